This design comes from an exercise in tuning for small area and a short achievable clock period on the open sky130 flow, not from production work. RTL that was checked went through simulation tests only; none was proved equivalent to the original. Runs are listed by start time; runs that overlapped did not see each other's results, and the first one shown may already differ from the original design. Not every run is shown, and edits may drop behaviour that the tests do not exercise. The RTL of runs 10, 26 and 31 was laid out without a check of its function.

==> design/flow/design.v <==
module invert (input wire i, output wire o);
   assign o = !i;
endmodule
module and2 (input wire i0, i1, output wire o);
  assign o = i0 & i1;
endmodule
module or2 (input wire i0, i1, output wire o);
  assign o = i0 | i1;
endmodule
module xor2 (input wire i0, i1, output wire o);
  assign o = i0 ^ i1;
endmodule
module nand2 (input wire i0, i1, output wire o);
   wire t;
   and2 and2_0 (i0, i1, t);
   invert invert_0 (t, o);
endmodule
module nor2 (input wire i0, i1, output wire o);
   wire t;
   or2 or2_0 (i0, i1, t);
   invert invert_0 (t, o);
endmodule
module xnor2 (input wire i0, i1, output wire o);
   wire t;
   xor2 xor2_0 (i0, i1, t);
   invert invert_0 (t, o);
endmodule
module and3 (input wire i0, i1, i2, output wire o);
   wire t;
   and2 and2_0 (i0, i1, t);
   and2 and2_1 (i2, t, o);
endmodule
module or3 (input wire i0, i1, i2, output wire o);
   wire t;
   or2 or2_0 (i0, i1, t);
   or2 or2_1 (i2, t, o);
endmodule
module nor3 (input wire i0, i1, i2, output wire o);
   wire t;
   or2 or2_0 (i0, i1, t);
   nor2 nor2_0 (i2, t, o);
endmodule
module nand3 (input wire i0, i1, i2, output wire o);
   wire t;
   and2 and2_0 (i0, i1, t);
   nand2 nand2_1 (i2, t, o);
endmodule
module xor3 (input wire i0, i1, i2, output wire o);
   wire t;
   xor2 xor2_0 (i0, i1, t);
   xor2 xor2_1 (i2, t, o);
endmodule
module xnor3 (input wire i0, i1, i2, output wire o);
   wire t;
   xor2 xor2_0 (i0, i1, t);
   xnor2 xnor2_0 (i2, t, o);
endmodule
module mux2 (input wire i0, i1, j, output wire o);
  assign o = (j==0)?i0:i1;
endmodule
module mux3 (input wire [0:2] i, input wire j1, j0, output wire o);
  wire  t;
  mux2 mux2_0 (i[0], i[1], j0, t);
  mux2 mux2_1 (t, i[2], j1, o);
endmodule
module mux4 (input wire [0:3] i, input wire j1, j0, output wire o);
  wire  t0, t1;
  mux2 mux2_0 (i[0], i[1], j1, t0);
  mux2 mux2_1 (i[2], i[3], j1, t1);
  mux2 mux2_2 (t0, t1, j0, o);
endmodule
module mux8 (input wire [0:7] i, input wire j2, j1, j0, output wire o);
  wire  t0, t1;
  mux4 mux4_0 (i[0:3], j2, j1, t0);
  mux4 mux4_1 (i[4:7], j2, j1, t1);
  mux2 mux2_0 (t0, t1, j0, o);
endmodule
module demux2 (input wire i, j, output wire o0, o1);
  assign o0 = (j==0)?i:1'b0;
  assign o1 = (j==1)?i:1'b0;
endmodule
module demux4 (input wire i, j1, j0, output wire [0:3] o);
  wire  t0, t1;
  demux2 demux2_0 (i, j1, t0, t1);
  demux2 demux2_1 (t0, j0, o[0], o[1]);
  demux2 demux2_2 (t1, j0, o[2], o[3]);
endmodule
module demux8 (input wire i, j2, j1, j0, output wire [0:7] o);
  wire  t0, t1;
  demux2 demux2_0 (i, j2, t0, t1);
  demux4 demux4_0 (t0, j1, j0, o[0:3]);
  demux4 demux4_1 (t1, j1, j0, o[4:7]);
endmodule
module df (input wire clk, in, output wire out);
  reg df_out;
  always@(posedge clk) df_out <= in;
  assign out = df_out;
endmodule
module dfr (input wire clk, reset, in, output wire out);
  wire reset_, df_in;
  invert invert_0 (reset, reset_);
  and2 and2_0 (in, reset_, df_in);
  df df_0 (clk, df_in, out);
endmodule
module dfrl (input wire clk, reset, load, in, output wire out);
  wire _in;
  mux2 mux2_0(out, in, load, _in);
  dfr dfr_1(clk, reset, _in, out);
endmodule
module dfs (input wire clk, set, in, output wire out);
  wire dfr_in,dfr_out;
  invert invert_0(in, dfr_in);
  invert invert_1(dfr_out, out);
  dfr dfr_2(clk, set, dfr_in, dfr_out);
endmodule
module dfsl (input wire clk, set, load, in, output wire out);
  wire _in;
  mux2 mux2_0(out, in, load, _in);
  dfs dfs_1(clk, set, _in, out);
endmodule
module fa (input wire i0, i1, cin, output wire sum, cout);
   wire t0, t1, t2;
   xor3 _i0 (i0, i1, cin, sum);
   and2 _i1 (i0, i1, t0);
   and2 _i2 (i1, cin, t1);
   and2 _i3 (cin, i0, t2);
   or3 _i4 (t0, t1, t2, cout);
endmodule
module addsub (input wire addsub, i0, i1, cin, output wire sumdiff, cout);
  wire t;
  fa _i0 (i0, t, cin, sumdiff, cout);
  xor2 _i1 (i1, addsub, t);
endmodule
module alu_slice (input wire [1:0] op, input wire i0, i1, cin, output wire o, cout);
   wire t_sumdiff, t_and, t_or, t_andor;
   addsub _i0 (op[0], i0, i1, cin, t_sumdiff, cout);
   and2 _i1 (i0, i1, t_and);
   or2 _i2 (i0, i1, t_or);
   mux2 _i3 (t_and, t_or, op[0], t_andor);
   mux2 _i4 (t_sumdiff, t_andor, op[1], o);
endmodule
module alu (input wire [1:0] op, input wire [15:0] i0, i1,
    output wire [15:0] o, output wire cout);
   wire	[14:0] c;
   alu_slice _i0 (op, i0[0], i1[0], op[0] , o[0], c[0]);
   alu_slice _i1 (op, i0[1], i1[1], c[0], o[1], c[1]);
   alu_slice _i2 (op, i0[2], i1[2], c[1], o[2], c[2]);
   alu_slice _i3 (op, i0[3], i1[3], c[2], o[3], c[3]);
   alu_slice _i4 (op, i0[4], i1[4], c[3], o[4], c[4]);
   alu_slice _i5 (op, i0[5], i1[5], c[4], o[5], c[5]);
   alu_slice _i6 (op, i0[6], i1[6], c[5], o[6], c[6]);
   alu_slice _i7 (op, i0[7], i1[7], c[6], o[7], c[7]);
   alu_slice _i8 (op, i0[8], i1[8], c[7], o[8], c[8]);
   alu_slice _i9 (op, i0[9], i1[9], c[8], o[9], c[9]);
   alu_slice _i10 (op, i0[10], i1[10], c[9] , o[10], c[10]);
   alu_slice _i11 (op, i0[11], i1[11], c[10], o[11], c[11]);
   alu_slice _i12 (op, i0[12], i1[12], c[11], o[12], c[12]);
   alu_slice _i13 (op, i0[13], i1[13], c[12], o[13], c[13]);
   alu_slice _i14 (op, i0[14], i1[14], c[13], o[14], c[14]);
   alu_slice _i15 (op, i0[15], i1[15], c[14], o[15], cout);
endmodule
module pc_slice (input wire clk, reset, cin, load, inc, sub, offset,
  output wire cout, pc);
  wire in, inc_;
  invert invert_0 (inc, inc_);
  and2 and2_0 (offset, inc_, t);
  addsub addsub_0 (sub, pc, t, cin, in, cout);
  dfrl dfrl_0 (clk, reset, load, in, pc);
endmodule
module pc_slice0 (input wire clk, reset, cin, load, inc, sub, offset,
  output wire cout, pc);
  wire in;
  or2 or2_0 (offset, inc, t);
  addsub addsub_0 (sub, pc, t, cin, in, cout);
  dfrl dfrl_0 (clk, reset, load, in, pc);
endmodule
module pc (input wire clk, reset, inc, add, sub, input wire [15:0] offset,
  output wire [15:0] pc);
  wire load; wire [15:0] c;
  or3 or3_0 (inc, add, sub, load);
  pc_slice0 pc_slice_0 (clk, reset, sub, load, inc, sub, offset[0], c[0], pc[0]);
  pc_slice pc_slice_1 (clk, reset, c[0], load, inc, sub, offset[1], c[1], pc[1]);
  pc_slice pc_slice_2 (clk, reset, c[1], load, inc, sub, offset[2], c[2], pc[2]);
  pc_slice pc_slice_3 (clk, reset, c[2], load, inc, sub, offset[3], c[3], pc[3]);
  pc_slice pc_slice_4 (clk, reset, c[3], load, inc, sub, offset[4], c[4], pc[4]);
  pc_slice pc_slice_5 (clk, reset, c[4], load, inc, sub, offset[5], c[5], pc[5]);
  pc_slice pc_slice_6 (clk, reset, c[5], load, inc, sub, offset[6], c[6], pc[6]);
  pc_slice pc_slice_7 (clk, reset, c[6], load, inc, sub, offset[7], c[7], pc[7]);
  pc_slice pc_slice_8 (clk, reset, c[7], load, inc, sub, offset[8], c[8], pc[8]);
  pc_slice pc_slice_9 (clk, reset, c[8], load, inc, sub, offset[9], c[9], pc[9]);
  pc_slice pc_slice_10 (clk, reset, c[9], load, inc, sub, offset[10], c[10], pc[10]);
  pc_slice pc_slice_11 (clk, reset, c[10], load, inc, sub, offset[11], c[11], pc[11]);
  pc_slice pc_slice_12 (clk, reset, c[11], load, inc, sub, offset[12], c[12], pc[12]);
  pc_slice pc_slice_13 (clk, reset, c[12], load, inc, sub, offset[13], c[13], pc[13]);
  pc_slice pc_slice_14 (clk, reset, c[13], load, inc, sub, offset[14], c[14], pc[14]);
  pc_slice pc_slice_15 (clk, reset, c[14], load, inc, sub, offset[15], c[15], pc[15]);
endmodule
module dfrl_16 (input wire  clk, reset, load, input wire [0:15] in, output wire [0:15] out);
  dfrl dfrl_0(clk, reset, load, in[0], out[0]);
  dfrl dfrl_1(clk, reset, load, in[1], out[1]);
  dfrl dfrl_2(clk, reset, load, in[2], out[2]);
  dfrl dfrl_3(clk, reset, load, in[3], out[3]);
  dfrl dfrl_4(clk, reset, load, in[4], out[4]);
  dfrl dfrl_5(clk, reset, load, in[5], out[5]);
  dfrl dfrl_6(clk, reset, load, in[6], out[6]);
  dfrl dfrl_7(clk, reset, load, in[7], out[7]);
  dfrl dfrl_8(clk, reset, load, in[8], out[8]);
  dfrl dfrl_9(clk, reset, load, in[9], out[9]);
  dfrl dfrl_10(clk, reset, load, in[10], out[10]);
  dfrl dfrl_11(clk, reset, load, in[11], out[11]);
  dfrl dfrl_12(clk, reset, load, in[12], out[12]);
  dfrl dfrl_13(clk, reset, load, in[13], out[13]);
  dfrl dfrl_14(clk, reset, load, in[14], out[14]);
  dfrl dfrl_15(clk, reset, load, in[15], out[15]);
endmodule
module mux2_16 (input wire [15:0] i0, i1, input wire j, output wire [15:0] o);
  mux2 mux2_0 (i0[0], i1[0], j, o[0]);
  mux2 mux2_1 (i0[1], i1[1], j, o[1]);
  mux2 mux2_2 (i0[2], i1[2], j, o[2]);
  mux2 mux2_3 (i0[3], i1[3], j, o[3]);
  mux2 mux2_4 (i0[4], i1[4], j, o[4]);
  mux2 mux2_5 (i0[5], i1[5], j, o[5]);
  mux2 mux2_6 (i0[6], i1[6], j, o[6]);
  mux2 mux2_7 (i0[7], i1[7], j, o[7]);
  mux2 mux2_8 (i0[8], i1[8], j, o[8]);
  mux2 mux2_9 (i0[9], i1[9], j, o[9]);
  mux2 mux2_10 (i0[10], i1[10], j, o[10]);
  mux2 mux2_11 (i0[11], i1[11], j, o[11]);
  mux2 mux2_12 (i0[12], i1[12], j, o[12]);
  mux2 mux2_13 (i0[13], i1[13], j, o[13]);
  mux2 mux2_14 (i0[14], i1[14], j, o[14]);
  mux2 mux2_15 (i0[15], i1[15], j, o[15]);
endmodule
module mux8_16 (input wire [0:15] i0, i1, i2, i3, i4, i5, i6, i7, input wire [0:2] j, output wire [0:15] o);
  mux8 mux8_0({i0[0], i1[0], i2[0], i3[0], i4[0], i5[0], i6[0], i7[0]}, j[0], j[1], j[2], o[0]);
  mux8 mux8_1({i0[1], i1[1], i2[1], i3[1], i4[1], i5[1], i6[1], i7[1]}, j[0], j[1], j[2], o[1]);
  mux8 mux8_2({i0[2], i1[2], i2[2], i3[2], i4[2], i5[2], i6[2], i7[2]}, j[0], j[1], j[2], o[2]);
  mux8 mux8_3({i0[3], i1[3], i2[3], i3[3], i4[3], i5[3], i6[3], i7[3]}, j[0], j[1], j[2], o[3]);
  mux8 mux8_4({i0[4], i1[4], i2[4], i3[4], i4[4], i5[4], i6[4], i7[4]}, j[0], j[1], j[2], o[4]);
  mux8 mux8_5({i0[5], i1[5], i2[5], i3[5], i4[5], i5[5], i6[5], i7[5]}, j[0], j[1], j[2], o[5]);
  mux8 mux8_6({i0[6], i1[6], i2[6], i3[6], i4[6], i5[6], i6[6], i7[6]}, j[0], j[1], j[2], o[6]);
  mux8 mux8_7({i0[7], i1[7], i2[7], i3[7], i4[7], i5[7], i6[7], i7[7]}, j[0], j[1], j[2], o[7]);
  mux8 mux8_8({i0[8], i1[8], i2[8], i3[8], i4[8], i5[8], i6[8], i7[8]}, j[0], j[1], j[2], o[8]);
  mux8 mux8_9({i0[9], i1[9], i2[9], i3[9], i4[9], i5[9], i6[9], i7[9]}, j[0], j[1], j[2], o[9]);
  mux8 mux8_10({i0[10], i1[10], i2[10], i3[10], i4[10], i5[10], i6[10], i7[10]}, j[0], j[1], j[2], o[10]);
  mux8 mux8_11({i0[11], i1[11], i2[11], i3[11], i4[11], i5[11], i6[11], i7[11]}, j[0], j[1], j[2], o[11]);
  mux8 mux8_12({i0[12], i1[12], i2[12], i3[12], i4[12], i5[12], i6[12], i7[12]}, j[0], j[1], j[2], o[12]);
  mux8 mux8_13({i0[13], i1[13], i2[13], i3[13], i4[13], i5[13], i6[13], i7[13]}, j[0], j[1], j[2], o[13]);
  mux8 mux8_14({i0[14], i1[14], i2[14], i3[14], i4[14], i5[14], i6[14], i7[14]}, j[0], j[1], j[2], o[14]);
  mux8 mux8_15({i0[15], i1[15], i2[15], i3[15], i4[15], i5[15], i6[15], i7[15]}, j[0], j[1], j[2], o[15]);
endmodule
module reg_file (input wire  clk, reset, wr, input wire [0:2] rd_addr_a, rd_addr_b, wr_addr, input wire [0:15] d_in, output wire [0:15] d_out_a, d_out_b);
  wire [0:7] load;
  wire [0:15] dout_0, dout_1, dout_2, dout_3, dout_4, dout_5, dout_6, dout_7;
  dfrl_16 dfrl_16_0(clk, reset, load[0], d_in, dout_0);
  dfrl_16 dfrl_16_1(clk, reset, load[1], d_in, dout_1);
  dfrl_16 dfrl_16_2(clk, reset, load[2], d_in, dout_2);
  dfrl_16 dfrl_16_3(clk, reset, load[3], d_in, dout_3);
  dfrl_16 dfrl_16_4(clk, reset, load[4], d_in, dout_4);
  dfrl_16 dfrl_16_5(clk, reset, load[5], d_in, dout_5);
  dfrl_16 dfrl_16_6(clk, reset, load[6], d_in, dout_6);
  dfrl_16 dfrl_16_7(clk, reset, load[7], d_in, dout_7);
  demux8 demux8_0(wr, wr_addr[2], wr_addr[1], wr_addr[0], load);
  mux8_16 mux8_16_9(dout_0, dout_1, dout_2, dout_3, dout_4, dout_5, dout_6, dout_7, rd_addr_a, d_out_a);
  mux8_16 mux8_16_10(dout_0, dout_1, dout_2, dout_3, dout_4, dout_5, dout_6, dout_7, rd_addr_b, d_out_b);
endmodule
module reg_alu (input wire clk, reset, sel, wr,   input wire [1:0] op, input wire [2:0] rd_addr_a,
  rd_addr_b, wr_addr, input wire [15:0] d_in, output wire [15:0] d_out_a, d_out_b, output wire cout);
  wire [15:0] d_in_alu, d_in_reg, pc_in, pc_out, alu_in_a, alu_in_b;
  wire cout_0;
  reg_file reg_file_0 (clk, reset, wr, rd_addr_a, rd_addr_b, wr_addr, d_in_reg,  alu_in_a, alu_in_b);
  mux2_16 mux2_16_0 (d_in, d_in_alu, sel, d_in_reg);
  alu alu_0 (op, alu_in_a, alu_in_b, d_in_alu, cout_0);
  dfrl dfrl_0 (clk, reset,  1'b1, cout_0, cout);
  assign d_out_a = alu_in_a;
  assign d_out_b = alu_in_b;
endmodule
module nor5 (input wire [0:4] i, output wire o);
  wire t;
  or3 or3_0 (i[0], i[1], i[2], t);
  nor3 nor3_0 (t, i[3], i[4], o);
endmodule
module ir (input wire clk, reset, load, input wire [15:0] din, output wire [15:0] dout);
  dfrl dfrl_0 (clk, reset, load, din['h0], dout['h0]);
  dfrl dfrl_1 (clk, reset, load, din['h1], dout['h1]);
  dfrl dfrl_2 (clk, reset, load, din['h2], dout['h2]);
  dfrl dfrl_3 (clk, reset, load, din['h3], dout['h3]);
  dfrl dfrl_4 (clk, reset, load, din['h4], dout['h4]);
  dfrl dfrl_5 (clk, reset, load, din['h5], dout['h5]);
  dfrl dfrl_6 (clk, reset, load, din['h6], dout['h6]);
  dfrl dfrl_7 (clk, reset, load, din['h7], dout['h7]);
  dfrl dfrl_8 (clk, reset, load, din['h8], dout['h8]);
  dfrl dfrl_9 (clk, reset, load, din['h9], dout['h9]);
  dfrl dfrl_a (clk, reset, load, din['ha], dout['ha]);
  dfrl dfrl_b (clk, reset, load, din['hb], dout['hb]);
  dfrl dfrl_c (clk, reset, load, din['hc], dout['hc]);
  dfrl dfrl_d (clk, reset, load, din['hd], dout['hd]);
  dfrl dfrl_e (clk, reset, load, din['he], dout['he]);
  dfrl dfrl_f (clk, reset, load, din['hf], dout['hf]);
endmodule
module control_logic (input wire clk, reset, input wire [15:0] cur_ins, output wire [2:0] rd_addr_a, rd_addr_b, wr_addr,
  output wire [1:0] op, output wire sel, jump, pc_inc, load_ir, wr_reg);
  wire ld_ins_, alu_ins, s, ld_ins, w, u, el, ef, eo, fi, fo,lo, wr_reg1, wr_reg2;
  invert invert_0(ld_ins,ld_ins_);
  nor5 nor5_11({cur_ins[11],cur_ins[12],cur_ins[13],cur_ins[14],cur_ins[15]}, alu_ins);
  invert invert_1(cur_ins[14],s);
  and2 and2_0(cur_ins[15], s, ld_ins);
  invert invert_2(cur_ins[10],w);
  invert invert_3(cur_ins[15],u);
  and3 and3_0(cur_ins[14], u, ef, jump);
  dfrl dfrl_0(clk, reset, 1'b1, fo, eo);
  or2 or2_0(el, fo, pc_inc);
  assign load_ir = fo;
  dfsl dfsl_0(clk, reset, 1'b1, fi, fo);
  and2 and2_1(eo, ld_ins_, ef);
  and2 and2_2(eo, ld_ins, el);
  and2 and2_3(ef, alu_ins, wr_reg1);
  and2 and2_4(el, ld_ins, wr_reg2);
  or2 or2_1(wr_reg1, wr_reg2, wr_reg);
  nand2 nand2_0(el, ld_ins, sel);
  dfrl dfrl_1(clk, reset, 1'b1, el, lo);
  or2 or2_3(lo, ef, fi);
  assign rd_addr_a = cur_ins[2:0];
  assign rd_addr_b = cur_ins[5:3];
  assign wr_addr = cur_ins[8:6];
  assign op = cur_ins[10:9];
endmodule
module mproc (input wire clk, reset, input wire [15:0] d_in, output wire [6:0] addr, output wire [15:0] d_out);
  wire pc_inc, cout, cout_, sub, sel, sel_addr; wire [2:0] rd_addr_a, rd_addr_b, wr_addr; wire [1:0] op; wire [8:0] _addr;
  wire [15:0] cur_ins, d_out_a, d_out_b;
  and2 and2_0 (jump, cout, sub);
  pc pc_0 (clk, reset, pc_inc, 1'b0, sub, {8'b0, cur_ins[7:0]}, {_addr, addr});
  ir ir_0 (clk, reset, load_ir, d_in, cur_ins);
  control_logic control_logic_0 (clk, reset, cur_ins, rd_addr_a, rd_addr_b, wr_addr, op, sel, jump, pc_inc, load_ir, wr_reg);
  reg_alu reg_alu_0 (clk, reset, sel, wr_reg, op, rd_addr_a, rd_addr_b, wr_addr, d_in, d_out_a, d_out_b, cout);
  assign d_out = d_out_a;
endmodule
==> design/flow/run.sh <==
#!/bin/bash
# synth_recipe.tcl (not shown) runs the flow's synth.tcl, then flattens the netlist and writes it again
# the make line also repeats each setting of config.mk as NAME=value (left out here)
make -C /OpenROAD-flow-scripts/flow DESIGN_CONFIG=/design/flow/config.mk WORK_HOME=/design/flow/orfs CLKGATE_MAP_FILE= SYNTH_SCRIPT=/design/flow/synth_recipe.tcl finish
==> design/flow/config.mk <==
export PLATFORM = sky130hd
export DESIGN_NAME = mproc
export DESIGN_NICKNAME = mproc
export VERILOG_FILES = /design/flow/design.v
export SDC_FILE = /design/flow/constraint.sdc
export NUM_CORES = 4
export LEC_CHECK = 0
export CAP_MARGIN = 20
export CORE_MARGIN = 2
export CORE_UTILIZATION = 40
export SLEW_MARGIN = 20
==> design/flow/constraint.sdc <==
create_clock -name core_clock -period 8.5 [get_ports {clk}]
set_input_delay 1.7000 -clock core_clock [delete_from_list [all_inputs] [get_ports {clk}]]
set_output_delay 1.7000 -clock core_clock [all_outputs]
set_load 0.01 [all_outputs]
==> results of run 1 <==
==> final cells by class <==
type	instances	area share
Timing Repair Buffer	69	0.0633
Clock buffer	21	0.0481
Sequential cell	155	0.318
Inverter	20	0.00768
Tap cell	275	0.0352
Clock inverter	11	0.0194
Multi-Input combinational cell	533	0.508
==> logic make-up after synthesis <==
family	synth area share
buf+inv	0.0686
simple gates	0.0967
fa+ha+maj	0.0659
compound gates	0.151
xor+xnor	0.0234
flops	0.360
mux	0.234
==> critical path: stages (launching register included) <==
cell                       delay [ns]
sky130_fd_sc_hd__dfxtp_2         0.38
sky130_fd_sc_hd__mux4_1          0.55
sky130_fd_sc_hd__mux2_2          0.31
sky130_fd_sc_hd__xnor2_2         0.16
sky130_fd_sc_hd__fa_2            0.24
sky130_fd_sc_hd__fa_1            0.17
sky130_fd_sc_hd__inv_1           0.06
sky130_fd_sc_hd__fa_1            0.42
sky130_fd_sc_hd__fa_2            0.39
sky130_fd_sc_hd__fa_2            0.41
sky130_fd_sc_hd__fa_2            0.39
sky130_fd_sc_hd__fa_1            0.43
sky130_fd_sc_hd__fa_1            0.43
sky130_fd_sc_hd__fa_1            0.43
sky130_fd_sc_hd__fa_1            0.43
sky130_fd_sc_hd__fa_1            0.43
sky130_fd_sc_hd__fa_2            0.39
sky130_fd_sc_hd__fa_1            0.42
sky130_fd_sc_hd__fa_1            0.39
sky130_fd_sc_hd__inv_1           0.08
sky130_fd_sc_hd__fa_1            0.40
sky130_fd_sc_hd__nor3b_1         0.15
sky130_fd_sc_hd__a221oi_2        0.21
sky130_fd_sc_hd__buf_4           0.20
sky130_fd_sc_hd__a211oi_1        0.08
==> per-stage QoR <==
step / cell area, um2 / hold slack [ns]
floorplan: 8620 / 0.370
CTS: 9750 / 0.394
global route: 9780 / 0.414
finish: 9780 / 0.391
global placement: 9090 / 0.382
detailed placement: 9090 / 0.386
==> metal layers <==
metal / wire, um / track usage
met5: 0 / 0
met4: 211 / 0.0463
met3: 687 / 0.0316
met2: 10200 / 0.315
met1: 10400 / 0.282
==> layout by cell type (no fill, tap or decap), types with 5 or more instances in the layout <==
cell type	instances
sky130_fd_sc_hd__dfxtp_1	151
sky130_fd_sc_hd__nor2_1	149
sky130_fd_sc_hd__a211oi_1	130
sky130_fd_sc_hd__mux4_2	48
sky130_fd_sc_hd__clkdlybuf4s50_1	39
sky130_fd_sc_hd__mux2_2	30
sky130_fd_sc_hd__buf_4	29
sky130_fd_sc_hd__xnor2_1	21
sky130_fd_sc_hd__inv_1	19
sky130_fd_sc_hd__mux2i_1	18
sky130_fd_sc_hd__clkbuf_16	17
sky130_fd_sc_hd__mux4_1	16
sky130_fd_sc_hd__fa_1	15
sky130_fd_sc_hd__maj3_2	14
sky130_fd_sc_hd__a221oi_2	14
sky130_fd_sc_hd__nor3_1	13
sky130_fd_sc_hd__nand2_1	13
sky130_fd_sc_hd__nor2_2	6
sky130_fd_sc_hd__a21oi_1	6
sky130_fd_sc_hd__fa_2	5
sky130_fd_sc_hd__bufinv_16	5
==> worst paths after layout <==
check	slack, ns	end	from	depth (start not counted)
worst min-delay path	0.39	control_logic_0.dfsl_0.dfs_1.dfr_2.df_0.df_out	control_logic_0.dfrl_1.dfr_1.df_0.df_out	1
worst min register to register	0.39	control_logic_0.dfsl_0.dfs_1.dfr_2.df_0.df_out	control_logic_0.dfrl_1.dfr_1.df_0.df_out	1
worst max-delay path	0.39	register	ir_0.dfrl_3.dfr_1.df_0.df_out	24
worst max register to register	0.39	register	ir_0.dfrl_3.dfr_1.df_0.df_out	24
==> run notes, run 1 <==
Status
The flow ran to the end and the layout has no timing, DRC or antenna violations.

Clock network
The number of hold buffers added after CTS was 0. The TritonCTS clock tree is yes. The maximum count of clock buffers along a single path is 2. Once the clock tree was built, the setup fixing pass inserted 0 buffers. The number of clock buffers added by TritonCTS is 17. Post-CTS repair changed the size of 0 cells. For the worst-skew pair, the clock arrives at the later sink with an insertion delay of between 0.4 and 0.5 ns. Clock-pin slew was measured on the worst setup and hold paths at around 0.06 ns. Clock tree synthesis found a total of between 150 and 200 sinks.

The tree is rooted in a sky130_fd_sc_hd__clkbuf_16. The CTS H-tree depth is 4.

Worst setup path
The startpoint kind of the worst setup timing path is a register. Data on the critical path is required at its endpoint by around 8.8 ns. The maximum fanout along the worst path is 8.

The endpoint type of the worst setup path is a register. The data arrival at the endpoint of the critical path is 8.38 ns. The startpoint-to-endpoint class of the critical path is reg -> reg.

Floorplanning
The placement row count is 53. The core region area is between 0.02 and 0.025 mm2. The die outline area is ~0.023 mm2. The number of I/O pins is between 40 and 50. For this configuration, the core starts out at a cell density of 0.409. From left edge to right edge, the die measures 151 um. The die height is between 150 and 200 um.

STA
The final worst clock skew is approximately 0.0086 ns. The final clock period utilization by the worst path is 0.954. Setup repair after global routing left no endpoint under its margin. For the finished layout, the period the worst path requires is 8.11 ns.

The hold violation total from the final report is 0. At the pin with the least slew margin, the transition time is approximately 1.1 ns. The worst path meets setup with approximately 0.39 ns of slack. The final sum of negative setup slack is 0 ns. Based on the critical path, the design can be clocked at up to around 120 MHz. The headroom to the max-slew limit is 0.245. The final-report max-slew violation count is 0. The setup violation total in the final timing report is 0.

Layout
After the last flow step, the layout net total stands at ~830. The total inserted antenna cells is 0. Summing all flip-flop and latch instances after layout gives a little over 0.003 mm2. Summing all multi-input logic gate instances after layout gives between 0.004 and 0.005 mm2. After the flow finishes, the layout carries non-filler instances totaling ~1,100. In the final layout, the share of cells above drive strength 1 is 0.230. The number of fill cells in the layout is 1,935.

The post-layout utilization of the core is 0.464. The area growth from synthesis to layout is 13.4%.

Yosys
Synthesis produced ~810 cells. The flop and latch count out of synthesis is 155. By area the synthesized netlist is led by sky130_fd_sc_hd__dfxtp_1, sky130_fd_sc_hd__mux4_2, sky130_fd_sc_hd__a211oi_1. The number of flops mapped to enable cells by yosys is 0. In the synthesized netlist the dominant register cell turns out to be sky130_fd_sc_hd__dfxtp_1. In the synthesized netlist, the cells that appear most often are sky130_fd_sc_hd__dfxtp_1, sky130_fd_sc_hd__nor2_1, sky130_fd_sc_hd__a211oi_1. The share of the Yosys chip area taken by registers is 0.360. The number of warnings issued by yosys is 6.

The async set-or-reset flop fraction in the synthesized netlist is 0. The cell taking the most area after synthesis is sky130_fd_sc_hd__dfxtp_1. When the netlist entered floorplanning its net count stood at approximately 840. The synthesized netlist contains 39 unique library cells. The mean cell area of the mapped netlist is between 10 and 15 um2. The synthesized cell area is 0.00862 mm2. Of the post-synthesis cell area, the dominant cell type holds 0.360.

Detailed routing
Across all layers, the routed design uses 6,072 vias. The detailed-router iteration count before antenna repair is 4. In the final routed layout, each cell accounts on average for slightly below 20 um.

The number of DRC violations after detailed-routing iteration 0 is just over 400. The post-detailed-routing wire length is roughly 21,000 um. After detailed routing, the number of vias per cell comes to 5.60. After detailed routing, the number of remaining DRC violations is 0.

In this run the remaining antenna-violating nets after routing total 0.

Global route
The number of global-route vias before repair was around 5,900. Entering global routing, the biggest net connects 86 pins. The number of antenna violations at the first check in global routing is 0.

The first global-routing pass estimated 34,100 um of wire. For this run, the total global-route usage over all layers was measured as 0.197. The residual overflow from global routing is 0.

Placed design
Routability-driven placement finished with a final weighted congestion of just over 0.8. The count of buffers inserted at the top-level ports is 40. The placed cell count is 1,052. Detailed placement ended at an HPWL of about 14,000 um. The setup slack at placement is around 0.05 ns.

Flow run
Across the run, the number of max-cap violations was 0.

Min path
The worst hold path belongs to the class reg -> reg.
Power of run 1 is not shown: the default activity estimate is doubtful for this run.
==> inputs of run 2 (changes only) <==
==> design/flow/design.v (replaced) <==
module mproc (input wire clk, reset, input wire [15:0] d_in, output wire [6:0] addr, output wire [15:0] d_out);
  reg  [6:0]   pc;
  reg  [10:0]  ir;       
  reg  [1:0]   cls;      
  reg  [127:0] rf;       
  reg          f, l, c;  
  wire e   = ~f & ~l;
  wire ld  = cls == 2'b10;
  wire ef  = e & ~ld;
  wire el  = e & ld;
  wire jmp = (cls == 2'b01) & ef;
  wire wr  = el | (ef & (cls == 2'b00));
  wire [15:0] a = rf[16*ir[2:0] +: 16];
  wire [15:0] b = rf[16*ir[5:3] +: 16];
  wire [1:0]  op = ir[10:9];
  wire [16:0] s  = {1'b0, a} + {1'b0, b ^ {16{op[0]}}} + {16'b0, op[0]};
  wire [15:0] res = op[1] ? (op[0] ? (a | b) : (a & b)) : s[15:0];
  wire nz = |d_in[13:11];
  wire [1:0] cls_in = {d_in[15] | (~d_in[14] & nz), d_in[14] | (~d_in[15] & nz)};
  wire [15:0] wd = reset ? 16'd0 : (el ? d_in : res);
  wire [2:0]  wa = ir[8:6];
  integer i;
  always @(posedge clk) begin
    c <= s[16];
    for (i = 0; i < 8; i = i + 1)
      if (reset | (wr & (wa == i))) rf[16*i +: 16] <= wd;
    if (reset) begin
      pc <= 7'd0; ir <= 11'd0; cls <= 2'b00; f <= 1'b1; l <= 1'b0; c <= 1'b0;
    end else begin
      if (el | f) pc <= pc + 7'd1;
      else if (jmp & c) pc <= pc - ir[6:0];
      if (f) begin ir <= d_in[10:0]; cls <= cls_in; end
      f <= l | ef;
      l <= el;
    end
  end
  assign addr  = pc;
  assign d_out = a;
endmodule
==> run 2 against run 1 <==
  * Still clean
  * Final area up 3.0%
  * Maximum frequency up 63%
  * Area after synthesis up 2.7%
  * Utilization down 0.055 points
  * Largest cell class is now sequential cells
==> run notes, run 2 <==
Yosys
The share of synthesized area in the top cell type comes to 0.434. The mean cell area of the mapped netlist is 13.3 um2. The fraction of the yosys area taken by sequential cells is 0.486. After technology mapping, the gate count stands at 664. The synthesized cell area is just under 0.009 mm2.

The synthesized netlist contains 67 unique library cells. For this run, the number of Yosys warnings is 1. Counting every net in the synthesized netlist gives 707. The flop and latch count out of synthesis is around 150. The number of flops mapped to enable cells by yosys is 128. sky130_fd_sc_hd__edfxtp_1 is the most common cell in the netlist.

Among all flip-flop cells after synthesis, the most frequent one is sky130_fd_sc_hd__edfxtp_1. Counting flops with an async set or reset pin after synthesis yields a share of 0. The largest total area in the synthesized netlist belongs to sky130_fd_sc_hd__edfxtp_1. In the synthesized netlist, the cells that appear most often are sky130_fd_sc_hd__edfxtp_1, sky130_fd_sc_hd__mux4_2, sky130_fd_sc_hd__nor2_1. Sorting the synthesized cells by area gives the leading types as sky130_fd_sc_hd__edfxtp_1, sky130_fd_sc_hd__mux4_2, sky130_fd_sc_hd__dfxtp_1.

STA
The time the final worst path needs with I/O delays and setup is roughly 5.0 ns. For the pin with the worst max-slew slack, the measured transition is 1.12 ns. For this run, the top clock speed supported by timing is between 200 and 250 MHz. Setup repair after global routing left no endpoint under its margin. The final-report max-slew violation count came to 0. The final worst clock skew is roughly 0.012 ns. The headroom to the max-slew limit is 0.254. After routing, the total negative slack on setup checks comes to 0 ns. Setup violations remaining at the end of the flow were counted as 0. The final clock period utilization by the worst path is 0.587. The hold violation total from the final report came to 0.

Floorplanning
The initial cell density of the core is 0.407. The die outline area is 0.0233 mm2. In this run the vertical extent of the chip is 153 um. The core region area is approximately 0.022 mm2. During I/O placement, the number of pins put on the boundary was 41. From left edge to right edge, the die measures roughly 150 um. The placement row count is between 50 and 60.

Clock network
The clock reaches the later pin of the worst-skew pair after between 0.4 and 0.5 ns. CTS saw ~150 sinks. The post-cts resize count is 0. The TritonCTS clock tree is yes. The maximum count of clock buffers along a single path is 2. After clock tree synthesis, the clock-pin slew on the worst setup and hold paths is approximately 0.060 ns. The number of setup buffers added after CTS is 0.

The clock root buffer is sky130_fd_sc_hd__clkbuf_16. Buffers inserted during clock tree synthesis total 17. For this design, the CTS-stage hold fixing added 0 buffers. The H-tree was split into 4 levels.

Worst setup path
For the worst setup path, the data arrival time is 5.10 ns. The worst setup path is captured at a register. The setup path with the least slack is of type reg -> reg. The startpoint kind of the worst setup timing path is a register. STA puts the critical path data required time at 8.62 ns. The maximum fanout along the worst path is 34.

Placed design
The detailed-placement wirelength estimate is 15,000 um. The congestion estimate from routability-driven global placement came to between 0.9 and 1. The count of buffers inserted at the top-level ports is 40.

Global route
The pin count of the biggest net entering global routing is 42. The number of global-route vias before repair is between 6,000 and 7,000. The number of antenna violations at the first check in global routing was 0. The first global-routing pass estimated about 35,000 um of wire. The residual overflow from global routing is 0.

For this run, the total global-route usage over all layers was measured as 0.200.

Layout
The library cells used most frequently in the layout, excluding fill and tap cells, are sky130_fd_sc_hd__edfxtp_1, sky130_fd_sc_hd__nor2_1, sky130_fd_sc_hd__mux4_2, sky130_fd_sc_hd__clkdlybuf4s50_1, sky130_fd_sc_hd__mux2i_1. The register with the most flip-flops in the layout has about 130 of them. The number of nets at the end of the flow is approximately 740. Of the cells placed in the final design, the portion with a size suffix greater than 1 is 0.202. The register with the most flip-flops is rf.

The area growth from synthesis to layout is 13.9%. The leading cell type in the layout, fill and taps excluded is sky130_fd_sc_hd__edfxtp_1. In the final layout, the registers with the most flip-flops are rf (128), ir (11), pc (7). The total inserted antenna cells is 0.

Status
The flow ran to the end and the layout has no timing, DRC or antenna violations.

Detailed routing
The number of nets still failing antenna checks after routing is 0. In the routed design, unresolved DRC markers number 0. Using the TritonRoute via totals, the vias-per-cell ratio works out to about 6.

The detailed-router iteration count before antenna repair is 5. The final layout contains routed wiring with a total length of between 20,000 and 25,000 um. The number of DRC violations after detailed-routing iteration 0 is 341.

The overall via count from detail_route is between 5,000 and 6,000. The routed wire length per instance is approximately 23 um.

Min path
The worst hold-check path type is reg -> reg.

Flow run
The number of max-cap violations is 0.
## run 2: changes by cell type in the layout (fill, tap and decap cells not counted), sizes merged, moves of 21 or more
| cell | previous run | this run |
|---|---|---|
| edfxtp | 0 | 128 |
| a211oi | 130 | 9 |
| dfxtp | 155 | 23 |
| nor2 | 155 | 63 |
| ha | 0 | 23 |
| a21oi | 6 | 27 |
## run 2: worst max-delay path, stage by stage (launching register included)
cell and delay, ns:
sky130_fd_sc_hd__dfxtp_2 1.03, sky130_fd_sc_hd__mux4_2 0.61, sky130_fd_sc_hd__mux2_2 0.35, sky130_fd_sc_hd__xnor2_1 0.16, sky130_fd_sc_hd__ha_1 0.32, sky130_fd_sc_hd__nand2_1 0.08, sky130_fd_sc_hd__or4b_2 0.68, sky130_fd_sc_hd__a21oi_1 0.20
sky130_fd_sc_hd__nand2b_1 0.27, sky130_fd_sc_hd__mux2i_1 0.26, sky130_fd_sc_hd__nor4_1 0.08, sky130_fd_sc_hd__a211oi_1 0.63
## run 2: final timing paths
path                             start     end  slack [ns]  depth (start not counted)
worst min register to register  cls[1]  cls[1]        0.51                          2
worst max register to register   ir[4]   rf[7]        3.51                         11
worst max-delay path             ir[4]   rf[7]        3.51                         11
worst min-delay path            cls[1]  cls[1]        0.51                          2
## run 2: layer usage
metal,GRT usage,wire length (um),part of all wire
met4,0.0573,387,0.017
met1,0.271,10200,0.44
met5,0,0,0
met3,0.0401,1290,0.056
met2,0.330,11100,0.48
## run 2: stage by stage
step / instances / util / area (um2) / hold slack [ns] / setup slack (ns)
5_1_grt: 988 / 0.463 / 10100 / 0.551 / 3.26
4_1_cts: 988 / 0.463 / 10100 / 0.514 / 3.52
3_3_place_gp: 956 / 0.436 / 9490 / 0.492 / 3.79
6_report: 988 / 0.463 / 10100 / 0.509 / 3.51
3_5_place_dp: 956 / 0.436 / 9490 / 0.504 / 3.54
2_1_floorplan: 664 / - / 8850 / 0.471 / 3.93
## run 2: layout make-up
| cell class | count | area [um2] |
|---|---|---|
| well taps | 280 | 350 |
| clock inverters | 13 | 149 |
| repair buffers | 50 | 475 |
| flip-flops and latches | 151 | 4310 |
| clock buffers | 19 | 433 |
| multi-input cells | 458 | 4300 |
| inverters | 17 | 63.8 |
| fillers | 1906 | 11700 |
## run 2: kinds of logic after synthesis
kind of cell | after synthesis | synth area share
fa+ha+maj | 31 | 0.0438
buf+inv | 55 | 0.0287
mux | 122 | 0.231
compound gates | 115 | 0.0886
flops | 151 | 0.486
xor+xnor | 32 | 0.0372
simple gates | 158 | 0.0847
Power of run 2 is not shown: the default activity estimate is doubtful for this run.
==> inputs of run 3 (changes only) <==
--- a/design/flow/design.v
+++ b/design/flow/design.v
@@ -10,10 +10,20 @@
   wire el  = e & ld;
   wire jmp = (cls == 2'b01) & ef;
   wire wr  = el | (ef & (cls == 2'b00));
-  wire [15:0] a = rf[16*ir[2:0] +: 16];
-  wire [15:0] b = rf[16*ir[5:3] +: 16];
+  wire [7:0] sa = 8'd1 << ir[2:0];
+  wire [7:0] sb = 8'd1 << ir[5:3];
+  reg [15:0] a, b;
+  integer k;
+  always @* begin
+    a = 16'd0; b = 16'd0;
+    for (k = 0; k < 8; k = k + 1) begin
+      a = a | (rf[16*k +: 16] & {16{sa[k]}});
+      b = b | (rf[16*k +: 16] & {16{sb[k]}});
+    end
+  end
   wire [1:0]  op = ir[10:9];
-  wire [16:0] s  = {1'b0, a} + {1'b0, b ^ {16{op[0]}}} + {16'b0, op[0]};
+  wire [17:0] s2 = {1'b0, a, 1'b1} + {1'b0, b ^ {16{op[0]}}, op[0]};
+  wire [16:0] s  = s2[17:1];
   wire [15:0] res = op[1] ? (op[0] ? (a | b) : (a & b)) : s[15:0];
   wire nz = |d_in[13:11];
   wire [1:0] cls_in = {d_in[15] | (~d_in[14] & nz), d_in[14] | (~d_in[15] & nz)};
--- a/design/flow/config.mk
+++ b/design/flow/config.mk
@@ -8,4 +8,5 @@
 export CAP_MARGIN = 20
 export CORE_MARGIN = 2
 export CORE_UTILIZATION = 40
+export SETUP_SLACK_MARGIN = 5.0
 export SLEW_MARGIN = 20
==> run 3 against run 2 <==
  * Via count is 14% higher
  * Routed wire length is 21% higher
  * Final area is 7.9% higher
  * Area after synthesis is 5.8% lower
  * Final cell count is 7.4% higher
  * Register-to-register slack better by 1.2 ns
  * Utilization is 7.1 points higher
  * Sequential share of layout area is 3.0 points lower
  * Worst hold slack better by 0.035 ns
==> run notes, run 3 <==
Yosys
The count of mapped cells out of synthesis is just under 700. The synthesized cell area is about 0.0083 mm2. The post-synthesis share of cell area spent on and, or, nand and nor gates is 0.0849.

The dominant combinational cell family by area after synthesis is compound AO/OA/AOI/OAI gates. The dominant synthesized flop cell is sky130_fd_sc_hd__edfxtp_1. The average instance in the mapped netlist occupies 12.2 um2. The flop and latch count out of synthesis is 151. The fraction of the mapped netlist area in adder cells is 0.0588.

The commonest cells after synthesis are sky130_fd_sc_hd__edfxtp_1, sky130_fd_sc_hd__nor2_1, sky130_fd_sc_hd__nand2_1. After synthesis, the share of flip-flops with an asynchronous set or reset is 0. The compound-gate portion of the synthesized area is 0.163. By area the synthesized netlist is led by sky130_fd_sc_hd__edfxtp_1, sky130_fd_sc_hd__dfxtp_1, sky130_fd_sc_hd__mux4_2. The area share of the largest cell type after synthesis is 0.461. When the netlist entered floorplanning its net count stood at 731.

sky130_fd_sc_hd__edfxtp_1 takes more of the synthesized area than any other cell. After synthesis, the share of cell area in mux cells is 0.111. The most numerous cell in the Yosys netlist is sky130_fd_sc_hd__edfxtp_1. The number of distinct standard cells referenced by the synthesized netlist is 62. The number of warnings issued by yosys is 1. The number of flops mapped to enable cells by yosys is around 130.

The share of the Yosys chip area taken by registers is 0.516. Of the total synthesized cell area, the portion taken by XOR and XNOR cells is 0.0357.

Worst setup path
The worst-case reg-to-reg path depth is 18. The library cell contributing the largest single delay on the critical path is sky130_fd_sc_hd__a222oi_1. In this run the worst path has a maximum fanout of 8. The combined buffer and inverter count along the critical path is 4. The startpoint kind of the worst setup timing path is a register. The startpoint of the worst-slack reg-to-reg timing path is ir[1]. Walking the worst path, the cells encountered are inv_4 > ha_4 > buf_12 > a222oi_1 > nand2_1 > nand2_2 > and2_4 > inv_4 > buf_6. The data arrival at the endpoint of the critical path is ~2.3 ns. Grouping stages by cell kind, the critical path spends the most delay in compound AO/OA/AOI/OAI gates.

The number of cells on the critical path is 9. In this run the worst setup path begins at ir[1]. The biggest cell delay along the critical path is 0.46 ns.

The endpoint type of the worst setup path is an output port. The cell type with the highest occurrence count on the critical path is sky130_fd_sc_hd__inv_4. Data on the critical path is required at its endpoint by 6.80 ns. The critical path in this run is classified as reg -> out.

Clock network
The number of buffers created by CTS is 17. The CTS H-tree depth is 4. The clock net in this run drives a total of approximately 150 sinks. TritonCTS built the clock tree. The clock passes through at most 2 buffers. Buffers inserted to repair hold after CTS numbered 0.

The clock insertion delay at the later pin of the skew report is around 0.43 ns. Clock-pin slew was measured on the worst setup and hold paths at around 0.060 ns. The root buffer cell chosen for the clock tree is sky130_fd_sc_hd__clkbuf_16.

Floorplanning
Pin placement for this block handled around 40 I/O pins. The placement row count is 52. The die is ~150 um wide.

The initial utilization of the core area, before any placement, comes to 0.409. The die height is 148 um. After floorplanning, the core was sized to cover 0.0204 mm2. The die outline area is around 0.022 mm2.

Global route
The number of antenna violations at the first check in global routing is 0. For this run the aggregate overflow at the end of global routing stands at 0. The number of global-route vias before repair is 6,643. Across every metal layer, demand over resource in global routing totals 0.250. The pin count of the biggest net entering global routing is 35. The global-route wire length before repair is ~40,000 um.

STA
The final-report max-slew violation count came to 0. The fmax is 250 MHz. The setup violation total in the final timing report is 0.

For the pin with the worst max-slew slack, the measured transition is ~1.1 ns. The final clock period utilization by the worst path is 0.471. The headroom to the max-slew limit is 0.242. Between clock sinks in the finished design, the worst skew comes to 0.00975 ns. The final sum of negative setup slack is 0 ns. Setup repair after global routing could not meet its margin everywhere. The routed design could run at a clock period as short as 4.00 ns.

The hold violation total from the final report came to 0.

Placed design
The final weighted congestion in routability-driven placement is ~0.88. The count of buffers inserted at the top-level ports is 40. The detailed-placement wirelength estimate is between 15,000 and 20,000 um.

Layout
Summing all multi-input logic gate instances after layout gives 0.00427 mm2. Counting flops per register, the top entry is rf. In the layout the commonest cells are sky130_fd_sc_hd__edfxtp_1, sky130_fd_sc_hd__nor2_1, sky130_fd_sc_hd__buf_4, sky130_fd_sc_hd__nand2_1, sky130_fd_sc_hd__mux2i_1.

The largest registers in the layout are rf (128), ir (11), pc (7). Relative to the synthesized area, the layout overhead comes to 30.4%. The flip-flop count of the largest register, all copies and words added is around 130. The leading cell type in the layout, fill and taps excluded is sky130_fd_sc_hd__edfxtp_1. The number of nets at the end of the flow is about 820.

In the final layout, the share of cells above drive strength 1 is 0.303. The sequential cell area is 0.00432 mm2. The number of fill cells in the layout is about 1,700.

Detailed routing
The post-detailed-routing wire length is between 20,000 and 30,000 um. The number of DRC violations after detailed-routing iteration 0 is 944. The per-cell via count in the routed design is roughly 6.4.

The routed layout has slightly below 7,000 vias. For this run, the detailed router's first-pass iteration total came to 9. The routed wire length per instance is 26.3 um. In the routed design, unresolved DRC markers number 0. The number of nets still failing antenna checks after routing is 0.

Min path
The tightest min-delay check is of the reg -> reg type. The worst hold path depth is 2. The beginning of the worst hold path is pc[3].

Status
The run finished with no timing, DRC or antenna violations.

Flow run
The number of max-cap violations is 0.
-- run 3: changes by cell type in the layout (fill, tap and decap cells not counted), sizes merged, moves of 14 or more --
cell	previous run	this run
nand2	30	47
mux2	25	11
buf	10	89
a222oi	0	32
clkdlybuf4s50	40	24
mux4	62	19
-- run 3: timing repair --
| action | 4_1_cts | 5_1_grt |
|---|---|---|
| pin swaps | 53 | 52 |
| gates resized for setup | 151 | 45 |
| endpoints found under the setup margin | 137 | 129 |
| cloned | 8 | 0 |
| buffers inserted | 38 | 22 |
-- run 3: tightest hold or removal path, stage by stage, from the launching register on --
cell and delay (ns):
sky130_fd_sc_hd__dfxtp_1 0.33, sky130_fd_sc_hd__a21oi_1 0.12, sky130_fd_sc_hd__nor2_1 0.05
-- run 3: area by class of cell --
| class | instances | share of cell area |
|---|---|---|
| Inverter | 20 | 0.00852 |
| Antenna cell | 1 | 0.000230 |
| Multi-Input combinational cell | 469 | 0.393 |
| Clock buffer | 19 | 0.0398 |
| Tap cell | 270 | 0.0311 |
| Sequential cell | 151 | 0.397 |
| Timing Repair Buffer | 118 | 0.114 |
| Clock inverter | 13 | 0.0165 |
-- run 3: final timing paths --
check | endpoint | slack, ns
setup / recovery | d_out[5] | 4.50
hold / removal | pc[3] | 0.54
setup reg to reg | rf[8] | 4.69
hold reg to reg | pc[3] | 0.54
-- run 3: kinds of logic after synthesis --
| family | count (synthesis) |
|---|---|
| AOI/OAI and AO/OA | 173 |
| xor gates and xnor gates | 34 |
| adders and majority gates | 41 |
| buffers and inverters | 64 |
| DFF | 151 |
| muxes | 67 |
| and+or+nand+nor | 154 |
-- run 3: per-layer routing --
layer	track usage	wire length [um]	up-vias
met2	0.384	12500	439
met1	0.337	11100	3342
li1	-	-	2882
met4	0.110	1250	0
met3	0.0623	3100	87
met5	0	0	-
-- run 3: metrics by stage --
stage	setup WS, ns	hold WS (ns)	instance area (um2)	instances	utilization
2_1_floorplan	5.01	0.486	8420	684	-
3_3_place_gp	4.13	0.499	9040	960	0.444
3_5_place_dp	4.07	0.524	9040	960	0.444
4_1_cts	4.54	0.532	10500	1038	0.514
5_1_grt	4.48	0.588	10900	1060	0.534
6_report	4.50	0.544	10900	1061	0.534
Power of run 3 is not shown: the default activity estimate is doubtful for this run.
==> inputs of run 4 (changes only) <==
--- a/design/flow/config.mk
+++ b/design/flow/config.mk
@@ -5,6 +5,7 @@
 export SDC_FILE = /design/flow/constraint.sdc
 export NUM_CORES = 4
 export LEC_CHECK = 0
+export ABC_AREA = 1
 export CAP_MARGIN = 20
 export CORE_MARGIN = 2
 export CORE_UTILIZATION = 40
==> run 4 against run 3 <==
  * Count of clock-buffer cells in the layout is 2 lower
  * Critical endpoint is now d_out[3]
  * Still clean
  * Utilization rose by 1.4 points
  * First-iteration DRC count is 2.2% higher
  * Global-route usage rose by 3.3 points
  * Via count increased by 19%
  * Synthesized cell count rose by 39%
==> run notes, run 4 <==
Status
The flow ran to the end and the layout has no timing, DRC or antenna violations.

Placed design
The placed instances occupy a cell area of a little over 0.009 mm2. The HPWL after detailed placement is 19,400 um. The congestion estimate from routability-driven global placement came to slightly below 1. Port buffering added 40 buffers.

The placed cell count is around 1,300.

STA
Setup repair after global routing could not meet its margin everywhere. The final-report max-slew violation count is 0. Setup violations remaining at the end of the flow were counted as 0.

The clock arrives with 0.0108 ns of skew. The fmax is between 200 and 300 MHz. The hold violation total from the final report is 0. Headroom to the max-slew limit came out at 0.370. The final clock period utilization by the worst path is 0.452.

The final sum of negative setup slack is 0 ns. The time the final worst path needs with I/O delays and setup is about 3.8 ns. For the pin with the worst max-slew slack, the measured transition is 0.944 ns.

Yosys
By area, the combinational part of the netlist is dominated by simple AND/OR/NAND/NOR gates. The compound-gate portion of the synthesized area is 0.160. The fraction of the yosys area taken by sequential cells is 0.507. The flop and latch count out of synthesis is approximately 150. The count of mapped cells out of synthesis is ~950. After synthesis, the cell types taking the most area are sky130_fd_sc_hd__edfxtp_1, sky130_fd_sc_hd__nand2_1, sky130_fd_sc_hd__dfxtp_1. Of the total synthesized cell area, the portion taken by full adders, half adders and majority gates is 0.0436. The number of nets handed over by synthesis was 995. The parity-gate share of the synthesized area counting xor and xnor cells is 0.00825. After synthesis, the mean cell area works out to between 8 and 9 um2. Ranked by instance count, the synthesized netlist is headed by sky130_fd_sc_hd__nand2_1, sky130_fd_sc_hd__edfxtp_1, sky130_fd_sc_hd__inv_1. The number of warnings issued by yosys is 1.

The number of distinct standard cells referenced by the synthesized netlist is 53. The biggest area contributor in the post-synthesis netlist is sky130_fd_sc_hd__edfxtp_1. The multiplexer fraction of the synthesized cell area is 0. The post-synthesis share of cell area spent on and, or, nand and nor gates is 0.204. By instance count, the leading cell after synthesis is sky130_fd_sc_hd__nand2_1.

The async set-or-reset flop fraction in the synthesized netlist is 0. The synthesized cell area is around 0.0085 mm2. In the synthesized netlist the dominant register cell turns out to be sky130_fd_sc_hd__edfxtp_1.

The share of synthesized area in the top cell type comes to 0.453. Counting flops with a built-in enable in the synthesized netlist gives ~130.

Clock network
Buffers inserted to repair hold after CTS numbered 0. The TritonCTS clock tree is yes. The maximum count of clock buffers along a single path is 2. The number of buffers created by CTS is 17. The CTS H-tree depth is 4. Clock-pin slew was measured on the worst setup and hold paths at 0.07 ns. The clock net sink count is 151. The clock root buffer is sky130_fd_sc_hd__clkbuf_16.

The clock insertion delay at the later pin of the skew report is roughly 0.45 ns.

Floorplanning
For this configuration, the core starts out at a cell density of 0.405. roughly 40 I/O pins were placed. The total area inside the core boundary comes to 0.0210 mm2. The floorplan step defined a die boundary enclosing 0.0224 mm2. The overall die width is 150 um. In this run the vertical extent of the chip is 150 um. Row generation in the floorplan step produced 53 rows.

Layout
In the final layout, the share of cells above drive strength 1 is 0.314. The top cell types in the final layout, fill and taps aside, are sky130_fd_sc_hd__nand2_1, sky130_fd_sc_hd__edfxtp_1, sky130_fd_sc_hd__inv_1, sky130_fd_sc_hd__buf_4, sky130_fd_sc_hd__a21oi_1. The register with the most flip-flops in the layout has approximately 130 of them. The register with the most flip-flops is rf. The final standard cell count with taps included and fillers excluded is roughly 1,400. The number of fill cells in the layout is 1,873. Relative to the synthesized area, the layout overhead comes to 35.3%. The post-route cell area is between 0.01 and 0.015 mm2. In the final design database the tool counted ~1,100 nets. In the final layout, the registers with the most flip-flops are rf (128), ir (11), pc (7). Leaving out fill and tap cells, the most frequent cell in the layout is sky130_fd_sc_hd__nand2_1.

The total inserted antenna cells is 0.

Detailed routing
The post-detailed-routing wire length is roughly 32,000 um. The detailed router finished its first iteration with between 900 and 1,000 violations. For this block, the via count after detailed routing is about 8,000. The first TritonRoute pass finished after 6 iterations.

Dividing the detail-routed wire length by the instance count gives ~23 um. The number of nets still failing antenna checks after routing is 0. Dividing the detail-routed via count by the number of cells gives approximately 5.9. In the routed design, unresolved DRC markers number 0.

Global route
The total global routing track utilization is 0.283. The global-route wire length before repair is ~46,000 um. The number of global-route vias before repair is ~7,600.

The pin count of the biggest net entering global routing is 29. The residual overflow from global routing is 0. The number of antenna violations at the first check in global routing is 0.

Worst setup path
The endpoint type of the worst setup path is an output port. The critical path starts at ir[1]. In this run the worst path has a maximum fanout of 5. The data arrival at the endpoint of the critical path is 2.14 ns. The cell type with the highest occurrence count on the critical path is sky130_fd_sc_hd__ha_4. Traced cell by cell, the critical path runs through inv_4 > ha_4 > ha_4 > buf_12 > buf_4 > a221oi_2 > o2111ai_2 > buf_2. The startpoint kind of the worst setup timing path is a register.

The combined buffer and inverter count along the critical path is 4. The startpoint-to-endpoint class of the critical path is reg -> out. The required time of the critical path is 6.80 ns. Among cell families on the critical path, the largest total delay comes from buffers and inverters. The startpoint of the worst-slack reg-to-reg timing path is ir[1]. The slowest stage of the critical path belongs to the cell sky130_fd_sc_hd__dfxtp_4.

The biggest cell delay along the critical path is just under 0.4 ns.

Flow run
The tool flagged a number of max-cap violations equal to 0.

Min path
The worst hold path begins at pc[6]. The worst hold-check path type is reg -> reg.
[run 4: kinds of logic (layout without fill, tap and decap cells)]
logic type      count (synthesis)  in the layout
compound gates                215            215
xor+xnor                        8              8
fa+ha+maj                      29             29
buf+inv                       161            299
flops                         151            151
simple gates                  384            384
[run 4: per-stage QoR]
step | hold slack [ns] | setup WS, ns | util
CTS | 0.451 | 4.67 | 0.520
detailed placement | 0.439 | 3.83 | 0.442
global route | 0.471 | 4.59 | 0.548
global placement | 0.437 | 3.89 | 0.442
finish | 0.456 | 4.66 | 0.548
floorplan | 0.416 | 5.02 | -
[run 4: cell type report]
type / instances / area (um2) / area share
tap: 275 / 344 / 0.0300
multi-input combinational: 636 / 4460 / 0.388
timing repair buffer: 131 / 1150 / 0.100
inverter: 136 / 599 / 0.0522
sequential: 151 / 4330 / 0.377
clock buffer: 17 / 425 / 0.0370
clock inverter: 15 / 176 / 0.0154
[run 4: layer usage]
metal	global-route usage	routed length, um	vias up
met5	0	0	-
met4	0.153	1430	0
met3	0.0713	3610	105
met1	0.372	12500	3836
li1	-	-	3592
met2	0.430	14100	505
[run 4: final timing paths]
kind	to	slack [ns]	cells past startpoint
worst max register to register	rf[14]	4.73	23
worst min-delay path	pc[6]	0.46	1
worst min register to register	pc[6]	0.46	1
worst max-delay path	d_out[3]	4.66	8
[run 4: timing repair]
action	in CTS	in global routing
gates cloned	0	1
pin swaps	43	48
setup buffers	56	22
gates resized for setup	225	102
setup endpoints to repair	185	136
hold endpoints to repair	0	0
Power of run 4 is not shown: the default activity estimate is doubtful for this run.
==> inputs of run 5 (changes only) <==
--- a/design/flow/design.v
+++ b/design/flow/design.v
@@ -3,6 +3,7 @@
   reg  [10:0]  ir;       
   reg  [1:0]   cls;      
   reg  [127:0] rf;       
+  reg  [15:0]  opa, opb; 
   reg          f, l, c;  
   wire e   = ~f & ~l;
   wire ld  = cls == 2'b10;
@@ -10,17 +11,18 @@
   wire el  = e & ld;
   wire jmp = (cls == 2'b01) & ef;
   wire wr  = el | (ef & (cls == 2'b00));
-  wire [7:0] sa = 8'd1 << ir[2:0];
-  wire [7:0] sb = 8'd1 << ir[5:3];
-  reg [15:0] a, b;
+  wire [7:0] sa = 8'd1 << d_in[2:0];
+  wire [7:0] sb = 8'd1 << d_in[5:3];
+  reg [15:0] ra, rb;
   integer k;
   always @* begin
-    a = 16'd0; b = 16'd0;
+    ra = 16'd0; rb = 16'd0;
     for (k = 0; k < 8; k = k + 1) begin
-      a = a | (rf[16*k +: 16] & {16{sa[k]}});
-      b = b | (rf[16*k +: 16] & {16{sb[k]}});
+      ra = ra | (rf[16*k +: 16] & {16{sa[k]}});
+      rb = rb | (rf[16*k +: 16] & {16{sb[k]}});
     end
   end
+  wire [15:0] a = opa, b = opb;
   wire [1:0]  op = ir[10:9];
   wire [17:0] s2 = {1'b0, a, 1'b1} + {1'b0, b ^ {16{op[0]}}, op[0]};
   wire [16:0] s  = s2[17:1];
@@ -29,11 +31,16 @@
   wire [1:0] cls_in = {d_in[15] | (~d_in[14] & nz), d_in[14] | (~d_in[15] & nz)};
   wire [15:0] wd = reset ? 16'd0 : (el ? d_in : res);
   wire [2:0]  wa = ir[8:6];
+  wire        fs = f & ~reset;
+  wire        ua = reset | f | (wr & (wa == ir[2:0]));
+  wire        ub = reset | f | (wr & (wa == ir[5:3]));
   integer i;
   always @(posedge clk) begin
     c <= s[16];
     for (i = 0; i < 8; i = i + 1)
       if (reset | (wr & (wa == i))) rf[16*i +: 16] <= wd;
+    if (ua) opa <= fs ? ra : wd;
+    if (ub) opb <= fs ? rb : wd;
     if (reset) begin
       pc <= 7'd0; ir <= 11'd0; cls <= 2'b00; f <= 1'b1; l <= 1'b0; c <= 1'b0;
     end else begin
@@ -45,5 +52,5 @@
     end
   end
   assign addr  = pc;
-  assign d_out = a;
+  assign d_out = opa;
 endmodule
==> run 5 against run 4 <==
  * Largest cell class is now sequential cells
  * First-iteration DRC count grew 11%
  * Flip-flop and latch count is 32 higher
  * Non-clock buffer count down 65
  * Utilization is 7.6 points lower
  * Worst hold slack gained 0.054 ns
  * Routed wire length decreased by 4.1%
  * Critical path type is now in -> reg
  * Maximum frequency is 11% higher
  * Critical path depth is the same
  * Final area is essentially flat
  * Sequential share of layout area rose by 8.2 points
  * Worst setup slack better by 0.39 ns
==> run notes, run 5 <==
Status
The run finished with no timing, DRC or antenna violations.

STA
Setup violations remaining at the end of the flow were counted as 0. The final-report max-slew violation count was 0. The worst path in the final design needs a cycle of between 3 and 4 ns, including I/O delays and setup.

Headroom to the max-slew limit came out at 0.446. The final sum of negative setup slack is 0 ns. Of the available clock period, the critical path in the final layout requires 0.406.

For the pin with the worst max-slew slack, the measured transition is ~0.82 ns. The hold violation total from the final report was 0. Setup repair after global routing could not meet its margin everywhere. For this run, the top clock speed supported by timing is a little under 300 MHz. The final worst clock skew is between 0.01 and 0.015 ns.

Yosys
Ranked by total cell area, the synthesized netlist is headed by sky130_fd_sc_hd__edfxtp_1, sky130_fd_sc_hd__nand2_1, sky130_fd_sc_hd__inv_1. The synthesized design contains approximately 180 register bits. The net count after synthesis is between 1,000 and 1,500.

The most numerous cell in the Yosys netlist is sky130_fd_sc_hd__nand2_1. The number of flops mapped to enable cells by yosys is 160. The area share of the largest cell type after synthesis is 0.485. Among all flip-flop cells after synthesis, the most frequent one is sky130_fd_sc_hd__edfxtp_1. The synthesized cell area is between 0.009 and 0.01 mm2. The number of distinct standard cells referenced by the synthesized netlist is 45. The synthesized design spends more area on one cell type than any other, namely sky130_fd_sc_hd__edfxtp_1. The fraction of the yosys area taken by sequential cells is 0.531. The count of mapped cells out of synthesis is ~1,100. The mean cell area of the mapped netlist is about 9.2 um2. For this run, the number of Yosys warnings is 1. Of all flip-flops after synthesis, the portion carrying an async set or reset was 0. The commonest cells after synthesis are sky130_fd_sc_hd__nand2_1, sky130_fd_sc_hd__inv_1, sky130_fd_sc_hd__edfxtp_1.

Detailed routing
The routed design has about 30,000 um of wire. The overall via count from detail_route is roughly 8,200. In the routed design, unresolved DRC markers number 0. The per-cell via count in the routed design is 5.60.

The first detailed-routing pass ran for 7 iterations. The number of nets still failing antenna checks after routing is 0. The number of DRC violations after detailed-routing iteration 0 is about 1,100. The routed wire length per instance is around 21 um.

Layout
In the final layout, the registers with the most flip-flops are rf (128), opa (16), opb (16). Ranked by flip-flop count, first place goes to rf. The top cell types in the final layout, fill and taps aside, are sky130_fd_sc_hd__nand2_1, sky130_fd_sc_hd__inv_1, sky130_fd_sc_hd__edfxtp_1, sky130_fd_sc_hd__nor2_1, sky130_fd_sc_hd__o22ai_1.

The fraction of final layout cells sized beyond drive strength 1 is 0.0862. The library cell used most frequently in the layout, excluding fill and tap cells, is sky130_fd_sc_hd__nand2_1. The number of antenna diodes in the final layout is 0. The post-layout utilization of the core is 0.472.

The flip-flop count of the largest register, all copies and words added is about 130. The number of nets at the end of the flow is 1,169. The area growth from synthesis to layout is 15.8%. The filler cells instantiated in the layout total ~2,300.

Worst setup path
Along the worst path, the maximum fanout reaches 16. Traced cell by cell, the critical path runs through clkdlybuf4s50_1 > inv_2 > nand3_4 > o22ai_1 > nor2_1 > o2111ai_1 > o21ai_0 > nand2_1. STA classifies the critical path startpoint as an input pin. The data arrival at the endpoint of the critical path is ~3.6 ns. The required time of the critical path is 8.67 ns. The biggest cell delay along the critical path is roughly 0.66 ns. The critical path in this run is classified as in -> reg. The library cell contributing the largest single delay on the critical path is sky130_fd_sc_hd__clkdlybuf4s50_1.

The endpoint type of the worst setup path is a register. The worst register-to-register path has a setup slack of approximately 5.3 ns.

Global route
The total global routing track utilization is 0.234. The first global-routing pass estimated around 46,000 um of wire. The number of global-route vias before repair is between 7,000 and 8,000.

The number of antenna violations at the first check in global routing is 0. Entering global routing, the biggest net connects 35 pins. The residual overflow from global routing is 0.

Clock network
CTS saw between 150 and 200 sinks. The number of buffers created by CTS is 17. The maximum count of clock buffers along a single path is 2.

The clock insertion delay at the later pin of the skew report is ~0.43 ns. The CTS H-tree depth is 4. The tree is rooted in a sky130_fd_sc_hd__clkbuf_16. The TritonCTS clock tree is yes.

The clock transition time at the flip-flop clock pins of the worst setup and hold paths is approximately 0.070 ns. The count of hold-fix buffers inserted at cts is 0.

Floorplanning
just over 40 I/O pins were placed. The die covers approximately 0.026 mm2. For this configuration, the core starts out at a cell density of 0.408. In this run the vertical extent of the chip is between 150 and 200 um. The placement row count is between 50 and 60. The core region area is 0.0243 mm2. The overall die width is 161 um.

Placed design
The detailed-placement wirelength estimate is slightly below 20,000 um. The congestion estimate from routability-driven global placement came to 0.917. Port buffering added 40 buffers.

Min path
In this run the worst hold path is classified as reg -> reg.

Flow run
The tool flagged a number of max-cap violations equal to 0.
[run 5: per-stage QoR]
stage / instances / area [um2] / setup WS [ns] / hold WS [ns]
2_1_floorplan: 1079 / 9910 / 5.44 / 0.432
3_3_place_gp: 1417 / 10700 / 4.20 / 0.498
4_1_cts: 1457 / 11400 / 4.99 / 0.507
5_1_grt: 1461 / 11500 / 4.94 / 0.531
6_report: 1461 / 11500 / 5.04 / 0.510
3_5_place_dp: 1417 / 10700 / 4.36 / 0.498
[run 5: layout make-up]
cell class / instances / area [um2] / share of cell area
sequential: 183 / 5270 / 0.459
timing repair buffer: 66 / 633 / 0.0552
clock inverter: 14 / 124 / 0.0108
multi-input combinational: 669 / 3900 / 0.340
tap: 324 / 405 / 0.0353
clock buffer: 18 / 429 / 0.0374
inverter: 187 / 723 / 0.0630
[run 5: cells by family after synthesis]
kind of cell,synth area share
fa+ha+maj,0.0500
xor+xnor,0.0256
compound gates,0.159
flops,0.531
buf+inv,0.0904
simple gates,0.143
[run 5: worst paths after layout]
kind         cells after the start    start     end
max reg2reg                     16        f   pc[6]
min reg2reg                      2   cls[0]  cls[0]
max                              8  d_in[5]  opb[5]
min                              2   cls[0]  cls[0]
[run 5: critical path: cells and delay by family]
kind / cells / cell delay [ns]
AOI/OAI and AO/OA: 3 / 0.56
and+or+nand+nor: 3 / 0.51
buffers and inverters: 2 / 0.85
[run 5: per-layer routing]
metal / global-route usage / wire length, um / vias up / part of all wire
li1: - / - / 3837 / -
met5: 0 / 0 / - / 0
met2: 0.376 / 13700 / 460 / 0.45
met3: 0.0511 / 2920 / 67 / 0.096
met1: 0.315 / 12800 / 3819 / 0.42
met4: 0.0816 / 923 / 0 / 0.030
[run 5: repair_timing]
item	CTS	global route
buffers inserted	8	4
resized for setup	16	10
endpoints found under the setup margin	22	35
Power of run 5 is not shown: the default activity estimate is doubtful for this run.
==> inputs of run 6 (changes only) <==
--- a/design/flow/config.mk
+++ b/design/flow/config.mk
@@ -5,7 +5,6 @@
 export SDC_FILE = /design/flow/constraint.sdc
 export NUM_CORES = 4
 export LEC_CHECK = 0
-export ABC_AREA = 1
 export CAP_MARGIN = 20
 export CORE_MARGIN = 2
 export CORE_UTILIZATION = 40
==> run 6 against run 5 <==
  * Die area increased by 3.9%
  * Critical path depth decreased by 2
  * Synthesized cell count decreased by 18%
  * Sequential share of layout area decreased by 0.69 points
  * Count of clock-buffer cells in the layout decreased by 1
  * Routed wire length decreased by 5.6%
  * Clock skew increased by 0.0011 ns
  * First-iteration DRC count decreased by 23%
  * Utilization decreased by 1.1 points
  * Global-route usage decreased by 1.7 points
  * Highest routed layer unchanged
  * Maximum frequency increased by 0.27%
  * Final cell count decreased by 15%
==> run notes, run 6 <==
STA
Setup violations remaining at the end of the flow were counted as 0. The final sum of negative setup slack is 0 ns. On the final layout, the worst clock skew is 0.0138 ns. The headroom to the max-slew limit is 0.289. The slew at the pin with the worst max-slew slack is about 1.1 ns. The final-report max-slew violation count is 0. The fmax is 290 MHz.

Subtracting the final worst setup slack from the clock period gives approximately 3.4 ns. Setup slack closes at 5.05 ns. The hold violation total from the final report is 0. Setup repair after global routing could not meet its margin everywhere.

Dividing the final minimum period by the clock period gives 0.405.

Min path
The worst hold-check path type is reg -> reg. The worst hold path begins at pc[2].

Yosys
The most numerous cell in the Yosys netlist is sky130_fd_sc_hd__edfxtp_1. Synthesis produced between 800 and 900 cells. In this run, distinct cell masters in the synthesized netlist total 72. The number of warnings issued by yosys is 1. In the synthesized netlist the dominant register cell turns out to be sky130_fd_sc_hd__edfxtp_1.

The number of nets handed over by synthesis was slightly above 900. The synthesized cell area is 0.0103 mm2. The fraction of the yosys area taken by sequential cells is 0.511. The async set-or-reset flop fraction in the synthesized netlist is 0. Sorting the synthesized cells by area gives the leading types as sky130_fd_sc_hd__edfxtp_1, sky130_fd_sc_hd__mux4_2, sky130_fd_sc_hd__dfxtp_1.

The cell taking the most area after synthesis is sky130_fd_sc_hd__edfxtp_1. By count the netlist is led by sky130_fd_sc_hd__edfxtp_1, sky130_fd_sc_hd__nor2_1, sky130_fd_sc_hd__a21oi_1. After synthesis the netlist holds a flip-flop and latch count of 183. The share of synthesized area in the top cell type comes to 0.466. The number of flops mapped to enable cells by yosys is between 150 and 200. The mean cell area of the mapped netlist is between 10 and 15 um2.

Clock network
In this run, post-CTS hold repair placed 0 buffers. In this run, post-CTS repair resized a total of 10 instances. In this run the number of H-tree levels came out at 4. TritonCTS created 17 clock buffers.

Post-CTS timing repair inserted 0 buffers for setup. Counting along the longest clock path gives a buffer depth of 2. Clock tree synthesis found a total of 183 sinks. The TritonCTS clock tree is yes.

The tree is rooted in a sky130_fd_sc_hd__clkbuf_16. After clock tree synthesis, the clock-pin slew on the worst setup and hold paths is 0.08 ns. The clock insertion delay at the later pin of the skew report is between 0.4 and 0.5 ns.

Detailed routing
The post-detailed-routing wire length is roughly 29,000 um. Using the TritonRoute via totals, the vias-per-cell ratio works out to roughly 6. Before antenna repair, the detailed router went through 7 iterations. After detailed routing, the number of remaining DRC violations is 0. The detailed router finished its first iteration with 820 violations. After detailed routing, the average wire length per cell comes to roughly 23 um. In this run the remaining antenna-violating nets after routing total 0. Detailed routing inserted a total of between 7,000 and 8,000 vias.

Placed design
The detailed-placement wirelength estimate is 19,000 um. The congestion estimate from routability-driven global placement came to roughly 0.89. Timing analysis after detailed placement gives a worst setup slack of ~4.3 ns. Buffers placed on the I/O ports in this run total 40. The placed cell count is 1,207.

Layout
The fraction of final layout cells sized beyond drive strength 1 is 0.135. Counting the fill cells in the layout gives ~2,300. The library cell used most frequently in the layout, excluding fill and tap cells, is sky130_fd_sc_hd__edfxtp_1. In the final layout, the registers with the most flip-flops are rf (128), opa (16), opb (16).

The register with the most flip-flops is rf. The total inserted antenna cells is 0. The area growth from synthesis to layout is 13.1%.

Registers take around 0.0053 mm2. The flip-flop count of the largest register, all copies and words added is 128. The number of nets at the end of the flow is around 940. In the final layout, the multi-input gates occupy 0.00481 mm2. Leaving out filler cells and counting taps, the final layout contains ~1,200. The top cell types in the final layout, fill and taps aside, are sky130_fd_sc_hd__edfxtp_1, sky130_fd_sc_hd__nor2_1, sky130_fd_sc_hd__a21oi_1, sky130_fd_sc_hd__mux2i_1, sky130_fd_sc_hd__nand2_1.

Floorplanning
For this design the top-level I/O count stands at slightly above 40. The core region is ~0.025 mm2. For this configuration, the core starts out at a cell density of 0.408. The die height is roughly 160 um.

After floorplanning, the core was divided into a little under 60 placement rows. The die outline area is between 0.02 and 0.03 mm2. The overall die width is 164 um.

Flow run
The number of max-cap violations is 0.

Worst setup path
The maximum fanout along the worst path is 39. The required time of the critical path is about 8.7 ns. The endpoint type of the worst setup path is a register. The register-to-register setup slack is 5.18 ns.

The startpoint identified for the worst register-to-register timing path is f. Tracing the worst setup path back leads to its startpoint at d_in[3]. STA classifies the critical path startpoint as an input pin. The critical path in this run is classified as in -> reg. The data arrival at the endpoint of the critical path is between 3 and 4 ns.

Global route
The total global routing track utilization is 0.217. The number of global-route vias before repair is a little over 7,000. Entering global routing, the biggest net connects 64 pins.

The global-route wire length before repair is approximately 44,000 um. Global routing finished with a remaining overflow of 0. The number of antenna violations at the first check in global routing is 0.

Status
The flow ran to the end and the layout has no timing, DRC or antenna violations.
run 6: kinds of logic after synthesis:
group / Yosys count / synth area share
muxes: 84 / 0.118
AOI/OAI and AO/OA: 254 / 0.168
xor gates and xnor gates: 35 / 0.0298
adders and majority gates: 36 / 0.0423
and+or+nand+nor: 216 / 0.101
buffers and inverters: 77 / 0.0304
DFF: 183 / 0.511
run 6: layer usage:
layer,global-route usage,part of all wire,wire length (um),up-vias
met1,0.315,0.46,13200,3750
met4,0.0553,0.017,473,0
met5,0,0,0,-
met3,0.0329,0.073,2100,38
li1,-,-,-,3467
met2,0.343,0.45,12900,311
run 6: worst max-delay path, cell delays in order:
cell	delay [ns]
sky130_fd_sc_hd__clkdlybuf4s50_1	0.49
sky130_fd_sc_hd__buf_8	0.29
sky130_fd_sc_hd__mux4_2	0.54
sky130_fd_sc_hd__mux2_2	0.28
sky130_fd_sc_hd__a21oi_1	0.18
sky130_fd_sc_hd__o41ai_1	0.09
run 6: stage by stage:
stage / area (um2) / utilization / hold slack, ns
6_report: 11700 / 0.461 / 0.543
2_1_floorplan: 10300 / - / 0.502
4_1_cts: 11600 / 0.459 / 0.544
5_1_grt: 11700 / 0.461 / 0.573
3_5_place_dp: 11000 / 0.434 / 0.527
3_3_place_gp: 11000 / 0.434 / 0.524
run 6: final cells by class:
cell class | instances | share of cell area
multi-input combinational | 625 | 0.413
timing repair buffer | 54 | 0.0445
clock buffer | 17 | 0.0365
sequential | 183 | 0.452
tap | 330 | 0.0354
inverter | 15 | 0.00483
clock inverter | 15 | 0.0136
run 6: final timing paths:
check	cells past startpoint	end
min reg2reg	2	pc[2]
max reg2reg	12	pc[6]
min	2	pc[2]
max	6	opb[9]
Power of run 6 is not shown: the default activity estimate is doubtful for this run.
==> inputs of run 7 (changes only) <==
--- a/design/flow/config.mk
+++ b/design/flow/config.mk
@@ -5,8 +5,10 @@
 export SDC_FILE = /design/flow/constraint.sdc
 export NUM_CORES = 4
 export LEC_CHECK = 0
+export ABC_AREA = 1
 export CAP_MARGIN = 20
 export CORE_MARGIN = 2
-export CORE_UTILIZATION = 40
+export CORE_UTILIZATION = 70
+export CTS_BUF_LIST = sky130_fd_sc_hd__clkbuf_8
 export SETUP_SLACK_MARGIN = 5.0
 export SLEW_MARGIN = 20
==> run 7 against run 6 <==
  * Utilization increased by 34 points
  * Routed wire length decreased by 0.71%
  * Non-clock buffer count increased by 12
  * Via count increased by 13%
  * Final area decreased by 4.5%
  * Worst setup slack got worse by 0.12 ns
  * Global-route usage increased by 16 points
  * Critical path type unchanged
  * Largest cell class unchanged
==> run notes, run 7 <==
Status
The run finished with no timing, DRC or antenna violations.

Layout
The largest registers in the layout are rf (128), opa (16), opb (16). The register with the most flip-flops in the layout has between 100 and 150 of them. Of the cells placed in the final design, the portion with a size suffix greater than 1 is 0.0854. The library cell used most frequently in the layout, excluding fill and tap cells, is sky130_fd_sc_hd__nand2_1. At the end of the flow, the number of nets in the layout was approximately 1,200.

Relative to the synthesized area, the layout overhead comes to 12.3%. The register with the most flip-flops is rf. The number of antenna diodes in the final layout is 0. Leaving out fill and tap cells, the most frequent cells in the layout are sky130_fd_sc_hd__nand2_1, sky130_fd_sc_hd__inv_1, sky130_fd_sc_hd__edfxtp_1, sky130_fd_sc_hd__nor2_1, sky130_fd_sc_hd__o22ai_1. The post-route cell area is 0.0111 mm2.

Yosys
The post-synthesis share of cell area spent on and, or, nand and nor gates is 0.143. For this run, the number of Yosys warnings is 1. Of the total synthesized cell area, the portion taken by XOR and XNOR cells is 0.0256.

After synthesis, the share of flip-flops with an asynchronous set or reset is 0. Sorting the synthesized cells by area gives the leading types as sky130_fd_sc_hd__edfxtp_1, sky130_fd_sc_hd__nand2_1, sky130_fd_sc_hd__inv_1. Counting flops and latches in the post-synthesis netlist gives around 180.

The most numerous cell in the Yosys netlist is sky130_fd_sc_hd__nand2_1. The compound-gate portion of the synthesized area came to 0.159. The dominant synthesized flop cell is sky130_fd_sc_hd__edfxtp_1. The net count after synthesis is about 1,100.

Of the post-synthesis cell area, the dominant cell type holds 0.485. Measured against the total synthesized area, the mux share comes to 0. The fraction of the yosys area taken by sequential cells is 0.531.

The mapped netlist covers between 0.009 and 0.01 mm2. The netlist uses 45 different library cells. The mean cell area of the mapped netlist is a little over 9 um2. By count the netlist is led by sky130_fd_sc_hd__nand2_1, sky130_fd_sc_hd__inv_1, sky130_fd_sc_hd__edfxtp_1. The dominant combinational cell family by area after synthesis is compound AO/OA/AOI/OAI gates. The cell taking the most area after synthesis is sky130_fd_sc_hd__edfxtp_1. Counting flops with a built-in enable in the synthesized netlist gives 160. In the synthesized netlist, the number of instances is 1,079. Of the total synthesized cell area, the portion taken by full adders, half adders and majority gates is 0.0500.

Floorplanning
In this run the count of I/O pins placed on the die edge is slightly above 40. The die height is ~120 um. The initial cell density of the core is 0.714. The die covers around 0.015 mm2. In this run the core area contains 43 standard-cell rows. The overall die width is 123 um. In this run the standard cell core region covers between 0.01 and 0.015 mm2.

Clock network
The clock root buffer is sky130_fd_sc_hd__clkbuf_8. The TritonCTS clock tree is yes. The clock insertion delay at the later pin of the skew report is 0.47 ns.

The clock transition time at the flip-flop clock pins of the worst setup and hold paths is between 0.1 and 0.15 ns. The CTS H-tree depth is 4. The count of hold-fix buffers inserted at cts is 0. The clock net sink count is roughly 180.

Clock tree synthesis inserted a total of 17 buffers. The clock passes through at most 2 buffers.

STA
The final worst clock skew is roughly 0.016 ns. Setup repair after global routing could not meet its margin everywhere. Measured against its own limit, the worst slew margin works out to 0.475. The worst path in the final design needs a cycle of roughly 3.6 ns, including I/O delays and setup. Setup violations remaining at the end of the flow were counted as 0. The final-report max-slew violation count is 0. At the pin with the least slew margin, the transition time is 0.788 ns.

In the post-route analysis, the smallest setup slack over all paths is just under 5 ns. Across all hold checks on the routed design, the worst slack comes to between 0.5 and 0.6 ns. The fmax is around 280 MHz. The final sum of negative setup slack is 0 ns.

The hold violation total from the final report is 0. Of the available clock period, the critical path in the final layout requires 0.419.

Detailed routing
The detailed-router iteration count before antenna repair is 6. The routed layout has between 8,000 and 9,000 vias. In the routed design, unresolved DRC markers number 0. Dividing the detail-routed wire length by the instance count gives between 20 and 25 um.

Dividing the detail-routed via count by the number of cells gives 6.47. After detailed routing, the met3 layer carries 3890 um of wire. The post-detailed-routing wire length is ~28,000 um. The highest metal layer carrying signal wires in the routed design is met4. Detailed routing placed a total of roughly 13,000 um of wire on met2. The number of nets still failing antenna checks after routing is 0. The first routing iteration left between 1,000 and 1,500 violations. For this block, wires on met1 add up to between 10,000 and 15,000 um.

Worst setup path
The cell type with the highest occurrence count on the critical path is sky130_fd_sc_hd__nand2_1. The critical path crosses 9 cells after its start point. Walking the worst path, the cells encountered are clkdlybuf4s50_1 > nor2_1 > nand2_1 > clkinvlp_4 > buf_12 > nand2_1 > o2111ai_1 > o31ai_1 > nand2_1. The capturing element of the worst setup path is opa[15]. The biggest cell delay along the critical path is between 0.7 and 0.8 ns. The combined buffer and inverter count along the critical path is 3. The endpoint type of the worst setup path is a register. The critical path starts at d_in[1]. Counting cells, the worst reg-to-reg path comes to 14.

The register-to-register setup slack is ~5.3 ns. STA classifies the critical path startpoint as an input pin. The gate family responsible for the most delay along the worst path is buffers and inverters.

The library cell contributing the largest single delay on the critical path is sky130_fd_sc_hd__clkdlybuf4s50_1. Data on the critical path is required at its endpoint by 8.73 ns. The critical path in this run is classified as in -> reg. Of all nets on the critical path, the largest fanout is 13. The reg-to-reg endpoint is rf[111]. The startpoint of the worst-slack reg-to-reg timing path is ir[9].

Data arrives at the worst endpoint at about 3.8 ns.

Global route
Across every metal layer, demand over resource in global routing totals 0.381. The pin count of the biggest net entering global routing is 35. The first global-routing pass estimated approximately 42,000 um of wire. The number of antenna violations at the first check in global routing came to 0. The number of global-route vias before repair came to just under 8,000. After global routing the overflow that remains totals 0.

Flow run
Across the run, the number of max-cap violations was 0.

Placed design
Buffers placed on the I/O ports in this run total 40. In this run the cell area measured after placement is 0.0105 mm2. The wire-length estimate of the detail-placed layout is 18,300 um. The final weighted congestion in routability-driven placement is 0.908. At the placement stage, the worst setup path has a slack of between 4 and 5 ns.

Min path
The worst hold-check path type is reg -> reg.
## run 7: cell count changes after synthesis, moves of 22 or more
cell,previous run,this run
sky130_fd_sc_hd__mux2i_1,39,0
sky130_fd_sc_hd__clkbuf_1,35,13
sky130_fd_sc_hd__nand2_1,37,202
sky130_fd_sc_hd__o21ai_0,32,62
sky130_fd_sc_hd__mux4_2,28,0
sky130_fd_sc_hd__o22ai_1,7,64
sky130_fd_sc_hd__nand3_1,11,41
sky130_fd_sc_hd__inv_1,15,181
## run 7: area by class of cell
class | count | area (um2)
clock buffers | 17 | 234
flip-flops and latches | 183 | 5270
multi-input cells | 669 | 3890
inverters | 187 | 724
clock inverters | 14 | 144
well taps | 180 | 225
fillers | 902 | 2750
repair buffers | 66 | 647
## run 7: repair_timing
item	4_1_cts	5_1_grt
endpoints found under the setup margin	24	20
pin swaps	0	1
buffers inserted	0	11
resized for setup	5	18
endpoints found under the hold margin	0	0
## run 7: how the worst min path moves through the flow
stage	endpoint	cells after the start	slack, ns	start
3_3_place_gp	f	2	0.47	l
3_5_place_dp	f	2	0.46	l
6_report	pc[6]	2	0.51	pc[6]
2_1_floorplan	f	2	0.43	l
4_1_cts	f	2	0.51	l
5_1_grt	pc[6]	2	0.52	pc[6]
## run 7: metrics by stage
| step | instances | utilization |
|---|---|---|
| 2_1_floorplan | 1079 | - |
| 3_3_place_gp | 1274 | 0.759 |
| 3_5_place_dp | 1274 | 0.759 |
| 4_1_cts | 1305 | 0.787 |
| 5_1_grt | 1316 | 0.802 |
| 6_report | 1316 | 0.802 |
## run 7: per-layer routing
layer | vias up | track usage
met2 | 705 | 0.599
met1 | 3865 | 0.515
met3 | 130 | 0.0830
li1 | 3813 | -
met4 | 0 | 0.164
met5 | - | 0
## run 7: cells by family after synthesis
family,Yosys count
DFF,183
adders and majority gates,42
and+or+nand+nor,340
AOI/OAI and AO/OA,258
xor gates and xnor gates,29
buffers and inverters,227
## run 7: tightest hold or removal path, cell delays in order, from the launching register on
cell                      delay, ns
sky130_fd_sc_hd__dfxtp_1       0.34
sky130_fd_sc_hd__nor2_1        0.10
sky130_fd_sc_hd__nor2_1        0.05
Power of run 7 is not shown: the default activity estimate is doubtful for this run.
==> inputs of run 8 (changes only) <==
--- a/design/flow/config.mk
+++ b/design/flow/config.mk
@@ -9,6 +9,5 @@
 export CAP_MARGIN = 20
 export CORE_MARGIN = 2
 export CORE_UTILIZATION = 70
-export CTS_BUF_LIST = sky130_fd_sc_hd__clkbuf_8
 export SETUP_SLACK_MARGIN = 5.0
 export SLEW_MARGIN = 20
==> run 8 against run 7 <==
  * Critical path depth fell by 1
  * Register-to-register slack barely moved
  * First-iteration DRC count rose by 26%
  * Non-clock buffer count fell by 4
  * Final cell count fell by 0.30%
  * Utilization rose by 0.95 points
  * Routed wire length rose by 1.1%
  * Worst hold slack got worse by 0.0092 ns
  * Final area rose by 1.2%
==> run notes, run 8 <==
Yosys
Counting flops with an async set or reset pin after synthesis yields a share of 0. Synthesis instantiated 45 different standard cells from the library. Sorting the synthesized cells by how often they occur yields sky130_fd_sc_hd__nand2_1, sky130_fd_sc_hd__inv_1, sky130_fd_sc_hd__edfxtp_1.

sky130_fd_sc_hd__edfxtp_1 takes more of the synthesized area than any other cell. The mean cell area of the mapped netlist is 9.19 um2. The fraction of the yosys area taken by sequential cells is 0.531.

The number of flops mapped to enable cells by yosys is 160. The area share of the largest cell type after synthesis is 0.485. The dominant synthesized flop cell is sky130_fd_sc_hd__edfxtp_1.

Counting flops and latches in the post-synthesis netlist gives 183. The net count after synthesis is approximately 1,100. The most numerous cell in the Yosys netlist is sky130_fd_sc_hd__nand2_1.

For this run, the number of Yosys warnings is 1. By area the synthesized netlist is led by sky130_fd_sc_hd__edfxtp_1, sky130_fd_sc_hd__nand2_1, sky130_fd_sc_hd__inv_1. The count of mapped cells out of synthesis is about 1,100. In this run the cell area of the synthesized design comes to 0.00991 mm2.

STA
The final worst clock skew is about 0.012 ns. The hold violation total from the final report is 0. Setup repair after global routing left no endpoint under its margin. The time the final worst path needs with I/O delays and setup is ~3.4 ns. Headroom to the max-slew limit came out at 0.455. In the finished design, the share of the clock period the worst path needs comes to 0.404. The final-report max-slew violation count came to 0. For the final routed database, the setup TNS stands at 0 ns. The setup violation total in the final timing report is 0.

The fmax is 291 MHz. The slew at the pin with the worst max-slew slack is a little over 0.8 ns.

Layout
In the final layout, the registers with the most flip-flops are rf (128), opa (16), opb (16). The top cell types in the final layout, fill and taps aside, are sky130_fd_sc_hd__nand2_1, sky130_fd_sc_hd__inv_1, sky130_fd_sc_hd__edfxtp_1, sky130_fd_sc_hd__nor2_1, sky130_fd_sc_hd__o22ai_1. The area growth from synthesis to layout is 13.6%.

The number of antenna diodes in the final layout is 0. The register with the most flip-flops is rf. The number of nets at the end of the flow is 1,165.

The flip-flop count of the largest register, all copies and words added is roughly 130. The leading cell type in the layout, fill and taps excluded is sky130_fd_sc_hd__nand2_1. The fraction of final layout cells sized beyond drive strength 1 is 0.0795.

Flow run
Across the run, the number of max-cap violations was 0.

Worst setup path
The reg-to-reg endpoint is rf[127]. The worst setup path is of the in -> reg kind. The startpoint kind of the worst setup timing path is an input pin.

STA classifies the critical path endpoint as a register. For flop-to-flop paths, the worst setup slack is between 5 and 6 ns. The required time of the critical path is just under 9 ns. In this run the worst path has a maximum fanout of 16. The data arrival at the endpoint of the critical path is 3.59 ns. In this run the critical register-to-register path is launched from ir[9].

The number of cells on the worst reg-to-reg path is 14.

Floorplanning
The initial cell density of the core is 0.714. The floorplan step defined a die boundary enclosing 0.0151 mm2. Measured along the y axis, the die boundary spans 123 um.

The total area inside the core boundary comes to roughly 0.014 mm2. The placement row count is 43. From left edge to right edge, the die measures 123 um.

The number of I/O pins is a little over 40.

Detailed routing
The number of DRC violations after detailed-routing iteration 0 is approximately 1,500. The detailed route wirelength on metal2 is between 10,000 and 15,000 um. The routed wire length per instance is between 20 and 25 um.

Before antenna repair, the detailed router went through 6 iterations. The number of remaining DRC errors is 0. The detailed router placed about 8,600 vias in this run. The per-cell via count in the routed design is ~6.6. The count of nets left with antenna violations once routing finished came out at 0. The met3 wire length is ~4000 um. In this run the top signal layer used is met4. After detailed routing, the wire length on met1 is between 10,000 and 15,000 um.

After detailed routing, the total wire length is 28,800 um.

Global route
Entering global routing, the biggest net connects 35 pins. The number of global-route vias before repair is 7,977. The number of antenna violations at the first check in global routing is 0. After global routing the overflow that remains totals 0. The total global routing track utilization is 0.391. The first global-routing pass estimated between 40,000 and 50,000 um of wire.

Clock network
The clock transition time at the flip-flop clock pins of the worst setup and hold paths is roughly 0.070 ns. The clock root buffer is sky130_fd_sc_hd__clkbuf_16. The CTS H-tree depth is 4. The number of buffers created by CTS is 17.

The clock insertion delay at the later pin of the skew report is around 0.44 ns. TritonCTS built the clock tree. The number of hold buffers added after CTS was 0.

Counting every sink on the clock net gives 183. The maximum count of clock buffers along a single path is 2.

Placed design
The detailed-placement wirelength estimate is about 18,000 um. At the end of routability-driven placement, the weighted congestion stood at between 0.9 and 1. Input and output buffers added on the ports amount to 40.

Min path
The startpoint identified for the worst hold timing path is l. The worst hold path belongs to the class reg -> reg. Along the worst hold path, the cell count comes to 2. The worst hold path terminates at f.

Status
The run finished with no timing, DRC or antenna violations.
## run 8: final cells by class
| class | count | area, um2 |
|---|---|---|
| tap | 180 | 225 |
| multi-input combinational | 669 | 3890 |
| inverter | 187 | 717 |
| fill | 882 | 2620 |
| clock inverter | 13 | 140 |
| timing repair buffer | 62 | 594 |
| sequential | 183 | 5270 |
| clock buffer | 18 | 429 |
## run 8: critical path, stage by stage
cell and delay (ns):
sky130_fd_sc_hd__clkdlybuf4s15_1 0.46, sky130_fd_sc_hd__inv_1 0.19, sky130_fd_sc_hd__nand3_1 0.11, sky130_fd_sc_hd__inv_1 0.31
sky130_fd_sc_hd__nand2_1 0.15, sky130_fd_sc_hd__o21ai_0 0.09, sky130_fd_sc_hd__nor4_1 0.41, sky130_fd_sc_hd__o21ai_0 0.16
## run 8: timing repair
action                     in CTS  in global routing
gates cloned                    0                  0
resized for setup              14                 10
buffers inserted                6                  1
pin swaps                       0                  0
setup endpoints to repair      32                 17
## run 8: worst max path at each step
stage	startpoint	to	slack (ns)	depth (start not counted)
floorplan	reset	rf[112]	5.44	4
global placement	reset	opa[3]	4.44	7
detailed placement	reset	opa[3]	4.32	7
CTS	d_in[2]	opa[13]	4.97	9
global route	d_in[4]	opb[6]	5.00	8
finish	d_in[4]	opb[6]	5.07	8
## run 8: cell families after synthesis
group,after synthesis,synth area share
and+or+nand+nor,340,0.143
AOI/OAI and AO/OA,258,0.159
buffers and inverters,227,0.0904
DFF,183,0.531
adders and majority gates,42,0.0500
xor gates and xnor gates,29,0.0256
## run 8: metrics by stage
| step | setup slack [ns] | hold WS [ns] | utilization | area [um2] | instances |
|---|---|---|---|---|---|
| finish | 5.07 | 0.502 | 0.811 | 11300 | 1312 |
| global route | 5.00 | 0.519 | 0.811 | 11300 | 1312 |
| CTS | 4.97 | 0.498 | 0.809 | 11200 | 1311 |
| detailed placement | 4.32 | 0.463 | 0.759 | 10500 | 1274 |
| global placement | 4.44 | 0.466 | 0.759 | 10500 | 1274 |
| floorplan | 5.44 | 0.432 | - | 9910 | 1079 |
## run 8: per-layer routing
layer	global-route usage	vias to the layer above
li1	-	3811
met4	0.186	0
met2	0.615	698
met5	0	-
met1	0.520	3942
met3	0.0863	148
Power of run 8 is not shown: the default activity estimate is doubtful for this run.
==> inputs of run 9 (changes only) <==
--- a/design/flow/design.v
+++ b/design/flow/design.v
@@ -11,17 +11,25 @@
   wire el  = e & ld;
   wire jmp = (cls == 2'b01) & ef;
   wire wr  = el | (ef & (cls == 2'b00));
-  wire [7:0] sa = 8'd1 << d_in[2:0];
-  wire [7:0] sb = 8'd1 << d_in[5:3];
-  reg [15:0] ra, rb;
-  integer k;
-  always @* begin
-    ra = 16'd0; rb = 16'd0;
-    for (k = 0; k < 8; k = k + 1) begin
-      ra = ra | (rf[16*k +: 16] & {16{sa[k]}});
-      rb = rb | (rf[16*k +: 16] & {16{sb[k]}});
-    end
-  end
+  wire       fs = f & ~reset;
+  wire [7:0] sa = (8'd1 << d_in[2:0]) & {8{fs}};
+  wire [7:0] sb = (8'd1 << d_in[5:3]) & {8{fs}};
+  wire [15:0] ra = (rf[15:0] & {16{sa[0]}}) |
+                     (rf[31:16] & {16{sa[1]}}) |
+                     (rf[47:32] & {16{sa[2]}}) |
+                     (rf[63:48] & {16{sa[3]}}) |
+                     (rf[79:64] & {16{sa[4]}}) |
+                     (rf[95:80] & {16{sa[5]}}) |
+                     (rf[111:96] & {16{sa[6]}}) |
+                     (rf[127:112] & {16{sa[7]}});
+  wire [15:0] rb = (rf[15:0] & {16{sb[0]}}) |
+                     (rf[31:16] & {16{sb[1]}}) |
+                     (rf[47:32] & {16{sb[2]}}) |
+                     (rf[63:48] & {16{sb[3]}}) |
+                     (rf[79:64] & {16{sb[4]}}) |
+                     (rf[95:80] & {16{sb[5]}}) |
+                     (rf[111:96] & {16{sb[6]}}) |
+                     (rf[127:112] & {16{sb[7]}});
   wire [15:0] a = opa, b = opb;
   wire [1:0]  op = ir[10:9];
   wire [17:0] s2 = {1'b0, a, 1'b1} + {1'b0, b ^ {16{op[0]}}, op[0]};
@@ -31,7 +39,6 @@
   wire [1:0] cls_in = {d_in[15] | (~d_in[14] & nz), d_in[14] | (~d_in[15] & nz)};
   wire [15:0] wd = reset ? 16'd0 : (el ? d_in : res);
   wire [2:0]  wa = ir[8:6];
-  wire        fs = f & ~reset;
   wire        ua = reset | f | (wr & (wa == ir[2:0]));
   wire        ub = reset | f | (wr & (wa == ir[5:3]));
   integer i;
@@ -39,8 +46,8 @@
     c <= s[16];
     for (i = 0; i < 8; i = i + 1)
       if (reset | (wr & (wa == i))) rf[16*i +: 16] <= wd;
-    if (ua) opa <= fs ? ra : wd;
-    if (ub) opb <= fs ? rb : wd;
+    if (ua) opa <= ra | (wd & {16{~fs}});
+    if (ub) opb <= rb | (wd & {16{~fs}});
     if (reset) begin
       pc <= 7'd0; ir <= 11'd0; cls <= 2'b00; f <= 1'b1; l <= 1'b0; c <= 1'b0;
     end else begin
--- a/design/flow/config.mk
+++ b/design/flow/config.mk
@@ -8,6 +8,6 @@
 export ABC_AREA = 1
 export CAP_MARGIN = 20
 export CORE_MARGIN = 2
-export CORE_UTILIZATION = 70
+export CORE_UTILIZATION = 50
 export SETUP_SLACK_MARGIN = 5.0
 export SLEW_MARGIN = 20
==> run 9 against run 8 <==
  * Critical path type unchanged
  * Highest routed layer unchanged
  * Via count shrank 6.6%
  * Synthesized cell count fell by 1.1%
  * Critical endpoint is now opa[10]
  * Worst setup slack got worse by 0.034 ns
  * Count of clock-buffer cells in the layout down 1
==> run notes, run 9 <==
Detailed routing
For this block, the via count after detailed routing is approximately 8,000. Wires add up to 30,100 um. The first routing iteration left around 1,000 violations. The number of remaining DRC errors is 0. After detailed routing, the met2 layer carries about 13,000 um of wire. The per-cell via count in the routed design is around 5.8. The top layer used by detailed routing is met4. The number of nets still failing antenna checks after routing is 0. In the detailed route, the total length drawn on met3 is 2980 um. The detailed-router iteration count before antenna repair is 5. The detailed router put a total of approximately 13,000 um of wire on met1.

The routed wire length per instance is ~22 um.

Layout
In the final layout, the registers with the most flip-flops are rf (128), opa (16), opb (16). The final standard cell count with taps included and fillers excluded is about 1,400. The post-layout utilization of the core is 0.580. After the last flow step, the layout net total stands at around 1,200.

Of the cells placed in the final design, the portion with a size suffix greater than 1 is 0.0858. From synthesis to final layout, the design area changed by 14.3%. The register with the most flip-flops is rf.

In the layout the commonest cells are sky130_fd_sc_hd__nand2_1, sky130_fd_sc_hd__edfxtp_1, sky130_fd_sc_hd__inv_1, sky130_fd_sc_hd__nor2_1. The register with the most flip-flops in the layout has 128 of them. 0 antenna diodes ended up in the layout. Leaving out fill and tap cells, the most frequent cell in the layout is sky130_fd_sc_hd__nand2_1. The multi-input combinational cells in the finished layout cover a total of around 0.004 mm2.

The number of fill cells in the layout is roughly 1,700. The sequential cell area is roughly 0.0053 mm2.

STA
The fmax is about 290 MHz. The hold violation total from the final report was 0. Setup repair after global routing could not meet its margin everywhere. The final worst clock skew is ~0.014 ns. The slew at the pin with the worst max-slew slack is approximately 0.9 ns. The final sum of negative setup slack is 0 ns. Setup violations remaining at the end of the flow were counted as 0.

The final-report max-slew violation count came to 0. The time the final worst path needs with I/O delays and setup is 3.47 ns. Of the available clock period, the critical path in the final layout requires 0.408. The headroom to the max-slew limit is 0.409.

Yosys
The fraction of the mapped netlist area in adder cells is 0.0495. The net count after synthesis is around 1,100. The mean cell area of the mapped netlist is just over 9 um2. The dominant combinational cell family by area after synthesis is simple AND/OR/NAND/NOR gates. The parity-gate share of the synthesized area counting xor and xnor cells is 0.0250. The most numerous cell in the Yosys netlist is sky130_fd_sc_hd__nand2_1. By count the netlist is led by sky130_fd_sc_hd__nand2_1, sky130_fd_sc_hd__edfxtp_1, sky130_fd_sc_hd__inv_1. The portion of synthesized area spent on multiplexers is 0. The synthesized design contains approximately 180 register bits. The compound-gate portion of the synthesized area was 0.124. The synthesized cell area is 0.00981 mm2. The post-synthesis share of cell area spent on and, or, nand and nor gates is 0.195. The cell taking the most area after synthesis is sky130_fd_sc_hd__edfxtp_1. In this run, distinct cell masters in the synthesized netlist total 44. The number of warnings issued by yosys is 1. Ranked by total cell area, the synthesized netlist is headed by sky130_fd_sc_hd__edfxtp_1, sky130_fd_sc_hd__nand2_1, sky130_fd_sc_hd__inv_1. The number of flops mapped to enable cells by yosys is 160. The async set-or-reset flop fraction in the synthesized netlist is 0. Synthesis handed over a netlist of 1,067 instances. The area share of the largest cell type after synthesis is 0.490.

The share of the Yosys chip area taken by registers is 0.537. The dominant synthesized flop cell is sky130_fd_sc_hd__edfxtp_1.

Flow run
The number of max-cap violations is 0.

Worst setup path
Data on the critical path arrives at its endpoint at between 3 and 4 ns. The required time of the critical path is between 8 and 9 ns. STA classifies the critical path startpoint as an input pin. The endpoint type of the worst setup path is a register. By startpoint and endpoint, the worst setup path is classified as in -> reg. The maximum fanout along the worst path is 10.

Floorplanning
The die outline area is slightly above 0.02 mm2. In this run the horizontal extent of the chip is 144 um. After floorplanning, the core was divided into between 50 and 60 placement rows. The number of I/O pins is 41. In this run the vertical extent of the chip is ~140 um. The initial cell density of the core is 0.507. The core region is ~0.019 mm2.

Global route
The pin count of the biggest net entering global routing is 37. The first global-routing pass estimated around 45,000 um of wire. The number of global-route vias before repair came to 7,321.

The residual overflow from global routing is 0. Across every metal layer, demand over resource in global routing totals 0.299. The number of antenna violations at the first check in global routing is 0.

Placed design
The placed cell count is 1,357. The detailed-placement wirelength estimate is 20,900 um. The count of buffers added on input and output ports is 40. The final weighted congestion in routability-driven placement is slightly above 0.9.

Clock network
The tree is rooted in a sky130_fd_sc_hd__clkbuf_16. The CTS H-tree depth is 4. The maximum count of clock buffers along a single path is 2. For the worst-skew pair, the clock arrives at the later sink with an insertion delay of roughly 0.43 ns.

The number of buffers created by CTS is 17. The clock net sink count is around 180. The TritonCTS clock tree is yes. The clock transition time at the flip-flop clock pins of the worst setup and hold paths is around 0.070 ns.

Status
The run finished with no timing, DRC or antenna violations.

Min path
The worst hold-check path type is reg -> reg.
==> run 9: cell count changes in the layout (fill, tap and decap cells not counted), sizes merged, moves of 8 or more <==
cell | previous run | this run
a21oi | 63 | 54
a22o | 0 | 10
inv | 189 | 147
nand2 | 203 | 277
nand3 | 46 | 38
nand4 | 4 | 19
nor3 | 5 | 26
o21ai | 68 | 60
o221ai | 8 | 0
o22ai | 64 | 25
o31ai | 14 | 0
==> run 9: stage by stage <==
stage / cell area [um2] / hold slack (ns) / worst slack, ns
detailed placement: 10600 / 0.433 / 3.80
finish: 11200 / 0.445 / 5.03
CTS: 11200 / 0.445 / 5.02
floorplan: 9810 / 0.414 / 5.30
global route: 11200 / 0.488 / 4.97
global placement: 10600 / 0.440 / 3.88
==> run 9: final cells by class <==
| class | instances | area share |
|---|---|---|
| tap | 265 | 0.0296 |
| multi-input combinational | 709 | 0.354 |
| timing repair buffer | 63 | 0.0509 |
| clock buffer | 17 | 0.0379 |
| clock inverter | 14 | 0.00904 |
| inverter | 144 | 0.0493 |
| sequential | 183 | 0.470 |
==> run 9: cells by family (layout without fill, tap and decap cells) <==
group / Yosys count / after routing
AOI/OAI and AO/OA: 195 / 195
xor gates and xnor gates: 28 / 28
adders and majority gates: 41 / 41
buffers and inverters: 175 / 238
DFF: 183 / 183
and+or+nand+nor: 445 / 445
==> run 9: timing repair <==
item / 4_1_cts / 5_1_grt
gates resized for setup: 11 / 8
hold buffers: 0 / 0
buffers inserted: 3 / 4
endpoints found under the setup margin: 80 / 14
pin swaps: 0 / 0
==> run 9: critical path, stage by stage <==
cell	delay, ns
sky130_fd_sc_hd__clkdlybuf4s50_1	0.65
sky130_fd_sc_hd__nor2_1	0.11
sky130_fd_sc_hd__nand2_2	0.27
sky130_fd_sc_hd__inv_2	0.22
sky130_fd_sc_hd__a32o_1	0.25
sky130_fd_sc_hd__nor3_1	0.31
sky130_fd_sc_hd__nand2_1	0.11
==> run 9: path summary, 6_finish.rpt <==
path	from	end	slack [ns]	depth (start not counted)
hold / removal	l	f	0.44	2
hold reg to reg	l	f	0.44	2
setup reg to reg	ir[9]	rf[20]	5.20	11
setup / recovery	d_in[2]	opa[10]	5.03	7
==> run 9: metal layers <==
metal / global-route usage / up-vias
met5: 0 / -
met4: 0.0996 / 0
met3: 0.0467 / 77
met2: 0.467 / 461
met1: 0.430 / 3705
li1: - / 3789
Power of run 9 is not shown: the default activity estimate is doubtful for this run.
==> inputs of run 10 (changes only) <==
==> design/flow/design.v (replaced) <==
module mproc (input wire clk, reset, input wire [15:0] d_in, output wire [6:0] addr, output wire [15:0] d_out);
  reg  [6:0]   pc;
  reg  [10:0]  ir;       
  reg  [1:0]   cls;      
  reg  [127:0] rf;       
  reg  [15:0]  opa, opb; 
  reg          f, l, c;  
  wire e   = ~f & ~l;
  wire ld  = cls == 2'b10;
  wire ef  = e & ~ld;
  wire el  = e & ld;
  wire jmp = (cls == 2'b01) & ef;
  wire wr  = el | (ef & (cls == 2'b00));
  wire       fs = f & ~reset;
  wire [7:0] sa = (8'd1 << d_in[2:0]) & {8{fs}};
  wire [7:0] sb = (8'd1 << d_in[5:3]) & {8{fs}};
  wire [15:0] ra, rb;
  rdmux rdmux_a (.rf(rf), .sel(sa), .wd(wd), .wen(~fs), .o(ra));
  rdmux rdmux_b (.rf(rf), .sel(sb), .wd(wd), .wen(~fs), .o(rb));
  wire [15:0] a = opa, b = opb;
  wire [1:0]  op = ir[10:9];
  wire [15:0] res;
  wire        co;
  alu alu_0 (.a(a), .b(b), .op(op), .res(res), .co(co));
  wire nz = |d_in[13:11];
  wire [1:0] cls_in = {d_in[15] | (~d_in[14] & nz), d_in[14] | (~d_in[15] & nz)};
  wire [15:0] wd = reset ? 16'd0 : (el ? d_in : res);
  wire [2:0]  wa = ir[8:6];
  wire        ua = reset | f | (wr & (wa == ir[2:0]));
  wire        ub = reset | f | (wr & (wa == ir[5:3]));
  integer i;
  always @(posedge clk) begin
    c <= co;
    for (i = 0; i < 8; i = i + 1)
      if (reset | (wr & (wa == i))) rf[16*i +: 16] <= wd;
    if (ua) opa <= ra;
    if (ub) opb <= rb;
    if (reset) begin
      pc <= 7'd0; ir <= 11'd0; cls <= 2'b00; f <= 1'b1; l <= 1'b0; c <= 1'b0;
    end else begin
      if (el | f) pc <= pc + 7'd1;
      else if (jmp & c) pc <= pc - ir[6:0];
      if (f) begin ir <= d_in[10:0]; cls <= cls_in; end
      f <= l | ef;
      l <= el;
    end
  end
  assign addr  = pc;
  assign d_out = opa;
endmodule
module rdmux (input wire [127:0] rf, input wire [7:0] sel, input wire [15:0] wd, input wire wen,
  output wire [15:0] o);
  assign o = (rf[15:0] & {16{sel[0]}}) | (rf[31:16] & {16{sel[1]}}) |
             (rf[47:32] & {16{sel[2]}}) | (rf[63:48] & {16{sel[3]}}) |
             (rf[79:64] & {16{sel[4]}}) | (rf[95:80] & {16{sel[5]}}) |
             (rf[111:96] & {16{sel[6]}}) | (rf[127:112] & {16{sel[7]}}) |
             (wd & {16{wen}});
endmodule
module alu (input wire [15:0] a, b, input wire [1:0] op, output wire [15:0] res, output wire co);
  wire [17:0] s2 = {1'b0, a, 1'b1} + {1'b0, b ^ {16{op[0]}}, op[0]};
  assign co  = s2[17];
  assign res = op[1] ? (op[0] ? (a | b) : (a & b)) : s2[16:1];
endmodule
==> design/flow/flow/run.sh (new file) <==
#!/bin/bash
# The standard layout, with repair_timing aiming for a larger setup margin and
# plain buffers on the ports.
set -euo pipefail
bash standard.sh SETUP_SLACK_MARGIN=5.8 "BUFFER_PORTS_ARGS=-buffer_cell sky130_fd_sc_hd__buf_2" finish > run_standard.log 2>&1
==> design/flow/standard.sh (new file) <==
#!/bin/bash
# synth_recipe.tcl (not shown) runs the flow's synth.tcl, then flattens the netlist and writes it again
# the make line also repeats each setting of config.mk as NAME=value (left out here)
make -C /OpenROAD-flow-scripts/flow DESIGN_CONFIG=/design/flow/config.mk WORK_HOME=/design/flow/orfs CLKGATE_MAP_FILE= SYNTH_SCRIPT=/design/flow/synth_recipe.tcl "${@:-finish}"
--- a/design/flow/config.mk
+++ b/design/flow/config.mk
@@ -5,9 +5,10 @@
 export SDC_FILE = /design/flow/constraint.sdc
 export NUM_CORES = 4
 export LEC_CHECK = 0
-export ABC_AREA = 1
 export CAP_MARGIN = 20
 export CORE_MARGIN = 2
 export CORE_UTILIZATION = 50
 export SETUP_SLACK_MARGIN = 5.0
 export SLEW_MARGIN = 20
+export SYNTH_HIERARCHICAL = 1
+export SYNTH_MINIMUM_KEEP_SIZE = 0
removed: design/flow/run.sh
==> run 10 against run 9 <==
  * Still clean on timing, DRC and antenna
  * Final area up 14%
  * Worst setup slack better by 0.33 ns
  * Flip-flop and latch count unchanged
  * First-iteration DRC count down 9.6%
  * Synthesized cell count is 26% lower
  * Critical path type is now reg -> reg
  * Largest cell class unchanged
==> run notes, run 10 <==
Clock network
The clock net sink count is 183. Hold repair after CTS inserted 0 buffers. The number of buffers created by CTS is 17. CTS placed an instance of sky130_fd_sc_hd__clkbuf_16 at the clock tree root. Counting along the longest clock path gives a buffer depth of 2. After clock tree synthesis, the clock-pin slew on the worst setup and hold paths is about 0.08 ns.

TritonCTS built the clock tree. The clock insertion delay at the later pin of the skew report is around 0.44 ns. The H-tree was split into 4 levels.

Yosys
The fraction of the yosys area taken by sequential cells is 0.544. The portion of synthesized area spent on multiplexers is 0.0202. For this run, asynchronously set or reset flops after synthesis account for 0. The area share of the largest cell type after synthesis is 0.496.

The dominant synthesized flop cell is sky130_fd_sc_hd__edfxtp_1. During synthesis, Yosys emitted a total of 7 warnings. The synthesized netlist contains 72 unique library cells. After synthesis, the largest family of logic cells by area is compound AO/OA/AOI/OAI gates.

The most numerous cell in the Yosys netlist is sky130_fd_sc_hd__edfxtp_1. Summed over all instances, the cell type with the most area after synthesis is sky130_fd_sc_hd__edfxtp_1. The compound-gate portion of the synthesized area is 0.210.

The synthesized cell area is 0.00968 mm2. The commonest cells after synthesis are sky130_fd_sc_hd__edfxtp_1, sky130_fd_sc_hd__nand2_1, sky130_fd_sc_hd__nor2_1. The fraction of the mapped netlist area in adder cells is 0.0522. The parity-gate share of the synthesized area counting xor and xnor cells is 0.0353. The synthesized design contains 183 register bits. Counting flops with a built-in enable in the synthesized netlist gives between 150 and 200. By area the synthesized netlist is led by sky130_fd_sc_hd__edfxtp_1, sky130_fd_sc_hd__dfxtp_1, sky130_fd_sc_hd__ha_1. The mean cell area of the mapped netlist is roughly 12 um2. The count of mapped cells out of synthesis is between 700 and 800. The post-synthesis share of cell area spent on and, or, nand and nor gates is 0.101. The net count after synthesis is approximately 840.

Global route
Global routing finished with a remaining overflow of 0. The first global-routing pass estimated 44,300 um of wire. The total global routing track utilization is 0.294.

The number of antenna violations at the first check in global routing is 0. The number of global-route vias before repair is 7,483. Entering global routing, the biggest net connects 33 pins.

Floorplanning
The initialized floorplan defines 50 standard-cell rows. For this configuration, the core starts out at a cell density of 0.514. The total area inside the core boundary comes to 0.0188 mm2.

Measured along the x axis, the die boundary spans between 100 and 150 um. The floorplan step set the die height to 143 um. The die outline area is 0.0205 mm2. In this run the count of I/O pins placed on the die edge is a little over 40.

Placed design
The count of buffers inserted at the top-level ports is 40. At the end of routability-driven placement, the weighted congestion stood at around 0.86. The placed cell count is around 1,100. After legalization and detailed placement, the total HPWL measured 17,900 um.

Layout
More flip-flops sit in one register than any other, and that register is rf. Fill cells in the final layout number around 1,300. The largest registers in the layout are rf (128), opa (16), opb (16). The flip-flop count of the largest register, all copies and words added is between 100 and 150. Excluding fillers, the count of instances in the completed layout stands at roughly 1,200.

In the final layout, the share of cells above drive strength 1 is 0.389. The total inserted antenna cells is 0. The area growth from synthesis to layout is 32.4%. After the last flow step, the layout net total stands at around 1,000.

Leaving out fill and tap cells, the most frequent cells in the layout are sky130_fd_sc_hd__edfxtp_1, sky130_fd_sc_hd__buf_4, sky130_fd_sc_hd__nand2_1, sky130_fd_sc_hd__nor2_1, sky130_fd_sc_hd__buf_6. The leading cell type in the layout, fill and taps excluded is sky130_fd_sc_hd__edfxtp_1.

Detailed routing
The overall via count from detail_route is 7,753. In the final routed layout, each cell accounts on average for around 25 um. The per-cell via count in the routed design is approximately 6.5. The detailed-router iteration count before antenna repair is 8.

In this run, the number of DRC markers left after iteration 0 of detailed routing was between 900 and 1,000. The post-detailed-routing wire length is roughly 30,000 um. For this run, design rule violations remaining after detail routing come to 0. The count of nets left with antenna violations once routing finished came out at 0.

Flow run
The number of max-cap violations is 0.

STA
The slew at the pin with the worst max-slew slack is approximately 0.84 ns. The setup violation total in the final timing report is 0. Setup repair after global routing could not meet its margin everywhere.

Derived from the worst setup path, the maximum achievable clock frequency is roughly 320 MHz. Counting I/O delays and the setup requirement, the final critical path takes between 3 and 4 ns. The hold violation total from the final report came to 0. The final-report max-slew violation count is 0.

Setup total negative slack on the finished layout was measured at 0 ns. Headroom to the max-slew limit came out at 0.436. Of the available clock period, the critical path in the final layout requires 0.368. The final worst clock skew is about 0.015 ns.

Worst setup path
Setup slack on the worst reg-to-reg path comes out at about 5.4 ns. Following the worst setup path forward leads to its endpoint at opb[4]. STA classifies the critical path startpoint as a register. The data arrival at the endpoint of the critical path is ~3.3 ns. The startpoint of the worst-slack reg-to-reg timing path is ir[9]. The worst setup path is captured at a register. By startpoint and endpoint, the worst setup path is classified as reg -> reg. Along the worst path, the maximum fanout reaches 6. The critical path launch point is ir[9]. The reg-to-reg endpoint is opb[4]. For the worst flop-to-flop path, the logic depth is 15. Data on the critical path is required at its endpoint by around 8.7 ns.

Min path
The worst hold-check path type is reg -> reg.

Status
The run finished with no timing, DRC or antenna violations.
==> run 10: layer usage <==
| layer | up-vias | track usage | wire, um |
|---|---|---|---|
| li1 | 3426 | - | - |
| met1 | 3853 | 0.399 | 12700 |
| met2 | 401 | 0.480 | 14300 |
| met3 | 73 | 0.0466 | 2140 |
| met4 | 0 | 0.105 | 884 |
| met5 | - | 0 | 0 |
==> run 10: timing repair <==
item,4_1_cts,5_1_grt
pin swaps,67,71
endpoints found under the setup margin,340,186
gates cloned,5,1
resized for setup,98,76
setup buffers,70,41
==> run 10: how the worst min path moves through the flow <==
stage / from / endpoint / slack (ns) / depth (start not counted)
after floorplan: ir[10] / ir[10] / 0.46 / 2
after global placement: pc[6] / pc[6] / 0.50 / 2
after detailed placement: pc[6] / pc[6] / 0.51 / 2
after CTS: pc[6] / pc[6] / 0.52 / 2
after global routing: pc[1] / pc[1] / 0.55 / 2
final: pc[1] / pc[1] / 0.52 / 2
==> run 10: per-stage QoR <==
| step | hold WS (ns) | worst slack (ns) | cell area, um2 | utilization |
|---|---|---|---|---|
| floorplan | 0.458 | 5.33 | 10100 | - |
| global placement | 0.495 | 4.68 | 10400 | 0.550 |
| detailed placement | 0.508 | 4.62 | 10400 | 0.550 |
| CTS | 0.519 | 5.39 | 12200 | 0.648 |
| global route | 0.552 | 5.25 | 12800 | 0.681 |
| finish | 0.518 | 5.37 | 12800 | 0.681 |
==> run 10: area by class of cell <==
type                       count  area, um2  area share
sequential                   183       5280       0.412
timing repair buffer         171       1640       0.128
clock inverter                15        191      0.0149
clock buffer                  17        425      0.0332
tap                          260        325      0.0254
inverter                       9       38.8     0.00303
multi-input combinational    546       4920       0.384
==> run 10: kinds of logic (layout without fill, tap and decap cells) <==
| group | count (synthesis) | in the layout |
|---|---|---|
| AO/OA/AOI/OAI | 242 | 242 |
| AND/OR/NAND/NOR | 203 | 203 |
| flip-flops | 183 | 183 |
| buffers and inverters | 61 | 212 |
| adder cells (fa/ha/maj) | 43 | 43 |
| XOR/XNOR | 39 | 39 |
| multiplexers | 19 | 19 |
==> run 10: worst max-delay path, cell delays in order (launching register included) <==
cell and delay [ns]:
sky130_fd_sc_hd__dfxtp_4 0.38, sky130_fd_sc_hd__buf_12 0.13, sky130_fd_sc_hd__buf_6 0.11, sky130_fd_sc_hd__xor2_1 0.15, sky130_fd_sc_hd__ha_1 0.31, sky130_fd_sc_hd__a21o_1 0.23
sky130_fd_sc_hd__a221oi_4 0.32, sky130_fd_sc_hd__buf_4 0.17, sky130_fd_sc_hd__buf_6 0.11, sky130_fd_sc_hd__buf_4 0.10, sky130_fd_sc_hd__xor2_1 0.13, sky130_fd_sc_hd__o21ai_1 0.09
sky130_fd_sc_hd__nand2_1 0.14, sky130_fd_sc_hd__a21oi_4 0.12, sky130_fd_sc_hd__a221oi_2 0.23, sky130_fd_sc_hd__nand3_1 0.12
==> run 10: per-module statistics from Yosys, one instance, submodules excluded <==
module / copies in the design / flops+latches / cells
alu: 1 / 0 / 199
rdmux: 2 / 0 / 93
mproc: 1 / 183 / 405
Power of run 10 is not shown: the default activity estimate is doubtful for this run.
==> inputs of run 11 (changes only) <==
==> design/flow/design.v (replaced) <==
module mproc (input wire clk, reset, input wire [15:0] d_in, output wire [6:0] addr, output wire [15:0] d_out);
  reg  [6:0]   pc;
  reg  [10:0]  ir;       
  reg  [1:0]   cls;      
  reg  [127:0] rf;       
  reg  [15:0]  opa, opb; 
  reg          f, l, c;  
  wire e   = ~f & ~l;
  wire ld  = cls == 2'b10;
  wire ef  = e & ~ld;
  wire el  = e & ld;
  wire jmp = (cls == 2'b01) & ef;
  wire wr  = el | (ef & (cls == 2'b00));
  wire       fs = f & ~reset;
  wire [7:0] sa = (8'd1 << d_in[2:0]) & {8{fs}};
  wire [7:0] sb = (8'd1 << d_in[5:3]) & {8{fs}};
  wire [15:0] ra = (rf[15:0] & {16{sa[0]}}) |
                     (rf[31:16] & {16{sa[1]}}) |
                     (rf[47:32] & {16{sa[2]}}) |
                     (rf[63:48] & {16{sa[3]}}) |
                     (rf[79:64] & {16{sa[4]}}) |
                     (rf[95:80] & {16{sa[5]}}) |
                     (rf[111:96] & {16{sa[6]}}) |
                     (rf[127:112] & {16{sa[7]}});
  wire [15:0] rb = (rf[15:0] & {16{sb[0]}}) |
                     (rf[31:16] & {16{sb[1]}}) |
                     (rf[47:32] & {16{sb[2]}}) |
                     (rf[63:48] & {16{sb[3]}}) |
                     (rf[79:64] & {16{sb[4]}}) |
                     (rf[95:80] & {16{sb[5]}}) |
                     (rf[111:96] & {16{sb[6]}}) |
                     (rf[127:112] & {16{sb[7]}});
  wire [15:0] a = opa, b = opb;
  wire [1:0]  op = ir[10:9];
  wire [17:0] s2 = {1'b0, a, 1'b1} + {1'b0, b ^ {16{op[0]}}, op[0]};
  wire [16:0] s  = s2[17:1];
  wire [15:0] res = op[1] ? (op[0] ? (a | b) : (a & b)) : s[15:0];
  wire nz = |d_in[13:11];
  wire [1:0] cls_in = {d_in[15] | (~d_in[14] & nz), d_in[14] | (~d_in[15] & nz)};
  wire [15:0] wd = reset ? 16'd0 : (el ? d_in : res);
  wire [2:0]  wa = ir[8:6];
  wire        ua = reset | f | (wr & (wa == ir[2:0]));
  wire        ub = reset | f | (wr & (wa == ir[5:3]));
  integer i;
  always @(posedge clk) begin
    c <= s[16];
    for (i = 0; i < 8; i = i + 1)
      if (reset | (wr & (wa == i))) rf[16*i +: 16] <= wd;
    if (ua) opa <= ra | (wd & {16{~fs}});
    if (ub) opb <= rb | (wd & {16{~fs}});
    if (reset) begin
      pc <= 7'd0; ir <= 11'd0; cls <= 2'b00; f <= 1'b1; l <= 1'b0; c <= 1'b0;
    end else begin
      if (el | f) pc <= pc + 7'd1;
      else if (jmp & c) pc <= pc - ir[6:0];
      if (f) begin ir <= d_in[10:0]; cls <= cls_in; end
      f <= l | ef;
      l <= el;
    end
  end
  assign addr  = pc;
  assign d_out = opa;
endmodule
==> design/flow/config.mk (replaced) <==
export PLATFORM = sky130hd
export DESIGN_NAME = mproc
export DESIGN_NICKNAME = mproc
export VERILOG_FILES = /design/flow/design.v
export SDC_FILE = /design/flow/constraint.sdc
export NUM_CORES = 4
export LEC_CHECK = 0
export ABC_AREA = 1
export CAP_MARGIN = 20
export CORE_MARGIN = 2
export CORE_UTILIZATION = 50
export SETUP_SLACK_MARGIN = 5.0
export SLEW_MARGIN = 20
==> run 11 against run 10 <==
  * Count of clock-buffer cells in the layout is the same
  * Flip-flop and latch count unchanged
  * Utilization down 2.2 points
  * Final area down 0.71%
  * Synthesized cell count increased by 35%
  * Largest cell class unchanged
  * Maximum frequency grew 11%
  * Non-clock buffer count fell by 31
  * Worst setup slack improved by 0.31 ns
  * First-iteration DRC count grew 2.1%
==> run notes, run 11 <==
Clock network
The TritonCTS clock tree is yes. The later pin in the worst-skew pair is clocked with a latency of 0.44 ns. The H-tree generated during clock tree synthesis spans 4 levels. For this design, the sink count on the clock tree is around 180.

The clock transition time at the flip-flop clock pins of the worst setup and hold paths is approximately 0.070 ns. The maximum count of clock buffers along a single path is 2. The number of clock buffers added by TritonCTS is 17. The clock root buffer is sky130_fd_sc_hd__clkbuf_16.

Floorplanning
The floorplan step defined a core boundary enclosing between 0.015 and 0.02 mm2. For this configuration, the core starts out at a cell density of 0.507. The overall die width is ~140 um. The die covers slightly above 0.02 mm2. In this run the vertical extent of the chip is between 100 and 150 um. about 40 I/O pins were placed.

After floorplanning, the core was divided into 51 placement rows.

Global route
The number of global-route vias before repair is between 8,000 and 9,000. The total global routing track utilization is 0.320. The pin count of the biggest net entering global routing is 35. The global-route wire length before repair is 48,200 um. The residual overflow from global routing is 0.

The number of antenna violations at the first check in global routing is 0.

Yosys
Of the total synthesized cell area, the portion taken by AND, OR, NAND and NOR gates is 0.195. Synthesis produced a netlist with a net count of 1,112. Yosys mapped a number of flops with a built-in enable equal to between 150 and 200.

Of the total synthesized cell area, the portion taken by XOR and XNOR cells is 0.0250. After synthesis, the largest family of logic cells by area is simple AND/OR/NAND/NOR gates. For this run, the number of Yosys warnings is 1. The fraction of the mapped netlist area in adder cells is 0.0495. By area the synthesized netlist is led by sky130_fd_sc_hd__edfxtp_1, sky130_fd_sc_hd__nand2_1, sky130_fd_sc_hd__inv_1.

The async set-or-reset flop fraction in the synthesized netlist is 0. The compound-gate portion of the synthesized area was 0.124. The number of different library cells used by synthesis comes to 44. The multiplexer fraction of the synthesized cell area is 0. The mean cell area of the mapped netlist is about 9 um2. Synthesis inferred 183 register bits. Of the post-synthesis cell area, the dominant cell type holds 0.490. The dominant synthesized flop cell is sky130_fd_sc_hd__edfxtp_1. The synthesized cell area is approximately 0.01 mm2.

Among all cell types in the netlist, the one instantiated most often is sky130_fd_sc_hd__nand2_1. After technology mapping, the gate count stands at approximately 1,100. The cell taking the most area after synthesis is sky130_fd_sc_hd__edfxtp_1.

Sorting the synthesized cells by how often they occur yields sky130_fd_sc_hd__nand2_1, sky130_fd_sc_hd__edfxtp_1, sky130_fd_sc_hd__inv_1. For this run, the register share of the synthesized area comes to 0.537.

STA
The final sum of negative setup slack is 0 ns. Setup repair after global routing could not meet its margin everywhere. The final-report max-slew violation count is 0. The setup violation total in the final timing report is 0.

On the final layout, the worst clock skew is between 0.01 and 0.015 ns. The hold violation total from the final report is 0. In the finished design, the share of the clock period the worst path needs comes to 0.332. In this run the tightest slew margin relative to its limit is 0.620. For the pin with the worst max-slew slack, the measured transition is between 0.5 and 0.6 ns. The time the final worst path needs with I/O delays and setup is around 2.8 ns. The fmax is roughly 350 MHz.

Detailed routing
The number of DRC violations after detailed-routing iteration 0 is between 900 and 1,000. The post-detailed-routing wire length is about 34,000 um. The detailed-router iteration count before antenna repair is 5. The number of remaining DRC errors is 0. The per-cell via count in the routed design is ~5.9. The overall via count from detail_route is roughly 8,700. The number of nets still failing antenna checks after routing is 0. The routed wire length per instance is approximately 23 um.

Worst setup path
The required time of the critical path is between 6 and 7 ns. For the worst setup path, the data arrival time is approximately 1.1 ns. The setup path with the least slack is of type reg -> out. The biggest cell delay along the critical path is ~0.50 ns.

The endpoint type of the worst setup path is an output port. The gate family responsible for the most delay along the worst path is flip-flops. The reg-to-reg endpoint is opb[14]. Of all nets on the critical path, the largest fanout is 4.

The startpoint kind of the worst setup timing path is a register. Counting both buffers and inverters, the worst setup path holds a total of 1. In this run the register-to-register setup slack is between 5 and 6 ns.

The library cell contributing the largest single delay on the critical path is sky130_fd_sc_hd__edfxtp_1. The signal on the critical path passes through buf_2. Measured in cells, the most critical reg-to-reg path has a length of 14. The startpoint of the worst-slack reg-to-reg timing path is opa[5].

Min path
Counting instances, the worst hold path has a depth of 2. The beginning of the worst hold path is l. The endpoint of the worst hold path is f.

The min-delay analysis places its worst path in the category reg -> reg.

Layout
The library cell used most frequently in the layout, excluding fill and tap cells, is sky130_fd_sc_hd__nand2_1. In the final layout, the registers with the most flip-flops are rf (128), opa (16), opb (16). The flip-flop count of the largest register, all copies and words added is around 130. The final layout contains between 1,000 and 1,500 nets. After filler insertion, the fill cell instance count of the layout stands at around 1,500. In the final layout, the share of cells above drive strength 1 is 0.275. The total inserted antenna cells is 0. The top cell types in the final layout, fill and taps aside, are sky130_fd_sc_hd__nand2_1, sky130_fd_sc_hd__edfxtp_1, sky130_fd_sc_hd__inv_1, sky130_fd_sc_hd__buf_4, sky130_fd_sc_hd__nor2_1.

The register with the most flip-flops in the final layout is rf. From synthesis to final layout, the design area changed by 29.7%.

Placed design
Detailed placement finished with a half-perimeter wire length of 21,100 um. The count of buffers added on input and output ports is 40. At the end of routability-driven placement, the weighted congestion stood at between 0.9 and 1.

Flow run
The tool flagged a number of max-cap violations equal to 0.

Status
The run finished with no timing, DRC or antenna violations.
==> run 11: tightest hold or removal path, stage by stage, from the launching register on <==
cell and delay, ns:
sky130_fd_sc_hd__dfxtp_1 0.33, sky130_fd_sc_hd__nor2_1 0.04, sky130_fd_sc_hd__nand2_1 0.05
==> run 11: logic make-up after synthesis <==
logic type      count (synthesis)
compound gates                195
fa+ha+maj                      41
buf+inv                       175
flops                         183
simple gates                  445
xor+xnor                       28
==> run 11: area by class of cell <==
class	count	area, um2	area share
clock buffer	17	425	0.0334
sequential	183	5270	0.414
timing repair buffer	140	1230	0.0964
multi-input combinational	709	4720	0.371
tap	265	332	0.0261
timing repair inverter	1	8.76	0.000688
clock inverter	15	160	0.0126
inverter	144	583	0.0458
==> run 11: repair_timing <==
| item | CTS | global route |
|---|---|---|
| setup endpoints to repair | 311 | 146 |
| setup buffers | 61 | 22 |
| pin swaps | 19 | 57 |
| gates cloned | 1 | 3 |
| hold buffers | 0 | 0 |
| resized for setup | 70 | 142 |
==> run 11: stage by stage <==
stage | hold slack (ns) | setup slack [ns] | area, um2 | cells | utilization
floorplan | 0.414 | 5.35 | 10000 | 1067 | -
global placement | 0.424 | 4.07 | 10600 | 1355 | 0.546
detailed placement | 0.433 | 3.96 | 10600 | 1355 | 0.546
CTS | 0.450 | 5.69 | 11900 | 1449 | 0.618
global route | 0.487 | 5.65 | 12700 | 1474 | 0.658
finish | 0.454 | 5.68 | 12700 | 1474 | 0.658
==> run 11: routing by layer <==
metal | vias to the layer above | track usage | part of all wire
li1 | 3948 | - | -
met1 | 4088 | 0.433 | 0.39
met2 | 557 | 0.509 | 0.46
met3 | 97 | 0.0649 | 0.11
met4 | 0 | 0.124 | 0.037
met5 | - | 0 | 0
==> run 11: worst max-delay path by stage <==
| stage | endpoint | depth (start not counted) | from | slack [ns] |
|---|---|---|---|---|
| after floorplan | opa[0] | 4 | f | 5.35 |
| after global placement | opa[0] | 10 | reset | 4.07 |
| after detailed placement | opa[0] | 10 | reset | 3.96 |
| after CTS | d_out[1] | 1 | opa[1] | 5.69 |
| after global routing | d_out[1] | 1 | opa[1] | 5.65 |
| final | d_out[1] | 1 | opa[1] | 5.68 |
Power of run 11 is not shown: the default activity estimate is doubtful for this run.
==> inputs of run 12 (changes only) <==
==> design/flow/flow/run.sh (replaced) <==
#!/bin/bash
# The standard layout, with repair_timing aiming for a larger setup margin.
set -euo pipefail
bash standard.sh SETUP_SLACK_MARGIN=5.6 finish > run_standard.log 2>&1
==> run 12 against run 11 <==
  * Count of clock-buffer cells in the layout unchanged
  * Sequential share of layout area increased by 3.1 points
  * Critical path depth did not move
  * Maximum frequency is 1.9% lower
  * Worst hold slack improved by 0.021 ns
  * Critical endpoint is now d_out[3]
==> run notes, run 12 <==
Status
The run finished with no timing, DRC or antenna violations.

Yosys
Synthesis produced a netlist with a net count of 1,112. Averaged over all synthesized cells, the footprint is 9.19 um2. The synthesized netlist occupies a cell area of roughly 0.01 mm2. The cell taking the most area after synthesis is sky130_fd_sc_hd__edfxtp_1. For this run, the register share of the synthesized area comes to 0.537. The share of synthesized area in the top cell type comes to 0.490. The number of warnings issued by yosys is 1.

The number of distinct standard cells referenced by the synthesized netlist is 44. The async set-or-reset flop fraction in the synthesized netlist is 0. The dominant synthesized flop cell is sky130_fd_sc_hd__edfxtp_1. The number of flops mapped to enable cells by yosys is 160. The count of mapped cells out of synthesis is about 1,100. After synthesis, the most frequently instantiated cells are sky130_fd_sc_hd__nand2_1, sky130_fd_sc_hd__edfxtp_1, sky130_fd_sc_hd__inv_1. By area the synthesized netlist is led by sky130_fd_sc_hd__edfxtp_1, sky130_fd_sc_hd__nand2_1, sky130_fd_sc_hd__inv_1. The flop and latch count out of synthesis is roughly 180. The most numerous cell in the Yosys netlist is sky130_fd_sc_hd__nand2_1.

Worst setup path
The maximum fanout along the worst path is 2. The biggest cell delay along the critical path is roughly 0.43 ns. The setup check on the worst reg-to-reg path leaves a slack of roughly 5.7 ns. The startpoint identified for the worst register-to-register timing path is ir[9]. The startpoint-to-endpoint class of the critical path is reg -> out. The gate family responsible for the most delay along the worst path is flip-flops. The worst setup path is captured at an output port.

The startpoint kind of the worst setup timing path is a register. The library cell contributing the largest single delay on the critical path is sky130_fd_sc_hd__edfxtp_1. Data on the critical path is required at its endpoint by between 6 and 7 ns. Walking the worst path, the cells encountered are dlygate4sd2_1. The data arrival at the endpoint of the critical path is 1.18 ns. The number of buffers and inverters on the critical path is 1. The worst register-to-register path ends at opb[7].

The worst register-to-register path has a depth of 13. The critical path launch point is opa[3].

Placed design
The detailed-placement wirelength estimate is 21,100 um. In this run the tool buffered the top-level ports with 40 buffer cells. The final weighted congestion in routability-driven placement is 0.913. Prior to clock tree synthesis, the placed netlist has a worst setup slack of between 3 and 4 ns.

Layout
The fraction of final layout cells sized beyond drive strength 1 is 0.161. For this run, the post-layout net count is about 1,200. Relative to the synthesized area, the layout overhead comes to 20.6%. The largest registers in the layout are rf (128), opa (16), opb (16). The number of fill cells in the layout is roughly 1,600.

The register with the most flip-flops is rf. The total inserted antenna cells is 0. Summing all flip-flop and latch instances after layout gives roughly 0.0053 mm2. The flip-flop count of the largest register, all copies and words added is 128. In the layout the commonest cells are sky130_fd_sc_hd__nand2_1, sky130_fd_sc_hd__edfxtp_1, sky130_fd_sc_hd__inv_1, sky130_fd_sc_hd__nor2_1, sky130_fd_sc_hd__buf_4.

The leading cell type in the layout, fill and taps excluded is sky130_fd_sc_hd__nand2_1. Summing all multi-input logic gate instances after layout gives between 0.004 and 0.005 mm2.

Global route
The number of global-route vias before repair is approximately 7,700. Entering global routing, the biggest net connects 37 pins. The total global routing track utilization is 0.309.

The number of antenna violations at the first check in global routing came to 0. The residual overflow from global routing is 0. The global-route wire length before repair is approximately 46,000 um.

STA
The final clock period utilization by the worst path is 0.338. The time the final worst path needs with I/O delays and setup is between 2 and 3 ns. The slew at the pin with the worst max-slew slack is roughly 0.86 ns. Measured against its own limit, the worst slew margin works out to 0.422. The smallest setup slack after layout is roughly 5.6 ns. Setup total negative slack on the finished layout was measured at 0 ns.

Setup violations remaining at the end of the flow were counted as 0. The final worst clock skew is between 0.01 and 0.015 ns. Setup repair after global routing could not meet its margin everywhere. The fmax is around 350 MHz. The final-report max-slew violation count is 0. The hold violation total from the final report was 0.

Min path
The path with the worst hold slack has its endpoint at f. The beginning of the worst hold path is l. The worst hold path was traced through 2 stages. The worst hold-check path type is reg -> reg.

Detailed routing
The routed layout has between 8,000 and 9,000 vias. The post-detailed-routing wire length is about 31,000 um. The first detailed-routing pass took 6 iterations. The number of remaining DRC errors is 0.

The number of nets still failing antenna checks after routing is 0. The number of DRC violations after detailed-routing iteration 0 is 748. The per-cell via count in the routed design is 5.72.

The routed wire length per instance is 21.8 um.

Clock network
The CTS H-tree depth is 4. The clock transition time at the flip-flop clock pins of the worst setup and hold paths is around 0.070 ns. CTS saw between 150 and 200 sinks. For the worst-skew pair, the clock arrives at the later sink with an insertion delay of 0.44 ns.

The clock passes through at most 2 buffers. In this run the clock root is driven by a sky130_fd_sc_hd__clkbuf_16. TritonCTS built the clock tree. The number of buffers created by CTS is 17.

Floorplanning
The region available for standard cell placement spans about 0.019 mm2. The floorplan has between 50 and 60 rows. The floorplan step set the die width to 144 um. For this configuration, the core starts out at a cell density of 0.507. Pin placement for this block handled ~40 I/O pins. The die outline area is 0.0208 mm2.

The die height is 144 um.

Flow run
The number of max-cap violations is 0.
-- run 12: cell counts after synthesis --
No cell type changed its count.
-- run 12: kinds of logic after synthesis --
family          Yosys count  synth area share
flops                   183             0.537
xor+xnor                 28            0.0250
fa+ha+maj                41            0.0495
buf+inv                 175            0.0705
simple gates            445             0.195
compound gates          195             0.124
-- run 12: what timing repair did --
item / CTS / global route
setup buffers: 39 / 10
pin swaps: 14 / 7
hold buffers: 0 / 0
setup endpoints to repair: 340 / 128
gates resized for setup: 101 / 38
-- run 12: worst max-delay path by stage --
stage                     cells past startpoint        to  slack, ns
after global routing                         13   opb[10]       5.49
after global placement                       10    opa[0]       3.55
after CTS                                     1  d_out[4]       5.60
final                                         1  d_out[3]       5.62
after detailed placement                     10    opa[7]       3.43
after floorplan                               4    opa[0]       5.35
-- run 12: cell type report --
| cell class | count | share of cell area |
|---|---|---|
| repair buffers | 104 | 0.0733 |
| inverters | 144 | 0.0481 |
| well taps | 265 | 0.0280 |
| multi-input cells | 709 | 0.358 |
| clock inverters | 15 | 0.0118 |
| flip-flops and latches | 183 | 0.445 |
| clock buffers | 17 | 0.0360 |
-- run 12: per-stage QoR --
| step | std cells | instance area [um2] | util | hold slack (ns) |
|---|---|---|---|---|
| 3_3_place_gp | 1356 | 10700 | 0.552 | 0.435 |
| 5_1_grt | 1437 | 11800 | 0.612 | 0.488 |
| 4_1_cts | 1427 | 11700 | 0.605 | 0.457 |
| 3_5_place_dp | 1356 | 10700 | 0.552 | 0.445 |
| 6_report | 1437 | 11800 | 0.612 | 0.475 |
| 2_1_floorplan | 1067 | 9890 | - | 0.414 |
-- run 12: per-layer routing --
layer	track usage	vias up	share of wire
met5	0	-	0
met3	0.0599	65	0.095
li1	-	3871	-
met1	0.426	3865	0.42
met4	0.101	0	0.027
met2	0.493	417	0.46
Power of run 12 is not shown: the default activity estimate is doubtful for this run.
==> inputs of run 13 (changes only) <==
==> design/flow/flow/run.sh (replaced) <==
#!/bin/bash
# The standard layout, with repair_timing aiming for a larger setup margin and
# plain buffers on the ports.
set -euo pipefail
bash standard.sh SETUP_SLACK_MARGIN=5.6 "BUFFER_PORTS_ARGS=-buffer_cell sky130_fd_sc_hd__buf_2" finish > run_standard.log 2>&1
--- a/design/flow/config.mk
+++ b/design/flow/config.mk
@@ -9,5 +9,6 @@
 export CAP_MARGIN = 20
 export CORE_MARGIN = 2
 export CORE_UTILIZATION = 50
+export CTS_CLUSTER_SIZE = 30
 export SETUP_SLACK_MARGIN = 5.0
 export SLEW_MARGIN = 20
==> run 13 against run 12 <==
  * Non-clock buffer count down 15
  * First-iteration DRC count increased by 35%
  * Synthesized cell count stayed put
  * Utilization decreased by 0.80 points
  * Critical endpoint is now opb[2]
  * Global-route usage shrank 0.33 points
  * Flip-flop and latch count unchanged
  * Final area fell by 1.3%
  * Final cell count fell by 0.97%
  * Largest cell class unchanged
  * Count of clock-buffer cells in the layout up 1
  * Routed wire length down 0.89%
==> run notes, run 13 <==
Detailed routing
The final layout contains routed wiring with a total length of slightly above 30,000 um. The number of DRC violations after detailed-routing iteration 0 is between 1,000 and 1,500. The first detailed-routing pass ran for 6 iterations. For this run, design rule violations remaining after detail routing come to 0. Detailed routing inserted a total of just over 8,000 vias. The per-cell via count in the routed design is around 5.8. Once detail routing completed, the nets flagged for antenna violations numbered 0. In the final routed layout, each cell accounts on average for around 22 um.

Worst setup path
The critical path contains buffers and inverters numbering 4 combined. The endpoint type of the worst setup path is a register. The cell family contributing the most delay on the critical path is simple AND/OR/NAND/NOR gates. The library cell contributing the largest single delay on the critical path is sky130_fd_sc_hd__nor3_1.

The required time of the critical path is 8.66 ns. Walking the worst path, the cells encountered are buf_8 > clkinv_16 > nand2_4 > nor2_1 > nand2_2 > clkinvlp_4 > buf_4 > a22o_1 > nor3_1 > nand2_1. The largest single stage delay on the critical path is roughly 0.2 ns. The number of cells on the critical path is 10. For the worst setup path, the data arrival time is 3.07 ns.

The worst-case reg-to-reg path depth is 16. The maximum fanout along the worst path is 16. The critical path is of the in -> reg type. The worst setup path is launched from an input pin.

Floorplanning
After floorplanning, the core was sized to cover about 0.019 mm2. The number of I/O pins is 41. The initial utilization of the core area, before any placement, comes to 0.507.

The floorplan step set the die height to around 140 um. The floorplan has 51 rows. The overall die width is 144 um.

The die covers 0.0208 mm2.

Status
The run finished with no timing, DRC or antenna violations.

STA
The worst path needs a little under 3 ns of the cycle, external delays included. The worst pin sits at a relative slew slack of 0.455. The hold violation total from the final report is 0. Adding up every negative setup slack in the final design gives 0 ns. The slew at the pin with the worst max-slew slack is 0.815 ns. The clock arrives with about 0.015 ns of skew.

The final-report max-slew violation count was 0. Setup repair after global routing could not meet its margin everywhere. The setup violation total in the final timing report is 0.

Hold is met by around 0.43 ns. The final clock period utilization by the worst path is 0.342. Timing would allow up to approximately 340 MHz.

Yosys
The dominant synthesized flop cell is sky130_fd_sc_hd__edfxtp_1. The largest total area in the synthesized netlist belongs to sky130_fd_sc_hd__edfxtp_1. The net count after synthesis is about 1,100. Of the post-synthesis cell area, the dominant cell type holds 0.490.

The commonest cells after synthesis are sky130_fd_sc_hd__nand2_1, sky130_fd_sc_hd__edfxtp_1, sky130_fd_sc_hd__inv_1. The number of flops mapped to enable cells by yosys is between 150 and 200. The synthesized netlist occupies a cell area of 0.00981 mm2. The share of the Yosys chip area taken by registers is 0.537. The most numerous cell in the Yosys netlist is sky130_fd_sc_hd__nand2_1.

The async set-or-reset flop fraction in the synthesized netlist is 0. The flop and latch count out of synthesis is about 180. By area the synthesized netlist is led by sky130_fd_sc_hd__edfxtp_1, sky130_fd_sc_hd__nand2_1, sky130_fd_sc_hd__inv_1. Counting every instance in the synthesized netlist gives around 1,100.

In this run the mean area of a mapped cell was a little over 9 um2. The synthesized netlist contains 44 unique library cells. The number of warnings issued by yosys is 1.

Layout
Once layout is complete, the utilization of the core stands at 0.604. The post-route cell area is 0.0117 mm2. The leading cell type in the layout, fill and taps excluded is sky130_fd_sc_hd__nand2_1.

The register with the most flip-flops in the layout has 128 of them. Ranked by flip-flop count, first place goes to rf. For this run, the post-layout net count is roughly 1,200. In the layout the commonest cells are sky130_fd_sc_hd__nand2_1, sky130_fd_sc_hd__edfxtp_1, sky130_fd_sc_hd__inv_1, sky130_fd_sc_hd__nor2_1, sky130_fd_sc_hd__o21ai_0. The repair_antennas step left the layout with diodes totalling 0. The area growth from synthesis to layout is 19.0%. The largest registers in the layout are rf (128), opa (16), opb (16). In the final layout, the share of cells above drive strength 1 is 0.169.

Clock network
For this design, the sink count on the clock tree is roughly 180. TritonCTS created 17 clock buffers. Clock latency on the worst-skew pair, taken at its later pin, is 0.44 ns.

The root buffer cell chosen for the clock tree is sky130_fd_sc_hd__clkbuf_16. The CTS H-tree depth is 4. TritonCTS built the clock tree.

Hold repair after CTS inserted 0 buffers. The maximum count of clock buffers along a single path is 2. The clock transition time at the flip-flop clock pins of the worst setup and hold paths is 0.08 ns.

Placed design
The cell area reported after detailed placement is 0.0105 mm2. The count of buffers inserted at the top-level ports is 40. Routability-driven placement finished with a final weighted congestion of 0.940. Detailed placement finished with a half-perimeter wire length of around 21,000 um.

Global route
The pin count of the biggest net entering global routing is 37. The number of antenna violations at the first check in global routing was 0. The number of global-route vias before repair came to 7,659. Across every metal layer, demand over resource in global routing totals 0.305. The first global-routing pass estimated 46,000 um of wire. The residual overflow from global routing is 0.

Flow run
The number of max-cap violations is 0.

Min path
The tightest min-delay check is of the reg -> reg type. The worst hold path depth is 2.
run 13: cell counts after synthesis:
Identical to the previous run, type by type.
run 13: cell type report:
cell class                 instances  area, um2
inverter                         144        581
tap                              265        332
timing repair inverter             1       11.3
fill                            1693       7660
clock buffer                      18        429
timing repair buffer              89        644
clock inverter                    14        179
multi-input combinational        709       4240
sequential                       183       5270
run 13: routing by layer:
layer	vias to the layer above	track usage	routed length [um]
li1	3828	-	-
met1	3869	0.422	12800
met2	491	0.483	14100
met3	89	0.0530	2980
met4	0	0.119	1170
met5	-	0	0
run 13: through the flow:
stage / setup WS [ns] / instances
2_1_floorplan: 5.35 / 1067
3_5_place_dp: 3.99 / 1355
3_3_place_gp: 4.07 / 1355
4_1_cts: 5.50 / 1416
6_report: 5.59 / 1423
5_1_grt: 5.51 / 1423
run 13: kinds of logic (layout without fill, tap and decap cells):
logic type,Yosys count,in the layout,share of synthesized area
adders and majority gates,41,41,0.0495
DFF,183,183,0.537
xor gates and xnor gates,28,28,0.0250
and+or+nand+nor,445,445,0.195
AOI/OAI and AO/OA,195,195,0.124
buffers and inverters,175,266,0.0705
run 13: what timing repair did:
action | CTS | global route
endpoints found under the setup margin | 149 | 111
gates resized for setup | 40 | 26
buffers inserted | 29 | 6
pin swaps | 11 | 6
cloned | 0 | 1
run 13: tightest hold or removal path, delay by kind of cell, from the launching register on:
family / cells / cell delay [ns]
flops: 1 / 0.33
simple gates: 2 / 0.09
run 13: path summary, 6_finish.rpt:
path,startpoint,end,slack [ns]
worst max-delay path,reset,opb[2],5.59
worst min-delay path,l,f,0.43
worst max register to register,ir[9],opb[5],5.77
worst min register to register,l,f,0.43
Power of run 13 is not shown: the default activity estimate is doubtful for this run.
==> inputs of run 14 (changes only) <==
==> design/flow/config.mk (replaced) <==
export PLATFORM = sky130hd
export DESIGN_NAME = mproc
export DESIGN_NICKNAME = mproc
export VERILOG_FILES = /design/flow/design.v
export SDC_FILE = /design/flow/constraint.sdc
export NUM_CORES = 4
export LEC_CHECK = 0
export CAP_MARGIN = 20
export CORE_MARGIN = 2
export CORE_UTILIZATION = 50
export SETUP_SLACK_MARGIN = 5.0
export SLEW_MARGIN = 20
==> run 14 against run 13 <==
  * Still clean on timing, DRC and antenna
  * Flip-flop and latch count unchanged
  * Worst hold slack better by 0.084 ns
  * Synthesized cell count down 20%
  * Register-to-register slack worse by 0.16 ns
  * Worst setup slack worse by 0.10 ns
  * Clock skew up 0.0032 ns
  * Non-clock buffer count up 33
  * Utilization up 4.1 points
  * Die area up 0.47%
  * Count of clock-buffer cells in the layout down 1
  * Largest cell class unchanged
  * Highest routed layer unchanged
==> run notes, run 14 <==
Layout
Leaving out fill and tap cells, the most frequent cells in the layout are sky130_fd_sc_hd__edfxtp_1, sky130_fd_sc_hd__a22oi_1, sky130_fd_sc_hd__buf_4, sky130_fd_sc_hd__nor2_1, sky130_fd_sc_hd__nand2_1. Leaving out fill and tap cells, the most frequent cell in the layout is sky130_fd_sc_hd__edfxtp_1. In the final layout, the registers with the most flip-flops are rf (128), opa (16), opb (16). In the final layout, the share of cells above drive strength 1 is 0.300. Relative to the synthesized area, the layout overhead comes to 26.8%. Ranked by flip-flop count, first place goes to rf. Across the whole layout, storage elements account for 0.00527 mm2.

0 antenna diodes ended up in the layout. Counting the fill cells in the layout gives ~1,500. The total area of multi-input combinational cells is approximately 0.005 mm2. After the last flow step, the layout net total stands at around 990. The register with the most flip-flops in the layout has between 100 and 150 of them.

Detailed routing
The number of nets still failing antenna checks after routing is 0. In the routed layout, each cell is associated on average with a via count of between 6 and 7. Before antenna repair, the detailed router went through 6 iterations.

The overall via count from detail_route is 8,477. The routed wire length per instance is 28.2 um. In this run, the number of DRC markers left after iteration 0 of detailed routing was 999. The routed design has roughly 35,000 um of wire. The number of remaining DRC errors is 0.

Yosys
The count of mapped cells out of synthesis is 857. Averaged over all synthesized cells, the footprint is 11.5 um2. Counting distinct cell types in the post-synthesis netlist gives 80. The synthesized design spends more area on one cell type than any other, namely sky130_fd_sc_hd__edfxtp_1. For this run, asynchronously set or reset flops after synthesis account for 0.

Summing every instance area after synthesis gives slightly below 0.01 mm2. By instance count, the leading cell after synthesis is sky130_fd_sc_hd__edfxtp_1. By count the netlist is led by sky130_fd_sc_hd__edfxtp_1, sky130_fd_sc_hd__a22oi_1, sky130_fd_sc_hd__nor2_1. For this run, the number of Yosys warnings is 1. In this run, synthesis produced a sequential element count of 183. Of the post-synthesis cell area, the dominant cell type holds 0.487. Ranked by total cell area, the synthesized netlist is headed by sky130_fd_sc_hd__edfxtp_1, sky130_fd_sc_hd__a22oi_1, sky130_fd_sc_hd__dfxtp_1. The number of flops mapped to enable cells by yosys is 160. The fraction of the yosys area taken by sequential cells is 0.534. The most used flip-flop cell after synthesis is sky130_fd_sc_hd__edfxtp_1.

The net count after synthesis is roughly 900.

Floorplanning
From bottom edge to top edge, the die measures ~140 um. The floorplan has just over 50 rows. The die outline area is between 0.02 and 0.025 mm2. After floorplanning, the core was sized to cover 0.0194 mm2. 41 I/O pins were placed. For this configuration, the core starts out at a cell density of 0.508. The floorplan step set the die width to about 140 um.

Worst setup path
STA classifies the critical path endpoint as a register. Along the worst path, the maximum fanout reaches 16. The startpoint-to-endpoint class of the critical path is in -> reg.

The worst setup path is launched from an input pin. STA puts the critical path data arrival time at around 3.2 ns. The required time of the critical path is approximately 8.7 ns.

Clock network
The TritonCTS clock tree is yes. The count of hold-fix buffers inserted at cts is 0. The clock transition time at the flip-flop clock pins of the worst setup and hold paths is roughly 0.08 ns. The clock root buffer is sky130_fd_sc_hd__clkbuf_16. At the later pin of the worst-skew pair, clock insertion delay measures 0.44 ns. The tree built by TritonCTS fans out to between 150 and 200 sinks. The CTS H-tree depth is 4.

The longest clock path from root to sink contains 2 buffers. The number of buffers created by CTS is 17.

STA
The hold violation total from the final report was 0. Setup repair after global routing could not meet its margin everywhere. The slew at the pin with the worst max-slew slack is roughly 0.77 ns.

The worst pin sits at a relative slew slack of 0.486. Timing would allow up to 332 MHz. The setup violation total in the final timing report is 0. The final worst clock skew is roughly 0.018 ns.

The final sum of negative setup slack is 0 ns. Dividing the final minimum period by the clock period gives 0.354. The final-report max-slew violation count came to 0. The time the final worst path needs with I/O delays and setup is between 3 and 4 ns.

Global route
The number of global-route vias before repair is between 8,000 and 9,000. The pin count of the biggest net entering global routing is 39. For this run, the total global-route usage over all layers was measured as 0.335. The total overflow left after global routing is 0. The number of antenna violations at the first check in global routing is 1.

The first global-routing pass estimated about 51,000 um of wire.

Status
The run finished with no timing, DRC or antenna violations.

Placed design
The final weighted congestion in routability-driven placement is between 0.9 and 1. The detailed-placement wirelength estimate is 21,600 um. The count of buffers inserted at the top-level ports is 40.

Min path
The worst hold-check path type is reg -> reg.

Flow run
Max-cap violations in this run came to 0.
## run 14: worst paths after layout
check	cells past startpoint	from	slack (ns)	end
setup / recovery	8	d_in[3]	5.49	opb[12]
hold / removal	2	pc[6]	0.52	pc[6]
setup reg to reg	9	ir[9]	5.61	rf[127]
hold reg to reg	2	pc[6]	0.52	pc[6]
## run 14: metrics by stage
| step | setup WS, ns | instance area (um2) | hold slack (ns) | utilization | cells |
|---|---|---|---|---|---|
| floorplan | 5.35 | 10200 | 0.478 | - | 857 |
| global placement | 4.43 | 10500 | 0.465 | 0.543 | 1125 |
| detailed placement | 4.35 | 10500 | 0.498 | 0.543 | 1125 |
| CTS | 5.51 | 12000 | 0.510 | 0.619 | 1211 |
| global route | 5.49 | 12500 | 0.530 | 0.644 | 1224 |
| finish | 5.49 | 12500 | 0.519 | 0.644 | 1224 |
## run 14: cell families after synthesis
| group | count (synthesis) | synth area share |
|---|---|---|
| AOI/OAI and AO/OA | 287 | 0.211 |
| xor gates and xnor gates | 41 | 0.0364 |
| and+or+nand+nor | 231 | 0.126 |
| buffers and inverters | 59 | 0.0270 |
| adders and majority gates | 38 | 0.0462 |
| muxes | 18 | 0.0192 |
| DFF | 183 | 0.534 |
## run 14: worst max-delay path, stage by stage
cell and delay (ns):
sky130_fd_sc_hd__buf_4 0.14, sky130_fd_sc_hd__nand2b_4 0.16, sky130_fd_sc_hd__buf_4 0.12, sky130_fd_sc_hd__nor3_2 0.03
sky130_fd_sc_hd__buf_4 0.23, sky130_fd_sc_hd__a221oi_4 0.27, sky130_fd_sc_hd__nand3_2 0.14, sky130_fd_sc_hd__or3b_1 0.37
## run 14: area by class of cell
| class | instances | area share |
|---|---|---|
| clock buffers | 17 | 0.0340 |
| flip-flops and latches | 183 | 0.421 |
| repair buffers | 122 | 0.0921 |
| well taps | 265 | 0.0265 |
| clock inverters | 15 | 0.0157 |
| inverters | 6 | 0.00210 |
| multi-input cells | 616 | 0.408 |
## run 14: layer usage
layer / up-vias / GRT usage / routed length [um]
li1: 3604 / - / -
met1: 4160 / 0.438 / 13400
met2: 567 / 0.531 / 16000
met3: 146 / 0.0768 / 3510
met4: 0 / 0.160 / 1720
met5: - / 0 / 0
## run 14: what timing repair did
item	in CTS	in global routing
gates resized for setup	72	72
pin swaps	25	28
hold endpoints to repair	0	0
setup endpoints to repair	313	156
buffers inserted	49	12
cloned	5	1
Power of run 14 is not shown: the default activity estimate is doubtful for this run.
==> inputs of run 15 (changes only) <==
--- a/design/flow/config.mk
+++ b/design/flow/config.mk
@@ -5,8 +5,10 @@
 export SDC_FILE = /design/flow/constraint.sdc
 export NUM_CORES = 4
 export LEC_CHECK = 0
+export ABC_AREA = 1
 export CAP_MARGIN = 20
 export CORE_MARGIN = 2
 export CORE_UTILIZATION = 50
+export CTS_BUF_LIST = sky130_fd_sc_hd__clkbuf_8
 export SETUP_SLACK_MARGIN = 5.0
 export SLEW_MARGIN = 20
==> run 15 against run 14 <==
  * Maximum frequency rose by 2.5%
  * Synthesized cell count rose by 25%
  * Worst hold slack got worse by 0.076 ns
  * Worst setup slack better by 0.072 ns
  * Area after synthesis decreased by 0.48%
  * Die area is 0.47% lower
  * Final area decreased by 8.2%
  * Sequential share of layout area increased by 3.7 points
  * Via count down 3.0%
  * Critical path depth rose by 5
  * First-iteration DRC count shrank 16%
  * Non-clock buffer count down 25
==> run notes, run 15 <==
Detailed routing
The number of DRC violations after detailed-routing iteration 0 is ~840. For this block, the routed nets add up to just over 30,000 um of wire. In this run the remaining antenna-violating nets after routing total 0. Summing over every cut layer, the via total after detailed routing is 8,226. The number of remaining DRC errors is 0.

Dividing the detail-routed wire length by the instance count gives around 22 um. After detailed routing, the number of vias per cell comes to between 5 and 6. The detailed-router iteration count before antenna repair is 5.

Layout
The post-layout utilization of the core is 0.594. The number of fill cells in the layout is ~1,700. The largest registers in the layout are rf (128), opa (16), opb (16). For this run, the post-layout net count is about 1,200. 0 antenna diodes ended up in the layout. The fraction of final layout cells sized beyond drive strength 1 is 0.170. The register with the most flip-flops in the layout has roughly 130 of them. The total area of multi-input combinational cells is 0.00420 mm2.

The library cells used most frequently in the layout, excluding fill and tap cells, are sky130_fd_sc_hd__nand2_1, sky130_fd_sc_hd__edfxtp_1, sky130_fd_sc_hd__inv_1, sky130_fd_sc_hd__nor2_1, sky130_fd_sc_hd__o21ai_0. The leading cell type in the layout, fill and taps excluded is sky130_fd_sc_hd__nand2_1. rf holds more flip-flops than any other register. The sequential cell area is around 0.0053 mm2. From synthesis to final layout, the design area changed by 17.0%. The count of cells in the finished layout, fillers not included, comes to approximately 1,400.

Worst setup path
At the worst endpoint, the arrival time is around 3.2 ns. The startpoint-to-endpoint class of the critical path is in -> reg. The startpoint kind of the worst setup timing path is an input pin. STA puts the critical path data required time at 8.73 ns. For the worst flop-to-flop path, the logic depth is 16. The worst setup path is captured at a register. Along the worst path, the maximum fanout reaches 31.

Yosys
Of all flip-flops after synthesis, the portion carrying an async set or reset was 0. The count of mapped cells out of synthesis is about 1,100. By area the synthesized netlist is led by sky130_fd_sc_hd__edfxtp_1, sky130_fd_sc_hd__nand2_1, sky130_fd_sc_hd__inv_1. The most numerous cell in the Yosys netlist is sky130_fd_sc_hd__nand2_1. The synthesized cell area is ~0.0098 mm2. Yosys mapped the design onto 44 distinct sky130hd cell types. The number of warnings issued by yosys is 1. The most used flip-flop cell after synthesis is sky130_fd_sc_hd__edfxtp_1.

The number of nets handed over by synthesis was around 1,100. For this run, the register share of the synthesized area comes to 0.537. The commonest cells after synthesis are sky130_fd_sc_hd__nand2_1, sky130_fd_sc_hd__edfxtp_1, sky130_fd_sc_hd__inv_1. The flop and latch count out of synthesis is between 150 and 200. The share of synthesized area in the top cell type comes to 0.490.

The number of flops mapped to enable cells by yosys is 160. The mean cell area of the mapped netlist is just over 9 um2. The synthesized design spends more area on one cell type than any other, namely sky130_fd_sc_hd__edfxtp_1.

STA
The final-report max-slew violation count is 0. Setup violations remaining at the end of the flow were counted as 0. The time the final worst path needs with I/O delays and setup is 2.94 ns. In the final timing run, aggregate negative setup slack is 0 ns. The hold violation total from the final report was 0. For the pin with the worst max-slew slack, the measured transition is around 0.84 ns. Timing would allow up to ~340 MHz.

The final clock period utilization by the worst path is 0.345. Setup repair after global routing could not meet its margin everywhere. The final worst clock skew is about 0.019 ns. Headroom to the max-slew limit came out at 0.440.

Floorplanning
The die is ~140 um wide. The initial cell density of the core is 0.507. The die outline area is 0.0208 mm2. The number of I/O pins is just over 40. The placement row count is 51. Measured along the y axis, the die boundary spans between 100 and 150 um. The core region area is between 0.015 and 0.02 mm2.

Global route
The pin count of the biggest net entering global routing is 37. The number of antenna violations at the first check in global routing is 0. Across every metal layer, demand over resource in global routing totals 0.306. The first global-routing pass estimated 46,000 um of wire. Global routing finished with a remaining overflow of 0. The number of global-route vias before repair is 7,637.

Clock network
The clock root buffer is sky130_fd_sc_hd__clkbuf_8. The clock insertion delay at the later pin of the skew report is roughly 0.48 ns. CTS saw 183 sinks. The CTS H-tree depth is 4. The maximum count of clock buffers along a single path is 2. The TritonCTS clock tree is yes.

The number of clock buffers added by TritonCTS is 17. The count of hold-fix buffers inserted at cts is 0. The clock transition time at the flip-flop clock pins of the worst setup and hold paths is roughly 0.11 ns.

Min path
In this run the worst hold path is classified as reg -> reg. The worst hold path was traced through 2 stages.

Placed design
The congestion estimate from routability-driven global placement came to approximately 0.94. In this run, placement finished with an instance count of ~1,400. In this run the tool buffered the top-level ports with 40 buffer cells. Once detailed placement completed, the half-perimeter wirelength came to between 20,000 and 25,000 um.

Status
The flow ran to the end and the layout has no timing, DRC or antenna violations.

Flow run
The tool flagged a number of max-cap violations equal to 0.
## run 15: cell type report
cell class                 instances  area share
clock buffer                      17      0.0204
clock inverter                    15      0.0159
inverter                         144      0.0487
multi-input combinational        709       0.366
sequential                       183       0.459
tap                              265      0.0289
timing repair buffer              97      0.0618
## run 15: worst paths after layout
kind,start,end,slack [ns]
setup / recovery,reset,opb[10],5.56
hold / removal,l,f,0.44
setup reg to reg,ir[9],opb[5],5.78
hold reg to reg,l,f,0.44
## run 15: critical path, cell delays in order
cell	delay, ns
sky130_fd_sc_hd__buf_4	0.17
sky130_fd_sc_hd__inv_8	0.11
sky130_fd_sc_hd__nand2_4	0.13
sky130_fd_sc_hd__nor2_1	0.06
sky130_fd_sc_hd__nand2_2	0.11
sky130_fd_sc_hd__clkinvlp_4	0.10
sky130_fd_sc_hd__buf_4	0.16
sky130_fd_sc_hd__nand2_1	0.07
sky130_fd_sc_hd__nand3_1	0.06
sky130_fd_sc_hd__a21oi_1	0.13
sky130_fd_sc_hd__nand4_1	0.09
sky130_fd_sc_hd__a21oi_1	0.17
sky130_fd_sc_hd__nand2_1	0.07
## run 15: cells by family after synthesis
kind of cell    share of synthesized area
flops                               0.537
compound gates                      0.124
buf+inv                            0.0705
xor+xnor                           0.0250
simple gates                        0.195
fa+ha+maj                          0.0495
## run 15: what timing repair did
action / 4_1_cts / 5_1_grt
resized for setup: 38 / 16
endpoints found under the setup margin: 151 / 128
pin swaps: 10 / 6
setup buffers: 28 / 15
hold endpoints to repair: 0 / 0
## run 15: through the flow
step	area (um2)	setup WS, ns	hold WS (ns)
final	11500	5.56	0.443
after global routing	11500	5.55	0.465
after CTS	11300	5.50	0.438
after detailed placement	10500	3.99	0.425
after global placement	10500	4.07	0.429
after floorplan	9890	5.35	0.414
## run 15: layer usage
| layer | GRT usage | routed length, um | share of wire |
|---|---|---|---|
| met5 | 0 | 0 | 0 |
| met4 | 0.114 | 961 | 0.031 |
| met3 | 0.0533 | 2900 | 0.094 |
| met2 | 0.485 | 14100 | 0.46 |
| met1 | 0.423 | 12900 | 0.42 |
Power of run 15 is not shown: the default activity estimate is doubtful for this run.
==> inputs of run 16 (changes only) <==
==> design/flow/flow/run.sh (replaced) <==
#!/bin/bash
# The standard layout, with repair_timing aiming for a larger setup margin and
# plain buffers on the ports.
set -euo pipefail
bash standard.sh SETUP_SLACK_MARGIN=5.45 "BUFFER_PORTS_ARGS=-buffer_cell sky130_fd_sc_hd__buf_2" finish > run_standard.log 2>&1
==> run 16 against run 15 <==
  * Largest cell class unchanged
  * Critical endpoint is now opa[11]
  * Die area unchanged
  * Worst setup slack got worse by 0.092 ns
  * Area after synthesis unchanged
==> run notes, run 16 <==
Worst setup path
The data arrival at the endpoint of the critical path is around 3.3 ns. The worst setup path is of the in -> reg kind. Along the worst path, the maximum fanout reaches 10. At the worst endpoint, the required time is 8.73 ns. The startpoint kind of the worst setup timing path is an input pin.

The endpoint type of the worst setup path is a register.

Detailed routing
The post-detailed-routing wire length is between 30,000 and 40,000 um. The number of remaining DRC errors is 0. The number of DRC violations after detailed-routing iteration 0 is roughly 830. The overall via count from detail_route is 8,071. In the final routed layout, each cell accounts on average for roughly 22 um. In this run the remaining antenna-violating nets after routing total 0. The detailed-router iteration count before antenna repair is 6. The per-cell via count in the routed design is 5.73.

Layout
The library cell used most frequently in the layout, excluding fill and tap cells, is sky130_fd_sc_hd__nand2_1. The library cells used most frequently in the layout, excluding fill and tap cells, are sky130_fd_sc_hd__nand2_1, sky130_fd_sc_hd__edfxtp_1, sky130_fd_sc_hd__inv_1, sky130_fd_sc_hd__nor2_1, sky130_fd_sc_hd__o21ai_0. The sequential cell area is between 0.005 and 0.006 mm2.

Counting the fill cells in the layout gives 1,750. The total inserted antenna cells is 0. The multi-input combinational cells in the finished layout cover a total of 0.00416 mm2. The register with the most flip-flops in the final layout is rf. In the final layout, the share of cells above drive strength 1 is 0.147. The number of nets at the end of the flow is 1,178. The largest registers in the layout are rf (128), opa (16), opb (16). The register with the most flip-flops in the layout has between 100 and 150 of them. The area growth from synthesis to layout is 14.6%.

Yosys
Of the synthesized area, sequential elements account for 0.537. The count of mapped cells out of synthesis is between 1,000 and 1,500. The area share of the largest cell type after synthesis is 0.490.

The number of warnings issued by yosys is 1. The dominant synthesized flop cell is sky130_fd_sc_hd__edfxtp_1. Counting flops and latches in the post-synthesis netlist gives between 150 and 200. A synthesized cell averages 9.19 um2.

Yosys attributes the largest share of cell area to sky130_fd_sc_hd__edfxtp_1, sky130_fd_sc_hd__nand2_1, sky130_fd_sc_hd__inv_1. In the synthesized netlist the async set-or-reset flop fraction comes to 0. sky130_fd_sc_hd__nand2_1 is the most common cell in the netlist. The number of different library cells used by synthesis comes to 44. The biggest area contributor in the post-synthesis netlist is sky130_fd_sc_hd__edfxtp_1. The synthesized design contains 160 enable-type register cells. The commonest cells after synthesis are sky130_fd_sc_hd__nand2_1, sky130_fd_sc_hd__edfxtp_1, sky130_fd_sc_hd__inv_1. The synthesized netlist occupies a cell area of slightly below 0.01 mm2. The net count after synthesis is about 1,100.

Clock network
The clock insertion delay at the later pin of the skew report is around 0.48 ns. TritonCTS built the clock tree. The clock transition time at the flip-flop clock pins of the worst setup and hold paths is 0.10 ns.

The clock net sink count is 183. CTS built an H-tree with a depth of 4. CTS placed an instance of sky130_fd_sc_hd__clkbuf_8 at the clock tree root. The maximum count of clock buffers along a single path is 2. TritonCTS created 17 clock buffers.

STA
The setup violation total in the final timing report is 0. The final-report max-slew violation count is 0. The final clock period utilization by the worst path is 0.356. Counting I/O delays and the setup requirement, the final critical path takes between 3 and 4 ns.

Setup repair after global routing could not meet its margin everywhere. The smallest setup slack after layout is 5.47 ns. The clock arrives with between 0.015 and 0.02 ns of skew.

The headroom to the max-slew limit is 0.448. The fmax is ~330 MHz. Adding up every negative setup slack in the final design gives 0 ns. The hold violation total from the final report is 0. At the pin with the least slew margin, the transition time is between 0.8 and 0.9 ns.

Global route
The number of global-route vias before repair came to 7,618. The first global-routing pass estimated 44,800 um of wire. Summed over all layers, the global routing overflow is 0. The pin count of the biggest net entering global routing is 37. For this run, the total global-route usage over all layers was measured as 0.300. The number of antenna violations at the first check in global routing is 0.

Placed design
The detailed-placement wirelength estimate is roughly 21,000 um. At the end of routability-driven placement, the weighted congestion stood at 0.932. The count of buffers added on input and output ports is 40. The setup slack at placement is 3.85 ns.

Floorplanning
The die is 144 um wide. The core region area is about 0.019 mm2. Pin placement for this block handled ~40 I/O pins. For this configuration, the core starts out at a cell density of 0.507.

The die covers between 0.02 and 0.025 mm2. The placement row count is 51. The die height is 144 um.

Min path
In this run the worst hold path is classified as reg -> reg.

Flow run
The tool flagged a number of max-cap violations equal to 0.

Status
The flow ran to the end and the layout has no timing, DRC or antenna violations.
## run 16: cell types whose count changed in the layout (fill, tap and decap cells not counted), sizes merged
cell / change
bufinv: +3
buf: -19
inv: -2
clkinv: -4
clkinvlp: +1
## run 16: repair_timing
item | CTS | global route
cloned | 0 | 0
setup buffers | 20 | 2
hold buffers | 0 | 0
pin swaps | 7 | 1
resized for setup | 23 | 19
endpoints found under the setup margin | 106 | 104
## run 16: worst max-delay path, stage by stage
cell                        delay, ns
sky130_fd_sc_hd__buf_4           0.17
sky130_fd_sc_hd__nor2_4          0.09
sky130_fd_sc_hd__nand2_1         0.42
sky130_fd_sc_hd__inv_2           0.28
sky130_fd_sc_hd__nand2_1         0.12
sky130_fd_sc_hd__o2111ai_1       0.11
sky130_fd_sc_hd__nor3_1          0.27
sky130_fd_sc_hd__nand2_1         0.09
## run 16: routing by layer
layer  share of wire  track usage  routed length [um]
met5               0            0                   0
met3           0.098       0.0593                2990
met2            0.45        0.482               13800
met4           0.036        0.125                1110
met1            0.41        0.399               12600
## run 16: metrics by stage
stage | cell area [um2] | util | hold slack, ns | std cells
3_3_place_gp | 10500 | 0.542 | 0.433 | 1357
6_report | 11200 | 0.581 | 0.456 | 1409
2_1_floorplan | 9870 | - | 0.414 | 1067
5_1_grt | 11200 | 0.581 | 0.477 | 1409
3_5_place_dp | 10500 | 0.542 | 0.435 | 1357
4_1_cts | 11100 | 0.577 | 0.461 | 1407
## run 16: kinds of logic after synthesis
logic type,after synthesis,synth area share
AOI/OAI and AO/OA,195,0.124
adders and majority gates,41,0.0495
buffers and inverters,175,0.0705
and+or+nand+nor,445,0.195
DFF,183,0.537
xor gates and xnor gates,28,0.0250
## run 16: path summary, 6_finish.rpt
kind / from / endpoint / slack, ns / cells past startpoint
min reg2reg: l / f / 0.46 / 2
min: l / f / 0.46 / 2
max: reset / opa[11] / 5.47 / 8
max reg2reg: ir[9] / rf[4] / 5.66 / 11
## run 16: final cells by class
class                   count  area share
multi-input cells         709       0.370
well taps                 265      0.0295
clock inverters            13      0.0170
inverters                 144      0.0497
clock buffers              17      0.0208
flip-flops and latches    183       0.468
repair buffers             78      0.0449
Power of run 16 is not shown: the default activity estimate is doubtful for this run.
==> inputs of run 17 (changes only) <==
--- a/design/flow/design.v
+++ b/design/flow/design.v
@@ -11,6 +11,11 @@
   wire el  = e & ld;
   wire jmp = (cls == 2'b01) & ef;
   wire wr  = el | (ef & (cls == 2'b00));
+  wire [2:0]  wa = ir[8:6];
+  wire [15:0] res;
+  wire [15:0] wd = reset ? 16'd0 : (el ? d_in : res);
+  wire        ua = reset | f | (wr & (wa == ir[2:0]));
+  wire        ub = reset | f | (wr & (wa == ir[5:3]));
   wire       fs = f & ~reset;
   wire [7:0] sa = (8'd1 << d_in[2:0]) & {8{fs}};
   wire [7:0] sb = (8'd1 << d_in[5:3]) & {8{fs}};
@@ -21,7 +26,8 @@
                      (rf[79:64] & {16{sa[4]}}) |
                      (rf[95:80] & {16{sa[5]}}) |
                      (rf[111:96] & {16{sa[6]}}) |
-                     (rf[127:112] & {16{sa[7]}});
+                     (rf[127:112] & {16{sa[7]}}) |
+                     (wd & {16{ua & ~fs}}) | (opa & {16{~ua}});
   wire [15:0] rb = (rf[15:0] & {16{sb[0]}}) |
                      (rf[31:16] & {16{sb[1]}}) |
                      (rf[47:32] & {16{sb[2]}}) |
@@ -29,25 +35,22 @@
                      (rf[79:64] & {16{sb[4]}}) |
                      (rf[95:80] & {16{sb[5]}}) |
                      (rf[111:96] & {16{sb[6]}}) |
-                     (rf[127:112] & {16{sb[7]}});
+                     (rf[127:112] & {16{sb[7]}}) |
+                     (wd & {16{ub & ~fs}}) | (opb & {16{~ub}});
   wire [15:0] a = opa, b = opb;
   wire [1:0]  op = ir[10:9];
   wire [17:0] s2 = {1'b0, a, 1'b1} + {1'b0, b ^ {16{op[0]}}, op[0]};
   wire [16:0] s  = s2[17:1];
-  wire [15:0] res = op[1] ? (op[0] ? (a | b) : (a & b)) : s[15:0];
+  assign res = op[1] ? (op[0] ? (a | b) : (a & b)) : s[15:0];
   wire nz = |d_in[13:11];
   wire [1:0] cls_in = {d_in[15] | (~d_in[14] & nz), d_in[14] | (~d_in[15] & nz)};
-  wire [15:0] wd = reset ? 16'd0 : (el ? d_in : res);
-  wire [2:0]  wa = ir[8:6];
-  wire        ua = reset | f | (wr & (wa == ir[2:0]));
-  wire        ub = reset | f | (wr & (wa == ir[5:3]));
   integer i;
   always @(posedge clk) begin
     c <= s[16];
     for (i = 0; i < 8; i = i + 1)
       if (reset | (wr & (wa == i))) rf[16*i +: 16] <= wd;
-    if (ua) opa <= ra | (wd & {16{~fs}});
-    if (ub) opb <= rb | (wd & {16{~fs}});
+    opa <= ra;
+    opb <= rb;
     if (reset) begin
       pc <= 7'd0; ir <= 11'd0; cls <= 2'b00; f <= 1'b1; l <= 1'b0; c <= 1'b0;
     end else begin
==> design/flow/flow/run.sh (replaced) <==
#!/bin/bash
# The standard layout, with repair_timing aiming for a larger setup margin and
# plain buffers on the ports.
set -euo pipefail
bash standard.sh SETUP_SLACK_MARGIN=5.9 "BUFFER_PORTS_ARGS=-buffer_cell sky130_fd_sc_hd__buf_2" finish > run_standard.log 2>&1
--- a/design/flow/config.mk
+++ b/design/flow/config.mk
@@ -9,6 +9,5 @@
 export CAP_MARGIN = 20
 export CORE_MARGIN = 2
 export CORE_UTILIZATION = 50
-export CTS_BUF_LIST = sky130_fd_sc_hd__clkbuf_8
 export SETUP_SLACK_MARGIN = 5.0
 export SLEW_MARGIN = 20
==> run 17 against run 16 <==
  * Area after synthesis grew 1.3%
  * Sequential share of layout area shrank 8.6 points
  * Synthesized cell count grew 15%
  * Final area rose by 17%
  * Utilization increased by 9.2 points
  * Flip-flop and latch count is the same
  * First-iteration DRC count grew 39%
  * Critical path type unchanged
  * Largest cell class is now multi-input combinational cells
==> run notes, run 17 <==
Yosys
The net count after synthesis is 1,267. The area share of the largest cell type after synthesis is 0.387. After synthesis, the share of flip-flops with an asynchronous set or reset is 0.

Counting flops and latches in the post-synthesis netlist gives 183. After synthesis, the largest family of logic cells by area is simple AND/OR/NAND/NOR gates. The fraction of the mapped netlist area in adder cells is 0.0348. Counting instances in the post-synthesis netlist gives the leading cell types as sky130_fd_sc_hd__nand2_1, sky130_fd_sc_hd__inv_1, sky130_fd_sc_hd__nor2_1. The largest total area in the synthesized netlist belongs to sky130_fd_sc_hd__edfxtp_1. The number of warnings issued by yosys is 1. For this run, the register share of the synthesized area comes to 0.498. Of the total synthesized cell area, the portion taken by AND, OR, NAND and NOR gates is 0.202. By instance count, the leading cell after synthesis is sky130_fd_sc_hd__nand2_1. Measured against the total synthesized area, the mux share comes to 0. The compound-gate portion of the synthesized area was 0.152. For this run, the leading register cell type out of synthesis is sky130_fd_sc_hd__edfxtp_1. The number of distinct standard cells referenced by the synthesized netlist is 46. Ranked by total cell area, the synthesized netlist is headed by sky130_fd_sc_hd__edfxtp_1, sky130_fd_sc_hd__dfxtp_1, sky130_fd_sc_hd__nand2_1.

The synthesized cell area is 0.00994 mm2. Of the total synthesized cell area, the portion taken by XOR and XNOR cells is 0.0123. Synthesis produced a netlist whose cell count is between 1,000 and 1,500. Counting flops with a built-in enable in the synthesized netlist gives ~130. Each instance of the synthesized netlist takes up on average just over 8 um2.

Worst setup path
The required time of the critical path is around 8.8 ns. The worst setup path is of the in -> reg kind. The gate family responsible for the most delay along the worst path is simple AND/OR/NAND/NOR gates. Of all nets on the critical path, the largest fanout is 5. Data arrives at the worst endpoint at roughly 3.1 ns. The startpoint kind of the worst setup timing path is an input pin. The library cell contributing the largest single delay on the critical path is sky130_fd_sc_hd__nor4_4. The combined buffer and inverter count along the critical path is 4. In this run the critical register-to-register path is launched from ir[9]. The worst-case reg-to-reg path depth is 13. In this design, the stage delay of the slowest critical-path cell is 0.37 ns.

The register-to-register setup slack is just under 6 ns. The cell type with the highest occurrence count on the critical path is sky130_fd_sc_hd__nand2_4. The signal on the critical path passes through buf_2 > inv_2 > nor2_4 > nand2_4 > clkinvlp_4 > buf_6 > nand2_4 > o21ai_4 > nor4_4 > nand3_1.

The worst setup path is captured at a register. The endpoint identified for the worst register-to-register timing path is rf[105].

Global route
The number of antenna violations at the first check in global routing was 0. The first global-routing pass estimated a little over 50,000 um of wire. In the global route stage, overall resource usage came out at 0.318. Global routing finished with a remaining overflow of 0. Entering global routing, the biggest net connects 38 pins. The number of global-route vias before repair is roughly 8,600.

Layout
The largest registers in the layout are rf (128), opa (16), opb (16). Leaving out fill and tap cells, the most frequent cell in the layout is sky130_fd_sc_hd__nand2_1. The final standard cell count with taps included and fillers excluded is around 1,600.

The number of fill cells in the layout is approximately 1,500. The fraction of final layout cells sized beyond drive strength 1 is 0.257. The register with the most flip-flops in the layout has ~130 of them. In the layout the commonest cells are sky130_fd_sc_hd__nand2_1, sky130_fd_sc_hd__inv_1, sky130_fd_sc_hd__edfxtp_1, sky130_fd_sc_hd__nor2_1, sky130_fd_sc_hd__buf_4.

The register with the most flip-flops is rf. The area growth from synthesis to layout is 31.9%. The final layout contains 1,388 nets. 0 antenna diodes ended up in the layout.

STA
The hold violation total from the final report was 0. The final clock period utilization by the worst path is 0.327. Static timing analysis puts the maximum clock frequency at between 300 and 400 MHz. The setup violation total in the final timing report is 0.

The final-report max-slew violation count is 0. The time the final worst path needs with I/O delays and setup is 2.78 ns. Clock skew on the completed layout was measured at 0.0126 ns.

Setup repair after global routing could not meet its margin everywhere. The final sum of negative setup slack is 0 ns. At the pin with the least slew margin, the transition time is 0.678 ns. The headroom to the max-slew limit is 0.543.

Placed design
The placed cell count is ~1,500. The final weighted congestion in routability-driven placement is ~0.92. The detailed-placement wirelength estimate is roughly 22,000 um.

The count of buffers inserted at the top-level ports is 40.

Floorplanning
The die is between 100 and 150 um tall. The placement row count is between 50 and 60. The total area inside the core boundary comes to between 0.015 and 0.02 mm2.

The initial utilization of the core area, before any placement, comes to 0.511. The floorplan step defined a die boundary enclosing ~0.021 mm2. During I/O placement, the number of pins put on the boundary was 41.

The overall die width is approximately 140 um.

Min path
The worst hold-check path type is reg -> reg. The endpoint of the worst hold path is f. The beginning of the worst hold path is l. The worst hold path depth is 2.

Detailed routing
The number of DRC violations after detailed-routing iteration 0 is around 1,200. After detailed routing, the total wire length is between 30,000 and 40,000 um. The per-cell via count in the routed design is around 6. After detailed routing, the number of remaining DRC violations is 0. The number of nets still failing antenna checks after routing is 0. Summing over every cut layer, the via total after detailed routing is roughly 9,700. The detailed-router iteration count before antenna repair is 6.

The routed wire length per instance is 22.4 um.

Clock network
The clock tree synthesis step divided the H-tree into 4 levels. TritonCTS built the clock tree. The maximum count of clock buffers along a single path is 2.

The clock insertion delay at the later pin of the skew report is 0.44 ns. The number of buffers created by CTS is 17. The count of hold-fix buffers inserted at cts is 0. The clock transition time at the flip-flop clock pins of the worst setup and hold paths is roughly 0.080 ns. Clock tree synthesis selected as its root buffer the cell sky130_fd_sc_hd__clkbuf_16. For this design, the sink count on the clock tree is ~180.

Status
The flow ran to the end and the layout has no timing, DRC or antenna violations.

Flow run
Across the run, the number of max-cap violations was 0.
[run 17: cell count changes after synthesis, sizes merged, moves of 17 or more]
cell | previous run | this run
o22ai | 25 | 70
a21oi | 54 | 76
inv | 144 | 215
nor3 | 26 | 9
nand2 | 277 | 241
nand3 | 38 | 63
nor2 | 76 | 148
dfxtp | 23 | 55
edfxtp | 160 | 128
[run 17: cell type report]
class / instances / area, um2 / area share
inverter: 217 / 896 / 0.0684
sequential: 183 / 5010 / 0.382
tap: 265 / 332 / 0.0253
multi-input combinational: 789 / 5020 / 0.383
clock inverter: 15 / 180 / 0.0137
timing repair buffer: 133 / 1220 / 0.0931
clock buffer: 17 / 425 / 0.0325
timing repair inverter: 2 / 16.3 / 0.00124
[run 17: how the worst max path moves through the flow]
stage	from	endpoint	slack [ns]	cells past startpoint
CTS	opa[6]	d_out[6]	5.86	1
finish	d_in[4]	opb[2]	5.72	10
floorplan	reset	opb[3]	5.65	11
global placement	reset	opa[7]	4.57	8
global route	reset	opb[0]	5.73	12
detailed placement	reset	opa[4]	4.55	8
[run 17: worst reg2reg max path: cells and delay by family, from the launching register on]
family | cells | cell delay (ns)
adders and majority gates | 1 | 0.37
xor gates and xnor gates | 1 | 0.17
DFF | 1 | 0.38
buffers and inverters | 2 | 0.20
AOI/OAI and AO/OA | 1 | 0.36
and+or+nand+nor | 8 | 0.85
[run 17: metal layers]
metal  share of wire  vias up  global-route usage  wire length, um
met3            0.12      133              0.0789             4330
met2            0.44      692               0.492            16000
met1            0.40     4493               0.434            14300
met4           0.043        0               0.116             1560
li1                -     4370                   -                -
met5               0        -                   0                0
[run 17: what timing repair did]
item,4_1_cts,5_1_grt
setup endpoints to repair,190,210
pin swaps,18,40
hold endpoints to repair,0,0
cloned,1,7
buffers inserted,42,40
resized for setup,151,114
[run 17: kinds of logic after synthesis]
| group | after synthesis |
|---|---|
| AOI/OAI and AO/OA | 257 |
| xor gates and xnor gates | 14 |
| buffers and inverters | 254 |
| and+or+nand+nor | 487 |
| adders and majority gates | 27 |
| DFF | 183 |
[run 17: through the flow]
step	utilization	cell area [um2]	setup WS [ns]	hold WS [ns]
3_5_place_dp	0.547	10600	4.55	0.476
2_1_floorplan	-	10300	5.65	0.441
5_1_grt	0.673	13100	5.73	0.535
3_3_place_gp	0.547	10600	4.57	0.456
6_report	0.673	13100	5.72	0.497
4_1_cts	0.626	12200	5.86	0.481
Power of run 17 is not shown: the default activity estimate is doubtful for this run.
==> inputs of run 18 (changes only) <==
--- a/design/flow/config.mk
+++ b/design/flow/config.mk
@@ -9,5 +9,6 @@
 export CAP_MARGIN = 20
 export CORE_MARGIN = 2
 export CORE_UTILIZATION = 50
+export CTS_BUF_LIST = sky130_fd_sc_hd__clkbuf_8 sky130_fd_sc_hd__clkbuf_16
 export SETUP_SLACK_MARGIN = 5.0
 export SLEW_MARGIN = 20
==> run 18 against run 17 <==
  * Sequential share of layout area unchanged
  * Area after synthesis unchanged
  * Global-route usage is the same
  * Count of clock-buffer cells in the layout stayed put
  * Final cell count did not move
  * Synthesized cell count did not move
  * Critical path type unchanged
  * Critical endpoint unchanged
  * Highest routed layer unchanged
==> run notes, run 18 <==
Clock network
The clock drives 183 sinks. In this run the clock root is driven by a sky130_fd_sc_hd__clkbuf_16. In this run the deepest clock path goes through 2 buffers. The number of buffers created by CTS is 17.

The clock reaches the later pin of the worst-skew pair after approximately 0.44 ns. The clock transition time at the flip-flop clock pins of the worst setup and hold paths is roughly 0.080 ns. The H-tree was split into 4 levels.

The TritonCTS clock tree is yes.

Worst setup path
The critical path goes through buf_2 > inv_2 > nor2_4 > nand2_4 > clkinvlp_4 > buf_6 > nand2_4 > o21ai_4 > nor4_4 > nand3_1. STA classifies the critical path startpoint as an input pin. Grouping stages by cell kind, the critical path spends the most delay in simple AND/OR/NAND/NOR gates. The slowest stage of the critical path belongs to the cell sky130_fd_sc_hd__nor4_4. Of all nets on the critical path, the largest fanout is 5.

The startpoint-to-endpoint class of the critical path is in -> reg. The combined buffer and inverter count along the critical path is 4. For this run, the slowest stage of the critical path takes about 0.37 ns.

The data arrival at the endpoint of the critical path is 3.07 ns. The endpoint type of the worst setup path is a register. The most numerous cell type found on the critical path is sky130_fd_sc_hd__nand2_4. Data on the critical path is required at its endpoint by 8.79 ns.

Detailed routing
The number of nets still failing antenna checks after routing is 0. The routed wire length per instance is 22.4 um. Summed over all layers, the routed wires come to 36,300 um.

The first detailed-routing pass took 6 iterations. After detailed routing, the number of vias per cell comes to around 6. For this block, the initial DRC count from the detailed router was 1,154. The top layer used by detailed routing is met4. The routed design uses between 4000 and 5000 um of met3 wire. The overall via count from detail_route is between 9,000 and 10,000.

In the final routing, the length of wire on met1 measures roughly 14,000 um. After detailed routing, the number of remaining DRC violations is 0. The routed design uses about 16,000 um of met2 wire.

Yosys
The number of distinct standard cells referenced by the synthesized netlist is 46. Counting flops with an async set or reset pin after synthesis yields a share of 0. For this run, the number of Yosys warnings is 1. The mean cell area of the mapped netlist is slightly above 8 um2. The cell taking the most area after synthesis is sky130_fd_sc_hd__edfxtp_1. The synthesized cell area is 0.00994 mm2. The number of nets in the synthesized netlist is 1,267.

The most numerous cell in the Yosys netlist is sky130_fd_sc_hd__nand2_1. The share of the Yosys chip area taken by registers is 0.498. Counting flops with a built-in enable in the synthesized netlist gives approximately 130. The count of mapped cells out of synthesis is about 1,200.

In this run, synthesis produced a sequential element count of 183. Counting instances in the post-synthesis netlist gives the leading cell types as sky130_fd_sc_hd__nand2_1, sky130_fd_sc_hd__inv_1, sky130_fd_sc_hd__nor2_1. Of the post-synthesis cell area, the dominant cell type holds 0.387. By area the synthesized netlist is led by sky130_fd_sc_hd__edfxtp_1, sky130_fd_sc_hd__dfxtp_1, sky130_fd_sc_hd__nand2_1.

The dominant synthesized flop cell is sky130_fd_sc_hd__edfxtp_1.

STA
Setup violations remaining at the end of the flow were counted as 0. The final worst clock skew is roughly 0.013 ns. The final-report max-slew violation count is 0.

At the pin with the least slew margin, the transition time is ~0.68 ns. The hold violation total from the final report is 0. For the finished layout, the period the worst path requires is 2.78 ns. Setup repair after global routing could not meet its margin everywhere. The final sum of negative setup slack is 0 ns. Of the available clock period, the critical path in the final layout requires 0.327. The fmax is approximately 360 MHz. Measured against its own limit, the worst slew margin works out to 0.543.

Global route
The number of global-route vias before repair is 8,559. Entering global routing, the biggest net connects 38 pins. The first global-routing pass estimated 50,300 um of wire. The residual overflow from global routing is 0. The number of antenna violations at the first check in global routing is 0.

The total global routing track utilization is 0.318.

Placed design
The count of buffers inserted at the top-level ports is 40. Routability-driven placement finished with a final weighted congestion of 0.922. The cell area reported after detailed placement is 0.0106 mm2. Detailed placement finished with a half-perimeter wire length of between 20,000 and 25,000 um.

Layout
The fraction of final layout cells sized beyond drive strength 1 is 0.257. The area growth from synthesis to layout is 31.9%. The flip-flop count of the largest register, all copies and words added is between 100 and 150. The repair_antennas step left the layout with diodes totalling 0.

The number of fill cells in the layout is approximately 1,500. Once layout is done, the placed cells without fillers occupy 0.0131 mm2. The library cells used most frequently in the layout, excluding fill and tap cells, are sky130_fd_sc_hd__nand2_1, sky130_fd_sc_hd__inv_1, sky130_fd_sc_hd__edfxtp_1, sky130_fd_sc_hd__nor2_1, sky130_fd_sc_hd__buf_4. In the final layout, the registers with the most flip-flops are rf (128), opa (16), opb (16). Once layout is complete, the utilization of the core stands at 0.673. The leading cell type in the layout, fill and taps excluded is sky130_fd_sc_hd__nand2_1. The number of nets at the end of the flow is around 1,400. Ranked by flip-flop count, first place goes to rf.

Floorplanning
The floorplan step defined a die boundary enclosing between 0.02 and 0.025 mm2. between 40 and 50 I/O pins were placed. The initial utilization of the core area, before any placement, comes to 0.511. The floorplan step set the die width to roughly 140 um.

The floorplan step set the die height to approximately 140 um. The placement row count is 51. The core region area is between 0.015 and 0.02 mm2.

Status
The run finished with no timing, DRC or antenna violations.

Min path
In this run the worst hold path is classified as reg -> reg.

Flow run
The number of max-cap violations is 0.
==> run 18: stage by stage <==
step	instances	hold WS (ns)	setup WS, ns
final	1621	0.497	5.72
after global routing	1621	0.535	5.73
after CTS	1574	0.481	5.86
after detailed placement	1499	0.476	4.55
after global placement	1499	0.456	4.57
after floorplan	1222	0.441	5.65
==> run 18: logic make-up after synthesis <==
kind of cell	after synthesis	synth area share
AOI/OAI and AO/OA	257	0.153
xor gates and xnor gates	14	0.0123
adders and majority gates	27	0.0348
buffers and inverters	254	0.100
DFF	183	0.498
and+or+nand+nor	487	0.202
==> run 18: repair_timing <==
item	4_1_cts	5_1_grt
cloned	1	7
buffers inserted	42	40
hold buffers	0	0
endpoints found under the setup margin	190	210
resized for setup	151	114
pin swaps	18	40
==> run 18: worst paths after layout <==
check / slack [ns] / depth (start not counted) / endpoint / startpoint
worst max-delay path: 5.72 / 10 / opb[2] / d_in[4]
worst min-delay path: 0.50 / 2 / f / l
worst max register to register: 5.94 / 13 / rf[105] / ir[9]
worst min register to register: 0.50 / 2 / f / l
==> run 18: per-layer routing <==
metal  vias to the layer above  GRT usage
met4                         0      0.116
met3                       133     0.0789
met1                      4493      0.434
li1                       4370          -
met2                       692      0.492
met5                         -          0
==> run 18: cell type report <==
type / count / area [um2] / share of cell area
inverter: 217 / 896 / 0.0684
sequential: 183 / 5010 / 0.382
clock inverter: 15 / 180 / 0.0137
clock buffer: 17 / 425 / 0.0325
tap: 265 / 332 / 0.0253
timing repair buffer: 133 / 1220 / 0.0931
multi-input combinational: 789 / 5020 / 0.383
timing repair inverter: 2 / 16.3 / 0.00124
==> run 18: worst register-to-register path, delay by kind of cell, from the launching register on <==
kind,cells,cell delay (ns)
AOI/OAI and AO/OA,1,0.36
xor gates and xnor gates,1,0.17
and+or+nand+nor,8,0.85
DFF,1,0.38
buffers and inverters,2,0.20
adders and majority gates,1,0.37
Power of run 18 is not shown: the default activity estimate is doubtful for this run.
==> inputs of run 19 (changes only) <==
==> design/flow/flow/run.sh (replaced) <==
#!/bin/bash
# The standard layout, with: abc mapping by flow/map.abc in synthesis,
# repair_timing aiming for a larger setup margin, plain buffers on the ports.
set -euo pipefail
W=$(pwd)
export FLOW_SYNTH_TCL=$W/synth_recipe.tcl
export ABC_SCRIPT_OVERRIDE=$W/flow/map.abc
bash standard.sh SYNTH_SCRIPT=$W/flow/synth_abc.tcl SETUP_SLACK_MARGIN=5.7 "BUFFER_PORTS_ARGS=-buffer_cell sky130_fd_sc_hd__buf_2" finish > run_standard.log 2>&1
==> design/flow/flow/map.abc (new file) <==
strash
&get -n
&dch
&nf -R 1000
&put
topo
stime -c
==> design/flow/flow/synth_abc.tcl (new file) <==
# The standard flow's synthesis (synth_recipe.tcl), with abc mapping the combinational
# logic by the script in ABC_SCRIPT_OVERRIDE instead of ORFS's abc script.
proc abc {args} {
  set i [lsearch -exact $args -script]
  if {$i >= 0} { lset args [expr {$i + 1}] $::env(ABC_SCRIPT_OVERRIDE) }
  yosys abc {*}$args
}
source $::env(FLOW_SYNTH_TCL)
--- a/design/flow/config.mk
+++ b/design/flow/config.mk
@@ -9,6 +9,6 @@
 export CAP_MARGIN = 20
 export CORE_MARGIN = 2
 export CORE_UTILIZATION = 50
-export CTS_BUF_LIST = sky130_fd_sc_hd__clkbuf_8 sky130_fd_sc_hd__clkbuf_16
+export CTS_BUF_LIST = sky130_fd_sc_hd__clkbuf_8
 export SETUP_SLACK_MARGIN = 5.0
 export SLEW_MARGIN = 20
==> run 19 against run 18 <==
  * Utilization barely moved
  * Routed wire length fell by 9.9%
  * Sequential share of layout area rose by 5.0 points
  * Count of clock-buffer cells in the layout rose by 1
  * Clock skew rose by 0.0048 ns
  * Final area fell by 12%
  * Worst setup slack got worse by 0.25 ns
  * Area after synthesis fell by 13%
  * Maximum frequency fell by 8.1%
  * First-iteration DRC count rose by 29%
  * Via count fell by 17%
  * Flip-flop and latch count did not move
==> run notes, run 19 <==
STA
Headroom to the max-slew limit came out at 0.497. For the final database, setup skew stands at roughly 0.017 ns. Of the available clock period, the critical path in the final layout requires 0.355. The setup violation total in the final timing report is 0. The slew at the pin with the worst max-slew slack is about 0.75 ns.

After routing, the total negative slack on setup checks comes to 0 ns. Setup repair after global routing could not meet its margin everywhere. Derived from the worst setup path, the maximum achievable clock frequency is approximately 330 MHz. The hold violation total from the final report is 0. The smallest setup slack after layout is approximately 5.5 ns.

The final-report max-slew violation count is 0. The worst path in the final design needs a cycle of approximately 3.0 ns, including I/O delays and setup.

Yosys
Counting flops with an async set or reset pin after synthesis yields a share of 0. The count of mapped cells out of synthesis is ~760. The synthesized cell area is around 0.0086 mm2. The mean cell area of the mapped netlist is between 10 and 15 um2. In this run, synthesis produced a sequential element count of between 150 and 200. In the synthesized netlist the dominant register cell turns out to be sky130_fd_sc_hd__edfxtp_1. The area share of the largest cell type after synthesis is 0.445. The share of the Yosys chip area taken by registers is 0.573. For this run, the number of Yosys warnings is 1. The net count after synthesis is 800. Sorting the synthesized cells by area gives the leading types as sky130_fd_sc_hd__edfxtp_1, sky130_fd_sc_hd__dfxtp_1, sky130_fd_sc_hd__a222oi_1. Yosys mapped a number of flops with a built-in enable equal to between 100 and 150. The number of distinct standard cells referenced by the synthesized netlist is 38. Of all cell types, the one taking the most synthesized area is sky130_fd_sc_hd__edfxtp_1. Sorting the synthesized cells by how often they occur yields sky130_fd_sc_hd__edfxtp_1, sky130_fd_sc_hd__nand2_1, sky130_fd_sc_hd__a21oi_1, sky130_fd_sc_hd__a222oi_1, sky130_fd_sc_hd__dfxtp_1. In the post-synthesis netlist, the cell with the most instances is sky130_fd_sc_hd__edfxtp_1.

Floorplanning
For this design the top-level I/O count stands at 41. The placement row count is 48. After floorplanning, the core was sized to cover 0.0171 mm2.

For this configuration, the core starts out at a cell density of 0.506. The die outline area is approximately 0.018 mm2. The die height is 135 um.

The overall die width is between 100 and 150 um.

Global route
For met3 alone, demand over resource in global routing was 0.111. The residual overflow from global routing is 0. The number of antenna violations at the first check in global routing is 0. The met2 routing resource usage after global routing is 0.536. The first global-routing pass estimated between 40,000 and 50,000 um of wire.

The most used routing layer in global routing is met2. Entering global routing, the biggest net connects 34 pins. For this run, the total global-route usage over all layers was measured as 0.355. The number of global-route vias before repair is between 7,000 and 8,000. The met1 usage is 0.454.

Worst setup path
The worst setup path is of the in -> reg kind. The reg-to-reg endpoint is opb[12]. The register-to-register setup slack is about 5.5 ns. The critical path starts at reset. STA classifies the critical path startpoint as an input pin.

Data on the critical path is required at its endpoint by between 8 and 9 ns. The maximum fanout along the worst path is 6. The startpoint of the worst-slack reg-to-reg timing path is ir[9]. The endpoint type of the worst setup path is a register. The worst register-to-register path has a depth of 17.

The data arrival at the endpoint of the critical path is approximately 3.4 ns. The capturing element of the worst setup path is opa[4].

Layout
Of the cells placed in the final design, the portion with a size suffix greater than 1 is 0.328. rf holds more flip-flops than any other register. The library cell used most frequently in the layout, excluding fill and tap cells, is sky130_fd_sc_hd__edfxtp_1. In the final layout, the registers with the most flip-flops are rf (128), opa (16), opb (16).

0 antenna diodes ended up in the layout. The flip-flop count of the largest register, all copies and words added is 128. For this run, the post-layout net count is approximately 980. The area growth from synthesis to layout is 33.1%. The top cell types in the final layout, fill and taps aside, are sky130_fd_sc_hd__edfxtp_1, sky130_fd_sc_hd__nand2_1, sky130_fd_sc_hd__buf_4, sky130_fd_sc_hd__a222oi_1, sky130_fd_sc_hd__a21oi_1.

Detailed routing
The number of DRC violations after detailed-routing iteration 0 is between 1,000 and 1,500. The detail route stage leaves a number of antenna-violating nets equal to 0. The per-cell via count in the routed design is 6.89. In the routed design, unresolved DRC markers number 0.

The routed wire length per instance is 28.0 um. The first detailed-routing pass took 9 iterations. The post-detailed-routing wire length is around 33,000 um. Summing over every cut layer, the via total after detailed routing is 8,056.

Placed design
The count of buffers inserted at the top-level ports is 40. The setup slack at placement is approximately 4.3 ns. Summed over all nets, the half-perimeter wirelength after detailed placement is around 17,000 um.

The final weighted congestion in routability-driven placement is roughly 0.88.

Clock network
The clock transition time at the flip-flop clock pins of the worst setup and hold paths is about 0.09 ns. TritonCTS built the clock tree. Buffers inserted during clock tree synthesis total 17.

The tree built by TritonCTS fans out to 183 sinks. In this run the deepest clock path goes through 2 buffers. The clock root buffer is sky130_fd_sc_hd__clkbuf_8. The CTS H-tree depth is 4. The later pin in the worst-skew pair is clocked with a latency of a little under 0.5 ns. Hold repair after CTS inserted 0 buffers.

Min path
The worst hold-check path type is reg -> reg.

Flow run
The number of max-cap violations is 0.

Status
The flow ran to the end and the layout has no timing, DRC or antenna violations.
==> run 19: cell count changes in the layout (fill, tap and decap cells not counted), sizes merged, moves of 20 or more <==
cell    before  now
nor2       148   49
a222oi       0   56
a21oi       76   56
a221o        0   21
xor2         8   36
o22ai       70    2
o21ai       73   49
buf        130  155
inv        217    9
nand2      245  119
nand3       63   20
==> run 19: timing repair <==
action | 4_1_cts | 5_1_grt
gates cloned | 1 | 1
buffers inserted | 85 | 24
endpoints found under the hold margin | 0 | 0
pin swaps | 59 | 61
endpoints found under the setup margin | 278 | 135
resized for setup | 95 | 74
==> run 19: metal layers <==
layer	wire length [um]	share of wire
met5	0	0
met4	1920	0.059
met3	4390	0.13
met2	14400	0.44
met1	11900	0.37
==> run 19: kinds of logic (layout without fill, tap and decap cells) <==
family | count (synthesis) | in the layout | share of synthesized area
AOI/OAI and AO/OA | 238 | 238 | 0.202
DFF | 183 | 183 | 0.573
buffers and inverters | 10 | 198 | 0.00435
muxes | 2 | 2 | 0.00232
xor gates and xnor gates | 41 | 41 | 0.0416
and+or+nand+nor | 241 | 242 | 0.121
adders and majority gates | 40 | 40 | 0.0551
==> run 19: cell type report <==
cell class                 count  area [um2]
fill                        1276        5570
sequential                   183        4970
multi-input combinational    563        4270
timing repair buffer         156        1560
tap                          225         282
clock buffer                  18         248
clock inverter                14         121
inverter                      10        38.8
==> run 19: worst min path at each step <==
| stage | from | endpoint | slack [ns] | cells after the start |
|---|---|---|---|---|
| final | rf[87] | opa[7] | 0.49 | 2 |
| after global routing | rf[66] | opb[2] | 0.51 | 2 |
| after CTS | rf[86] | opa[6] | 0.49 | 2 |
| after detailed placement | rf[86] | opa[6] | 0.47 | 2 |
| after global placement | rf[66] | opb[2] | 0.45 | 2 |
| after floorplan | rf[66] | opb[2] | 0.44 | 2 |
==> run 19: worst max-delay path, stage by stage <==
cell and delay [ns]:
sky130_fd_sc_hd__buf_16 0.08, sky130_fd_sc_hd__nand2b_4 0.16, sky130_fd_sc_hd__buf_12 0.11, sky130_fd_sc_hd__nor3_4 0.04
sky130_fd_sc_hd__buf_12 0.16, sky130_fd_sc_hd__buf_12 0.15, sky130_fd_sc_hd__a222oi_1 0.33, sky130_fd_sc_hd__nand4_1 0.14
sky130_fd_sc_hd__a221o_1 0.27, sky130_fd_sc_hd__a221o_1 0.25
==> run 19: per-stage QoR <==
step | cells | hold WS (ns) | cell area, um2 | util
floorplan | 755 | 0.443 | 8850 | -
global placement | 1025 | 0.454 | 9400 | 0.551
detailed placement | 1026 | 0.469 | 9420 | 0.552
CTS | 1144 | 0.489 | 11000 | 0.645
global route | 1169 | 0.510 | 11500 | 0.674
finish | 1169 | 0.492 | 11500 | 0.674
Power of run 19 is not shown: the default activity estimate is doubtful for this run.
==> inputs of run 20 (changes only) <==
==> design/flow/flow/map.abc (replaced) <==
strash
dch
map -a
topo
stime -c
==> run 20 against run 19 <==
  * Utilization is 0.80 points higher
  * Worst hold slack worse by 0.033 ns
  * Register-to-register slack worse by 0.23 ns
  * Critical path type is now reg -> reg
  * Non-clock buffer count is 11 higher
  * Highest routed layer unchanged
  * Area after synthesis is 4.9% higher
  * Clock skew is 0.0042 ns lower
  * Flip-flop and latch count stayed put
  * Critical path depth is 12 higher
==> run notes, run 20 <==
STA
The final-report max-slew violation count was 0. Once routing completed, OpenROAD measured the worst setup slack at between 5 and 6 ns. The headroom to the max-slew limit is 0.496.

Summed over all failing endpoints, the final setup total negative slack is 0 ns. At the pin with the least slew margin, the transition time is roughly 0.76 ns. The setup violation total in the final timing report is 0. The hold violation total from the final report was 0.

Counting I/O delays and the setup requirement, the final critical path takes between 3 and 4 ns. Of the available clock period, the critical path in the final layout requires 0.377. For this run, the top clock speed supported by timing is 312 MHz.

Setup repair after global routing could not meet its margin everywhere. For the final database, setup skew stands at between 0.01 and 0.015 ns.

Global route
Entering global routing, the biggest net connects 23 pins. The number of antenna violations at the first check in global routing was 0. The total overflow left after global routing is 0. The total global routing track utilization is 0.347.

The number of global-route vias before repair is ~8,100. The first global-routing pass estimated ~50,000 um of wire.

Floorplanning
The floorplan step defined a core boundary enclosing approximately 0.018 mm2. The die is between 100 and 150 um tall. During I/O placement, the number of pins put on the boundary was just over 40. For this configuration, the core starts out at a cell density of 0.508. The placement row count is 49. The overall die width is ~140 um.

The die covers 0.0192 mm2.

Layout
The largest registers in the layout are rf (128), opa (16), opb (16). At the end of the flow the core is filled with cells to 0.682. 0 antenna diodes ended up in the layout. From synthesis to final layout, the design area changed by 34.3%. The register with the most flip-flops in the layout has ~130 of them. Counting the fill cells in the layout gives ~1,400. Summing all multi-input logic gate instances after layout gives ~0.0044 mm2. The register with the most flip-flops is rf.

The number of nets at the end of the flow is ~1,200. In the layout the commonest cells are sky130_fd_sc_hd__edfxtp_1, sky130_fd_sc_hd__nand2_1, sky130_fd_sc_hd__clkinv_1, sky130_fd_sc_hd__buf_4, sky130_fd_sc_hd__nor2_1. The fraction of final layout cells sized beyond drive strength 1 is 0.328. The leading cell type in the layout, fill and taps excluded is sky130_fd_sc_hd__edfxtp_1. The sequential cell area is 0.00498 mm2.

Yosys
The async set-or-reset flop fraction in the synthesized netlist is 0. The most numerous cell in the Yosys netlist is sky130_fd_sc_hd__clkinv_1. The synthesized cell area is about 0.009 mm2. The net count after synthesis is 991. Sorting the synthesized cells by how often they occur yields sky130_fd_sc_hd__clkinv_1, sky130_fd_sc_hd__nand2_1, sky130_fd_sc_hd__edfxtp_1. The mean cell area of the mapped netlist is between 9 and 10 um2. The synthesized design spends more area on one cell type than any other, namely sky130_fd_sc_hd__edfxtp_1. Synthesis produced a netlist whose cell count is 946. After synthesis the netlist holds a flip-flop and latch count of 183. The area share of the largest cell type after synthesis is 0.424. The number of distinct standard cells referenced by the synthesized netlist is 34. For this run, the register share of the synthesized area comes to 0.546. For this run, the number of Yosys warnings is 1. The dominant synthesized flop cell is sky130_fd_sc_hd__edfxtp_1.

Yosys mapped a number of flops with a built-in enable equal to approximately 130. By area the synthesized netlist is led by sky130_fd_sc_hd__edfxtp_1, sky130_fd_sc_hd__dfxtp_1, sky130_fd_sc_hd__clkinv_1.

Worst setup path
The largest single stage delay on the critical path is approximately 0.46 ns. The most numerous cell type found on the critical path is sky130_fd_sc_hd__nor2_4. Walking the worst path, the cells encountered are clkinv_8 > nor2_4 > nor2_2 > ha_1 > nand2_1 > clkinv_2 > a221o_2 > nand2_4 > nand2_4 > a21oi_4 > clkinv_2 > a21oi_4 > inv_4 > buf_4 > buf_6 > buf_6 > nor2_4 > o221ai_2 > o21ai_4 > nor2_4 > nand2_1 > nand4_1.

STA classifies the critical path startpoint as a register. The startpoint-to-endpoint class of the critical path is reg -> reg. The required time of the critical path is approximately 9 ns. The critical path contains buffers and inverters numbering 7 combined.

The library cell contributing the largest single delay on the critical path is sky130_fd_sc_hd__dfxtp_4. The maximum fanout along the worst path is 6. The endpoint type of the worst setup path is a register. The gate family responsible for the most delay along the worst path is compound AO/OA/AOI/OAI gates. The data arrival at the endpoint of the critical path is 3.56 ns.

Clock network
The count of hold-fix buffers inserted at cts is 0. CTS saw ~180 sinks. The cell sitting at the root of the clock tree is a sky130_fd_sc_hd__clkbuf_8.

After clock tree synthesis, the clock-pin slew on the worst setup and hold paths is around 0.10 ns. The number of buffers created by CTS is 17. The clock passes through at most 2 buffers.

TritonCTS built the clock tree. CTS built an H-tree with a depth of 4. The clock reaches the later pin of the worst-skew pair after approximately 0.47 ns.

Placed design
During placement, the flow inserted port buffers numbering 40. At the end of routability-driven placement, the weighted congestion stood at between 0.9 and 1. Once detailed placement completed, the half-perimeter wirelength came to approximately 21,000 um. The setup slack at placement is between 4 and 5 ns.

Detailed routing
The number of remaining DRC errors is 0. The routed wire length per instance is ~25 um. The first detailed-routing pass took 7 iterations. The first routing iteration left ~1,200 violations. The overall via count from detail_route is 8,805. For this block, the routed nets add up to ~34,000 um of wire. In the routed layout, each cell is associated on average with a via count of around 6.4. In this run the remaining antenna-violating nets after routing total 0.

Flow run
The number of max-cap violations is 0.

Status
The run finished with no timing, DRC or antenna violations.

Min path
The worst hold-check path type is reg -> reg.
[run 20: changes by cell type in the layout (fill, tap and decap cells not counted), moves of 25 or more]
cell                       delta
sky130_fd_sc_hd__clkinv_1    +95
sky130_fd_sc_hd__o22ai_1     +25
sky130_fd_sc_hd__buf_4       +32
sky130_fd_sc_hd__a222oi_1    -56
sky130_fd_sc_hd__nor2_1      +51
sky130_fd_sc_hd__a221oi_1    +31
[run 20: final timing paths]
check / start / end / slack, ns / cells after the start
max: ir[9] / opb[12] / 5.29 / 22
min reg2reg: pc[6] / pc[6] / 0.46 / 2
min: pc[6] / pc[6] / 0.46 / 2
max reg2reg: ir[9] / opb[12] / 5.29 / 22
[run 20: metrics by stage]
step	hold WS [ns]	cells	cell area [um2]
floorplan	0.455	946	9360
detailed placement	0.446	1227	10000
global route	0.495	1375	12200
CTS	0.461	1350	11700
finish	0.458	1375	12200
global placement	0.438	1227	10000
[run 20: final cells by class]
| class | instances | share of cell area |
|---|---|---|
| clock inverter | 15 | 0.0117 |
| tap | 229 | 0.0236 |
| clock buffer | 17 | 0.0192 |
| timing repair buffer | 167 | 0.121 |
| sequential | 183 | 0.409 |
| multi-input combinational | 623 | 0.364 |
| inverter | 141 | 0.0511 |
[run 20: what timing repair did]
action / CTS / global route
setup buffers: 88 / 23
gates cloned: 3 / 2
endpoints found under the hold margin: 0 / 0
resized for setup: 111 / 76
setup endpoints to repair: 307 / 133
pin swaps: 43 / 30
[run 20: tightest hold or removal path: cells and delay by family, from the launching register on]
kind	cells	cell delay (ns)
AO/OA/AOI/OAI	1	0.05
flip-flops	1	0.32
buffers and inverters	1	0.05
[run 20: cells by family (layout without fill, tap and decap cells)]
family / Yosys count / after routing / share of synthesized area
simple gates: 300 / 301 / 0.135
compound gates: 277 / 277 / 0.205
flops: 183 / 183 / 0.546
buf+inv: 141 / 340 / 0.0584
fa+ha+maj: 27 / 27 / 0.0381
xor+xnor: 18 / 18 / 0.0174
[run 20: metal layers]
layer	part of all wire	global-route usage	vias up	routed length, um
met5	0	0	-	0
met4	0.054	0.158	0	1860
met3	0.11	0.0673	129	3720
met2	0.45	0.536	614	15200
met1	0.39	0.480	4195	13300
li1	-	-	3867	-
Power of run 20 is not shown: the default activity estimate is doubtful for this run.
==> inputs of run 21 (changes only) <==
==> design/flow/flow/run.sh (replaced) <==
#!/bin/bash
# The standard layout, with repair_timing aiming for a larger setup margin and
# plain buffers on the ports.
set -euo pipefail
bash standard.sh SETUP_SLACK_MARGIN=5.7 "BUFFER_PORTS_ARGS=-buffer_cell sky130_fd_sc_hd__buf_2" finish > run_standard.log 2>&1
removed: design/flow/flow/map.abc
removed: design/flow/flow/synth_abc.tcl
==> run 21 against run 20 <==
  * Still clean on timing, DRC and antenna
  * Final cell count increased by 13%
  * Die area rose by 9.4%
  * Worst hold slack improved by 0.028 ns
  * Synthesized cell count up 29%
  * Area after synthesis increased by 9.7%
  * Utilization fell by 8.2 points
  * Sequential share of layout area up 1.6 points
  * Critical endpoint is now opa[4]
  * Largest cell class unchanged
==> run notes, run 21 <==
Status
The flow ran to the end and the layout has no timing, DRC or antenna violations.

Clock network
For the worst-skew pair, the clock arrives at the later sink with an insertion delay of approximately 0.47 ns. The maximum count of clock buffers along a single path is 2. The clock root buffer is sky130_fd_sc_hd__clkbuf_8. The number of buffers created by CTS is 17.

The clock net sink count is ~180. The H-tree was split into 4 levels. After clock tree synthesis, the clock-pin slew on the worst setup and hold paths is roughly 0.10 ns. The TritonCTS clock tree is yes. For this design, the CTS-stage hold fixing added 0 buffers.

STA
The headroom to the max-slew limit is 0.385. The final worst clock skew is approximately 0.024 ns. The time the final worst path needs with I/O delays and setup is between 2 and 3 ns. Setup violations remaining at the end of the flow were counted as 0. The slew at the pin with the worst max-slew slack is about 0.9 ns. The fmax is 356 MHz. The hold violation total from the final report came to 0. The final clock period utilization by the worst path is 0.330. Setup repair after global routing could not meet its margin everywhere. Across all hold checks on the routed design, the worst slack comes to slightly below 0.5 ns.

The final-report max-slew violation count is 0. The final sum of negative setup slack is 0 ns.

Min path
The worst hold-check path type is reg -> reg. The worst hold path begins at l.

Placed design
The congestion estimate from routability-driven global placement came to between 0.9 and 1. In this run, placement finished with an instance count of roughly 1,500. The count of buffers inserted at the top-level ports is 40. The detailed-placement wirelength estimate is 22,100 um.

Floorplanning
The region available for standard cell placement spans 0.0195 mm2. The die outline area is 0.0210 mm2. The number of I/O pins is just over 40. Measured along the x axis, the die boundary spans ~140 um.

The initial cell density of the core is 0.511. The floorplan has 51 rows. The die height is between 100 and 150 um.

Detailed routing
In this run the remaining antenna-violating nets after routing total 0. In the final routed layout, each cell accounts on average for around 21 um. The detailed-router iteration count before antenna repair is 8.

The number of remaining DRC errors is 0. The overall via count from detail_route is 8,961. For this block, the routed nets add up to 32,600 um of wire. The number of DRC violations after detailed-routing iteration 0 is between 1,000 and 1,500. The per-cell via count in the routed design is between 5 and 6.

Worst setup path
The endpoint type of the worst setup path is a register. For flop-to-flop paths, the worst setup slack is 5.78 ns. The data arrival at the endpoint of the critical path is 3.21 ns. STA classifies the critical path startpoint as an input pin. The maximum fanout along the worst path is 9.

In this run the worst setup path begins at d_in[0]. At the worst endpoint, the required time is 8.91 ns. The startpoint of the worst-slack reg-to-reg timing path is ir[9]. The setup path with the least slack is of type in -> reg.

Layout
At the end of the flow, the number of nets in the layout was about 1,300. Relative to the synthesized area, the layout overhead comes to 17.4%. The leading cell type in the layout, fill and taps excluded is sky130_fd_sc_hd__nand2_1. The library cells used most frequently in the layout, excluding fill and tap cells, are sky130_fd_sc_hd__nand2_1, sky130_fd_sc_hd__inv_1, sky130_fd_sc_hd__nor2_1, sky130_fd_sc_hd__edfxtp_1, sky130_fd_sc_hd__o22ai_1. The final standard cell count with taps included and fillers excluded is between 1,500 and 2,000. The register with the most flip-flops is rf. Summing all multi-input logic gate instances after layout gives 0.00456 mm2. The fraction of final layout cells sized beyond drive strength 1 is 0.156. The largest registers in the layout are rf (128), opa (16), opb (16). The sequential cell area is between 0.004 and 0.005 mm2.

The number of fill cells in the layout is 1,756. The flip-flop count of the largest register, all copies and words added is between 100 and 150. The repair_antennas step left the layout with diodes totalling 0.

Yosys
The async set-or-reset flop fraction in the synthesized netlist is 0. Synthesis produced a netlist with a net count of approximately 1,300. The area share of the largest cell type after synthesis is 0.387.

The count of mapped cells out of synthesis is 1,222. In the post-synthesis netlist, the biggest area contributors are sky130_fd_sc_hd__edfxtp_1, sky130_fd_sc_hd__dfxtp_1, sky130_fd_sc_hd__nand2_1. The cell taking the most area after synthesis is sky130_fd_sc_hd__edfxtp_1.

Synthesis inferred 183 register bits. Among all flip-flop cells after synthesis, the most frequent one is sky130_fd_sc_hd__edfxtp_1. The mean cell area of the mapped netlist is about 8.1 um2.

The synthesized netlist contains 46 unique library cells. For this run, the number of Yosys warnings is 1. The share of the Yosys chip area taken by registers is 0.498.

Ranked by instance count, the synthesized netlist is headed by sky130_fd_sc_hd__nand2_1, sky130_fd_sc_hd__inv_1, sky130_fd_sc_hd__nor2_1. The most numerous cell in the Yosys netlist is sky130_fd_sc_hd__nand2_1. The mapped netlist covers approximately 0.01 mm2. In this run, synthesis inferred between 100 and 150 flip-flops with an integrated enable.

Global route
In the global route stage, overall resource usage came out at 0.307. The residual overflow from global routing is 0. The first global-routing pass estimated 48,900 um of wire. Entering global routing, the biggest net connects 33 pins. The number of antenna violations at the first check in global routing is 0. The number of global-route vias before repair is 8,292.

Flow run
The number of max-cap violations is 0.
[run 21: cell types whose count changed in the layout (fill, tap and decap cells not counted), moves of 21 or more]
cell                       before  now
sky130_fd_sc_hd__nand3_1       15   63
sky130_fd_sc_hd__a221oi_1      33    0
sky130_fd_sc_hd__clkinv_1     104    0
sky130_fd_sc_hd__clkinv_2      23    1
sky130_fd_sc_hd__a21oi_1       43   64
sky130_fd_sc_hd__buf_4         99   33
sky130_fd_sc_hd__inv_1          1  204
sky130_fd_sc_hd__nor2_1        77  135
sky130_fd_sc_hd__o22ai_1       27   68
sky130_fd_sc_hd__nand2_1      120  221
[run 21: worst paths after layout]
path,end,cells past startpoint
max reg2reg,rf[18],9
max,opa[4],9
min reg2reg,f,2
min,f,2
[run 21: worst max-delay path: stages]
cell and delay (ns):
sky130_fd_sc_hd__buf_2 0.16, sky130_fd_sc_hd__inv_1 0.07, sky130_fd_sc_hd__nor2_1 0.45, sky130_fd_sc_hd__nand2_4 0.23, sky130_fd_sc_hd__clkinv_4 0.16, sky130_fd_sc_hd__a21oi_1 0.09, sky130_fd_sc_hd__o2111ai_1 0.20, sky130_fd_sc_hd__nor2_1 0.07
sky130_fd_sc_hd__nand2_1 0.07
[run 21: area by class of cell]
cell class | instances | share of cell area
Sequential cell | 183 | 0.425
Timing Repair inverter | 1 | 0.000965
Multi-Input combinational cell | 785 | 0.390
Timing Repair Buffer | 76 | 0.0429
Tap cell | 265 | 0.0284
Clock inverter | 15 | 0.0175
Clock buffer | 17 | 0.0201
Inverter | 217 | 0.0748
[run 21: what timing repair did]
action / in CTS / in global routing
buffers inserted: 14 / 13
endpoints found under the setup margin: 173 / 149
pin swaps: 5 / 10
gates resized for setup: 72 / 30
cloned: 0 / 1
[run 21: layer usage]
layer	up-vias	GRT usage	share of wire
li1	4220	-	-
met1	4163	0.441	0.44
met5	-	0	0
met3	63	0.0399	0.086
met2	515	0.484	0.45
met4	0	0.0970	0.023
[run 21: stage by stage]
step,cell area [um2],worst slack [ns],utilization
after global placement,10600,4.51,0.544
after floorplan,10200,5.65,-
after detailed placement,10600,4.40,0.544
final,11700,5.69,0.600
after global routing,11700,5.65,0.600
after CTS,11400,5.66,0.587
[run 21: cell families (layout without fill, tap and decap cells)]
group,count (synthesis),after routing,synth area share
buffers and inverters,254,326,0.100
AO/OA/AOI/OAI,257,257,0.153
adder cells (fa/ha/maj),27,27,0.0348
flip-flops,183,183,0.498
AND/OR/NAND/NOR,487,487,0.202
XOR/XNOR,14,14,0.0123
Power of run 21 is not shown: the default activity estimate is doubtful for this run.
==> inputs of run 22 (changes only) <==
--- a/design/flow/config.mk
+++ b/design/flow/config.mk
@@ -8,7 +8,7 @@
 export ABC_AREA = 1
 export CAP_MARGIN = 20
 export CORE_MARGIN = 2
-export CORE_UTILIZATION = 50
+export CORE_UTILIZATION = 60
 export CTS_BUF_LIST = sky130_fd_sc_hd__clkbuf_8
 export SETUP_SLACK_MARGIN = 5.0
 export SLEW_MARGIN = 20
==> run 22 against run 21 <==
  * Critical path depth decreased by 2
  * Global-route usage increased by 5.3 points
  * Flip-flop and latch count unchanged
  * Area after synthesis unchanged
  * Die area decreased by 16%
  * Critical path type unchanged
  * Largest cell class unchanged
==> run notes, run 22 <==
Min path
The path class of the tightest hold or removal check is reg -> reg. The worst hold path depth is 2. The beginning of the worst hold path is l. The worst hold path terminates at f.

Floorplanning
For this design the top-level I/O count stands at 41. The die outline area is 0.0176 mm2. The placement row count is 47. For this configuration, the core starts out at a cell density of 0.606. The die height is between 100 and 150 um. The overall die width is roughly 130 um. The core region area is around 0.016 mm2.

Detailed routing
The overall via count from detail_route is 9,207. The number of DRC violations after detailed-routing iteration 0 is about 1,300. In the routed layout, each cell is associated on average with a via count of 6.06. The number of nets still failing antenna checks after routing is 0.

After detailed routing, the number of remaining DRC violations is 0. The first detailed-routing pass took 6 iterations. The routed wire length per instance is between 20 and 25 um. In the detailed route, the total length drawn on met3 is 3700 um. Signal routing reaches up to met4. Summed over all layers, the routed wires come to approximately 32,000 um. The detailed route wirelength on metal2 is approximately 14,000 um. In the final routing, the length of wire on met1 measures around 13,000 um.

Yosys
The fraction of the yosys area taken by sequential cells is 0.498. Synthesis produced a netlist whose cell count is ~1,200. The most numerous cell in the Yosys netlist is sky130_fd_sc_hd__nand2_1.

The async set-or-reset flop fraction in the synthesized netlist is 0. The number of distinct standard cells referenced by the synthesized netlist is 46. The flop and latch count out of synthesis is approximately 180. The net count after synthesis is between 1,000 and 1,500. The area share of the largest cell type after synthesis is 0.387.

The synthesized design contains ~130 enable-type register cells. The synthesized cell area is about 0.01 mm2. By area the synthesized netlist is led by sky130_fd_sc_hd__edfxtp_1, sky130_fd_sc_hd__dfxtp_1, sky130_fd_sc_hd__nand2_1.

For this run, the number of Yosys warnings is 1. The mean cell area of the mapped netlist is approximately 8.1 um2. The cell taking the most area after synthesis is sky130_fd_sc_hd__edfxtp_1. By count the netlist is led by sky130_fd_sc_hd__nand2_1, sky130_fd_sc_hd__inv_1, sky130_fd_sc_hd__nor2_1. The dominant synthesized flop cell is sky130_fd_sc_hd__edfxtp_1.

STA
For this run, the top clock speed supported by timing is between 300 and 400 MHz. The final-report max-slew violation count is 0. For the final database, setup skew stands at around 0.023 ns.

The slew at the pin with the worst max-slew slack is between 1 and 1.5 ns. Setup violations remaining at the end of the flow were counted as 0. The headroom to the max-slew limit is 0.325.

The hold violation total from the final report is 0. The final-layout worst hold slack is roughly 0.5 ns. The final clock period utilization by the worst path is 0.330. Setup repair after global routing could not meet its margin everywhere. The time the final worst path needs with I/O delays and setup is roughly 2.8 ns. The final sum of negative setup slack is 0 ns.

Worst setup path
The startpoint of the worst-slack reg-to-reg timing path is ir[7]. At the worst endpoint, the required time is 8.93 ns. The worst-case reg-to-reg path depth is 7.

The data arrival at the endpoint of the critical path is 3.23 ns. The endpoint type of the worst setup path is a register. The maximum fanout along the worst path is 12. By startpoint and endpoint, the worst setup path is classified as in -> reg. The startpoint kind of the worst setup timing path is an input pin. The reg-to-reg endpoint is opb[10]. Across all register-to-register paths, the minimum setup slack is between 5 and 6 ns.

Layout
Leaving out fill and tap cells, the most frequent cell in the layout is sky130_fd_sc_hd__nand2_1. The largest registers in the layout are rf (128), opa (16), opb (16). 0 antenna diodes ended up in the layout. Counting flops per register, the top entry is rf. The number of fill cells in the layout is around 1,300. In the layout the commonest cells are sky130_fd_sc_hd__nand2_1, sky130_fd_sc_hd__inv_1, sky130_fd_sc_hd__nor2_1, sky130_fd_sc_hd__edfxtp_1, sky130_fd_sc_hd__o22ai_1. Relative to the synthesized area, the layout overhead comes to 17.1%.

The finished layout holds ~1,500 standard cells, fillers aside. In the final layout, the share of cells above drive strength 1 is 0.157. The register with the most flip-flops in the layout has between 100 and 150 of them. The number of nets at the end of the flow is about 1,300. After routing the design area is 0.0116 mm2.

Clock network
The CTS H-tree depth is 4. The clock root buffer is sky130_fd_sc_hd__clkbuf_8. The longest clock path from root to sink contains 2 buffers. The number of clock buffers added by TritonCTS is 17. For this design, the CTS-stage hold fixing added 0 buffers. Clock latency on the worst-skew pair, taken at its later pin, is 0.50 ns. The clock net sink count is roughly 180.

The clock transition time at the flip-flop clock pins of the worst setup and hold paths is between 0.1 and 0.15 ns. TritonCTS built the clock tree.

Global route
The global-route wire length before repair is ~48,000 um. Across every metal layer, demand over resource in global routing totals 0.360. Summed over all layers, the global routing overflow is 0. The number of global-route vias before repair is slightly above 8,000. The pin count of the biggest net entering global routing is 33. The number of antenna violations at the first check in global routing is 0.

Placed design
The placed cell count is 1,454. Once detailed placement completed, the half-perimeter wirelength came to ~21,000 um. Once placement finished, the instance area stood at 0.0105 mm2. During placement, the flow inserted port buffers numbering 40. The final weighted congestion in routability-driven placement is 0.973.

Flow run
Max-cap violations in this run came to 0.

Status
The flow ran to the end and the layout has no timing, DRC or antenna violations.
run 22: cell counts after synthesis:
No cell type changed its count.
run 22: cell families (layout without fill, tap and decap cells):
| family | after synthesis | count (layout) | share of synthesized area |
|---|---|---|---|
| compound gates | 257 | 257 | 0.153 |
| fa+ha+maj | 27 | 27 | 0.0348 |
| buf+inv | 254 | 331 | 0.100 |
| xor+xnor | 14 | 14 | 0.0123 |
| flops | 183 | 183 | 0.498 |
| simple gates | 487 | 487 | 0.202 |
run 22: final cells by class:
cell class                 count  area [um2]  area share
multi-input combinational    785        4520       0.388
timing repair buffer          81         573      0.0492
sequential                   183        4960       0.426
timing repair inverter         1        11.3    0.000968
tap                          220         275      0.0237
clock buffer                  17         234      0.0201
inverter                     217         873      0.0751
clock inverter                15         190      0.0163
run 22: metal layers:
metal  vias up  GRT usage
met4         0      0.152
met3       120     0.0739
met2       627      0.543
li1       4248          -
met5         -          0
met1      4212      0.508
run 22: timing repair:
item                       in CTS  in global routing
gates cloned                    0                  1
setup endpoints to repair     173                149
resized for setup              66                 33
setup buffers                   8                 24
pin swaps                       3                 15
run 22: worst max-delay path by stage:
stage | depth (start not counted) | endpoint | startpoint
floorplan | 11 | opb[5] | reset
CTS | 10 | opa[9] | reset
finish | 7 | opb[1] | reset
detailed placement | 8 | opa[12] | reset
global placement | 8 | opa[12] | reset
global route | 16 | pc[5] | f
run 22: stage by stage:
stage	setup WS (ns)	util
after floorplan	5.65	-
after global placement	4.46	0.642
after detailed placement	4.45	0.642
after CTS	5.69	0.687
after global routing	5.67	0.709
final	5.70	0.709
run 22: worst max-delay path: stages:
cell and delay [ns]:
sky130_fd_sc_hd__buf_16 0.13, sky130_fd_sc_hd__buf_4 0.18, sky130_fd_sc_hd__nor2_2 0.35, sky130_fd_sc_hd__nand2_1 0.31, sky130_fd_sc_hd__clkinvlp_4 0.34, sky130_fd_sc_hd__nand2_1 0.11, sky130_fd_sc_hd__nand3_1 0.10
Power of run 22 is not shown: the default activity estimate is doubtful for this run.
==> inputs of run 23 (changes only) <==
--- a/design/flow/design.v
+++ b/design/flow/design.v
@@ -2,7 +2,8 @@
   reg  [6:0]   pc;
   reg  [10:0]  ir;       
   reg  [1:0]   cls;      
-  reg  [127:0] rf;       
+  reg  [127:0] rfn;      
+  wire [127:0] rf = ~rfn;
   reg  [15:0]  opa, opb; 
   reg          f, l, c;  
   wire e   = ~f & ~l;
@@ -48,7 +49,7 @@
   always @(posedge clk) begin
     c <= s[16];
     for (i = 0; i < 8; i = i + 1)
-      if (reset | (wr & (wa == i))) rf[16*i +: 16] <= wd;
+      if (reset | (wr & (wa == i))) rfn[16*i +: 16] <= ~wd;
     opa <= ra;
     opb <= rb;
     if (reset) begin
--- a/design/flow/config.mk
+++ b/design/flow/config.mk
@@ -8,7 +8,7 @@
 export ABC_AREA = 1
 export CAP_MARGIN = 20
 export CORE_MARGIN = 2
-export CORE_UTILIZATION = 60
+export CORE_UTILIZATION = 50
 export CTS_BUF_LIST = sky130_fd_sc_hd__clkbuf_8
 export SETUP_SLACK_MARGIN = 5.0
 export SLEW_MARGIN = 20
==> run 23 against run 22 <==
  * Synthesized cell count down 10%
  * Still clean on timing, DRC and antenna
  * Global-route usage decreased by 5.8 points
  * Die area up 16%
  * Routed wire length decreased by 5.1%
  * Via count shrank 8.4%
==> run notes, run 23 <==
STA
At the pin with the least slew margin, the transition time is 0.767 ns. The fmax is 355 MHz. The hold violation total from the final report is 0. Of the available clock period, the critical path in the final layout requires 0.331. Setup repair after global routing could not meet its margin everywhere. Headroom to the max-slew limit came out at 0.488. For the finished layout, the period the worst path requires is approximately 2.8 ns.

The final-report max-slew violation count is 0. The clock arrives with approximately 0.023 ns of skew. The final-layout worst hold slack is about 0.5 ns. Setup violations remaining at the end of the flow were counted as 0. For the final routed database, the setup TNS stands at 0 ns.

Worst setup path
The startpoint-to-endpoint class of the critical path is in -> reg. The data arrival at the endpoint of the critical path is 3.22 ns. For the worst setup path, the data required time is 8.90 ns. The worst setup path is captured at a register. The startpoint kind of the worst setup timing path is an input pin. In this run the worst path has a maximum fanout of 16.

Floorplanning
Measured along the y axis, the die boundary spans 143 um. The core region area is 0.0188 mm2. For this configuration, the core starts out at a cell density of 0.512. The die outline area is 0.0204 mm2. After floorplanning, the core was divided into 50 placement rows. The overall die width is 143 um. 41 I/O pins were placed.

Layout
In the layout the commonest cells are sky130_fd_sc_hd__nand2_1, sky130_fd_sc_hd__nor2_1, sky130_fd_sc_hd__edfxtp_1, sky130_fd_sc_hd__o22ai_1, sky130_fd_sc_hd__inv_1. The final standard cell count with taps included and fillers excluded is about 1,400. The register with the most flip-flops in the layout has about 130 of them. The register with the most flip-flops is rfn. In the final layout, the share of cells above drive strength 1 is 0.152. 0 antenna diodes ended up in the layout. The largest registers in the layout are rfn (128), opa (16), opb (16). The leading cell type in the layout, fill and taps excluded is sky130_fd_sc_hd__nand2_1. The number of nets at the end of the flow is ~1,200.

The area growth from synthesis to layout is 14.1%. Measured on the finished design, the core utilization comes to 0.585.

Placed design
The final weighted congestion in routability-driven placement is 0.873. Once detailed placement completed, the half-perimeter wirelength came to just under 20,000 um. The count of buffers inserted at the top-level ports is 40. The placed cell count is between 1,000 and 1,500.

Clock network
For the worst-skew pair, the clock arrives at the later sink with an insertion delay of just under 0.5 ns. TritonCTS built the clock tree. The number of buffers created by CTS is 17. Clock-pin slew was measured on the worst setup and hold paths at ~0.12 ns.

For this design, the CTS-stage hold fixing added 0 buffers. The clock net sink count is around 180. The CTS H-tree depth is 4.

The clock root buffer is sky130_fd_sc_hd__clkbuf_8. Counting along the longest clock path gives a buffer depth of 2.

Detailed routing
The number of remaining DRC errors is 0. Once detail routing completed, the nets flagged for antenna violations numbered 0. After detailed routing, the number of vias per cell comes to 5.99.

After detailed routing, the average wire length per cell comes to ~21 um. Across all layers, the routed design uses between 8,000 and 9,000 vias. Before antenna repair, the detailed router went through 6 iterations. The number of DRC violations after detailed-routing iteration 0 is roughly 830. After detailed routing, the total wire length is roughly 30,000 um.

Global route
The number of global-route vias before repair is ~7,700. Entering global routing, the biggest net connects 36 pins. Summed over all layers, the global routing overflow is 0. In the global route stage, overall resource usage came out at 0.301.

The global-route wire length before repair is 45,300 um. The number of antenna violations at the first check in global routing is 0.

Yosys
For this run, the number of Yosys warnings is 1. The most numerous cell in the Yosys netlist is sky130_fd_sc_hd__nand2_1. Of all cell types, the one taking the most synthesized area is sky130_fd_sc_hd__edfxtp_1.

The area share of the largest cell type after synthesis is 0.398. Counting flops with a built-in enable in the synthesized netlist gives approximately 130. After synthesis the cells add up to just under 0.01 mm2. Ranked by instance count, the synthesized netlist is headed by sky130_fd_sc_hd__nand2_1, sky130_fd_sc_hd__nor2_1, sky130_fd_sc_hd__edfxtp_1.

Among all flip-flop cells after synthesis, the most frequent one is sky130_fd_sc_hd__edfxtp_1. After synthesis the netlist holds a flip-flop and latch count of roughly 180. By area the synthesized netlist is led by sky130_fd_sc_hd__edfxtp_1, sky130_fd_sc_hd__dfxtp_1, sky130_fd_sc_hd__nand2_1. The count of mapped cells out of synthesis is 1,096. Synthesis produced a netlist with a net count of between 1,000 and 1,500.

Dividing the synthesized area by the synthesized cell count gives about 8.8 um2. Counting distinct cell types in the post-synthesis netlist gives 48. The fraction of the yosys area taken by sequential cells is 0.512. The async set-or-reset flop fraction in the synthesized netlist is 0.

Status
The run finished with no timing, DRC or antenna violations.

Min path
In this run the worst hold path is classified as reg -> reg.

Flow run
The number of max-cap violations is 0.
[run 23: cell type report]
class	count	area, um2
inverter	115	452
timing repair buffer	61	405
fill	1641	7820
clock buffer	17	234
clock inverter	15	203
sequential	183	4970
multi-input combinational	757	4410
tap	260	325
timing repair inverter	1	8.76
[run 23: kinds of logic after synthesis]
logic type                 synth area share
adders and majority gates            0.0358
AOI/OAI and AO/OA                     0.162
and+or+nand+nor                       0.202
buffers and inverters                0.0707
DFF                                   0.512
xor gates and xnor gates             0.0163
[run 23: routing by layer]
layer	share of wire	vias to the layer above	global-route usage
li1	-	3939	-
met1	0.44	3975	0.433
met2	0.44	458	0.460
met3	0.088	61	0.0500
met4	0.028	0	0.113
met5	0	-	0
[run 23: path summary, 6_finish.rpt]
path	from	slack, ns	endpoint	cells after the start
setup / recovery	d_in[5]	5.68	opb[1]	8
hold / removal	pc[6]	0.51	pc[6]	2
setup reg to reg	ir[6]	5.83	opa[2]	6
hold reg to reg	pc[6]	0.51	pc[6]	2
[run 23: worst max-delay path: stages]
cell and delay [ns]:
sky130_fd_sc_hd__buf_2 0.19, sky130_fd_sc_hd__clkinvlp_4 0.24, sky130_fd_sc_hd__nor2_8 0.22, sky130_fd_sc_hd__nand2_4 0.19, sky130_fd_sc_hd__or2_2 0.34, sky130_fd_sc_hd__o2111ai_1 0.15, sky130_fd_sc_hd__nor3_1 0.09, sky130_fd_sc_hd__o21ai_1 0.09
[run 23: what timing repair did]
item	in CTS	in global routing
gates resized for setup	43	33
pin swaps	3	3
setup buffers	3	9
cloned	2	0
setup endpoints to repair	173	128
[run 23: metrics by stage]
| stage | worst slack [ns] | cell area [um2] |
|---|---|---|
| final | 5.68 | 11000 |
| after floorplan | 5.71 | 9810 |
| after CTS | 5.70 | 10800 |
| after global routing | 5.66 | 11000 |
| after global placement | 4.14 | 10100 |
| after detailed placement | 4.10 | 10100 |
Power of run 23 is not shown: the default activity estimate is doubtful for this run.
==> inputs of run 24 (changes only) <==
==> design/flow/flow/run.sh (replaced) <==
#!/bin/bash
# The standard layout, with repair_timing aiming for a larger setup margin and
# plain buffers on the ports.
set -euo pipefail
bash standard.sh SETUP_SLACK_MARGIN=5.8 "BUFFER_PORTS_ARGS=-buffer_cell sky130_fd_sc_hd__buf_2" finish > run_standard.log 2>&1
--- a/design/flow/config.mk
+++ b/design/flow/config.mk
@@ -8,7 +8,7 @@
 export ABC_AREA = 1
 export CAP_MARGIN = 20
 export CORE_MARGIN = 2
-export CORE_UTILIZATION = 50
+export CORE_UTILIZATION = 65
 export CTS_BUF_LIST = sky130_fd_sc_hd__clkbuf_8
 export SETUP_SLACK_MARGIN = 5.0
 export SLEW_MARGIN = 20
==> run 24 against run 23 <==
  * Still clean
  * Final cell count down 4.0%
  * Critical path type unchanged
  * Flip-flop and latch count did not move
  * Clock skew decreased by 0.0096 ns
==> run notes, run 24 <==
Layout
In the final layout, the registers with the most flip-flops are rfn (128), opa (16), opb (16). Summing all flip-flop and latch instances after layout gives between 0.005 and 0.006 mm2. Leaving out fill and tap cells, the most frequent cell in the layout is sky130_fd_sc_hd__nand2_1. The number of fill cells in the layout is 1,001. The total inserted antenna cells is 0. Compared with the post-synthesis result, the final layout area differs by 16.3%. The fraction of final layout cells sized beyond drive strength 1 is 0.180.

In the layout the commonest cells are sky130_fd_sc_hd__nand2_1, sky130_fd_sc_hd__edfxtp_1, sky130_fd_sc_hd__nor2_1, sky130_fd_sc_hd__o22ai_1, sky130_fd_sc_hd__inv_1. In the final layout, the multi-input gates occupy about 0.0045 mm2. The flip-flop count of the largest register, all copies and words added is around 130.

The net count of the finished layout is roughly 1,200. Ranked by flip-flop count, first place goes to rfn.

Worst setup path
The critical path launch point is d_in[0]. The endpoint type of the worst setup path is a register. Along the worst path, the maximum fanout reaches 16. The startpoint kind of the worst setup timing path is an input pin. At the worst endpoint, the arrival time is between 3 and 4 ns. The startpoint of the worst-slack reg-to-reg timing path is ir[6].

The startpoint-to-endpoint class of the critical path is in -> reg. The required time of the critical path is approximately 8.9 ns.

STA
The fmax is 364 MHz. The final-report max-slew violation count was 0. Setup repair after global routing could not meet its margin everywhere. The clock arrives with 0.0131 ns of skew.

Setup violations remaining at the end of the flow were counted as 0. The time the final worst path needs with I/O delays and setup is roughly 2.7 ns. In the finished design, the share of the clock period the worst path needs comes to 0.323. Measured against its own limit, the worst slew margin works out to 0.466. The slew at the pin with the worst max-slew slack is about 0.8 ns. The hold violation total from the final report came to 0. The final sum of negative setup slack is 0 ns.

Yosys
Sorting the synthesized cells by area gives the leading types as sky130_fd_sc_hd__edfxtp_1, sky130_fd_sc_hd__dfxtp_1, sky130_fd_sc_hd__nand2_1. The most numerous cell in the Yosys netlist is sky130_fd_sc_hd__nand2_1. The number of nets handed over by synthesis was around 1,100. The number of flops mapped to enable cells by yosys is 128.

The number of distinct standard cells referenced by the synthesized netlist is 48. After synthesis the netlist holds a flip-flop and latch count of about 180. For this run, the number of Yosys warnings is 1.

By count the netlist is led by sky130_fd_sc_hd__nand2_1, sky130_fd_sc_hd__nor2_1, sky130_fd_sc_hd__edfxtp_1. The mean cell area of the mapped netlist is ~8.8 um2. The share of synthesized area in the top cell type comes to 0.398. The fraction of the yosys area taken by sequential cells is 0.512. Of all cell types, the one taking the most synthesized area is sky130_fd_sc_hd__edfxtp_1. The synthesized netlist occupies a cell area of slightly below 0.01 mm2. The dominant synthesized flop cell is sky130_fd_sc_hd__edfxtp_1. After technology mapping, the gate count stands at 1,096. Counting flops with an async set or reset pin after synthesis yields a share of 0.

Detailed routing
The detail route stage leaves a number of antenna-violating nets equal to 0. After the first detailed-routing iteration, the DRC count stood at ~1,400. For this block, the via count after detailed routing is 8,839. The post-detailed-routing wire length is 30,400 um.

For this run, the detailed router's first-pass iteration total came to 7. The per-cell via count in the routed design is around 6.5. After detailed routing, the number of remaining DRC violations is 0.

The routed wire length per instance is about 22 um.

Clock network
Clock latency on the worst-skew pair, taken at its later pin, is around 0.48 ns. After clock tree synthesis, the clock-pin slew on the worst setup and hold paths is ~0.10 ns. The CTS H-tree depth is 4.

Clock tree synthesis inserted a total of 17 buffers. The clock root buffer is sky130_fd_sc_hd__clkbuf_8. TritonCTS built the clock tree. The count of hold-fix buffers inserted at cts is 0. The clock net sink count is ~180.

The clock passes through at most 2 buffers.

Global route
For this run the aggregate overflow at the end of global routing stands at 0. The global-route wire length before repair is about 45,000 um. The total global routing track utilization is 0.379.

Entering global routing, the biggest net connects 36 pins. The number of antenna violations at the first check in global routing was 0. The number of global-route vias before repair is a little over 8,000.

Floorplanning
The initial cell density of the core is 0.664. The floorplan step set the die height to roughly 130 um. The core region area is around 0.015 mm2.

The floorplan has 44 rows. The die outline area is 0.0158 mm2. The overall die width is about 130 um. During I/O placement, the number of pins put on the boundary was just over 40.

Placed design
The count of buffers inserted at the top-level ports is 40. Routability-driven placement finished with a final weighted congestion of around 0.91. The detailed-placement wirelength estimate is between 15,000 and 20,000 um.

Min path
The beginning of the worst hold path is l. The tightest min-delay check is of the reg -> reg type.

Status
The flow ran to the end and the layout has no timing, DRC or antenna violations.

Flow run
The number of max-cap violations is 0.
[run 24: metrics by stage]
step	area (um2)	instances	hold WS, ns	utilization	setup WS (ns)
2_1_floorplan	9850	1096	0.459	-	5.79
3_3_place_gp	10100	1288	0.475	0.694	4.73
3_5_place_dp	10100	1288	0.481	0.694	4.71
4_1_cts	10900	1340	0.503	0.751	5.80
5_1_grt	11200	1353	0.524	0.772	5.71
6_report	11200	1353	0.498	0.772	5.75
[run 24: routing by layer]
layer,vias up,routed length [um],track usage
li1,3994,-,-
met1,4067,11900,0.532
met2,639,13300,0.563
met3,139,3880,0.0913
met4,0,1340,0.178
met5,-,0,0
[run 24: logic make-up (layout without fill, tap and decap cells)]
group / Yosys count / after routing / share of synthesized area
buffers and inverters: 157 / 229 / 0.0707
flip-flops: 183 / 183 / 0.512
AO/OA/AOI/OAI: 266 / 266 / 0.162
adder cells (fa/ha/maj): 27 / 27 / 0.0358
XOR/XNOR: 18 / 18 / 0.0163
AND/OR/NAND/NOR: 445 / 446 / 0.202
[run 24: worst paths after layout]
path,endpoint,slack (ns),cells after the start
worst min-delay path,f,0.50,2
worst max-delay path,opa[5],5.75,9
worst min register to register,f,0.50,2
worst max register to register,opa[5],5.77,6
[run 24: cell type report]
| cell class | instances | share of cell area |
|---|---|---|
| Sequential cell | 183 | 0.447 |
| Multi-Input combinational cell | 757 | 0.398 |
| Timing Repair Buffer | 82 | 0.0564 |
| Inverter | 115 | 0.0403 |
| Clock buffer | 17 | 0.0209 |
| Tap cell | 184 | 0.0205 |
| Clock inverter | 14 | 0.0155 |
| Timing Repair inverter | 1 | 0.000781 |
[run 24: what timing repair did]
item,4_1_cts,5_1_grt
setup buffers,19,13
gates resized for setup,69,51
pin swaps,3,3
endpoints found under the setup margin,185,157
gates cloned,2,0
[run 24: critical path, stage by stage]
cell                      delay [ns]
sky130_fd_sc_hd__buf_2          0.19
sky130_fd_sc_hd__inv_1          0.17
sky130_fd_sc_hd__nor2_4         0.25
sky130_fd_sc_hd__nand2_4        0.23
sky130_fd_sc_hd__o22ai_1        0.25
sky130_fd_sc_hd__nor2_1         0.06
sky130_fd_sc_hd__nand2_1        0.09
sky130_fd_sc_hd__a31oi_1        0.04
sky130_fd_sc_hd__o21ai_0        0.12
Power of run 24 is not shown: the default activity estimate is doubtful for this run.
==> inputs of run 25 (changes only) <==
==> design/flow/flow/run.sh (replaced) <==
#!/bin/bash
# The standard layout, with repair_timing aiming for a larger setup margin and
# plain buffers on the ports.
set -euo pipefail
bash standard.sh SETUP_SLACK_MARGIN=5.8 "BUFFER_PORTS_ARGS=-buffer_cell sky130_fd_sc_hd__buf_1" finish > run_standard.log 2>&1
--- a/design/flow/config.mk
+++ b/design/flow/config.mk
@@ -8,7 +8,7 @@
 export ABC_AREA = 1
 export CAP_MARGIN = 20
 export CORE_MARGIN = 2
-export CORE_UTILIZATION = 65
+export CORE_UTILIZATION = 50
 export CTS_BUF_LIST = sky130_fd_sc_hd__clkbuf_8
 export SETUP_SLACK_MARGIN = 5.0
 export SLEW_MARGIN = 20
==> run 25 against run 24 <==
  * Largest cell class unchanged
  * Synthesized cell count did not move
  * Critical path type unchanged
  * First-iteration DRC count shrank 22%
  * Critical endpoint is now opb[14]
  * Area after synthesis unchanged
  * Count of clock-buffer cells in the layout unchanged
  * Worst hold slack improved by 0.0035 ns
  * Via count decreased by 2.2%
  * Non-clock buffer count is 17 higher
  * Worst setup slack improved by 0.017 ns
==> run notes, run 25 <==
Status
The run finished with no timing, DRC or antenna violations.

Yosys
The cell taking the most area after synthesis is sky130_fd_sc_hd__edfxtp_1. The count of mapped cells out of synthesis is 1,096. By count the netlist is led by sky130_fd_sc_hd__nand2_1, sky130_fd_sc_hd__nor2_1, sky130_fd_sc_hd__edfxtp_1. After synthesis, the cell types taking the most area are sky130_fd_sc_hd__edfxtp_1, sky130_fd_sc_hd__dfxtp_1, sky130_fd_sc_hd__nand2_1. Counting every net in the synthesized netlist gives around 1,100.

The share of the Yosys chip area taken by registers is 0.512. The number of distinct standard cells referenced by the synthesized netlist is 48. The mean cell area of the mapped netlist is around 8.8 um2. Synthesis inferred between 150 and 200 register bits. In the synthesized netlist the dominant register cell turns out to be sky130_fd_sc_hd__edfxtp_1. sky130_fd_sc_hd__nand2_1 is the most common cell in the netlist. The synthesized cell area is 0.00965 mm2. In the synthesized netlist the async set-or-reset flop fraction comes to 0. Counting flops with a built-in enable in the synthesized netlist gives between 100 and 150.

Of the post-synthesis cell area, the dominant cell type holds 0.398. For this run, the number of Yosys warnings is 1.

STA
The clock arrives with about 0.020 ns of skew. The headroom to the max-slew limit is 0.413. The slew at the pin with the worst max-slew slack is just under 0.9 ns.

Once routing completed, OpenROAD measured the worst setup slack at roughly 5.8 ns. Derived from the worst setup path, the maximum achievable clock frequency is approximately 370 MHz. Setup violations remaining at the end of the flow were counted as 0. Of the available clock period, the critical path in the final layout requires 0.321.

The final-report max-slew violation count is 0. Subtracting the final worst setup slack from the clock period gives ~2.7 ns. The hold violation total from the final report is 0. In the final timing run, aggregate negative setup slack is 0 ns.

Setup repair after global routing could not meet its margin everywhere.

Global route
The number of global-route vias before repair is roughly 7,700. The number of antenna violations at the first check in global routing is 0. The met2 routing resource usage after global routing is 0.457. In the global route stage, met1 resource usage came out at 0.428. The total global routing track utilization is 0.303. The pin count of the biggest net entering global routing is 36. The global-route wire length before repair is around 45,000 um. The residual overflow from global routing is 0. The most used routing layer in global routing is met2. The met3 layer usage reported by global route is 0.0677.

Clock network
The TritonCTS clock tree is yes. The clock net sink count is roughly 180. The clock root buffer is sky130_fd_sc_hd__clkbuf_8. After clock tree synthesis, the flow added hold-fix buffers numbering 0. The number of buffers created by CTS is 17.

The H-tree was split into 4 levels. The clock insertion delay at the later pin of the skew report is 0.47 ns. The maximum count of clock buffers along a single path is 2.

Clock-pin slew was measured on the worst setup and hold paths at roughly 0.09 ns.

Layout
The register with the most flip-flops in the layout has 128 of them. The final standard cell count with taps included and fillers excluded is around 1,400. Relative to the synthesized area, the layout overhead comes to 20.3%. The largest registers in the layout are rfn (128), opa (16), opb (16).

rfn holds more flip-flops than any other register. The fraction of final layout cells sized beyond drive strength 1 is 0.194. In the layout the commonest cells are sky130_fd_sc_hd__nand2_1, sky130_fd_sc_hd__edfxtp_1, sky130_fd_sc_hd__nor2_1, sky130_fd_sc_hd__o22ai_1, sky130_fd_sc_hd__inv_1. The total inserted antenna cells is 0. After the last flow step, the layout net total stands at ~1,200. The leading cell type in the layout, fill and taps excluded is sky130_fd_sc_hd__nand2_1.

Detailed routing
In the routed layout, each cell is associated on average with a via count of 5.97. The overall via count from detail_route is approximately 8,600. In this run the remaining antenna-violating nets after routing total 0.

The detailed router finished its first iteration with ~1,100 violations. The routed wire length per instance is 21.6 um. In the routed design, unresolved DRC markers number 0. The post-detailed-routing wire length is 31,300 um. The first detailed-routing pass took 5 iterations.

Worst setup path
The data arrival at the endpoint of the critical path is roughly 3.1 ns. Of all nets on the critical path, the largest fanout is 7. The startpoint of the worst-slack reg-to-reg timing path is ir[9]. The required time of the critical path is roughly 9 ns.

The critical path is of the in -> reg type. The critical path launch point is d_in[5]. STA classifies the critical path endpoint as a register. The startpoint kind of the worst setup timing path is an input pin.

Placed design
OpenSTA, run right after detailed placement, puts the worst setup slack at 4.38 ns. Once placement completed, the tool counted placed cells totaling ~1,400. The detailed-placement wirelength estimate is 19,500 um. The congestion estimate from routability-driven global placement came to about 0.87. The count of buffers inserted at the top-level ports is 40.

Floorplanning
Measured along the y axis, the die boundary spans roughly 140 um. 41 I/O pins were placed. The overall die width is roughly 140 um. The die covers a little over 0.02 mm2.

The placement row count is 50. The core region area is 0.0188 mm2. For this configuration, the core starts out at a cell density of 0.512.

Min path
The beginning of the worst hold path is l. The worst hold-check path type is reg -> reg.

Flow run
The number of max-cap violations is 0.
## run 25: cell count changes in the layout (fill, tap and decap cells not counted), sizes merged, moves of 2 or more
cell,delta
buf,+15
inv,+3
clkbuf,+2
clkinvlp,-2
## run 25: area by class of cell
cell class | instances | area (um2)
multi-input combinational | 759 | 4520
clock inverter | 15 | 178
clock buffer | 17 | 234
inverter | 115 | 452
fill | 1572 | 7220
timing repair buffer | 99 | 875
sequential | 183 | 5010
tap | 260 | 325
timing repair inverter | 1 | 8.76
## run 25: stage by stage
step	instance area, um2	utilization	hold WS, ns
after floorplan	9850	-	0.459
after global placement	10100	0.539	0.476
after detailed placement	10100	0.539	0.480
after CTS	11100	0.587	0.501
after global routing	11600	0.616	0.526
final	11600	0.616	0.502
## run 25: logic make-up (layout without fill, tap and decap cells)
kind of cell | after synthesis | in the layout | share of synthesized area
simple gates | 445 | 448 | 0.202
compound gates | 266 | 266 | 0.162
flops | 183 | 183 | 0.512
buf+inv | 157 | 247 | 0.0707
fa+ha+maj | 27 | 27 | 0.0358
xor+xnor | 18 | 18 | 0.0163
## run 25: timing repair
action | in CTS | in global routing
setup endpoints to repair | 313 | 165
pin swaps | 5 | 10
gates resized for setup | 105 | 64
cloned | 3 | 2
setup buffers | 21 | 26
## run 25: routing by layer
metal,up-vias,share of wire
li1,4034,-
met4,0,0.033
met2,509,0.44
met5,-,0
met3,89,0.11
met1,4015,0.42
## run 25: critical path, cell delays in order
cell and delay, ns:
sky130_fd_sc_hd__buf_2 0.19, sky130_fd_sc_hd__clkinvlp_4 0.13, sky130_fd_sc_hd__nor2_1 0.27, sky130_fd_sc_hd__nand2_4 0.17, sky130_fd_sc_hd__buf_12 0.18, sky130_fd_sc_hd__o22ai_1 0.16, sky130_fd_sc_hd__nor2_1 0.07, sky130_fd_sc_hd__nand2_1 0.13
sky130_fd_sc_hd__a31oi_1 0.06, sky130_fd_sc_hd__nand2_1 0.08
## run 25: worst paths after layout
| check | to | slack [ns] | cells after the start |
|---|---|---|---|
| setup / recovery | opb[14] | 5.77 | 10 |
| hold / removal | f | 0.50 | 2 |
| setup reg to reg | opb[0] | 5.96 | 13 |
| hold reg to reg | f | 0.50 | 2 |
Power of run 25 is not shown: the default activity estimate is doubtful for this run.
==> inputs of run 26 (changes only) <==
--- a/design/flow/design.v
+++ b/design/flow/design.v
@@ -40,14 +40,32 @@
                      (wd & {16{ub & ~fs}}) | (opb & {16{~ub}});
   wire [15:0] a = opa, b = opb;
   wire [1:0]  op = ir[10:9];
-  wire [17:0] s2 = {1'b0, a, 1'b1} + {1'b0, b ^ {16{op[0]}}, op[0]};
-  wire [16:0] s  = s2[17:1];
-  assign res = op[1] ? (op[0] ? (a | b) : (a & b)) : s[15:0];
+  wire [15:0] bx = b ^ {16{op[0]}};
+  wire [15:0] g0 = a & bx, p0 = a ^ bx;
+  wire [15:0] g1, p1, g2, p2, g3, p3, g4, p4;
+  wire [15:0] gi = {g0[15:1], g0[0] | (p0[0] & op[0])};
+  genvar gi_;
+  generate
+    for (gi_ = 0; gi_ < 16; gi_ = gi_ + 1) begin : pfx
+      if ((gi_ % 2) >= 1) begin assign g1[gi_] = gi[gi_] | (p0[gi_] & gi[gi_ - 1 - (gi_ % 1)]); assign p1[gi_] = p0[gi_] & p0[gi_-1]; end
+      else begin assign g1[gi_] = gi[gi_]; assign p1[gi_] = p0[gi_]; end
+      if ((gi_ % 4) >= 2) begin assign g2[gi_] = g1[gi_] | (p1[gi_] & g1[gi_ - (gi_ % 2) - 1]); assign p2[gi_] = p1[gi_] & p1[gi_ - (gi_ % 2) - 1]; end
+      else begin assign g2[gi_] = g1[gi_]; assign p2[gi_] = p1[gi_]; end
+      if ((gi_ % 8) >= 4) begin assign g3[gi_] = g2[gi_] | (p2[gi_] & g2[gi_ - (gi_ % 4) - 1]); assign p3[gi_] = p2[gi_] & p2[gi_ - (gi_ % 4) - 1]; end
+      else begin assign g3[gi_] = g2[gi_]; assign p3[gi_] = p2[gi_]; end
+      if ((gi_ % 16) >= 8) begin assign g4[gi_] = g3[gi_] | (p3[gi_] & g3[gi_ - (gi_ % 8) - 1]); assign p4[gi_] = p3[gi_] & p3[gi_ - (gi_ % 8) - 1]; end
+      else begin assign g4[gi_] = g3[gi_]; assign p4[gi_] = p3[gi_]; end
+    end
+  endgenerate
+  wire [15:0] cin = {g4[14:0], op[0]};
+  wire [15:0] sum = p0 ^ cin;
+  wire co = g4[15];
+  assign res = op[1] ? (op[0] ? (a | b) : (a & b)) : sum;
   wire nz = |d_in[13:11];
   wire [1:0] cls_in = {d_in[15] | (~d_in[14] & nz), d_in[14] | (~d_in[15] & nz)};
   integer i;
   always @(posedge clk) begin
-    c <= s[16];
+    c <= co;
     for (i = 0; i < 8; i = i + 1)
       if (reset | (wr & (wa == i))) rfn[16*i +: 16] <= ~wd;
     opa <= ra;
==> design/flow/flow/run.sh (replaced) <==
#!/bin/bash
# The standard layout, with repair_timing aiming for a larger setup margin and
# plain buffers on the ports.
set -euo pipefail
bash standard.sh SETUP_SLACK_MARGIN=5.8 "BUFFER_PORTS_ARGS=-buffer_cell sky130_fd_sc_hd__buf_2" finish > run_standard.log 2>&1
==> run 26 against run 25 <==
  * Maximum frequency decreased by 4.2%
  * Die area shrank 3.0%
  * Routed wire length increased by 6.5%
  * Largest cell class unchanged
  * Count of clock-buffer cells in the layout did not move
  * Still clean
==> run notes, run 26 <==
Layout
The post-layout utilization of the core is 0.645. The leading cell type in the layout, fill and taps excluded is sky130_fd_sc_hd__nand2_1. More flip-flops sit in one register than any other, and that register is rfn. Leaving out fill and tap cells, the most frequent cells in the layout are sky130_fd_sc_hd__nand2_1, sky130_fd_sc_hd__edfxtp_1, sky130_fd_sc_hd__nor2_1, sky130_fd_sc_hd__o22ai_1, sky130_fd_sc_hd__inv_1.

0 antenna diodes ended up in the layout. From synthesis to final layout, the design area changed by 27.8%. The fraction of final layout cells sized beyond drive strength 1 is 0.279. The number of fill cells in the layout is 1,482.

The largest registers in the layout are rfn (128), opa (16), opb (16). The register with the most flip-flops in the layout has about 130 of them. At the end of the flow, the number of nets in the layout was 1,203.

Worst setup path
The combined buffer and inverter count along the critical path is 3. The biggest cell delay along the critical path is ~0.42 ns. The startpoint-to-endpoint class of the critical path is reg -> reg. In this run the worst path has a maximum fanout of 8. The required time of the critical path is just under 9 ns. The worst setup path is launched from a register. The library cell contributing the largest single delay on the critical path is sky130_fd_sc_hd__fa_2. The data arrival at the endpoint of the critical path is approximately 3.1 ns. The cell type with the highest occurrence count on the critical path is sky130_fd_sc_hd__nand2_2. The gate family responsible for the most delay along the worst path is adder cells. The worst setup path is captured at a register. Walking the worst path, the cells encountered are clkbuf_16 > inv_1 > o21ai_1 > fa_2 > nand2_2 > nand2_2 > and2_4 > fa_2 > nand2_2 > nor3b_4 > o21ai_2 > o21ai_2 > inv_2.

Yosys
Ranked by total cell area, the synthesized netlist is headed by sky130_fd_sc_hd__edfxtp_1, sky130_fd_sc_hd__dfxtp_1, sky130_fd_sc_hd__o22ai_1. The count of mapped cells out of synthesis is roughly 1,000. The area share of the largest cell type after synthesis is 0.411. The number of warnings issued by yosys is 1.

The fraction of the yosys area taken by sequential cells is 0.529. Of all cell types, the one taking the most synthesized area is sky130_fd_sc_hd__edfxtp_1. Counting every net in the synthesized netlist gives ~1,100. The dominant synthesized flop cell is sky130_fd_sc_hd__edfxtp_1. The flop and latch count out of synthesis is roughly 180. The number of flops mapped to enable cells by yosys is approximately 130.

The synthesized cell area is 0.00935 mm2. The most numerous cell in the Yosys netlist is sky130_fd_sc_hd__nand2_1. Counting distinct cell types in the post-synthesis netlist gives 44. The mean cell area of the mapped netlist is roughly 9 um2. After synthesis, the most frequently instantiated cells are sky130_fd_sc_hd__nand2_1, sky130_fd_sc_hd__nor2_1, sky130_fd_sc_hd__edfxtp_1. The async set-or-reset flop fraction in the synthesized netlist is 0.

Clock network
Buffers inserted to repair hold after CTS numbered 0. TritonCTS built the clock tree. The later pin in the worst-skew pair is clocked with a latency of approximately 0.48 ns. The number of buffers created by CTS is 17.

Counting along the longest clock path gives a buffer depth of 2. The clock net sink count is roughly 180. Clock-pin slew was measured on the worst setup and hold paths at ~0.090 ns. CTS placed an instance of sky130_fd_sc_hd__clkbuf_8 at the clock tree root. The CTS H-tree depth is 4.

Global route
The total global routing track utilization is 0.307. Summed over all layers, the global routing overflow is 0. The number of antenna violations at the first check in global routing came to 0.

The pin count of the biggest net entering global routing is 23. The number of global-route vias before repair is ~7,700. The global-route wire length before repair is about 45,000 um.

Detailed routing
Dividing the detail-routed wire length by the instance count gives about 24 um. Dividing the detail-routed via count by the number of cells gives roughly 6.2. The detailed-router iteration count before antenna repair is 5. Wires add up to 33,400 um.

In this run the remaining antenna-violating nets after routing total 0. The final route contains between 8,000 and 9,000 vias. After the first detailed-routing iteration, the DRC count stood at about 1,200. For this run, design rule violations remaining after detail routing come to 0.

Flow run
The number of max-cap violations is 0.

Floorplanning
The initial cell density of the core is 0.505. The placement row count is 50. The die outline area is just under 0.02 mm2. In this run the horizontal extent of the chip is around 140 um.

The floorplan step defined a core boundary enclosing approximately 0.019 mm2. The number of I/O pins is just over 40. The die is between 100 and 150 um tall.

STA
Measured against its own limit, the worst slew margin works out to 0.341. The setup violation total in the final timing report is 0. Static timing analysis puts the maximum clock frequency at roughly 350 MHz. Setup repair after global routing could not meet its margin everywhere.

The routed design could run at a clock period as short as ~2.9 ns. The hold violation total from the final report was 0. The final-report max-slew violation count is 0. Final hold analysis gives a worst-case slack of roughly 0.50 ns.

In the finished design, the share of the clock period the worst path needs comes to 0.335. The final worst clock skew is ~0.022 ns. For the pin with the worst max-slew slack, the measured transition is 0.987 ns. The final sum of negative setup slack is 0 ns.

Status
The flow ran to the end and the layout has no timing, DRC or antenna violations.

Min path
The tightest min-delay check is of the reg -> reg type.

Placed design
The count of buffers inserted at the top-level ports is 40. The congestion estimate from routability-driven global placement came to around 0.86. The detailed-placement wirelength estimate is between 15,000 and 20,000 um.
run 26: cell types whose count changed after synthesis, sizes merged, moves of 7 or more:
cell | previous run | this run
nand4 | 5 | 17
nand3 | 61 | 38
a31oi | 26 | 0
a21oi | 41 | 49
o21ai | 66 | 46
inv | 114 | 121
nand2 | 205 | 192
run 26: cell type report:
type / count / area, um2 / area share
clock buffer: 17 / 234 / 0.0196
timing repair buffer: 135 / 1130 / 0.0948
inverter: 121 / 523 / 0.0438
timing repair inverter: 1 / 11.3 / 0.000942
sequential: 183 / 5000 / 0.419
multi-input combinational: 700 / 4550 / 0.381
clock inverter: 15 / 201 / 0.0169
tap: 234 / 293 / 0.0245
run 26: through the flow:
step	setup slack (ns)	cell area, um2	instances
CTS	5.72	11000	1348
global route	5.61	12000	1406
detailed placement	4.93	9990	1283
floorplan	5.73	9680	1037
global placement	4.99	9990	1283
finish	5.65	12000	1406
run 26: final timing paths:
path | start | to | slack [ns] | cells past startpoint
worst max register to register | ir[9] | rfn[117] | 5.65 | 13
worst min register to register | pc[0] | pc[0] | 0.50 | 2
worst max-delay path | ir[9] | rfn[117] | 5.65 | 13
worst min-delay path | pc[0] | pc[0] | 0.50 | 2
run 26: cells by family after synthesis:
kind of cell / count (synthesis) / synth area share
AOI/OAI and AO/OA: 238 / 0.153
xor gates and xnor gates: 16 / 0.0150
adders and majority gates: 26 / 0.0388
buffers and inverters: 159 / 0.0708
DFF: 183 / 0.529
and+or+nand+nor: 415 / 0.193
run 26: what timing repair did:
| item | in CTS | in global routing |
|---|---|---|
| pin swaps | 16 | 34 |
| gates resized for setup | 92 | 101 |
| buffers inserted | 31 | 51 |
| setup endpoints to repair | 166 | 164 |
| gates cloned | 2 | 7 |
run 26: metal layers:
metal	track usage	vias to the layer above	wire, um
met3	0.0523	109	3450
met4	0.132	0	1570
met1	0.419	4095	13400
met5	0	-	0
met2	0.490	588	15000
li1	-	3873	-
run 26: worst min-delay path: cells and delay by family, from the launching register on:
kind	cells	cell delay (ns)
simple gates	1	0.07
flops	1	0.34
compound gates	1	0.06
Power of run 26 is not shown: the default activity estimate is doubtful for this run.
==> inputs of run 27 (changes only) <==
--- a/design/flow/design.v
+++ b/design/flow/design.v
@@ -40,32 +40,14 @@
                      (wd & {16{ub & ~fs}}) | (opb & {16{~ub}});
   wire [15:0] a = opa, b = opb;
   wire [1:0]  op = ir[10:9];
-  wire [15:0] bx = b ^ {16{op[0]}};
-  wire [15:0] g0 = a & bx, p0 = a ^ bx;
-  wire [15:0] g1, p1, g2, p2, g3, p3, g4, p4;
-  wire [15:0] gi = {g0[15:1], g0[0] | (p0[0] & op[0])};
-  genvar gi_;
-  generate
-    for (gi_ = 0; gi_ < 16; gi_ = gi_ + 1) begin : pfx
-      if ((gi_ % 2) >= 1) begin assign g1[gi_] = gi[gi_] | (p0[gi_] & gi[gi_ - 1 - (gi_ % 1)]); assign p1[gi_] = p0[gi_] & p0[gi_-1]; end
-      else begin assign g1[gi_] = gi[gi_]; assign p1[gi_] = p0[gi_]; end
-      if ((gi_ % 4) >= 2) begin assign g2[gi_] = g1[gi_] | (p1[gi_] & g1[gi_ - (gi_ % 2) - 1]); assign p2[gi_] = p1[gi_] & p1[gi_ - (gi_ % 2) - 1]; end
-      else begin assign g2[gi_] = g1[gi_]; assign p2[gi_] = p1[gi_]; end
-      if ((gi_ % 8) >= 4) begin assign g3[gi_] = g2[gi_] | (p2[gi_] & g2[gi_ - (gi_ % 4) - 1]); assign p3[gi_] = p2[gi_] & p2[gi_ - (gi_ % 4) - 1]; end
-      else begin assign g3[gi_] = g2[gi_]; assign p3[gi_] = p2[gi_]; end
-      if ((gi_ % 16) >= 8) begin assign g4[gi_] = g3[gi_] | (p3[gi_] & g3[gi_ - (gi_ % 8) - 1]); assign p4[gi_] = p3[gi_] & p3[gi_ - (gi_ % 8) - 1]; end
-      else begin assign g4[gi_] = g3[gi_]; assign p4[gi_] = p3[gi_]; end
-    end
-  endgenerate
-  wire [15:0] cin = {g4[14:0], op[0]};
-  wire [15:0] sum = p0 ^ cin;
-  wire co = g4[15];
-  assign res = op[1] ? (op[0] ? (a | b) : (a & b)) : sum;
+  wire [17:0] s2 = {1'b0, a, 1'b1} + {1'b0, b ^ {16{op[0]}}, op[0]};
+  wire [16:0] s  = s2[17:1];
+  assign res = op[1] ? (op[0] ? (a | b) : (a & b)) : s[15:0];
   wire nz = |d_in[13:11];
   wire [1:0] cls_in = {d_in[15] | (~d_in[14] & nz), d_in[14] | (~d_in[15] & nz)};
   integer i;
   always @(posedge clk) begin
-    c <= co;
+    c <= s[16];
     for (i = 0; i < 8; i = i + 1)
       if (reset | (wr & (wa == i))) rfn[16*i +: 16] <= ~wd;
     opa <= ra;
==> run 27 against run 26 <==
  * Largest cell class unchanged
  * Maximum frequency is 5.7% higher
  * Flip-flop and latch count unchanged
  * Count of clock-buffer cells in the layout stayed put
  * Routed wire length is 5.0% lower
  * Worst setup slack better by 0.15 ns
  * Final area shrank 3.3%
  * Clock skew fell by 0.0046 ns
  * First-iteration DRC count shrank 13%
  * Still clean on timing, DRC and antenna
  * Final cell count increased by 3.9%
  * Non-clock buffer count is 24 lower
  * Synthesized cell count is 5.7% higher
  * Die area up 3.1%
==> run notes, run 27 <==
Yosys
The number of warnings issued by yosys is 1. Synthesis produced ~1,100 cells. In the synthesized netlist the async set-or-reset flop fraction comes to 0. The number of distinct standard cells referenced by the synthesized netlist is between 40 and 50. The net count after synthesis is about 1,100. After synthesis, the cell types taking the most area are sky130_fd_sc_hd__edfxtp_1, sky130_fd_sc_hd__dfxtp_1, sky130_fd_sc_hd__nand2_1.

After synthesis the netlist holds a flip-flop and latch count of roughly 180. Of the post-synthesis cell area, the dominant cell type holds 0.398. Yosys instantiated no cell more often than sky130_fd_sc_hd__nand2_1. The cell taking the most area after synthesis is sky130_fd_sc_hd__edfxtp_1. In the synthesized netlist the dominant register cell turns out to be sky130_fd_sc_hd__edfxtp_1.

The mean cell area of the mapped netlist is between 8 and 9 um2. The number of flops mapped to enable cells by yosys is between 100 and 150. After synthesis, the most frequently instantiated cells are sky130_fd_sc_hd__nand2_1, sky130_fd_sc_hd__nor2_1, sky130_fd_sc_hd__edfxtp_1. The synthesized netlist occupies a cell area of approximately 0.0096 mm2. For this run, the register share of the synthesized area comes to 0.512.

Worst setup path
The endpoint type of the worst setup path is an output port. The worst-case reg-to-reg path depth is 6. Grouping stages by cell kind, the critical path spends the most delay in flip-flops. The startpoint-to-endpoint class of the critical path is reg -> out. STA classifies the critical path startpoint as a register.

The combined buffer and inverter count along the critical path is 1. The data arrival at the endpoint of the critical path is 1.00 ns. The library cell contributing the largest single delay on the critical path is sky130_fd_sc_hd__dfxtp_4.

Walking the worst path, the cells encountered are buf_6. In this run the number of cells on the critical path is 1. In this run the worst path has a maximum fanout of 2.

The biggest cell delay along the critical path is roughly 0.41 ns. STA puts the critical path data required time at approximately 7 ns.

Layout
The register with the most flip-flops is rfn. The multi-input combinational cells in the finished layout cover a total of roughly 0.0045 mm2. The number of nets at the end of the flow is roughly 1,200. In the layout the commonest cells are sky130_fd_sc_hd__nand2_1, sky130_fd_sc_hd__nor2_1, sky130_fd_sc_hd__edfxtp_1, sky130_fd_sc_hd__o22ai_1, sky130_fd_sc_hd__inv_1. The area growth from synthesis to layout is 19.8%. The layout has approximately 1,600 filler cells. The flip-flop count of the largest register, all copies and words added is 128. In the final layout, the share of cells above drive strength 1 is 0.207. The sequential cell area is roughly 0.005 mm2. Leaving out fill and tap cells, the most frequent cell in the layout is sky130_fd_sc_hd__nand2_1. The largest registers in the layout are rfn (128), opa (16), opb (16). The post-route cell area is between 0.01 and 0.015 mm2. The post-layout utilization of the core is 0.614. The number of antenna diodes in the final layout is 0.

Clock network
The H-tree was split into 4 levels. The number of buffers created by CTS is 17. The clock net sink count is between 150 and 200. Clock tree synthesis selected as its root buffer the cell sky130_fd_sc_hd__clkbuf_8.

The clock transition time at the flip-flop clock pins of the worst setup and hold paths is 0.11 ns. The TritonCTS clock tree is yes. The maximum count of clock buffers along a single path is 2. Clock latency on the worst-skew pair, taken at its later pin, is roughly 0.48 ns.

STA
Setup repair after global routing could not meet its margin everywhere. The final-report max-slew violation count is 0. Of the available clock period, the critical path in the final layout requires 0.317. The clock period could shrink to 2.70 ns. The final sum of negative setup slack is 0 ns. The final worst clock skew is roughly 0.017 ns. The setup violation total in the final timing report is 0. At the pin with the least slew margin, the transition time is a little over 0.8 ns. Derived from the worst setup path, the maximum achievable clock frequency is roughly 370 MHz. The headroom to the max-slew limit is 0.449. The hold violation total from the final report was 0. Across all hold checks on the routed design, the worst slack comes to about 0.49 ns.

Global route
The first global-routing pass estimated 46,400 um of wire. The number of global-route vias before repair was about 7,800. The residual overflow from global routing is 0. The pin count of the biggest net entering global routing is 33.

The number of antenna violations at the first check in global routing was 0. The total global routing track utilization is 0.309.

Floorplanning
The die height is roughly 140 um. The region available for standard cell placement spans roughly 0.019 mm2. In this run the horizontal extent of the chip is 143 um.

The initial cell density of the core is 0.512. just over 40 I/O pins were placed. The placement row count is 50.

The die covers 0.0204 mm2.

Detailed routing
In the routed design, unresolved DRC markers number 0. The final route contains 8,663 vias. Once detail routing completed, the nets flagged for antenna violations numbered 0. The detailed-router iteration count before antenna repair is 6. The per-cell via count in the routed design is 5.93. For this block, the routed nets add up to roughly 32,000 um of wire. The number of DRC violations after detailed-routing iteration 0 is 1,031. The routed wire length per instance is between 20 and 25 um.

Min path
The worst hold path depth is 2. The min-delay analysis places its worst path in the category reg -> reg.

Placed design
Summing all placed instances gives a cell area of about 0.010 mm2. The detailed-placement wirelength estimate is 19,800 um. The count of buffers inserted at the top-level ports is 40. The final weighted congestion in routability-driven placement is around 0.91.

Flow run
The number of max-cap violations is 0.

Status
The flow ran to the end and the layout has no timing, DRC or antenna violations.
-- run 27: changes by cell type after synthesis, moves of 6 or more --
cell and delta:
sky130_fd_sc_hd__nor2_4 -6, sky130_fd_sc_hd__a21oi_1 -8, sky130_fd_sc_hd__nand4_1 -13, sky130_fd_sc_hd__nand3_1 +21, sky130_fd_sc_hd__inv_1 -6, sky130_fd_sc_hd__nand2_1 +12, sky130_fd_sc_hd__o21ai_0 +14, sky130_fd_sc_hd__a31oi_1 +26
-- run 27: final timing paths --
path | startpoint | to | slack, ns
hold / removal | pc[6] | pc[6] | 0.49
setup / recovery | opa[2] | d_out[2] | 5.80
setup reg to reg | ir[6] | opb[11] | 5.92
hold reg to reg | pc[6] | pc[6] | 0.49
-- run 27: final cells by class --
cell class	count	area share
clock inverters	15	0.0149
multi-input cells	759	0.389
well taps	260	0.0281
clock buffers	17	0.0202
repair buffers	111	0.0743
flip-flops and latches	183	0.433
repair inverters	1	0.000758
inverters	115	0.0405
-- run 27: metal layers --
metal  global-route usage  vias to the layer above  part of all wire
li1                     -                     4052                 -
met1                0.436                     4021              0.43
met2                0.467                      519              0.43
met3               0.0741                       71              0.11
met4                0.107                        0             0.026
met5                    0                        -                 0
-- run 27: timing repair --
item                                    CTS  global route
endpoints found under the setup margin  187           144
setup buffers                            32            29
pin swaps                                 4             9
gates cloned                              2             2
gates resized for setup                  76            43
hold buffers                              0             0
-- run 27: cell families (layout without fill, tap and decap cells) --
kind of cell    Yosys count  count (layout)  share of synthesized area
flops                   183             183                      0.512
xor+xnor                 18              18                     0.0163
buf+inv                 157             259                     0.0707
fa+ha+maj                27              27                     0.0358
simple gates            445             448                      0.202
compound gates          266             266                      0.162
-- run 27: worst register-to-register path, cell delays in order (launching register included) --
cell                      delay (ns)
sky130_fd_sc_hd__dfxtp_1        0.69
sky130_fd_sc_hd__xnor2_1        0.21
sky130_fd_sc_hd__nand4_2        0.55
sky130_fd_sc_hd__o21ai_1        0.52
sky130_fd_sc_hd__buf_4          0.28
sky130_fd_sc_hd__nand3_1        0.19
sky130_fd_sc_hd__nand2_1        0.09
-- run 27: metrics by stage --
stage,worst slack (ns),instances
floorplan,5.79,1096
global placement,4.74,1364
detailed placement,4.69,1364
CTS,5.77,1430
global route,5.77,1461
finish,5.80,1461
Power of run 27 is not shown: the default activity estimate is doubtful for this run.
==> inputs of run 28 (changes only) <==
--- a/design/flow/config.mk
+++ b/design/flow/config.mk
@@ -12,3 +12,4 @@
 export CTS_BUF_LIST = sky130_fd_sc_hd__clkbuf_8
 export SETUP_SLACK_MARGIN = 5.0
 export SLEW_MARGIN = 20
+export TNS_END_PERCENT = 0
==> run 28 against run 27 <==
  * Final cell count shrank 3.4%
  * Global-route usage fell by 0.071 points
  * Flip-flop and latch count unchanged
  * Clock skew increased by 0.0077 ns
  * First-iteration DRC count fell by 16%
  * Worst setup slack lost 0.12 ns
  * Largest cell class unchanged
==> run notes, run 28 <==
Clock network
No sink is reached through more buffers than the 2 on the longest clock path. The clock reaches the later pin of the worst-skew pair after around 0.48 ns. TritonCTS built the clock tree. The clock transition time at the flip-flop clock pins of the worst setup and hold paths is ~0.11 ns. The CTS H-tree depth is 4. The clock drives between 150 and 200 sinks. The number of buffers created by CTS is 17.

The clock root buffer is sky130_fd_sc_hd__clkbuf_8.

Floorplanning
The die height is between 100 and 150 um. The placement row count is 50. The die is roughly 140 um wide. roughly 40 I/O pins were placed. The initial cell density of the core is 0.512. The die outline area is ~0.020 mm2.

The region available for standard cell placement spans between 0.015 and 0.02 mm2.

Yosys
The most numerous cell in the Yosys netlist is sky130_fd_sc_hd__nand2_1. The async set-or-reset flop fraction in the synthesized netlist is 0. The dominant synthesized flop cell is sky130_fd_sc_hd__edfxtp_1. A synthesized cell averages roughly 8.8 um2. The fraction of the yosys area taken by sequential cells is 0.512. The commonest cells after synthesis are sky130_fd_sc_hd__nand2_1, sky130_fd_sc_hd__nor2_1, sky130_fd_sc_hd__edfxtp_1. In this run the cell area of the synthesized design comes to around 0.0096 mm2.

For this run, the number of Yosys warnings is 1. The count of mapped cells out of synthesis is approximately 1,100. In this run, distinct cell masters in the synthesized netlist total 48.

Sorting the synthesized cells by area gives the leading types as sky130_fd_sc_hd__edfxtp_1, sky130_fd_sc_hd__dfxtp_1, sky130_fd_sc_hd__nand2_1. The net count after synthesis is about 1,100. The flop and latch count out of synthesis is about 180. The largest total area in the synthesized netlist belongs to sky130_fd_sc_hd__edfxtp_1. The area share of the largest cell type after synthesis is 0.398.

The number of flops mapped to enable cells by yosys is 128.

STA
The worst path needs ~2.8 ns of the cycle, external delays included. The final-report max-slew violation count came to 0. Setup violations remaining at the end of the flow were counted as 0. The hold violation total from the final report is 0. The final clock period utilization by the worst path is 0.332. After routing, the total negative slack on setup checks comes to 0 ns. Setup slack on the critical path of the routed design comes to between 5 and 6 ns. In this run the tightest slew margin relative to its limit is 0.478. The final worst clock skew is 0.0248 ns.

Derived from the worst setup path, the maximum achievable clock frequency is ~350 MHz. Setup repair after global routing could not meet its margin everywhere. At the pin with the least slew margin, the transition time is 0.782 ns. Final hold analysis gives a worst-case slack of 0.510 ns.

Layout
The total inserted antenna cells is 0. In the final layout, the registers with the most flip-flops are rfn (128), opa (16), opb (16). For this run, the post-layout net count is ~1,200. The leading cell type in the layout, fill and taps excluded is sky130_fd_sc_hd__nand2_1. Of the cells placed in the final design, the portion with a size suffix greater than 1 is 0.141. The final standard cell count with taps included and fillers excluded is about 1,400. The number of fill cells in the layout is 1,684.

The area growth from synthesis to layout is 13.0%. The flip-flop count of the largest register, all copies and words added is 128. The register with the most flip-flops is rfn. In the layout the commonest cells are sky130_fd_sc_hd__nand2_1, sky130_fd_sc_hd__nor2_1, sky130_fd_sc_hd__edfxtp_1, sky130_fd_sc_hd__o22ai_1, sky130_fd_sc_hd__inv_1.

Global route
The number of antenna violations at the first check in global routing is 0. Entering global routing, the biggest net connects 36 pins. The first global-routing pass estimated 46,200 um of wire.

The number of global-route vias before repair is a little under 8,000. The total overflow left after global routing is 0. The total global routing track utilization is 0.308.

Detailed routing
The number of nets still failing antenna checks after routing is 0. Summed over all layers, the routed wires come to 30,700 um. The top layer used by detailed routing is met4.

The number of remaining DRC errors is 0. Wire segments on met2 add up to roughly 13,000 um in the final route. After the first detailed-routing iteration, the DRC count stood at between 800 and 900.

The detailed router placed between 8,000 and 9,000 vias in this run. The met3 wire length is 3150 um. The detailed router put a total of approximately 13,000 um of wire on met1. The routed wire length per instance is ~22 um. The detailed-router iteration count before antenna repair is 7. After detailed routing, the number of vias per cell comes to approximately 6.0.

Worst setup path
The required time of the critical path is 8.84 ns. The capturing element of the worst setup path is opb[11]. The worst-case reg-to-reg path depth is 14.

Along the worst path, the maximum fanout reaches 17. The worst setup path is captured at a register. The startpoint-to-endpoint class of the critical path is in -> reg.

The worst setup path is launched from an input pin. At the worst endpoint, the arrival time is approximately 3.2 ns. Setup slack on the worst reg-to-reg path comes out at around 5.8 ns. The startpoint of the worst-slack reg-to-reg timing path is ir[9]. The critical path launch point is reset.

The reg-to-reg endpoint is rfn[125].

Placed design
The detailed-placement wirelength estimate is slightly below 20,000 um. The count of buffers inserted at the top-level ports is 40. Including well taps, the total number of placed cells is 1,363. The congestion estimate from routability-driven global placement came to 0.872. Timing analysis after detailed placement gives a worst setup slack of between 4 and 5 ns.

Min path
The worst hold-check path type is reg -> reg.

Flow run
Max-cap violations in this run came to 0.

Status
The flow ran to the end and the layout has no timing, DRC or antenna violations.
==> run 28: changes by cell type in the layout (fill, tap and decap cells not counted), sizes merged <==
cell | previous run | this run
buf | 108 | 64
clkinvlp | 2 | 4
inv | 122 | 120
nand2 | 207 | 205
clkbuf | 20 | 17
==> run 28: worst min-delay path by stage <==
stage	startpoint	to	slack, ns	depth (start not counted)
2_1_floorplan	l	f	0.46	2
3_3_place_gp	l	f	0.48	2
3_5_place_dp	l	f	0.49	2
4_1_cts	l	f	0.51	2
5_1_grt	opb[9]	opb[9]	0.53	2
6_report	pc[6]	pc[6]	0.51	2
==> run 28: cell type report <==
cell class,instances,area (um2),share of cell area
Clock buffer,17,234,0.0215
Clock inverter,15,105,0.00964
Inverter,115,452,0.0414
Multi-Input combinational cell,757,4390,0.402
Sequential cell,183,4960,0.455
Tap cell,260,325,0.0298
Timing Repair Buffer,64,428,0.0393
Timing Repair inverter,1,8.76,0.000804
==> run 28: kinds of logic (layout without fill, tap and decap cells) <==
group,Yosys count,in the layout,share of synthesized area
adders and majority gates,27,27,0.0358
and+or+nand+nor,445,446,0.202
xor gates and xnor gates,18,18,0.0163
AOI/OAI and AO/OA,266,266,0.162
buffers and inverters,157,212,0.0707
DFF,183,183,0.512
==> run 28: critical path, cell delays in order <==
cell and delay (ns):
sky130_fd_sc_hd__buf_6 0.16, sky130_fd_sc_hd__inv_12 0.08, sky130_fd_sc_hd__nand2_8 0.18, sky130_fd_sc_hd__nor2_8 0.09, sky130_fd_sc_hd__nand2_4 0.26, sky130_fd_sc_hd__o22ai_1 0.11
sky130_fd_sc_hd__nor2_1 0.13, sky130_fd_sc_hd__o211ai_1 0.10, sky130_fd_sc_hd__nor3_1 0.25, sky130_fd_sc_hd__nand2_1 0.08
==> run 28: routing by layer <==
| layer | up-vias | track usage |
|---|---|---|
| met5 | - | 0 |
| met4 | 0 | 0.115 |
| met3 | 89 | 0.0708 |
| met2 | 488 | 0.466 |
| met1 | 3920 | 0.433 |
| li1 | 3940 | - |
==> run 28: what timing repair did <==
item	4_1_cts	5_1_grt
endpoints found under the setup margin	186	162
gates cloned	2	0
hold buffers	0	0
pin swaps	5	2
setup buffers	12	3
resized for setup	48	10
==> run 28: per-stage QoR <==
step	utilization	instance area, um2
2_1_floorplan	-	9830
3_3_place_gp	0.540	10200
3_5_place_dp	0.540	10200
4_1_cts	0.576	10800
5_1_grt	0.579	10900
6_report	0.579	10900
Power of run 28 is not shown: the default activity estimate is doubtful for this run.
==> inputs of run 29 (changes only) <==
==> design/flow/flow/run.sh (replaced) <==
#!/bin/bash
# The standard layout, with repair_timing aiming for a larger setup margin and
# plain buffers on the ports.
set -euo pipefail
bash standard.sh SETUP_SLACK_MARGIN=6.0 "BUFFER_PORTS_ARGS=-buffer_cell sky130_fd_sc_hd__buf_2" finish > run_standard.log 2>&1
==> run 29 against run 28 <==
  * Still clean
  * Area after synthesis unchanged
  * Sequential share of layout area decreased by 2.3 points
  * Flip-flop and latch count unchanged
  * Utilization increased by 3.7 points
  * Final area increased by 6.4%
  * Critical path type unchanged
==> run notes, run 29 <==
Status
The flow ran to the end and the layout has no timing, DRC or antenna violations.

Yosys
The most common cell in the synthesized netlist is sky130_fd_sc_hd__nand2_1. The area share of the largest cell type after synthesis is 0.398. The number of warnings issued by yosys is 1. By count the netlist is led by sky130_fd_sc_hd__nand2_1, sky130_fd_sc_hd__nor2_1, sky130_fd_sc_hd__edfxtp_1. Synthesis handed over a netlist of 1,096 instances.

The dominant synthesized flop cell is sky130_fd_sc_hd__edfxtp_1. In this run, synthesis produced a sequential element count of 183. The number of nets in the synthesized netlist is 1,141. The mean cell area of the mapped netlist is between 8 and 9 um2. The cell taking the most area after synthesis is sky130_fd_sc_hd__edfxtp_1. By area the synthesized netlist is led by sky130_fd_sc_hd__edfxtp_1, sky130_fd_sc_hd__dfxtp_1, sky130_fd_sc_hd__nand2_1. For this run, the register share of the synthesized area comes to 0.512. The netlist uses between 40 and 50 different library cells. The number of flops mapped to enable cells by yosys is between 100 and 150.

The synthesized cell area is 0.00965 mm2. In the synthesized netlist the async set-or-reset flop fraction comes to 0.

Placed design
Prior to clock tree synthesis, the placed netlist has a worst setup slack of about 4.5 ns. The detailed-placement wirelength estimate is slightly below 20,000 um. The count of buffers inserted at the top-level ports is 40. Routability-driven placement finished with a final weighted congestion of 0.872.

Min path
The path class of the tightest hold or removal check is reg -> reg.

Global route
The first global-routing pass estimated around 47,000 um of wire. The number of global-route vias before repair is about 8,000. The number of antenna violations at the first check in global routing is 1. For this run, the total global-route usage over all layers was measured as 0.317. The residual overflow from global routing is 0. Entering global routing, the biggest net connects 33 pins.

Detailed routing
In the routed design, unresolved DRC markers number 0. The count of nets left with antenna violations once routing finished came out at 0. The per-cell via count in the routed design is about 6.0. The post-detailed-routing wire length is ~32,000 um.

The first TritonRoute pass finished after 5 iterations. The number of DRC violations after detailed-routing iteration 0 is slightly below 1,000. Detailed routing inserted a total of 8,711 vias.

The routed wire length per instance is 22.1 um.

STA
Setup repair after global routing could not meet its margin everywhere. The setup violation total in the final timing report is 0. The final-report max-slew violation count was 0.

The worst path meets setup with approximately 5.8 ns of slack. Headroom to the max-slew limit came out at 0.449. The final sum of negative setup slack is 0 ns. The worst path in the final design needs a cycle of 2.68 ns, including I/O delays and setup. The hold violation total from the final report is 0. The clock arrives with 0.0196 ns of skew. At the pin with the least slew margin, the transition time is slightly above 0.8 ns. Timing would allow up to about 370 MHz. Of the available clock period, the critical path in the final layout requires 0.315.

Floorplanning
The number of I/O pins is 41. The core region area is 0.0188 mm2. The initial cell density of the core is 0.512. The die covers a little over 0.02 mm2.

Measured along the y axis, the die boundary spans 143 um. The die is around 140 um wide. The placement row count is 50.

Worst setup path
The critical path in this run is classified as in -> reg. The required time of the critical path is ~9 ns. The endpoint type of the worst setup path is a register. The startpoint kind of the worst setup timing path is an input pin. In this run the worst path has a maximum fanout of 16. The data arrival at the endpoint of the critical path is 3.10 ns.

Clock network
The clock transition time at the flip-flop clock pins of the worst setup and hold paths is ~0.10 ns. TritonCTS built the clock tree. The clock root buffer is sky130_fd_sc_hd__clkbuf_8.

TritonCTS created 17 clock buffers. The later pin in the worst-skew pair is clocked with a latency of ~0.48 ns. The maximum count of clock buffers along a single path is 2. The clock net sink count is 183. In this run, post-CTS hold repair placed 0 buffers. The CTS H-tree depth is 4.

Layout
The filler cells instantiated in the layout total about 1,600. The leading cell type in the layout, fill and taps excluded is sky130_fd_sc_hd__nand2_1. The fraction of final layout cells sized beyond drive strength 1 is 0.209.

The total inserted antenna cells is 0. The library cells used most frequently in the layout, excluding fill and tap cells, are sky130_fd_sc_hd__nand2_1, sky130_fd_sc_hd__edfxtp_1, sky130_fd_sc_hd__nor2_1, sky130_fd_sc_hd__o22ai_1, sky130_fd_sc_hd__inv_1. The area growth from synthesis to layout is 20.2%. In the final layout, the registers with the most flip-flops are rfn (128), opa (16), opb (16).

The number of nets at the end of the flow is ~1,200. The register with the most flip-flops is rfn. The register with the most flip-flops in the layout has between 100 and 150 of them.

Flow run
Across the run, the number of max-cap violations was 0.
-- run 29: cell counts after synthesis --
Identical to the previous run, type by type.
-- run 29: critical path, stage by stage --
cell	delay, ns
sky130_fd_sc_hd__buf_2	0.18
sky130_fd_sc_hd__nand2_1	0.15
sky130_fd_sc_hd__nor2_4	0.20
sky130_fd_sc_hd__nand2_8	0.15
sky130_fd_sc_hd__or2_2	0.30
sky130_fd_sc_hd__o21ai_0	0.08
sky130_fd_sc_hd__nor2_1	0.09
sky130_fd_sc_hd__nand2_1	0.11
sky130_fd_sc_hd__a31oi_1	0.05
sky130_fd_sc_hd__nand2_1	0.08
-- run 29: worst paths after layout --
path	start	end	slack (ns)	cells after the start
worst max-delay path	d_in[3]	opb[8]	5.82	10
worst min-delay path	pc[6]	pc[6]	0.51	2
worst max register to register	ir[6]	opb[6]	5.97	7
worst min register to register	pc[6]	pc[6]	0.51	2
-- run 29: layout make-up --
type	count	area, um2	area share
inverter	115	455	0.0393
sequential	183	5010	0.432
timing repair inverter	1	8.76	0.000755
clock buffer	17	234	0.0202
multi-input combinational	758	4590	0.396
timing repair buffer	105	868	0.0748
clock inverter	15	105	0.00906
tap	260	325	0.0280
-- run 29: routing by layer --
metal  GRT usage  up-vias  wire length, um
met1       0.432     4067            13500
met4       0.110        2             1050
met5           0        -                9
met2       0.481      515            13800
met3       0.100       86             3720
li1            -     4041                -
-- run 29: cell families (layout without fill, tap and decap cells) --
group	count (synthesis)	count (layout)	synth area share
buf+inv	157	253	0.0707
flops	183	183	0.512
simple gates	445	447	0.202
fa+ha+maj	27	27	0.0358
compound gates	266	266	0.162
xor+xnor	18	18	0.0163
-- run 29: what timing repair did --
| item | in CTS | in global routing |
|---|---|---|
| buffers inserted | 39 | 17 |
| endpoints found under the hold margin | 0 | 0 |
| resized for setup | 97 | 53 |
| pin swaps | 7 | 10 |
| cloned | 2 | 1 |
| setup endpoints to repair | 191 | 181 |
-- run 29: per-stage QoR --
step | cells | util | area (um2) | hold slack, ns
after floorplan | 1096 | - | 9830 | 0.459
after global placement | 1363 | 0.540 | 10200 | 0.477
after detailed placement | 1363 | 0.540 | 10200 | 0.488
after CTS | 1436 | 0.596 | 11200 | 0.505
after global routing | 1454 | 0.616 | 11600 | 0.533
final | 1454 | 0.616 | 11600 | 0.508
Power of run 29 is not shown: the default activity estimate is doubtful for this run.
==> inputs of run 30 (changes only) <==
==> design/flow/flow/run.sh (replaced) <==
#!/bin/bash
# The standard layout, with repair_timing aiming for a larger setup margin and
# plain buffers on the ports.
set -euo pipefail
bash standard.sh SETUP_SLACK_MARGIN=5.8 "BUFFER_PORTS_ARGS=-buffer_cell sky130_fd_sc_hd__buf_2" finish > run_standard.log 2>&1
--- a/design/flow/config.mk
+++ b/design/flow/config.mk
@@ -10,6 +10,6 @@
 export CORE_MARGIN = 2
 export CORE_UTILIZATION = 50
 export CTS_BUF_LIST = sky130_fd_sc_hd__clkbuf_8
+export PLACE_DENSITY = 0.75
 export SETUP_SLACK_MARGIN = 5.0
 export SLEW_MARGIN = 20
-export TNS_END_PERCENT = 0
==> run 30 against run 29 <==
  * Critical endpoint is now opb[2]
  * Routed wire length fell by 6.5%
  * Die area did not move
  * Critical path depth rose by 1
  * Flip-flop and latch count did not move
  * Worst setup slack got worse by 0.15 ns
  * Count of clock-buffer cells in the layout did not move
  * Final area fell by 1.4%
  * Clock skew fell by 0.0052 ns
  * Global-route usage fell by 3.4 points
  * Worst hold slack got worse by 0.012 ns
==> run notes, run 30 <==
Status
The run finished with no timing, DRC or antenna violations.

Detailed routing
In the final routing, the length of wire on met1 measures roughly 11,000 um. The top layer used by detailed routing is met4. The detailed router placed around 9,000 vias in this run.

Once detail routing completed, the nets flagged for antenna violations numbered 0. The post-detailed-routing wire length is ~30,000 um. For this run, design rule violations remaining after detail routing come to 0. Wire segments on met3 add up to approximately 3800 um in the final route.

The first TritonRoute pass finished after 8 iterations. The per-cell via count in the routed design is slightly above 6. The detailed route wirelength on metal2 is 13,300 um.

The routed wire length per instance is ~21 um. For this block, the initial DRC count from the detailed router was between 1,500 and 2,000.

Placed design
The count of buffers added on input and output ports is 40. At the end of routability-driven placement, the weighted congestion stood at approximately 0.91. The cell area reported after detailed placement is between 0.01 and 0.015 mm2. The HPWL after detailed placement is ~18,000 um. The placed cell count is between 1,000 and 1,500.

Clock network
The H-tree was split into 4 levels. Clock tree synthesis inserted a total of 17 buffers. The clock drives ~180 sinks. The maximum count of clock buffers along a single path is 2. The clock transition time at the flip-flop clock pins of the worst setup and hold paths is ~0.11 ns.

CTS placed an instance of sky130_fd_sc_hd__clkbuf_8 at the clock tree root. The clock insertion delay at the later pin of the skew report is between 0.4 and 0.5 ns. The TritonCTS clock tree is yes.

Floorplanning
The number of I/O pins is slightly above 40. The core region area is roughly 0.019 mm2. The placement row count is 50. The die outline area is approximately 0.020 mm2. The die height is between 100 and 150 um. The initial cell density of the core is 0.512. In this run the horizontal extent of the chip is roughly 140 um.

Layout
At the end of the flow, the number of nets in the layout was between 1,000 and 1,500. More flip-flops sit in one register than any other, and that register is rfn. The final standard cell count with taps included and fillers excluded is between 1,000 and 1,500.

The largest registers in the layout are rfn (128), opa (16), opb (16). From synthesis to final layout, the design area changed by 18.5%. The post-layout utilization of the core is 0.607. The fraction of final layout cells sized beyond drive strength 1 is 0.192. The library cell used most frequently in the layout, excluding fill and tap cells, is sky130_fd_sc_hd__nand2_1. The top cell types in the final layout, fill and taps aside, are sky130_fd_sc_hd__nand2_1, sky130_fd_sc_hd__edfxtp_1, sky130_fd_sc_hd__nor2_1, sky130_fd_sc_hd__o22ai_1, sky130_fd_sc_hd__inv_1. The repair_antennas step left the layout with diodes totalling 0. The register with the most flip-flops in the layout has approximately 130 of them. The post-route cell area is between 0.01 and 0.015 mm2.

STA
Setup repair after global routing could not meet its margin everywhere. Based on the critical path, the design can be clocked at up to around 350 MHz. The final-report max-slew violation count is 0.

In the final timing run, aggregate negative setup slack is 0 ns. Setup violations remaining at the end of the flow were counted as 0. The final worst clock skew is around 0.014 ns.

For the pin with the worst max-slew slack, the measured transition is between 0.7 and 0.8 ns. Headroom to the max-slew limit came out at 0.480. Dividing the final minimum period by the clock period gives 0.332. The hold violation total from the final report was 0.

The time the final worst path needs with I/O delays and setup is 2.83 ns.

Yosys
The synthesized cell area is a little under 0.01 mm2. Sorting the synthesized cells by how often they occur yields sky130_fd_sc_hd__nand2_1, sky130_fd_sc_hd__nor2_1, sky130_fd_sc_hd__edfxtp_1. The most numerous cell in the Yosys netlist is sky130_fd_sc_hd__nand2_1. After synthesis, the share of flip-flops with an asynchronous set or reset is 0. After synthesis, the cell types taking the most area are sky130_fd_sc_hd__edfxtp_1, sky130_fd_sc_hd__dfxtp_1, sky130_fd_sc_hd__nand2_1. For this run, the number of Yosys warnings is 1.

In the synthesized netlist the dominant register cell turns out to be sky130_fd_sc_hd__edfxtp_1. The count of mapped cells out of synthesis is between 1,000 and 1,500. Dividing the synthesized area by the synthesized cell count gives between 8 and 9 um2. The share of synthesized area in the top cell type comes to 0.398.

The number of flops mapped to enable cells by yosys is 128. The share of the Yosys chip area taken by registers is 0.512. The flop and latch count out of synthesis is 183.

Counting every net in the synthesized netlist gives 1,141. In this run, distinct cell masters in the synthesized netlist total 48. The cell taking the most area after synthesis is sky130_fd_sc_hd__edfxtp_1.

Global route
The first global-routing pass estimated around 44,000 um of wire. The number of antenna violations at the first check in global routing is 0. The number of global-route vias before repair is 7,963. The total global routing track utilization is 0.284. Global routing finished with a remaining overflow of 0. Entering global routing, the biggest net connects 36 pins.

Worst setup path
The startpoint kind of the worst setup timing path is an input pin. STA classifies the critical path endpoint as a register. The maximum fanout along the worst path is 17. Data on the critical path is required at its endpoint by 8.91 ns. The worst register-to-register path has a depth of 13. The startpoint-to-endpoint class of the critical path is in -> reg. The data arrival at the endpoint of the critical path is 3.23 ns.

Min path
The worst hold path depth is 2. The worst hold path belongs to the class reg -> reg.

Flow run
Across the run, the number of max-cap violations was 0.
==> run 30: cell counts after synthesis <==
Identical to the previous run, type by type.
==> run 30: logic make-up after synthesis <==
| family | synth area share |
|---|---|
| adder cells (fa/ha/maj) | 0.0358 |
| AO/OA/AOI/OAI | 0.162 |
| flip-flops | 0.512 |
| XOR/XNOR | 0.0163 |
| AND/OR/NAND/NOR | 0.202 |
| buffers and inverters | 0.0707 |
==> run 30: final timing paths <==
check / from / endpoint / slack (ns)
max: reset / opb[2] / 5.67
min reg2reg: pc[6] / pc[6] / 0.50
min: pc[6] / pc[6] / 0.50
max reg2reg: ir[9] / rfn[11] / 5.93
==> run 30: stage by stage <==
step,setup WS (ns),hold WS (ns)
3_3_place_gp,4.70,0.471
5_1_grt,5.67,0.506
6_report,5.67,0.496
2_1_floorplan,5.79,0.459
4_1_cts,5.72,0.508
3_5_place_dp,4.69,0.490
==> run 30: layer usage <==
layer | up-vias | track usage
met2 | 703 | 0.440
li1 | 4015 | -
met4 | 0 | 0.134
met1 | 4016 | 0.378
met3 | 149 | 0.0654
met5 | - | 0
==> run 30: timing repair <==
item                                    in CTS  in global routing
gates cloned                                 4                  1
setup buffers                               28                 12
pin swaps                                    3                  4
endpoints found under the setup margin     189                140
resized for setup                           76                 47
hold endpoints to repair                     0                  0
hold buffers                                 0                  0
==> run 30: critical path, stage by stage <==
cell	delay, ns
sky130_fd_sc_hd__buf_12	0.13
sky130_fd_sc_hd__inv_12	0.10
sky130_fd_sc_hd__nand2_8	0.09
sky130_fd_sc_hd__buf_4	0.17
sky130_fd_sc_hd__nor2_8	0.17
sky130_fd_sc_hd__nand2_4	0.20
sky130_fd_sc_hd__o22ai_1	0.26
sky130_fd_sc_hd__nor2_1	0.12
sky130_fd_sc_hd__nand2_1	0.10
sky130_fd_sc_hd__a31oi_1	0.06
sky130_fd_sc_hd__o21ai_1	0.10
==> run 30: cell type report <==
| cell class | count | area, um2 |
|---|---|---|
| clock inverter | 15 | 195 |
| timing repair buffer | 89 | 683 |
| clock buffer | 17 | 234 |
| fill | 1450 | 7390 |
| timing repair inverter | 1 | 8.76 |
| multi-input combinational | 760 | 4530 |
| tap | 260 | 325 |
| inverter | 115 | 454 |
| sequential | 183 | 5010 |
Power of run 30 is not shown: the default activity estimate is doubtful for this run.
==> inputs of run 31 (changes only) <==
--- a/design/flow/design.v
+++ b/design/flow/design.v
@@ -18,6 +18,10 @@
   wire        ua = reset | f | (wr & (wa == ir[2:0]));
   wire        ub = reset | f | (wr & (wa == ir[5:3]));
   wire       fs = f & ~reset;
+  wire        wra = ~reset & (wa == ir[2:0]), wrb = ~reset & (wa == ir[5:3]);
+  wire        aw  = ef & (cls == 2'b00);
+  wire        bya_alu = wra & aw & ~f, bya_ld = wra & el & ~f;
+  wire        byb_alu = wrb & aw & ~f, byb_ld = wrb & el & ~f;
   wire [7:0] sa = (8'd1 << d_in[2:0]) & {8{fs}};
   wire [7:0] sb = (8'd1 << d_in[5:3]) & {8{fs}};
   wire [15:0] ra = (rf[15:0] & {16{sa[0]}}) |
@@ -28,7 +32,7 @@
                      (rf[95:80] & {16{sa[5]}}) |
                      (rf[111:96] & {16{sa[6]}}) |
                      (rf[127:112] & {16{sa[7]}}) |
-                     (wd & {16{ua & ~fs}}) | (opa & {16{~ua}});
+                     (res & {16{bya_alu}}) | (d_in & {16{bya_ld}}) | (opa & {16{~ua}});
   wire [15:0] rb = (rf[15:0] & {16{sb[0]}}) |
                      (rf[31:16] & {16{sb[1]}}) |
                      (rf[47:32] & {16{sb[2]}}) |
@@ -37,7 +41,7 @@
                      (rf[95:80] & {16{sb[5]}}) |
                      (rf[111:96] & {16{sb[6]}}) |
                      (rf[127:112] & {16{sb[7]}}) |
-                     (wd & {16{ub & ~fs}}) | (opb & {16{~ub}});
+                     (res & {16{byb_alu}}) | (d_in & {16{byb_ld}}) | (opb & {16{~ub}});
   wire [15:0] a = opa, b = opb;
   wire [1:0]  op = ir[10:9];
   wire [17:0] s2 = {1'b0, a, 1'b1} + {1'b0, b ^ {16{op[0]}}, op[0]};
--- a/design/flow/config.mk
+++ b/design/flow/config.mk
@@ -10,6 +10,5 @@
 export CORE_MARGIN = 2
 export CORE_UTILIZATION = 50
 export CTS_BUF_LIST = sky130_fd_sc_hd__clkbuf_8
-export PLACE_DENSITY = 0.75
 export SETUP_SLACK_MARGIN = 5.0
 export SLEW_MARGIN = 20
==> run 31 against run 30 <==
  * Still clean
  * Utilization increased by 0.77 points
  * Clock skew up 0.0079 ns
  * Worst hold slack improved by 0.0025 ns
  * Critical path type unchanged
  * Largest cell class unchanged
  * Highest routed layer unchanged
==> run notes, run 31 <==
Yosys
Yosys mapped a number of flops with a built-in enable equal to around 130. A synthesized cell averages roughly 8.6 um2. The cell taking the most area after synthesis is sky130_fd_sc_hd__edfxtp_1. In the post-synthesis netlist, the biggest area contributors are sky130_fd_sc_hd__edfxtp_1, sky130_fd_sc_hd__dfxtp_1, sky130_fd_sc_hd__nand2_1. In the synthesized netlist the dominant register cell turns out to be sky130_fd_sc_hd__edfxtp_1. The count of mapped cells out of synthesis is ~1,100. The netlist uses 41 different library cells.

Synthesis inferred 183 register bits. Of the post-synthesis cell area, the dominant cell type holds 0.395. The number of nets handed over by synthesis was between 1,000 and 1,500. For this run, the register share of the synthesized area comes to 0.508. sky130_fd_sc_hd__nand2_1 is the most common cell in the netlist. The async set-or-reset flop fraction in the synthesized netlist is 0. After synthesis, the most frequently instantiated cells are sky130_fd_sc_hd__nand2_1, sky130_fd_sc_hd__nor2_1, sky130_fd_sc_hd__edfxtp_1. In this run the cell area of the synthesized design comes to 0.00973 mm2. The number of warnings issued by yosys is 1.

Layout
In the layout the commonest cells are sky130_fd_sc_hd__nand2_1, sky130_fd_sc_hd__edfxtp_1, sky130_fd_sc_hd__o22ai_1, sky130_fd_sc_hd__nor2_1, sky130_fd_sc_hd__inv_1. Summing all multi-input logic gate instances after layout gives about 0.0048 mm2. In the final layout, flip-flops and latches occupy around 0.005 mm2. The fraction of final layout cells sized beyond drive strength 1 is 0.236.

Once layout is complete, the cells apart from fillers number around 1,500. The post-route cell area is between 0.01 and 0.015 mm2. The area growth from synthesis to layout is 21.8%. In the final layout, the registers with the most flip-flops are rfn (128), opa (16), opb (16). 0 antenna diodes ended up in the layout. The register with the most flip-flops is rfn.

Fill cells in the final layout number 1,673. The number of nets at the end of the flow is ~1,300. The register with the most flip-flops in the layout has 128 of them. Leaving out fill and tap cells, the most frequent cell in the layout is sky130_fd_sc_hd__nand2_1.

Floorplanning
Pin placement for this block handled 41 I/O pins. The core region area is about 0.019 mm2. The placement row count is 51. The die height is between 100 and 150 um. The initial cell density of the core is 0.505. The die outline area is ~0.021 mm2. The floorplan step set the die width to 143 um.

Clock network
The clock root buffer is sky130_fd_sc_hd__clkbuf_8. After clock tree synthesis, the clock-pin slew on the worst setup and hold paths is 0.10 ns. Clock tree synthesis inserted a total of 17 buffers. The maximum count of clock buffers along a single path is 2. The H-tree was split into 4 levels. At the later pin of the worst-skew pair, clock insertion delay measures 0.49 ns. The tree built by TritonCTS fans out to about 180 sinks.

TritonCTS built the clock tree. The count of hold-fix buffers inserted at cts is 0.

Worst setup path
Of all nets on the critical path, the largest fanout is 15. The register-to-register setup slack is between 5 and 6 ns. For this design, the slowest cell found on the critical path is sky130_fd_sc_hd__o211ai_1. On the worst path, the slowest cell contributes a delay of around 0.21 ns. The critical path goes through buf_2 > clkinvlp_4 > nor2_4 > buf_6 > nand2_8 > o22ai_1 > nor2_1 > o211ai_1 > nor2_1 > nand2_1.

The worst setup path is captured at a register. The capturing element of the worst setup path is opa[15]. The reg-to-reg endpoint is rfn[12].

Data on the critical path is required at its endpoint by just under 9 ns. Data arrives at the worst endpoint at ~3.1 ns. The worst-case reg-to-reg path depth is 15.

The startpoint of the worst-slack reg-to-reg timing path is ir[9]. STA classifies the critical path startpoint as an input pin. The cell type with the highest occurrence count on the critical path is sky130_fd_sc_hd__nor2_1. The worst setup path is of the in -> reg kind. The critical path launch point is d_in[2].

Placed design
Summing all placed instances gives a cell area of 0.0104 mm2. The detailed-placement wirelength estimate is roughly 22,000 um. The placed cell count is 1,413. Input and output buffers added on the ports amount to 40.

The final weighted congestion in routability-driven placement is approximately 0.97.

Global route
The number of global-route vias before repair is 8,187. The number of antenna violations at the first check in global routing is 0. The first global-routing pass estimated approximately 49,000 um of wire. The residual overflow from global routing is 0.

The pin count of the biggest net entering global routing is 24. In the global route stage, overall resource usage came out at 0.322.

STA
The final-report max-slew violation count was 0. The final sum of negative setup slack is 0 ns. The fmax is approximately 370 MHz. The time the final worst path needs with I/O delays and setup is about 2.7 ns. The final worst clock skew is roughly 0.022 ns. In this run the tightest slew margin relative to its limit is 0.481. Of the available clock period, the critical path in the final layout requires 0.317.

For the pin with the worst max-slew slack, the measured transition is ~0.8 ns. The hold violation total from the final report is 0. The setup violation total in the final timing report is 0. Setup repair after global routing could not meet its margin everywhere.

Detailed routing
Detailed routing inserted a total of ~9,100 vias. The first detailed-routing pass took 6 iterations. The number of nets still failing antenna checks after routing is 0. After detailed routing, the total wire length is about 33,000 um. The number of DRC violations after detailed-routing iteration 0 is ~1,300. Dividing the detail-routed wire length by the instance count gives roughly 22 um. The number of remaining DRC errors is 0. Using the TritonRoute via totals, the vias-per-cell ratio works out to approximately 6.

Status
The run finished with no timing, DRC or antenna violations.

Min path
The worst hold path belongs to the class reg -> reg.

Flow run
The number of max-cap violations is 0.
[run 31: cell types whose count changed in the layout (fill, tap and decap cells not counted), moves of 8 or more]
cell,before,now
sky130_fd_sc_hd__nor3_1,12,2
sky130_fd_sc_hd__inv_2,3,11
sky130_fd_sc_hd__dfxtp_2,12,21
sky130_fd_sc_hd__buf_4,44,59
sky130_fd_sc_hd__nor2_4,6,15
sky130_fd_sc_hd__o21ai_0,53,33
sky130_fd_sc_hd__nand2_1,180,213
sky130_fd_sc_hd__nand4_1,4,12
sky130_fd_sc_hd__a21oi_1,40,54
sky130_fd_sc_hd__a31oi_1,26,2
sky130_fd_sc_hd__nor2_1,127,111
sky130_fd_sc_hd__o21ai_1,11,0
[run 31: critical path: cells and delay by family]
family	cells	cell delay, ns
buffers and inverters	3	0.55
AO/OA/AOI/OAI	2	0.37
AND/OR/NAND/NOR	5	0.50
[run 31: layout make-up]
cell class	count	area share
multi-input cells	793	0.404
inverters	124	0.0433
clock buffers	18	0.0209
repair inverters	1	0.000950
well taps	265	0.0280
repair buffers	107	0.0719
clock inverters	14	0.00897
flip-flops and latches	183	0.422
[run 31: how the worst min path moves through the flow]
stage	from	to	slack (ns)	depth (start not counted)
after detailed placement	opb[4]	opb[4]	0.49	2
after floorplan	l	f	0.44	2
final	pc[6]	pc[6]	0.50	2
after global placement	opb[4]	opb[4]	0.48	2
after CTS	opa[6]	opa[6]	0.49	2
after global routing	cls[0]	cls[0]	0.52	2
[run 31: logic make-up after synthesis]
logic type,after synthesis,share of synthesized area
fa+ha+maj,28,0.0365
simple gates,497,0.216
compound gates,250,0.155
buf+inv,161,0.0691
xor+xnor,17,0.0153
flops,183,0.508
[run 31: through the flow]
stage	hold slack (ns)	setup slack, ns	util
after global placement	0.482	4.85	0.539
after global routing	0.517	5.71	0.615
after CTS	0.494	5.80	0.581
after detailed placement	0.485	4.85	0.539
after floorplan	0.437	5.71	-
final	0.498	5.81	0.615
[run 31: repair_timing]
action	in CTS	in global routing
resized for setup	79	90
gates cloned	2	1
endpoints found under the setup margin	174	157
setup buffers	20	37
pin swaps	7	28
[run 31: layer usage]
metal / GRT usage / part of all wire / vias up
met5: 0 / 0 / -
met4: 0.156 / 0.040 / 0
met3: 0.0630 / 0.10 / 109
met2: 0.481 / 0.44 / 557
met1: 0.452 / 0.41 / 4244
li1: - / - / 4162
Power of run 31 is not shown: the default activity estimate is doubtful for this run.
==> inputs of run 32 (changes only) <==
--- a/design/flow/design.v
+++ b/design/flow/design.v
@@ -18,10 +18,6 @@
   wire        ua = reset | f | (wr & (wa == ir[2:0]));
   wire        ub = reset | f | (wr & (wa == ir[5:3]));
   wire       fs = f & ~reset;
-  wire        wra = ~reset & (wa == ir[2:0]), wrb = ~reset & (wa == ir[5:3]);
-  wire        aw  = ef & (cls == 2'b00);
-  wire        bya_alu = wra & aw & ~f, bya_ld = wra & el & ~f;
-  wire        byb_alu = wrb & aw & ~f, byb_ld = wrb & el & ~f;
   wire [7:0] sa = (8'd1 << d_in[2:0]) & {8{fs}};
   wire [7:0] sb = (8'd1 << d_in[5:3]) & {8{fs}};
   wire [15:0] ra = (rf[15:0] & {16{sa[0]}}) |
@@ -32,7 +28,7 @@
                      (rf[95:80] & {16{sa[5]}}) |
                      (rf[111:96] & {16{sa[6]}}) |
                      (rf[127:112] & {16{sa[7]}}) |
-                     (res & {16{bya_alu}}) | (d_in & {16{bya_ld}}) | (opa & {16{~ua}});
+                     (wd & {16{ua & ~fs}}) | (opa & {16{~ua}});
   wire [15:0] rb = (rf[15:0] & {16{sb[0]}}) |
                      (rf[31:16] & {16{sb[1]}}) |
                      (rf[47:32] & {16{sb[2]}}) |
@@ -41,7 +37,7 @@
                      (rf[95:80] & {16{sb[5]}}) |
                      (rf[111:96] & {16{sb[6]}}) |
                      (rf[127:112] & {16{sb[7]}}) |
-                     (res & {16{byb_alu}}) | (d_in & {16{byb_ld}}) | (opb & {16{~ub}});
+                     (wd & {16{ub & ~fs}}) | (opb & {16{~ub}});
   wire [15:0] a = opa, b = opb;
   wire [1:0]  op = ir[10:9];
   wire [17:0] s2 = {1'b0, a, 1'b1} + {1'b0, b ^ {16{op[0]}}, op[0]};
--- a/design/flow/config.mk
+++ b/design/flow/config.mk
@@ -9,6 +9,5 @@
 export CAP_MARGIN = 20
 export CORE_MARGIN = 2
 export CORE_UTILIZATION = 50
-export CTS_BUF_LIST = sky130_fd_sc_hd__clkbuf_8
 export SETUP_SLACK_MARGIN = 5.0
 export SLEW_MARGIN = 20
==> run 32 against run 31 <==
  * Routed wire length is 5.3% lower
  * Critical path depth is 1 higher
  * Via count is 4.7% lower
  * Area after synthesis is 0.81% lower
  * Global-route usage is 1.7 points lower
  * Maximum frequency is 0.42% lower
  * Critical endpoint is now opb[14]
==> run notes, run 32 <==
Detailed routing
The overall via count from detail_route is 8,649. The detailed-router iteration count before antenna repair is 6. Dividing the detail-routed wire length by the instance count gives 21.9 um.

The number of nets still failing antenna checks after routing is 0. After detailed routing, the number of vias per cell comes to about 6. The post-detailed-routing wire length is ~32,000 um. The number of remaining DRC errors is 0. For this block, the initial DRC count from the detailed router was 1,049.

Yosys
The commonest cells after synthesis are sky130_fd_sc_hd__nand2_1, sky130_fd_sc_hd__nor2_1, sky130_fd_sc_hd__edfxtp_1. The fraction of the yosys area taken by sequential cells is 0.512. By area the synthesized netlist is led by sky130_fd_sc_hd__edfxtp_1, sky130_fd_sc_hd__dfxtp_1, sky130_fd_sc_hd__nand2_1. The number of nets in the synthesized netlist is about 1,100.

Summing every instance area after synthesis gives 0.00965 mm2. The async set-or-reset flop fraction in the synthesized netlist is 0. The dominant synthesized flop cell is sky130_fd_sc_hd__edfxtp_1. The synthesized design contains 183 register bits. The area share of the largest cell type after synthesis is 0.398. The most numerous cell in the Yosys netlist is sky130_fd_sc_hd__nand2_1. Counting flops with a built-in enable in the synthesized netlist gives 128.

Of all cell types, the one taking the most synthesized area is sky130_fd_sc_hd__edfxtp_1. The number of warnings issued by yosys is 1. The cell count after synthesis came out at about 1,100. The number of distinct standard cells referenced by the synthesized netlist is 48. The mean cell area of the mapped netlist is 8.80 um2.

Worst setup path
In this design, the stage delay of the slowest critical-path cell is 0.25 ns. The library cell contributing the largest single delay on the critical path is sky130_fd_sc_hd__nand2_4. Along the worst path, the maximum fanout reaches 16.

By startpoint and endpoint, the worst setup path is classified as in -> reg. Walking the worst path, the cells encountered are buf_12 > inv_12 > nand2_8 > buf_4 > nor2_8 > nand2_4 > o22ai_1 > nor2_1 > nand2_1 > a31oi_1 > nand2_1. For the worst setup path, the data arrival time is just over 3 ns. STA classifies the critical path startpoint as an input pin. For the worst setup path, the data required time is 8.83 ns. The worst setup path is captured at a register. The cell type with the highest occurrence count on the critical path is sky130_fd_sc_hd__nand2_1.

Layout
The flip-flop count of the largest register, all copies and words added is 128. The library cell used most frequently in the layout, excluding fill and tap cells, is sky130_fd_sc_hd__nand2_1. In the final layout, the share of cells above drive strength 1 is 0.197. Ranked by flip-flop count, first place goes to rfn. The multi-input combinational cells in the finished layout cover a total of approximately 0.0045 mm2. The largest registers in the layout are rfn (128), opa (16), opb (16).

Relative to the synthesized area, the layout overhead comes to 20.9%. After filler insertion, the fill cell instance count of the layout stands at ~1,600. 0 antenna diodes ended up in the layout. In the layout the commonest cells are sky130_fd_sc_hd__nand2_1, sky130_fd_sc_hd__edfxtp_1, sky130_fd_sc_hd__nor2_1, sky130_fd_sc_hd__o22ai_1, sky130_fd_sc_hd__inv_1.

The sequential cells in the finished layout cover a total of roughly 0.0050 mm2. The final layout contains around 1,200 nets.

Global route
Entering global routing, the biggest net connects 33 pins. The number of global-route vias before repair is roughly 7,800. The number of antenna violations at the first check in global routing was 0. For this run, the total global-route usage over all layers was measured as 0.305. The first global-routing pass estimated between 40,000 and 50,000 um of wire. The residual overflow from global routing is 0.

Placed design
At the end of routability-driven placement, the weighted congestion stood at roughly 0.91. The count of buffers inserted at the top-level ports is 40. The detailed-placement wirelength estimate is 19,800 um.

Floorplanning
The core region area is 0.0188 mm2. The overall die width is roughly 140 um. The placement row count is 50. The die height is roughly 140 um. The die outline area is a little over 0.02 mm2. The initial cell density of the core is 0.512. Pin placement for this block handled 41 I/O pins.

STA
Measured against its own limit, the worst slew margin works out to 0.485. Setup violations remaining at the end of the flow were counted as 0. The final clock period utilization by the worst path is 0.318.

The fmax is ~370 MHz. For the final database, setup skew stands at 0.0134 ns. The final sum of negative setup slack is 0 ns. The hold violation total from the final report is 0. After layout, the minimum clock period comes to between 2 and 3 ns. The final-report max-slew violation count is 0. Setup repair after global routing could not meet its margin everywhere. At the pin with the least slew margin, the transition time is between 0.7 and 0.8 ns.

Clock network
The count of hold-fix buffers inserted at cts is 0. The TritonCTS clock tree is yes. After clock tree synthesis, the clock-pin slew on the worst setup and hold paths is about 0.08 ns. For the worst-skew pair, the clock arrives at the later sink with an insertion delay of 0.44 ns. CTS saw around 180 sinks. In this run the number of H-tree levels came out at 4.

Counting along the longest clock path gives a buffer depth of 2. The number of buffers created by CTS is 17. Clock tree synthesis selected as its root buffer the cell sky130_fd_sc_hd__clkbuf_16.

Status
The flow ran to the end and the layout has no timing, DRC or antenna violations.

Flow run
The number of max-cap violations is 0.

Min path
The worst hold-check path type is reg -> reg.
-- run 32: changes by cell type after synthesis, sizes merged, moves of 6 or more --
cell    before  now
nand2      246  205
o21ai       35   66
a31oi        3   26
a21oi       60   41
inv        123  114
nand4       12    5
nand3       67   61
o211ai       9    3
-- run 32: worst paths after layout --
| kind | from | endpoint | slack [ns] | depth (start not counted) |
|---|---|---|---|---|
| max | reset | opb[14] | 5.80 | 11 |
| min | pc[6] | pc[6] | 0.50 | 2 |
| min reg2reg | pc[6] | pc[6] | 0.50 | 2 |
| max reg2reg | ir[9] | rfn[87] | 5.91 | 10 |
-- run 32: critical path: cells and delay by family --
family          cells  cell delay (ns)
simple gates        6             0.76
buf+inv             3             0.29
compound gates      2             0.27
-- run 32: timing repair --
| item | CTS | global route |
|---|---|---|
| gates cloned | 2 | 1 |
| buffers inserted | 17 | 28 |
| hold endpoints to repair | 0 | 0 |
| pin swaps | 6 | 16 |
| gates resized for setup | 64 | 48 |
| endpoints found under the setup margin | 183 | 136 |
-- run 32: cell type report --
type / instances / share of cell area
Timing Repair Buffer: 95 / 0.0658
Inverter: 115 / 0.0392
Tap cell: 260 / 0.0279
Sequential cell: 183 / 0.427
Timing Repair inverter: 1 / 0.000751
Multi-Input combinational cell: 758 / 0.388
Clock buffer: 17 / 0.0365
Clock inverter: 15 / 0.0148
-- run 32: through the flow --
step | util | setup slack [ns] | std cells | hold slack (ns) | instance area (um2)
2_1_floorplan | - | 5.79 | 1096 | 0.459 | 9850
3_3_place_gp | 0.541 | 4.74 | 1364 | 0.475 | 10200
3_5_place_dp | 0.541 | 4.69 | 1364 | 0.490 | 10200
4_1_cts | 0.595 | 5.81 | 1415 | 0.500 | 11200
5_1_grt | 0.620 | 5.67 | 1444 | 0.533 | 11700
6_report | 0.620 | 5.80 | 1444 | 0.496 | 11700
-- run 32: cells by family after synthesis --
logic type	after synthesis	synth area share
fa+ha+maj	27	0.0358
flops	183	0.512
compound gates	266	0.162
xor+xnor	18	0.0163
buf+inv	157	0.0707
simple gates	445	0.202
-- run 32: layer usage --
| layer | global-route usage | wire, um |
|---|---|---|
| met3 | 0.0661 | 3410 |
| met5 | 0 | 0 |
| met2 | 0.472 | 13700 |
| met4 | 0.0907 | 1040 |
| met1 | 0.434 | 13400 |
Power of run 32 is not shown: the default activity estimate is doubtful for this run.
==> inputs of run 33 (changes only) <==
--- a/design/flow/design.v
+++ b/design/flow/design.v
@@ -45,6 +45,9 @@
   assign res = op[1] ? (op[0] ? (a | b) : (a & b)) : s[15:0];
   wire nz = |d_in[13:11];
   wire [1:0] cls_in = {d_in[15] | (~d_in[14] & nz), d_in[14] | (~d_in[15] & nz)};
+  wire       pc_inc = el | f;
+  wire [6:0] pc_add = pc_inc ? 7'd1 : ~ir[6:0];
+  wire       pc_cin = ~pc_inc;
   integer i;
   always @(posedge clk) begin
     c <= s[16];
@@ -55,8 +58,7 @@
     if (reset) begin
       pc <= 7'd0; ir <= 11'd0; cls <= 2'b00; f <= 1'b1; l <= 1'b0; c <= 1'b0;
     end else begin
-      if (el | f) pc <= pc + 7'd1;
-      else if (jmp & c) pc <= pc - ir[6:0];
+      if (el | f | (jmp & c)) pc <= pc + pc_add + {6'd0, pc_cin};
       if (f) begin ir <= d_in[10:0]; cls <= cls_in; end
       f <= l | ef;
       l <= el;
--- a/design/flow/config.mk
+++ b/design/flow/config.mk
@@ -9,5 +9,6 @@
 export CAP_MARGIN = 20
 export CORE_MARGIN = 2
 export CORE_UTILIZATION = 50
+export CTS_BUF_LIST = sky130_fd_sc_hd__clkbuf_8
 export SETUP_SLACK_MARGIN = 5.0
 export SLEW_MARGIN = 20
==> run 33 against run 32 <==
  * Critical path type unchanged
  * Flip-flop and latch count unchanged
  * Maximum frequency decreased by 0.37%
  * Largest cell class unchanged
  * Global-route usage decreased by 1.6 points
  * Clock skew decreased by 0.0013 ns
  * Count of clock-buffer cells in the layout unchanged
  * Final area decreased by 3.1%
  * Worst setup slack got worse by 0.010 ns
  * Synthesized cell count decreased by 2.3%
  * Sequential share of layout area increased by 1.5 points
==> run notes, run 33 <==
Status
The flow ran to the end and the layout has no timing, DRC or antenna violations.

Worst setup path
STA puts the critical path data arrival time at 3.12 ns. The gate family responsible for the most delay along the worst path is simple AND/OR/NAND/NOR gates. Together, buffers and inverters on the worst path number 3. Traced cell by cell, the critical path runs through buf_6 > inv_12 > nand2_8 > buf_12 > nor2_8 > nand2_4 > o22ai_1 > nor2_1 > nand2_1 > a21oi_1 > o21ai_0.

Of all nets on the critical path, the largest fanout is 16. On the worst path, the slowest cell contributes a delay of between 0.2 and 0.3 ns. The required time of the critical path is about 8.9 ns.

The endpoint type of the worst setup path is a register. Among all stages on the critical path, the largest delay is contributed by sky130_fd_sc_hd__o22ai_1. The startpoint kind of the worst setup timing path is an input pin.

The worst setup path is of the in -> reg kind.

Detailed routing
After detailed routing, the average wire length per cell comes to between 20 and 25 um. The number of nets still failing antenna checks after routing is 0. In the routed design, unresolved DRC markers number 0. The overall via count from detail_route is between 8,000 and 9,000.

After detailed routing, the number of vias per cell comes to between 5 and 6. The post-detailed-routing wire length is approximately 30,000 um. The number of DRC violations after detailed-routing iteration 0 is about 940. The detailed-router iteration count before antenna repair is 5.

STA
The final-report max-slew violation count came to 0. Setup repair after global routing could not meet its margin everywhere. For the final routed database, the setup TNS stands at 0 ns. On the final layout, the worst clock skew is around 0.012 ns. For this run, the top clock speed supported by timing is 368 MHz. The headroom to the max-slew limit is 0.434.

The setup violation total in the final timing report is 0. Counting I/O delays and the setup requirement, the final critical path takes approximately 2.7 ns. For the pin with the worst max-slew slack, the measured transition is roughly 0.85 ns. The final clock period utilization by the worst path is 0.319. The hold violation total from the final report is 0.

Placed design
The detailed-placement wirelength estimate is around 20,000 um. Port buffering added 40 buffers. The cell area reported after detailed placement is between 0.01 and 0.015 mm2. The final weighted congestion in routability-driven placement is 0.898.

Layout
The leading cell type in the layout, fill and taps excluded is sky130_fd_sc_hd__nand2_1. Measured on the finished design, the core utilization comes to 0.603. The post-route cell area is around 0.011 mm2. In the final layout, the share of cells above drive strength 1 is 0.204. The top cell types in the final layout, fill and taps aside, are sky130_fd_sc_hd__nand2_1, sky130_fd_sc_hd__edfxtp_1, sky130_fd_sc_hd__nor2_1, sky130_fd_sc_hd__o22ai_1, sky130_fd_sc_hd__inv_1. The register with the most flip-flops is rfn. The total inserted antenna cells is 0. The flip-flop count of the largest register, all copies and words added is between 100 and 150. The number of nets at the end of the flow is roughly 1,200. From synthesis to final layout, the design area changed by 17.6%. In the final layout, the registers with the most flip-flops are rfn (128), opa (16), opb (16).

Floorplanning
The number of I/O pins is 41. The overall die width is approximately 140 um. The core region is between 0.015 and 0.02 mm2. The die outline area is a little over 0.02 mm2.

The initialized floorplan defines 50 standard-cell rows. The initial utilization of the core area, before any placement, comes to 0.513. The die is between 100 and 150 um tall.

Yosys
The fraction of the yosys area taken by sequential cells is 0.514. By area, the combinational part of the netlist is dominated by simple AND/OR/NAND/NOR gates. The number of distinct standard cells referenced by the synthesized netlist is 49.

The count of mapped cells out of synthesis is between 1,000 and 1,500. The compound-gate portion of the synthesized area is 0.166. In the synthesized netlist, the cells that appear most often are sky130_fd_sc_hd__nand2_1, sky130_fd_sc_hd__nor2_1, sky130_fd_sc_hd__edfxtp_1. The net count after synthesis is ~1,100. The area share of the largest cell type after synthesis is 0.400. Counting flops with an async set or reset pin after synthesis yields a share of 0.

The mean cell area of the mapped netlist is 8.98 um2. The cell area that synthesis handed to floorplanning was approximately 0.0096 mm2. After synthesis, the cell types taking the most area are sky130_fd_sc_hd__edfxtp_1, sky130_fd_sc_hd__dfxtp_1, sky130_fd_sc_hd__o22ai_1. The dominant synthesized flop cell is sky130_fd_sc_hd__edfxtp_1.

The post-synthesis share of cell area spent on and, or, nand and nor gates is 0.202. The fraction of the mapped netlist area in adder cells is 0.0364. The number of flops mapped to enable cells by yosys is between 100 and 150.

For this run, the number of Yosys warnings is 1. The most common cell in the synthesized netlist is sky130_fd_sc_hd__nand2_1. After synthesis the netlist holds a flip-flop and latch count of around 180. The cell taking the most area after synthesis is sky130_fd_sc_hd__edfxtp_1. Of the total synthesized cell area, the portion taken by XOR and XNOR cells is 0.0100. Measured against the total synthesized area, the mux share comes to 0.

Min path
The worst hold-check path type is reg -> reg.

Clock network
The clock root buffer is sky130_fd_sc_hd__clkbuf_8. The H-tree was split into 4 levels. The TritonCTS clock tree is yes. The clock net sink count is between 150 and 200.

The clock insertion delay at the later pin of the skew report is between 0.4 and 0.5 ns. The count of hold-fix buffers inserted at cts is 0. In this run the deepest clock path goes through 2 buffers. The clock transition time at the flip-flop clock pins of the worst setup and hold paths is around 0.10 ns. The number of buffers created by CTS is 17.

Global route
The first global-routing pass estimated 43,700 um of wire. The number of antenna violations at the first check in global routing came to 0. Across every metal layer, demand over resource in global routing totals 0.290. The residual overflow from global routing is 0.

Entering global routing, the biggest net connects 41 pins. The number of global-route vias before repair is ~7,500.

Flow run
The tool flagged a number of max-cap violations equal to 0.
run 33: cell count changes after synthesis, moves of 12 or more:
cell | before | now
sky130_fd_sc_hd__inv_1 | 110 | 98
sky130_fd_sc_hd__nand2_1 | 196 | 184
sky130_fd_sc_hd__a21oi_1 | 41 | 63
sky130_fd_sc_hd__a31oi_1 | 26 | 0
run 33: kinds of logic after synthesis:
family / count (synthesis)
XOR/XNOR: 11
flip-flops: 183
AO/OA/AOI/OAI: 274
AND/OR/NAND/NOR: 428
adder cells (fa/ha/maj): 27
buffers and inverters: 148
run 33: final timing paths:
path / startpoint / end / slack (ns) / cells past startpoint
setup / recovery: reset / opb[2] / 5.79 / 11
hold / removal: opa[10] / opa[10] / 0.49 / 2
setup reg to reg: ir[9] / rfn[67] / 5.97 / 12
hold reg to reg: opa[10] / opa[10] / 0.49 / 2
run 33: what timing repair did:
item | 4_1_cts | 5_1_grt
pin swaps | 2 | 14
resized for setup | 47 | 69
cloned | 1 | 3
setup endpoints to repair | 273 | 175
buffers inserted | 8 | 32
run 33: tightest hold or removal path, cell delays in order, from the launching register on:
cell                      delay [ns]
sky130_fd_sc_hd__dfxtp_2        0.35
sky130_fd_sc_hd__a21oi_1        0.06
sky130_fd_sc_hd__nand2_1        0.06
run 33: cell type report:
type                       instances  area (um2)
multi-input combinational        742        4430
fill                            1590        7460
tap                              234         293
clock inverter                    15         178
sequential                       183        5000
timing repair buffer              90         722
timing repair inverter             1        8.76
clock buffer                      17         234
inverter                         111         442
run 33: routing by layer:
layer  part of all wire  GRT usage  vias to the layer above
li1                   -          -                     3916
met1               0.43      0.413                     3943
met2               0.46      0.452                      433
met3              0.096     0.0567                       56
met4              0.021     0.0839                        0
met5                  0          0                        -
run 33: stage by stage:
step | hold WS, ns | worst slack [ns] | cells
after floorplan | 0.454 | 5.80 | 1071
after global placement | 0.473 | 4.63 | 1317
after detailed placement | 0.483 | 4.58 | 1317
after CTS | 0.507 | 5.79 | 1358
after global routing | 0.526 | 5.70 | 1393
final | 0.488 | 5.79 | 1393
Power of run 33 is not shown: the default activity estimate is doubtful for this run.
==> inputs of run 34 (changes only) <==
--- a/design/flow/config.mk
+++ b/design/flow/config.mk
@@ -12,3 +12,4 @@
 export CTS_BUF_LIST = sky130_fd_sc_hd__clkbuf_8
 export SETUP_SLACK_MARGIN = 5.0
 export SLEW_MARGIN = 20
+export TNS_END_PERCENT = 0
==> run 34 against run 33 <==
  * Utilization decreased by 2.9 points
  * Global-route usage is 0.44 points lower
  * Still clean on timing, DRC and antenna
  * Via count down 2.0%
  * Register-to-register slack worse by 0.09 ns
  * Sequential share of layout area rose by 1.7 points
  * Final cell count shrank 2.0%
  * Flip-flop and latch count unchanged
  * Final area fell by 4.7%
  * Critical path depth is 10 lower
  * Worst setup slack lost 0.064 ns
==> run notes, run 34 <==
Detailed routing
The post-detailed-routing wire length is 28,700 um. The number of DRC violations after detailed-routing iteration 0 is roughly 950. In the routed layout, each cell is associated on average with a via count of 5.99. The number of nets still failing antenna checks after routing is 0.

The first detailed-routing pass took 5 iterations. In the routed design, unresolved DRC markers number 0. After detailed routing, the average wire length per cell comes to about 21 um. The overall via count from detail_route is 8,177.

STA
The final-report max-slew violation count was 0. The hold violation total from the final report came to 0. Setup repair after global routing could not meet its margin everywhere. The fmax is 360 MHz. The headroom to the max-slew limit is 0.426.

The final sum of negative setup slack is 0 ns. The setup violation total in the final timing report is 0. The final worst clock skew is about 0.015 ns. The slew at the pin with the worst max-slew slack is between 0.8 and 0.9 ns. The final clock period utilization by the worst path is 0.327. Subtracting the final worst setup slack from the clock period gives around 2.8 ns.

Yosys
The most used flip-flop cell after synthesis is sky130_fd_sc_hd__edfxtp_1. The commonest cells after synthesis are sky130_fd_sc_hd__nand2_1, sky130_fd_sc_hd__nor2_1, sky130_fd_sc_hd__edfxtp_1. The synthesized cell area is ~0.0096 mm2. Counting flops with an async set or reset pin after synthesis yields a share of 0. The most numerous cell in the Yosys netlist is sky130_fd_sc_hd__nand2_1. For this run, the register share of the synthesized area comes to 0.514. The area share of the largest cell type after synthesis is 0.400. The synthesized netlist contains 49 unique library cells. The flop and latch count out of synthesis is 183.

Each instance of the synthesized netlist takes up on average 8.98 um2. By area the synthesized netlist is led by sky130_fd_sc_hd__edfxtp_1, sky130_fd_sc_hd__dfxtp_1, sky130_fd_sc_hd__o22ai_1. The cell taking the most area after synthesis is sky130_fd_sc_hd__edfxtp_1. For this run, the number of Yosys warnings is 1. The net count after synthesis is approximately 1,100. Synthesis produced 1,071 cells.

The synthesized design contains 128 enable-type register cells.

Clock network
CTS built an H-tree with a depth of 4. The clock net sink count is roughly 180. The clock root buffer is sky130_fd_sc_hd__clkbuf_8. The maximum count of clock buffers along a single path is 2. Clock tree synthesis inserted a total of 17 buffers.

The clock insertion delay at the later pin of the skew report is 0.47 ns. The TritonCTS clock tree is yes. After clock tree synthesis, the clock-pin slew on the worst setup and hold paths is roughly 0.10 ns.

Min path
For hold timing, the worst endpoint is f. The worst hold path depth is 2. The startpoint identified for the worst hold timing path is l. The worst hold path belongs to the class reg -> reg.

Placed design
The count of buffers inserted at the top-level ports is 40. The placed cell count is about 1,300. Routability-driven placement finished with a final weighted congestion of between 0.9 and 1. Detailed placement finished with a half-perimeter wire length of approximately 20,000 um.

Worst setup path
The biggest cell delay along the critical path is 0.44 ns. The signal on the critical path passes through buf_2. The gate family responsible for the most delay along the worst path is flip-flops. The maximum fanout along the worst path is 4. STA puts the critical path data required time at 6.80 ns. The data arrival at the endpoint of the critical path is 1.08 ns. The worst-case reg-to-reg path depth is 12. The worst register-to-register path begins at ir[9]. The endpoint type of the worst setup path is an output port.

The combined buffer and inverter count along the critical path is 1. The library cell contributing the largest single delay on the critical path is sky130_fd_sc_hd__dfxtp_1. In this run the register-to-register setup slack is 5.88 ns.

The startpoint kind of the worst setup timing path is a register. The worst register-to-register path ends at rfn[19]. The setup path with the least slack is of type reg -> out.

Layout
The register with the most flip-flops is rfn. The finished layout holds between 1,000 and 1,500 standard cells, fillers aside. The fraction of final layout cells sized beyond drive strength 1 is 0.154. The area growth from synthesis to layout is 12.0%. For this run, the post-layout net count is about 1,200. The number of fill cells in the layout is ~1,700. The register with the most flip-flops in the layout has ~130 of them. The largest registers in the layout are rfn (128), opa (16), opb (16). The library cells used most frequently in the layout, excluding fill and tap cells, are sky130_fd_sc_hd__nand2_1, sky130_fd_sc_hd__edfxtp_1, sky130_fd_sc_hd__nor2_1, sky130_fd_sc_hd__o22ai_1, sky130_fd_sc_hd__inv_1. The repair_antennas step left the layout with diodes totalling 0. The library cell used most frequently in the layout, excluding fill and tap cells, is sky130_fd_sc_hd__nand2_1.

Floorplanning
The initial cell density of the core is 0.513. The die is about 140 um wide. In this run the vertical extent of the chip is 143 um. In this run the core area contains 50 standard-cell rows. The core region area is ~0.019 mm2. The number of I/O pins is approximately 40. The die outline area is 0.0204 mm2.

Global route
The number of global-route vias before repair is around 7,500. The pin count of the biggest net entering global routing is 36. The first global-routing pass estimated 43,300 um of wire. The residual overflow from global routing is 0. The number of antenna violations at the first check in global routing is 0. The total global routing track utilization is 0.285.

Flow run
Across the run, the number of max-cap violations was 0.

Status
The run finished with no timing, DRC or antenna violations.
==> run 34: cells by family after synthesis <==
kind of cell,share of synthesized area
and+or+nand+nor,0.202
buffers and inverters,0.0717
adders and majority gates,0.0364
AOI/OAI and AO/OA,0.166
DFF,0.514
xor gates and xnor gates,0.0100
==> run 34: layout make-up <==
| cell class | count | area, um2 | share of cell area |
|---|---|---|---|
| well taps | 234 | 293 | 0.0272 |
| repair inverters | 1 | 8.76 | 0.000813 |
| clock inverters | 15 | 129 | 0.0120 |
| repair buffers | 64 | 412 | 0.0382 |
| clock buffers | 17 | 234 | 0.0217 |
| flip-flops and latches | 183 | 4950 | 0.460 |
| inverters | 111 | 442 | 0.0410 |
| multi-input cells | 740 | 4300 | 0.399 |
==> run 34: per-layer routing <==
| layer | vias up | share of wire | global-route usage |
|---|---|---|---|
| li1 | 3865 | - | - |
| met1 | 3822 | 0.43 | 0.406 |
| met2 | 409 | 0.46 | 0.446 |
| met3 | 81 | 0.082 | 0.0459 |
| met4 | 0 | 0.028 | 0.0964 |
| met5 | - | 0 | 0 |
==> run 34: per-stage QoR <==
step / setup slack, ns / util / hold WS, ns / instance area [um2]
after floorplan: 5.79 / - / 0.454 / 9790
after global placement: 4.65 / 0.536 / 0.476 / 10100
after detailed placement: 4.60 / 0.536 / 0.480 / 10100
after CTS: 5.56 / 0.558 / 0.503 / 10500
after global routing: 5.65 / 0.574 / 0.521 / 10800
final: 5.72 / 0.574 / 0.507 / 10800
==> run 34: worst max path at each step <==
stage                    end  startpoint  cells past startpoint
finish              d_out[8]      opa[8]                      1
global route         rfn[78]       ir[9]                     18
CTS                   opb[4]       reset                      8
detailed placement    opa[1]       reset                      9
global placement      opa[7]       reset                      9
floorplan             opb[4]       reset                      8
==> run 34: timing repair <==
item	CTS	global route
setup endpoints to repair	205	184
hold buffers	0	0
gates resized for setup	7	47
gates cloned	0	1
setup buffers	2	13
pin swaps	1	8
Power of run 34 is not shown: the default activity estimate is doubtful for this run.
==> inputs of run 35 (changes only) <==
--- a/design/flow/design.v
+++ b/design/flow/design.v
@@ -45,9 +45,6 @@
   assign res = op[1] ? (op[0] ? (a | b) : (a & b)) : s[15:0];
   wire nz = |d_in[13:11];
   wire [1:0] cls_in = {d_in[15] | (~d_in[14] & nz), d_in[14] | (~d_in[15] & nz)};
-  wire       pc_inc = el | f;
-  wire [6:0] pc_add = pc_inc ? 7'd1 : ~ir[6:0];
-  wire       pc_cin = ~pc_inc;
   integer i;
   always @(posedge clk) begin
     c <= s[16];
@@ -58,7 +55,8 @@
     if (reset) begin
       pc <= 7'd0; ir <= 11'd0; cls <= 2'b00; f <= 1'b1; l <= 1'b0; c <= 1'b0;
     end else begin
-      if (el | f | (jmp & c)) pc <= pc + pc_add + {6'd0, pc_cin};
+      if (el | f) pc <= pc + 7'd1;
+      else if (jmp & c) pc <= pc - ir[6:0];
       if (f) begin ir <= d_in[10:0]; cls <= cls_in; end
       f <= l | ef;
       l <= el;
==> design/flow/run.sh (new file) <==
#!/bin/bash
# synth_recipe.tcl (not shown) runs the flow's synth.tcl, then flattens the netlist and writes it again
# the make line also repeats each setting of config.mk as NAME=value (left out here)
make -C /OpenROAD-flow-scripts/flow DESIGN_CONFIG=/design/flow/config.mk WORK_HOME=/design/flow/orfs CLKGATE_MAP_FILE= SYNTH_SCRIPT=/design/flow/synth_recipe.tcl finish
--- a/design/flow/config.mk
+++ b/design/flow/config.mk
@@ -12,4 +12,3 @@
 export CTS_BUF_LIST = sky130_fd_sc_hd__clkbuf_8
 export SETUP_SLACK_MARGIN = 5.0
 export SLEW_MARGIN = 20
-export TNS_END_PERCENT = 0
removed: design/flow/flow/run.sh
removed: design/flow/standard.sh
==> run 35 against run 34 <==
  * Largest cell class unchanged
  * Worst setup slack got worse by 0.65 ns
  * Flip-flop and latch count unchanged
  * Critical path type is now in -> reg
  * Critical path depth up 9
  * Die area grew 0.29%
  * Synthesized cell count rose by 2.3%
  * Register-to-register slack lost 0.60 ns
  * Clock skew is 0.0070 ns higher
  * Final cell count increased by 2.4%
  * Highest routed layer unchanged
  * Area after synthesis rose by 0.30%
  * Global-route usage up 1.1 points
  * First-iteration DRC count down 8.9%
  * Worst hold slack better by 0.0088 ns
==> run notes, run 35 <==
Status
The flow ran to the end and the layout has no timing, DRC or antenna violations.

Detailed routing
The routed wire length per instance is 21.5 um. Detailed routing inserted a total of 8,282 vias. The post-detailed-routing wire length is approximately 30,000 um. The number of DRC violations after detailed-routing iteration 0 is 863. In the routed design, unresolved DRC markers number 0. The per-cell via count in the routed design is 5.92. The first detailed-routing pass took 6 iterations.

Once detail routing completed, the nets flagged for antenna violations numbered 0.

Clock network
Buffers inserted during clock tree synthesis total 17. Once the clock tree was built, the setup fixing pass inserted 0 buffers. The CTS H-tree depth is 4. TritonCTS built the clock tree. The clock transition time at the flip-flop clock pins of the worst setup and hold paths is 0.10 ns. The clock reaches the later pin of the worst-skew pair after approximately 0.48 ns. The maximum count of clock buffers along a single path is 2. The clock net sink count is 183. The clock root buffer is sky130_fd_sc_hd__clkbuf_8.

STA
Measured against its own limit, the worst slew margin works out to 0.290. Of the available clock period, the critical path in the final layout requires 0.403. The smallest setup slack after layout is between 5 and 6 ns. The final sum of negative setup slack is 0 ns. The setup violation total in the final timing report is 0.

The hold violation total from the final report was 0. The fmax is between 200 and 300 MHz. The final worst clock skew is 0.0217 ns. At the pin with the least slew margin, the transition time is roughly 1.1 ns. Setup repair after global routing left no endpoint under its margin. The time the final worst path needs with I/O delays and setup is 3.42 ns. The final-report max-slew violation count came to 0.

Layout
The area growth from synthesis to layout is 12.7%. In the final layout, the registers with the most flip-flops are rfn (128), opa (16), opb (16). The register with the most flip-flops is rfn. The number of nets at the end of the flow is between 1,000 and 1,500. The number of antenna diodes in the final layout is 0. The number of fill cells in the layout is between 1,500 and 2,000.

Of the cells placed in the final design, the portion with a size suffix greater than 1 is 0.0835. The register with the most flip-flops in the layout has around 130 of them. In the layout the commonest cells are sky130_fd_sc_hd__nand2_1, sky130_fd_sc_hd__nor2_1, sky130_fd_sc_hd__edfxtp_1, sky130_fd_sc_hd__o22ai_1, sky130_fd_sc_hd__inv_1. The library cell used most frequently in the layout, excluding fill and tap cells, is sky130_fd_sc_hd__nand2_1.

Worst setup path
For the worst flop-to-flop path, the logic depth is 16. Data on the critical path is required at its endpoint by a little under 9 ns. The slowest stage of the critical path belongs to the cell sky130_fd_sc_hd__clkdlybuf4s50_1. Traced cell by cell, the critical path runs through clkdlybuf4s50_1 > inv_1 > nor2_1 > nand2_4 > or2_2 > o21ai_0 > nor2_1 > nand2_1 > a31oi_1 > o21ai_0. The maximum fanout along the worst path is 15. For the worst setup path, the data arrival time is around 3.8 ns. The startpoint-to-endpoint class of the critical path is in -> reg.

The worst setup path is captured at a register. The startpoint kind of the worst setup timing path is an input pin. The biggest cell delay along the critical path is 0.63 ns.

Global route
The residual overflow from global routing is 0. Entering global routing, the biggest net connects 33 pins. The first global-routing pass estimated approximately 45,000 um of wire. The number of antenna violations at the first check in global routing is 0. The total global routing track utilization is 0.297.

The number of global-route vias before repair was just under 8,000.

Yosys
The number of different library cells used by synthesis comes to 48. The mean cell area of the mapped netlist is 8.80 um2. The number of warnings issued by yosys is 1. After technology mapping, the gate count stands at roughly 1,100.

The net count after synthesis is approximately 1,100. The most used flip-flop cell after synthesis is sky130_fd_sc_hd__edfxtp_1. Summing every instance area after synthesis gives 0.00965 mm2. The synthesized design spends more area on one cell type than any other, namely sky130_fd_sc_hd__edfxtp_1. Synthesis inferred approximately 180 register bits.

The most numerous cell in the Yosys netlist is sky130_fd_sc_hd__nand2_1. In the synthesized netlist, the cells that appear most often are sky130_fd_sc_hd__nand2_1, sky130_fd_sc_hd__nor2_1, sky130_fd_sc_hd__edfxtp_1. Of all flip-flops after synthesis, the portion carrying an async set or reset was 0. Ranked by total cell area, the synthesized netlist is headed by sky130_fd_sc_hd__edfxtp_1, sky130_fd_sc_hd__dfxtp_1, sky130_fd_sc_hd__nand2_1. The fraction of the yosys area taken by sequential cells is 0.512. Yosys mapped a number of flops with a built-in enable equal to 128. The share of synthesized area in the top cell type comes to 0.398.

Floorplanning
Measured along the x axis, the die boundary spans between 100 and 150 um. The placement row count is 50. The core region is 0.0188 mm2. The initial utilization of the core area, before any placement, comes to 0.512. The die outline area is ~0.020 mm2. Pin placement for this block handled between 40 and 50 I/O pins. In this run the vertical extent of the chip is 143 um.

Placed design
At the placement stage, the worst setup path has a slack of 3.81 ns. During placement, the flow inserted port buffers numbering 40. The congestion estimate from routability-driven global placement came to ~0.9.

The wire-length estimate of the detail-placed layout is approximately 20,000 um.

Flow run
The tool flagged a number of max-cap violations equal to 0.

Min path
The worst hold-check path type is reg -> reg. The worst hold path depth is 2.
-- run 35: stage by stage --
stage	cell area (um2)	util	cells	hold slack [ns]
floorplan	9650	-	1096	0.459
global placement	10300	0.545	1364	0.495
detailed placement	10300	0.545	1364	0.486
CTS	10900	0.577	1397	0.518
global route	10900	0.577	1398	0.545
finish	10900	0.577	1398	0.516
-- run 35: timing repair --
action                                  in CTS  in global routing
gates resized for setup                     28                  3
gates cloned                                 1                  1
endpoints found under the setup margin      33                 22
hold buffers                                 0                  0
pin swaps                                    1                  1
hold endpoints to repair                     0                  0
-- run 35: logic make-up (layout without fill, tap and decap cells) --
family	Yosys count	count (layout)	share of synthesized area
adder cells (fa/ha/maj)	27	27	0.0358
AND/OR/NAND/NOR	445	446	0.202
XOR/XNOR	18	18	0.0163
buffers and inverters	157	198	0.0707
AO/OA/AOI/OAI	266	266	0.162
flip-flops	183	183	0.512
-- run 35: routing by layer --
layer	track usage	vias up	wire length, um	part of all wire
met4	0.101	0	667	0.022
met2	0.452	421	13200	0.44
met5	0	-	0	0
met1	0.435	3884	13500	0.45
li1	-	3919	-	-
met3	0.0443	58	2670	0.089
-- run 35: final timing paths --
| check | slack, ns | to | start |
|---|---|---|---|
| max | 5.08 | opa[2] | d_in[0] |
| min | 0.52 | pc[6] | pc[6] |
| max reg2reg | 5.28 | pc[5] | f |
| min reg2reg | 0.52 | pc[6] | pc[6] |
-- run 35: cell type report --
type                            count  area [um2]  area share
Sequential cell                   183        4940       0.455
Multi-Input combinational cell    757        4200       0.386
Timing Repair Buffer               50         470      0.0433
Inverter                          115         462      0.0425
Tap cell                          260         325      0.0299
Clock buffer                       17         234      0.0215
Clock inverter                     15         225      0.0207
Timing Repair inverter              1        8.76    0.000806
-- run 35: critical path, delay by kind of cell --
family | cells | cell delay [ns]
AO/OA/AOI/OAI | 3 | 0.23
buffers and inverters | 2 | 0.79
AND/OR/NAND/NOR | 5 | 1.09
Power of run 35 is not shown: the default activity estimate is doubtful for this run.
==> inputs of run 36 (changes only) <==
--- a/design/flow/design.v
+++ b/design/flow/design.v
@@ -45,6 +45,9 @@
   assign res = op[1] ? (op[0] ? (a | b) : (a & b)) : s[15:0];
   wire nz = |d_in[13:11];
   wire [1:0] cls_in = {d_in[15] | (~d_in[14] & nz), d_in[14] | (~d_in[15] & nz)};
+  wire       pc_inc = el | f;
+  wire [6:0] pc_add = pc_inc ? 7'd1 : ~ir[6:0];
+  wire       pc_cin = ~pc_inc;
   integer i;
   always @(posedge clk) begin
     c <= s[16];
@@ -55,8 +58,7 @@
     if (reset) begin
       pc <= 7'd0; ir <= 11'd0; cls <= 2'b00; f <= 1'b1; l <= 1'b0; c <= 1'b0;
     end else begin
-      if (el | f) pc <= pc + 7'd1;
-      else if (jmp & c) pc <= pc - ir[6:0];
+      if (el | f | (jmp & c)) pc <= pc + pc_add + {6'd0, pc_cin};
       if (f) begin ir <= d_in[10:0]; cls <= cls_in; end
       f <= l | ef;
       l <= el;
==> design/flow/flow/run.sh (new file) <==
#!/bin/bash
# The standard layout, with repair_timing aiming for a larger setup margin and
# plain buffers on the ports.
set -euo pipefail
bash standard.sh SETUP_SLACK_MARGIN=5.95 "BUFFER_PORTS_ARGS=-buffer_cell sky130_fd_sc_hd__buf_2" finish > run_standard.log 2>&1
==> design/flow/standard.sh (new file) <==
#!/bin/bash
# synth_recipe.tcl (not shown) runs the flow's synth.tcl, then flattens the netlist and writes it again
# the make line also repeats each setting of config.mk as NAME=value (left out here)
make -C /OpenROAD-flow-scripts/flow DESIGN_CONFIG=/design/flow/config.mk WORK_HOME=/design/flow/orfs CLKGATE_MAP_FILE= SYNTH_SCRIPT=/design/flow/synth_recipe.tcl "${@:-finish}"
--- a/design/flow/config.mk
+++ b/design/flow/config.mk
@@ -12,3 +12,4 @@
 export CTS_BUF_LIST = sky130_fd_sc_hd__clkbuf_8
 export SETUP_SLACK_MARGIN = 5.0
 export SLEW_MARGIN = 20
+export TNS_END_PERCENT = 0
removed: design/flow/run.sh
==> run 36 against run 35 <==
  * First-iteration DRC count up 14%
  * Clock skew down 0.010 ns
  * Die area down 0.29%
  * Maximum frequency up 24%
  * Flip-flop and latch count unchanged
  * Area after synthesis down 0.30%
  * Final cell count down 2.0%
  * Global-route usage up 0.14 points
  * Synthesized cell count down 2.3%
  * Worst setup slack better by 0.66 ns
  * Utilization about the same
  * Non-clock buffer count up 19
  * Critical path type unchanged
  * Largest cell class unchanged
==> run notes, run 36 <==
Status
The flow ran to the end and the layout has no timing, DRC or antenna violations.

Clock network
The maximum count of clock buffers along a single path is 2. The clock drives around 180 sinks. CTS placed an instance of sky130_fd_sc_hd__clkbuf_8 at the clock tree root. TritonCTS built the clock tree.

In this run, CTS created clock tree buffers numbering 17. The clock insertion delay at the later pin of the skew report is ~0.47 ns. The CTS H-tree depth is 4. After clock tree synthesis, the clock-pin slew on the worst setup and hold paths is 0.09 ns.

Layout
The flip-flop count of the largest register, all copies and words added is ~130. In the final layout, the share of cells above drive strength 1 is 0.170. From synthesis to final layout, the design area changed by 12.6%. In the layout the commonest cells are sky130_fd_sc_hd__nand2_1, sky130_fd_sc_hd__edfxtp_1, sky130_fd_sc_hd__nor2_1, sky130_fd_sc_hd__o22ai_1, sky130_fd_sc_hd__inv_1.

0 antenna diodes ended up in the layout. The largest registers in the layout are rfn (128), opa (16), opb (16). Counting the fill cells in the layout gives approximately 1,700. Leaving out fill and tap cells, the most frequent cell in the layout is sky130_fd_sc_hd__nand2_1.

The net count of the finished layout is roughly 1,200. More flip-flops sit in one register than any other, and that register is rfn.

Yosys
The count of mapped cells out of synthesis is roughly 1,100. The number of warnings issued by yosys is 1. The net count after synthesis is approximately 1,100.

In the post-synthesis netlist, the biggest area contributors are sky130_fd_sc_hd__edfxtp_1, sky130_fd_sc_hd__dfxtp_1, sky130_fd_sc_hd__o22ai_1. The number of distinct standard cells referenced by the synthesized netlist is a little under 50. The dominant synthesized flop cell is sky130_fd_sc_hd__edfxtp_1. The most numerous cell in the Yosys netlist is sky130_fd_sc_hd__nand2_1.

The share of synthesized area in the top cell type comes to 0.400. Dividing the synthesized area by the synthesized cell count gives approximately 9 um2. The cell taking the most area after synthesis is sky130_fd_sc_hd__edfxtp_1. The async set-or-reset flop fraction in the synthesized netlist is 0. The fraction of the yosys area taken by sequential cells is 0.514.

The number of flops mapped to enable cells by yosys is 128. The commonest cells after synthesis are sky130_fd_sc_hd__nand2_1, sky130_fd_sc_hd__nor2_1, sky130_fd_sc_hd__edfxtp_1. Synthesis inferred between 150 and 200 register bits. The mapped netlist covers just under 0.01 mm2.

STA
Timing would allow up to ~360 MHz. In this run the tightest slew margin relative to its limit is 0.357. Dividing the final minimum period by the clock period gives 0.325. For the pin with the worst max-slew slack, the measured transition is slightly below 1 ns. The setup violation total in the final timing report is 0. The hold violation total from the final report is 0. Setup repair after global routing could not meet its margin everywhere.

Between clock sinks in the finished design, the worst skew comes to 0.0116 ns. The final-report max-slew violation count is 0. The final sum of negative setup slack is 0 ns.

After layout, the minimum clock period comes to approximately 2.8 ns.

Worst setup path
The required time of the critical path is 8.91 ns. The biggest cell delay along the critical path is 0.35 ns. STA classifies the critical path endpoint as a register. The startpoint kind of the worst setup timing path is an input pin.

The startpoint-to-endpoint class of the critical path is in -> reg. The maximum fanout along the worst path is 16. Walking the worst path, the cells encountered are buf_2 > inv_2 > nor2_1 > nand2_8 > or2_0 > o21ai_0 > nor2_1 > nand2_1 > a21oi_1 > nand2_1.

The data arrival at the endpoint of the critical path is approximately 3.2 ns. On the critical path, the stage with the largest delay is an instance of sky130_fd_sc_hd__nor2_1.

Min path
In this run the worst hold path is classified as reg -> reg.

Global route
The total global routing track utilization is 0.298. Global routing finished with a remaining overflow of 0. The global-route wire length before repair is around 45,000 um. The number of global-route vias before repair is 7,763. The pin count of the biggest net entering global routing is 29. The number of antenna violations at the first check in global routing is 0.

Flow run
The number of max-cap violations is 0.

Floorplanning
The die height is ~140 um. The initial cell density of the core is 0.513. The die covers 0.0204 mm2. The die is around 140 um wide. The total area inside the core boundary comes to about 0.019 mm2. During I/O placement, the number of pins put on the boundary was approximately 40. In this run the core area contains 50 standard-cell rows.

Placed design
The count of buffers inserted at the top-level ports is 40. The final weighted congestion in routability-driven placement is around 0.90. The detailed-placement wirelength estimate is 19,800 um.

Detailed routing
The routed wire length per instance is between 20 and 25 um. The per-cell via count in the routed design is between 6 and 7. For this block, the routed nets add up to between 20,000 and 30,000 um of wire. For this run, the detailed router's first-pass iteration total came to 6. The detailed router finished its first iteration with approximately 1,000 violations. The count of nets left with antenna violations once routing finished came out at 0. For this run, design rule violations remaining after detail routing come to 0. The overall via count from detail_route is ~8,300.
run 36: cell types whose count changed after synthesis, sizes merged, moves of 5 or more:
cell,before,now
nand3,61,55
xor2,9,4
a31oi,26,0
nor3,12,6
o22ai,117,122
nor2,141,135
a21oi,41,64
clkbuf,13,8
run 36: final timing paths:
| path | cells after the start | startpoint | slack (ns) | endpoint |
|---|---|---|---|---|
| setup / recovery | 10 | d_in[2] | 5.73 | opa[11] |
| setup reg to reg | 3 | ir[6] | 5.82 | rfn[21] |
| hold reg to reg | 2 | opa[14] | 0.51 | opa[14] |
| hold / removal | 2 | opa[14] | 0.51 | opa[14] |
run 36: logic make-up (layout without fill, tap and decap cells):
family	Yosys count	count (layout)	synth area share
and+or+nand+nor	428	428	0.202
AOI/OAI and AO/OA	274	274	0.166
DFF	183	183	0.514
buffers and inverters	148	213	0.0717
adders and majority gates	27	27	0.0364
xor gates and xnor gates	11	11	0.0100
run 36: metal layers:
metal | vias up | GRT usage | routed length (um)
met5 | - | 0 | 0
met4 | 0 | 0.120 | 1050
met3 | 92 | 0.0550 | 2660
met2 | 436 | 0.460 | 13200
met1 | 3878 | 0.418 | 12800
li1 | 3868 | - | -
run 36: cell type report:
type                    count  area (um2)  area share
inverters                 111         443      0.0409
well taps                 234         293      0.0270
repair inverters            1        8.76    0.000809
clock inverters            15         150      0.0139
flip-flops and latches    183        5000       0.462
clock buffers              17         234      0.0216
multi-input cells         740        4260       0.393
repair buffers             69         444      0.0410
run 36: stage by stage:
step	setup slack [ns]	cells	hold WS, ns	instance area (um2)	utilization
6_report	5.73	1370	0.508	10800	0.577
5_1_grt	5.67	1370	0.533	10800	0.577
4_1_cts	5.82	1370	0.503	10800	0.575
3_5_place_dp	4.85	1317	0.484	10100	0.536
3_3_place_gp	4.90	1317	0.474	10100	0.536
2_1_floorplan	5.84	1071	0.454	9810	-
run 36: critical path: cells and delay by family:
family | cells | cell delay, ns
AOI/OAI and AO/OA | 2 | 0.12
and+or+nand+nor | 6 | 1.06
buffers and inverters | 2 | 0.28
run 36: what timing repair did:
action | in CTS | in global routing
resized for setup | 58 | 11
hold buffers | 0 | 0
gates cloned | 1 | 0
pin swaps | 5 | 0
setup buffers | 20 | 0
endpoints found under the setup margin | 208 | 195
Power of run 36 is not shown: the default activity estimate is doubtful for this run.
==> inputs of run 37 (changes only) <==
==> design/flow/flow/run.sh (replaced) <==
#!/bin/bash
# The standard layout, with repair_timing aiming for a larger setup margin and
# plain buffers on the ports.
set -euo pipefail
bash standard.sh SETUP_SLACK_MARGIN=5.8 "BUFFER_PORTS_ARGS=-buffer_cell sky130_fd_sc_hd__buf_2" finish > run_standard.log 2>&1
--- a/design/flow/config.mk
+++ b/design/flow/config.mk
@@ -8,7 +8,7 @@
 export ABC_AREA = 1
 export CAP_MARGIN = 20
 export CORE_MARGIN = 2
-export CORE_UTILIZATION = 50
+export CORE_UTILIZATION = 55
 export CTS_BUF_LIST = sky130_fd_sc_hd__clkbuf_8
 export SETUP_SLACK_MARGIN = 5.0
 export SLEW_MARGIN = 20
==> run 37 against run 36 <==
  * Via count decreased by 1.7%
  * Clock skew is 0.0079 ns higher
  * Global-route usage is 1.5 points higher
  * Final area down 2.2%
  * Worst hold slack worse by 0.0061 ns
  * Highest routed layer unchanged
  * Maximum frequency is 0.78% lower
  * Routed wire length decreased by 5.0%
  * Non-clock buffer count fell by 16
  * Area after synthesis unchanged
  * Sequential share of layout area up 0.60 points
==> run notes, run 37 <==
Worst setup path
The combined buffer and inverter count along the critical path is 3. The capturing element of the worst setup path is opa[11]. The required time of the critical path is approximately 8.9 ns. The gate family responsible for the most delay along the worst path is simple AND/OR/NAND/NOR gates. In this run the worst setup path begins at reset.

The worst-case reg-to-reg path depth is 13. The most numerous cell type found on the critical path is sky130_fd_sc_hd__nand2_1. The number of cells on the critical path is 10. The data arrival at the endpoint of the critical path is 3.17 ns.

The maximum fanout along the worst path is 16. In this run the critical register-to-register path is launched from ir[9]. In this run the register-to-register setup slack is 5.80 ns. The worst setup path is of the in -> reg kind. The library cell contributing the largest single delay on the critical path is sky130_fd_sc_hd__nand2_4. Walking the worst path, the cells encountered are buf_4 > inv_12 > nand2_8 > inv_6 > nand2_4 > o22ai_1 > nor2_1 > nand2_1 > a21oi_1 > nand2_1. For this run, the slowest stage of the critical path takes 0.27 ns. The reg-to-reg endpoint is rfn[95]. STA classifies the critical path endpoint as a register.

The startpoint kind of the worst setup timing path is an input pin.

Clock network
The clock passes through at most 2 buffers. The CTS H-tree depth is 4. The TritonCTS clock tree is yes. The tree built by TritonCTS fans out to ~180 sinks. The number of buffers created by CTS is 17.

The clock insertion delay at the later pin of the skew report is 0.48 ns. The clock transition time at the flip-flop clock pins of the worst setup and hold paths is between 0.1 and 0.15 ns. The clock root buffer is sky130_fd_sc_hd__clkbuf_8. The count of hold-fix buffers inserted at cts is 0.

STA
The hold violation total from the final report came to 0. The time the final worst path needs with I/O delays and setup is ~2.8 ns. On the final layout, the worst clock skew is 0.0195 ns. The slew at the pin with the worst max-slew slack is slightly above 0.9 ns.

Setup violations remaining at the end of the flow were counted as 0. The final clock period utilization by the worst path is 0.328. Setup repair after global routing could not meet its margin everywhere.

Adding up every negative setup slack in the final design gives 0 ns. The final-report max-slew violation count is 0. The headroom to the max-slew limit is 0.390. The tightest hold path in the finished design has a slack of between 0.5 and 0.6 ns.

The fmax is 359 MHz.

Yosys
The number of flops mapped to enable cells by yosys is ~130. After synthesis the cells add up to 0.00962 mm2. The share of synthesized area in the top cell type comes to 0.400. The netlist uses 49 different library cells.

The number of warnings issued by yosys is 1. The most used flip-flop cell after synthesis is sky130_fd_sc_hd__edfxtp_1. Ranked by instance count, the synthesized netlist is headed by sky130_fd_sc_hd__nand2_1, sky130_fd_sc_hd__nor2_1, sky130_fd_sc_hd__edfxtp_1. The fraction of the yosys area taken by sequential cells is 0.514. The average instance in the mapped netlist occupies roughly 9 um2. Yosys attributes the largest share of cell area to sky130_fd_sc_hd__edfxtp_1, sky130_fd_sc_hd__dfxtp_1, sky130_fd_sc_hd__o22ai_1. Of all cell types, the one taking the most synthesized area is sky130_fd_sc_hd__edfxtp_1. The async set-or-reset flop fraction in the synthesized netlist is 0. The most numerous cell in the Yosys netlist is sky130_fd_sc_hd__nand2_1. Synthesis inferred between 150 and 200 register bits. Synthesis handed over a netlist of roughly 1,100 instances. The net count after synthesis is 1,115.

Layout
Once layout is complete, the utilization of the core stands at 0.617. After filler insertion, the fill cell instance count of the layout stands at roughly 1,600. The top cell types in the final layout, fill and taps aside, are sky130_fd_sc_hd__nand2_1, sky130_fd_sc_hd__nor2_1, sky130_fd_sc_hd__edfxtp_1, sky130_fd_sc_hd__o22ai_1, sky130_fd_sc_hd__inv_1. The post-route cell area is 0.0106 mm2. The total inserted antenna cells is 0. The library cell used most frequently in the layout, excluding fill and tap cells, is sky130_fd_sc_hd__nand2_1. Counting flops per register, the top entry is rfn. The total area of multi-input combinational cells is approximately 0.0042 mm2. The area growth from synthesis to layout is 10.1%. In the final layout, the share of cells above drive strength 1 is 0.141.

The number of nets at the end of the flow is between 1,000 and 1,500. The register with the most flip-flops in the layout has around 130 of them. The largest registers in the layout are rfn (128), opa (16), opb (16). The sequential cell area is ~0.0050 mm2.

Floorplanning
The die is roughly 140 um wide. The die is about 140 um tall. For this configuration, the core starts out at a cell density of 0.560. The number of I/O pins is 41. In this run the core area contains 48 standard-cell rows. The die outline area is 0.0186 mm2. The core region is about 0.017 mm2.

Detailed routing
After detailed routing, the average wire length per cell comes to 21.0 um. The number of DRC violations after detailed-routing iteration 0 is between 800 and 900. The detailed router placed between 8,000 and 9,000 vias in this run. The number of remaining DRC errors is 0. The number of nets still failing antenna checks after routing is 0. Dividing the detail-routed via count by the number of cells gives ~6. Before antenna repair, the detailed router went through 7 iterations. The post-detailed-routing wire length is ~28,000 um.

Placed design
In this run the cell area measured after placement is 0.0101 mm2. The count of buffers inserted at the top-level ports is 40. At the end of routability-driven placement, the weighted congestion stood at 0.924. Detailed placement ended at an HPWL of about 19,000 um.

Global route
The residual overflow from global routing is 0. The number of antenna violations at the first check in global routing is 0. The number of global-route vias before repair was roughly 7,400. The global-route wire length before repair is ~43,000 um. The total global routing track utilization is 0.313.

The pin count of the biggest net entering global routing is 31.

Min path
The tightest min-delay check is of the reg -> reg type.

Status
The flow ran to the end and the layout has no timing, DRC or antenna violations.

Flow run
Across the run, the number of max-cap violations was 0.
[run 37: cell counts after synthesis]
Identical to the previous run, type by type.
[run 37: cell type report]
cell class | instances | share of cell area
clock inverter | 15 | 0.0143
timing repair inverter | 1 | 0.000827
inverter | 111 | 0.0412
timing repair buffer | 53 | 0.0291
clock buffer | 17 | 0.0221
tap | 225 | 0.0266
sequential | 183 | 0.468
multi-input combinational | 740 | 0.398
[run 37: timing repair]
| action | 4_1_cts | 5_1_grt |
|---|---|---|
| gates cloned | 1 | 0 |
| setup buffers | 2 | 2 |
| endpoints found under the setup margin | 198 | 167 |
| hold endpoints to repair | 0 | 0 |
| gates resized for setup | 25 | 7 |
| pin swaps | 2 | 2 |
[run 37: logic make-up (layout without fill, tap and decap cells)]
family / after synthesis / in the layout / synth area share
AND/OR/NAND/NOR: 428 / 428 / 0.202
AO/OA/AOI/OAI: 274 / 274 / 0.166
flip-flops: 183 / 183 / 0.514
buffers and inverters: 148 / 197 / 0.0717
adder cells (fa/ha/maj): 27 / 27 / 0.0364
XOR/XNOR: 11 / 11 / 0.0100
[run 37: worst min path at each step]
stage | start | endpoint | slack [ns] | depth (start not counted)
after floorplan | opb[11] | opb[11] | 0.45 | 2
final | l | f | 0.50 | 2
after global routing | l | f | 0.52 | 2
after detailed placement | l | f | 0.48 | 2
after CTS | l | f | 0.50 | 2
after global placement | l | f | 0.47 | 2
[run 37: per-stage QoR]
stage | std cells | worst slack (ns)
finish | 1345 | 5.71
floorplan | 1071 | 5.79
CTS | 1343 | 5.72
detailed placement | 1308 | 4.60
global route | 1345 | 5.60
global placement | 1308 | 4.64
[run 37: worst min-delay path, stage by stage (launching register included)]
cell and delay [ns]:
sky130_fd_sc_hd__dfxtp_1 0.32, sky130_fd_sc_hd__inv_1 0.08, sky130_fd_sc_hd__nand3_1 0.08
[run 37: layer usage]
layer | part of all wire | wire length, um | GRT usage | up-vias
met5 | 0 | 0 | 0 | -
met3 | 0.085 | 2400 | 0.0634 | 94
met1 | 0.44 | 12400 | 0.443 | 3788
li1 | - | - | - | 3838
met2 | 0.44 | 12400 | 0.471 | 410
met4 | 0.038 | 1080 | 0.129 | 0
Power of run 37 is not shown: the default activity estimate is doubtful for this run.
==> inputs of run 38 (changes only) <==
--- a/design/flow/config.mk
+++ b/design/flow/config.mk
@@ -8,7 +8,7 @@
 export ABC_AREA = 1
 export CAP_MARGIN = 20
 export CORE_MARGIN = 2
-export CORE_UTILIZATION = 55
+export CORE_UTILIZATION = 60
 export CTS_BUF_LIST = sky130_fd_sc_hd__clkbuf_8
 export SETUP_SLACK_MARGIN = 5.0
 export SLEW_MARGIN = 20
==> run 38 against run 37 <==
  * Largest cell class unchanged
  * Worst hold slack improved by 0.0049 ns
  * Final area is 0.71% higher
  * Clock skew shrank 0.0028 ns
  * Critical path depth fell by 1
  * Area after synthesis did not move
  * Synthesized cell count unchanged
  * Non-clock buffer count is 4 higher
==> run notes, run 38 <==
Floorplanning
For this configuration, the core starts out at a cell density of 0.610. Measured along the x axis, the die boundary spans 131 um. The die is approximately 130 um tall. The region available for standard cell placement spans ~0.016 mm2.

Row generation in the floorplan step produced 46 rows. The die outline area is 0.0171 mm2. Pin placement for this block handled 41 I/O pins.

Worst setup path
The largest individual stage delay along the critical path comes from the cell sky130_fd_sc_hd__nor2_1. Data on the critical path is required at its endpoint by slightly below 9 ns. Walking the worst path, the cells encountered are buf_2 > inv_1 > nor2_1 > nand2_4 > o22ai_1 > nor2_1 > nand2_1 > a21oi_1 > nand2_1. The capturing element of the worst setup path is opb[10]. The worst setup path is of the in -> reg kind. The number of buffers and inverters on the critical path is 2. The largest single stage delay on the critical path is 0.41 ns. For flop-to-flop paths, the worst setup slack is about 5.8 ns. Data on the critical path arrives at its endpoint at 3.25 ns. The kind of cell with the highest combined delay along the critical path is simple AND/OR/NAND/NOR gates. The worst register-to-register path begins at ir[9]. The worst-case reg-to-reg path depth is 15. The maximum fanout along the worst path is 16. The number of cells on the critical path is 9. The critical path launch point is d_in[3].

The reg-to-reg endpoint is rfn[52]. The startpoint kind of the worst setup timing path is an input pin. The endpoint type of the worst setup path is a register.

Yosys
The mean cell area of the mapped netlist is about 9 um2. The cell taking the most area after synthesis is sky130_fd_sc_hd__edfxtp_1. After synthesis, the cell types taking the most area are sky130_fd_sc_hd__edfxtp_1, sky130_fd_sc_hd__dfxtp_1, sky130_fd_sc_hd__o22ai_1. In the synthesized netlist the dominant register cell turns out to be sky130_fd_sc_hd__edfxtp_1.

The net count after synthesis is about 1,100. The number of flops mapped to enable cells by yosys is about 130. In this run the cell area of the synthesized design comes to a little under 0.01 mm2. The number of warnings issued by yosys is 1. Synthesis inferred around 180 register bits. The async set-or-reset flop fraction in the synthesized netlist is 0. The netlist uses 49 different library cells. In the synthesized netlist, the number of instances is 1,071. The commonest cells after synthesis are sky130_fd_sc_hd__nand2_1, sky130_fd_sc_hd__nor2_1, sky130_fd_sc_hd__edfxtp_1.

The most common cell in the synthesized netlist is sky130_fd_sc_hd__nand2_1. Of the post-synthesis cell area, the dominant cell type holds 0.400. The fraction of the yosys area taken by sequential cells is 0.514.

STA
Across the routed clock network, the largest skew measured is 0.0167 ns. The final clock period utilization by the worst path is 0.333. The setup violation total in the final timing report is 0. The hold violation total from the final report is 0. Static timing analysis puts the maximum clock frequency at 353 MHz. The routed design could run at a clock period as short as between 2 and 3 ns. In this run the tightest slew margin relative to its limit is 0.350. For the pin with the worst max-slew slack, the measured transition is 0.972 ns.

The final sum of negative setup slack is 0 ns. Setup repair after global routing could not meet its margin everywhere. The final-report max-slew violation count came to 0.

Detailed routing
The detailed router put a total of between 10,000 and 15,000 um of wire on met1. The first detailed-routing pass ran for 8 iterations. In the detailed route, the total length drawn on met2 is 12,600 um. The number of nets still failing antenna checks after routing is 0.

Across all layers, the routed design uses between 8,000 and 9,000 vias. The routed wire length per instance is 21.1 um. Dividing the detail-routed via count by the number of cells gives 6.14.

Detailed routing placed a total of approximately 3000 um of wire on met3. The top layer used by detailed routing is met4. The number of remaining DRC errors is 0. The post-detailed-routing wire length is about 28,000 um. The first routing iteration left between 900 and 1,000 violations.

Layout
The largest registers in the layout are rfn (128), opa (16), opb (16). The flip-flop count of the largest register, all copies and words added is 128. The library cell used most frequently in the layout, excluding fill and tap cells, is sky130_fd_sc_hd__nand2_1. The filler cells instantiated in the layout total 1,334.

The total inserted antenna cells is 0. The fraction of final layout cells sized beyond drive strength 1 is 0.147. From synthesis to final layout, the design area changed by 10.9%. In the layout the commonest cells are sky130_fd_sc_hd__nand2_1, sky130_fd_sc_hd__edfxtp_1, sky130_fd_sc_hd__nor2_1, sky130_fd_sc_hd__o22ai_1, sky130_fd_sc_hd__inv_1. The number of nets at the end of the flow is ~1,200.

The register with the most flip-flops is rfn.

Global route
The first global-routing pass estimated between 40,000 and 50,000 um of wire. For this run the aggregate overflow at the end of global routing stands at 0. Entering global routing, the biggest net connects 29 pins. The number of global-route vias before repair was roughly 7,400. The number of antenna violations at the first check in global routing is 0.

The total global routing track utilization is 0.338.

Clock network
The number of buffers created by CTS is 17. The clock root buffer is sky130_fd_sc_hd__clkbuf_8. The count of hold-fix buffers inserted at cts is 0. Clock-pin slew was measured on the worst setup and hold paths at around 0.10 ns. The later pin in the worst-skew pair is clocked with a latency of approximately 0.48 ns. TritonCTS built the clock tree. The clock net sink count is ~180.

Counting along the longest clock path gives a buffer depth of 2. In this run the number of H-tree levels came out at 4.

Placed design
Port buffering added 40 buffers. The wire-length estimate of the detail-placed layout is ~19,000 um. Routability-driven placement finished with a final weighted congestion of 0.942.

Status
The flow ran to the end and the layout has no timing, DRC or antenna violations.

Min path
The worst hold-check path type is reg -> reg.

Flow run
The number of max-cap violations is 0.
## run 38: cell types whose count changed in the layout (fill, tap and decap cells not counted), moves of 3 or more
| cell | before | now |
|---|---|---|
| sky130_fd_sc_hd__buf_4 | 13 | 17 |
| sky130_fd_sc_hd__nand2_8 | 4 | 9 |
| sky130_fd_sc_hd__nor2_2 | 0 | 3 |
| sky130_fd_sc_hd__nand2_4 | 15 | 10 |
| sky130_fd_sc_hd__nor2_1 | 130 | 127 |
## run 38: worst register-to-register path: cells and delay by family (launching register included)
family / cells / cell delay, ns
and+or+nand+nor: 8 / 0.87
DFF: 1 / 0.43
buffers and inverters: 4 / 0.41
adders and majority gates: 1 / 0.24
AOI/OAI and AO/OA: 1 / 0.23
xor gates and xnor gates: 1 / 0.16
## run 38: through the flow
stage           util  setup slack, ns  cells  instance area, um2  hold WS, ns
6_report       0.676             5.67   1340               10700        0.507
5_1_grt        0.676             5.60   1340               10700        0.532
4_1_cts        0.675             5.73   1339               10600        0.505
3_5_place_dp   0.637             4.61   1300               10100        0.481
3_3_place_gp   0.637             4.65   1300               10100        0.473
2_1_floorplan      -             5.79   1071                9790        0.454
## run 38: kinds of logic after synthesis
group | Yosys count | synth area share
simple gates | 428 | 0.202
buf+inv | 148 | 0.0717
xor+xnor | 11 | 0.0100
compound gates | 274 | 0.166
fa+ha+maj | 27 | 0.0364
flops | 183 | 0.514
## run 38: layer usage
layer | vias up | track usage
li1 | 3851 | -
met1 | 3824 | 0.462
met2 | 474 | 0.528
met3 | 75 | 0.0790
met4 | 0 | 0.138
met5 | - | 0
## run 38: timing repair
action | in CTS | in global routing
pin swaps | 4 | 1
endpoints found under the setup margin | 188 | 169
endpoints found under the hold margin | 0 | 0
resized for setup | 32 | 8
cloned | 1 | 0
buffers inserted | 6 | 1
## run 38: cell type report
class / count / area, um2 / area share
Tap cell: 216 / 270 / 0.0253
Clock buffer: 17 / 234 / 0.0219
Timing Repair Buffer: 57 / 334 / 0.0313
Clock inverter: 15 / 159 / 0.0149
Multi-Input combinational cell: 740 / 4270 / 0.400
Timing Repair inverter: 1 / 8.76 / 0.000821
Inverter: 111 / 437 / 0.0409
Sequential cell: 183 / 4960 / 0.465
## run 38: worst min-delay path by stage
stage	start	endpoint	slack, ns	cells after the start
2_1_floorplan	opb[11]	opb[11]	0.45	2
3_3_place_gp	opb[12]	opb[12]	0.47	2
3_5_place_dp	opb[7]	opb[7]	0.48	2
4_1_cts	opb[7]	opb[7]	0.51	2
5_1_grt	opb[7]	opb[7]	0.53	2
6_report	opb[7]	opb[7]	0.51	2
Power of run 38 is not shown: the default activity estimate is doubtful for this run.
==> inputs of run 39 (changes only) <==
==> design/flow/run.sh (new file) <==
#!/bin/bash
# synth_recipe.tcl (not shown) runs the flow's synth.tcl, then flattens the netlist and writes it again
# the make line also repeats each setting of config.mk as NAME=value (left out here)
make -C /OpenROAD-flow-scripts/flow DESIGN_CONFIG=/design/flow/config.mk WORK_HOME=/design/flow/orfs CLKGATE_MAP_FILE= SYNTH_SCRIPT=/design/flow/synth_recipe.tcl finish
--- a/design/flow/config.mk
+++ b/design/flow/config.mk
@@ -8,7 +8,7 @@
 export ABC_AREA = 1
 export CAP_MARGIN = 20
 export CORE_MARGIN = 2
-export CORE_UTILIZATION = 60
+export CORE_UTILIZATION = 55
 export CTS_BUF_LIST = sky130_fd_sc_hd__clkbuf_8
 export SETUP_SLACK_MARGIN = 5.0
 export SLEW_MARGIN = 20
removed: design/flow/flow/run.sh
removed: design/flow/standard.sh
==> run 39 against run 38 <==
  * Still clean
  * Final area is 0.39% lower
  * Register-to-register slack worse by 0.54 ns
  * Sequential share of layout area is 0.063 points higher
  * Utilization is 5.8 points lower
  * Worst setup slack worse by 0.62 ns
  * Area after synthesis stayed put
  * Flip-flop and latch count stayed put
  * Non-clock buffer count is 8 lower
  * Critical endpoint is now opa[15]
  * Largest cell class unchanged
==> run notes, run 39 <==
Worst setup path
The startpoint-to-endpoint class of the critical path is in -> reg. Walking the worst path, the cells encountered are clkdlybuf4s50_1 > bufinv_16 > nand2_8 > inv_6 > nand2_4 > o21a_1 > o221ai_1 > nor3_1 > nand2_1. Across all register-to-register paths, the minimum setup slack is approximately 5.3 ns. The critical path launch point is reset. In this design, the stage delay of the slowest critical-path cell is about 0.63 ns. STA classifies the critical path endpoint as a register. The endpoint identified for the worst register-to-register timing path is pc[6]. The number of cells on the worst reg-to-reg path is 19. The data arrival at the endpoint of the critical path is around 3.8 ns. The startpoint kind of the worst setup timing path is an input pin.

The largest individual stage delay along the critical path comes from the cell sky130_fd_sc_hd__clkdlybuf4s50_1. Counting both buffers and inverters, the worst setup path holds a total of 3. The gate family responsible for the most delay along the worst path is buffers and inverters. In this run the critical register-to-register path is launched from f. The maximum fanout along the worst path is 31. The required time of the critical path is a little under 9 ns.

Detailed routing
After detailed routing, the average wire length per cell comes to roughly 21 um. The per-cell via count in the routed design is ~6. The post-detailed-routing wire length is between 20,000 and 30,000 um. The number of nets still failing antenna checks after routing is 0. Summing over every cut layer, the via total after detailed routing is 8,066.

The detailed-router iteration count before antenna repair is 5. In the routed design, unresolved DRC markers number 0. The number of DRC violations after detailed-routing iteration 0 is around 1,100.

Floorplanning
Pin placement for this block handled a little over 40 I/O pins. The die height is ~140 um. The floorplan step defined a die boundary enclosing 0.0186 mm2.

The floorplan step defined a core boundary enclosing 0.0172 mm2. The overall die width is between 100 and 150 um. The placement row count is between 40 and 50. The initial utilization of the core area, before any placement, comes to 0.560.

Layout
The flip-flop count of the largest register, all copies and words added is 128. The largest registers in the layout are rfn (128), opa (16), opb (16). The count of cells in the finished layout, fillers not included, comes to roughly 1,300. Of the cells placed in the final design, the portion with a size suffix greater than 1 is 0.0879. The register with the most flip-flops in the final layout is rfn.

In the layout the commonest cells are sky130_fd_sc_hd__nand2_1, sky130_fd_sc_hd__nor2_1, sky130_fd_sc_hd__edfxtp_1, sky130_fd_sc_hd__o22ai_1, sky130_fd_sc_hd__inv_1. After the last flow step, the layout net total stands at 1,146. 0 antenna diodes ended up in the layout. The area growth from synthesis to layout is 10.4%. The leading cell type in the layout, fill and taps excluded is sky130_fd_sc_hd__nand2_1.

Yosys
For this run, the number of Yosys warnings is 1. sky130_fd_sc_hd__nand2_1 is the most common cell in the netlist. The count of mapped cells out of synthesis is around 1,100. The net count after synthesis is 1,115. The synthesized cell area is approximately 0.0096 mm2. The fraction of the yosys area taken by sequential cells is 0.514.

The largest total area in the synthesized netlist belongs to sky130_fd_sc_hd__edfxtp_1. Of the post-synthesis cell area, the dominant cell type holds 0.400. The average instance in the mapped netlist occupies between 8 and 9 um2. By count the netlist is led by sky130_fd_sc_hd__nand2_1, sky130_fd_sc_hd__nor2_1, sky130_fd_sc_hd__edfxtp_1. Counting flops and latches in the post-synthesis netlist gives 183. By area the synthesized netlist is led by sky130_fd_sc_hd__edfxtp_1, sky130_fd_sc_hd__dfxtp_1, sky130_fd_sc_hd__o22ai_1.

The synthesized design contains about 130 enable-type register cells. The dominant synthesized flop cell is sky130_fd_sc_hd__edfxtp_1. Counting distinct cell types in the post-synthesis netlist gives 49. The async set-or-reset flop fraction in the synthesized netlist is 0.

Min path
The path with the worst hold slack has its endpoint at f. In this run the worst hold path is classified as reg -> reg. The worst hold path begins at l. The worst hold path depth is 2.

Clock network
The root buffer cell chosen for the clock tree is sky130_fd_sc_hd__clkbuf_8. The clock passes through at most 2 buffers. The number of clock buffers added by TritonCTS is 17. Post-CTS timing repair inserted 0 buffers for setup.

In this run the number of H-tree levels came out at 4. The clock transition time at the flip-flop clock pins of the worst setup and hold paths is ~0.10 ns. The TritonCTS clock tree is yes. Counting every sink on the clock net gives ~180. The later pin in the worst-skew pair is clocked with a latency of ~0.47 ns.

STA
The time the final worst path needs with I/O delays and setup is roughly 3.5 ns. The hold violation total from the final report is 0. Setup repair after global routing could not meet its margin everywhere. The final clock period utilization by the worst path is 0.406.

The headroom to the max-slew limit is 0.396. Hold timing on the final database bottoms out at a slack of roughly 0.49 ns. The setup violation total in the final timing report is 0. Based on the critical path, the design can be clocked at up to approximately 290 MHz. The final worst clock skew is between 0.02 and 0.025 ns. The final sum of negative setup slack is 0 ns. The final-report max-slew violation count is 0.

For the pin with the worst max-slew slack, the measured transition is about 0.9 ns.

Global route
In the global route stage, overall resource usage came out at 0.313. The global-route wire length before repair is around 43,000 um. The pin count of the biggest net entering global routing is 32. The residual overflow from global routing is 0. The number of global-route vias before repair came to 7,461.

The number of antenna violations at the first check in global routing came to 0.

Placed design
At the end of routability-driven placement, the weighted congestion stood at approximately 0.9. Counting tap cells, the placed design contains a total of 1,308 instances. The wire-length estimate of the detail-placed layout is between 15,000 and 20,000 um. In this run the tool buffered the top-level ports with 40 buffer cells.

Status
The run finished with no timing, DRC or antenna violations.

Flow run
The number of max-cap violations is 0.
==> run 39: cell types whose count changed in the layout (fill, tap and decap cells not counted), sizes merged <==
cell / delta
clkinvlp: -1
buf: -48
clkinv: -1
bufinv: +2
inv: -1
clkdlybuf4s50: +40
==> run 39: cells by family after synthesis <==
logic type / count (synthesis) / synth area share
AND/OR/NAND/NOR: 428 / 0.202
buffers and inverters: 148 / 0.0717
XOR/XNOR: 11 / 0.0100
adder cells (fa/ha/maj): 27 / 0.0364
flip-flops: 183 / 0.514
AO/OA/AOI/OAI: 274 / 0.166
==> run 39: repair_timing <==
action / CTS / global route
endpoints found under the hold margin: 0 / 0
setup endpoints to repair: 32 / 28
gates resized for setup: 2 / 10
hold buffers: 0 / 0
==> run 39: stage by stage <==
step                       util  setup slack [ns]  area, um2
after global placement    0.592              4.33      10200
after detailed placement  0.592              4.28      10200
after global routing      0.619              4.99      10600
after floorplan               -              5.38       9620
after CTS                 0.615              5.02      10600
final                     0.619              5.05      10600
==> run 39: tightest hold or removal path: stages (launching register included) <==
cell and delay (ns):
sky130_fd_sc_hd__dfxtp_1 0.31, sky130_fd_sc_hd__inv_1 0.07, sky130_fd_sc_hd__nand3_1 0.08
==> run 39: routing by layer <==
metal | vias up | GRT usage | part of all wire
met5 | - | 0 | 0
met4 | 0 | 0.104 | 0.029
met3 | 77 | 0.0757 | 0.098
met2 | 448 | 0.482 | 0.44
met1 | 3717 | 0.436 | 0.43
li1 | 3824 | - | -
==> run 39: area by class of cell <==
cell class / instances / area [um2]
multi-input combinational: 740 / 4080
clock inverter: 15 / 163
sequential: 183 / 4940
clock buffer: 17 / 234
tap: 225 / 282
inverter: 111 / 450
fill: 1492 / 6550
timing repair buffer: 49 / 468
==> run 39: worst max-delay path by stage <==
| stage | to | slack (ns) | cells past startpoint |
|---|---|---|---|
| finish | opa[15] | 5.05 | 9 |
| floorplan | rfn[0] | 5.38 | 4 |
| global route | opa[1] | 4.99 | 9 |
| CTS | opa[1] | 5.02 | 8 |
| detailed placement | opb[3] | 4.28 | 11 |
| global placement | opa[7] | 4.33 | 9 |
Power of run 39 is not shown: the default activity estimate is doubtful for this run.

what the ideal ports hide:
How much do the figures lean on ideal ports? The routed layouts below were timed once more, with nothing changed but the port constraints. Step 1 sets driving cells, clkbuf_16 on the clock port and buf_2 on the other inputs (assumed; they add their load-dependent delay and slew). Step 2 times the ports against the registers' clock, not the clock port: input delays grow and output delays shrink by t, the midpoint of the rising clock arrivals with the driver on. Three values: no drivers, after step 1, after step 2; two values: the first two.
| run | t, ns | setup slack, ns | worst setup path at the end | clock arrival spread, ns | worst register clock-pin slew, ns |
|---|---|---|---|---|---|
| run 1 | 0.461 | 0.388 / 0.388 / 0.388 | register to register | 0.008 / 0.008 | 0.06 / 0.06 |
| run 2 | 0.463 | 3.514 / 3.514 / 3.514 | register to register | 0.012 / 0.012 | 0.07 / 0.07 |
| run 3 | 0.471 | 4.499 / 4.454 / 4.627 | input to register | 0.010 / 0.010 | 0.06 / 0.06 |
| run 4 | 0.486 | 4.659 / 4.613 / 4.623 | input to register | 0.010 / 0.011 | 0.07 / 0.07 |
| run 5 | 0.480 | 5.045 / 5.075 / 4.595 | input to register | 0.014 / 0.014 | 0.07 / 0.07 |
| run 6 | 0.475 | 5.054 / 5.078 / 4.603 | input to register | 0.014 / 0.014 | 0.08 / 0.08 |
| run 7 | 0.506 | 4.939 / 4.949 / 4.443 | input to register | 0.016 / 0.016 | 0.11 / 0.11 |
| run 8 | 0.479 | 5.068 / 5.087 / 4.608 | input to register | 0.013 / 0.013 | 0.08 / 0.08 |
| run 9 | 0.468 | 5.034 / 5.051 / 4.583 | input to register | 0.015 / 0.016 | 0.07 / 0.07 |
| run 10 | 0.485 | 5.369 / 5.369 / 5.201 | input to register | 0.016 / 0.016 | 0.08 / 0.08 |
| run 11 | 0.476 | 5.678 / 5.633 / 5.220 | input to register | 0.014 / 0.014 | 0.08 / 0.08 |
| run 12 | 0.487 | 5.623 / 5.573 / 5.156 | input to register | 0.011 / 0.012 | 0.08 / 0.08 |
| run 13 | 0.485 | 5.593 / 5.567 / 5.103 | input to register | 0.015 / 0.015 | 0.08 / 0.08 |
| run 14 | 0.477 | 5.492 / 5.392 / 4.915 | input to register | 0.017 / 0.018 | 0.08 / 0.08 |
| run 15 | 0.510 | 5.564 / 5.568 / 5.066 | input to register | 0.019 / 0.019 | 0.11 / 0.11 |
| run 16 | 0.509 | 5.472 / 5.490 / 4.981 | input to register | 0.020 / 0.020 | 0.10 / 0.10 |
| run 17 | 0.479 | 5.725 / 5.701 / 5.221 | input to register | 0.013 / 0.013 | 0.08 / 0.08 |
| run 18 | 0.479 | 5.725 / 5.701 / 5.221 | input to register | 0.013 / 0.013 | 0.08 / 0.08 |
| run 19 | 0.520 | 5.479 / 5.380 / 4.859 | input to register | 0.017 / 0.017 | 0.11 / 0.11 |
| run 20 | 0.502 | 5.294 / 5.294 / 4.948 | input to register | 0.014 / 0.014 | 0.10 / 0.10 |
| run 21 | 0.504 | 5.693 / 5.678 / 5.174 | input to register | 0.024 / 0.024 | 0.12 / 0.12 |
| run 22 | 0.528 | 5.696 / 5.672 / 5.144 | input to register | 0.024 / 0.024 | 0.12 / 0.12 |
| run 23 | 0.520 | 5.684 / 5.693 / 5.179 | input to register | 0.023 / 0.023 | 0.12 / 0.12 |
| run 24 | 0.512 | 5.751 / 5.749 / 5.253 | input to register | 0.015 / 0.014 | 0.10 / 0.10 |
| run 25 | 0.503 | 5.769 / 5.780 / 5.277 | input to register | 0.020 / 0.020 | 0.11 / 0.11 |
| run 26 | 0.511 | 5.649 / 5.649 / 5.234 | input to register | 0.022 / 0.022 | 0.11 / 0.11 |
| run 27 | 0.518 | 5.803 / 5.760 / 5.302 | input to register | 0.018 / 0.019 | 0.11 / 0.11 |
| run 28 | 0.504 | 5.679 / 5.664 / 5.171 | input to register | 0.025 / 0.025 | 0.11 / 0.11 |
| run 29 | 0.509 | 5.819 / 5.788 / 5.320 | input to register | 0.019 / 0.020 | 0.10 / 0.10 |
| run 30 | 0.518 | 5.674 / 5.645 / 5.127 | input to register | 0.016 / 0.016 | 0.11 / 0.11 |
| run 31 | 0.520 | 5.807 / 5.788 / 5.274 | input to register | 0.022 / 0.022 | 0.10 / 0.10 |
| run 32 | 0.484 | 5.796 / 5.764 / 5.295 | input to register | 0.014 / 0.014 | 0.08 / 0.08 |
| run 33 | 0.510 | 5.786 / 5.779 / 5.287 | input to register | 0.013 / 0.012 | 0.11 / 0.11 |
| run 34 | 0.502 | 5.723 / 5.682 / 5.226 | input to register | 0.016 / 0.015 | 0.10 / 0.10 |
| run 35 | 0.510 | 5.077 / 5.093 / 4.583 | input to register | 0.022 / 0.021 | 0.11 / 0.11 |
| run 36 | 0.497 | 5.734 / 5.748 / 5.250 | input to register | 0.012 / 0.013 | 0.10 / 0.10 |
| run 37 | 0.515 | 5.712 / 5.691 / 5.207 | input to register | 0.020 / 0.020 | 0.11 / 0.11 |
| run 38 | 0.509 | 5.671 / 5.674 / 5.178 | input to register | 0.016 / 0.016 | 0.11 / 0.11 |
| run 39 | 0.498 | 5.049 / 5.066 / 4.568 | input to register | 0.022 / 0.022 | 0.11 / 0.11 |
After both steps setup and hold are still met in every run listed. The setup slack of run 19, which loses most, moves by -0.099 ns with the drivers and by -0.620 ns with both steps.
